Context: an optimization exercise on an open-source flow, tuned for small area and a short achievable clock period. The choices shown serve that exercise and are no tape-out recipe.
At most, simulation tests tie the RTL to the original design; equivalence was not proved.
Order is by start time. A run may have started before the one above it ended, and the first run may already hold edits.
Some runs may be left out. An edit can pass the tests and still lose a function that they never use.
No functional check of the RTL was part of runs 4 to 6, 8 to 11, 17 and 18.

==> design.v <==
`timescale 1ns / 1ps
module cordic_advanced #(
    parameter DATA_WIDTH = 18,           
    parameter ANGLE_WIDTH = 32,          
    parameter ITERATIONS = 18,           
    parameter PIPELINE_STAGES = 18       
)(
    input  wire                         clk,
    input  wire                         rst_n,
    input  wire                         enable,
    input  wire signed [DATA_WIDTH-1:0] x_in,
    input  wire signed [DATA_WIDTH-1:0] y_in,
    input  wire signed [ANGLE_WIDTH-1:0] z_in,           
    input  wire                         data_valid_in,
    output wire                         data_ready_out,
    output wire signed [DATA_WIDTH:0]   x_out,
    output wire signed [DATA_WIDTH:0]   y_out,
    output wire signed [ANGLE_WIDTH-1:0] z_out,
    output wire                         data_valid_out,
    input  wire                         data_ready_in,
    output wire                         overflow,
    output wire [15:0]                  iterations_count,
    output wire [31:0]                  throughput_counter
);
    localparam real CORDIC_GAIN = 1.646760258121;
    localparam signed [DATA_WIDTH-1:0] K_INVERSE = 
        (DATA_WIDTH == 16) ? 16'd19898 :
        (DATA_WIDTH == 18) ? 18'd79593 :
        (DATA_WIDTH == 20) ? 20'd318371 : 16'd19898;
    function [ANGLE_WIDTH-1:0] atan_lut;
        input integer idx;
        begin
            case(idx)
                0:  atan_lut = 32'h20000000;   
                1:  atan_lut = 32'h12E4051E;   
                2:  atan_lut = 32'h09FB385B;   
                3:  atan_lut = 32'h051111D4;   
                4:  atan_lut = 32'h028B0D43;   
                5:  atan_lut = 32'h0145D7E1;   
                6:  atan_lut = 32'h00A2F61E;   
                7:  atan_lut = 32'h00517C55;   
                8:  atan_lut = 32'h0028BE53;   
                9:  atan_lut = 32'h00145F2E;   
                10: atan_lut = 32'h000A2F98;   
                11: atan_lut = 32'h000517CC;   
                12: atan_lut = 32'h00028BE6;   
                13: atan_lut = 32'h000145F3;   
                14: atan_lut = 32'h0000A2F9;
                15: atan_lut = 32'h0000517D;
                16: atan_lut = 32'h000028BE;
                17: atan_lut = 32'h0000145F;
                18: atan_lut = 32'h00000A2F;
                19: atan_lut = 32'h00000518;
                20: atan_lut = 32'h0000028C;
                21: atan_lut = 32'h00000146;
                22: atan_lut = 32'h000000A3;
                23: atan_lut = 32'h00000051;
                24: atan_lut = 32'h00000028;
                25: atan_lut = 32'h00000014;
                26: atan_lut = 32'h0000000A;
                27: atan_lut = 32'h00000005;
                28: atan_lut = 32'h00000002;
                29: atan_lut = 32'h00000001;
                default: atan_lut = 32'h00000000;
            endcase
        end
    endfunction
    reg signed [DATA_WIDTH:0]   x_pipe [0:PIPELINE_STAGES];
    reg signed [DATA_WIDTH:0]   y_pipe [0:PIPELINE_STAGES];
    reg signed [ANGLE_WIDTH-1:0] z_pipe [0:PIPELINE_STAGES];
    reg                         valid_pipe [0:PIPELINE_STAGES];
    reg [15:0] iteration_counter;
    reg [31:0] throughput_cnt;
    reg        overflow_flag;
    assign data_ready_out = enable;
    assign data_valid_out = valid_pipe[PIPELINE_STAGES];
    assign iterations_count = iteration_counter;
    assign throughput_counter = throughput_cnt;
    assign overflow = overflow_flag;
    wire [1:0] quadrant;
    assign quadrant = z_in[ANGLE_WIDTH-1:ANGLE_WIDTH-2];
    always @(posedge clk or negedge rst_n) begin
        if (!rst_n) begin
            x_pipe[0] <= 0;
            y_pipe[0] <= 0;
            z_pipe[0] <= 0;
            valid_pipe[0] <= 0;
        end else if (enable && data_valid_in) begin
            valid_pipe[0] <= 1'b1;
            case (quadrant)
                2'b00, 2'b11: begin   
                    x_pipe[0] <= {x_in[DATA_WIDTH-1], x_in};
                    y_pipe[0] <= {y_in[DATA_WIDTH-1], y_in};
                    z_pipe[0] <= z_in;
                end
                2'b01: begin   
                    x_pipe[0] <= -{y_in[DATA_WIDTH-1], y_in};
                    y_pipe[0] <= {x_in[DATA_WIDTH-1], x_in};
                    z_pipe[0] <= {2'b00, z_in[ANGLE_WIDTH-3:0]};
                end
                2'b10: begin   
                    x_pipe[0] <= {y_in[DATA_WIDTH-1], y_in};
                    y_pipe[0] <= -{x_in[DATA_WIDTH-1], x_in};
                    z_pipe[0] <= {2'b11, z_in[ANGLE_WIDTH-3:0]};
                end
            endcase
        end else if (enable) begin
            valid_pipe[0] <= 0;
        end
    end
    genvar i;
    generate
        for (i = 0; i < PIPELINE_STAGES; i = i + 1) begin : cordic_pipeline
            wire decision_sign;
            wire signed [DATA_WIDTH:0] x_shifted, y_shifted;
            assign x_shifted = x_pipe[i] >>> i;
            assign y_shifted = y_pipe[i] >>> i;
            assign decision_sign = z_pipe[i][ANGLE_WIDTH-1];
            always @(posedge clk or negedge rst_n) begin
                if (!rst_n) begin
                    x_pipe[i+1] <= 0;
                    y_pipe[i+1] <= 0;
                    z_pipe[i+1] <= 0;
                    valid_pipe[i+1] <= 0;
                end else if (enable) begin
                    valid_pipe[i+1] <= valid_pipe[i];
                    if (valid_pipe[i]) begin
                        if (decision_sign) begin   
                            x_pipe[i+1] <= x_pipe[i] + y_shifted;
                            y_pipe[i+1] <= y_pipe[i] - x_shifted;
                            z_pipe[i+1] <= z_pipe[i] + atan_lut(i);
                        end else begin   
                            x_pipe[i+1] <= x_pipe[i] - y_shifted;
                            y_pipe[i+1] <= y_pipe[i] + x_shifted;
                            z_pipe[i+1] <= z_pipe[i] - atan_lut(i);
                        end
                    end else begin
                        x_pipe[i+1] <= x_pipe[i];
                        y_pipe[i+1] <= y_pipe[i];
                        z_pipe[i+1] <= z_pipe[i];
                    end
                end
            end
        end
    endgenerate
    assign x_out = x_pipe[PIPELINE_STAGES];
    assign y_out = y_pipe[PIPELINE_STAGES];
    assign z_out = z_pipe[PIPELINE_STAGES];
    always @(posedge clk or negedge rst_n) begin
        if (!rst_n) begin
            overflow_flag <= 0;
        end else begin
            if (valid_pipe[PIPELINE_STAGES]) begin
                overflow_flag <= (x_pipe[PIPELINE_STAGES] == {1'b1, {DATA_WIDTH{1'b0}}}) ||
                                 (y_pipe[PIPELINE_STAGES] == {1'b1, {DATA_WIDTH{1'b0}}});
            end
        end
    end
    always @(posedge clk or negedge rst_n) begin
        if (!rst_n) begin
            iteration_counter <= 0;
            throughput_cnt <= 0;
        end else begin
            if (data_valid_in && enable)
                iteration_counter <= iteration_counter + 1;
            if (data_valid_out && data_ready_in)
                throughput_cnt <= throughput_cnt + 1;
        end
    end
endmodule
module cordic_sincos #(
    parameter DATA_WIDTH = 18,
    parameter ANGLE_WIDTH = 32,
    parameter PIPELINE_STAGES = 18
)(
    input  wire                         clk,
    input  wire                         rst_n,
    input  wire                         enable,
    input  wire signed [ANGLE_WIDTH-1:0] angle,
    input  wire                         angle_valid,
    output wire                         angle_ready,
    output wire signed [DATA_WIDTH:0]   cos_out,
    output wire signed [DATA_WIDTH:0]   sin_out,
    output wire                         result_valid,
    input  wire                         result_ready
);
    localparam signed [DATA_WIDTH-1:0] K_INV = 
        (DATA_WIDTH == 16) ? 16'd19898 :
        (DATA_WIDTH == 18) ? 18'd79593 :
        (DATA_WIDTH == 20) ? 20'd318371 : 16'd19898;
    wire overflow;
    wire [15:0] iter_count;
    wire [31:0] throughput;
    cordic_advanced #(
        .DATA_WIDTH(DATA_WIDTH),
        .ANGLE_WIDTH(ANGLE_WIDTH),
        .ITERATIONS(PIPELINE_STAGES),
        .PIPELINE_STAGES(PIPELINE_STAGES)
    ) cordic_core (
        .clk(clk),
        .rst_n(rst_n),
        .enable(enable),
        .x_in(K_INV),
        .y_in({DATA_WIDTH{1'b0}}),
        .z_in(angle),
        .data_valid_in(angle_valid),
        .data_ready_out(angle_ready),
        .x_out(cos_out),
        .y_out(sin_out),
        .z_out(),
        .data_valid_out(result_valid),
        .data_ready_in(result_ready),
        .overflow(overflow),
        .iterations_count(iter_count),
        .throughput_counter(throughput)
    );
endmodule
==> run.sh <==
#!/bin/bash
# synth_recipe.tcl (not shown) runs the flow's synth.tcl, then flattens the netlist and writes it again
# the make line also repeats each setting of config.mk as NAME=value (left out here)
make -C /OpenROAD-flow-scripts/flow DESIGN_CONFIG=/design/flow/config.mk WORK_HOME=/design/flow/orfs CLKGATE_MAP_FILE= SYNTH_SCRIPT=/design/flow/synth_recipe.tcl finish
==> config.mk <==
export PLATFORM = sky130hd
export DESIGN_NAME = cordic_advanced
export DESIGN_NICKNAME = cordic_advanced
export VERILOG_FILES = /design/flow/design.v
export SDC_FILE = /design/flow/constraint.sdc
export NUM_CORES = 4
export LEC_CHECK = 0
export CAP_MARGIN = 20
export CORE_MARGIN = 2
export CORE_UTILIZATION = 40
export SLEW_MARGIN = 20
==> constraint.sdc <==
create_clock -name core_clock -period 4.5 [get_ports {clk}]
set_input_delay 0.9000 -clock core_clock [delete_from_list [all_inputs] [get_ports {clk}]]
set_output_delay 0.9000 -clock core_clock [all_outputs]
set_load 0.01 [all_outputs]
==> parameters.txt, run 1 <==
Parameter                              Value

Floorplanning
  Standard-cell rows ... 204
  Area of the core region ... 0.309 mm2
  Die outline width ... 561 um
  Die outline area ... 0.314 mm2
  Die extent in y ... 561 um
  Initial Utilization ... 40.1%
  Ports placed on the boundary ... 194

Cells and area
  Register Area ... 0.0350 mm2
  Total area of multi-input combinational cells ... 0.0844 mm2
  Layout cells sized above 1 ... 4.86%
  Fillcell total ... 30,678
  Net count of the finished layout ... 16,270
  Synth-to-layout area growth ... 10.4%

Logic synthesis
  Share of synthesized registers carrying an async set or reset ... 100%
  Number of enable flip-flop cells after synthesis ... 0
  Avg Cell Area, Syn ... 8.30 um2
  Flop and latch count out of synthesis ... 1,398
  Top cells by area in the synthesized netlist ... sky130_fd_sc_hd__dfrtp_1 28%, sky130_fd_sc_hd__ha_1 13%, sky130_fd_sc_hd__a21oi_1 8.4%
  Synthesized instance count ... 14,926
  Number of different library cells in the post-synthesis netlist ... 98
  Share of the synthesized area in the top cell type ... 28.2%
  Sequential element share of the synthesized area ... 28.2%
  Largest area contributor in the netlist ... sky130_fd_sc_hd__dfrtp_1
  Warning count from the yosys run ... 5
  Flip-flop cell with the highest count after synthesis ... sky130_fd_sc_hd__dfrtp_1
  Post-Synthesis Cell Area ... 0.124 mm2

STA
  Sum of negative setup slack ... 0 ns
  Final hold vios ... 0
  Unrepaired setup endpoints after global routing ... no
  Final setup viols ... 0
  Minimum period implied by the final worst setup slack ... 4.18 ns
  Max-slew violations ... 0
  Period utilization ... 92.9%
  Top achievable clock speed ... 0.239 GHz
  Relative slew margins ... 26.8%
  Maximum clock skew at final layout ... 0.0708 ns
  Worst slew pin tran ... 1.10 ns

Global route
  Global-route wire length before repair ... 559 mm
  Total Routing Usage GR ... 21.5%
  Number of antenna violations at the first check in global routing ... 3
  Leftover overflow at the end of global routing ... 0
  Pin count of the biggest net entering global routing ... 172
  Via count of the first global-routing pass ... 101,158

Hold path
  Worst min path class ... flop to flop

Clock tree
  Later-pin clock latency in the skew report ... 0.89 ns
  Clock tree from TritonCTS ... done
  Number of H-tree branching levels ... 4
  TritonCTS Buffers ... 178
  Number of buffers inserted to repair setup after CTS ... 0
  Clock transition at the registers of the reported paths ... 0.06 ns
  Cell at the root of the clock tree ... sky130_fd_sc_hd__clkbuf_16
  CTS Sinks ... 1,398
  Clock Path Buffers ... 4

Worst setup path
  Critical Path Source Type ... flop
  Slowest Stage Delay on Critical Path ... 0.45 ns
  Ordered cell list for the critical path ... inv_1, ha_1, nor3b_1, nand3b_1, ha_1, mux2_2, ha_1, a21o_1, a21oi_1, o21ai_0, a211oi_1, nor3b_1, o21a_1, o41ai_1, o21ai_0, nand3_1
  Most repeated library cell on the critical path ... sky130_fd_sc_hd__ha_1
  Largest fanout on the critical path ... 5
  Classification of the worst setup path ... flop to flop
  Critical path data required time ... 5.29 ns
  Standard cell with the maximum stage delay on the critical path ... sky130_fd_sc_hd__dfrtp_1
  Kind of capture point of the worst setup path ... flop
  Arrival time of data at the critical path endpoint ... 4.97 ns

Detailed routing
  Detailed-route DRC error count ... 0
  Post-detailed-route wirelength per cell ... 18.2 um
  Violation count after the first detailed-routing iteration ... 6,510
  Count of TritonRoute iterations in the first routing pass ... 6
  Number of antenna-violating nets in the routed design ... 0
  Number of vias in the routed layout ... 106,670
  Avg Vias per Cell ... 5.57
  Aggregate routed wire length ... 348 mm

Placed design
  Half-perimeter wire length after placement ... 263 mm
  Count of buffers from port buffering ... 193
  Final weighted congestion of routability-driven global placement ... 0.905

Status
  Result of the run ... timing/DRC/antenna clean

Run
  Count of max-cap constraint violations ... 0
-- worst max-delay path: cells and delay by family (launching register included) --
| family | cells | cell delay (ns) |
|---|---|---|
| simple gates | 4 | 0.86 |
| mux | 1 | 0.26 |
| compound gates | 7 | 1.65 |
| flops | 1 | 0.45 |
| buf+inv | 1 | 0.11 |
| fa+ha+maj | 3 | 0.81 |
-- final cells by class --
type | instances | share of cell area [%]
Sequential cell | 1398 | 25.6
Tap cell | 4120 | 3.77
Inverter | 559 | 1.54
Multi-Input combinational cell | 12333 | 61.7
Clock inverter | 85 | 0.746
Clock buffer | 236 | 3.70
Timing Repair Buffer | 406 | 2.90
Antenna cell | 1 | 0.00183
-- state kept, by name, summed over array words and instances, names as in the netlist --
| register | flops |
|---|---|
| y_pipe | 361 |
| z_pipe | 608 |
| x_pipe | 361 |
| valid_pipe | 19 |
| overflow_flag | 1 |
| throughput_cnt | 32 |
| iteration_counter | 16 |
-- synth_stat cells, types with 107 or more instances --
master / n
sky130_fd_sc_hd__a21oi_1: 2076
sky130_fd_sc_hd__nor2_1: 1896
sky130_fd_sc_hd__dfrtp_1: 1398
sky130_fd_sc_hd__ha_1: 1266
sky130_fd_sc_hd__xnor2_1: 908
sky130_fd_sc_hd__nand2_1: 841
sky130_fd_sc_hd__mux2i_1: 776
sky130_fd_sc_hd__o21ai_0: 582
sky130_fd_sc_hd__a21o_1: 551
sky130_fd_sc_hd__inv_1: 544
sky130_fd_sc_hd__clkbuf_1: 525
sky130_fd_sc_hd__xor2_1: 376
sky130_fd_sc_hd__nand3_1: 313
sky130_fd_sc_hd__nor3_1: 294
sky130_fd_sc_hd__nor2b_1: 192
sky130_fd_sc_hd__a31oi_1: 185
sky130_fd_sc_hd__a211oi_1: 178
sky130_fd_sc_hd__o21bai_1: 133
sky130_fd_sc_hd__or3_1: 132
sky130_fd_sc_hd__o21a_1: 131
sky130_fd_sc_hd__o21ai_1: 130
sky130_fd_sc_hd__nand2b_1: 119
sky130_fd_sc_hd__and3_1: 107
-- stage by stage --
stage	instance area (um2)	setup slack, ns	utilization [%]	cells	hold slack, ns
global placement	131000	0.428	42.3	18815	0.457
floorplan	124000	0.397	-	14926	0.440
finish	137000	0.320	44.3	19138	0.472
global route	137000	0.0147	44.3	19138	0.479
CTS	137000	0.409	44.3	19137	0.444
detailed placement	131000	0.411	42.3	18815	0.457
-- placed cells by master (no fill, tap or decap), types with 37 or more instances in the layout --
master                            instances
sky130_fd_sc_hd__a211o_1                 39
sky130_fd_sc_hd__a211oi_1               178
sky130_fd_sc_hd__a21o_1                 551
sky130_fd_sc_hd__a21oi_1               2076
sky130_fd_sc_hd__a31oi_1                185
sky130_fd_sc_hd__and3_1                 107
sky130_fd_sc_hd__buf_4                  180
sky130_fd_sc_hd__clkbuf_16              181
sky130_fd_sc_hd__clkdlybuf4s50_1        191
sky130_fd_sc_hd__dfrtp_1               1378
sky130_fd_sc_hd__fa_1                    55
sky130_fd_sc_hd__ha_1                  1266
sky130_fd_sc_hd__inv_1                  543
sky130_fd_sc_hd__mux2_2                  95
sky130_fd_sc_hd__mux2i_1                776
sky130_fd_sc_hd__nand2_1                840
sky130_fd_sc_hd__nand2b_1               119
sky130_fd_sc_hd__nand3_1                313
sky130_fd_sc_hd__nand4_1                 92
sky130_fd_sc_hd__nor2_1                1896
sky130_fd_sc_hd__nor2b_1                192
sky130_fd_sc_hd__nor3_1                 294
sky130_fd_sc_hd__nor4_1                  57
sky130_fd_sc_hd__o211ai_1               100
sky130_fd_sc_hd__o21a_1                 131
sky130_fd_sc_hd__o21ai_0                582
sky130_fd_sc_hd__o21ai_1                130
sky130_fd_sc_hd__o21bai_1               133
sky130_fd_sc_hd__o221ai_1                40
sky130_fd_sc_hd__o31ai_1                 68
sky130_fd_sc_hd__o41ai_1                 37
sky130_fd_sc_hd__or2_2                   38
sky130_fd_sc_hd__or3_1                  132
sky130_fd_sc_hd__xnor2_1                908
sky130_fd_sc_hd__xor2_1                 376
-- kinds of logic (layout without fill, tap and decap cells) --
family                   after synthesis  count (layout)  share of synthesized area [%]
AO/OA/AOI/OAI                       4616            4616                           22.8
other                                  0               1                              0
flip-flops                          1398            1398                           28.2
XOR/XNOR                            1284            1284                           9.08
multiplexers                         874             874                           7.16
AND/OR/NAND/NOR                     4238            4238                           15.4
adder cells (fa/ha/maj)             1321            1321                           13.7
buffers and inverters               1195            1286                           3.63
-- routing by layer --
layer | routed length (um) | vias to the layer above | track usage, % | part of all wire (%)
li1 | - | 53784 | - | -
met1 | 160000 | 50448 | 28.9 | 46
met2 | 165000 | 1950 | 36.5 | 47
met3 | 12300 | 488 | 2.00 | 3.5
met4 | 10400 | 0 | 6.22 | 3.0
met5 | 0 | - | 0 | 0
-- final timing paths --
kind,startpoint,endpoint,slack [ns],depth (start not counted)
max,x_pipe[10][10]$_DFFE_PN0P_,y_pipe[11][18]$_DFFE_PN0P_,0.32,16
min,z_pipe[0][10]$_DFFE_PN0P_,z_pipe[0][10]$_DFFE_PN0P_,0.47,2
max reg2reg,x_pipe[10][10]$_DFFE_PN0P_,y_pipe[11][18]$_DFFE_PN0P_,0.32,16
min reg2reg,z_pipe[0][10]$_DFFE_PN0P_,z_pipe[0][10]$_DFFE_PN0P_,0.47,2
max in group asynchronous,rst_n,x_pipe[5][1]$_DFFE_PN0P_,2.57,4
min in group asynchronous,rst_n,x_pipe[10][3]$_DFFE_PN0P_,0.60,2
-- timing repair --
| item | in CTS | in global routing |
|---|---|---|
| endpoints found under the setup margin | 0 | 1 |
| hold buffers | 1 | 0 |
| endpoints found under the hold margin | 35 | 0 |
| resized for setup | 0 | 1 |
Power of run 1 is not shown: the default activity estimate is doubtful for this run.
==> run 2: changes to the inputs <==
==> design.v (replaced) <==
module cordic_advanced #(
    parameter DATA_WIDTH = 18,
    parameter ANGLE_WIDTH = 32,
    parameter ITERATIONS = 18,
    parameter PIPELINE_STAGES = 18
)(
    input  wire                         clk,
    input  wire                         rst_n,
    input  wire                         enable,
    input  wire signed [DATA_WIDTH-1:0] x_in,
    input  wire signed [DATA_WIDTH-1:0] y_in,
    input  wire signed [ANGLE_WIDTH-1:0] z_in,
    input  wire                         data_valid_in,
    output wire                         data_ready_out,
    output wire signed [DATA_WIDTH:0]   x_out,
    output wire signed [DATA_WIDTH:0]   y_out,
    output wire signed [ANGLE_WIDTH-1:0] z_out,
    output wire                         data_valid_out,
    input  wire                         data_ready_in,
    output wire                         overflow,
    output wire [15:0]                  iterations_count,
    output wire [31:0]                  throughput_counter
);
    assign data_ready_out = enable;
    wire accept = enable & data_valid_in;
    wire [18:0] xe = {x_in[17], x_in};
    wire [18:0] ye = {y_in[17], y_in};
    wire [1:0] q = z_in[31:30];
    wire [18:0] x0 = (q == 2'b01) ? -ye : (q == 2'b10) ? ye : xe;
    wire [18:0] y0 = (q == 2'b01) ? xe : (q == 2'b10) ? -xe : ye;
    wire [30:0] z0 = {q[0] ^ q[1] ? q[1] : z_in[30], z_in[29:0]};
    wire v0 = data_valid_in;
    wire d0 = z0[30];
    wire [18:0] xs0 = y0;
    wire [18:0] ys0 = x0;
    wire [18:0] x1 = x0 + (xs0 ^ {19{~d0}}) + {18'd0, ~d0};
    wire [18:0] y1 = y0 + (ys0 ^ {19{d0}}) + {18'd0, d0};
    wire [29:0] z1 = z0[29:0] + (d0 ? 30'h20000000 : 30'h20000000);
    wire v1 = v0;
    reg [18:0] xq1, yq1;
    reg [29:0] zq1;
    reg vq1;
    always @(posedge clk) if (enable) begin xq1 <= x1; yq1 <= y1; zq1 <= z1; end
    always @(posedge clk or negedge rst_n)
        if (!rst_n) vq1 <= 1'b0; else if (enable) vq1 <= v1;
    wire d1 = zq1[29];
    wire [18:0] xs1 = {{1{yq1[18]}}, yq1[18:1]};
    wire [18:0] ys1 = {{1{xq1[18]}}, xq1[18:1]};
    wire [18:0] x2 = xq1 + (xs1 ^ {19{~d1}}) + {18'd0, ~d1};
    wire [18:0] y2 = yq1 + (ys1 ^ {19{d1}}) + {18'd0, d1};
    wire [29:0] z2 = zq1[29:0] + (d1 ? 30'h12e4051e : 30'h2d1bfae2);
    wire v2 = vq1;
    reg [18:0] xq2, yq2;
    reg [29:0] zq2;
    reg vq2;
    always @(posedge clk) if (enable) begin xq2 <= x2; yq2 <= y2; zq2 <= z2; end
    always @(posedge clk or negedge rst_n)
        if (!rst_n) vq2 <= 1'b0; else if (enable) vq2 <= v2;
    wire d2 = zq2[29];
    wire [18:0] xs2 = {{2{yq2[18]}}, yq2[18:2]};
    wire [18:0] ys2 = {{2{xq2[18]}}, xq2[18:2]};
    wire [18:0] x3 = xq2 + (xs2 ^ {19{~d2}}) + {18'd0, ~d2};
    wire [18:0] y3 = yq2 + (ys2 ^ {19{d2}}) + {18'd0, d2};
    wire [28:0] z3 = zq2[28:0] + (d2 ? 29'h9fb385b : 29'h1604c7a5);
    wire v3 = vq2;
    reg [18:0] xq3, yq3;
    reg [28:0] zq3;
    reg vq3;
    always @(posedge clk) if (enable) begin xq3 <= x3; yq3 <= y3; zq3 <= z3; end
    always @(posedge clk or negedge rst_n)
        if (!rst_n) vq3 <= 1'b0; else if (enable) vq3 <= v3;
    wire d3 = zq3[28];
    wire [18:0] xs3 = {{3{yq3[18]}}, yq3[18:3]};
    wire [18:0] ys3 = {{3{xq3[18]}}, xq3[18:3]};
    wire [18:0] x4 = xq3 + (xs3 ^ {19{~d3}}) + {18'd0, ~d3};
    wire [18:0] y4 = yq3 + (ys3 ^ {19{d3}}) + {18'd0, d3};
    wire [27:0] z4 = zq3[27:0] + (d3 ? 28'h51111d4 : 28'haeeee2c);
    wire v4 = vq3;
    reg [18:0] xq4, yq4;
    reg [27:0] zq4;
    reg vq4;
    always @(posedge clk) if (enable) begin xq4 <= x4; yq4 <= y4; zq4 <= z4; end
    always @(posedge clk or negedge rst_n)
        if (!rst_n) vq4 <= 1'b0; else if (enable) vq4 <= v4;
    wire d4 = zq4[27];
    wire [18:0] xs4 = {{4{yq4[18]}}, yq4[18:4]};
    wire [18:0] ys4 = {{4{xq4[18]}}, xq4[18:4]};
    wire [18:0] x5 = xq4 + (xs4 ^ {19{~d4}}) + {18'd0, ~d4};
    wire [18:0] y5 = yq4 + (ys4 ^ {19{d4}}) + {18'd0, d4};
    wire [26:0] z5 = zq4[26:0] + (d4 ? 27'h28b0d43 : 27'h574f2bd);
    wire v5 = vq4;
    reg [18:0] xq5, yq5;
    reg [26:0] zq5;
    reg vq5;
    always @(posedge clk) if (enable) begin xq5 <= x5; yq5 <= y5; zq5 <= z5; end
    always @(posedge clk or negedge rst_n)
        if (!rst_n) vq5 <= 1'b0; else if (enable) vq5 <= v5;
    wire d5 = zq5[26];
    wire [18:0] xs5 = {{5{yq5[18]}}, yq5[18:5]};
    wire [18:0] ys5 = {{5{xq5[18]}}, xq5[18:5]};
    wire [18:0] x6 = xq5 + (xs5 ^ {19{~d5}}) + {18'd0, ~d5};
    wire [18:0] y6 = yq5 + (ys5 ^ {19{d5}}) + {18'd0, d5};
    wire [25:0] z6 = zq5[25:0] + (d5 ? 26'h145d7e1 : 26'h2ba281f);
    wire v6 = vq5;
    reg [18:0] xq6, yq6;
    reg [25:0] zq6;
    reg vq6;
    always @(posedge clk) if (enable) begin xq6 <= x6; yq6 <= y6; zq6 <= z6; end
    always @(posedge clk or negedge rst_n)
        if (!rst_n) vq6 <= 1'b0; else if (enable) vq6 <= v6;
    wire d6 = zq6[25];
    wire [18:0] xs6 = {{6{yq6[18]}}, yq6[18:6]};
    wire [18:0] ys6 = {{6{xq6[18]}}, xq6[18:6]};
    wire [18:0] x7 = xq6 + (xs6 ^ {19{~d6}}) + {18'd0, ~d6};
    wire [18:0] y7 = yq6 + (ys6 ^ {19{d6}}) + {18'd0, d6};
    wire [24:0] z7 = zq6[24:0] + (d6 ? 25'ha2f61e : 25'h15d09e2);
    wire v7 = vq6;
    reg [18:0] xq7, yq7;
    reg [24:0] zq7;
    reg vq7;
    always @(posedge clk) if (enable) begin xq7 <= x7; yq7 <= y7; zq7 <= z7; end
    always @(posedge clk or negedge rst_n)
        if (!rst_n) vq7 <= 1'b0; else if (enable) vq7 <= v7;
    wire d7 = zq7[24];
    wire [18:0] xs7 = {{7{yq7[18]}}, yq7[18:7]};
    wire [18:0] ys7 = {{7{xq7[18]}}, xq7[18:7]};
    wire [18:0] x8 = xq7 + (xs7 ^ {19{~d7}}) + {18'd0, ~d7};
    wire [18:0] y8 = yq7 + (ys7 ^ {19{d7}}) + {18'd0, d7};
    wire [23:0] z8 = zq7[23:0] + (d7 ? 24'h517c55 : 24'hae83ab);
    wire v8 = vq7;
    reg [18:0] xq8, yq8;
    reg [23:0] zq8;
    reg vq8;
    always @(posedge clk) if (enable) begin xq8 <= x8; yq8 <= y8; zq8 <= z8; end
    always @(posedge clk or negedge rst_n)
        if (!rst_n) vq8 <= 1'b0; else if (enable) vq8 <= v8;
    wire d8 = zq8[23];
    wire [18:0] xs8 = {{8{yq8[18]}}, yq8[18:8]};
    wire [18:0] ys8 = {{8{xq8[18]}}, xq8[18:8]};
    wire [18:0] x9 = xq8 + (xs8 ^ {19{~d8}}) + {18'd0, ~d8};
    wire [18:0] y9 = yq8 + (ys8 ^ {19{d8}}) + {18'd0, d8};
    wire [22:0] z9 = zq8[22:0] + (d8 ? 23'h28be53 : 23'h5741ad);
    wire v9 = vq8;
    reg [18:0] xq9, yq9;
    reg [22:0] zq9;
    reg vq9;
    always @(posedge clk) if (enable) begin xq9 <= x9; yq9 <= y9; zq9 <= z9; end
    always @(posedge clk or negedge rst_n)
        if (!rst_n) vq9 <= 1'b0; else if (enable) vq9 <= v9;
    wire d9 = zq9[22];
    wire [18:0] xs9 = {{9{yq9[18]}}, yq9[18:9]};
    wire [18:0] ys9 = {{9{xq9[18]}}, xq9[18:9]};
    wire [18:0] x10 = xq9 + (xs9 ^ {19{~d9}}) + {18'd0, ~d9};
    wire [18:0] y10 = yq9 + (ys9 ^ {19{d9}}) + {18'd0, d9};
    wire [21:0] z10 = zq9[21:0] + (d9 ? 22'h145f2e : 22'h2ba0d2);
    wire v10 = vq9;
    reg [18:0] xq10, yq10;
    reg [21:0] zq10;
    reg vq10;
    always @(posedge clk) if (enable) begin xq10 <= x10; yq10 <= y10; zq10 <= z10; end
    always @(posedge clk or negedge rst_n)
        if (!rst_n) vq10 <= 1'b0; else if (enable) vq10 <= v10;
    wire d10 = zq10[21];
    wire [18:0] xs10 = {{10{yq10[18]}}, yq10[18:10]};
    wire [18:0] ys10 = {{10{xq10[18]}}, xq10[18:10]};
    wire [18:0] x11 = xq10 + (xs10 ^ {19{~d10}}) + {18'd0, ~d10};
    wire [18:0] y11 = yq10 + (ys10 ^ {19{d10}}) + {18'd0, d10};
    wire [20:0] z11 = zq10[20:0] + (d10 ? 21'ha2f98 : 21'h15d068);
    wire v11 = vq10;
    reg [18:0] xq11, yq11;
    reg [20:0] zq11;
    reg vq11;
    always @(posedge clk) if (enable) begin xq11 <= x11; yq11 <= y11; zq11 <= z11; end
    always @(posedge clk or negedge rst_n)
        if (!rst_n) vq11 <= 1'b0; else if (enable) vq11 <= v11;
    wire d11 = zq11[20];
    wire [18:0] xs11 = {{11{yq11[18]}}, yq11[18:11]};
    wire [18:0] ys11 = {{11{xq11[18]}}, xq11[18:11]};
    wire [18:0] x12 = xq11 + (xs11 ^ {19{~d11}}) + {18'd0, ~d11};
    wire [18:0] y12 = yq11 + (ys11 ^ {19{d11}}) + {18'd0, d11};
    wire [19:0] z12 = zq11[19:0] + (d11 ? 20'h517cc : 20'hae834);
    wire v12 = vq11;
    reg [18:0] xq12, yq12;
    reg [19:0] zq12;
    reg vq12;
    always @(posedge clk) if (enable) begin xq12 <= x12; yq12 <= y12; zq12 <= z12; end
    always @(posedge clk or negedge rst_n)
        if (!rst_n) vq12 <= 1'b0; else if (enable) vq12 <= v12;
    wire d12 = zq12[19];
    wire [18:0] xs12 = {{12{yq12[18]}}, yq12[18:12]};
    wire [18:0] ys12 = {{12{xq12[18]}}, xq12[18:12]};
    wire [18:0] x13 = xq12 + (xs12 ^ {19{~d12}}) + {18'd0, ~d12};
    wire [18:0] y13 = yq12 + (ys12 ^ {19{d12}}) + {18'd0, d12};
    wire [18:0] z13 = zq12[18:0] + (d12 ? 19'h28be6 : 19'h5741a);
    wire v13 = vq12;
    reg [18:0] xq13, yq13;
    reg [18:0] zq13;
    reg vq13;
    always @(posedge clk) if (enable) begin xq13 <= x13; yq13 <= y13; zq13 <= z13; end
    always @(posedge clk or negedge rst_n)
        if (!rst_n) vq13 <= 1'b0; else if (enable) vq13 <= v13;
    wire d13 = zq13[18];
    wire [18:0] xs13 = {{13{yq13[18]}}, yq13[18:13]};
    wire [18:0] ys13 = {{13{xq13[18]}}, xq13[18:13]};
    wire [18:0] x14 = xq13 + (xs13 ^ {19{~d13}}) + {18'd0, ~d13};
    wire [18:0] y14 = yq13 + (ys13 ^ {19{d13}}) + {18'd0, d13};
    wire [17:0] z14 = zq13[17:0] + (d13 ? 18'h145f3 : 18'h2ba0d);
    wire v14 = vq13;
    reg [18:0] xq14, yq14;
    reg [17:0] zq14;
    reg vq14;
    always @(posedge clk) if (enable) begin xq14 <= x14; yq14 <= y14; zq14 <= z14; end
    always @(posedge clk or negedge rst_n)
        if (!rst_n) vq14 <= 1'b0; else if (enable) vq14 <= v14;
    wire d14 = zq14[17];
    wire [18:0] xs14 = {{14{yq14[18]}}, yq14[18:14]};
    wire [18:0] ys14 = {{14{xq14[18]}}, xq14[18:14]};
    wire [18:0] x15 = xq14 + (xs14 ^ {19{~d14}}) + {18'd0, ~d14};
    wire [18:0] y15 = yq14 + (ys14 ^ {19{d14}}) + {18'd0, d14};
    wire [16:0] z15 = zq14[16:0] + (d14 ? 17'ha2f9 : 17'h15d07);
    wire v15 = vq14;
    reg [18:0] xq15, yq15;
    reg [16:0] zq15;
    reg vq15;
    always @(posedge clk) if (enable) begin xq15 <= x15; yq15 <= y15; zq15 <= z15; end
    always @(posedge clk or negedge rst_n)
        if (!rst_n) vq15 <= 1'b0; else if (enable) vq15 <= v15;
    wire d15 = zq15[16];
    wire [18:0] xs15 = {{15{yq15[18]}}, yq15[18:15]};
    wire [18:0] ys15 = {{15{xq15[18]}}, xq15[18:15]};
    wire [18:0] x16 = xq15 + (xs15 ^ {19{~d15}}) + {18'd0, ~d15};
    wire [18:0] y16 = yq15 + (ys15 ^ {19{d15}}) + {18'd0, d15};
    wire [15:0] z16 = zq15[15:0] + (d15 ? 16'h517d : 16'hae83);
    wire v16 = vq15;
    reg [18:0] xq16, yq16;
    reg [15:0] zq16;
    reg vq16;
    always @(posedge clk) if (enable) begin xq16 <= x16; yq16 <= y16; zq16 <= z16; end
    always @(posedge clk or negedge rst_n)
        if (!rst_n) vq16 <= 1'b0; else if (enable) vq16 <= v16;
    wire d16 = zq16[15];
    wire [18:0] xs16 = {{16{yq16[18]}}, yq16[18:16]};
    wire [18:0] ys16 = {{16{xq16[18]}}, xq16[18:16]};
    wire [18:0] x17 = xq16 + (xs16 ^ {19{~d16}}) + {18'd0, ~d16};
    wire [18:0] y17 = yq16 + (ys16 ^ {19{d16}}) + {18'd0, d16};
    wire [14:0] z17 = zq16[14:0] + (d16 ? 15'h28be : 15'h5742);
    wire v17 = vq16;
    reg [18:0] xq17, yq17;
    reg [14:0] zq17;
    reg vq17;
    always @(posedge clk) if (enable) begin xq17 <= x17; yq17 <= y17; zq17 <= z17; end
    always @(posedge clk or negedge rst_n)
        if (!rst_n) vq17 <= 1'b0; else if (enable) vq17 <= v17;
    wire d17 = zq17[14];
    wire [18:0] xs17 = {{17{yq17[18]}}, yq17[18:17]};
    wire [18:0] ys17 = {{17{xq17[18]}}, xq17[18:17]};
    wire [18:0] x18 = xq17 + (xs17 ^ {19{~d17}}) + {18'd0, ~d17};
    wire [18:0] y18 = yq17 + (ys17 ^ {19{d17}}) + {18'd0, d17};
    wire [13:0] z18 = zq17[13:0] + (d17 ? 14'h145f : 14'h2ba1);
    wire v18 = vq17;
    reg [18:0] xq18, yq18;
    reg [13:0] zq18;
    reg vq18;
    always @(posedge clk) if (enable) begin xq18 <= x18; yq18 <= y18; zq18 <= z18; end
    always @(posedge clk or negedge rst_n)
        if (!rst_n) vq18 <= 1'b0; else if (enable) vq18 <= v18;
    assign x_out = xq18;
    assign y_out = yq18;
    assign z_out = {{18{zq18[13]}}, zq18};
    assign data_valid_out = vq18;
    reg        overflow_flag;
    reg [15:0] iteration_counter;
    reg [31:0] throughput_cnt;
    assign overflow = overflow_flag;
    assign iterations_count = iteration_counter;
    assign throughput_counter = throughput_cnt;
    always @(posedge clk or negedge rst_n) begin
        if (!rst_n) begin
            overflow_flag <= 1'b0;
            iteration_counter <= 16'd0;
            throughput_cnt <= 32'd0;
        end else begin
            if (data_valid_out)
                overflow_flag <= (x_out == 19'h40000) || (y_out == 19'h40000);
            if (accept)
                iteration_counter <= iteration_counter + 16'd1;
            if (data_valid_out && data_ready_in)
                throughput_cnt <= throughput_cnt + 32'd1;
        end
    end
endmodule
==> run 2 against run 1 <==
Effect of this change:
- still clean on timing, DRC and antenna
- hold slack worse by 0.18 ns
- design area is 30% lower
- area after synthesis is 32% lower
- die area decreased by 32%
- global-route usage is 5.4 points lower
- flip-flop and latch count decreased by 244
- wire length decreased by 49%
- sequential share of layout area grew 10 points
- largest cell class unchanged
- highest routed layer unchanged
==> parameters.txt, run 2 <==
Parameter                              Value

Cells and area
  Net count of the finished layout ... 9,610
  Fillcell total ... 19,375
  Max reg flops ... 32
  Biggest register ... throughput_cnt
  Top library cells by usage in the layout, fill and taps aside ... 1,087 x sky130_fd_sc_hd__edfxtp_1, 943 x sky130_fd_sc_hd__ha_1, 781 x sky130_fd_sc_hd__xnor2_1, 702 x sky130_fd_sc_hd__nor2_1, 604 x sky130_fd_sc_hd__a21oi_1
  Largest registers ... throughput_cnt x32, zq1 x30, zq2 x30
  Layout cells sized above 1 ... 7.04%
  Commonest non-fill, non-tap cell in the layout ... sky130_fd_sc_hd__edfxtp_1
  Synth-to-layout area growth ... 13.5%

Worst setup path
  Largest fanout on the critical path ... 4
  Kind of capture point of the worst setup path ... flop
  Slowest Stage Delay on Critical Path ... 0.42 ns
  Gate family responsible for the most delay along the worst path ... compound AO/OA/AOI/OAI gates
  Classification of the worst setup path ... input pin to flop
  Arrival time of data at the critical path endpoint ... 4.85 ns
  Ordered cell list for the critical path ... clkdlybuf4s50_1, or3b_4, or3_4, or3_4, a22o_1, a221o_1, xnor2_1, ha_1, a21oi_2, nor2_1, a21oi_2, o31ai_4, nor4_2, buf_4, o311ai_2, o41ai_2, xnor2_1
  Standard cell with the maximum stage delay on the critical path ... sky130_fd_sc_hd__clkdlybuf4s50_1
  Critical path buffer and inverter count ... 2
  Critical Path Source Type ... input pin
  Critical path data required time ... 4.99 ns

Floorplanning
  Die extent in y ... 463 um
  Initial Utilization ... 40.3%
  Standard-cell rows ... 168
  Die outline area ... 0.215 mm2
  Area of the core region ... 0.210 mm2
  Die outline width ... 463 um
  Ports placed on the boundary ... 194

Logic synthesis
  Flip-flop cell with the highest count after synthesis ... sky130_fd_sc_hd__edfxtp_1
  Post-Synthesis Cell Area ... 0.0844 mm2
  Fraction of the mapped netlist area in compound gates ... 16.9%
  Largest area contributor in the netlist ... sky130_fd_sc_hd__edfxtp_1
  Adder-cell area share of the yosys netlist ... 15.3%
  Dominant combinational cell family by area after synthesis ... compound AO/OA/AOI/OAI gates
  Count leader, synth ... sky130_fd_sc_hd__edfxtp_1
  Most common library cells after synthesis ... 1,087 x sky130_fd_sc_hd__edfxtp_1, 944 x sky130_fd_sc_hd__ha_1, 781 x sky130_fd_sc_hd__xnor2_1, 702 x sky130_fd_sc_hd__nor2_1, 606 x sky130_fd_sc_hd__a21oi_1
  Xor and xnor fraction of the mapped netlist area ... 13.1%
  Top cells by area in the synthesized netlist ... sky130_fd_sc_hd__edfxtp_1 39%, sky130_fd_sc_hd__ha_1 14%, sky130_fd_sc_hd__xnor2_1 8.1%
  Area fraction in and, or, nand and nor cells after synthesis ... 11.6%
  Share of synthesized registers carrying an async set or reset ... 5.81%
  Synthesized instance count ... 8,051
  Number of enable flip-flop cells after synthesis ... 1,087
  Avg Cell Area, Syn ... 10.5 um2
  Sequential element share of the synthesized area ... 40.7%
  Flop and latch count out of synthesis ... 1,154
  Warning count from the yosys run ... 1
  Number of different library cells in the post-synthesis netlist ... 88
  Share of the synthesized area in the top cell type ... 38.7%
  Portion of netlist area occupied by mux cells ... 0.550%

Global route
  GR peak layer ... met2
  Number of antenna violations at the first check in global routing ... 1
  Met1 Resource Use GR ... 19.0%
  Global-route wire length before repair ... 292 mm
  Met3 track demand over resource ... 2.17%
  Leftover overflow at the end of global routing ... 0
  Global Route met2 Usage ... 30.3%
  Via count of the first global-routing pass ... 60,031
  Pin count of the biggest net entering global routing ... 171
  Total Routing Usage GR ... 16.1%

Clock tree
  Later-pin clock latency in the skew report ... 0.77 ns
  Post-CTS Hold Fix Bufs ... 0
  Cell at the root of the clock tree ... sky130_fd_sc_hd__clkbuf_16
  Number of H-tree branching levels ... 4
  Clock tree from TritonCTS ... done
  Clock Path Buffers ... 3
  TritonCTS Buffers ... 138
  CTS Sinks ... 1,154
  Clock transition at the registers of the reported paths ... 0.06 ns

Run
  Count of max-cap constraint violations ... 0

Detailed routing
  Aggregate routed wire length ... 178 mm
  Count of TritonRoute iterations in the first routing pass ... 5
  Detailed-route DRC error count ... 0
  Number of vias in the routed layout ... 60,621
  Avg Vias per Cell ... 5.29
  Violation count after the first detailed-routing iteration ... 2,916
  Number of antenna-violating nets in the routed design ... 0
  Post-detailed-route wirelength per cell ... 15.5 um

STA
  Minimum period implied by the final worst setup slack ... 4.36 ns
  Period utilization ... 96.8%
  Final setup viols ... 0
  Final hold vios ... 0
  Relative slew margins ... 35.8%
  Tightest hold margin ... 0.295 ns
  Unrepaired setup endpoints after global routing ... no
  Maximum clock skew at final layout ... 0.0303 ns
  Worst Setup Slack, final ... 0.143 ns
  Top achievable clock speed ... 0.230 GHz
  Worst slew pin tran ... 0.962 ns
  Sum of negative setup slack ... 0 ns
  Max-slew violations ... 0

Placed design
  Count of buffers from port buffering ... 193
  Half-perimeter wire length after placement ... 138 mm
  Worst Setup Slack post-DPL ... -1.09 ns
  Final weighted congestion of routability-driven global placement ... 0.880

Status
  Result of the run ... timing/DRC/antenna clean

Hold path
  Worst min path class ... input pin to async pin
[run 2: changes by cell type in the layout (fill, tap and decap cells not counted), sizes merged, moves of 322 or more]
cell	delta
a21oi	-1472
dfrtp	-1331
edfxtp	+1087
ha	-322
mux2i	-769
nand2	-487
nor2	-1194
o21ai	-336
[run 2: what timing repair did]
item                                    4_1_cts  5_1_grt
buffers inserted                              0        2
endpoints found under the setup margin        2        8
pin swaps                                     2        4
gates resized for setup                       2        9
[run 2: worst paths after layout]
kind,to,depth (start not counted),from,slack [ns]
worst max-delay path,yq1[18]$_DFFE_PP_,17,y_in[2],0.14
worst min-delay path,vq18$_DFFE_PN0P_,1,rst_n,0.29
worst max register to register,zq9[21]$_DFFE_PP_,11,zq8[23]$_DFFE_PP_,0.45
worst min register to register,zq12[1]$_DFFE_PP_,0,zq11[1]$_DFFE_PP_,0.41
max in group asynchronous,iteration_counter[1]$_DFFE_PN0P_,2,rst_n,3.32
min in group core_clock,zq12[1]$_DFFE_PP_,0,zq11[1]$_DFFE_PP_,0.41
[run 2: through the flow]
stage | cell area (um2) | std cells | util (%)
final | 95700 | 11452 | 45.7
after global routing | 95700 | 11450 | 45.7
after CTS | 95700 | 11448 | 45.7
after detailed placement | 91400 | 11203 | 43.6
after global placement | 91400 | 11203 | 43.6
after floorplan | 84400 | 8051 | -
[run 2: kinds of logic (layout without fill, tap and decap cells)]
group	Yosys count	after routing
AO/OA/AOI/OAI	2137	2137
AND/OR/NAND/NOR	2048	2048
XOR/XNOR	1263	1263
flip-flops	1154	1154
adder cells (fa/ha/maj)	997	997
buffers and inverters	410	1004
multiplexers	42	42
other	0	2
[run 2: worst register-to-register path: cells and delay by family (launching register included)]
family	cells	cell delay [ns]
buffers and inverters	2	0.62
AO/OA/AOI/OAI	7	2.11
flip-flops	1	0.63
adder cells (fa/ha/maj)	1	0.36
XOR/XNOR	1	0.09
[run 2: layer usage]
metal | vias up | wire length, um
li1 | 31082 | -
met1 | 28402 | 76200
met2 | 862 | 91400
met3 | 275 | 5710
met4 | 0 | 4350
met5 | - | 0
[run 2: final cells by class]
class                      count  area (um2)  share of cell area (%)
multi-input combinational   6487       48500                    50.7
sequential                  1154       34300                    35.8
timing repair buffer         461        4030                    4.21
clock buffer                 174        3640                    3.80
tap                         2805        3510                    3.67
inverter                     298        1120                    1.17
clock inverter                71         611                   0.638
antenna                        2        5.00                 0.00523
Power of run 2 is not shown: default switching activity piles up to over one toggle a cycle in this logic, so the estimate is an artifact.
==> run 3: changes to the inputs <==
--- a/design.v
+++ b/design.v
@@ -25,9 +25,15 @@
     wire accept = enable & data_valid_in;
-    wire [18:0] xe = {x_in[17], x_in};
-    wire [18:0] ye = {y_in[17], y_in};
-    wire [1:0] q = z_in[31:30];
+    reg [17:0] xr, yr;
+    reg [31:0] zr;
+    reg vin;
+    always @(posedge clk) if (enable) begin xr <= x_in; yr <= y_in; zr <= z_in; end
+    always @(posedge clk or negedge rst_n)
+        if (!rst_n) vin <= 1'b0; else if (enable) vin <= data_valid_in;
+    wire [18:0] xe = {xr[17], xr};
+    wire [18:0] ye = {yr[17], yr};
+    wire [1:0] q = zr[31:30];
     wire [18:0] x0 = (q == 2'b01) ? -ye : (q == 2'b10) ? ye : xe;
     wire [18:0] y0 = (q == 2'b01) ? xe : (q == 2'b10) ? -xe : ye;
-    wire [30:0] z0 = {q[0] ^ q[1] ? q[1] : z_in[30], z_in[29:0]};
-    wire v0 = data_valid_in;
+    wire [30:0] z0 = {q[0] ^ q[1] ? q[1] : zr[30], zr[29:0]};
+    wire v0 = vin;
     wire d0 = z0[30];
==> run 3 against run 2 <==
Effect of this change:
- maximum frequency shrank 0.75%
- first-iteration DRC count grew 13%
- synthesized cell count decreased by 1.2%
- non-clock buffer count shrank 126
- critical path depth grew 1
- setup slack worse by 0.033 ns
- area after synthesis rose by 2.0%
- wire length increased by 2.0%
==> parameters.txt, run 3 <==
Parameter                              Value

Global route
  Via count of the first global-routing pass ... 59,631
  Pin count of the biggest net entering global routing ... 155
  Global-route wire length before repair ... 296 mm
  Number of antenna violations at the first check in global routing ... 0
  Total Routing Usage GR ... 16.2%
  Leftover overflow at the end of global routing ... 0

Cells and area
  Final standard cell utilization of the core ... 45.4%
  Top library cells by usage in the layout, fill and taps aside ... 1,155 x sky130_fd_sc_hd__edfxtp_1, 940 x sky130_fd_sc_hd__ha_1, 848 x sky130_fd_sc_hd__xnor2_1, 789 x sky130_fd_sc_hd__a21oi_1, 468 x sky130_fd_sc_hd__xor2_1
  Layout cells sized above 1 ... 6.19%
  Net count of the finished layout ... 9,367
  Diode insertion count for antenna repair ... 0
  Commonest non-fill, non-tap cell in the layout ... sky130_fd_sc_hd__edfxtp_1
  Synth-to-layout area growth ... 13.0%
  Non-filler cells, final ... 11,250
  Largest registers ... throughput_cnt x32, zr x32

Logic synthesis
  Share of synthesized registers carrying an async set or reset ... 5.56%
  Xor and xnor fraction of the mapped netlist area ... 13.4%
  Number of enable flip-flop cells after synthesis ... 1,155
  Adder-cell area share of the yosys netlist ... 15.0%
  Dominant combinational cell family by area after synthesis ... compound AO/OA/AOI/OAI gates
  Post-Synthesis Cell Area ... 0.0861 mm2
  Fraction of the mapped netlist area in compound gates ... 17.9%
  Flip-flop cell with the highest count after synthesis ... sky130_fd_sc_hd__edfxtp_1
  Avg Cell Area, Syn ... 10.8 um2
  Share of the synthesized area in the top cell type ... 40.3%
  Portion of netlist area occupied by mux cells ... 0.519%
  Warning count from the yosys run ... 1
  Number of different library cells in the post-synthesis netlist ... 94
  Flop and latch count out of synthesis ... 1,223
  Sequential element share of the synthesized area ... 42.3%
  Count leader, synth ... sky130_fd_sc_hd__edfxtp_1
  Most common library cells after synthesis ... 1,155 x sky130_fd_sc_hd__edfxtp_1, 944 x sky130_fd_sc_hd__ha_1, 849 x sky130_fd_sc_hd__xnor2_1, 794 x sky130_fd_sc_hd__a21oi_1, 468 x sky130_fd_sc_hd__xor2_1
  Largest area contributor in the netlist ... sky130_fd_sc_hd__edfxtp_1
  Area fraction in and, or, nand and nor cells after synthesis ... 9.05%
  Top cells by area in the synthesized netlist ... sky130_fd_sc_hd__edfxtp_1 40%, sky130_fd_sc_hd__ha_1 14%, sky130_fd_sc_hd__xnor2_1 8.6%
  Synthesized instance count ... 7,951

Floorplanning
  Die extent in y ... 468 um
  Area of the core region ... 0.214 mm2
  Ports placed on the boundary ... 194
  Standard-cell rows ... 170
  Die outline width ... 468 um
  Die outline area ... 0.219 mm2
  Initial Utilization ... 40.2%

Placed design
  Final weighted congestion of routability-driven global placement ... 0.900
  Half-perimeter wire length after placement ... 139 mm
  Count of buffers from port buffering ... 193
  Placed instance count ... 10,984
  Worst Setup Slack post-DPL ... -0.179 ns

Clock tree
  Clock transition at the registers of the reported paths ... 0.06 ns
  Cell at the root of the clock tree ... sky130_fd_sc_hd__clkbuf_16
  CTS Sinks ... 1,223
  Number of H-tree branching levels ... 4
  Clock Path Buffers ... 3
  TritonCTS Buffers ... 144
  Clock tree from TritonCTS ... done
  Later-pin clock latency in the skew report ... 0.79 ns

Status
  Result of the run ... timing/DRC/antenna clean

STA
  Maximum clock skew at final layout ... 0.0316 ns
  Worst Setup Slack, final ... 0.110 ns
  Minimum period implied by the final worst setup slack ... 4.39 ns
  Period utilization ... 97.6%
  Max-slew violations ... 0
  Tightest hold margin ... 0.267 ns
  Relative slew margins ... 28.5%
  Unrepaired setup endpoints after global routing ... yes
  Worst slew pin tran ... 1.07 ns
  Final hold vios ... 0
  Top achievable clock speed ... 0.228 GHz
  Final setup viols ... 0

Worst setup path
  Arrival time of data at the critical path endpoint ... 4.90 ns
  Worst reg2reg setup slack ... 0.11 ns
  Critical Path Source Type ... flop
  Critical path data required time ... 5.01 ns
  Kind of capture point of the worst setup path ... flop
  Classification of the worst setup path ... flop to flop
  Largest fanout on the critical path ... 4

Detailed routing
  Avg Vias per Cell ... 5.36
  Detailed-route DRC error count ... 0
  Aggregate routed wire length ... 181 mm
  Number of vias in the routed layout ... 60,267
  Post-detailed-route wirelength per cell ... 16.1 um
  Violation count after the first detailed-routing iteration ... 3,290
  Number of antenna-violating nets in the routed design ... 0
  Count of TritonRoute iterations in the first routing pass ... 6

Run
  Count of max-cap constraint violations ... 0

Hold path
  Worst min path class ... input pin to async pin
==> run 3: critical path, stage by stage (launching register included) <==
cell	delay, ns
sky130_fd_sc_hd__edfxtp_1	0.39
sky130_fd_sc_hd__inv_2	0.07
sky130_fd_sc_hd__ha_2	0.18
sky130_fd_sc_hd__or3b_4	0.38
sky130_fd_sc_hd__or3_4	0.35
sky130_fd_sc_hd__or2_4	0.25
sky130_fd_sc_hd__a22o_1	0.18
sky130_fd_sc_hd__a221o_1	0.36
sky130_fd_sc_hd__xnor2_1	0.14
sky130_fd_sc_hd__ha_1	0.30
sky130_fd_sc_hd__and2_4	0.18
sky130_fd_sc_hd__a221oi_4	0.25
sky130_fd_sc_hd__o21ai_2	0.11
sky130_fd_sc_hd__a21o_1	0.19
sky130_fd_sc_hd__a21oi_2	0.15
sky130_fd_sc_hd__buf_6	0.13
sky130_fd_sc_hd__nor2b_4	0.04
sky130_fd_sc_hd__o41ai_2	0.32
sky130_fd_sc_hd__xnor2_1	0.12
==> run 3: cells by family after synthesis <==
group	after synthesis
buffers and inverters	419
AND/OR/NAND/NOR	1574
multiplexers	40
XOR/XNOR	1317
flip-flops	1223
adder cells (fa/ha/maj)	997
AO/OA/AOI/OAI	2381
==> run 3: final timing paths <==
check                      cells past startpoint         startpoint                        endpoint
setup / recovery                              18    yr[1]$_DFFE_PP_               yq1[16]$_DFFE_PP_
hold / removal                                 1              rst_n  throughput_cnt[27]$_DFFE_PN0P_
setup reg to reg                              18    yr[1]$_DFFE_PP_               yq1[16]$_DFFE_PP_
hold reg to reg                                0  zq16[0]$_DFFE_PP_               zq17[0]$_DFFE_PP_
max in group asynchronous                      2              rst_n                vq10$_DFFE_PN0P_
min in group core_clock                        0  zq16[0]$_DFFE_PP_               zq17[0]$_DFFE_PP_
==> run 3: per-stage QoR <==
step | area (um2) | setup TNS (ns)
5_1_grt | 97300 | -0.149
4_1_cts | 97000 | 0
2_1_floorplan | 86100 | 0
6_report | 97300 | 0
3_5_place_dp | 92100 | -0.486
3_3_place_gp | 92100 | -0.490
==> run 3: layout make-up <==
| type | instances | area (um2) |
|---|---|---|
| inverter | 284 | 1070 |
| timing repair buffer | 335 | 3130 |
| sequential | 1223 | 36400 |
| tap | 2838 | 3550 |
| multi-input combinational | 6309 | 48300 |
| clock buffer | 173 | 3830 |
| fill | 19598 | 117000 |
| clock inverter | 88 | 1000 |
==> run 3: routing by layer <==
layer	GRT usage, %	share of wire, %	up-vias
met5	0	0	-
met4	5.00	2.7	0
met3	2.55	3.8	288
met2	28.3	48	954
met1	20.6	45	28362
li1	-	-	30663
==> run 3: repair_timing <==
item,4_1_cts,5_1_grt
resized for setup,8,41
setup endpoints to repair,6,10
pin swaps,3,28
setup buffers,3,3
hold buffers,0,0
Power of run 3 is left out for the same reason.
==> run 4: changes to the inputs <==
==> design.v (replaced) <==
module cordic_advanced #(
    parameter DATA_WIDTH = 18,
    parameter ANGLE_WIDTH = 32,
    parameter ITERATIONS = 18,
    parameter PIPELINE_STAGES = 18
)(
    input  wire                         clk,
    input  wire                         rst_n,
    input  wire                         enable,
    input  wire signed [DATA_WIDTH-1:0] x_in,
    input  wire signed [DATA_WIDTH-1:0] y_in,
    input  wire signed [ANGLE_WIDTH-1:0] z_in,
    input  wire                         data_valid_in,
    output wire                         data_ready_out,
    output wire signed [DATA_WIDTH:0]   x_out,
    output wire signed [DATA_WIDTH:0]   y_out,
    output wire signed [ANGLE_WIDTH-1:0] z_out,
    output wire                         data_valid_out,
    input  wire                         data_ready_in,
    output wire                         overflow,
    output wire [15:0]                  iterations_count,
    output wire [31:0]                  throughput_counter
);
    assign data_ready_out = enable;
    wire accept = enable & data_valid_in;
    wire [18:0] xe = {x_in[17], x_in};
    wire [18:0] ye = {y_in[17], y_in};
    wire [18:0] nxe = -xe;
    wire [18:0] nye = -ye;
    wire q1 = z_in[31], q0 = z_in[30];
    wire [18:0] xa = (q1 == q0) ? xe : nxe;
    wire [18:0] xb = q1 ? ye : nye;
    wire [18:0] ya = q1 ? nxe : xe;
    wire [18:0] yb = (q1 == q0) ? ye : nye;
    wire [18:0] x1;
    add_sk_19 u_x1 (.a(xa), .b(xb), .ci(1'b0), .s(x1));
    wire [18:0] y1;
    add_sk_19 u_y1 (.a(ya), .b(yb), .ci(1'b0), .s(y1));
    wire [29:0] z1 = {~z_in[29], z_in[28:0]};
    wire v1 = data_valid_in;
    reg [18:0] xq1, yq1;
    reg [29:0] zq1;
    reg vq1;
    always @(posedge clk) if (enable) begin xq1 <= x1; yq1 <= y1; zq1 <= z1; end
    always @(posedge clk or negedge rst_n)
        if (!rst_n) vq1 <= 1'b0; else if (enable) vq1 <= v1;
    wire d1 = zq1[29];
    wire d2;
    wire [28:0] z3;
    zpair_1 u_zp1 (.z(zq1), .dn(d2), .zo(z3));
    wire [18:0] xb1 = {{1{yq1[18]}}, yq1[18:1]} ^ {19{~d1}};
    wire [18:0] yb1 = {{1{xq1[18]}}, xq1[18:1]} ^ {19{d1}};
    wire [18:0] x1h;
    add_sk_19 u_x1h (.a(xq1), .b(xb1), .ci(~d1), .s(x1h));
    wire [18:0] y1h;
    add_sk_19 u_y1h (.a(yq1), .b(yb1), .ci(d1), .s(y1h));
    wire [18:0] xb2 = {{2{y1h[18]}}, y1h[18:2]} ^ {19{~d2}};
    wire [18:0] yb2 = {{2{x1h[18]}}, x1h[18:2]} ^ {19{d2}};
    wire [18:0] x3;
    add_sk_19 u_x3 (.a(x1h), .b(xb2), .ci(~d2), .s(x3));
    wire [18:0] y3;
    add_sk_19 u_y3 (.a(y1h), .b(yb2), .ci(d2), .s(y3));
    wire v3 = vq1;
    reg [18:0] xq3, yq3;
    reg [28:0] zq3;
    reg vq3;
    always @(posedge clk) if (enable) begin xq3 <= x3; yq3 <= y3; zq3 <= z3; end
    always @(posedge clk or negedge rst_n)
        if (!rst_n) vq3 <= 1'b0; else if (enable) vq3 <= v3;
    wire d3 = zq3[28];
    wire d4;
    wire [26:0] z5;
    zpair_3 u_zp3 (.z(zq3), .dn(d4), .zo(z5));
    wire [18:0] xb3 = {{3{yq3[18]}}, yq3[18:3]} ^ {19{~d3}};
    wire [18:0] yb3 = {{3{xq3[18]}}, xq3[18:3]} ^ {19{d3}};
    wire [18:0] x3h;
    add_sk_19 u_x3h (.a(xq3), .b(xb3), .ci(~d3), .s(x3h));
    wire [18:0] y3h;
    add_sk_19 u_y3h (.a(yq3), .b(yb3), .ci(d3), .s(y3h));
    wire [18:0] xb4 = {{4{y3h[18]}}, y3h[18:4]} ^ {19{~d4}};
    wire [18:0] yb4 = {{4{x3h[18]}}, x3h[18:4]} ^ {19{d4}};
    wire [18:0] x5;
    add_sk_19 u_x5 (.a(x3h), .b(xb4), .ci(~d4), .s(x5));
    wire [18:0] y5;
    add_sk_19 u_y5 (.a(y3h), .b(yb4), .ci(d4), .s(y5));
    wire v5 = vq3;
    reg [18:0] xq5, yq5;
    reg [26:0] zq5;
    reg vq5;
    always @(posedge clk) if (enable) begin xq5 <= x5; yq5 <= y5; zq5 <= z5; end
    always @(posedge clk or negedge rst_n)
        if (!rst_n) vq5 <= 1'b0; else if (enable) vq5 <= v5;
    wire d5 = zq5[26];
    wire d6;
    wire [24:0] z7;
    zpair_5 u_zp5 (.z(zq5), .dn(d6), .zo(z7));
    wire [18:0] xb5 = {{5{yq5[18]}}, yq5[18:5]} ^ {19{~d5}};
    wire [18:0] yb5 = {{5{xq5[18]}}, xq5[18:5]} ^ {19{d5}};
    wire [18:0] x5h;
    add_sk_19 u_x5h (.a(xq5), .b(xb5), .ci(~d5), .s(x5h));
    wire [18:0] y5h;
    add_sk_19 u_y5h (.a(yq5), .b(yb5), .ci(d5), .s(y5h));
    wire [18:0] xb6 = {{6{y5h[18]}}, y5h[18:6]} ^ {19{~d6}};
    wire [18:0] yb6 = {{6{x5h[18]}}, x5h[18:6]} ^ {19{d6}};
    wire [18:0] x7;
    add_sk_19 u_x7 (.a(x5h), .b(xb6), .ci(~d6), .s(x7));
    wire [18:0] y7;
    add_sk_19 u_y7 (.a(y5h), .b(yb6), .ci(d6), .s(y7));
    wire v7 = vq5;
    reg [18:0] xq7, yq7;
    reg [24:0] zq7;
    reg vq7;
    always @(posedge clk) if (enable) begin xq7 <= x7; yq7 <= y7; zq7 <= z7; end
    always @(posedge clk or negedge rst_n)
        if (!rst_n) vq7 <= 1'b0; else if (enable) vq7 <= v7;
    wire d7 = zq7[24];
    wire d8;
    wire [22:0] z9;
    zpair_7 u_zp7 (.z(zq7), .dn(d8), .zo(z9));
    wire [18:0] xb7 = {{7{yq7[18]}}, yq7[18:7]} ^ {19{~d7}};
    wire [18:0] yb7 = {{7{xq7[18]}}, xq7[18:7]} ^ {19{d7}};
    wire [18:0] x7h;
    add_sk_19 u_x7h (.a(xq7), .b(xb7), .ci(~d7), .s(x7h));
    wire [18:0] y7h;
    add_sk_19 u_y7h (.a(yq7), .b(yb7), .ci(d7), .s(y7h));
    wire [18:0] xb8 = {{8{y7h[18]}}, y7h[18:8]} ^ {19{~d8}};
    wire [18:0] yb8 = {{8{x7h[18]}}, x7h[18:8]} ^ {19{d8}};
    wire [18:0] x9;
    add_sk_19 u_x9 (.a(x7h), .b(xb8), .ci(~d8), .s(x9));
    wire [18:0] y9;
    add_sk_19 u_y9 (.a(y7h), .b(yb8), .ci(d8), .s(y9));
    wire v9 = vq7;
    reg [18:0] xq9, yq9;
    reg [22:0] zq9;
    reg vq9;
    always @(posedge clk) if (enable) begin xq9 <= x9; yq9 <= y9; zq9 <= z9; end
    always @(posedge clk or negedge rst_n)
        if (!rst_n) vq9 <= 1'b0; else if (enable) vq9 <= v9;
    wire d9 = zq9[22];
    wire d10;
    wire [20:0] z11;
    zpair_9 u_zp9 (.z(zq9), .dn(d10), .zo(z11));
    wire [18:0] xb9 = {{9{yq9[18]}}, yq9[18:9]} ^ {19{~d9}};
    wire [18:0] yb9 = {{9{xq9[18]}}, xq9[18:9]} ^ {19{d9}};
    wire [18:0] x9h;
    add_sk_19 u_x9h (.a(xq9), .b(xb9), .ci(~d9), .s(x9h));
    wire [18:0] y9h;
    add_sk_19 u_y9h (.a(yq9), .b(yb9), .ci(d9), .s(y9h));
    wire [18:0] xb10 = {{10{y9h[18]}}, y9h[18:10]} ^ {19{~d10}};
    wire [18:0] yb10 = {{10{x9h[18]}}, x9h[18:10]} ^ {19{d10}};
    wire [18:0] x11;
    add_sk_19 u_x11 (.a(x9h), .b(xb10), .ci(~d10), .s(x11));
    wire [18:0] y11;
    add_sk_19 u_y11 (.a(y9h), .b(yb10), .ci(d10), .s(y11));
    wire v11 = vq9;
    reg [18:0] xq11, yq11;
    reg [20:0] zq11;
    reg vq11;
    always @(posedge clk) if (enable) begin xq11 <= x11; yq11 <= y11; zq11 <= z11; end
    always @(posedge clk or negedge rst_n)
        if (!rst_n) vq11 <= 1'b0; else if (enable) vq11 <= v11;
    wire d11 = zq11[20];
    wire d12;
    wire [18:0] z13;
    zpair_11 u_zp11 (.z(zq11), .dn(d12), .zo(z13));
    wire [18:0] xb11 = {{11{yq11[18]}}, yq11[18:11]} ^ {19{~d11}};
    wire [18:0] yb11 = {{11{xq11[18]}}, xq11[18:11]} ^ {19{d11}};
    wire [18:0] x11h;
    add_sk_19 u_x11h (.a(xq11), .b(xb11), .ci(~d11), .s(x11h));
    wire [18:0] y11h;
    add_sk_19 u_y11h (.a(yq11), .b(yb11), .ci(d11), .s(y11h));
    wire [18:0] xb12 = {{12{y11h[18]}}, y11h[18:12]} ^ {19{~d12}};
    wire [18:0] yb12 = {{12{x11h[18]}}, x11h[18:12]} ^ {19{d12}};
    wire [18:0] x13;
    add_sk_19 u_x13 (.a(x11h), .b(xb12), .ci(~d12), .s(x13));
    wire [18:0] y13;
    add_sk_19 u_y13 (.a(y11h), .b(yb12), .ci(d12), .s(y13));
    wire v13 = vq11;
    reg [18:0] xq13, yq13;
    reg [18:0] zq13;
    reg vq13;
    always @(posedge clk) if (enable) begin xq13 <= x13; yq13 <= y13; zq13 <= z13; end
    always @(posedge clk or negedge rst_n)
        if (!rst_n) vq13 <= 1'b0; else if (enable) vq13 <= v13;
    wire d13 = zq13[18];
    wire d14;
    wire [16:0] z15;
    zpair_13 u_zp13 (.z(zq13), .dn(d14), .zo(z15));
    wire [18:0] xb13 = {{13{yq13[18]}}, yq13[18:13]} ^ {19{~d13}};
    wire [18:0] yb13 = {{13{xq13[18]}}, xq13[18:13]} ^ {19{d13}};
    wire [18:0] x13h;
    add_sk_19 u_x13h (.a(xq13), .b(xb13), .ci(~d13), .s(x13h));
    wire [18:0] y13h;
    add_sk_19 u_y13h (.a(yq13), .b(yb13), .ci(d13), .s(y13h));
    wire [18:0] xb14 = {{14{y13h[18]}}, y13h[18:14]} ^ {19{~d14}};
    wire [18:0] yb14 = {{14{x13h[18]}}, x13h[18:14]} ^ {19{d14}};
    wire [18:0] x15;
    add_sk_19 u_x15 (.a(x13h), .b(xb14), .ci(~d14), .s(x15));
    wire [18:0] y15;
    add_sk_19 u_y15 (.a(y13h), .b(yb14), .ci(d14), .s(y15));
    wire v15 = vq13;
    reg [18:0] xq15, yq15;
    reg [16:0] zq15;
    reg vq15;
    always @(posedge clk) if (enable) begin xq15 <= x15; yq15 <= y15; zq15 <= z15; end
    always @(posedge clk or negedge rst_n)
        if (!rst_n) vq15 <= 1'b0; else if (enable) vq15 <= v15;
    wire d15 = zq15[16];
    wire d16;
    wire [14:0] z17;
    zpair_15 u_zp15 (.z(zq15), .dn(d16), .zo(z17));
    wire [18:0] xb15 = {{15{yq15[18]}}, yq15[18:15]} ^ {19{~d15}};
    wire [18:0] yb15 = {{15{xq15[18]}}, xq15[18:15]} ^ {19{d15}};
    wire [18:0] x15h;
    add_sk_19 u_x15h (.a(xq15), .b(xb15), .ci(~d15), .s(x15h));
    wire [18:0] y15h;
    add_sk_19 u_y15h (.a(yq15), .b(yb15), .ci(d15), .s(y15h));
    wire [18:0] xb16 = {{16{y15h[18]}}, y15h[18:16]} ^ {19{~d16}};
    wire [18:0] yb16 = {{16{x15h[18]}}, x15h[18:16]} ^ {19{d16}};
    wire [18:0] x17;
    add_sk_19 u_x17 (.a(x15h), .b(xb16), .ci(~d16), .s(x17));
    wire [18:0] y17;
    add_sk_19 u_y17 (.a(y15h), .b(yb16), .ci(d16), .s(y17));
    wire v17 = vq15;
    reg [18:0] xq17, yq17;
    reg [14:0] zq17;
    reg vq17;
    always @(posedge clk) if (enable) begin xq17 <= x17; yq17 <= y17; zq17 <= z17; end
    always @(posedge clk or negedge rst_n)
        if (!rst_n) vq17 <= 1'b0; else if (enable) vq17 <= v17;
    wire d17 = zq17[14];
    wire [18:0] xb17 = {{17{yq17[18]}}, yq17[18:17]} ^ {19{~d17}};
    wire [18:0] yb17 = {{17{xq17[18]}}, xq17[18:17]} ^ {19{d17}};
    wire [18:0] x18;
    add_sk_19 u_x18 (.a(xq17), .b(xb17), .ci(~d17), .s(x18));
    wire [18:0] y18;
    add_sk_19 u_y18 (.a(yq17), .b(yb17), .ci(d17), .s(y18));
    wire [13:0] z18 = zq17[13:0] + (d17 ? 14'h145f : 14'h2ba1);
    assign x_out = x18;
    assign y_out = y18;
    assign z_out = {{18{z18[13]}}, z18};
    assign data_valid_out = vq17;
    reg        overflow_flag;
    reg [15:0] iteration_counter;
    reg [31:0] throughput_cnt;
    assign overflow = overflow_flag;
    assign iterations_count = iteration_counter;
    assign throughput_counter = throughput_cnt;
    always @(posedge clk or negedge rst_n) begin
        if (!rst_n) begin
            overflow_flag <= 1'b0;
            iteration_counter <= 16'd0;
            throughput_cnt <= 32'd0;
        end else begin
            if (data_valid_out)
                overflow_flag <= (x_out == 19'h40000) || (y_out == 19'h40000);
            if (accept)
                iteration_counter <= iteration_counter + 16'd1;
            if (data_valid_out && data_ready_in)
                throughput_cnt <= throughput_cnt + 32'd1;
        end
    end
endmodule
module add_sk_19 (input [18:0] a, input [18:0] b, input ci, output [18:0] s);
    wire [18:0] p = a ^ b;
    wire [18:0] g = a & b;
    wire [18:0] c;
    wire G0_17 = g[17] | (p[17] & g[16]);
    wire P0_17 = p[17] & p[16];
    wire G0_15 = g[15] | (p[15] & g[14]);
    wire P0_15 = p[15] & p[14];
    wire G0_13 = g[13] | (p[13] & g[12]);
    wire P0_13 = p[13] & p[12];
    wire G0_11 = g[11] | (p[11] & g[10]);
    wire P0_11 = p[11] & p[10];
    wire G0_9 = g[9] | (p[9] & g[8]);
    wire P0_9 = p[9] & p[8];
    wire G0_7 = g[7] | (p[7] & g[6]);
    wire P0_7 = p[7] & p[6];
    wire G0_5 = g[5] | (p[5] & g[4]);
    wire P0_5 = p[5] & p[4];
    wire G0_3 = g[3] | (p[3] & g[2]);
    wire P0_3 = p[3] & p[2];
    wire G0_1 = g[1] | (p[1] & (g[0] | (p[0] & ci)));
    wire G1_15 = G0_15 | (P0_15 & G0_13);
    wire P1_15 = P0_15 & P0_13;
    wire G1_14 = g[14] | (p[14] & G0_13);
    wire P1_14 = p[14] & P0_13;
    wire G1_11 = G0_11 | (P0_11 & G0_9);
    wire P1_11 = P0_11 & P0_9;
    wire G1_10 = g[10] | (p[10] & G0_9);
    wire P1_10 = p[10] & P0_9;
    wire G1_7 = G0_7 | (P0_7 & G0_5);
    wire P1_7 = P0_7 & P0_5;
    wire G1_6 = g[6] | (p[6] & G0_5);
    wire P1_6 = p[6] & P0_5;
    wire G1_3 = G0_3 | (P0_3 & G0_1);
    wire P1_3 = P0_3 & p[1];
    wire G1_2 = g[2] | (p[2] & G0_1);
    wire P1_2 = p[2] & p[1];
    wire G2_15 = G1_15 | (P1_15 & G1_11);
    wire P2_15 = P1_15 & P1_11;
    wire G2_14 = G1_14 | (P1_14 & G1_11);
    wire P2_14 = P1_14 & P1_11;
    wire G2_13 = G0_13 | (P0_13 & G1_11);
    wire P2_13 = P0_13 & P1_11;
    wire G2_12 = g[12] | (p[12] & G1_11);
    wire P2_12 = p[12] & P1_11;
    wire G2_7 = G1_7 | (P1_7 & G1_3);
    wire P2_7 = P1_7 & P1_3;
    wire G2_6 = G1_6 | (P1_6 & G1_3);
    wire P2_6 = P1_6 & P1_3;
    wire G2_5 = G0_5 | (P0_5 & G1_3);
    wire P2_5 = P0_5 & P1_3;
    wire G2_4 = g[4] | (p[4] & G1_3);
    wire P2_4 = p[4] & P1_3;
    wire G3_15 = G2_15 | (P2_15 & G2_7);
    wire P3_15 = P2_15 & P2_7;
    wire G3_14 = G2_14 | (P2_14 & G2_7);
    wire P3_14 = P2_14 & P2_7;
    wire G3_13 = G2_13 | (P2_13 & G2_7);
    wire P3_13 = P2_13 & P2_7;
    wire G3_12 = G2_12 | (P2_12 & G2_7);
    wire P3_12 = P2_12 & P2_7;
    wire G3_11 = G1_11 | (P1_11 & G2_7);
    wire P3_11 = P1_11 & P2_7;
    wire G3_10 = G1_10 | (P1_10 & G2_7);
    wire P3_10 = P1_10 & P2_7;
    wire G3_9 = G0_9 | (P0_9 & G2_7);
    wire P3_9 = P0_9 & P2_7;
    wire G3_8 = g[8] | (p[8] & G2_7);
    wire P3_8 = p[8] & P2_7;
    wire G4_17 = G0_17 | (P0_17 & G3_15);
    wire P4_17 = P0_17 & P3_15;
    wire G4_16 = g[16] | (p[16] & G3_15);
    wire P4_16 = p[16] & P3_15;
    assign c[0] = ci;
    assign c[1] = (g[0] | (p[0] & ci));
    assign c[2] = G0_1;
    assign c[3] = G1_2;
    assign c[4] = G1_3;
    assign c[5] = G2_4;
    assign c[6] = G2_5;
    assign c[7] = G2_6;
    assign c[8] = G2_7;
    assign c[9] = G3_8;
    assign c[10] = G3_9;
    assign c[11] = G3_10;
    assign c[12] = G3_11;
    assign c[13] = G3_12;
    assign c[14] = G3_13;
    assign c[15] = G3_14;
    assign c[16] = G3_15;
    assign c[17] = G4_16;
    assign c[18] = G4_17;
    assign s = p ^ c;
endmodule
module zpair_1 (input [29:0] z, output dn, output [28:0] zo);
    wire d = z[29];
    wire [29:0] zp = z[29:0] + 30'h12e4051e;
    wire [29:0] zm = z[29:0] + 30'h2d1bfae2;
    assign dn = d ? zp[29] : zm[29];
    wire [28:0] k = d ? (dn ? 29'h1cdf3d79 : 29'h8e8ccc3) : (dn ? 29'h1717333d : 29'h320c287);
    assign zo = z[28:0] + k;
endmodule
module zpair_11 (input [20:0] z, output dn, output [18:0] zo);
    wire d = z[20];
    wire [19:0] zp = z[19:0] + 20'h517cc;
    wire [19:0] zm = z[19:0] + 20'hae834;
    assign dn = d ? zp[19] : zm[19];
    wire [18:0] k = d ? (dn ? 19'h7a3b2 : 19'h28be6) : (dn ? 19'h5741a : 19'h5c4e);
    assign zo = z[18:0] + k;
endmodule
module zpair_13 (input [18:0] z, output dn, output [16:0] zo);
    wire d = z[18];
    wire [17:0] zp = z[17:0] + 18'h145f3;
    wire [17:0] zm = z[17:0] + 18'h2ba0d;
    assign dn = d ? zp[17] : zm[17];
    wire [16:0] k = d ? (dn ? 17'h1e8ec : 17'ha2fa) : (dn ? 17'h15d06 : 17'h1714);
    assign zo = z[16:0] + k;
endmodule
module zpair_15 (input [16:0] z, output dn, output [14:0] zo);
    wire d = z[16];
    wire [15:0] zp = z[15:0] + 16'h517d;
    wire [15:0] zm = z[15:0] + 16'hae83;
    assign dn = d ? zp[15] : zm[15];
    wire [14:0] k = d ? (dn ? 15'h7a3b : 15'h28bf) : (dn ? 15'h5741 : 15'h5c5);
    assign zo = z[14:0] + k;
endmodule
module zpair_3 (input [28:0] z, output dn, output [26:0] zo);
    wire d = z[28];
    wire [27:0] zp = z[27:0] + 28'h51111d4;
    wire [27:0] zm = z[27:0] + 28'haeeee2c;
    assign dn = d ? zp[27] : zm[27];
    wire [26:0] k = d ? (dn ? 27'h79c1f17 : 27'h2860491) : (dn ? 27'h579fb6f : 27'h63e0e9);
    assign zo = z[26:0] + k;
endmodule
module zpair_5 (input [26:0] z, output dn, output [24:0] zo);
    wire d = z[26];
    wire [25:0] zp = z[25:0] + 26'h145d7e1;
    wire [25:0] zm = z[25:0] + 26'h2ba281f;
    assign dn = d ? zp[25] : zm[25];
    wire [24:0] k = d ? (dn ? 25'h1e8cdff : 25'ha2e1c3) : (dn ? 25'h15d1e3d : 25'h173201);
    assign zo = z[24:0] + k;
endmodule
module zpair_7 (input [24:0] z, output dn, output [22:0] zo);
    wire d = z[24];
    wire [23:0] zp = z[23:0] + 24'h517c55;
    wire [23:0] zm = z[23:0] + 24'hae83ab;
    assign dn = d ? zp[23] : zm[23];
    wire [22:0] k = d ? (dn ? 23'h7a3aa8 : 23'h28be02) : (dn ? 23'h5741fe : 23'h5c558);
    assign zo = z[22:0] + k;
endmodule
module zpair_9 (input [22:0] z, output dn, output [20:0] zo);
    wire d = z[22];
    wire [21:0] zp = z[21:0] + 22'h145f2e;
    wire [21:0] zm = z[21:0] + 22'h2ba0d2;
    assign dn = d ? zp[21] : zm[21];
    wire [20:0] k = d ? (dn ? 21'h1e8ec6 : 21'ha2f96) : (dn ? 21'h15d06a : 21'h1713a);
    assign zo = z[20:0] + k;
endmodule
--- a/config.mk
+++ b/config.mk
@@ -11 +11,2 @@
 export SLEW_MARGIN = 20
+export SYNTH_HIERARCHICAL = 1
==> run 4 against run 3 <==
Effect of this change:
- now fails the layout checks on setup timing
- sequential share of layout area down 19 points
- die area down 23%
- area after synthesis down 23%
- via count down 0.14%
- synthesized cell count down 13%
- global-route usage up 5.0 points
- critical path depth up 5
- clock skew up 0.016 ns
- highest routed layer unchanged
==> parameters.txt, run 4 <==
Parameter                              Value

STA
  Top achievable clock speed ... 0.192 GHz
  Maximum clock skew at final layout ... 0.0480 ns
  Minimum period implied by the final worst setup slack ... 5.20 ns
  Max-slew violations ... 0
  Worst Setup Slack, final ... -0.699 ns
  Period utilization ... 116%
  Worst slew pin tran ... 1.01 ns
  Final setup viols ... 325
  Unrepaired setup endpoints after global routing ... yes
  Final hold vios ... 0
  Relative slew margins ... 32.9%

Cells and area
  Layout cells sized above 1 ... 35.2%
  Register Area ... 0.0179 mm2
  Fillcell total ... 13,791
  Commonest non-fill, non-tap cell in the layout ... sky130_fd_sc_hd__buf_4
  Total area of multi-input combinational cells ... 0.0498 mm2
  Biggest register ... throughput_cnt
  Synth-to-layout area growth ... 45.3%
  Largest registers ... throughput_cnt x32, zq1 x30, zq3 x29
  Top library cells by usage in the layout, fill and taps aside ... 2,274 x sky130_fd_sc_hd__buf_4, 749 x sky130_fd_sc_hd__ha_1, 588 x sky130_fd_sc_hd__inv_1, 548 x sky130_fd_sc_hd__edfxtp_1, 475 x sky130_fd_sc_hd__xnor2_1
  Net count of the finished layout ... 10,535
  Max reg flops ... 32

Placed design
  Worst Setup Slack post-DPL ... -0.931 ns
  Count of buffers from port buffering ... 193
  Half-perimeter wire length after placement ... 146 mm
  Final weighted congestion of routability-driven global placement ... 0.886

Detailed routing
  Count of TritonRoute iterations in the first routing pass ... 5
  Post-detailed-route wirelength per cell ... 15.7 um
  Violation count after the first detailed-routing iteration ... 2,661
  Avg Vias per Cell ... 5.17
  Number of vias in the routed layout ... 60,181
  Number of antenna-violating nets in the routed design ... 0
  Aggregate routed wire length ... 183 mm
  Detailed-route DRC error count ... 0

Logic synthesis
  Number of enable flip-flop cells after synthesis ... 548
  Flop and latch count out of synthesis ... 606
  Most common library cells after synthesis ... 845 x sky130_fd_sc_hd__ha_1, 633 x sky130_fd_sc_hd__inv_1, 548 x sky130_fd_sc_hd__edfxtp_1, 538 x sky130_fd_sc_hd__xnor2_1, 462 x sky130_fd_sc_hd__nor2_1
  Post-Synthesis Cell Area ... 0.0662 mm2
  Synthesized instance count ... 6,885
  Avg Cell Area, Syn ... 9.61 um2
  Share of the synthesized area in the top cell type ... 24.9%
  Top cells by area in the synthesized netlist ... sky130_fd_sc_hd__edfxtp_1 25%, sky130_fd_sc_hd__ha_1 16%, sky130_fd_sc_hd__xnor2_1 7.1%
  Largest area contributor in the netlist ... sky130_fd_sc_hd__edfxtp_1
  Flip-flop cell with the highest count after synthesis ... sky130_fd_sc_hd__edfxtp_1
  Warning count from the yosys run ... 7
  Sequential element share of the synthesized area ... 27.1%
  Number of different library cells in the post-synthesis netlist ... 128
  Count leader, synth ... sky130_fd_sc_hd__ha_1
  Share of synthesized registers carrying an async set or reset ... 9.57%

Global route
  Via count of the first global-routing pass ... 62,288
  Leftover overflow at the end of global routing ... 0
  Number of antenna violations at the first check in global routing ... 2
  Global-route wire length before repair ... 300 mm
  Total Routing Usage GR ... 21.3%
  Pin count of the biggest net entering global routing ... 156

Floorplanning
  Standard-cell rows ... 149
  Die outline width ... 411 um
  Die extent in y ... 411 um
  Ports placed on the boundary ... 194
  Area of the core region ... 0.165 mm2
  Initial Utilization ... 40.2%
  Die outline area ... 0.169 mm2

Clock tree
  TritonCTS Buffers ... 78
  Cell at the root of the clock tree ... sky130_fd_sc_hd__clkbuf_16
  Clock transition at the registers of the reported paths ... 0.06 ns
  Clock Path Buffers ... 3
  Clock tree from TritonCTS ... done
  Later-pin clock latency in the skew report ... 0.71 ns
  CTS Sinks ... 606
  Number of H-tree branching levels ... 3

Status
  Result of the run ... complete, but fails checks
  SO Viols ... setup timing

Hold path
  Worst min path class ... input pin to async pin

Worst setup path
  Ordered cell list for the critical path ... buf_6, xor2_1, inv_1, fa_2, inv_2, fa_2, a211oi_4, buf_4, buf_4, nor3_1, o21a_1, buf_4, a2111oi_2, a211oi_1, buf_4, xnor2_4, ha_1, a21oi_1, o21ai_0, o2bb2ai_2, a211o_1, fa_2, xor2_1
  Most repeated library cell on the critical path ... sky130_fd_sc_hd__buf_4
  Arrival time of data at the critical path endpoint ... 5.64 ns
  Slowest Stage Delay on Critical Path ... 0.45 ns
  Critical path data required time ... 4.94 ns
  Standard cell with the maximum stage delay on the critical path ... sky130_fd_sc_hd__edfxtp_1
  Kind of capture point of the worst setup path ... flop
  Critical Path Source Type ... flop
  Largest fanout on the critical path ... 5
  Classification of the worst setup path ... flop to flop

Run
  Count of max-cap constraint violations ... 0
run 4: changes by cell type in the layout (fill, tap and decap cells not counted), sizes merged, moves of 123 or more:
cell | before | now
a21oi | 795 | 461
o21ai | 376 | 253
xnor2 | 849 | 541
edfxtp | 1155 | 548
buf | 144 | 2388
a21o | 384 | 245
fa | 53 | 223
inv | 293 | 640
run 4: routing by layer:
metal	routed length (um)	global-route usage [%]
met1	76200	25.0
met2	95200	40.4
met3	6140	2.01
met4	5120	6.44
met5	0	0
run 4: worst paths after layout:
path | start | end | slack [ns] | depth (start not counted)
max in group asynchronous | rst_n | iteration_counter[11]$_DFFE_PN0P_ | 3.43 | 2
setup reg to reg | zq7[24]$_DFFE_PP_ | xq9[17]$_DFFE_PP_ | -0.70 | 23
hold / removal | rst_n | throughput_cnt[19]$_DFFE_PN0P_ | 0.23 | 1
hold reg to reg | zq11[0]$_DFFE_PP_ | zq13[0]$_DFFE_PP_ | 0.42 | 0
min in group core_clock | zq11[0]$_DFFE_PP_ | zq13[0]$_DFFE_PP_ | 0.42 | 0
setup / recovery | zq7[24]$_DFFE_PP_ | xq9[17]$_DFFE_PP_ | -0.70 | 23
run 4: logic make-up after synthesis:
logic type / Yosys count / synth area share, %
AND/OR/NAND/NOR: 1560 / 12.2
other: 1 / 0.00567
multiplexers: 66 / 1.03
buffers and inverters: 788 / 4.74
flip-flops: 606 / 27.1
XOR/XNOR: 959 / 12.8
adder cells (fa/ha/maj): 1085 / 23.0
AO/OA/AOI/OAI: 1820 / 19.2
run 4: per-stage QoR:
step                      instance area, um2  std cells  setup TNS (ns)  hold WS (ns)  utilization, %
final                                  96200      11648          -91.15         0.235            58.4
after global routing                   96200      11647         -170.59         0.267            58.4
after CTS                              94200      11564          -96.48         0.201            57.2
after detailed placement               87900      11259         -112.96         0.408            53.4
after global placement                 87900      11259          -95.64         0.403            53.4
after floorplan                        67800       6886         -188.67         0.475               -
run 4: layout make-up:
class                           instances  area share, %
Clock buffer                           92           2.13
Antenna cell                            3        0.00780
Timing Repair Buffer                 2576           21.4
Sequential cell                       606           18.6
Inverter                              640           2.57
Clock inverter                         50          0.581
Tap cell                             2189           2.85
Multi-Input combinational cell       5492           51.8
run 4: repair_timing:
item	in CTS	in global routing
pin swaps	215	166
gates resized for setup	520	258
gates cloned	4	1
setup buffers	165	88
endpoints found under the setup margin	343	401
hold buffers	0	0
run 4: critical path, delay by kind of cell, from the launching register on:
family	cells	cell delay (ns)
AO/OA/AOI/OAI	8	1.85
adder cells (fa/ha/maj)	4	1.22
buffers and inverters	7	0.87
XOR/XNOR	3	0.52
flip-flops	1	0.45
AND/OR/NAND/NOR	1	0.05
run 4: modules after synthesis (local to each module, per instance), excerpt:
module	cells	area (um2)	flip-flops and latches	copies in the design
zpair_1	291	2170	0	1
zpair_5	289	2080	0	1
zpair_9	226	1710	0	1
zpair_13	127	1040	0	1
zpair_15	137	992	0	1
add_sk_19	99	788	0	36
Power of run 4 is left out for the same reason.
==> run 5: changes to the inputs <==
--- a/design.v
+++ b/design.v
@@ -35,5 +35,5 @@
     wire [18:0] x1;
-    add_sk_19 u_x1 (.a(xa), .b(xb), .ci(1'b0), .s(x1));
+    add_bk_19 u_x1 (.a(xa), .b(xb), .ci(1'b0), .s(x1));
     wire [18:0] y1;
-    add_sk_19 u_y1 (.a(ya), .b(yb), .ci(1'b0), .s(y1));
+    add_bk_19 u_y1 (.a(ya), .b(yb), .ci(1'b0), .s(y1));
     wire [29:0] z1 = {~z_in[29], z_in[28:0]};
@@ -53,5 +53,5 @@
     wire [18:0] x1h;
-    add_sk_19 u_x1h (.a(xq1), .b(xb1), .ci(~d1), .s(x1h));
+    add_bk_19 u_x1h (.a(xq1), .b(xb1), .ci(~d1), .s(x1h));
     wire [18:0] y1h;
-    add_sk_19 u_y1h (.a(yq1), .b(yb1), .ci(d1), .s(y1h));
+    add_bk_19 u_y1h (.a(yq1), .b(yb1), .ci(d1), .s(y1h));
     wire [18:0] xb2 = {{2{y1h[18]}}, y1h[18:2]} ^ {19{~d2}};
@@ -59,5 +59,5 @@
     wire [18:0] x3;
-    add_sk_19 u_x3 (.a(x1h), .b(xb2), .ci(~d2), .s(x3));
+    add_bk_19 u_x3 (.a(x1h), .b(xb2), .ci(~d2), .s(x3));
     wire [18:0] y3;
-    add_sk_19 u_y3 (.a(y1h), .b(yb2), .ci(d2), .s(y3));
+    add_bk_19 u_y3 (.a(y1h), .b(yb2), .ci(d2), .s(y3));
     wire v3 = vq1;
@@ -76,5 +76,5 @@
     wire [18:0] x3h;
-    add_sk_19 u_x3h (.a(xq3), .b(xb3), .ci(~d3), .s(x3h));
+    add_bk_19 u_x3h (.a(xq3), .b(xb3), .ci(~d3), .s(x3h));
     wire [18:0] y3h;
-    add_sk_19 u_y3h (.a(yq3), .b(yb3), .ci(d3), .s(y3h));
+    add_bk_19 u_y3h (.a(yq3), .b(yb3), .ci(d3), .s(y3h));
     wire [18:0] xb4 = {{4{y3h[18]}}, y3h[18:4]} ^ {19{~d4}};
@@ -82,5 +82,5 @@
     wire [18:0] x5;
-    add_sk_19 u_x5 (.a(x3h), .b(xb4), .ci(~d4), .s(x5));
+    add_bk_19 u_x5 (.a(x3h), .b(xb4), .ci(~d4), .s(x5));
     wire [18:0] y5;
-    add_sk_19 u_y5 (.a(y3h), .b(yb4), .ci(d4), .s(y5));
+    add_bk_19 u_y5 (.a(y3h), .b(yb4), .ci(d4), .s(y5));
     wire v5 = vq3;
@@ -99,5 +99,5 @@
     wire [18:0] x5h;
-    add_sk_19 u_x5h (.a(xq5), .b(xb5), .ci(~d5), .s(x5h));
+    add_bk_19 u_x5h (.a(xq5), .b(xb5), .ci(~d5), .s(x5h));
     wire [18:0] y5h;
-    add_sk_19 u_y5h (.a(yq5), .b(yb5), .ci(d5), .s(y5h));
+    add_bk_19 u_y5h (.a(yq5), .b(yb5), .ci(d5), .s(y5h));
     wire [18:0] xb6 = {{6{y5h[18]}}, y5h[18:6]} ^ {19{~d6}};
@@ -105,5 +105,5 @@
     wire [18:0] x7;
-    add_sk_19 u_x7 (.a(x5h), .b(xb6), .ci(~d6), .s(x7));
+    add_bk_19 u_x7 (.a(x5h), .b(xb6), .ci(~d6), .s(x7));
     wire [18:0] y7;
-    add_sk_19 u_y7 (.a(y5h), .b(yb6), .ci(d6), .s(y7));
+    add_bk_19 u_y7 (.a(y5h), .b(yb6), .ci(d6), .s(y7));
     wire v7 = vq5;
@@ -122,5 +122,5 @@
     wire [18:0] x7h;
-    add_sk_19 u_x7h (.a(xq7), .b(xb7), .ci(~d7), .s(x7h));
+    add_bk_19 u_x7h (.a(xq7), .b(xb7), .ci(~d7), .s(x7h));
     wire [18:0] y7h;
-    add_sk_19 u_y7h (.a(yq7), .b(yb7), .ci(d7), .s(y7h));
+    add_bk_19 u_y7h (.a(yq7), .b(yb7), .ci(d7), .s(y7h));
     wire [18:0] xb8 = {{8{y7h[18]}}, y7h[18:8]} ^ {19{~d8}};
@@ -128,5 +128,5 @@
     wire [18:0] x9;
-    add_sk_19 u_x9 (.a(x7h), .b(xb8), .ci(~d8), .s(x9));
+    add_bk_19 u_x9 (.a(x7h), .b(xb8), .ci(~d8), .s(x9));
     wire [18:0] y9;
-    add_sk_19 u_y9 (.a(y7h), .b(yb8), .ci(d8), .s(y9));
+    add_bk_19 u_y9 (.a(y7h), .b(yb8), .ci(d8), .s(y9));
     wire v9 = vq7;
@@ -145,5 +145,5 @@
     wire [18:0] x9h;
-    add_sk_19 u_x9h (.a(xq9), .b(xb9), .ci(~d9), .s(x9h));
+    add_bk_19 u_x9h (.a(xq9), .b(xb9), .ci(~d9), .s(x9h));
     wire [18:0] y9h;
-    add_sk_19 u_y9h (.a(yq9), .b(yb9), .ci(d9), .s(y9h));
+    add_bk_19 u_y9h (.a(yq9), .b(yb9), .ci(d9), .s(y9h));
     wire [18:0] xb10 = {{10{y9h[18]}}, y9h[18:10]} ^ {19{~d10}};
@@ -151,5 +151,5 @@
     wire [18:0] x11;
-    add_sk_19 u_x11 (.a(x9h), .b(xb10), .ci(~d10), .s(x11));
+    add_bk_19 u_x11 (.a(x9h), .b(xb10), .ci(~d10), .s(x11));
     wire [18:0] y11;
-    add_sk_19 u_y11 (.a(y9h), .b(yb10), .ci(d10), .s(y11));
+    add_bk_19 u_y11 (.a(y9h), .b(yb10), .ci(d10), .s(y11));
     wire v11 = vq9;
@@ -168,5 +168,5 @@
     wire [18:0] x11h;
-    add_sk_19 u_x11h (.a(xq11), .b(xb11), .ci(~d11), .s(x11h));
+    add_bk_19 u_x11h (.a(xq11), .b(xb11), .ci(~d11), .s(x11h));
     wire [18:0] y11h;
-    add_sk_19 u_y11h (.a(yq11), .b(yb11), .ci(d11), .s(y11h));
+    add_bk_19 u_y11h (.a(yq11), .b(yb11), .ci(d11), .s(y11h));
     wire [18:0] xb12 = {{12{y11h[18]}}, y11h[18:12]} ^ {19{~d12}};
@@ -174,5 +174,5 @@
     wire [18:0] x13;
-    add_sk_19 u_x13 (.a(x11h), .b(xb12), .ci(~d12), .s(x13));
+    add_bk_19 u_x13 (.a(x11h), .b(xb12), .ci(~d12), .s(x13));
     wire [18:0] y13;
-    add_sk_19 u_y13 (.a(y11h), .b(yb12), .ci(d12), .s(y13));
+    add_bk_19 u_y13 (.a(y11h), .b(yb12), .ci(d12), .s(y13));
     wire v13 = vq11;
@@ -191,5 +191,5 @@
     wire [18:0] x13h;
-    add_sk_19 u_x13h (.a(xq13), .b(xb13), .ci(~d13), .s(x13h));
+    add_bk_19 u_x13h (.a(xq13), .b(xb13), .ci(~d13), .s(x13h));
     wire [18:0] y13h;
-    add_sk_19 u_y13h (.a(yq13), .b(yb13), .ci(d13), .s(y13h));
+    add_bk_19 u_y13h (.a(yq13), .b(yb13), .ci(d13), .s(y13h));
     wire [18:0] xb14 = {{14{y13h[18]}}, y13h[18:14]} ^ {19{~d14}};
@@ -197,5 +197,5 @@
     wire [18:0] x15;
-    add_sk_19 u_x15 (.a(x13h), .b(xb14), .ci(~d14), .s(x15));
+    add_bk_19 u_x15 (.a(x13h), .b(xb14), .ci(~d14), .s(x15));
     wire [18:0] y15;
-    add_sk_19 u_y15 (.a(y13h), .b(yb14), .ci(d14), .s(y15));
+    add_bk_19 u_y15 (.a(y13h), .b(yb14), .ci(d14), .s(y15));
     wire v15 = vq13;
@@ -214,5 +214,5 @@
     wire [18:0] x15h;
-    add_sk_19 u_x15h (.a(xq15), .b(xb15), .ci(~d15), .s(x15h));
+    add_bk_19 u_x15h (.a(xq15), .b(xb15), .ci(~d15), .s(x15h));
     wire [18:0] y15h;
-    add_sk_19 u_y15h (.a(yq15), .b(yb15), .ci(d15), .s(y15h));
+    add_bk_19 u_y15h (.a(yq15), .b(yb15), .ci(d15), .s(y15h));
     wire [18:0] xb16 = {{16{y15h[18]}}, y15h[18:16]} ^ {19{~d16}};
@@ -220,5 +220,5 @@
     wire [18:0] x17;
-    add_sk_19 u_x17 (.a(x15h), .b(xb16), .ci(~d16), .s(x17));
+    add_bk_19 u_x17 (.a(x15h), .b(xb16), .ci(~d16), .s(x17));
     wire [18:0] y17;
-    add_sk_19 u_y17 (.a(y15h), .b(yb16), .ci(d16), .s(y17));
+    add_bk_19 u_y17 (.a(y15h), .b(yb16), .ci(d16), .s(y17));
     wire v17 = vq15;
@@ -234,5 +234,5 @@
     wire [18:0] x18;
-    add_sk_19 u_x18 (.a(xq17), .b(xb17), .ci(~d17), .s(x18));
+    add_bk_19 u_x18 (.a(xq17), .b(xb17), .ci(~d17), .s(x18));
     wire [18:0] y18;
-    add_sk_19 u_y18 (.a(yq17), .b(yb17), .ci(d17), .s(y18));
+    add_bk_19 u_y18 (.a(yq17), .b(yb17), .ci(d17), .s(y18));
     wire [13:0] z18 = zq17[13:0] + (d17 ? 14'h145f : 14'h2ba1);
@@ -263,3 +263,3 @@
 endmodule
-module add_sk_19 (input [18:0] a, input [18:0] b, input ci, output [18:0] s);
+module add_bk_19 (input [18:0] a, input [18:0] b, input ci, output [18:0] s);
     wire [18:0] p = a ^ b;
@@ -267,90 +267,78 @@
     wire [18:0] c;
-    wire G0_17 = g[17] | (p[17] & g[16]);
-    wire P0_17 = p[17] & p[16];
-    wire G0_15 = g[15] | (p[15] & g[14]);
-    wire P0_15 = p[15] & p[14];
-    wire G0_13 = g[13] | (p[13] & g[12]);
-    wire P0_13 = p[13] & p[12];
-    wire G0_11 = g[11] | (p[11] & g[10]);
-    wire P0_11 = p[11] & p[10];
-    wire G0_9 = g[9] | (p[9] & g[8]);
-    wire P0_9 = p[9] & p[8];
-    wire G0_7 = g[7] | (p[7] & g[6]);
-    wire P0_7 = p[7] & p[6];
-    wire G0_5 = g[5] | (p[5] & g[4]);
-    wire P0_5 = p[5] & p[4];
-    wire G0_3 = g[3] | (p[3] & g[2]);
-    wire P0_3 = p[3] & p[2];
-    wire G0_1 = g[1] | (p[1] & (g[0] | (p[0] & ci)));
-    wire G1_15 = G0_15 | (P0_15 & G0_13);
-    wire P1_15 = P0_15 & P0_13;
-    wire G1_14 = g[14] | (p[14] & G0_13);
-    wire P1_14 = p[14] & P0_13;
-    wire G1_11 = G0_11 | (P0_11 & G0_9);
-    wire P1_11 = P0_11 & P0_9;
-    wire G1_10 = g[10] | (p[10] & G0_9);
-    wire P1_10 = p[10] & P0_9;
-    wire G1_7 = G0_7 | (P0_7 & G0_5);
-    wire P1_7 = P0_7 & P0_5;
-    wire G1_6 = g[6] | (p[6] & G0_5);
-    wire P1_6 = p[6] & P0_5;
-    wire G1_3 = G0_3 | (P0_3 & G0_1);
-    wire P1_3 = P0_3 & p[1];
-    wire G1_2 = g[2] | (p[2] & G0_1);
-    wire P1_2 = p[2] & p[1];
-    wire G2_15 = G1_15 | (P1_15 & G1_11);
-    wire P2_15 = P1_15 & P1_11;
-    wire G2_14 = G1_14 | (P1_14 & G1_11);
-    wire P2_14 = P1_14 & P1_11;
-    wire G2_13 = G0_13 | (P0_13 & G1_11);
-    wire P2_13 = P0_13 & P1_11;
-    wire G2_12 = g[12] | (p[12] & G1_11);
-    wire P2_12 = p[12] & P1_11;
-    wire G2_7 = G1_7 | (P1_7 & G1_3);
-    wire P2_7 = P1_7 & P1_3;
-    wire G2_6 = G1_6 | (P1_6 & G1_3);
-    wire P2_6 = P1_6 & P1_3;
-    wire G2_5 = G0_5 | (P0_5 & G1_3);
-    wire P2_5 = P0_5 & P1_3;
-    wire G2_4 = g[4] | (p[4] & G1_3);
-    wire P2_4 = p[4] & P1_3;
-    wire G3_15 = G2_15 | (P2_15 & G2_7);
-    wire P3_15 = P2_15 & P2_7;
-    wire G3_14 = G2_14 | (P2_14 & G2_7);
-    wire P3_14 = P2_14 & P2_7;
-    wire G3_13 = G2_13 | (P2_13 & G2_7);
-    wire P3_13 = P2_13 & P2_7;
-    wire G3_12 = G2_12 | (P2_12 & G2_7);
-    wire P3_12 = P2_12 & P2_7;
-    wire G3_11 = G1_11 | (P1_11 & G2_7);
-    wire P3_11 = P1_11 & P2_7;
-    wire G3_10 = G1_10 | (P1_10 & G2_7);
-    wire P3_10 = P1_10 & P2_7;
-    wire G3_9 = G0_9 | (P0_9 & G2_7);
-    wire P3_9 = P0_9 & P2_7;
-    wire G3_8 = g[8] | (p[8] & G2_7);
-    wire P3_8 = p[8] & P2_7;
-    wire G4_17 = G0_17 | (P0_17 & G3_15);
-    wire P4_17 = P0_17 & P3_15;
-    wire G4_16 = g[16] | (p[16] & G3_15);
-    wire P4_16 = p[16] & P3_15;
+    wire Gu0_1 = g[1] | (p[1] & (g[0] | (p[0] & ci)));
+    wire Gu0_3 = g[3] | (p[3] & g[2]);
+    wire Pu0_3 = p[3] & p[2];
+    wire Gu0_5 = g[5] | (p[5] & g[4]);
+    wire Pu0_5 = p[5] & p[4];
+    wire Gu0_7 = g[7] | (p[7] & g[6]);
+    wire Pu0_7 = p[7] & p[6];
+    wire Gu0_9 = g[9] | (p[9] & g[8]);
+    wire Pu0_9 = p[9] & p[8];
+    wire Gu0_11 = g[11] | (p[11] & g[10]);
+    wire Pu0_11 = p[11] & p[10];
+    wire Gu0_13 = g[13] | (p[13] & g[12]);
+    wire Pu0_13 = p[13] & p[12];
+    wire Gu0_15 = g[15] | (p[15] & g[14]);
+    wire Pu0_15 = p[15] & p[14];
+    wire Gu0_17 = g[17] | (p[17] & g[16]);
+    wire Pu0_17 = p[17] & p[16];
+    wire Gu1_3 = Gu0_3 | (Pu0_3 & Gu0_1);
+    wire Pu1_3 = Pu0_3 & p[1];
+    wire Gu1_7 = Gu0_7 | (Pu0_7 & Gu0_5);
+    wire Pu1_7 = Pu0_7 & Pu0_5;
+    wire Gu1_11 = Gu0_11 | (Pu0_11 & Gu0_9);
+    wire Pu1_11 = Pu0_11 & Pu0_9;
+    wire Gu1_15 = Gu0_15 | (Pu0_15 & Gu0_13);
+    wire Pu1_15 = Pu0_15 & Pu0_13;
+    wire Gu2_7 = Gu1_7 | (Pu1_7 & Gu1_3);
+    wire Pu2_7 = Pu1_7 & Pu1_3;
+    wire Gu2_15 = Gu1_15 | (Pu1_15 & Gu1_11);
+    wire Pu2_15 = Pu1_15 & Pu1_11;
+    wire Gu3_15 = Gu2_15 | (Pu2_15 & Gu2_7);
+    wire Pu3_15 = Pu2_15 & Pu2_7;
+    wire Gd2_11 = Gu1_11 | (Pu1_11 & Gu2_7);
+    wire Pd2_11 = Pu1_11 & Pu2_7;
+    wire Gd1_5 = Gu0_5 | (Pu0_5 & Gu1_3);
+    wire Pd1_5 = Pu0_5 & Pu1_3;
+    wire Gd1_9 = Gu0_9 | (Pu0_9 & Gu2_7);
+    wire Pd1_9 = Pu0_9 & Pu2_7;
+    wire Gd1_13 = Gu0_13 | (Pu0_13 & Gd2_11);
+    wire Pd1_13 = Pu0_13 & Pd2_11;
+    wire Gd1_17 = Gu0_17 | (Pu0_17 & Gu3_15);
+    wire Pd1_17 = Pu0_17 & Pu3_15;
+    wire Gd0_2 = g[2] | (p[2] & Gu0_1);
+    wire Pd0_2 = p[2] & p[1];
+    wire Gd0_4 = g[4] | (p[4] & Gu1_3);
+    wire Pd0_4 = p[4] & Pu1_3;
+    wire Gd0_6 = g[6] | (p[6] & Gd1_5);
+    wire Pd0_6 = p[6] & Pd1_5;
+    wire Gd0_8 = g[8] | (p[8] & Gu2_7);
+    wire Pd0_8 = p[8] & Pu2_7;
+    wire Gd0_10 = g[10] | (p[10] & Gd1_9);
+    wire Pd0_10 = p[10] & Pd1_9;
+    wire Gd0_12 = g[12] | (p[12] & Gd2_11);
+    wire Pd0_12 = p[12] & Pd2_11;
+    wire Gd0_14 = g[14] | (p[14] & Gd1_13);
+    wire Pd0_14 = p[14] & Pd1_13;
+    wire Gd0_16 = g[16] | (p[16] & Gu3_15);
+    wire Pd0_16 = p[16] & Pu3_15;
     assign c[0] = ci;
     assign c[1] = (g[0] | (p[0] & ci));
-    assign c[2] = G0_1;
-    assign c[3] = G1_2;
-    assign c[4] = G1_3;
-    assign c[5] = G2_4;
-    assign c[6] = G2_5;
-    assign c[7] = G2_6;
-    assign c[8] = G2_7;
-    assign c[9] = G3_8;
-    assign c[10] = G3_9;
-    assign c[11] = G3_10;
-    assign c[12] = G3_11;
-    assign c[13] = G3_12;
-    assign c[14] = G3_13;
-    assign c[15] = G3_14;
-    assign c[16] = G3_15;
-    assign c[17] = G4_16;
-    assign c[18] = G4_17;
+    assign c[2] = Gu0_1;
+    assign c[3] = Gd0_2;
+    assign c[4] = Gu1_3;
+    assign c[5] = Gd0_4;
+    assign c[6] = Gd1_5;
+    assign c[7] = Gd0_6;
+    assign c[8] = Gu2_7;
+    assign c[9] = Gd0_8;
+    assign c[10] = Gd1_9;
+    assign c[11] = Gd0_10;
+    assign c[12] = Gd2_11;
+    assign c[13] = Gd0_12;
+    assign c[14] = Gd1_13;
+    assign c[15] = Gd0_14;
+    assign c[16] = Gu3_15;
+    assign c[17] = Gd0_16;
+    assign c[18] = Gd1_17;
     assign s = p ^ c;
==> run 5 against run 4 <==
Effect of this change:
- the layout still fails its checks (setup timing)
- critical path depth shrank 2
- core utilization decreased by 2.3 points
- synthesized cell count is 12% lower
- via count shrank 16%
- clock skew down 0.014 ns
- setup slack worse by 0.39 ns
- wire length down 16%
- flip-flop and latch count unchanged
- maximum frequency decreased by 6.9%
- register-to-register slack lost 0.39 ns
- highest routed layer unchanged
==> parameters.txt, run 5 <==
Parameter                              Value

Floorplanning
  Initial Utilization ... 40.3%
  Area of the core region ... 0.159 mm2
  Die outline area ... 0.163 mm2
  Die outline width ... 404 um
  Die extent in y ... 404 um
  Ports placed on the boundary ... 194
  Standard-cell rows ... 146

Logic synthesis
  Fraction of the mapped netlist area in compound gates ... 17.3%
  Share of the synthesized area in the top cell type ... 25.8%
  Top cells by area in the synthesized netlist ... sky130_fd_sc_hd__edfxtp_1 26%, sky130_fd_sc_hd__ha_1 17%, sky130_fd_sc_hd__fa_1 12%
  Largest area contributor in the netlist ... sky130_fd_sc_hd__edfxtp_1
  Portion of netlist area occupied by mux cells ... 0.529%
  Dominant combinational cell family by area after synthesis ... adder cells
  Flop and latch count out of synthesis ... 606
  Most common library cells after synthesis ... 845 x sky130_fd_sc_hd__ha_1, 561 x sky130_fd_sc_hd__inv_1, 548 x sky130_fd_sc_hd__edfxtp_1, 508 x sky130_fd_sc_hd__xnor2_1, 485 x sky130_fd_sc_hd__xor2_1
  Adder-cell area share of the yosys netlist ... 28.3%
  Warning count from the yosys run ... 7
  Share of synthesized registers carrying an async set or reset ... 9.57%
  Count leader, synth ... sky130_fd_sc_hd__ha_1
  Sequential element share of the synthesized area ... 28.0%
  Number of different library cells in the post-synthesis netlist ... 124
  Synthesized instance count ... 6,062
  Post-Synthesis Cell Area ... 0.0639 mm2
  Number of enable flip-flop cells after synthesis ... 548
  Flip-flop cell with the highest count after synthesis ... sky130_fd_sc_hd__edfxtp_1
  Area fraction in and, or, nand and nor cells after synthesis ... 7.37%
  Avg Cell Area, Syn ... 10.5 um2
  Xor and xnor fraction of the mapped netlist area ... 13.9%

Worst setup path
  Critical Path Source Type ... flop
  Slowest Stage Delay on Critical Path ... 0.56 ns
  Arrival time of data at the critical path endpoint ... 6.02 ns
  Critical path buffer and inverter count ... 4
  Critical path data required time ... 4.93 ns
  Kind of capture point of the worst setup path ... flop
  Classification of the worst setup path ... flop to flop
  Ordered cell list for the critical path ... buf_6, buf_4, buf_8, xnor2_4, fa_2, a211o_1, a211oi_2, o31ai_4, buf_4, a21o_1, a21o_1, fa_2, xor2_2, ha_1, a211o_1, a211oi_4, o31ai_4, a21o_1, a21o_1, fa_2, xor2_1
  Gate family responsible for the most delay along the worst path ... compound AO/OA/AOI/OAI gates
  Standard cell with the maximum stage delay on the critical path ... sky130_fd_sc_hd__fa_2
  Largest fanout on the critical path ... 4
  Most repeated library cell on the critical path ... sky130_fd_sc_hd__a21o_1

Detailed routing
  Number of vias in the routed layout ... 50,778
  Post-detailed-route wirelength per cell ... 15.2 um
  Aggregate routed wire length ... 154 mm
  Count of TritonRoute iterations in the first routing pass ... 5
  Detailed-route DRC error count ... 0
  Violation count after the first detailed-routing iteration ... 2,027
  Number of antenna-violating nets in the routed design ... 0
  Avg Vias per Cell ... 5.03

STA
  Minimum period implied by the final worst setup slack ... 5.59 ns
  Final setup viols ... 280
  Maximum clock skew at final layout ... 0.0336 ns
  Sum of negative setup slack ... -136.46 ns
  Top achievable clock speed ... 0.179 GHz
  Relative slew margins ... 45.0%
  Worst slew pin tran ... 0.825 ns
  Unrepaired setup endpoints after global routing ... yes
  Max-slew violations ... 0
  Period utilization ... 124%
  Final hold vios ... 0
  Worst Setup Slack, final ... -1.09 ns

Global route
  Via count of the first global-routing pass ... 53,403
  Total Routing Usage GR ... 18.7%
  Number of antenna violations at the first check in global routing ... 0
  Pin count of the biggest net entering global routing ... 142
  Leftover overflow at the end of global routing ... 0
  Global-route wire length before repair ... 254 mm

Hold path
  Worst min path class ... input pin to async pin

Cells and area
  Commonest non-fill, non-tap cell in the layout ... sky130_fd_sc_hd__buf_4
  Final design instance area without fill ... 0.0891 mm2
  Fillcell total ... 13,420
  Biggest register ... throughput_cnt
  Diode insertion count for antenna repair ... 0
  Layout cells sized above 1 ... 34.4%
  Net count of the finished layout ... 9,254
  Top library cells by usage in the layout, fill and taps aside ... 1,635 x sky130_fd_sc_hd__buf_4, 765 x sky130_fd_sc_hd__ha_1, 548 x sky130_fd_sc_hd__edfxtp_1, 499 x sky130_fd_sc_hd__inv_1, 448 x sky130_fd_sc_hd__xnor2_1
  Synth-to-layout area growth ... 39.4%
  Final standard cell utilization of the core ... 56.2%
  Max reg flops ... 32
  Largest registers ... throughput_cnt x32, zq1 x30, zq3 x29

Clock tree
  Clock transition at the registers of the reported paths ... 0.06 ns
  Number of H-tree branching levels ... 3
  Clock tree from TritonCTS ... done
  TritonCTS Buffers ... 78
  Clock Path Buffers ... 3
  CTS Sinks ... 606
  Later-pin clock latency in the skew report ... 0.69 ns
  Post-CTS Hold Fix Bufs ... 0
  Cell at the root of the clock tree ... sky130_fd_sc_hd__clkbuf_16

Placed design
  Half-perimeter wire length after placement ... 122 mm
  Final weighted congestion of routability-driven global placement ... 0.860
  Count of buffers from port buffering ... 193
  Worst Setup Slack post-DPL ... -1.17 ns
  Post-place instance area ... 0.0806 mm2

Status
  SO Viols ... setup timing
  Result of the run ... complete, but fails checks

Run
  Count of max-cap constraint violations ... 0
==> run 5: cell types whose count changed after synthesis, moves of 42 or more <==
cell                      previous run  this run
sky130_fd_sc_hd__nor2_1            462       171
sky130_fd_sc_hd__fa_1              223       367
sky130_fd_sc_hd__a31oi_1           149        38
sky130_fd_sc_hd__nor3_1            128        52
sky130_fd_sc_hd__a21oi_1           453       378
sky130_fd_sc_hd__nand3_1           163        89
sky130_fd_sc_hd__xor2_1            412       485
sky130_fd_sc_hd__and2_1             88        16
sky130_fd_sc_hd__inv_1             633       561
sky130_fd_sc_hd__or3_1              96        24
sky130_fd_sc_hd__o21ai_0           233       191
==> run 5: repair_timing <==
item,4_1_cts,5_1_grt
buffers inserted,196,95
resized for setup,643,185
cloned,6,0
pin swaps,375,232
setup endpoints to repair,356,364
==> run 5: layout make-up <==
| type | count | area, um2 | share of cell area (%) |
|---|---|---|---|
| flip-flops and latches | 606 | 17900 | 20.1 |
| clock inverters | 45 | 584 | 0.656 |
| inverters | 568 | 2210 | 2.48 |
| clock buffers | 95 | 2150 | 2.42 |
| multi-input cells | 4740 | 47400 | 53.3 |
| repair buffers | 1973 | 16200 | 18.1 |
| well taps | 2072 | 2590 | 2.91 |
| repair inverters | 2 | 12.5 | 0.0140 |
==> run 5: worst paths after layout <==
check | from | to | slack (ns) | cells past startpoint
max | zq11[20]$_DFFE_PP_ | yq13[15]$_DFFE_PP_ | -1.09 | 21
min | rst_n | throughput_cnt[15]$_DFFE_PN0P_ | 0.19 | 1
max reg2reg | zq11[20]$_DFFE_PP_ | yq13[15]$_DFFE_PP_ | -1.09 | 21
min reg2reg | zq11[0]$_DFFE_PP_ | zq13[0]$_DFFE_PP_ | 0.43 | 0
max in group asynchronous | rst_n | vq17$_DFFE_PN0P_ | 3.47 | 2
min in group core_clock | zq11[0]$_DFFE_PP_ | zq13[0]$_DFFE_PP_ | 0.43 | 0
==> run 5: cells by family (layout without fill, tap and decap cells) <==
group,count (synthesis),count (layout)
AOI/OAI and AO/OA,1551,1551
adders and majority gates,1230,1230
xor gates and xnor gates,1003,1003
and+or+nand+nor,922,922
buffers and inverters,717,2683
DFF,606,606
muxes,32,32
other,1,2
==> run 5: layer usage <==
| layer | vias up | global-route usage (%) | wire length (um) |
|---|---|---|---|
| met4 | 0 | 5.78 | 4340 |
| met2 | 621 | 37.6 | 85000 |
| li1 | 25539 | - | - |
| met1 | 24383 | 20.1 | 60700 |
| met3 | 235 | 1.80 | 3560 |
| met5 | - | 0 | 0 |
==> run 5: modules after synthesis, one instance, submodules excluded <==
module           cell area [um2]  copies in the design  cells inside  flops+latches
add_bk_19                    728                    36            77              0
cordic_advanced            24300                     1          1483            606
zpair_1                     2170                     1           291              0
zpair_11                    1710                     1           241              0
zpair_13                    1040                     1           127              0
zpair_15                     992                     1           137              0
zpair_3                     1930                     1           263              0
zpair_5                     2080                     1           289              0
zpair_7                     1780                     1           233              0
zpair_9                     1710                     1           226              0
==> run 5: worst register-to-register path, delay by kind of cell (launching register included) <==
kind / cells / cell delay [ns]
compound gates: 10 / 2.31
xor+xnor: 3 / 0.51
fa+ha+maj: 4 / 1.55
buf+inv: 4 / 0.58
flops: 1 / 0.40
==> run 5: metrics by stage <==
stage / hold slack [ns] / cells
floorplan: 0.475 / 6063
global placement: 0.411 / 9702
detailed placement: 0.415 / 9702
CTS: 0.141 / 10027
global route: 0.214 / 10101
finish: 0.186 / 10101
Power of run 5 is left out for the same reason.
==> run 6: changes to the inputs <==
==> design.v (replaced) <==
module cordic_advanced #(
    parameter DATA_WIDTH = 18,
    parameter ANGLE_WIDTH = 32,
    parameter ITERATIONS = 18,
    parameter PIPELINE_STAGES = 18
)(
    input  wire                         clk,
    input  wire                         rst_n,
    input  wire                         enable,
    input  wire signed [DATA_WIDTH-1:0] x_in,
    input  wire signed [DATA_WIDTH-1:0] y_in,
    input  wire signed [ANGLE_WIDTH-1:0] z_in,
    input  wire                         data_valid_in,
    output wire                         data_ready_out,
    output wire signed [DATA_WIDTH:0]   x_out,
    output wire signed [DATA_WIDTH:0]   y_out,
    output wire signed [ANGLE_WIDTH-1:0] z_out,
    output wire                         data_valid_out,
    input  wire                         data_ready_in,
    output wire                         overflow,
    output wire [15:0]                  iterations_count,
    output wire [31:0]                  throughput_counter
);
    assign data_ready_out = enable;
    wire accept = enable & data_valid_in;
    wire [18:0] xe = {x_in[17], x_in};
    wire [18:0] ye = {y_in[17], y_in};
    wire [18:0] nxe = -xe;
    wire [18:0] nye = -ye;
    wire q1 = z_in[31], q0 = z_in[30];
    wire [18:0] xa = (q1 == q0) ? xe : nxe;
    wire [18:0] xb = q1 ? ye : nye;
    wire [18:0] ya = q1 ? nxe : xe;
    wire [18:0] yb = (q1 == q0) ? ye : nye;
    wire [18:0] x1;
    add_sk_19 u_x1 (.a(xa), .b(xb), .ci(1'b0), .s(x1));
    wire [18:0] y1;
    add_sk_19 u_y1 (.a(ya), .b(yb), .ci(1'b0), .s(y1));
    wire [29:0] z1 = {~z_in[29], z_in[28:0]};
    wire dd1, dd2;
    wire [28:0] zz3;
    zpair_1 u_zp1 (.z(z1), .d(dd1), .dn(dd2), .zo(zz3));
    reg [18:0] xq1, yq1;
    reg [28:0] zq1;
    reg [1:0] dq1;
    reg vq1;
    always @(posedge clk) if (enable) begin
        xq1 <= x1; yq1 <= y1; zq1 <= zz3; dq1 <= {dd2, dd1};
    end
    always @(posedge clk or negedge rst_n)
        if (!rst_n) vq1 <= 1'b0; else if (enable) vq1 <= data_valid_in;
    wire d1 = dq1[0], d2 = dq1[1];
    wire [18:0] x1h;
    add_sk_19 u_x1h (.a(xq1), .b({{1{yq1[18]}}, yq1[18:1]} ^ {19{~d1}}), .ci(~d1), .s(x1h));
    wire [18:0] y1h;
    add_sk_19 u_y1h (.a(yq1), .b({{1{xq1[18]}}, xq1[18:1]} ^ {19{d1}}), .ci(d1), .s(y1h));
    wire [18:0] x3;
    add_sk_19 u_x3 (.a(x1h), .b({{2{y1h[18]}}, y1h[18:2]} ^ {19{~d2}}), .ci(~d2), .s(x3));
    wire [18:0] y3;
    add_sk_19 u_y3 (.a(y1h), .b({{2{x1h[18]}}, x1h[18:2]} ^ {19{d2}}), .ci(d2), .s(y3));
    wire dd3, dd4;
    wire [26:0] zz5;
    zpair_3 u_zp3 (.z(zq1), .d(dd3), .dn(dd4), .zo(zz5));
    reg [18:0] xq3, yq3;
    reg [26:0] zq3;
    reg [1:0] dq3;
    reg vq3;
    always @(posedge clk) if (enable) begin
        xq3 <= x3; yq3 <= y3; zq3 <= zz5; dq3 <= {dd4, dd3};
    end
    always @(posedge clk or negedge rst_n)
        if (!rst_n) vq3 <= 1'b0; else if (enable) vq3 <= vq1;
    wire d3 = dq3[0], d4 = dq3[1];
    wire [18:0] x3h;
    add_sk_19 u_x3h (.a(xq3), .b({{3{yq3[18]}}, yq3[18:3]} ^ {19{~d3}}), .ci(~d3), .s(x3h));
    wire [18:0] y3h;
    add_sk_19 u_y3h (.a(yq3), .b({{3{xq3[18]}}, xq3[18:3]} ^ {19{d3}}), .ci(d3), .s(y3h));
    wire [18:0] x5;
    add_sk_19 u_x5 (.a(x3h), .b({{4{y3h[18]}}, y3h[18:4]} ^ {19{~d4}}), .ci(~d4), .s(x5));
    wire [18:0] y5;
    add_sk_19 u_y5 (.a(y3h), .b({{4{x3h[18]}}, x3h[18:4]} ^ {19{d4}}), .ci(d4), .s(y5));
    wire dd5, dd6;
    wire [24:0] zz7;
    zpair_5 u_zp5 (.z(zq3), .d(dd5), .dn(dd6), .zo(zz7));
    reg [18:0] xq5, yq5;
    reg [24:0] zq5;
    reg [1:0] dq5;
    reg vq5;
    always @(posedge clk) if (enable) begin
        xq5 <= x5; yq5 <= y5; zq5 <= zz7; dq5 <= {dd6, dd5};
    end
    always @(posedge clk or negedge rst_n)
        if (!rst_n) vq5 <= 1'b0; else if (enable) vq5 <= vq3;
    wire d5 = dq5[0], d6 = dq5[1];
    wire [18:0] x5h;
    add_sk_19 u_x5h (.a(xq5), .b({{5{yq5[18]}}, yq5[18:5]} ^ {19{~d5}}), .ci(~d5), .s(x5h));
    wire [18:0] y5h;
    add_sk_19 u_y5h (.a(yq5), .b({{5{xq5[18]}}, xq5[18:5]} ^ {19{d5}}), .ci(d5), .s(y5h));
    wire [18:0] x7;
    add_sk_19 u_x7 (.a(x5h), .b({{6{y5h[18]}}, y5h[18:6]} ^ {19{~d6}}), .ci(~d6), .s(x7));
    wire [18:0] y7;
    add_sk_19 u_y7 (.a(y5h), .b({{6{x5h[18]}}, x5h[18:6]} ^ {19{d6}}), .ci(d6), .s(y7));
    wire dd7, dd8;
    wire [22:0] zz9;
    zpair_7 u_zp7 (.z(zq5), .d(dd7), .dn(dd8), .zo(zz9));
    reg [18:0] xq7, yq7;
    reg [22:0] zq7;
    reg [1:0] dq7;
    reg vq7;
    always @(posedge clk) if (enable) begin
        xq7 <= x7; yq7 <= y7; zq7 <= zz9; dq7 <= {dd8, dd7};
    end
    always @(posedge clk or negedge rst_n)
        if (!rst_n) vq7 <= 1'b0; else if (enable) vq7 <= vq5;
    wire d7 = dq7[0], d8 = dq7[1];
    wire [18:0] x7h;
    add_sk_19 u_x7h (.a(xq7), .b({{7{yq7[18]}}, yq7[18:7]} ^ {19{~d7}}), .ci(~d7), .s(x7h));
    wire [18:0] y7h;
    add_sk_19 u_y7h (.a(yq7), .b({{7{xq7[18]}}, xq7[18:7]} ^ {19{d7}}), .ci(d7), .s(y7h));
    wire [18:0] x9;
    add_sk_19 u_x9 (.a(x7h), .b({{8{y7h[18]}}, y7h[18:8]} ^ {19{~d8}}), .ci(~d8), .s(x9));
    wire [18:0] y9;
    add_sk_19 u_y9 (.a(y7h), .b({{8{x7h[18]}}, x7h[18:8]} ^ {19{d8}}), .ci(d8), .s(y9));
    wire dd9, dd10;
    wire [20:0] zz11;
    zpair_9 u_zp9 (.z(zq7), .d(dd9), .dn(dd10), .zo(zz11));
    reg [18:0] xq9, yq9;
    reg [20:0] zq9;
    reg [1:0] dq9;
    reg vq9;
    always @(posedge clk) if (enable) begin
        xq9 <= x9; yq9 <= y9; zq9 <= zz11; dq9 <= {dd10, dd9};
    end
    always @(posedge clk or negedge rst_n)
        if (!rst_n) vq9 <= 1'b0; else if (enable) vq9 <= vq7;
    wire d9 = dq9[0], d10 = dq9[1];
    wire [18:0] x9h;
    add_sk_19 u_x9h (.a(xq9), .b({{9{yq9[18]}}, yq9[18:9]} ^ {19{~d9}}), .ci(~d9), .s(x9h));
    wire [18:0] y9h;
    add_sk_19 u_y9h (.a(yq9), .b({{9{xq9[18]}}, xq9[18:9]} ^ {19{d9}}), .ci(d9), .s(y9h));
    wire [18:0] x11;
    add_sk_19 u_x11 (.a(x9h), .b({{10{y9h[18]}}, y9h[18:10]} ^ {19{~d10}}), .ci(~d10), .s(x11));
    wire [18:0] y11;
    add_sk_19 u_y11 (.a(y9h), .b({{10{x9h[18]}}, x9h[18:10]} ^ {19{d10}}), .ci(d10), .s(y11));
    wire dd11, dd12;
    wire [18:0] zz13;
    zpair_11 u_zp11 (.z(zq9), .d(dd11), .dn(dd12), .zo(zz13));
    reg [18:0] xq11, yq11;
    reg [18:0] zq11;
    reg [1:0] dq11;
    reg vq11;
    always @(posedge clk) if (enable) begin
        xq11 <= x11; yq11 <= y11; zq11 <= zz13; dq11 <= {dd12, dd11};
    end
    always @(posedge clk or negedge rst_n)
        if (!rst_n) vq11 <= 1'b0; else if (enable) vq11 <= vq9;
    wire d11 = dq11[0], d12 = dq11[1];
    wire [18:0] x11h;
    add_sk_19 u_x11h (.a(xq11), .b({{11{yq11[18]}}, yq11[18:11]} ^ {19{~d11}}), .ci(~d11), .s(x11h));
    wire [18:0] y11h;
    add_sk_19 u_y11h (.a(yq11), .b({{11{xq11[18]}}, xq11[18:11]} ^ {19{d11}}), .ci(d11), .s(y11h));
    wire [18:0] x13;
    add_sk_19 u_x13 (.a(x11h), .b({{12{y11h[18]}}, y11h[18:12]} ^ {19{~d12}}), .ci(~d12), .s(x13));
    wire [18:0] y13;
    add_sk_19 u_y13 (.a(y11h), .b({{12{x11h[18]}}, x11h[18:12]} ^ {19{d12}}), .ci(d12), .s(y13));
    wire dd13, dd14;
    wire [16:0] zz15;
    zpair_13 u_zp13 (.z(zq11), .d(dd13), .dn(dd14), .zo(zz15));
    reg [18:0] xq13, yq13;
    reg [16:0] zq13;
    reg [1:0] dq13;
    reg vq13;
    always @(posedge clk) if (enable) begin
        xq13 <= x13; yq13 <= y13; zq13 <= zz15; dq13 <= {dd14, dd13};
    end
    always @(posedge clk or negedge rst_n)
        if (!rst_n) vq13 <= 1'b0; else if (enable) vq13 <= vq11;
    wire d13 = dq13[0], d14 = dq13[1];
    wire [18:0] x13h;
    add_sk_19 u_x13h (.a(xq13), .b({{13{yq13[18]}}, yq13[18:13]} ^ {19{~d13}}), .ci(~d13), .s(x13h));
    wire [18:0] y13h;
    add_sk_19 u_y13h (.a(yq13), .b({{13{xq13[18]}}, xq13[18:13]} ^ {19{d13}}), .ci(d13), .s(y13h));
    wire [18:0] x15;
    add_sk_19 u_x15 (.a(x13h), .b({{14{y13h[18]}}, y13h[18:14]} ^ {19{~d14}}), .ci(~d14), .s(x15));
    wire [18:0] y15;
    add_sk_19 u_y15 (.a(y13h), .b({{14{x13h[18]}}, x13h[18:14]} ^ {19{d14}}), .ci(d14), .s(y15));
    wire dd15, dd16;
    wire [14:0] zz17;
    zpair_15 u_zp15 (.z(zq13), .d(dd15), .dn(dd16), .zo(zz17));
    reg [18:0] xq15, yq15;
    reg [14:0] zq15;
    reg [1:0] dq15;
    reg vq15;
    always @(posedge clk) if (enable) begin
        xq15 <= x15; yq15 <= y15; zq15 <= zz17; dq15 <= {dd16, dd15};
    end
    always @(posedge clk or negedge rst_n)
        if (!rst_n) vq15 <= 1'b0; else if (enable) vq15 <= vq13;
    wire d15 = dq15[0], d16 = dq15[1];
    wire [18:0] x15h;
    add_sk_19 u_x15h (.a(xq15), .b({{15{yq15[18]}}, yq15[18:15]} ^ {19{~d15}}), .ci(~d15), .s(x15h));
    wire [18:0] y15h;
    add_sk_19 u_y15h (.a(yq15), .b({{15{xq15[18]}}, xq15[18:15]} ^ {19{d15}}), .ci(d15), .s(y15h));
    wire [18:0] x17;
    add_sk_19 u_x17 (.a(x15h), .b({{16{y15h[18]}}, y15h[18:16]} ^ {19{~d16}}), .ci(~d16), .s(x17));
    wire [18:0] y17;
    add_sk_19 u_y17 (.a(y15h), .b({{16{x15h[18]}}, x15h[18:16]} ^ {19{d16}}), .ci(d16), .s(y17));
    wire dd17 = zq15[14];
    wire [13:0] zz18 = zq15[13:0] + (dd17 ? 14'h145f : 14'h2ba1);
    reg [18:0] xq17, yq17;
    reg [13:0] zq17;
    reg [0:0] dq17;
    reg vq17;
    always @(posedge clk) if (enable) begin
        xq17 <= x17; yq17 <= y17; zq17 <= zz18; dq17 <= dd17;
    end
    always @(posedge clk or negedge rst_n)
        if (!rst_n) vq17 <= 1'b0; else if (enable) vq17 <= vq15;
    wire d17 = dq17[0];
    wire [18:0] x18;
    add_sk_19 u_x18 (.a(xq17), .b({{17{yq17[18]}}, yq17[18:17]} ^ {19{~d17}}), .ci(~d17), .s(x18));
    wire [18:0] y18;
    add_sk_19 u_y18 (.a(yq17), .b({{17{xq17[18]}}, xq17[18:17]} ^ {19{d17}}), .ci(d17), .s(y18));
    assign x_out = x18;
    assign y_out = y18;
    assign z_out = {{18{zq17[13]}}, zq17};
    assign data_valid_out = vq17;
    reg        overflow_flag;
    reg [15:0] iteration_counter;
    reg [31:0] throughput_cnt;
    assign overflow = overflow_flag;
    assign iterations_count = iteration_counter;
    assign throughput_counter = throughput_cnt;
    always @(posedge clk or negedge rst_n) begin
        if (!rst_n) begin
            overflow_flag <= 1'b0;
            iteration_counter <= 16'd0;
            throughput_cnt <= 32'd0;
        end else begin
            if (data_valid_out)
                overflow_flag <= (x_out == 19'h40000) || (y_out == 19'h40000);
            if (accept)
                iteration_counter <= iteration_counter + 16'd1;
            if (data_valid_out && data_ready_in)
                throughput_cnt <= throughput_cnt + 32'd1;
        end
    end
endmodule
module add_sk_15 (input [14:0] a, input [14:0] b, input ci, output [14:0] s);
    wire [14:0] p = a ^ b;
    wire [14:0] g = a & b;
    wire [14:0] c;
    wire G0_13 = g[13] | (p[13] & g[12]);
    wire P0_13 = p[13] & p[12];
    wire G0_11 = g[11] | (p[11] & g[10]);
    wire P0_11 = p[11] & p[10];
    wire G0_9 = g[9] | (p[9] & g[8]);
    wire P0_9 = p[9] & p[8];
    wire G0_7 = g[7] | (p[7] & g[6]);
    wire P0_7 = p[7] & p[6];
    wire G0_5 = g[5] | (p[5] & g[4]);
    wire P0_5 = p[5] & p[4];
    wire G0_3 = g[3] | (p[3] & g[2]);
    wire P0_3 = p[3] & p[2];
    wire G0_1 = g[1] | (p[1] & (g[0] | (p[0] & ci)));
    wire G1_11 = G0_11 | (P0_11 & G0_9);
    wire P1_11 = P0_11 & P0_9;
    wire G1_10 = g[10] | (p[10] & G0_9);
    wire P1_10 = p[10] & P0_9;
    wire G1_7 = G0_7 | (P0_7 & G0_5);
    wire P1_7 = P0_7 & P0_5;
    wire G1_6 = g[6] | (p[6] & G0_5);
    wire P1_6 = p[6] & P0_5;
    wire G1_3 = G0_3 | (P0_3 & G0_1);
    wire G1_2 = g[2] | (p[2] & G0_1);
    wire G2_13 = G0_13 | (P0_13 & G1_11);
    wire P2_13 = P0_13 & P1_11;
    wire G2_12 = g[12] | (p[12] & G1_11);
    wire P2_12 = p[12] & P1_11;
    wire G2_7 = G1_7 | (P1_7 & G1_3);
    wire G2_6 = G1_6 | (P1_6 & G1_3);
    wire G2_5 = G0_5 | (P0_5 & G1_3);
    wire G2_4 = g[4] | (p[4] & G1_3);
    wire G3_13 = G2_13 | (P2_13 & G2_7);
    wire G3_12 = G2_12 | (P2_12 & G2_7);
    wire G3_11 = G1_11 | (P1_11 & G2_7);
    wire G3_10 = G1_10 | (P1_10 & G2_7);
    wire G3_9 = G0_9 | (P0_9 & G2_7);
    wire G3_8 = g[8] | (p[8] & G2_7);
    assign c[0] = ci;
    assign c[1] = (g[0] | (p[0] & ci));
    assign c[2] = G0_1;
    assign c[3] = G1_2;
    assign c[4] = G1_3;
    assign c[5] = G2_4;
    assign c[6] = G2_5;
    assign c[7] = G2_6;
    assign c[8] = G2_7;
    assign c[9] = G3_8;
    assign c[10] = G3_9;
    assign c[11] = G3_10;
    assign c[12] = G3_11;
    assign c[13] = G3_12;
    assign c[14] = G3_13;
    assign s = p ^ c;
endmodule
module add_sk_17 (input [16:0] a, input [16:0] b, input ci, output [16:0] s);
    wire [16:0] p = a ^ b;
    wire [16:0] g = a & b;
    wire [16:0] c;
    wire G0_15 = g[15] | (p[15] & g[14]);
    wire P0_15 = p[15] & p[14];
    wire G0_13 = g[13] | (p[13] & g[12]);
    wire P0_13 = p[13] & p[12];
    wire G0_11 = g[11] | (p[11] & g[10]);
    wire P0_11 = p[11] & p[10];
    wire G0_9 = g[9] | (p[9] & g[8]);
    wire P0_9 = p[9] & p[8];
    wire G0_7 = g[7] | (p[7] & g[6]);
    wire P0_7 = p[7] & p[6];
    wire G0_5 = g[5] | (p[5] & g[4]);
    wire P0_5 = p[5] & p[4];
    wire G0_3 = g[3] | (p[3] & g[2]);
    wire P0_3 = p[3] & p[2];
    wire G0_1 = g[1] | (p[1] & (g[0] | (p[0] & ci)));
    wire G1_15 = G0_15 | (P0_15 & G0_13);
    wire P1_15 = P0_15 & P0_13;
    wire G1_14 = g[14] | (p[14] & G0_13);
    wire P1_14 = p[14] & P0_13;
    wire G1_11 = G0_11 | (P0_11 & G0_9);
    wire P1_11 = P0_11 & P0_9;
    wire G1_10 = g[10] | (p[10] & G0_9);
    wire P1_10 = p[10] & P0_9;
    wire G1_7 = G0_7 | (P0_7 & G0_5);
    wire P1_7 = P0_7 & P0_5;
    wire G1_6 = g[6] | (p[6] & G0_5);
    wire P1_6 = p[6] & P0_5;
    wire G1_3 = G0_3 | (P0_3 & G0_1);
    wire G1_2 = g[2] | (p[2] & G0_1);
    wire G2_15 = G1_15 | (P1_15 & G1_11);
    wire P2_15 = P1_15 & P1_11;
    wire G2_14 = G1_14 | (P1_14 & G1_11);
    wire P2_14 = P1_14 & P1_11;
    wire G2_13 = G0_13 | (P0_13 & G1_11);
    wire P2_13 = P0_13 & P1_11;
    wire G2_12 = g[12] | (p[12] & G1_11);
    wire P2_12 = p[12] & P1_11;
    wire G2_7 = G1_7 | (P1_7 & G1_3);
    wire G2_6 = G1_6 | (P1_6 & G1_3);
    wire G2_5 = G0_5 | (P0_5 & G1_3);
    wire G2_4 = g[4] | (p[4] & G1_3);
    wire G3_15 = G2_15 | (P2_15 & G2_7);
    wire G3_14 = G2_14 | (P2_14 & G2_7);
    wire G3_13 = G2_13 | (P2_13 & G2_7);
    wire G3_12 = G2_12 | (P2_12 & G2_7);
    wire G3_11 = G1_11 | (P1_11 & G2_7);
    wire G3_10 = G1_10 | (P1_10 & G2_7);
    wire G3_9 = G0_9 | (P0_9 & G2_7);
    wire G3_8 = g[8] | (p[8] & G2_7);
    assign c[0] = ci;
    assign c[1] = (g[0] | (p[0] & ci));
    assign c[2] = G0_1;
    assign c[3] = G1_2;
    assign c[4] = G1_3;
    assign c[5] = G2_4;
    assign c[6] = G2_5;
    assign c[7] = G2_6;
    assign c[8] = G2_7;
    assign c[9] = G3_8;
    assign c[10] = G3_9;
    assign c[11] = G3_10;
    assign c[12] = G3_11;
    assign c[13] = G3_12;
    assign c[14] = G3_13;
    assign c[15] = G3_14;
    assign c[16] = G3_15;
    assign s = p ^ c;
endmodule
module add_sk_19 (input [18:0] a, input [18:0] b, input ci, output [18:0] s);
    wire [18:0] p = a ^ b;
    wire [18:0] g = a & b;
    wire [18:0] c;
    wire G0_17 = g[17] | (p[17] & g[16]);
    wire P0_17 = p[17] & p[16];
    wire G0_15 = g[15] | (p[15] & g[14]);
    wire P0_15 = p[15] & p[14];
    wire G0_13 = g[13] | (p[13] & g[12]);
    wire P0_13 = p[13] & p[12];
    wire G0_11 = g[11] | (p[11] & g[10]);
    wire P0_11 = p[11] & p[10];
    wire G0_9 = g[9] | (p[9] & g[8]);
    wire P0_9 = p[9] & p[8];
    wire G0_7 = g[7] | (p[7] & g[6]);
    wire P0_7 = p[7] & p[6];
    wire G0_5 = g[5] | (p[5] & g[4]);
    wire P0_5 = p[5] & p[4];
    wire G0_3 = g[3] | (p[3] & g[2]);
    wire P0_3 = p[3] & p[2];
    wire G0_1 = g[1] | (p[1] & (g[0] | (p[0] & ci)));
    wire G1_15 = G0_15 | (P0_15 & G0_13);
    wire P1_15 = P0_15 & P0_13;
    wire G1_14 = g[14] | (p[14] & G0_13);
    wire P1_14 = p[14] & P0_13;
    wire G1_11 = G0_11 | (P0_11 & G0_9);
    wire P1_11 = P0_11 & P0_9;
    wire G1_10 = g[10] | (p[10] & G0_9);
    wire P1_10 = p[10] & P0_9;
    wire G1_7 = G0_7 | (P0_7 & G0_5);
    wire P1_7 = P0_7 & P0_5;
    wire G1_6 = g[6] | (p[6] & G0_5);
    wire P1_6 = p[6] & P0_5;
    wire G1_3 = G0_3 | (P0_3 & G0_1);
    wire G1_2 = g[2] | (p[2] & G0_1);
    wire G2_15 = G1_15 | (P1_15 & G1_11);
    wire P2_15 = P1_15 & P1_11;
    wire G2_14 = G1_14 | (P1_14 & G1_11);
    wire P2_14 = P1_14 & P1_11;
    wire G2_13 = G0_13 | (P0_13 & G1_11);
    wire P2_13 = P0_13 & P1_11;
    wire G2_12 = g[12] | (p[12] & G1_11);
    wire P2_12 = p[12] & P1_11;
    wire G2_7 = G1_7 | (P1_7 & G1_3);
    wire G2_6 = G1_6 | (P1_6 & G1_3);
    wire G2_5 = G0_5 | (P0_5 & G1_3);
    wire G2_4 = g[4] | (p[4] & G1_3);
    wire G3_15 = G2_15 | (P2_15 & G2_7);
    wire G3_14 = G2_14 | (P2_14 & G2_7);
    wire G3_13 = G2_13 | (P2_13 & G2_7);
    wire G3_12 = G2_12 | (P2_12 & G2_7);
    wire G3_11 = G1_11 | (P1_11 & G2_7);
    wire G3_10 = G1_10 | (P1_10 & G2_7);
    wire G3_9 = G0_9 | (P0_9 & G2_7);
    wire G3_8 = g[8] | (p[8] & G2_7);
    wire G4_17 = G0_17 | (P0_17 & G3_15);
    wire G4_16 = g[16] | (p[16] & G3_15);
    assign c[0] = ci;
    assign c[1] = (g[0] | (p[0] & ci));
    assign c[2] = G0_1;
    assign c[3] = G1_2;
    assign c[4] = G1_3;
    assign c[5] = G2_4;
    assign c[6] = G2_5;
    assign c[7] = G2_6;
    assign c[8] = G2_7;
    assign c[9] = G3_8;
    assign c[10] = G3_9;
    assign c[11] = G3_10;
    assign c[12] = G3_11;
    assign c[13] = G3_12;
    assign c[14] = G3_13;
    assign c[15] = G3_14;
    assign c[16] = G3_15;
    assign c[17] = G4_16;
    assign c[18] = G4_17;
    assign s = p ^ c;
endmodule
module add_sk_21 (input [20:0] a, input [20:0] b, input ci, output [20:0] s);
    wire [20:0] p = a ^ b;
    wire [20:0] g = a & b;
    wire [20:0] c;
    wire G0_19 = g[19] | (p[19] & g[18]);
    wire P0_19 = p[19] & p[18];
    wire G0_17 = g[17] | (p[17] & g[16]);
    wire P0_17 = p[17] & p[16];
    wire G0_15 = g[15] | (p[15] & g[14]);
    wire P0_15 = p[15] & p[14];
    wire G0_13 = g[13] | (p[13] & g[12]);
    wire P0_13 = p[13] & p[12];
    wire G0_11 = g[11] | (p[11] & g[10]);
    wire P0_11 = p[11] & p[10];
    wire G0_9 = g[9] | (p[9] & g[8]);
    wire P0_9 = p[9] & p[8];
    wire G0_7 = g[7] | (p[7] & g[6]);
    wire P0_7 = p[7] & p[6];
    wire G0_5 = g[5] | (p[5] & g[4]);
    wire P0_5 = p[5] & p[4];
    wire G0_3 = g[3] | (p[3] & g[2]);
    wire P0_3 = p[3] & p[2];
    wire G0_1 = g[1] | (p[1] & (g[0] | (p[0] & ci)));
    wire G1_19 = G0_19 | (P0_19 & G0_17);
    wire P1_19 = P0_19 & P0_17;
    wire G1_18 = g[18] | (p[18] & G0_17);
    wire P1_18 = p[18] & P0_17;
    wire G1_15 = G0_15 | (P0_15 & G0_13);
    wire P1_15 = P0_15 & P0_13;
    wire G1_14 = g[14] | (p[14] & G0_13);
    wire P1_14 = p[14] & P0_13;
    wire G1_11 = G0_11 | (P0_11 & G0_9);
    wire P1_11 = P0_11 & P0_9;
    wire G1_10 = g[10] | (p[10] & G0_9);
    wire P1_10 = p[10] & P0_9;
    wire G1_7 = G0_7 | (P0_7 & G0_5);
    wire P1_7 = P0_7 & P0_5;
    wire G1_6 = g[6] | (p[6] & G0_5);
    wire P1_6 = p[6] & P0_5;
    wire G1_3 = G0_3 | (P0_3 & G0_1);
    wire G1_2 = g[2] | (p[2] & G0_1);
    wire G2_15 = G1_15 | (P1_15 & G1_11);
    wire P2_15 = P1_15 & P1_11;
    wire G2_14 = G1_14 | (P1_14 & G1_11);
    wire P2_14 = P1_14 & P1_11;
    wire G2_13 = G0_13 | (P0_13 & G1_11);
    wire P2_13 = P0_13 & P1_11;
    wire G2_12 = g[12] | (p[12] & G1_11);
    wire P2_12 = p[12] & P1_11;
    wire G2_7 = G1_7 | (P1_7 & G1_3);
    wire G2_6 = G1_6 | (P1_6 & G1_3);
    wire G2_5 = G0_5 | (P0_5 & G1_3);
    wire G2_4 = g[4] | (p[4] & G1_3);
    wire G3_15 = G2_15 | (P2_15 & G2_7);
    wire G3_14 = G2_14 | (P2_14 & G2_7);
    wire G3_13 = G2_13 | (P2_13 & G2_7);
    wire G3_12 = G2_12 | (P2_12 & G2_7);
    wire G3_11 = G1_11 | (P1_11 & G2_7);
    wire G3_10 = G1_10 | (P1_10 & G2_7);
    wire G3_9 = G0_9 | (P0_9 & G2_7);
    wire G3_8 = g[8] | (p[8] & G2_7);
    wire G4_19 = G1_19 | (P1_19 & G3_15);
    wire G4_18 = G1_18 | (P1_18 & G3_15);
    wire G4_17 = G0_17 | (P0_17 & G3_15);
    wire G4_16 = g[16] | (p[16] & G3_15);
    assign c[0] = ci;
    assign c[1] = (g[0] | (p[0] & ci));
    assign c[2] = G0_1;
    assign c[3] = G1_2;
    assign c[4] = G1_3;
    assign c[5] = G2_4;
    assign c[6] = G2_5;
    assign c[7] = G2_6;
    assign c[8] = G2_7;
    assign c[9] = G3_8;
    assign c[10] = G3_9;
    assign c[11] = G3_10;
    assign c[12] = G3_11;
    assign c[13] = G3_12;
    assign c[14] = G3_13;
    assign c[15] = G3_14;
    assign c[16] = G3_15;
    assign c[17] = G4_16;
    assign c[18] = G4_17;
    assign c[19] = G4_18;
    assign c[20] = G4_19;
    assign s = p ^ c;
endmodule
module add_sk_23 (input [22:0] a, input [22:0] b, input ci, output [22:0] s);
    wire [22:0] p = a ^ b;
    wire [22:0] g = a & b;
    wire [22:0] c;
    wire G0_21 = g[21] | (p[21] & g[20]);
    wire P0_21 = p[21] & p[20];
    wire G0_19 = g[19] | (p[19] & g[18]);
    wire P0_19 = p[19] & p[18];
    wire G0_17 = g[17] | (p[17] & g[16]);
    wire P0_17 = p[17] & p[16];
    wire G0_15 = g[15] | (p[15] & g[14]);
    wire P0_15 = p[15] & p[14];
    wire G0_13 = g[13] | (p[13] & g[12]);
    wire P0_13 = p[13] & p[12];
    wire G0_11 = g[11] | (p[11] & g[10]);
    wire P0_11 = p[11] & p[10];
    wire G0_9 = g[9] | (p[9] & g[8]);
    wire P0_9 = p[9] & p[8];
    wire G0_7 = g[7] | (p[7] & g[6]);
    wire P0_7 = p[7] & p[6];
    wire G0_5 = g[5] | (p[5] & g[4]);
    wire P0_5 = p[5] & p[4];
    wire G0_3 = g[3] | (p[3] & g[2]);
    wire P0_3 = p[3] & p[2];
    wire G0_1 = g[1] | (p[1] & (g[0] | (p[0] & ci)));
    wire G1_19 = G0_19 | (P0_19 & G0_17);
    wire P1_19 = P0_19 & P0_17;
    wire G1_18 = g[18] | (p[18] & G0_17);
    wire P1_18 = p[18] & P0_17;
    wire G1_15 = G0_15 | (P0_15 & G0_13);
    wire P1_15 = P0_15 & P0_13;
    wire G1_14 = g[14] | (p[14] & G0_13);
    wire P1_14 = p[14] & P0_13;
    wire G1_11 = G0_11 | (P0_11 & G0_9);
    wire P1_11 = P0_11 & P0_9;
    wire G1_10 = g[10] | (p[10] & G0_9);
    wire P1_10 = p[10] & P0_9;
    wire G1_7 = G0_7 | (P0_7 & G0_5);
    wire P1_7 = P0_7 & P0_5;
    wire G1_6 = g[6] | (p[6] & G0_5);
    wire P1_6 = p[6] & P0_5;
    wire G1_3 = G0_3 | (P0_3 & G0_1);
    wire G1_2 = g[2] | (p[2] & G0_1);
    wire G2_21 = G0_21 | (P0_21 & G1_19);
    wire P2_21 = P0_21 & P1_19;
    wire G2_20 = g[20] | (p[20] & G1_19);
    wire P2_20 = p[20] & P1_19;
    wire G2_15 = G1_15 | (P1_15 & G1_11);
    wire P2_15 = P1_15 & P1_11;
    wire G2_14 = G1_14 | (P1_14 & G1_11);
    wire P2_14 = P1_14 & P1_11;
    wire G2_13 = G0_13 | (P0_13 & G1_11);
    wire P2_13 = P0_13 & P1_11;
    wire G2_12 = g[12] | (p[12] & G1_11);
    wire P2_12 = p[12] & P1_11;
    wire G2_7 = G1_7 | (P1_7 & G1_3);
    wire G2_6 = G1_6 | (P1_6 & G1_3);
    wire G2_5 = G0_5 | (P0_5 & G1_3);
    wire G2_4 = g[4] | (p[4] & G1_3);
    wire G3_15 = G2_15 | (P2_15 & G2_7);
    wire G3_14 = G2_14 | (P2_14 & G2_7);
    wire G3_13 = G2_13 | (P2_13 & G2_7);
    wire G3_12 = G2_12 | (P2_12 & G2_7);
    wire G3_11 = G1_11 | (P1_11 & G2_7);
    wire G3_10 = G1_10 | (P1_10 & G2_7);
    wire G3_9 = G0_9 | (P0_9 & G2_7);
    wire G3_8 = g[8] | (p[8] & G2_7);
    wire G4_21 = G2_21 | (P2_21 & G3_15);
    wire G4_20 = G2_20 | (P2_20 & G3_15);
    wire G4_19 = G1_19 | (P1_19 & G3_15);
    wire G4_18 = G1_18 | (P1_18 & G3_15);
    wire G4_17 = G0_17 | (P0_17 & G3_15);
    wire G4_16 = g[16] | (p[16] & G3_15);
    assign c[0] = ci;
    assign c[1] = (g[0] | (p[0] & ci));
    assign c[2] = G0_1;
    assign c[3] = G1_2;
    assign c[4] = G1_3;
    assign c[5] = G2_4;
    assign c[6] = G2_5;
    assign c[7] = G2_6;
    assign c[8] = G2_7;
    assign c[9] = G3_8;
    assign c[10] = G3_9;
    assign c[11] = G3_10;
    assign c[12] = G3_11;
    assign c[13] = G3_12;
    assign c[14] = G3_13;
    assign c[15] = G3_14;
    assign c[16] = G3_15;
    assign c[17] = G4_16;
    assign c[18] = G4_17;
    assign c[19] = G4_18;
    assign c[20] = G4_19;
    assign c[21] = G4_20;
    assign c[22] = G4_21;
    assign s = p ^ c;
endmodule
module add_sk_25 (input [24:0] a, input [24:0] b, input ci, output [24:0] s);
    wire [24:0] p = a ^ b;
    wire [24:0] g = a & b;
    wire [24:0] c;
    wire G0_23 = g[23] | (p[23] & g[22]);
    wire P0_23 = p[23] & p[22];
    wire G0_21 = g[21] | (p[21] & g[20]);
    wire P0_21 = p[21] & p[20];
    wire G0_19 = g[19] | (p[19] & g[18]);
    wire P0_19 = p[19] & p[18];
    wire G0_17 = g[17] | (p[17] & g[16]);
    wire P0_17 = p[17] & p[16];
    wire G0_15 = g[15] | (p[15] & g[14]);
    wire P0_15 = p[15] & p[14];
    wire G0_13 = g[13] | (p[13] & g[12]);
    wire P0_13 = p[13] & p[12];
    wire G0_11 = g[11] | (p[11] & g[10]);
    wire P0_11 = p[11] & p[10];
    wire G0_9 = g[9] | (p[9] & g[8]);
    wire P0_9 = p[9] & p[8];
    wire G0_7 = g[7] | (p[7] & g[6]);
    wire P0_7 = p[7] & p[6];
    wire G0_5 = g[5] | (p[5] & g[4]);
    wire P0_5 = p[5] & p[4];
    wire G0_3 = g[3] | (p[3] & g[2]);
    wire P0_3 = p[3] & p[2];
    wire G0_1 = g[1] | (p[1] & (g[0] | (p[0] & ci)));
    wire G1_23 = G0_23 | (P0_23 & G0_21);
    wire P1_23 = P0_23 & P0_21;
    wire G1_22 = g[22] | (p[22] & G0_21);
    wire P1_22 = p[22] & P0_21;
    wire G1_19 = G0_19 | (P0_19 & G0_17);
    wire P1_19 = P0_19 & P0_17;
    wire G1_18 = g[18] | (p[18] & G0_17);
    wire P1_18 = p[18] & P0_17;
    wire G1_15 = G0_15 | (P0_15 & G0_13);
    wire P1_15 = P0_15 & P0_13;
    wire G1_14 = g[14] | (p[14] & G0_13);
    wire P1_14 = p[14] & P0_13;
    wire G1_11 = G0_11 | (P0_11 & G0_9);
    wire P1_11 = P0_11 & P0_9;
    wire G1_10 = g[10] | (p[10] & G0_9);
    wire P1_10 = p[10] & P0_9;
    wire G1_7 = G0_7 | (P0_7 & G0_5);
    wire P1_7 = P0_7 & P0_5;
    wire G1_6 = g[6] | (p[6] & G0_5);
    wire P1_6 = p[6] & P0_5;
    wire G1_3 = G0_3 | (P0_3 & G0_1);
    wire G1_2 = g[2] | (p[2] & G0_1);
    wire G2_23 = G1_23 | (P1_23 & G1_19);
    wire P2_23 = P1_23 & P1_19;
    wire G2_22 = G1_22 | (P1_22 & G1_19);
    wire P2_22 = P1_22 & P1_19;
    wire G2_21 = G0_21 | (P0_21 & G1_19);
    wire P2_21 = P0_21 & P1_19;
    wire G2_20 = g[20] | (p[20] & G1_19);
    wire P2_20 = p[20] & P1_19;
    wire G2_15 = G1_15 | (P1_15 & G1_11);
    wire P2_15 = P1_15 & P1_11;
    wire G2_14 = G1_14 | (P1_14 & G1_11);
    wire P2_14 = P1_14 & P1_11;
    wire G2_13 = G0_13 | (P0_13 & G1_11);
    wire P2_13 = P0_13 & P1_11;
    wire G2_12 = g[12] | (p[12] & G1_11);
    wire P2_12 = p[12] & P1_11;
    wire G2_7 = G1_7 | (P1_7 & G1_3);
    wire G2_6 = G1_6 | (P1_6 & G1_3);
    wire G2_5 = G0_5 | (P0_5 & G1_3);
    wire G2_4 = g[4] | (p[4] & G1_3);
    wire G3_15 = G2_15 | (P2_15 & G2_7);
    wire G3_14 = G2_14 | (P2_14 & G2_7);
    wire G3_13 = G2_13 | (P2_13 & G2_7);
    wire G3_12 = G2_12 | (P2_12 & G2_7);
    wire G3_11 = G1_11 | (P1_11 & G2_7);
    wire G3_10 = G1_10 | (P1_10 & G2_7);
    wire G3_9 = G0_9 | (P0_9 & G2_7);
    wire G3_8 = g[8] | (p[8] & G2_7);
    wire G4_23 = G2_23 | (P2_23 & G3_15);
    wire G4_22 = G2_22 | (P2_22 & G3_15);
    wire G4_21 = G2_21 | (P2_21 & G3_15);
    wire G4_20 = G2_20 | (P2_20 & G3_15);
    wire G4_19 = G1_19 | (P1_19 & G3_15);
    wire G4_18 = G1_18 | (P1_18 & G3_15);
    wire G4_17 = G0_17 | (P0_17 & G3_15);
    wire G4_16 = g[16] | (p[16] & G3_15);
    assign c[0] = ci;
    assign c[1] = (g[0] | (p[0] & ci));
    assign c[2] = G0_1;
    assign c[3] = G1_2;
    assign c[4] = G1_3;
    assign c[5] = G2_4;
    assign c[6] = G2_5;
    assign c[7] = G2_6;
    assign c[8] = G2_7;
    assign c[9] = G3_8;
    assign c[10] = G3_9;
    assign c[11] = G3_10;
    assign c[12] = G3_11;
    assign c[13] = G3_12;
    assign c[14] = G3_13;
    assign c[15] = G3_14;
    assign c[16] = G3_15;
    assign c[17] = G4_16;
    assign c[18] = G4_17;
    assign c[19] = G4_18;
    assign c[20] = G4_19;
    assign c[21] = G4_20;
    assign c[22] = G4_21;
    assign c[23] = G4_22;
    assign c[24] = G4_23;
    assign s = p ^ c;
endmodule
module add_sk_27 (input [26:0] a, input [26:0] b, input ci, output [26:0] s);
    wire [26:0] p = a ^ b;
    wire [26:0] g = a & b;
    wire [26:0] c;
    wire G0_25 = g[25] | (p[25] & g[24]);
    wire P0_25 = p[25] & p[24];
    wire G0_23 = g[23] | (p[23] & g[22]);
    wire P0_23 = p[23] & p[22];
    wire G0_21 = g[21] | (p[21] & g[20]);
    wire P0_21 = p[21] & p[20];
    wire G0_19 = g[19] | (p[19] & g[18]);
    wire P0_19 = p[19] & p[18];
    wire G0_17 = g[17] | (p[17] & g[16]);
    wire P0_17 = p[17] & p[16];
    wire G0_15 = g[15] | (p[15] & g[14]);
    wire P0_15 = p[15] & p[14];
    wire G0_13 = g[13] | (p[13] & g[12]);
    wire P0_13 = p[13] & p[12];
    wire G0_11 = g[11] | (p[11] & g[10]);
    wire P0_11 = p[11] & p[10];
    wire G0_9 = g[9] | (p[9] & g[8]);
    wire P0_9 = p[9] & p[8];
    wire G0_7 = g[7] | (p[7] & g[6]);
    wire P0_7 = p[7] & p[6];
    wire G0_5 = g[5] | (p[5] & g[4]);
    wire P0_5 = p[5] & p[4];
    wire G0_3 = g[3] | (p[3] & g[2]);
    wire P0_3 = p[3] & p[2];
    wire G0_1 = g[1] | (p[1] & (g[0] | (p[0] & ci)));
    wire G1_23 = G0_23 | (P0_23 & G0_21);
    wire P1_23 = P0_23 & P0_21;
    wire G1_22 = g[22] | (p[22] & G0_21);
    wire P1_22 = p[22] & P0_21;
    wire G1_19 = G0_19 | (P0_19 & G0_17);
    wire P1_19 = P0_19 & P0_17;
    wire G1_18 = g[18] | (p[18] & G0_17);
    wire P1_18 = p[18] & P0_17;
    wire G1_15 = G0_15 | (P0_15 & G0_13);
    wire P1_15 = P0_15 & P0_13;
    wire G1_14 = g[14] | (p[14] & G0_13);
    wire P1_14 = p[14] & P0_13;
    wire G1_11 = G0_11 | (P0_11 & G0_9);
    wire P1_11 = P0_11 & P0_9;
    wire G1_10 = g[10] | (p[10] & G0_9);
    wire P1_10 = p[10] & P0_9;
    wire G1_7 = G0_7 | (P0_7 & G0_5);
    wire P1_7 = P0_7 & P0_5;
    wire G1_6 = g[6] | (p[6] & G0_5);
    wire P1_6 = p[6] & P0_5;
    wire G1_3 = G0_3 | (P0_3 & G0_1);
    wire G1_2 = g[2] | (p[2] & G0_1);
    wire G2_23 = G1_23 | (P1_23 & G1_19);
    wire P2_23 = P1_23 & P1_19;
    wire G2_22 = G1_22 | (P1_22 & G1_19);
    wire P2_22 = P1_22 & P1_19;
    wire G2_21 = G0_21 | (P0_21 & G1_19);
    wire P2_21 = P0_21 & P1_19;
    wire G2_20 = g[20] | (p[20] & G1_19);
    wire P2_20 = p[20] & P1_19;
    wire G2_15 = G1_15 | (P1_15 & G1_11);
    wire P2_15 = P1_15 & P1_11;
    wire G2_14 = G1_14 | (P1_14 & G1_11);
    wire P2_14 = P1_14 & P1_11;
    wire G2_13 = G0_13 | (P0_13 & G1_11);
    wire P2_13 = P0_13 & P1_11;
    wire G2_12 = g[12] | (p[12] & G1_11);
    wire P2_12 = p[12] & P1_11;
    wire G2_7 = G1_7 | (P1_7 & G1_3);
    wire G2_6 = G1_6 | (P1_6 & G1_3);
    wire G2_5 = G0_5 | (P0_5 & G1_3);
    wire G2_4 = g[4] | (p[4] & G1_3);
    wire G3_25 = G0_25 | (P0_25 & G2_23);
    wire P3_25 = P0_25 & P2_23;
    wire G3_24 = g[24] | (p[24] & G2_23);
    wire P3_24 = p[24] & P2_23;
    wire G3_15 = G2_15 | (P2_15 & G2_7);
    wire G3_14 = G2_14 | (P2_14 & G2_7);
    wire G3_13 = G2_13 | (P2_13 & G2_7);
    wire G3_12 = G2_12 | (P2_12 & G2_7);
    wire G3_11 = G1_11 | (P1_11 & G2_7);
    wire G3_10 = G1_10 | (P1_10 & G2_7);
    wire G3_9 = G0_9 | (P0_9 & G2_7);
    wire G3_8 = g[8] | (p[8] & G2_7);
    wire G4_25 = G3_25 | (P3_25 & G3_15);
    wire G4_24 = G3_24 | (P3_24 & G3_15);
    wire G4_23 = G2_23 | (P2_23 & G3_15);
    wire G4_22 = G2_22 | (P2_22 & G3_15);
    wire G4_21 = G2_21 | (P2_21 & G3_15);
    wire G4_20 = G2_20 | (P2_20 & G3_15);
    wire G4_19 = G1_19 | (P1_19 & G3_15);
    wire G4_18 = G1_18 | (P1_18 & G3_15);
    wire G4_17 = G0_17 | (P0_17 & G3_15);
    wire G4_16 = g[16] | (p[16] & G3_15);
    assign c[0] = ci;
    assign c[1] = (g[0] | (p[0] & ci));
    assign c[2] = G0_1;
    assign c[3] = G1_2;
    assign c[4] = G1_3;
    assign c[5] = G2_4;
    assign c[6] = G2_5;
    assign c[7] = G2_6;
    assign c[8] = G2_7;
    assign c[9] = G3_8;
    assign c[10] = G3_9;
    assign c[11] = G3_10;
    assign c[12] = G3_11;
    assign c[13] = G3_12;
    assign c[14] = G3_13;
    assign c[15] = G3_14;
    assign c[16] = G3_15;
    assign c[17] = G4_16;
    assign c[18] = G4_17;
    assign c[19] = G4_18;
    assign c[20] = G4_19;
    assign c[21] = G4_20;
    assign c[22] = G4_21;
    assign c[23] = G4_22;
    assign c[24] = G4_23;
    assign c[25] = G4_24;
    assign c[26] = G4_25;
    assign s = p ^ c;
endmodule
module add_sk_29 (input [28:0] a, input [28:0] b, input ci, output [28:0] s);
    wire [28:0] p = a ^ b;
    wire [28:0] g = a & b;
    wire [28:0] c;
    wire G0_27 = g[27] | (p[27] & g[26]);
    wire P0_27 = p[27] & p[26];
    wire G0_25 = g[25] | (p[25] & g[24]);
    wire P0_25 = p[25] & p[24];
    wire G0_23 = g[23] | (p[23] & g[22]);
    wire P0_23 = p[23] & p[22];
    wire G0_21 = g[21] | (p[21] & g[20]);
    wire P0_21 = p[21] & p[20];
    wire G0_19 = g[19] | (p[19] & g[18]);
    wire P0_19 = p[19] & p[18];
    wire G0_17 = g[17] | (p[17] & g[16]);
    wire P0_17 = p[17] & p[16];
    wire G0_15 = g[15] | (p[15] & g[14]);
    wire P0_15 = p[15] & p[14];
    wire G0_13 = g[13] | (p[13] & g[12]);
    wire P0_13 = p[13] & p[12];
    wire G0_11 = g[11] | (p[11] & g[10]);
    wire P0_11 = p[11] & p[10];
    wire G0_9 = g[9] | (p[9] & g[8]);
    wire P0_9 = p[9] & p[8];
    wire G0_7 = g[7] | (p[7] & g[6]);
    wire P0_7 = p[7] & p[6];
    wire G0_5 = g[5] | (p[5] & g[4]);
    wire P0_5 = p[5] & p[4];
    wire G0_3 = g[3] | (p[3] & g[2]);
    wire P0_3 = p[3] & p[2];
    wire G0_1 = g[1] | (p[1] & (g[0] | (p[0] & ci)));
    wire G1_27 = G0_27 | (P0_27 & G0_25);
    wire P1_27 = P0_27 & P0_25;
    wire G1_26 = g[26] | (p[26] & G0_25);
    wire P1_26 = p[26] & P0_25;
    wire G1_23 = G0_23 | (P0_23 & G0_21);
    wire P1_23 = P0_23 & P0_21;
    wire G1_22 = g[22] | (p[22] & G0_21);
    wire P1_22 = p[22] & P0_21;
    wire G1_19 = G0_19 | (P0_19 & G0_17);
    wire P1_19 = P0_19 & P0_17;
    wire G1_18 = g[18] | (p[18] & G0_17);
    wire P1_18 = p[18] & P0_17;
    wire G1_15 = G0_15 | (P0_15 & G0_13);
    wire P1_15 = P0_15 & P0_13;
    wire G1_14 = g[14] | (p[14] & G0_13);
    wire P1_14 = p[14] & P0_13;
    wire G1_11 = G0_11 | (P0_11 & G0_9);
    wire P1_11 = P0_11 & P0_9;
    wire G1_10 = g[10] | (p[10] & G0_9);
    wire P1_10 = p[10] & P0_9;
    wire G1_7 = G0_7 | (P0_7 & G0_5);
    wire P1_7 = P0_7 & P0_5;
    wire G1_6 = g[6] | (p[6] & G0_5);
    wire P1_6 = p[6] & P0_5;
    wire G1_3 = G0_3 | (P0_3 & G0_1);
    wire G1_2 = g[2] | (p[2] & G0_1);
    wire G2_23 = G1_23 | (P1_23 & G1_19);
    wire P2_23 = P1_23 & P1_19;
    wire G2_22 = G1_22 | (P1_22 & G1_19);
    wire P2_22 = P1_22 & P1_19;
    wire G2_21 = G0_21 | (P0_21 & G1_19);
    wire P2_21 = P0_21 & P1_19;
    wire G2_20 = g[20] | (p[20] & G1_19);
    wire P2_20 = p[20] & P1_19;
    wire G2_15 = G1_15 | (P1_15 & G1_11);
    wire P2_15 = P1_15 & P1_11;
    wire G2_14 = G1_14 | (P1_14 & G1_11);
    wire P2_14 = P1_14 & P1_11;
    wire G2_13 = G0_13 | (P0_13 & G1_11);
    wire P2_13 = P0_13 & P1_11;
    wire G2_12 = g[12] | (p[12] & G1_11);
    wire P2_12 = p[12] & P1_11;
    wire G2_7 = G1_7 | (P1_7 & G1_3);
    wire G2_6 = G1_6 | (P1_6 & G1_3);
    wire G2_5 = G0_5 | (P0_5 & G1_3);
    wire G2_4 = g[4] | (p[4] & G1_3);
    wire G3_27 = G1_27 | (P1_27 & G2_23);
    wire P3_27 = P1_27 & P2_23;
    wire G3_26 = G1_26 | (P1_26 & G2_23);
    wire P3_26 = P1_26 & P2_23;
    wire G3_25 = G0_25 | (P0_25 & G2_23);
    wire P3_25 = P0_25 & P2_23;
    wire G3_24 = g[24] | (p[24] & G2_23);
    wire P3_24 = p[24] & P2_23;
    wire G3_15 = G2_15 | (P2_15 & G2_7);
    wire G3_14 = G2_14 | (P2_14 & G2_7);
    wire G3_13 = G2_13 | (P2_13 & G2_7);
    wire G3_12 = G2_12 | (P2_12 & G2_7);
    wire G3_11 = G1_11 | (P1_11 & G2_7);
    wire G3_10 = G1_10 | (P1_10 & G2_7);
    wire G3_9 = G0_9 | (P0_9 & G2_7);
    wire G3_8 = g[8] | (p[8] & G2_7);
    wire G4_27 = G3_27 | (P3_27 & G3_15);
    wire G4_26 = G3_26 | (P3_26 & G3_15);
    wire G4_25 = G3_25 | (P3_25 & G3_15);
    wire G4_24 = G3_24 | (P3_24 & G3_15);
    wire G4_23 = G2_23 | (P2_23 & G3_15);
    wire G4_22 = G2_22 | (P2_22 & G3_15);
    wire G4_21 = G2_21 | (P2_21 & G3_15);
    wire G4_20 = G2_20 | (P2_20 & G3_15);
    wire G4_19 = G1_19 | (P1_19 & G3_15);
    wire G4_18 = G1_18 | (P1_18 & G3_15);
    wire G4_17 = G0_17 | (P0_17 & G3_15);
    wire G4_16 = g[16] | (p[16] & G3_15);
    assign c[0] = ci;
    assign c[1] = (g[0] | (p[0] & ci));
    assign c[2] = G0_1;
    assign c[3] = G1_2;
    assign c[4] = G1_3;
    assign c[5] = G2_4;
    assign c[6] = G2_5;
    assign c[7] = G2_6;
    assign c[8] = G2_7;
    assign c[9] = G3_8;
    assign c[10] = G3_9;
    assign c[11] = G3_10;
    assign c[12] = G3_11;
    assign c[13] = G3_12;
    assign c[14] = G3_13;
    assign c[15] = G3_14;
    assign c[16] = G3_15;
    assign c[17] = G4_16;
    assign c[18] = G4_17;
    assign c[19] = G4_18;
    assign c[20] = G4_19;
    assign c[21] = G4_20;
    assign c[22] = G4_21;
    assign c[23] = G4_22;
    assign c[24] = G4_23;
    assign c[25] = G4_24;
    assign c[26] = G4_25;
    assign c[27] = G4_26;
    assign c[28] = G4_27;
    assign s = p ^ c;
endmodule
module msb_11m (input [19:0] z, output o);
    wire t0g = 1'b0 | (z[1] & 1'b0);
    wire t0p = z[1] & z[0];
    wire t1g = 1'b0 | (z[3] & z[2]);
    wire t1p = z[3] & ~z[2];
    wire t2g = z[5] | (~z[5] & z[4]);
    wire t2p = ~z[5] & ~z[4];
    wire t3g = 1'b0 | (z[7] & 1'b0);
    wire t3p = z[7] & z[6];
    wire t4g = 1'b0 | (z[9] & 1'b0);
    wire t4p = z[9] & z[8];
    wire t5g = z[11] | (~z[11] & 1'b0);
    wire t5p = ~z[11] & z[10];
    wire t6g = z[13] | (~z[13] & 1'b0);
    wire t6p = ~z[13] & z[12];
    wire t7g = z[15] | (~z[15] & z[14]);
    wire t7p = ~z[15] & ~z[14];
    wire t8g = z[17] | (~z[17] & 1'b0);
    wire t8p = ~z[17] & z[16];
    wire t9g = t1g | (t1p & t0g);
    wire t9p = t1p & t0p;
    wire t10g = t3g | (t3p & t2g);
    wire t10p = t3p & t2p;
    wire t11g = t5g | (t5p & t4g);
    wire t11p = t5p & t4p;
    wire t12g = t7g | (t7p & t6g);
    wire t12p = t7p & t6p;
    wire t13g = 1'b0 | (z[18] & t8g);
    wire t13p = z[18] & t8p;
    wire t14g = t10g | (t10p & t9g);
    wire t14p = t10p & t9p;
    wire t15g = t12g | (t12p & t11g);
    wire t15p = t12p & t11p;
    wire t16g = t15g | (t15p & t14g);
    wire t16p = t15p & t14p;
    wire t17g = t13g | (t13p & t16g);
    wire t17p = t13p & t16p;
    assign o = z[19] ^ t17g ^ 1'b1;
endmodule
module msb_11p (input [19:0] z, output o);
    wire t0g = 1'b0 | (z[1] & 1'b0);
    wire t0p = z[1] & z[0];
    wire t1g = z[3] | (~z[3] & z[2]);
    wire t1p = ~z[3] & ~z[2];
    wire t2g = 1'b0 | (z[5] & 1'b0);
    wire t2p = z[5] & z[4];
    wire t3g = z[7] | (~z[7] & z[6]);
    wire t3p = ~z[7] & ~z[6];
    wire t4g = z[9] | (~z[9] & z[8]);
    wire t4p = ~z[9] & ~z[8];
    wire t5g = 1'b0 | (z[11] & z[10]);
    wire t5p = z[11] & ~z[10];
    wire t6g = 1'b0 | (z[13] & z[12]);
    wire t6p = z[13] & ~z[12];
    wire t7g = 1'b0 | (z[15] & 1'b0);
    wire t7p = z[15] & z[14];
    wire t8g = 1'b0 | (z[17] & z[16]);
    wire t8p = z[17] & ~z[16];
    wire t9g = t1g | (t1p & t0g);
    wire t9p = t1p & t0p;
    wire t10g = t3g | (t3p & t2g);
    wire t10p = t3p & t2p;
    wire t11g = t5g | (t5p & t4g);
    wire t11p = t5p & t4p;
    wire t12g = t7g | (t7p & t6g);
    wire t12p = t7p & t6p;
    wire t13g = z[18] | (~z[18] & t8g);
    wire t13p = ~z[18] & t8p;
    wire t14g = t10g | (t10p & t9g);
    wire t14p = t10p & t9p;
    wire t15g = t12g | (t12p & t11g);
    wire t15p = t12p & t11p;
    wire t16g = t15g | (t15p & t14g);
    wire t16p = t15p & t14p;
    wire t17g = t13g | (t13p & t16g);
    wire t17p = t13p & t16p;
    assign o = z[19] ^ t17g;
endmodule
module msb_13m (input [17:0] z, output o);
    wire t0g = 1'b0 | (z[1] & z[0]);
    wire t0p = z[1] & ~z[0];
    wire t1g = z[3] | (~z[3] & z[2]);
    wire t1p = ~z[3] & ~z[2];
    wire t2g = 1'b0 | (z[5] & 1'b0);
    wire t2p = z[5] & z[4];
    wire t3g = 1'b0 | (z[7] & 1'b0);
    wire t3p = z[7] & z[6];
    wire t4g = z[9] | (~z[9] & 1'b0);
    wire t4p = ~z[9] & z[8];
    wire t5g = z[11] | (~z[11] & 1'b0);
    wire t5p = ~z[11] & z[10];
    wire t6g = z[13] | (~z[13] & z[12]);
    wire t6p = ~z[13] & ~z[12];
    wire t7g = z[15] | (~z[15] & 1'b0);
    wire t7p = ~z[15] & z[14];
    wire t8g = t1g | (t1p & t0g);
    wire t8p = t1p & t0p;
    wire t9g = t3g | (t3p & t2g);
    wire t9p = t3p & t2p;
    wire t10g = t5g | (t5p & t4g);
    wire t10p = t5p & t4p;
    wire t11g = t7g | (t7p & t6g);
    wire t11p = t7p & t6p;
    wire t12g = t9g | (t9p & t8g);
    wire t12p = t9p & t8p;
    wire t13g = t11g | (t11p & t10g);
    wire t13p = t11p & t10p;
    wire t14g = t13g | (t13p & t12g);
    wire t14p = t13p & t12p;
    wire t15g = 1'b0 | (z[16] & t14g);
    wire t15p = z[16] & t14p;
    assign o = z[17] ^ t15g ^ 1'b1;
endmodule
module msb_13p (input [17:0] z, output o);
    wire t0g = z[1] | (~z[1] & z[0]);
    wire t0p = ~z[1] & ~z[0];
    wire t1g = 1'b0 | (z[3] & 1'b0);
    wire t1p = z[3] & z[2];
    wire t2g = z[5] | (~z[5] & z[4]);
    wire t2p = ~z[5] & ~z[4];
    wire t3g = z[7] | (~z[7] & z[6]);
    wire t3p = ~z[7] & ~z[6];
    wire t4g = 1'b0 | (z[9] & z[8]);
    wire t4p = z[9] & ~z[8];
    wire t5g = 1'b0 | (z[11] & z[10]);
    wire t5p = z[11] & ~z[10];
    wire t6g = 1'b0 | (z[13] & 1'b0);
    wire t6p = z[13] & z[12];
    wire t7g = 1'b0 | (z[15] & z[14]);
    wire t7p = z[15] & ~z[14];
    wire t8g = t1g | (t1p & t0g);
    wire t8p = t1p & t0p;
    wire t9g = t3g | (t3p & t2g);
    wire t9p = t3p & t2p;
    wire t10g = t5g | (t5p & t4g);
    wire t10p = t5p & t4p;
    wire t11g = t7g | (t7p & t6g);
    wire t11p = t7p & t6p;
    wire t12g = t9g | (t9p & t8g);
    wire t12p = t9p & t8p;
    wire t13g = t11g | (t11p & t10g);
    wire t13p = t11p & t10p;
    wire t14g = t13g | (t13p & t12g);
    wire t14p = t13p & t12p;
    wire t15g = z[16] | (~z[16] & t14g);
    wire t15p = ~z[16] & t14p;
    assign o = z[17] ^ t15g;
endmodule
module msb_15m (input [15:0] z, output o);
    wire t0g = z[1] | (~z[1] & z[0]);
    wire t0p = ~z[1] & ~z[0];
    wire t1g = 1'b0 | (z[3] & 1'b0);
    wire t1p = z[3] & z[2];
    wire t2g = 1'b0 | (z[5] & 1'b0);
    wire t2p = z[5] & z[4];
    wire t3g = z[7] | (~z[7] & 1'b0);
    wire t3p = ~z[7] & z[6];
    wire t4g = z[9] | (~z[9] & 1'b0);
    wire t4p = ~z[9] & z[8];
    wire t5g = z[11] | (~z[11] & z[10]);
    wire t5p = ~z[11] & ~z[10];
    wire t6g = z[13] | (~z[13] & 1'b0);
    wire t6p = ~z[13] & z[12];
    wire t7g = t1g | (t1p & t0g);
    wire t7p = t1p & t0p;
    wire t8g = t3g | (t3p & t2g);
    wire t8p = t3p & t2p;
    wire t9g = t5g | (t5p & t4g);
    wire t9p = t5p & t4p;
    wire t10g = 1'b0 | (z[14] & t6g);
    wire t10p = z[14] & t6p;
    wire t11g = t8g | (t8p & t7g);
    wire t11p = t8p & t7p;
    wire t12g = t10g | (t10p & t9g);
    wire t12p = t10p & t9p;
    wire t13g = t12g | (t12p & t11g);
    wire t13p = t12p & t11p;
    assign o = z[15] ^ t13g ^ 1'b1;
endmodule
module msb_15p (input [15:0] z, output o);
    wire t0g = 1'b0 | (z[1] & z[0]);
    wire t0p = z[1] & ~z[0];
    wire t1g = z[3] | (~z[3] & z[2]);
    wire t1p = ~z[3] & ~z[2];
    wire t2g = z[5] | (~z[5] & z[4]);
    wire t2p = ~z[5] & ~z[4];
    wire t3g = 1'b0 | (z[7] & z[6]);
    wire t3p = z[7] & ~z[6];
    wire t4g = 1'b0 | (z[9] & z[8]);
    wire t4p = z[9] & ~z[8];
    wire t5g = 1'b0 | (z[11] & 1'b0);
    wire t5p = z[11] & z[10];
    wire t6g = 1'b0 | (z[13] & z[12]);
    wire t6p = z[13] & ~z[12];
    wire t7g = t1g | (t1p & t0g);
    wire t7p = t1p & t0p;
    wire t8g = t3g | (t3p & t2g);
    wire t8p = t3p & t2p;
    wire t9g = t5g | (t5p & t4g);
    wire t9p = t5p & t4p;
    wire t10g = z[14] | (~z[14] & t6g);
    wire t10p = ~z[14] & t6p;
    wire t11g = t8g | (t8p & t7g);
    wire t11p = t8p & t7p;
    wire t12g = t10g | (t10p & t9g);
    wire t12p = t10p & t9p;
    wire t13g = t12g | (t12p & t11g);
    wire t13p = t12p & t11p;
    assign o = z[15] ^ t13g;
endmodule
module msb_1m (input [29:0] z, output o);
    wire t0g = z[1] | (~z[1] & 1'b0);
    wire t0p = ~z[1] & z[0];
    wire t1g = 1'b0 | (z[3] & 1'b0);
    wire t1p = z[3] & z[2];
    wire t2g = z[5] | (~z[5] & 1'b0);
    wire t2p = ~z[5] & z[4];
    wire t3g = z[7] | (~z[7] & z[6]);
    wire t3p = ~z[7] & ~z[6];
    wire t4g = z[9] | (~z[9] & 1'b0);
    wire t4p = ~z[9] & z[8];
    wire t5g = z[11] | (~z[11] & 1'b0);
    wire t5p = ~z[11] & z[10];
    wire t6g = z[13] | (~z[13] & z[12]);
    wire t6p = ~z[13] & ~z[12];
    wire t7g = z[15] | (~z[15] & z[14]);
    wire t7p = ~z[15] & ~z[14];
    wire t8g = z[17] | (~z[17] & z[16]);
    wire t8p = ~z[17] & ~z[16];
    wire t9g = z[19] | (~z[19] & 1'b0);
    wire t9p = ~z[19] & z[18];
    wire t10g = 1'b0 | (z[21] & z[20]);
    wire t10p = z[21] & ~z[20];
    wire t11g = 1'b0 | (z[23] & 1'b0);
    wire t11p = z[23] & z[22];
    wire t12g = 1'b0 | (z[25] & z[24]);
    wire t12p = z[25] & ~z[24];
    wire t13g = z[27] | (~z[27] & z[26]);
    wire t13p = ~z[27] & ~z[26];
    wire t14g = t1g | (t1p & t0g);
    wire t14p = t1p & t0p;
    wire t15g = t3g | (t3p & t2g);
    wire t15p = t3p & t2p;
    wire t16g = t5g | (t5p & t4g);
    wire t16p = t5p & t4p;
    wire t17g = t7g | (t7p & t6g);
    wire t17p = t7p & t6p;
    wire t18g = t9g | (t9p & t8g);
    wire t18p = t9p & t8p;
    wire t19g = t11g | (t11p & t10g);
    wire t19p = t11p & t10p;
    wire t20g = t13g | (t13p & t12g);
    wire t20p = t13p & t12p;
    wire t21g = t15g | (t15p & t14g);
    wire t21p = t15p & t14p;
    wire t22g = t17g | (t17p & t16g);
    wire t22p = t17p & t16p;
    wire t23g = t19g | (t19p & t18g);
    wire t23p = t19p & t18p;
    wire t24g = 1'b0 | (z[28] & t20g);
    wire t24p = z[28] & t20p;
    wire t25g = t22g | (t22p & t21g);
    wire t25p = t22p & t21p;
    wire t26g = t24g | (t24p & t23g);
    wire t26p = t24p & t23p;
    wire t27g = t26g | (t26p & t25g);
    wire t27p = t26p & t25p;
    assign o = z[29] ^ t27g ^ 1'b1;
endmodule
module msb_1p (input [29:0] z, output o);
    wire t0g = z[1] | (~z[1] & 1'b0);
    wire t0p = ~z[1] & z[0];
    wire t1g = z[3] | (~z[3] & z[2]);
    wire t1p = ~z[3] & ~z[2];
    wire t2g = 1'b0 | (z[5] & z[4]);
    wire t2p = z[5] & ~z[4];
    wire t3g = 1'b0 | (z[7] & 1'b0);
    wire t3p = z[7] & z[6];
    wire t4g = 1'b0 | (z[9] & z[8]);
    wire t4p = z[9] & ~z[8];
    wire t5g = 1'b0 | (z[11] & z[10]);
    wire t5p = z[11] & ~z[10];
    wire t6g = 1'b0 | (z[13] & 1'b0);
    wire t6p = z[13] & z[12];
    wire t7g = 1'b0 | (z[15] & 1'b0);
    wire t7p = z[15] & z[14];
    wire t8g = 1'b0 | (z[17] & 1'b0);
    wire t8p = z[17] & z[16];
    wire t9g = 1'b0 | (z[19] & z[18]);
    wire t9p = z[19] & ~z[18];
    wire t10g = z[21] | (~z[21] & 1'b0);
    wire t10p = ~z[21] & z[20];
    wire t11g = z[23] | (~z[23] & z[22]);
    wire t11p = ~z[23] & ~z[22];
    wire t12g = z[25] | (~z[25] & 1'b0);
    wire t12p = ~z[25] & z[24];
    wire t13g = 1'b0 | (z[27] & 1'b0);
    wire t13p = z[27] & z[26];
    wire t14g = t1g | (t1p & t0g);
    wire t14p = t1p & t0p;
    wire t15g = t3g | (t3p & t2g);
    wire t15p = t3p & t2p;
    wire t16g = t5g | (t5p & t4g);
    wire t16p = t5p & t4p;
    wire t17g = t7g | (t7p & t6g);
    wire t17p = t7p & t6p;
    wire t18g = t9g | (t9p & t8g);
    wire t18p = t9p & t8p;
    wire t19g = t11g | (t11p & t10g);
    wire t19p = t11p & t10p;
    wire t20g = t13g | (t13p & t12g);
    wire t20p = t13p & t12p;
    wire t21g = t15g | (t15p & t14g);
    wire t21p = t15p & t14p;
    wire t22g = t17g | (t17p & t16g);
    wire t22p = t17p & t16p;
    wire t23g = t19g | (t19p & t18g);
    wire t23p = t19p & t18p;
    wire t24g = z[28] | (~z[28] & t20g);
    wire t24p = ~z[28] & t20p;
    wire t25g = t22g | (t22p & t21g);
    wire t25p = t22p & t21p;
    wire t26g = t24g | (t24p & t23g);
    wire t26p = t24p & t23p;
    wire t27g = t26g | (t26p & t25g);
    wire t27p = t26p & t25p;
    assign o = z[29] ^ t27g;
endmodule
module msb_3m (input [27:0] z, output o);
    wire t0g = 1'b0 | (z[1] & 1'b0);
    wire t0p = z[1] & z[0];
    wire t1g = z[3] | (~z[3] & z[2]);
    wire t1p = ~z[3] & ~z[2];
    wire t2g = z[5] | (~z[5] & 1'b0);
    wire t2p = ~z[5] & z[4];
    wire t3g = 1'b0 | (z[7] & 1'b0);
    wire t3p = z[7] & z[6];
    wire t4g = z[9] | (~z[9] & 1'b0);
    wire t4p = ~z[9] & z[8];
    wire t5g = z[11] | (~z[11] & z[10]);
    wire t5p = ~z[11] & ~z[10];
    wire t6g = z[13] | (~z[13] & 1'b0);
    wire t6p = ~z[13] & z[12];
    wire t7g = z[15] | (~z[15] & z[14]);
    wire t7p = ~z[15] & ~z[14];
    wire t8g = z[17] | (~z[17] & 1'b0);
    wire t8p = ~z[17] & z[16];
    wire t9g = z[19] | (~z[19] & z[18]);
    wire t9p = ~z[19] & ~z[18];
    wire t10g = z[21] | (~z[21] & 1'b0);
    wire t10p = ~z[21] & z[20];
    wire t11g = z[23] | (~z[23] & z[22]);
    wire t11p = ~z[23] & ~z[22];
    wire t12g = z[25] | (~z[25] & 1'b0);
    wire t12p = ~z[25] & z[24];
    wire t13g = t1g | (t1p & t0g);
    wire t13p = t1p & t0p;
    wire t14g = t3g | (t3p & t2g);
    wire t14p = t3p & t2p;
    wire t15g = t5g | (t5p & t4g);
    wire t15p = t5p & t4p;
    wire t16g = t7g | (t7p & t6g);
    wire t16p = t7p & t6p;
    wire t17g = t9g | (t9p & t8g);
    wire t17p = t9p & t8p;
    wire t18g = t11g | (t11p & t10g);
    wire t18p = t11p & t10p;
    wire t19g = 1'b0 | (z[26] & t12g);
    wire t19p = z[26] & t12p;
    wire t20g = t14g | (t14p & t13g);
    wire t20p = t14p & t13p;
    wire t21g = t16g | (t16p & t15g);
    wire t21p = t16p & t15p;
    wire t22g = t18g | (t18p & t17g);
    wire t22p = t18p & t17p;
    wire t23g = t21g | (t21p & t20g);
    wire t23p = t21p & t20p;
    wire t24g = t19g | (t19p & t22g);
    wire t24p = t19p & t22p;
    wire t25g = t24g | (t24p & t23g);
    wire t25p = t24p & t23p;
    assign o = z[27] ^ t25g ^ 1'b1;
endmodule
module msb_3p (input [27:0] z, output o);
    wire t0g = 1'b0 | (z[1] & 1'b0);
    wire t0p = z[1] & z[0];
    wire t1g = 1'b0 | (z[3] & z[2]);
    wire t1p = z[3] & ~z[2];
    wire t2g = 1'b0 | (z[5] & z[4]);
    wire t2p = z[5] & ~z[4];
    wire t3g = z[7] | (~z[7] & z[6]);
    wire t3p = ~z[7] & ~z[6];
    wire t4g = 1'b0 | (z[9] & z[8]);
    wire t4p = z[9] & ~z[8];
    wire t5g = 1'b0 | (z[11] & 1'b0);
    wire t5p = z[11] & z[10];
    wire t6g = 1'b0 | (z[13] & z[12]);
    wire t6p = z[13] & ~z[12];
    wire t7g = 1'b0 | (z[15] & 1'b0);
    wire t7p = z[15] & z[14];
    wire t8g = 1'b0 | (z[17] & z[16]);
    wire t8p = z[17] & ~z[16];
    wire t9g = 1'b0 | (z[19] & 1'b0);
    wire t9p = z[19] & z[18];
    wire t10g = 1'b0 | (z[21] & z[20]);
    wire t10p = z[21] & ~z[20];
    wire t11g = 1'b0 | (z[23] & 1'b0);
    wire t11p = z[23] & z[22];
    wire t12g = 1'b0 | (z[25] & z[24]);
    wire t12p = z[25] & ~z[24];
    wire t13g = t1g | (t1p & t0g);
    wire t13p = t1p & t0p;
    wire t14g = t3g | (t3p & t2g);
    wire t14p = t3p & t2p;
    wire t15g = t5g | (t5p & t4g);
    wire t15p = t5p & t4p;
    wire t16g = t7g | (t7p & t6g);
    wire t16p = t7p & t6p;
    wire t17g = t9g | (t9p & t8g);
    wire t17p = t9p & t8p;
    wire t18g = t11g | (t11p & t10g);
    wire t18p = t11p & t10p;
    wire t19g = z[26] | (~z[26] & t12g);
    wire t19p = ~z[26] & t12p;
    wire t20g = t14g | (t14p & t13g);
    wire t20p = t14p & t13p;
    wire t21g = t16g | (t16p & t15g);
    wire t21p = t16p & t15p;
    wire t22g = t18g | (t18p & t17g);
    wire t22p = t18p & t17p;
    wire t23g = t21g | (t21p & t20g);
    wire t23p = t21p & t20p;
    wire t24g = t19g | (t19p & t22g);
    wire t24p = t19p & t22p;
    wire t25g = t24g | (t24p & t23g);
    wire t25p = t24p & t23p;
    assign o = z[27] ^ t25g;
endmodule
module msb_5m (input [25:0] z, output o);
    wire t0g = z[1] | (~z[1] & z[0]);
    wire t0p = ~z[1] & ~z[0];
    wire t1g = z[3] | (~z[3] & z[2]);
    wire t1p = ~z[3] & ~z[2];
    wire t2g = 1'b0 | (z[5] & z[4]);
    wire t2p = z[5] & ~z[4];
    wire t3g = 1'b0 | (z[7] & 1'b0);
    wire t3p = z[7] & z[6];
    wire t4g = 1'b0 | (z[9] & 1'b0);
    wire t4p = z[9] & z[8];
    wire t5g = z[11] | (~z[11] & 1'b0);
    wire t5p = ~z[11] & z[10];
    wire t6g = z[13] | (~z[13] & 1'b0);
    wire t6p = ~z[13] & z[12];
    wire t7g = 1'b0 | (z[15] & 1'b0);
    wire t7p = z[15] & z[14];
    wire t8g = z[17] | (~z[17] & 1'b0);
    wire t8p = ~z[17] & z[16];
    wire t9g = z[19] | (~z[19] & 1'b0);
    wire t9p = ~z[19] & z[18];
    wire t10g = z[21] | (~z[21] & z[20]);
    wire t10p = ~z[21] & ~z[20];
    wire t11g = z[23] | (~z[23] & 1'b0);
    wire t11p = ~z[23] & z[22];
    wire t12g = t1g | (t1p & t0g);
    wire t12p = t1p & t0p;
    wire t13g = t3g | (t3p & t2g);
    wire t13p = t3p & t2p;
    wire t14g = t5g | (t5p & t4g);
    wire t14p = t5p & t4p;
    wire t15g = t7g | (t7p & t6g);
    wire t15p = t7p & t6p;
    wire t16g = t9g | (t9p & t8g);
    wire t16p = t9p & t8p;
    wire t17g = t11g | (t11p & t10g);
    wire t17p = t11p & t10p;
    wire t18g = t13g | (t13p & t12g);
    wire t18p = t13p & t12p;
    wire t19g = t15g | (t15p & t14g);
    wire t19p = t15p & t14p;
    wire t20g = t17g | (t17p & t16g);
    wire t20p = t17p & t16p;
    wire t21g = t19g | (t19p & t18g);
    wire t21p = t19p & t18p;
    wire t22g = 1'b0 | (z[24] & t20g);
    wire t22p = z[24] & t20p;
    wire t23g = t22g | (t22p & t21g);
    wire t23p = t22p & t21p;
    assign o = z[25] ^ t23g ^ 1'b1;
endmodule
module msb_5p (input [25:0] z, output o);
    wire t0g = 1'b0 | (z[1] & z[0]);
    wire t0p = z[1] & ~z[0];
    wire t1g = 1'b0 | (z[3] & 1'b0);
    wire t1p = z[3] & z[2];
    wire t2g = z[5] | (~z[5] & 1'b0);
    wire t2p = ~z[5] & z[4];
    wire t3g = z[7] | (~z[7] & z[6]);
    wire t3p = ~z[7] & ~z[6];
    wire t4g = z[9] | (~z[9] & z[8]);
    wire t4p = ~z[9] & ~z[8];
    wire t5g = 1'b0 | (z[11] & z[10]);
    wire t5p = z[11] & ~z[10];
    wire t6g = 1'b0 | (z[13] & z[12]);
    wire t6p = z[13] & ~z[12];
    wire t7g = z[15] | (~z[15] & z[14]);
    wire t7p = ~z[15] & ~z[14];
    wire t8g = 1'b0 | (z[17] & z[16]);
    wire t8p = z[17] & ~z[16];
    wire t9g = 1'b0 | (z[19] & z[18]);
    wire t9p = z[19] & ~z[18];
    wire t10g = 1'b0 | (z[21] & 1'b0);
    wire t10p = z[21] & z[20];
    wire t11g = 1'b0 | (z[23] & z[22]);
    wire t11p = z[23] & ~z[22];
    wire t12g = t1g | (t1p & t0g);
    wire t12p = t1p & t0p;
    wire t13g = t3g | (t3p & t2g);
    wire t13p = t3p & t2p;
    wire t14g = t5g | (t5p & t4g);
    wire t14p = t5p & t4p;
    wire t15g = t7g | (t7p & t6g);
    wire t15p = t7p & t6p;
    wire t16g = t9g | (t9p & t8g);
    wire t16p = t9p & t8p;
    wire t17g = t11g | (t11p & t10g);
    wire t17p = t11p & t10p;
    wire t18g = t13g | (t13p & t12g);
    wire t18p = t13p & t12p;
    wire t19g = t15g | (t15p & t14g);
    wire t19p = t15p & t14p;
    wire t20g = t17g | (t17p & t16g);
    wire t20p = t17p & t16p;
    wire t21g = t19g | (t19p & t18g);
    wire t21p = t19p & t18p;
    wire t22g = z[24] | (~z[24] & t20g);
    wire t22p = ~z[24] & t20p;
    wire t23g = t22g | (t22p & t21g);
    wire t23p = t22p & t21p;
    assign o = z[25] ^ t23g;
endmodule
module msb_7m (input [23:0] z, output o);
    wire t0g = z[1] | (~z[1] & z[0]);
    wire t0p = ~z[1] & ~z[0];
    wire t1g = z[3] | (~z[3] & 1'b0);
    wire t1p = ~z[3] & z[2];
    wire t2g = z[5] | (~z[5] & 1'b0);
    wire t2p = ~z[5] & z[4];
    wire t3g = z[7] | (~z[7] & 1'b0);
    wire t3p = ~z[7] & z[6];
    wire t4g = z[9] | (~z[9] & z[8]);
    wire t4p = ~z[9] & ~z[8];
    wire t5g = 1'b0 | (z[11] & 1'b0);
    wire t5p = z[11] & z[10];
    wire t6g = 1'b0 | (z[13] & 1'b0);
    wire t6p = z[13] & z[12];
    wire t7g = z[15] | (~z[15] & 1'b0);
    wire t7p = ~z[15] & z[14];
    wire t8g = z[17] | (~z[17] & 1'b0);
    wire t8p = ~z[17] & z[16];
    wire t9g = z[19] | (~z[19] & z[18]);
    wire t9p = ~z[19] & ~z[18];
    wire t10g = z[21] | (~z[21] & 1'b0);
    wire t10p = ~z[21] & z[20];
    wire t11g = t1g | (t1p & t0g);
    wire t11p = t1p & t0p;
    wire t12g = t3g | (t3p & t2g);
    wire t12p = t3p & t2p;
    wire t13g = t5g | (t5p & t4g);
    wire t13p = t5p & t4p;
    wire t14g = t7g | (t7p & t6g);
    wire t14p = t7p & t6p;
    wire t15g = t9g | (t9p & t8g);
    wire t15p = t9p & t8p;
    wire t16g = 1'b0 | (z[22] & t10g);
    wire t16p = z[22] & t10p;
    wire t17g = t12g | (t12p & t11g);
    wire t17p = t12p & t11p;
    wire t18g = t14g | (t14p & t13g);
    wire t18p = t14p & t13p;
    wire t19g = t16g | (t16p & t15g);
    wire t19p = t16p & t15p;
    wire t20g = t18g | (t18p & t17g);
    wire t20p = t18p & t17p;
    wire t21g = t19g | (t19p & t20g);
    wire t21p = t19p & t20p;
    assign o = z[23] ^ t21g ^ 1'b1;
endmodule
module msb_7p (input [23:0] z, output o);
    wire t0g = 1'b0 | (z[1] & z[0]);
    wire t0p = z[1] & ~z[0];
    wire t1g = 1'b0 | (z[3] & z[2]);
    wire t1p = z[3] & ~z[2];
    wire t2g = 1'b0 | (z[5] & z[4]);
    wire t2p = z[5] & ~z[4];
    wire t3g = 1'b0 | (z[7] & z[6]);
    wire t3p = z[7] & ~z[6];
    wire t4g = 1'b0 | (z[9] & 1'b0);
    wire t4p = z[9] & z[8];
    wire t5g = z[11] | (~z[11] & z[10]);
    wire t5p = ~z[11] & ~z[10];
    wire t6g = z[13] | (~z[13] & z[12]);
    wire t6p = ~z[13] & ~z[12];
    wire t7g = 1'b0 | (z[15] & z[14]);
    wire t7p = z[15] & ~z[14];
    wire t8g = 1'b0 | (z[17] & z[16]);
    wire t8p = z[17] & ~z[16];
    wire t9g = 1'b0 | (z[19] & 1'b0);
    wire t9p = z[19] & z[18];
    wire t10g = 1'b0 | (z[21] & z[20]);
    wire t10p = z[21] & ~z[20];
    wire t11g = t1g | (t1p & t0g);
    wire t11p = t1p & t0p;
    wire t12g = t3g | (t3p & t2g);
    wire t12p = t3p & t2p;
    wire t13g = t5g | (t5p & t4g);
    wire t13p = t5p & t4p;
    wire t14g = t7g | (t7p & t6g);
    wire t14p = t7p & t6p;
    wire t15g = t9g | (t9p & t8g);
    wire t15p = t9p & t8p;
    wire t16g = z[22] | (~z[22] & t10g);
    wire t16p = ~z[22] & t10p;
    wire t17g = t12g | (t12p & t11g);
    wire t17p = t12p & t11p;
    wire t18g = t14g | (t14p & t13g);
    wire t18p = t14p & t13p;
    wire t19g = t16g | (t16p & t15g);
    wire t19p = t16p & t15p;
    wire t20g = t18g | (t18p & t17g);
    wire t20p = t18p & t17p;
    wire t21g = t19g | (t19p & t20g);
    wire t21p = t19p & t20p;
    assign o = z[23] ^ t21g;
endmodule
module msb_9m (input [21:0] z, output o);
    wire t0g = z[1] | (~z[1] & 1'b0);
    wire t0p = ~z[1] & z[0];
    wire t1g = 1'b0 | (z[3] & 1'b0);
    wire t1p = z[3] & z[2];
    wire t2g = 1'b0 | (z[5] & z[4]);
    wire t2p = z[5] & ~z[4];
    wire t3g = z[7] | (~z[7] & z[6]);
    wire t3p = ~z[7] & ~z[6];
    wire t4g = 1'b0 | (z[9] & 1'b0);
    wire t4p = z[9] & z[8];
    wire t5g = 1'b0 | (z[11] & 1'b0);
    wire t5p = z[11] & z[10];
    wire t6g = z[13] | (~z[13] & 1'b0);
    wire t6p = ~z[13] & z[12];
    wire t7g = z[15] | (~z[15] & 1'b0);
    wire t7p = ~z[15] & z[14];
    wire t8g = z[17] | (~z[17] & z[16]);
    wire t8p = ~z[17] & ~z[16];
    wire t9g = z[19] | (~z[19] & 1'b0);
    wire t9p = ~z[19] & z[18];
    wire t10g = t1g | (t1p & t0g);
    wire t10p = t1p & t0p;
    wire t11g = t3g | (t3p & t2g);
    wire t11p = t3p & t2p;
    wire t12g = t5g | (t5p & t4g);
    wire t12p = t5p & t4p;
    wire t13g = t7g | (t7p & t6g);
    wire t13p = t7p & t6p;
    wire t14g = t9g | (t9p & t8g);
    wire t14p = t9p & t8p;
    wire t15g = t11g | (t11p & t10g);
    wire t15p = t11p & t10p;
    wire t16g = t13g | (t13p & t12g);
    wire t16p = t13p & t12p;
    wire t17g = 1'b0 | (z[20] & t14g);
    wire t17p = z[20] & t14p;
    wire t18g = t16g | (t16p & t15g);
    wire t18p = t16p & t15p;
    wire t19g = t17g | (t17p & t18g);
    wire t19p = t17p & t18p;
    assign o = z[21] ^ t19g ^ 1'b1;
endmodule
module msb_9p (input [21:0] z, output o);
    wire t0g = z[1] | (~z[1] & 1'b0);
    wire t0p = ~z[1] & z[0];
    wire t1g = z[3] | (~z[3] & z[2]);
    wire t1p = ~z[3] & ~z[2];
    wire t2g = z[5] | (~z[5] & 1'b0);
    wire t2p = ~z[5] & z[4];
    wire t3g = 1'b0 | (z[7] & 1'b0);
    wire t3p = z[7] & z[6];
    wire t4g = z[9] | (~z[9] & z[8]);
    wire t4p = ~z[9] & ~z[8];
    wire t5g = z[11] | (~z[11] & z[10]);
    wire t5p = ~z[11] & ~z[10];
    wire t6g = 1'b0 | (z[13] & z[12]);
    wire t6p = z[13] & ~z[12];
    wire t7g = 1'b0 | (z[15] & z[14]);
    wire t7p = z[15] & ~z[14];
    wire t8g = 1'b0 | (z[17] & 1'b0);
    wire t8p = z[17] & z[16];
    wire t9g = 1'b0 | (z[19] & z[18]);
    wire t9p = z[19] & ~z[18];
    wire t10g = t1g | (t1p & t0g);
    wire t10p = t1p & t0p;
    wire t11g = t3g | (t3p & t2g);
    wire t11p = t3p & t2p;
    wire t12g = t5g | (t5p & t4g);
    wire t12p = t5p & t4p;
    wire t13g = t7g | (t7p & t6g);
    wire t13p = t7p & t6p;
    wire t14g = t9g | (t9p & t8g);
    wire t14p = t9p & t8p;
    wire t15g = t11g | (t11p & t10g);
    wire t15p = t11p & t10p;
    wire t16g = t13g | (t13p & t12g);
    wire t16p = t13p & t12p;
    wire t17g = z[20] | (~z[20] & t14g);
    wire t17p = ~z[20] & t14p;
    wire t18g = t16g | (t16p & t15g);
    wire t18p = t16p & t15p;
    wire t19g = t17g | (t17p & t18g);
    wire t19p = t17p & t18p;
    assign o = z[21] ^ t19g;
endmodule
module zpair_1 (input [29:0] z, output d, output dn, output [28:0] zo);
    assign d = z[29];
    wire sp, sm;
    msb_1p u_p (.z(z[29:0]), .o(sp));
    msb_1m u_m (.z(z[29:0]), .o(sm));
    assign dn = d ? sp : sm;
    wire [28:0] k = d ? (dn ? 29'h1cdf3d79 : 29'h8e8ccc3) : (dn ? 29'h1717333d : 29'h320c287);
    add_sk_29 u_add (.a(z[28:0]), .b(k), .ci(1'b0), .s(zo));
endmodule
module zpair_11 (input [20:0] z, output d, output dn, output [18:0] zo);
    assign d = z[20];
    wire sp, sm;
    msb_11p u_p (.z(z[19:0]), .o(sp));
    msb_11m u_m (.z(z[19:0]), .o(sm));
    assign dn = d ? sp : sm;
    wire [18:0] k = d ? (dn ? 19'h7a3b2 : 19'h28be6) : (dn ? 19'h5741a : 19'h5c4e);
    add_sk_19 u_add (.a(z[18:0]), .b(k), .ci(1'b0), .s(zo));
endmodule
module zpair_13 (input [18:0] z, output d, output dn, output [16:0] zo);
    assign d = z[18];
    wire sp, sm;
    msb_13p u_p (.z(z[17:0]), .o(sp));
    msb_13m u_m (.z(z[17:0]), .o(sm));
    assign dn = d ? sp : sm;
    wire [16:0] k = d ? (dn ? 17'h1e8ec : 17'ha2fa) : (dn ? 17'h15d06 : 17'h1714);
    add_sk_17 u_add (.a(z[16:0]), .b(k), .ci(1'b0), .s(zo));
endmodule
module zpair_15 (input [16:0] z, output d, output dn, output [14:0] zo);
    assign d = z[16];
    wire sp, sm;
    msb_15p u_p (.z(z[15:0]), .o(sp));
    msb_15m u_m (.z(z[15:0]), .o(sm));
    assign dn = d ? sp : sm;
    wire [14:0] k = d ? (dn ? 15'h7a3b : 15'h28bf) : (dn ? 15'h5741 : 15'h5c5);
    add_sk_15 u_add (.a(z[14:0]), .b(k), .ci(1'b0), .s(zo));
endmodule
module zpair_3 (input [28:0] z, output d, output dn, output [26:0] zo);
    assign d = z[28];
    wire sp, sm;
    msb_3p u_p (.z(z[27:0]), .o(sp));
    msb_3m u_m (.z(z[27:0]), .o(sm));
    assign dn = d ? sp : sm;
    wire [26:0] k = d ? (dn ? 27'h79c1f17 : 27'h2860491) : (dn ? 27'h579fb6f : 27'h63e0e9);
    add_sk_27 u_add (.a(z[26:0]), .b(k), .ci(1'b0), .s(zo));
endmodule
module zpair_5 (input [26:0] z, output d, output dn, output [24:0] zo);
    assign d = z[26];
    wire sp, sm;
    msb_5p u_p (.z(z[25:0]), .o(sp));
    msb_5m u_m (.z(z[25:0]), .o(sm));
    assign dn = d ? sp : sm;
    wire [24:0] k = d ? (dn ? 25'h1e8cdff : 25'ha2e1c3) : (dn ? 25'h15d1e3d : 25'h173201);
    add_sk_25 u_add (.a(z[24:0]), .b(k), .ci(1'b0), .s(zo));
endmodule
module zpair_7 (input [24:0] z, output d, output dn, output [22:0] zo);
    assign d = z[24];
    wire sp, sm;
    msb_7p u_p (.z(z[23:0]), .o(sp));
    msb_7m u_m (.z(z[23:0]), .o(sm));
    assign dn = d ? sp : sm;
    wire [22:0] k = d ? (dn ? 23'h7a3aa8 : 23'h28be02) : (dn ? 23'h5741fe : 23'h5c558);
    add_sk_23 u_add (.a(z[22:0]), .b(k), .ci(1'b0), .s(zo));
endmodule
module zpair_9 (input [22:0] z, output d, output dn, output [20:0] zo);
    assign d = z[22];
    wire sp, sm;
    msb_9p u_p (.z(z[21:0]), .o(sp));
    msb_9m u_m (.z(z[21:0]), .o(sm));
    assign dn = d ? sp : sm;
    wire [20:0] k = d ? (dn ? 21'h1e8ec6 : 21'ha2f96) : (dn ? 21'h15d06a : 21'h1713a);
    add_sk_21 u_add (.a(z[20:0]), .b(k), .ci(1'b0), .s(zo));
endmodule
==> run 6 against run 5 <==
Effect of this change:
- still fails the layout checks on setup timing
- global-route usage grew 1.7 points
- non-clock buffer count is 152 higher
- flip-flop and latch count is 1 higher
- critical path depth is 2 higher
- die area is 3.0% lower
- design area increased by 0.34%
- critical endpoint is now yq9[17]$_DFFE_PP_
==> parameters.txt, run 6 <==
Parameter                              Value

Status
  Result of the run ... complete, but fails checks
  SO Viols ... setup timing

Floorplanning
  Standard-cell rows ... 144
  Area of the core region ... 0.154 mm2
  Die outline width ... 397 um
  Initial Utilization ... 40.3%
  Ports placed on the boundary ... 194
  Die extent in y ... 397 um
  Die outline area ... 0.158 mm2

Logic synthesis
  Sequential element share of the synthesized area ... 29.0%
  Fraction of the mapped netlist area in compound gates ... 17.5%
  Most common library cells after synthesis ... 744 x sky130_fd_sc_hd__ha_1, 671 x sky130_fd_sc_hd__inv_1, 549 x sky130_fd_sc_hd__edfxtp_1, 500 x sky130_fd_sc_hd__xnor2_1, 409 x sky130_fd_sc_hd__xor2_1
  Top cells by area in the synthesized netlist ... sky130_fd_sc_hd__edfxtp_1 27%, sky130_fd_sc_hd__ha_1 15%, sky130_fd_sc_hd__fa_1 8.5%
  Largest area contributor in the netlist ... sky130_fd_sc_hd__edfxtp_1
  Synthesized instance count ... 6,220
  Dominant combinational cell family by area after synthesis ... adder cells
  Area fraction in and, or, nand and nor cells after synthesis ... 11.2%
  Xor and xnor fraction of the mapped netlist area ... 12.9%
  Flip-flop cell with the highest count after synthesis ... sky130_fd_sc_hd__edfxtp_1
  Share of the synthesized area in the top cell type ... 26.6%
  Avg Cell Area, Syn ... 9.96 um2
  Number of different library cells in the post-synthesis netlist ... 120
  Flop and latch count out of synthesis ... 607
  Number of enable flip-flop cells after synthesis ... 549
  Post-Synthesis Cell Area ... 0.0619 mm2
  Portion of netlist area occupied by mux cells ... 1.11%
  Adder-cell area share of the yosys netlist ... 23.5%
  Warning count from the yosys run ... 7
  Share of synthesized registers carrying an async set or reset ... 9.56%
  Count leader, synth ... sky130_fd_sc_hd__ha_1

Worst setup path
  Ordered cell list for the critical path ... xnor2_2, inv_1, fa_2, inv_2, fa_2, a211oi_4, buf_4, nor3_1, o21a_1, a211o_1, buf_4, a211oi_4, buf_6, xor2_4, buf_12, buf_6, ha_1, a21o_1, a21oi_2, o2bb2ai_1, a211o_1, fa_2, xor2_1
  Largest fanout on the critical path ... 5
  Critical Path Source Type ... flop
  Gate family responsible for the most delay along the worst path ... compound AO/OA/AOI/OAI gates
  Critical path data required time ... 4.91 ns
  Most repeated library cell on the critical path ... sky130_fd_sc_hd__fa_2
  Slowest Stage Delay on Critical Path ... 0.50 ns
  Arrival time of data at the critical path endpoint ... 5.65 ns
  Classification of the worst setup path ... flop to flop
  Kind of capture point of the worst setup path ... flop
  Critical path buffer and inverter count ... 7
  Standard cell with the maximum stage delay on the critical path ... sky130_fd_sc_hd__edfxtp_1

STA
  Final hold vios ... 0
  Top achievable clock speed ... 0.191 GHz
  Minimum period implied by the final worst setup slack ... 5.23 ns
  Period utilization ... 116%
  Maximum clock skew at final layout ... 0.0430 ns
  Worst Setup Slack, final ... -0.734 ns
  Unrepaired setup endpoints after global routing ... yes
  Final setup viols ... 207
  Max-slew violations ... 0
  Relative slew margins ... 12.1%
  Worst slew pin tran ... 1.32 ns

Cells and area
  Commonest non-fill, non-tap cell in the layout ... sky130_fd_sc_hd__buf_4
  Synth-to-layout area growth ... 44.3%
  Largest registers ... throughput_cnt x32, zq1 x29, zq3 x27
  Biggest register ... throughput_cnt
  Top library cells by usage in the layout, fill and taps aside ... 1,805 x sky130_fd_sc_hd__buf_4, 698 x sky130_fd_sc_hd__ha_1, 614 x sky130_fd_sc_hd__inv_1, 549 x sky130_fd_sc_hd__edfxtp_1, 412 x sky130_fd_sc_hd__xnor2_1
  Final design instance area without fill ... 0.0894 mm2
  Max reg flops ... 32
  Layout cells sized above 1 ... 35.8%
  Net count of the finished layout ... 9,421
  Diode insertion count for antenna repair ... 0

Clock tree
  Post-CTS Hold Fix Bufs ... 0
  Clock transition at the registers of the reported paths ... 0.06 ns
  Clock Path Buffers ... 3
  Number of H-tree branching levels ... 3
  CTS Sinks ... 607
  Clock tree from TritonCTS ... done
  TritonCTS Buffers ... 76
  Later-pin clock latency in the skew report ... 0.69 ns
  Cell at the root of the clock tree ... sky130_fd_sc_hd__clkbuf_16

Detailed routing
  Number of antenna-violating nets in the routed design ... 0
  Count of TritonRoute iterations in the first routing pass ... 5
  Aggregate routed wire length ... 165 mm
  Avg Vias per Cell ... 5.12
  Post-detailed-route wirelength per cell ... 15.8 um
  Violation count after the first detailed-routing iteration ... 2,320
  Detailed-route DRC error count ... 0
  Number of vias in the routed layout ... 53,450

Placed design
  Final weighted congestion of routability-driven global placement ... 0.856
  Post-place instance area ... 0.0798 mm2
  Count of buffers from port buffering ... 193
  Half-perimeter wire length after placement ... 130 mm

Global route
  Pin count of the biggest net entering global routing ... 158
  Number of antenna violations at the first check in global routing ... 0
  Global-route wire length before repair ... 269 mm
  Total Routing Usage GR ... 20.4%
  Via count of the first global-routing pass ... 55,150
  Leftover overflow at the end of global routing ... 0

Hold path
  Worst min path class ... input pin to async pin

Run
  Count of max-cap constraint violations ... 0
run 6: cell families (layout without fill, tap and decap cells):
logic type | count (synthesis) | count (layout)
multiplexers | 64 | 64
AO/OA/AOI/OAI | 1545 | 1545
buffers and inverters | 760 | 2934
flip-flops | 607 | 607
AND/OR/NAND/NOR | 1313 | 1313
XOR/XNOR | 909 | 910
adder cells (fa/ha/maj) | 1007 | 1007
other | 15 | 20
run 6: cell type report:
| type | count | area [um2] |
|---|---|---|
| Fill cell | 12876 | 64500 |
| Multi-Input combinational cell | 4859 | 46500 |
| Sequential cell | 607 | 17900 |
| Timing Repair Buffer | 2125 | 17000 |
| Tap cell | 2044 | 2560 |
| Inverter | 672 | 2520 |
| Clock buffer | 85 | 1990 |
| Clock inverter | 52 | 818 |
run 6: layer usage:
metal | track usage, % | part of all wire [%] | wire length, um
met4 | 5.81 | 2.6 | 4240
met3 | 1.87 | 2.7 | 4510
met5 | 0 | 0 | 0
met2 | 36.8 | 50 | 82800
met1 | 25.8 | 44 | 73300
run 6: path summary, 6_finish.rpt:
kind / from / to / slack [ns] / cells past startpoint
max in group asynchronous: rst_n / vq9$_DFFE_PN0P_ / 3.41 / 2
hold reg to reg: iteration_counter[15]$_DFFE_PN0P_ / iteration_counter[15]$_DFFE_PN0P_ / 0.47 / 1
setup / recovery: dq7[0]$_DFFE_PP_ / yq9[17]$_DFFE_PP_ / -0.73 / 23
min in group core_clock: iteration_counter[15]$_DFFE_PN0P_ / iteration_counter[15]$_DFFE_PN0P_ / 0.47 / 1
hold / removal: rst_n / iteration_counter[13]$_DFFE_PN0P_ / 0.23 / 1
setup reg to reg: dq7[0]$_DFFE_PP_ / yq9[17]$_DFFE_PP_ / -0.73 / 23
run 6: modules after synthesis (local to each module, per instance), a selection:
module	cells inside	copies in the design	flops+latches	cell area (um2)
zpair_5	6	1	0	43.8
msb_5p	14	1	0	98.8
add_sk_23	116	1	0	965
zpair_11	6	1	0	43.8
msb_15m	8	1	0	72.6
zpair_7	9	1	0	51.3
msb_9m	10	1	0	82.6
zpair_13	8	1	0	50.0
add_sk_27	140	1	0	1120
zpair_9	6	1	0	43.8
msb_3p	15	1	0	109
cordic_advanced	1479	1	607	24300
add_sk_21	126	1	0	972
msb_11p	8	1	0	56.3
msb_7p	13	1	0	83.8
run 6: timing repair:
item,CTS,global route
endpoints found under the setup margin,233,276
setup buffers,210,129
pin swaps,308,263
gates resized for setup,618,382
gates cloned,1,1
hold endpoints to repair,0,0
run 6: stage by stage:
| stage | worst slack, ns | TNS [ns] | hold WS (ns) | util, % | instances |
|---|---|---|---|---|---|
| 3_3_place_gp | -0.733 | -55.56 | 0.455 | 51.9 | 10034 |
| 3_5_place_dp | -0.763 | -69.85 | 0.465 | 51.9 | 10034 |
| 2_1_floorplan | -0.656 | -19.01 | 0.475 | - | 6225 |
| 4_1_cts | -0.646 | -49.41 | 0.187 | 56.4 | 10363 |
| 6_report | -0.734 | -56.55 | 0.229 | 58.1 | 10444 |
| 5_1_grt | -0.925 | -102.63 | 0.265 | 58.1 | 10444 |
Power of run 6 is left out for the same reason.
==> run 7: too many edits to list; what changed since run 6 <==
design.v: 1804 -> 13178 lines; modules unchanged: 32
  cordic_advanced: edited, 248 -> 11604 lines, shown in part
  g_a21oi: new, 3 lines
  g_inv: new, 3 lines
  g_nand2: new, 3 lines
  g_nor2: new, 3 lines
  g_o21ai: new, 3 lines
  g_xor2: new, 3 lines
==> module cordic_advanced, changes in run 7, first 51 of 11519 lines <==
@@ -52,10 +52,1436 @@
     wire d1 = dq1[0], d2 = dq1[1];
-    wire [18:0] x1h;
-    add_sk_19 u_x1h (.a(xq1), .b({{1{yq1[18]}}, yq1[18:1]} ^ {19{~d1}}), .ci(~d1), .s(x1h));
-    wire [18:0] y1h;
-    add_sk_19 u_y1h (.a(yq1), .b({{1{xq1[18]}}, xq1[18:1]} ^ {19{d1}}), .ci(d1), .s(y1h));
-    wire [18:0] x3;
-    add_sk_19 u_x3 (.a(x1h), .b({{2{y1h[18]}}, y1h[18:2]} ^ {19{~d2}}), .ci(~d2), .s(x3));
-    wire [18:0] y3;
-    add_sk_19 u_y3 (.a(y1h), .b({{2{x1h[18]}}, x1h[18:2]} ^ {19{d2}}), .ci(d2), .s(y3));
+    wire n1;
+    g_xor2 u_n1 (.a(yq1[1]), .b(d1), .y(n1));
+    wire n2;
+    g_xor2 u_n2 (.a(yq1[2]), .b(d1), .y(n2));
+    wire n3;
+    g_xor2 u_n3 (.a(yq1[3]), .b(d1), .y(n3));
+    wire n4;
+    g_xor2 u_n4 (.a(yq1[4]), .b(d1), .y(n4));
+    wire n5;
+    g_xor2 u_n5 (.a(yq1[5]), .b(d1), .y(n5));
+    wire n6;
+    g_xor2 u_n6 (.a(yq1[6]), .b(d1), .y(n6));
+    wire n7;
+    g_xor2 u_n7 (.a(yq1[7]), .b(d1), .y(n7));
+    wire n8;
+    g_xor2 u_n8 (.a(yq1[8]), .b(d1), .y(n8));
+    wire n9;
+    g_xor2 u_n9 (.a(yq1[9]), .b(d1), .y(n9));
+    wire n10;
+    g_xor2 u_n10 (.a(yq1[10]), .b(d1), .y(n10));
+    wire n11;
+    g_xor2 u_n11 (.a(yq1[11]), .b(d1), .y(n11));
+    wire n12;
+    g_xor2 u_n12 (.a(yq1[12]), .b(d1), .y(n12));
+    wire n13;
+    g_xor2 u_n13 (.a(yq1[13]), .b(d1), .y(n13));
+    wire n14;
+    g_xor2 u_n14 (.a(yq1[14]), .b(d1), .y(n14));
+    wire n15;
+    g_xor2 u_n15 (.a(yq1[15]), .b(d1), .y(n15));
+    wire n16;
+    g_xor2 u_n16 (.a(yq1[16]), .b(d1), .y(n16));
+    wire n17;
+    g_xor2 u_n17 (.a(yq1[17]), .b(d1), .y(n17));
+    wire n18;
+    g_xor2 u_n18 (.a(yq1[18]), .b(d1), .y(n18));
+    wire n19;
+    g_xor2 u_n19 (.a(xq1[0]), .b(n1), .y(n19));
+    wire n20;
+    g_xor2 u_n20 (.a(xq1[1]), .b(n2), .y(n20));
+    wire n21;
==> module g_a21oi as of run 7 <==
module g_a21oi (input a1, input a2, input b1, output y);
    assign y = ~((a1 & a2) | b1);
endmodule
==> module g_inv as of run 7 <==
module g_inv (input a, output y);
    assign y = ~a;
endmodule
==> module g_nand2 as of run 7 <==
module g_nand2 (input a, input b, output y);
    assign y = ~(a & b);
endmodule
==> module g_nor2 as of run 7 <==
module g_nor2 (input a, input b, output y);
    assign y = ~(a | b);
endmodule
==> module g_o21ai as of run 7 <==
module g_o21ai (input a1, input a2, input b1, output y);
    assign y = ~((a1 | a2) & b1);
endmodule
==> module g_xor2 as of run 7 <==
module g_xor2 (input a, input b, output y);
    assign y = a ^ b;
endmodule
==> run 7 against run 6 <==
Effect of this change:
- the run now finishes clean
- via count increased by 0.47%
- die area increased by 4.5%
- count of clock-buffer cells in the layout increased by 15
- maximum frequency increased by 19%
- core utilization decreased by 9.5 points
- area after synthesis increased by 4.6%
- clock skew decreased by 0.019 ns
- critical path depth decreased by 9
- global-route usage decreased by 3.5 points
- synthesized cell count increased by 30%
- non-clock buffer count decreased by 1456
- design area decreased by 13%
- critical path type unchanged
- critical endpoint is now zq7[22]$_DFFE_PP_
==> parameters.txt, run 7 <==
Parameter                              Value

Status
  Result of the run ... timing/DRC/antenna clean

Cells and area
  Layout cells sized above 1 ... 17.7%
  Net count of the finished layout ... 9,123
  Non-filler cells, final ... 11,011
  Synth-to-layout area growth ... 20.6%
  Diode insertion count for antenna repair ... 0
  Biggest register ... throughput_cnt
  Max reg flops ... 32
  Commonest non-fill, non-tap cell in the layout ... sky130_fd_sc_hd__xor2_1
  Top library cells by usage in the layout, fill and taps aside ... 1,651 x sky130_fd_sc_hd__xor2_1, 1,084 x sky130_fd_sc_hd__inv_1, 1,021 x sky130_fd_sc_hd__nor2_1, 942 x sky130_fd_sc_hd__nand2_1, 629 x sky130_fd_sc_hd__o21ai_1
  Largest registers ... throughput_cnt x32, zq1 x29, zq3 x27
  Final standard cell utilization of the core ... 48.6%

Logic synthesis
  Sequential element share of the synthesized area ... 27.7%
  Most common library cells after synthesis ... 1,732 x sky130_fd_sc_hd__xor2_1, 1,124 x sky130_fd_sc_hd__nor2_1, 1,111 x sky130_fd_sc_hd__inv_1, 953 x sky130_fd_sc_hd__nand2_1, 759 x sky130_fd_sc_hd__o21ai_1
  Number of different library cells in the post-synthesis netlist ... 120
  Share of synthesized registers carrying an async set or reset ... 9.56%
  Largest area contributor in the netlist ... sky130_fd_sc_hd__edfxtp_1
  Top cells by area in the synthesized netlist ... sky130_fd_sc_hd__edfxtp_1 25%, sky130_fd_sc_hd__xor2_1 23%, sky130_fd_sc_hd__a21oi_2 6.6%
  Synthesized instance count ... 8,105
  Count leader, synth ... sky130_fd_sc_hd__xor2_1
  Post-Synthesis Cell Area ... 0.0648 mm2
  Flop and latch count out of synthesis ... 607
  Warning count from the yosys run ... 7
  Flip-flop cell with the highest count after synthesis ... sky130_fd_sc_hd__edfxtp_1
  Share of the synthesized area in the top cell type ... 25.5%
  Number of enable flip-flop cells after synthesis ... 549
  Avg Cell Area, Syn ... 7.99 um2

Placed design
  Final weighted congestion of routability-driven global placement ... 0.875
  Placed instance count ... 10,723
  Half-perimeter wire length after placement ... 114 mm
  Count of buffers from port buffering ... 193

Worst setup path
  Slowest Stage Delay on Critical Path ... 0.46 ns
  Kind of capture point of the worst setup path ... flop
  Arrival time of data at the critical path endpoint ... 4.80 ns
  Ordered cell list for the critical path ... nand4b_1, or4_4, a2111o_1, o211ai_1, nor2b_4, a21o_4, ha_4, a21oi_4, a21oi_2, o31a_2, a2111o_1, a221o_1, or4_1, and3_1
  Critical path data required time ... 4.91 ns
  Classification of the worst setup path ... flop to flop
  Reg-to-reg startpoint ... zq5[21]$_DFFE_PP_
  Critical path buffer and inverter count ... 0
  Standard cell with the maximum stage delay on the critical path ... sky130_fd_sc_hd__or4_1
  Critical Path Source Type ... flop
  Largest fanout on the critical path ... 4
  Worst Setup SP ... zq5[21]$_DFFE_PP_
  Gate family responsible for the most delay along the worst path ... compound AO/OA/AOI/OAI gates
  Most repeated library cell on the critical path ... sky130_fd_sc_hd__a2111o_1

STA
  Top achievable clock speed ... 0.228 GHz
  Period utilization ... 97.5%
  Worst slew pin tran ... 0.966 ns
  Final hold vios ... 0
  Maximum clock skew at final layout ... 0.0237 ns
  Relative slew margins ... 35.6%
  Sum of negative setup slack ... 0 ns
  Tightest hold margin ... 0.260 ns
  Final setup viols ... 0
  Unrepaired setup endpoints after global routing ... yes
  Max-slew violations ... 0
  Minimum period implied by the final worst setup slack ... 4.39 ns

Clock tree
  Clock Path Buffers ... 3
  Number of H-tree branching levels ... 3
  Cell at the root of the clock tree ... sky130_fd_sc_hd__clkbuf_16
  CTS Sinks ... 607
  Clock tree from TritonCTS ... done
  Clock transition at the registers of the reported paths ... 0.06 ns
  Later-pin clock latency in the skew report ... 0.67 ns
  TritonCTS Buffers ... 81

Detailed routing
  Avg Vias per Cell ... 4.88
  Number of antenna-violating nets in the routed design ... 0
  Number of vias in the routed layout ... 53,701
  Violation count after the first detailed-routing iteration ... 2,213
  Count of TritonRoute iterations in the first routing pass ... 6
  Detailed-route DRC error count ... 0
  Aggregate routed wire length ... 145 mm
  Post-detailed-route wirelength per cell ... 13.2 um

Global route
  Pin count of the biggest net entering global routing ... 153
  Leftover overflow at the end of global routing ... 0
  Global-route wire length before repair ... 238 mm
  Total Routing Usage GR ... 16.9%
  Via count of the first global-routing pass ... 51,517
  Number of antenna violations at the first check in global routing ... 0

Floorplanning
  Area of the core region ... 0.161 mm2
  Die extent in y ... 406 um
  Initial Utilization ... 40.3%
  Die outline width ... 406 um
  Standard-cell rows ... 147
  Die outline area ... 0.165 mm2
  Ports placed on the boundary ... 194

Run
  Count of max-cap constraint violations ... 0

Hold path
  Worst min path class ... input pin to async pin
-- run 7: changes by cell type after synthesis, moves of 239 or more --
| cell | previous run | this run |
|---|---|---|
| sky130_fd_sc_hd__a21oi_1 | 359 | 120 |
| sky130_fd_sc_hd__a21oi_2 | 11 | 488 |
| sky130_fd_sc_hd__ha_1 | 744 | 200 |
| sky130_fd_sc_hd__inv_1 | 671 | 1111 |
| sky130_fd_sc_hd__nand2_1 | 171 | 953 |
| sky130_fd_sc_hd__nor2_1 | 399 | 1124 |
| sky130_fd_sc_hd__o21ai_1 | 16 | 759 |
| sky130_fd_sc_hd__xnor2_1 | 500 | 156 |
| sky130_fd_sc_hd__xor2_1 | 409 | 1732 |
-- run 7: timing repair --
| item | CTS | global route |
|---|---|---|
| hold buffers | 0 | 0 |
| cloned | 1 | 18 |
| setup endpoints to repair | 36 | 172 |
| gates resized for setup | 23 | 188 |
| pin swaps | 7 | 63 |
| buffers inserted | 12 | 114 |
-- run 7: path summary, 6_finish.rpt --
path	endpoint	slack (ns)	depth (start not counted)
worst max-delay path	zq7[22]$_DFFE_PP_	0.11	14
worst min-delay path	throughput_cnt[13]$_DFFE_PN0P_	0.26	1
worst max register to register	zq7[22]$_DFFE_PP_	0.11	14
worst min register to register	throughput_cnt[31]$_DFFE_PN0P_	0.47	1
max in group asynchronous	iteration_counter[11]$_DFFE_PN0P_	3.40	2
min in group core_clock	throughput_cnt[31]$_DFFE_PN0P_	0.47	1
-- run 7: stage by stage --
stage	setup slack, ns	area [um2]
after floorplan	-0.816	66200
after detailed placement	-0.224	73100
after CTS	0.00329	76000
final	0.112	78100
after global placement	-0.239	73100
after global routing	-0.0625	78100
-- run 7: layout make-up --
type | instances | area (um2)
clock buffers | 100 | 2210
repair buffers | 669 | 6030
fillers | 15282 | 82600
well taps | 2160 | 2700
inverters | 1112 | 4210
multi-input cells | 6311 | 44500
repair inverters | 9 | 65.1
flip-flops and latches | 607 | 17900
clock inverters | 43 | 423
-- run 7: cell families after synthesis --
| group | after synthesis | share of synthesized area [%] |
|---|---|---|
| other cells | 15 | 0.0869 |
| compound gates | 1703 | 17.6 |
| xor+xnor | 1888 | 25.5 |
| simple gates | 2410 | 15.6 |
| fa+ha+maj | 259 | 5.69 |
| buf+inv | 1194 | 7.31 |
| mux | 29 | 0.524 |
| flops | 607 | 27.7 |
-- run 7: layer usage --
metal	track usage [%]	up-vias	wire length (um)
met1	19.3	24918	60400
met5	0	-	0
met2	33.0	681	77000
met3	1.93	230	3890
li1	-	27872	-
met4	4.09	0	3840
-- run 7: modules after synthesis, one instance, submodules excluded, a selection --
| module | times used | area [um2] | cells |
|---|---|---|---|
| add_sk_29 | 1 | 1210 | 152 |
| add_sk_27 | 1 | 1180 | 154 |
| add_sk_21 | 1 | 917 | 108 |
| add_sk_19 | 3 | 788 | 99 |
| add_sk_17 | 1 | 658 | 81 |
| msb_5m | 1 | 161 | 22 |
| msb_3m | 1 | 134 | 18 |
| msb_1p | 1 | 116 | 16 |
| msb_9p | 1 | 115 | 17 |
| msb_3p | 1 | 109 | 15 |
| msb_11m | 1 | 108 | 13 |
| msb_9m | 1 | 82.6 | 10 |
| msb_13p | 1 | 70.1 | 11 |
| msb_15p | 1 | 56.3 | 8 |
| zpair_1 | 1 | 43.8 | 6 |
| g_inv | 935 | 3.75 | 1 |
Power of run 7 is left out for the same reason.
==> run 8: too many edits to list; what changed since run 7 <==
design.v: 13178 -> 13624 lines; modules unchanged: 22
  cordic_advanced: edited, 11604 -> 12194 lines, shown in part
  add_bk_15: new, 50 lines
  add_bk_17: new, 60 lines
  add_bk_19: new, 66 lines, not shown
  add_bk_21: new, 74 lines, not shown
  add_bk_23: new, 80 lines, not shown
  add_bk_25: new, 90 lines, not shown
  add_bk_27: new, 96 lines, not shown
  add_bk_29: new, 104 lines, not shown
  zpair_1: edited, 9 -> 9 lines
  zpair_11: edited, 9 -> 9 lines
  zpair_13: edited, 9 -> 9 lines
  zpair_15: edited, 9 -> 9 lines
  zpair_3: edited, 9 -> 9 lines
  zpair_5: edited, 9 -> 9 lines
  zpair_7: edited, 9 -> 9 lines
  zpair_9: edited, 9 -> 9 lines
  removed: add_sk_15, add_sk_17, add_sk_19, add_sk_21, add_sk_23, add_sk_25, add_sk_27, add_sk_29
==> module cordic_advanced, changes in run 8, first 49 of 17984 lines <==
@@ -34,4545 +34,4528 @@
     wire [18:0] yb = (q1 == q0) ? ye : nye;
-    wire [18:0] x1;
-    add_sk_19 u_x1 (.a(xa), .b(xb), .ci(1'b0), .s(x1));
-    wire [18:0] y1;
-    add_sk_19 u_y1 (.a(ya), .b(yb), .ci(1'b0), .s(y1));
-    wire [29:0] z1 = {~z_in[29], z_in[28:0]};
-    wire dd1, dd2;
-    wire [28:0] zz3;
-    zpair_1 u_zp1 (.z(z1), .d(dd1), .dn(dd2), .zo(zz3));
-    reg [18:0] xq1, yq1;
-    reg [28:0] zq1;
-    reg [1:0] dq1;
-    reg vq1;
-    always @(posedge clk) if (enable) begin
-        xq1 <= x1; yq1 <= y1; zq1 <= zz3; dq1 <= {dd2, dd1};
-    end
-    always @(posedge clk or negedge rst_n)
-        if (!rst_n) vq1 <= 1'b0; else if (enable) vq1 <= data_valid_in;
-    wire d1 = dq1[0], d2 = dq1[1];
     wire n1;
-    g_xor2 u_n1 (.a(yq1[1]), .b(d1), .y(n1));
+    g_nand2 u_n1 (.a(xa[0]), .b(xb[0]), .y(n1));
     wire n2;
-    g_xor2 u_n2 (.a(yq1[2]), .b(d1), .y(n2));
+    g_nor2 u_n2 (.a(xa[0]), .b(xb[0]), .y(n2));
     wire n3;
-    g_xor2 u_n3 (.a(yq1[3]), .b(d1), .y(n3));
+    g_xor2 u_n3 (.a(xa[0]), .b(xb[0]), .y(n3));
     wire n4;
-    g_xor2 u_n4 (.a(yq1[4]), .b(d1), .y(n4));
+    g_nand2 u_n4 (.a(xa[1]), .b(xb[1]), .y(n4));
     wire n5;
-    g_xor2 u_n5 (.a(yq1[5]), .b(d1), .y(n5));
+    g_nor2 u_n5 (.a(xa[1]), .b(xb[1]), .y(n5));
     wire n6;
-    g_xor2 u_n6 (.a(yq1[6]), .b(d1), .y(n6));
+    g_xor2 u_n6 (.a(xa[1]), .b(xb[1]), .y(n6));
     wire n7;
-    g_xor2 u_n7 (.a(yq1[7]), .b(d1), .y(n7));
+    g_nand2 u_n7 (.a(xa[2]), .b(xb[2]), .y(n7));
     wire n8;
-    g_xor2 u_n8 (.a(yq1[8]), .b(d1), .y(n8));
+    g_nor2 u_n8 (.a(xa[2]), .b(xb[2]), .y(n8));
     wire n9;
-    g_xor2 u_n9 (.a(yq1[9]), .b(d1), .y(n9));
+    g_xor2 u_n9 (.a(xa[2]), .b(xb[2]), .y(n9));
     wire n10;
-    g_xor2 u_n10 (.a(yq1[10]), .b(d1), .y(n10));
==> module add_bk_15 as of run 8 <==
module add_bk_15 (input [14:0] a, input [14:0] b, input ci, output [14:0] s);
    wire [14:0] p = a ^ b;
    wire [14:0] g = a & b;
    wire [14:0] c;
    wire Gu0_1 = g[1] | (p[1] & (g[0] | (p[0] & ci)));
    wire Gu0_3 = g[3] | (p[3] & g[2]);
    wire Pu0_3 = p[3] & p[2];
    wire Gu0_5 = g[5] | (p[5] & g[4]);
    wire Pu0_5 = p[5] & p[4];
    wire Gu0_7 = g[7] | (p[7] & g[6]);
    wire Pu0_7 = p[7] & p[6];
    wire Gu0_9 = g[9] | (p[9] & g[8]);
    wire Pu0_9 = p[9] & p[8];
    wire Gu0_11 = g[11] | (p[11] & g[10]);
    wire Pu0_11 = p[11] & p[10];
    wire Gu0_13 = g[13] | (p[13] & g[12]);
    wire Pu0_13 = p[13] & p[12];
    wire Gu1_3 = Gu0_3 | (Pu0_3 & Gu0_1);
    wire Gu1_7 = Gu0_7 | (Pu0_7 & Gu0_5);
    wire Pu1_7 = Pu0_7 & Pu0_5;
    wire Gu1_11 = Gu0_11 | (Pu0_11 & Gu0_9);
    wire Pu1_11 = Pu0_11 & Pu0_9;
    wire Gu2_7 = Gu1_7 | (Pu1_7 & Gu1_3);
    wire Gd2_11 = Gu1_11 | (Pu1_11 & Gu2_7);
    wire Gd1_5 = Gu0_5 | (Pu0_5 & Gu1_3);
    wire Gd1_9 = Gu0_9 | (Pu0_9 & Gu2_7);
    wire Gd1_13 = Gu0_13 | (Pu0_13 & Gd2_11);
    wire Gd0_2 = g[2] | (p[2] & Gu0_1);
    wire Gd0_4 = g[4] | (p[4] & Gu1_3);
    wire Gd0_6 = g[6] | (p[6] & Gd1_5);
    wire Gd0_8 = g[8] | (p[8] & Gu2_7);
    wire Gd0_10 = g[10] | (p[10] & Gd1_9);
    wire Gd0_12 = g[12] | (p[12] & Gd2_11);
    assign c[0] = ci;
    assign c[1] = (g[0] | (p[0] & ci));
    assign c[2] = Gu0_1;
    assign c[3] = Gd0_2;
    assign c[4] = Gu1_3;
    assign c[5] = Gd0_4;
    assign c[6] = Gd1_5;
    assign c[7] = Gd0_6;
    assign c[8] = Gu2_7;
    assign c[9] = Gd0_8;
    assign c[10] = Gd1_9;
    assign c[11] = Gd0_10;
    assign c[12] = Gd2_11;
    assign c[13] = Gd0_12;
    assign c[14] = Gd1_13;
    assign s = p ^ c;
endmodule
==> module add_bk_17 as of run 8 <==
module add_bk_17 (input [16:0] a, input [16:0] b, input ci, output [16:0] s);
    wire [16:0] p = a ^ b;
    wire [16:0] g = a & b;
    wire [16:0] c;
    wire Gu0_1 = g[1] | (p[1] & (g[0] | (p[0] & ci)));
    wire Gu0_3 = g[3] | (p[3] & g[2]);
    wire Pu0_3 = p[3] & p[2];
    wire Gu0_5 = g[5] | (p[5] & g[4]);
    wire Pu0_5 = p[5] & p[4];
    wire Gu0_7 = g[7] | (p[7] & g[6]);
    wire Pu0_7 = p[7] & p[6];
    wire Gu0_9 = g[9] | (p[9] & g[8]);
    wire Pu0_9 = p[9] & p[8];
    wire Gu0_11 = g[11] | (p[11] & g[10]);
    wire Pu0_11 = p[11] & p[10];
    wire Gu0_13 = g[13] | (p[13] & g[12]);
    wire Pu0_13 = p[13] & p[12];
    wire Gu0_15 = g[15] | (p[15] & g[14]);
    wire Pu0_15 = p[15] & p[14];
    wire Gu1_3 = Gu0_3 | (Pu0_3 & Gu0_1);
    wire Gu1_7 = Gu0_7 | (Pu0_7 & Gu0_5);
    wire Pu1_7 = Pu0_7 & Pu0_5;
    wire Gu1_11 = Gu0_11 | (Pu0_11 & Gu0_9);
    wire Pu1_11 = Pu0_11 & Pu0_9;
    wire Gu1_15 = Gu0_15 | (Pu0_15 & Gu0_13);
    wire Pu1_15 = Pu0_15 & Pu0_13;
    wire Gu2_7 = Gu1_7 | (Pu1_7 & Gu1_3);
    wire Gu2_15 = Gu1_15 | (Pu1_15 & Gu1_11);
    wire Pu2_15 = Pu1_15 & Pu1_11;
    wire Gu3_15 = Gu2_15 | (Pu2_15 & Gu2_7);
    wire Gd2_11 = Gu1_11 | (Pu1_11 & Gu2_7);
    wire Gd1_5 = Gu0_5 | (Pu0_5 & Gu1_3);
    wire Gd1_9 = Gu0_9 | (Pu0_9 & Gu2_7);
    wire Gd1_13 = Gu0_13 | (Pu0_13 & Gd2_11);
    wire Gd0_2 = g[2] | (p[2] & Gu0_1);
    wire Gd0_4 = g[4] | (p[4] & Gu1_3);
    wire Gd0_6 = g[6] | (p[6] & Gd1_5);
    wire Gd0_8 = g[8] | (p[8] & Gu2_7);
    wire Gd0_10 = g[10] | (p[10] & Gd1_9);
    wire Gd0_12 = g[12] | (p[12] & Gd2_11);
    wire Gd0_14 = g[14] | (p[14] & Gd1_13);
    assign c[0] = ci;
    assign c[1] = (g[0] | (p[0] & ci));
    assign c[2] = Gu0_1;
    assign c[3] = Gd0_2;
    assign c[4] = Gu1_3;
    assign c[5] = Gd0_4;
    assign c[6] = Gd1_5;
    assign c[7] = Gd0_6;
    assign c[8] = Gu2_7;
    assign c[9] = Gd0_8;
    assign c[10] = Gd1_9;
    assign c[11] = Gd0_10;
    assign c[12] = Gd2_11;
    assign c[13] = Gd0_12;
    assign c[14] = Gd1_13;
    assign c[15] = Gd0_14;
    assign c[16] = Gu3_15;
    assign s = p ^ c;
endmodule
==> module zpair_1, changes in run 8 <==
@@ -7,3 +7,3 @@
     wire [28:0] k = d ? (dn ? 29'h1cdf3d79 : 29'h8e8ccc3) : (dn ? 29'h1717333d : 29'h320c287);
-    add_sk_29 u_add (.a(z[28:0]), .b(k), .ci(1'b0), .s(zo));
+    add_bk_29 u_add (.a(z[28:0]), .b(k), .ci(1'b0), .s(zo));
 endmodule
==> module zpair_11, changes in run 8 <==
@@ -7,3 +7,3 @@
     wire [18:0] k = d ? (dn ? 19'h7a3b2 : 19'h28be6) : (dn ? 19'h5741a : 19'h5c4e);
-    add_sk_19 u_add (.a(z[18:0]), .b(k), .ci(1'b0), .s(zo));
+    add_bk_19 u_add (.a(z[18:0]), .b(k), .ci(1'b0), .s(zo));
 endmodule
==> module zpair_13, changes in run 8 <==
@@ -7,3 +7,3 @@
     wire [16:0] k = d ? (dn ? 17'h1e8ec : 17'ha2fa) : (dn ? 17'h15d06 : 17'h1714);
-    add_sk_17 u_add (.a(z[16:0]), .b(k), .ci(1'b0), .s(zo));
+    add_bk_17 u_add (.a(z[16:0]), .b(k), .ci(1'b0), .s(zo));
 endmodule
==> module zpair_15, changes in run 8 <==
@@ -7,3 +7,3 @@
     wire [14:0] k = d ? (dn ? 15'h7a3b : 15'h28bf) : (dn ? 15'h5741 : 15'h5c5);
-    add_sk_15 u_add (.a(z[14:0]), .b(k), .ci(1'b0), .s(zo));
+    add_bk_15 u_add (.a(z[14:0]), .b(k), .ci(1'b0), .s(zo));
 endmodule
==> module zpair_3, changes in run 8 <==
@@ -7,3 +7,3 @@
     wire [26:0] k = d ? (dn ? 27'h79c1f17 : 27'h2860491) : (dn ? 27'h579fb6f : 27'h63e0e9);
-    add_sk_27 u_add (.a(z[26:0]), .b(k), .ci(1'b0), .s(zo));
+    add_bk_27 u_add (.a(z[26:0]), .b(k), .ci(1'b0), .s(zo));
 endmodule
==> module zpair_5, changes in run 8 <==
@@ -7,3 +7,3 @@
     wire [24:0] k = d ? (dn ? 25'h1e8cdff : 25'ha2e1c3) : (dn ? 25'h15d1e3d : 25'h173201);
-    add_sk_25 u_add (.a(z[24:0]), .b(k), .ci(1'b0), .s(zo));
+    add_bk_25 u_add (.a(z[24:0]), .b(k), .ci(1'b0), .s(zo));
 endmodule
==> module zpair_7, changes in run 8 <==
@@ -7,3 +7,3 @@
     wire [22:0] k = d ? (dn ? 23'h7a3aa8 : 23'h28be02) : (dn ? 23'h5741fe : 23'h5c558);
-    add_sk_23 u_add (.a(z[22:0]), .b(k), .ci(1'b0), .s(zo));
+    add_bk_23 u_add (.a(z[22:0]), .b(k), .ci(1'b0), .s(zo));
 endmodule
==> module zpair_9, changes in run 8 <==
@@ -7,3 +7,3 @@
     wire [20:0] k = d ? (dn ? 21'h1e8ec6 : 21'ha2f96) : (dn ? 21'h15d06a : 21'h1713a);
-    add_sk_21 u_add (.a(z[20:0]), .b(k), .ci(1'b0), .s(zo));
+    add_bk_21 u_add (.a(z[20:0]), .b(k), .ci(1'b0), .s(zo));
 endmodule
==> run 8 against run 7 <==
Effect of this change:
- wire length down 1.5%
- hold slack better by 0.089 ns
- clock skew up 0.035 ns
- area after synthesis grew 0.20%
- flip-flop and latch count unchanged
- critical path depth grew 1
==> parameters.txt, run 8 <==
Parameter                              Value

STA
  Period utilization ... 95.7%
  Final hold vios ... 0
  Unrepaired setup endpoints after global routing ... yes
  Worst slew pin tran ... 1.02 ns
  Top achievable clock speed ... 0.232 GHz
  Final setup viols ... 0
  Minimum period implied by the final worst setup slack ... 4.30 ns
  Max-slew violations ... 0
  Maximum clock skew at final layout ... 0.0586 ns
  Relative slew margins ... 32.1%
  Tightest hold margin ... 0.350 ns
  Sum of negative setup slack ... 0 ns

Cells and area
  Top library cells by usage in the layout, fill and taps aside ... 1,720 x sky130_fd_sc_hd__xor2_1, 1,136 x sky130_fd_sc_hd__inv_1, 1,040 x sky130_fd_sc_hd__nor2_1, 1,008 x sky130_fd_sc_hd__nand2_1, 685 x sky130_fd_sc_hd__o21ai_1
  Commonest non-fill, non-tap cell in the layout ... sky130_fd_sc_hd__xor2_1
  Synth-to-layout area growth ... 20.1%
  Net count of the finished layout ... 9,161
  Final design instance area without fill ... 0.0780 mm2
  Biggest register ... throughput_cnt
  Layout cells sized above 1 ... 17.4%
  Max reg flops ... 32
  Largest registers ... throughput_cnt x32, zq1 x29, zq3 x27

Detailed routing
  Violation count after the first detailed-routing iteration ... 2,301
  Detailed-route DRC error count ... 0
  Post-detailed-route wirelength per cell ... 12.9 um
  Count of TritonRoute iterations in the first routing pass ... 6
  Number of vias in the routed layout ... 53,234
  Aggregate routed wire length ... 143 mm
  Number of antenna-violating nets in the routed design ... 0
  Avg Vias per Cell ... 4.82

Clock tree
  Cell at the root of the clock tree ... sky130_fd_sc_hd__clkbuf_16
  Clock tree from TritonCTS ... done
  Clock transition at the registers of the reported paths ... 0.05 ns
  TritonCTS Buffers ... 79
  Number of H-tree branching levels ... 3
  Clock Path Buffers ... 3
  Later-pin clock latency in the skew report ... 0.69 ns
  CTS Sinks ... 607

Placed design
  Post-place instance area ... 0.0735 mm2
  Count of buffers from port buffering ... 193
  Half-perimeter wire length after placement ... 114 mm
  Final weighted congestion of routability-driven global placement ... 0.858

Worst setup path
  Worst reg2reg setup slack ... 0.20 ns
  Standard cell with the maximum stage delay on the critical path ... sky130_fd_sc_hd__or4_1
  Path depth of the worst reg2reg path ... 15
  Classification of the worst setup path ... flop to flop
  Reg-to-reg startpoint ... zq5[13]$_DFFE_PP_
  Kind of capture point of the worst setup path ... flop
  Critical Path Source Type ... flop
  RR Endpoint ... zq7[21]$_DFFE_PP_
  Slowest Stage Delay on Critical Path ... 0.53 ns
  Arrival time of data at the critical path endpoint ... 4.71 ns
  Critical path data required time ... 4.91 ns
  Largest fanout on the critical path ... 4
  Ordered cell list for the critical path ... or4_1, o21ai_1, o21ai_1, a31oi_2, xnor2_2, a21oi_1, fa_1, a211o_1, a211oi_2, o31ai_2, a21oi_2, inv_2, o21a_1, fa_1, xor2_1

Logic synthesis
  Warning count from the yosys run ... 7
  Avg Cell Area, Syn ... 7.98 um2
  Largest area contributor in the netlist ... sky130_fd_sc_hd__edfxtp_1
  Post-Synthesis Cell Area ... 0.0649 mm2
  Most common library cells after synthesis ... 1,800 x sky130_fd_sc_hd__xor2_1, 1,162 x sky130_fd_sc_hd__inv_1, 1,122 x sky130_fd_sc_hd__nor2_1, 1,017 x sky130_fd_sc_hd__nand2_1, 810 x sky130_fd_sc_hd__o21ai_1
  Number of different library cells in the post-synthesis netlist ... 116
  Share of the synthesized area in the top cell type ... 25.4%
  Sequential element share of the synthesized area ... 27.6%
  Count leader, synth ... sky130_fd_sc_hd__xor2_1
  Share of synthesized registers carrying an async set or reset ... 9.56%
  Top cells by area in the synthesized netlist ... sky130_fd_sc_hd__edfxtp_1 25%, sky130_fd_sc_hd__xor2_1 24%, sky130_fd_sc_hd__a21oi_2 6.9%
  Flip-flop cell with the highest count after synthesis ... sky130_fd_sc_hd__edfxtp_1
  Flop and latch count out of synthesis ... 607
  Synthesized instance count ... 8,132
  Number of enable flip-flop cells after synthesis ... 549

Floorplanning
  Die outline width ... 407 um
  Die outline area ... 0.165 mm2
  Standard-cell rows ... 147
  Area of the core region ... 0.161 mm2
  Ports placed on the boundary ... 194
  Initial Utilization ... 40.4%
  Die extent in y ... 407 um

Global route
  Number of antenna violations at the first check in global routing ... 1
  Global-route wire length before repair ... 238 mm
  Leftover overflow at the end of global routing ... 0
  Via count of the first global-routing pass ... 52,137
  Pin count of the biggest net entering global routing ... 136
  Total Routing Usage GR ... 16.9%

Hold path
  Worst min path class ... input pin to async pin

Run
  Count of max-cap constraint violations ... 0

Status
  Result of the run ... timing/DRC/antenna clean
## run 8: cell types whose count changed in the layout (fill, tap and decap cells not counted), moves of 29 or more
cell,previous run,this run
sky130_fd_sc_hd__fa_1,58,93
sky130_fd_sc_hd__ha_1,197,168
sky130_fd_sc_hd__inv_1,1084,1136
sky130_fd_sc_hd__nand2_1,942,1008
sky130_fd_sc_hd__o21ai_1,629,685
sky130_fd_sc_hd__xnor2_1,155,123
sky130_fd_sc_hd__xor2_1,1651,1720
## run 8: critical path: cells and delay by family, from the launching register on
kind,cells,cell delay [ns]
DFF,1,0.42
and+or+nand+nor,1,0.53
buffers and inverters,1,0.05
AOI/OAI and AO/OA,9,1.84
xor gates and xnor gates,2,0.36
adders and majority gates,2,0.84
## run 8: per-module statistics from Yosys (local to each module, per instance), a selection
module	cell area (um2)	cells
add_bk_29	1240	145
add_bk_27	1130	130
add_bk_21	896	103
add_bk_17	714	81
msb_11m	108	13
msb_5p	98.8	14
msb_7p	83.8	13
msb_15p	56.3	8
zpair_9	43.8	6
zpair_11	43.8	6
g_o21ai	5.00	1
g_inv	3.75	1
## run 8: per-stage QoR
step                      setup WS, ns  std cells  util, %
after CTS                      0.00152      10953     47.5
final                            0.196      11049     48.5
after global routing            -0.140      11048     48.5
after global placement          -0.492      10784     45.7
after floorplan                 -0.816       8136        -
after detailed placement        -0.465      10784     45.7
## run 8: how the worst max path moves through the flow
stage                      startpoint                 end  slack [ns]  cells past startpoint
floorplan           dq15[0]$_DFFE_PP_  yq17[18]$_DFFE_PP_       -0.82                     20
global placement             z_in[17]   zq1[27]$_DFFE_PP_       -0.49                     18
detailed placement           z_in[17]   zq1[27]$_DFFE_PP_       -0.47                     18
CTS                 dq13[0]$_DFFE_PP_  xq15[17]$_DFFE_PP_       0.002                     23
global route         dq9[0]$_DFFE_PP_  xq11[18]$_DFFE_PP_       -0.14                     24
finish              zq5[13]$_DFFE_PP_   zq7[21]$_DFFE_PP_        0.20                     15
## run 8: cell type report
type	count	area [um2]
timing repair inverter	7	50.0
fill	15277	82800
clock buffer	99	2090
multi-input combinational	6288	44200
inverter	1164	4410
tap	2160	2700
timing repair buffer	680	6080
clock inverter	43	493
antenna	1	2.50
sequential	607	17900
## run 8: cell families (layout without fill, tap and decap cells)
| family | count (synthesis) | after routing | synth area share [%] |
|---|---|---|---|
| mux | 26 | 26 | 0.476 |
| xor+xnor | 1924 | 1925 | 26.0 |
| compound gates | 1682 | 1682 | 17.2 |
| flops | 607 | 607 | 27.6 |
| fa+ha+maj | 261 | 261 | 6.11 |
| simple gates | 2376 | 2376 | 14.9 |
| other cells | 14 | 19 | 0.0810 |
| buf+inv | 1242 | 1993 | 7.57 |
## run 8: metal layers
layer	wire length [um]	vias up	track usage [%]
met1	59800	24583	19.3
met2	75500	661	32.7
met5	0	-	0
met4	3810	0	5.06
li1	-	27754	-
met3	3840	236	1.98
## run 8: repair_timing
action	4_1_cts	5_1_grt
cloned	2	10
endpoints found under the hold margin	0	0
hold buffers	0	0
pin swaps	6	36
gates resized for setup	11	145
buffers inserted	25	85
endpoints found under the setup margin	26	159
Power of run 8 is left out for the same reason.
## Run 9: large edit since run 8, in outline
design.v: 13624 -> 12643 lines; modules unchanged: 38
  cordic_advanced: edited, 12194 -> 11210 lines, shown in part
  g_xnor2: new, 3 lines
==> module cordic_advanced, changes in run 9, first 51 of 17405 lines <==
@@ -279,3 +279,3 @@
     wire n123;
-    g_xor2 u_n123 (.a(n6), .b(n1), .y(n123));
+    g_xnor2 u_n123 (.a(n6), .b(n1), .y(n123));
     wire n124;
@@ -285,3 +285,3 @@
     wire n126;
-    g_xor2 u_n126 (.a(n15), .b(n77), .y(n126));
+    g_xnor2 u_n126 (.a(n15), .b(n77), .y(n126));
     wire n127;
@@ -289,3 +289,3 @@
     wire n128;
-    g_xor2 u_n128 (.a(n21), .b(n98), .y(n128));
+    g_xnor2 u_n128 (.a(n21), .b(n98), .y(n128));
     wire n129;
@@ -297,3 +297,3 @@
     wire n132;
-    g_xor2 u_n132 (.a(n33), .b(n113), .y(n132));
+    g_xnor2 u_n132 (.a(n33), .b(n113), .y(n132));
     wire n133;
@@ -303,3 +303,3 @@
     wire n135;
-    g_xor2 u_n135 (.a(n42), .b(n116), .y(n135));
+    g_xnor2 u_n135 (.a(n42), .b(n116), .y(n135));
     wire n136;
@@ -307,5 +307,5 @@
     wire n137;
-    g_xor2 u_n137 (.a(n48), .b(n118), .y(n137));
+    g_xnor2 u_n137 (.a(n48), .b(n118), .y(n137));
     wire n138;
-    g_xor2 u_n138 (.a(n51), .b(n119), .y(n138));
+    g_xnor2 u_n138 (.a(n51), .b(n119), .y(n138));
     wire n139;
@@ -313,11858 +313,10874 @@
     wire n140;
-    g_xor2 u_n140 (.a(n57), .b(n122), .y(n140));
+    g_xnor2 u_n140 (.a(n57), .b(n122), .y(n140));
+    wire [18:0] x1 = {n140, n139, n138, n137, n136, n135, n134, n133, n132, n131, n130, n129, n128, n127, n126, n125, n124, n123, n3};
     wire n141;
-    g_inv u_n141 (.a(n123), .y(n141));
+    g_nand2 u_n141 (.a(ya[0]), .b(yb[0]), .y(n141));
     wire n142;
-    g_inv u_n142 (.a(n126), .y(n142));
+    g_nor2 u_n142 (.a(ya[0]), .b(yb[0]), .y(n142));
     wire n143;
-    g_inv u_n143 (.a(n128), .y(n143));
+    g_xor2 u_n143 (.a(ya[0]), .b(yb[0]), .y(n143));
     wire n144;
-    g_inv u_n144 (.a(n132), .y(n144));
+    g_nand2 u_n144 (.a(ya[1]), .b(yb[1]), .y(n144));
     wire n145;
==> module g_xnor2 as of run 9 <==
module g_xnor2 (input a, input b, output y);
    assign y = ~(a ^ b);
endmodule
==> run 9 against run 8 <==
Effect of this change:
- still clean
- register-to-register slack improved by 0.06 ns
- critical path depth is 3 lower
- synthesized cell count is 6.1% lower
- area after synthesis decreased by 2.8%
- global-route usage rose by 0.26 points
- via count is 3.5% lower
- critical path type is now flop to output pin
- critical endpoint is now x_out[14]
- largest cell class unchanged
==> parameters.txt, run 9 <==
Parameter                              Value

Placed design
  Post-place instance area ... 0.0718 mm2
  Final weighted congestion of routability-driven global placement ... 0.888
  Count of buffers from port buffering ... 193
  Half-perimeter wire length after placement ... 115 mm
  Placed instance count ... 10,243

Worst setup path
  Worst reg2reg setup slack ... 0.26 ns
  Classification of the worst setup path ... flop to output pin
  Reg-to-reg startpoint ... dq9[0]$_DFFE_PP_
  Critical Path Source Type ... flop
  Arrival time of data at the critical path endpoint ... 3.51 ns
  RR Endpoint ... yq11[18]$_DFFE_PP_
  Capture point of the critical path ... x_out[14]
  Path depth of the worst reg2reg path ... 23
  Largest fanout on the critical path ... 7
  Critical path data required time ... 3.60 ns
  Worst Setup SP ... dq17$_DFFE_PP_
  Kind of capture point of the worst setup path ... output pin

Clock tree
  CTS Sinks ... 607
  Clock tree from TritonCTS ... done
  Later-pin clock latency in the skew report ... 0.69 ns
  Clock transition at the registers of the reported paths ... 0.05 ns
  Clock Path Buffers ... 3
  Cell at the root of the clock tree ... sky130_fd_sc_hd__clkbuf_16
  TritonCTS Buffers ... 78
  Number of H-tree branching levels ... 3

Logic synthesis
  Number of different library cells in the post-synthesis netlist ... 116
  Count leader, synth ... sky130_fd_sc_hd__xor2_1
  Number of enable flip-flop cells after synthesis ... 549
  Flop and latch count out of synthesis ... 607
  Avg Cell Area, Syn ... 8.25 um2
  Sequential element share of the synthesized area ... 28.5%
  Warning count from the yosys run ... 7
  Flip-flop cell with the highest count after synthesis ... sky130_fd_sc_hd__edfxtp_1
  Share of synthesized registers carrying an async set or reset ... 9.56%
  Largest area contributor in the netlist ... sky130_fd_sc_hd__edfxtp_1
  Synthesized instance count ... 7,640
  Share of the synthesized area in the top cell type ... 26.2%
  Most common library cells after synthesis ... 1,359 x sky130_fd_sc_hd__xor2_1, 1,122 x sky130_fd_sc_hd__nor2_1, 1,017 x sky130_fd_sc_hd__nand2_1, 810 x sky130_fd_sc_hd__o21ai_1, 670 x sky130_fd_sc_hd__inv_1
  Post-Synthesis Cell Area ... 0.0630 mm2
  Top cells by area in the synthesized netlist ... sky130_fd_sc_hd__edfxtp_1 26%, sky130_fd_sc_hd__xor2_1 19%, sky130_fd_sc_hd__xnor2_1 7.8%

Global route
  Total Routing Usage GR ... 17.2%
  Global-route wire length before repair ... 235 mm
  Via count of the first global-routing pass ... 49,746
  Number of antenna violations at the first check in global routing ... 1
  Pin count of the biggest net entering global routing ... 173
  Leftover overflow at the end of global routing ... 0

STA
  Relative slew margins ... 27.2%
  Final setup viols ... 0
  Maximum clock skew at final layout ... 0.0395 ns
  Minimum period implied by the final worst setup slack ... 4.41 ns
  Worst slew pin tran ... 1.09 ns
  Final hold vios ... 0
  Max-slew violations ... 0
  Period utilization ... 97.9%
  Top achievable clock speed ... 0.227 GHz
  Sum of negative setup slack ... 0 ns

Cells and area
  Non-filler cells, final ... 10,450
  Final standard cell utilization of the core ... 48.3%
  Synth-to-layout area growth ... 19.8%
  Top library cells by usage in the layout, fill and taps aside ... 1,329 x sky130_fd_sc_hd__xor2_1, 1,072 x sky130_fd_sc_hd__nor2_1, 1,013 x sky130_fd_sc_hd__nand2_1, 691 x sky130_fd_sc_hd__o21ai_1, 661 x sky130_fd_sc_hd__inv_1
  Layout cells sized above 1 ... 17.7%
  Final design instance area without fill ... 0.0756 mm2
  Biggest register ... throughput_cnt
  Commonest non-fill, non-tap cell in the layout ... sky130_fd_sc_hd__xor2_1
  Net count of the finished layout ... 8,665
  Largest registers ... throughput_cnt x32, zq1 x29, zq3 x27
  Max reg flops ... 32

Floorplanning
  Die outline area ... 0.161 mm2
  Die outline width ... 401 um
  Ports placed on the boundary ... 194
  Standard-cell rows ... 145
  Initial Utilization ... 40.3%
  Die extent in y ... 401 um
  Area of the core region ... 0.156 mm2

Run
  Count of max-cap constraint violations ... 0

Detailed routing
  Post-detailed-route wirelength per cell ... 13.6 um
  Number of antenna-violating nets in the routed design ... 0
  Detailed-route DRC error count ... 0
  Violation count after the first detailed-routing iteration ... 2,345
  Aggregate routed wire length ... 142 mm
  Number of vias in the routed layout ... 51,384
  Avg Vias per Cell ... 4.92
  Count of TritonRoute iterations in the first routing pass ... 7

Status
  Result of the run ... timing/DRC/antenna clean

Hold path
  Worst min path class ... input pin to async pin
==> run 9: worst min path at each step <==
stage / endpoint / slack, ns / cells past startpoint
floorplan: vq11$_DFFE_PN0P_ / 0.47 / 1
global placement: throughput_cnt[31]$_DFFE_PN0P_ / 0.46 / 1
detailed placement: throughput_cnt[31]$_DFFE_PN0P_ / 0.47 / 1
CTS: throughput_cnt[30]$_DFFE_PN0P_ / 0.33 / 1
global route: iteration_counter[2]$_DFFE_PN0P_ / 0.40 / 1
finish: iteration_counter[2]$_DFFE_PN0P_ / 0.36 / 1
==> run 9: modules after synthesis, one instance, submodules excluded, excerpt <==
module / cells inside / area, um2
msb_11p: 8 / 56.3
add_bk_15: 71 / 619
zpair_1: 6 / 43.8
zpair_9: 6 / 43.8
g_xnor2: 1 / 8.76
msb_15m: 8 / 72.6
add_bk_21: 103 / 896
cordic_advanced: 1100 / 21300
zpair_13: 8 / 50.0
==> run 9: metrics by stage <==
stage / setup slack, ns / hold WS [ns]
after floorplan: -0.376 / 0.475
after global placement: -0.435 / 0.461
after detailed placement: -0.448 / 0.469
after CTS: 0.00933 / 0.330
after global routing: -0.0851 / 0.401
final: 0.0942 / 0.363
==> run 9: layout make-up <==
class | instances | area (um2)
inverters | 672 | 2520
clock buffers | 93 | 2030
diodes | 1 | 2.50
repair buffers | 680 | 5930
clock inverters | 47 | 533
flip-flops and latches | 607 | 17900
fillers | 14799 | 80800
well taps | 2058 | 2570
multi-input cells | 6292 | 44000
==> run 9: critical path, cell delays in order, from the launching register on <==
cell and delay (ns):
sky130_fd_sc_hd__edfxtp_1 0.41, sky130_fd_sc_hd__buf_12 0.17, sky130_fd_sc_hd__xnor2_2 0.21, sky130_fd_sc_hd__nor2_1 0.07, sky130_fd_sc_hd__o21ai_1 0.19, sky130_fd_sc_hd__inv_1 0.10, sky130_fd_sc_hd__o21ai_4 0.18, sky130_fd_sc_hd__a21oi_2 0.10
sky130_fd_sc_hd__o21ai_1 0.19, sky130_fd_sc_hd__inv_1 0.13, sky130_fd_sc_hd__o21ai_1 0.20, sky130_fd_sc_hd__xor2_1 0.27, sky130_fd_sc_hd__clkdlybuf4s50_1 0.60
==> run 9: logic make-up after synthesis <==
kind of cell    after synthesis  synth area share (%)
xor+xnor                   1924                  26.7
fa+ha+maj                   261                  6.29
mux                          26                 0.490
other cells                  14                0.0834
compound gates             1682                  17.7
buf+inv                     750                  4.87
flops                       607                  28.5
simple gates               2376                  15.3
==> run 9: what timing repair did <==
action                                  in CTS  in global routing
pin swaps                                    6                 21
setup buffers                               13                 47
cloned                                       0                  6
endpoints found under the setup margin      28                144
gates resized for setup                     12                 82
hold buffers                                 0                  0
==> run 9: layer usage <==
layer  GRT usage (%)  vias to the layer above  share of wire, %
li1                -                    26781                 -
met1            20.4                    23755                43
met2            32.1                      661                51
met3            2.01                      187               3.3
met4            5.22                        0               2.6
met5               0                        -                 0
Power of run 9 is left out for the same reason.
## Run 10: large edit since run 9, in outline
design.v: 12643 -> 12237 lines; modules unchanged: 39
  cordic_advanced: edited, 11210 -> 10798 lines, shown in part
  g_a22oi: new, 3 lines
  g_a2bb2oi: new, 3 lines
==> module cordic_advanced, changes in run 10, first 42 of 15405 lines <==
@@ -755,735 +755,735 @@
     wire n353;
-    g_nand2 u_n353 (.a(xq1[18]), .b(n298), .y(n353));
+    g_o21ai u_n353 (.a1(n300), .a2(d1), .b1(n299), .y(n353));
     wire n354;
-    g_nor2 u_n354 (.a(xq1[18]), .b(n298), .y(n354));
+    g_inv u_n354 (.a(n353), .y(n354));
     wire n355;
-    g_xor2 u_n355 (.a(xq1[18]), .b(n298), .y(n355));
+    g_o21ai u_n355 (.a1(n303), .a2(n354), .b1(n302), .y(n355));
     wire n356;
-    g_o21ai u_n356 (.a1(n300), .a2(d1), .b1(n299), .y(n356));
+    g_o21ai u_n356 (.a1(n309), .a2(n305), .b1(n308), .y(n356));
     wire n357;
-    g_inv u_n357 (.a(n356), .y(n357));
+    g_nor2 u_n357 (.a(n309), .b(n306), .y(n357));
     wire n358;
-    g_o21ai u_n358 (.a1(n303), .a2(n357), .b1(n302), .y(n358));
+    g_o21ai u_n358 (.a1(n315), .a2(n311), .b1(n314), .y(n358));
     wire n359;
-    g_o21ai u_n359 (.a1(n309), .a2(n305), .b1(n308), .y(n359));
+    g_nor2 u_n359 (.a(n315), .b(n312), .y(n359));
     wire n360;
-    g_nor2 u_n360 (.a(n309), .b(n306), .y(n360));
+    g_o21ai u_n360 (.a1(n321), .a2(n317), .b1(n320), .y(n360));
     wire n361;
-    g_o21ai u_n361 (.a1(n315), .a2(n311), .b1(n314), .y(n361));
+    g_nor2 u_n361 (.a(n321), .b(n318), .y(n361));
     wire n362;
-    g_nor2 u_n362 (.a(n315), .b(n312), .y(n362));
+    g_o21ai u_n362 (.a1(n327), .a2(n323), .b1(n326), .y(n362));
     wire n363;
-    g_o21ai u_n363 (.a1(n321), .a2(n317), .b1(n320), .y(n363));
+    g_nor2 u_n363 (.a(n327), .b(n324), .y(n363));
     wire n364;
-    g_nor2 u_n364 (.a(n321), .b(n318), .y(n364));
+    g_o21ai u_n364 (.a1(n333), .a2(n329), .b1(n332), .y(n364));
     wire n365;
-    g_o21ai u_n365 (.a1(n327), .a2(n323), .b1(n326), .y(n365));
+    g_nor2 u_n365 (.a(n333), .b(n330), .y(n365));
     wire n366;
-    g_nor2 u_n366 (.a(n327), .b(n324), .y(n366));
==> module g_a22oi as of run 10 <==
module g_a22oi (input a1, input a2, input b1, input b2, output y);
    assign y = ~((a1 & a2) | (b1 & b2));
endmodule
==> module g_a2bb2oi as of run 10 <==
module g_a2bb2oi (input a1n, input a2n, input b1, input b2, output y);
    assign y = ~((~a1n & ~a2n) | (b1 & b2));
endmodule
==> run 10 against run 9 <==
Effect of this change:
- flip-flop and latch count did not move
- wire length fell by 0.98%
- maximum frequency is 0.60% higher
- first-iteration DRC count down 19%
- highest routed layer is now met5
==> parameters.txt, run 10 <==
Parameter                              Value

Status
  Result of the run ... timing/DRC/antenna clean

Global route
  Pin count of the biggest net entering global routing ... 151
  Leftover overflow at the end of global routing ... 0
  Via count of the first global-routing pass ... 48,162
  Global-route wire length before repair ... 231 mm
  Total Routing Usage GR ... 17.5%
  Number of antenna violations at the first check in global routing ... 6

Cells and area
  Biggest register ... throughput_cnt
  Non-filler cells, final ... 10,202
  Top library cells by usage in the layout, fill and taps aside ... 1,186 x sky130_fd_sc_hd__nand2_1, 926 x sky130_fd_sc_hd__nor2_1, 907 x sky130_fd_sc_hd__xor2_1, 888 x sky130_fd_sc_hd__inv_1, 618 x sky130_fd_sc_hd__xnor2_1
  Final design instance area without fill ... 0.0747 mm2
  Synth-to-layout area growth ... 21.1%
  Total area of multi-input combinational cells ... 0.0417 mm2
  Largest registers ... throughput_cnt x32, zq1 x29, zq3 x27
  Register Area ... 0.0179 mm2
  Net count of the finished layout ... 8,431
  Max reg flops ... 32
  Final standard cell utilization of the core ... 48.6%
  Layout cells sized above 1 ... 19.7%
  Fillcell total ... 14,451
  Commonest non-fill, non-tap cell in the layout ... sky130_fd_sc_hd__nand2_1

Detailed routing
  Violation count after the first detailed-routing iteration ... 1,904
  Count of TritonRoute iterations in the first routing pass ... 6
  Aggregate routed wire length ... 141 mm
  Post-detailed-route wirelength per cell ... 13.8 um
  Avg Vias per Cell ... 4.84
  Detailed-route DRC error count ... 0
  Number of vias in the routed layout ... 49,370
  Number of antenna-violating nets in the routed design ... 0

Worst setup path
  Critical path data required time ... 4.92 ns
  Kind of capture point of the worst setup path ... flop
  Classification of the worst setup path ... flop to flop
  Reg-to-reg startpoint ... dq9[0]$_DFFE_PP_
  Worst reg2reg setup slack ... 0.12 ns
  Standard cell with the maximum stage delay on the critical path ... sky130_fd_sc_hd__edfxtp_1
  Critical path buffer and inverter count ... 5
  Largest fanout on the critical path ... 14
  Arrival time of data at the critical path endpoint ... 4.79 ns
  Worst Setup SP ... dq9[0]$_DFFE_PP_
  Most repeated library cell on the critical path ... sky130_fd_sc_hd__nor2_1
  Critical Path Source Type ... flop
  Slowest Stage Delay on Critical Path ... 0.41 ns
  Ordered cell list for the critical path ... buf_12, xnor2_4, nor2_1, o21ai_1, inv_1, o21ai_2, a21oi_2, o21ai_4, a21oi_4, inv_1, nand2_1, a2bb2oi_2, xnor2_2, xor2_1, nor2_1, nor2_1, a21oi_2, o21ai_2, inv_2, o21ai_4, buf_4, nand2_2, a2bb2oi_2, xnor2_1
  Cell count along the critical path ... 24
  RR Endpoint ... yq11[11]$_DFFE_PP_
  Capture point of the critical path ... yq11[11]$_DFFE_PP_
  Gate family responsible for the most delay along the worst path ... compound AO/OA/AOI/OAI gates
  Path depth of the worst reg2reg path ... 24

Hold path
  Worst min path class ... input pin to async pin

Logic synthesis
  Count leader, synth ... sky130_fd_sc_hd__nand2_1
  Share of synthesized registers carrying an async set or reset ... 9.56%
  Avg Cell Area, Syn ... 8.42 um2
  Number of different library cells in the post-synthesis netlist ... 114
  Warning count from the yosys run ... 7
  Largest area contributor in the netlist ... sky130_fd_sc_hd__edfxtp_1
  Synthesized instance count ... 7,331
  Top cells by area in the synthesized netlist ... sky130_fd_sc_hd__edfxtp_1 27%, sky130_fd_sc_hd__xor2_1 14%, sky130_fd_sc_hd__xnor2_1 10%
  Flop and latch count out of synthesis ... 607
  Most common library cells after synthesis ... 1,199 x sky130_fd_sc_hd__nand2_1, 990 x sky130_fd_sc_hd__nor2_1, 953 x sky130_fd_sc_hd__xor2_1, 908 x sky130_fd_sc_hd__inv_1, 701 x sky130_fd_sc_hd__xnor2_1
  Post-Synthesis Cell Area ... 0.0617 mm2
  Sequential element share of the synthesized area ... 29.1%
  Share of the synthesized area in the top cell type ... 26.7%
  Number of enable flip-flop cells after synthesis ... 549
  Flip-flop cell with the highest count after synthesis ... sky130_fd_sc_hd__edfxtp_1

STA
  Max-slew violations ... 0
  Sum of negative setup slack ... 0 ns
  Minimum period implied by the final worst setup slack ... 4.38 ns
  Final setup viols ... 0
  Maximum clock skew at final layout ... 0.0287 ns
  Final hold vios ... 0
  Unrepaired setup endpoints after global routing ... yes
  Relative slew margins ... 34.7%
  Period utilization ... 97.3%
  Top achievable clock speed ... 0.228 GHz
  Worst slew pin tran ... 0.979 ns

Floorplanning
  Die outline width ... 397 um
  Ports placed on the boundary ... 194
  Initial Utilization ... 40.1%
  Die outline area ... 0.157 mm2
  Die extent in y ... 397 um
  Area of the core region ... 0.154 mm2
  Standard-cell rows ... 144

Clock tree
  Clock transition at the registers of the reported paths ... 0.07 ns
  TritonCTS Buffers ... 79
  Number of H-tree branching levels ... 3
  Cell at the root of the clock tree ... sky130_fd_sc_hd__clkbuf_16
  Later-pin clock latency in the skew report ... 0.68 ns
  Clock tree from TritonCTS ... done
  CTS Sinks ... 607
  Clock Path Buffers ... 3

Placed design
  Final weighted congestion of routability-driven global placement ... 0.863
  Count of buffers from port buffering ... 193
  Half-perimeter wire length after placement ... 114 mm
  Placed instance count ... 10,005
  Post-place instance area ... 0.0704 mm2

Run
  Count of max-cap constraint violations ... 0
run 10: cell count changes after synthesis, moves of 182 or more:
cell	before	now
sky130_fd_sc_hd__a21oi_2	509	235
sky130_fd_sc_hd__nand2_1	1017	1199
sky130_fd_sc_hd__xor2_1	1359	953
sky130_fd_sc_hd__inv_1	670	908
sky130_fd_sc_hd__a2bb2oi_2	0	196
sky130_fd_sc_hd__o21ai_1	810	455
run 10: worst register-to-register path: stages, from the launching register on:
cell	delay [ns]
sky130_fd_sc_hd__edfxtp_1	0.41
sky130_fd_sc_hd__buf_12	0.18
sky130_fd_sc_hd__xnor2_4	0.19
sky130_fd_sc_hd__nor2_1	0.05
sky130_fd_sc_hd__o21ai_1	0.16
sky130_fd_sc_hd__inv_1	0.07
sky130_fd_sc_hd__o21ai_2	0.20
sky130_fd_sc_hd__a21oi_2	0.11
sky130_fd_sc_hd__o21ai_4	0.26
sky130_fd_sc_hd__a21oi_4	0.14
sky130_fd_sc_hd__inv_1	0.14
sky130_fd_sc_hd__nand2_1	0.16
sky130_fd_sc_hd__a2bb2oi_2	0.18
sky130_fd_sc_hd__xnor2_2	0.21
sky130_fd_sc_hd__xor2_1	0.24
sky130_fd_sc_hd__nor2_1	0.09
sky130_fd_sc_hd__nor2_1	0.15
sky130_fd_sc_hd__a21oi_2	0.11
sky130_fd_sc_hd__o21ai_2	0.24
sky130_fd_sc_hd__inv_2	0.07
sky130_fd_sc_hd__o21ai_4	0.22
sky130_fd_sc_hd__buf_4	0.15
sky130_fd_sc_hd__nand2_2	0.10
sky130_fd_sc_hd__a2bb2oi_2	0.16
sky130_fd_sc_hd__xnor2_1	0.15
run 10: per-layer routing:
metal / wire length, um / vias to the layer above / global-route usage, %
li1: - / 25621 / -
met4: 4940 / 2 / 6.45
met1: 59100 / 22855 / 20.2
met2: 72500 / 652 / 33.0
met5: 7 / - / 0
met3: 4000 / 240 / 1.91
run 10: worst min-delay path by stage:
stage | startpoint | end | slack [ns]
2_1_floorplan | vq11$_DFFE_PN0P_ | vq11$_DFFE_PN0P_ | 0.47
3_3_place_gp | iteration_counter[15]$_DFFE_PN0P_ | iteration_counter[15]$_DFFE_PN0P_ | 0.47
3_5_place_dp | throughput_cnt[31]$_DFFE_PN0P_ | throughput_cnt[31]$_DFFE_PN0P_ | 0.47
4_1_cts | rst_n | throughput_cnt[26]$_DFFE_PN0P_ | 0.31
5_1_grt | rst_n | throughput_cnt[24]$_DFFE_PN0P_ | 0.39
6_report | rst_n | throughput_cnt[26]$_DFFE_PN0P_ | 0.36
run 10: kinds of logic (layout without fill, tap and decap cells):
family / Yosys count / in the layout / synth area share (%)
adder cells (fa/ha/maj): 261 / 261 / 6.43
other: 14 / 19 / 0.0852
AO/OA/AOI/OAI: 1333 / 1333 / 17.8
multiplexers: 25 / 25 / 0.485
XOR/XNOR: 1654 / 1654 / 23.5
buffers and inverters: 996 / 1818 / 6.49
AND/OR/NAND/NOR: 2441 / 2441 / 16.1
flip-flops: 607 / 607 / 29.1
run 10: stage by stage:
step,worst slack (ns),hold WS [ns]
final,0.121,0.357
after global routing,-0.140,0.394
after CTS,0.000465,0.311
after detailed placement,-0.488,0.472
after global placement,-0.562,0.466
after floorplan,-0.221,0.475
run 10: final cells by class:
class,count,area share (%)
inverter,910,4.57
antenna,1,0.00335
timing repair buffer,767,8.64
sequential,607,24.0
clock inverter,42,0.642
multi-input combinational,5732,55.9
clock buffer,99,2.86
tap,2044,3.42
run 10: modules after synthesis (local to each module, per instance), excerpt:
module	cell area, um2	cells	copies in the design
add_bk_15	619	71	1
add_bk_23	990	115	1
g_a21oi	8.76	1	230
g_nand2	3.75	1	1094
msb_11m	108	13	1
msb_11p	56.3	8	1
msb_1p	116	16	1
msb_7m	118	17	1
msb_7p	83.8	13	1
msb_9p	115	17	1
zpair_1	43.8	6	1
zpair_15	43.8	6	1
run 10: what timing repair did:
item                       CTS  global route
setup endpoints to repair   61           185
buffers inserted             5            49
hold buffers                 0             0
gates resized for setup     15           185
cloned                       0             1
pin swaps                    1            71
Power of run 10 is left out for the same reason.
==> run 11: changes to the inputs <==
==> design.v: back to that of run 9 <==
--- a/config.mk
+++ b/config.mk
@@ -10,2 +10,4 @@
 export CORE_UTILIZATION = 40
+export CTS_CLUSTER_DIAMETER = 100
+export CTS_CLUSTER_SIZE = 30
 export SLEW_MARGIN = 20
==> run 11 against run 10 <==
Effect of this change:
- maximum frequency rose by 1.3%
- area after synthesis up 2.2%
- global-route usage decreased by 0.50 points
==> parameters.txt, run 11 <==
Parameter                              Value

Worst setup path
  Classification of the worst setup path ... flop to output pin
  Capture point of the critical path ... y_out[9]
  Largest fanout on the critical path ... 7
  Worst reg2reg setup slack ... 0.26 ns
  Slowest Stage Delay on Critical Path ... 0.59 ns
  Critical path data required time ... 3.60 ns
  Kind of capture point of the worst setup path ... output pin
  Critical Path Source Type ... flop
  Arrival time of data at the critical path endpoint ... 3.42 ns
  Reg-to-reg startpoint ... zq5[13]$_DFFE_PP_
  Ordered cell list for the critical path ... buf_12, xor2_4, buf_4, nor2_1, o21ai_2, a21oi_2, o21ai_1, inv_1, o21ai_1, xor2_1, clkdlybuf4s50_1
  RR Endpoint ... zq7[21]$_DFFE_PP_
  Worst Setup SP ... dq17$_DFFE_PP_
  Path depth of the worst reg2reg path ... 15
  Most repeated library cell on the critical path ... sky130_fd_sc_hd__o21ai_1
  Standard cell with the maximum stage delay on the critical path ... sky130_fd_sc_hd__clkdlybuf4s50_1

STA
  Final setup viols ... 0
  Minimum period implied by the final worst setup slack ... 4.32 ns
  Final hold vios ... 0
  Worst Setup Slack, final ... 0.176 ns
  Maximum clock skew at final layout ... 0.0251 ns
  Period utilization ... 96.1%
  Relative slew margins ... 28.2%
  Top achievable clock speed ... 0.231 GHz
  Worst slew pin tran ... 1.08 ns
  Sum of negative setup slack ... 0 ns
  Max-slew violations ... 0

Detailed routing
  Count of TritonRoute iterations in the first routing pass ... 5
  Avg Vias per Cell ... 4.93
  Post-detailed-route wirelength per cell ... 13.6 um
  Aggregate routed wire length ... 141 mm
  Number of vias in the routed layout ... 51,109
  Violation count after the first detailed-routing iteration ... 2,382
  Number of antenna-violating nets in the routed design ... 0
  Detailed-route DRC error count ... 0

Global route
  Global-route wire length before repair ... 234 mm
  Pin count of the biggest net entering global routing ... 173
  Total Routing Usage GR ... 17.0%
  Via count of the first global-routing pass ... 49,339
  Leftover overflow at the end of global routing ... 0
  Number of antenna violations at the first check in global routing ... 1

Placed design
  Worst Setup Slack post-DPL ... -0.448 ns
  Placed instance count ... 10,243
  Final weighted congestion of routability-driven global placement ... 0.888
  Count of buffers from port buffering ... 193
  Half-perimeter wire length after placement ... 115 mm

Run
  Count of max-cap constraint violations ... 0

Hold path
  Worst min path class ... input pin to async pin

Floorplanning
  Die outline area ... 0.161 mm2
  Die outline width ... 401 um
  Standard-cell rows ... 145
  Die extent in y ... 401 um
  Ports placed on the boundary ... 194
  Area of the core region ... 0.156 mm2
  Initial Utilization ... 40.3%

Clock tree
  Clock Path Buffers ... 3
  Post-CTS Hold Fix Bufs ... 0
  Clock transition at the registers of the reported paths ... 0.11 ns
  Cell at the root of the clock tree ... sky130_fd_sc_hd__clkbuf_16
  Number of H-tree branching levels ... 2
  Clock tree from TritonCTS ... done
  TritonCTS Buffers ... 36
  Later-pin clock latency in the skew report ... 0.63 ns
  CTS Sinks ... 607

Logic synthesis
  Count leader, synth ... sky130_fd_sc_hd__xor2_1
  Share of the synthesized area in the top cell type ... 26.2%
  Top cells by area in the synthesized netlist ... sky130_fd_sc_hd__edfxtp_1 26%, sky130_fd_sc_hd__xor2_1 19%, sky130_fd_sc_hd__xnor2_1 7.8%
  Flip-flop cell with the highest count after synthesis ... sky130_fd_sc_hd__edfxtp_1
  Synthesized instance count ... 7,640
  Number of enable flip-flop cells after synthesis ... 549
  Most common library cells after synthesis ... 1,359 x sky130_fd_sc_hd__xor2_1, 1,122 x sky130_fd_sc_hd__nor2_1, 1,017 x sky130_fd_sc_hd__nand2_1, 810 x sky130_fd_sc_hd__o21ai_1, 670 x sky130_fd_sc_hd__inv_1
  Flop and latch count out of synthesis ... 607
  Warning count from the yosys run ... 7
  Avg Cell Area, Syn ... 8.25 um2
  Post-Synthesis Cell Area ... 0.0630 mm2
  Share of synthesized registers carrying an async set or reset ... 9.56%
  Sequential element share of the synthesized area ... 28.5%
  Largest area contributor in the netlist ... sky130_fd_sc_hd__edfxtp_1
  Number of different library cells in the post-synthesis netlist ... 116

Cells and area
  Top library cells by usage in the layout, fill and taps aside ... 1,329 x sky130_fd_sc_hd__xor2_1, 1,074 x sky130_fd_sc_hd__nor2_1, 1,013 x sky130_fd_sc_hd__nand2_1, 694 x sky130_fd_sc_hd__o21ai_1, 660 x sky130_fd_sc_hd__inv_1
  Largest registers ... throughput_cnt x32, zq1 x29, zq3 x27
  Layout cells sized above 1 ... 17.1%
  Non-filler cells, final ... 10,376
  Final standard cell utilization of the core ... 47.5%
  Biggest register ... throughput_cnt
  Max reg flops ... 32
  Commonest non-fill, non-tap cell in the layout ... sky130_fd_sc_hd__xor2_1
  Net count of the finished layout ... 8,622
  Synth-to-layout area growth ... 17.8%

Status
  Result of the run ... timing/DRC/antenna clean
[run 11: cell type report]
| class | count | area, um2 |
|---|---|---|
| repair buffers | 679 | 5910 |
| inverters | 672 | 2520 |
| clock buffers | 38 | 930 |
| fillers | 14924 | 82100 |
| diodes | 2 | 5.00 |
| multi-input cells | 6292 | 44000 |
| well taps | 2058 | 2570 |
| clock inverters | 28 | 380 |
| flip-flops and latches | 607 | 17900 |
[run 11: Yosys stat by module, one instance, submodules excluded, excerpt]
module / cells / times used
cordic_advanced: 1100 / 1
g_nand2: 1 / 900
msb_5p: 14 / 1
g_inv: 1 / 483
msb_13p: 11 / 1
g_nor2: 1 / 1042
add_bk_23: 115 / 1
[run 11: metrics by stage]
step	area [um2]	hold WS, ns
floorplan	64400	0.475
global route	74200	0.401
finish	74300	0.368
global placement	71800	0.461
CTS	73300	0.348
detailed placement	71800	0.469
[run 11: worst min-delay path by stage]
stage	end	cells past startpoint	start	slack, ns
2_1_floorplan	vq11$_DFFE_PN0P_	1	vq11$_DFFE_PN0P_	0.47
3_3_place_gp	throughput_cnt[31]$_DFFE_PN0P_	1	throughput_cnt[31]$_DFFE_PN0P_	0.46
3_5_place_dp	throughput_cnt[31]$_DFFE_PN0P_	1	throughput_cnt[31]$_DFFE_PN0P_	0.47
4_1_cts	throughput_cnt[30]$_DFFE_PN0P_	1	rst_n	0.35
5_1_grt	throughput_cnt[22]$_DFFE_PN0P_	1	rst_n	0.40
6_report	throughput_cnt[25]$_DFFE_PN0P_	1	rst_n	0.37
[run 11: per-layer routing]
metal | vias up | routed length, um | GRT usage, %
met4 | 0 | 3760 | 4.55
met2 | 620 | 71800 | 32.1
li1 | 26657 | - | -
met3 | 168 | 3590 | 1.52
met1 | 23664 | 61500 | 20.4
met5 | - | 0 | 0
[run 11: cells by family (layout without fill, tap and decap cells)]
kind of cell | count (synthesis) | in the layout | share of synthesized area (%)
AND/OR/NAND/NOR | 2376 | 2376 | 15.3
multiplexers | 26 | 26 | 0.490
adder cells (fa/ha/maj) | 261 | 261 | 6.29
flip-flops | 607 | 607 | 28.5
AO/OA/AOI/OAI | 1682 | 1682 | 17.7
XOR/XNOR | 1924 | 1929 | 26.7
other | 14 | 20 | 0.0834
buffers and inverters | 750 | 1417 | 4.87
[run 11: worst max-delay path, delay by kind of cell, from the launching register on]
family / cells / cell delay, ns
AOI/OAI and AO/OA: 4 / 0.68
xor gates and xnor gates: 2 / 0.58
buffers and inverters: 4 / 1.06
DFF: 1 / 0.42
and+or+nand+nor: 1 / 0.05
[run 11: timing repair]
action / CTS / global route
gates cloned: 0 / 5
pin swaps: 6 / 19
setup endpoints to repair: 24 / 137
buffers inserted: 12 / 48
resized for setup: 6 / 80
endpoints found under the hold margin: 0 / 0
Power of run 11 is left out for the same reason.
==> run 12: too many edits to list; what changed since run 11 <==
design.v: 12643 -> 12419 lines; modules unchanged: 39
  cordic_advanced: edited, 11210 -> 10986 lines, shown in part
==> module cordic_advanced, changes in run 12, first 42 of 15402 lines <==
@@ -755,735 +755,735 @@
     wire n353;
-    g_nand2 u_n353 (.a(xq1[18]), .b(n298), .y(n353));
+    g_o21ai u_n353 (.a1(n300), .a2(d1), .b1(n299), .y(n353));
     wire n354;
-    g_nor2 u_n354 (.a(xq1[18]), .b(n298), .y(n354));
+    g_inv u_n354 (.a(n353), .y(n354));
     wire n355;
-    g_xor2 u_n355 (.a(xq1[18]), .b(n298), .y(n355));
+    g_o21ai u_n355 (.a1(n303), .a2(n354), .b1(n302), .y(n355));
     wire n356;
-    g_o21ai u_n356 (.a1(n300), .a2(d1), .b1(n299), .y(n356));
+    g_o21ai u_n356 (.a1(n309), .a2(n305), .b1(n308), .y(n356));
     wire n357;
-    g_inv u_n357 (.a(n356), .y(n357));
+    g_nor2 u_n357 (.a(n309), .b(n306), .y(n357));
     wire n358;
-    g_o21ai u_n358 (.a1(n303), .a2(n357), .b1(n302), .y(n358));
+    g_o21ai u_n358 (.a1(n315), .a2(n311), .b1(n314), .y(n358));
     wire n359;
-    g_o21ai u_n359 (.a1(n309), .a2(n305), .b1(n308), .y(n359));
+    g_nor2 u_n359 (.a(n315), .b(n312), .y(n359));
     wire n360;
-    g_nor2 u_n360 (.a(n309), .b(n306), .y(n360));
+    g_o21ai u_n360 (.a1(n321), .a2(n317), .b1(n320), .y(n360));
     wire n361;
-    g_o21ai u_n361 (.a1(n315), .a2(n311), .b1(n314), .y(n361));
+    g_nor2 u_n361 (.a(n321), .b(n318), .y(n361));
     wire n362;
-    g_nor2 u_n362 (.a(n315), .b(n312), .y(n362));
+    g_o21ai u_n362 (.a1(n327), .a2(n323), .b1(n326), .y(n362));
     wire n363;
-    g_o21ai u_n363 (.a1(n321), .a2(n317), .b1(n320), .y(n363));
+    g_nor2 u_n363 (.a(n327), .b(n324), .y(n363));
     wire n364;
-    g_nor2 u_n364 (.a(n321), .b(n318), .y(n364));
+    g_o21ai u_n364 (.a1(n333), .a2(n329), .b1(n332), .y(n364));
     wire n365;
-    g_o21ai u_n365 (.a1(n327), .a2(n323), .b1(n326), .y(n365));
+    g_nor2 u_n365 (.a(n333), .b(n330), .y(n365));
     wire n366;
-    g_nor2 u_n366 (.a(n327), .b(n324), .y(n366));
--- a/config.mk
+++ b/config.mk
@@ -7,3 +7,3 @@
 export LEC_CHECK = 0
-export CAP_MARGIN = 20
+export CAP_MARGIN = 5
 export CORE_MARGIN = 2
@@ -12,3 +12,3 @@
 export CTS_CLUSTER_SIZE = 30
-export SLEW_MARGIN = 20
+export SLEW_MARGIN = 5
 export SYNTH_HIERARCHICAL = 1
==> run 12 against run 11 <==
Effect of this change:
- still clean
- area after synthesis decreased by 5.6%
- cell count down 2.9%
- register-to-register slack worse by 0.08 ns
- count of clock-buffer cells in the layout increased by 4
- via count decreased by 4.0%
- core utilization increased by 0.60 points
- critical path type is now flop to flop
==> parameters.txt, run 12 <==
Parameter                              Value

Status
  Result of the run ... timing/DRC/antenna clean

Logic synthesis
  Portion of netlist area occupied by mux cells ... 0.502%
  Sequential element share of the synthesized area ... 30.1%
  Avg Cell Area, Syn ... 8.01 um2
  Largest area contributor in the netlist ... sky130_fd_sc_hd__edfxtp_1
  Dominant combinational cell family by area after synthesis ... XOR/XNOR gates
  Warning count from the yosys run ... 7
  Xor and xnor fraction of the mapped netlist area ... 24.3%
  Most common library cells after synthesis ... 1,353 x sky130_fd_sc_hd__nand2_1, 1,225 x sky130_fd_sc_hd__xor2_1, 1,110 x sky130_fd_sc_hd__nor2_1, 734 x sky130_fd_sc_hd__inv_1, 727 x sky130_fd_sc_hd__o21ai_1
  Area fraction in and, or, nand and nor cells after synthesis ... 18.4%
  Post-Synthesis Cell Area ... 0.0595 mm2
  Top cells by area in the synthesized netlist ... sky130_fd_sc_hd__edfxtp_1 28%, sky130_fd_sc_hd__xor2_1 18%, sky130_fd_sc_hd__nand2_1 8.5%
  Flip-flop cell with the highest count after synthesis ... sky130_fd_sc_hd__edfxtp_1
  Fraction of the mapped netlist area in compound gates ... 14.2%
  Adder-cell area share of the yosys netlist ... 6.66%
  Count leader, synth ... sky130_fd_sc_hd__nand2_1
  Flop and latch count out of synthesis ... 607
  Share of synthesized registers carrying an async set or reset ... 9.56%
  Number of enable flip-flop cells after synthesis ... 549
  Synthesized instance count ... 7,429
  Share of the synthesized area in the top cell type ... 27.7%
  Number of different library cells in the post-synthesis netlist ... 113

Detailed routing
  Avg Vias per Cell ... 4.87
  Count of TritonRoute iterations in the first routing pass ... 5
  Post-detailed-route wirelength per cell ... 13.5 um
  Detailed-route DRC error count ... 0
  Aggregate routed wire length ... 136 mm
  Violation count after the first detailed-routing iteration ... 1,868
  Number of antenna-violating nets in the routed design ... 0
  Number of vias in the routed layout ... 49,066

STA
  Max-slew violations ... 0
  Sum of negative setup slack ... 0 ns
  Period utilization ... 96.0%
  Unrepaired setup endpoints after global routing ... yes
  Relative slew margins ... 30.7%
  Maximum clock skew at final layout ... 0.0382 ns
  Final hold vios ... 0
  Worst slew pin tran ... 1.03 ns
  Final setup viols ... 0
  Top achievable clock speed ... 0.231 GHz
  Minimum period implied by the final worst setup slack ... 4.32 ns

Global route
  Pin count of the biggest net entering global routing ... 181
  Global-route wire length before repair ... 222 mm
  Leftover overflow at the end of global routing ... 0
  Number of antenna violations at the first check in global routing ... 2
  Total Routing Usage GR ... 17.2%
  Via count of the first global-routing pass ... 47,129

Cells and area
  Net count of the finished layout ... 8,443
  Final standard cell utilization of the core ... 48.1%
  Layout cells sized above 1 ... 15.7%
  Largest registers ... throughput_cnt x32, zq1 x29, zq3 x27
  Max reg flops ... 32
  Commonest non-fill, non-tap cell in the layout ... sky130_fd_sc_hd__nand2_1
  Non-filler cells, final ... 10,070
  Synth-to-layout area growth ... 19.3%
  Final design instance area without fill ... 0.0710 mm2
  Fillcell total ... 14,025
  Biggest register ... throughput_cnt
  Top library cells by usage in the layout, fill and taps aside ... 1,330 x sky130_fd_sc_hd__nand2_1, 1,156 x sky130_fd_sc_hd__xor2_1, 1,043 x sky130_fd_sc_hd__nor2_1, 717 x sky130_fd_sc_hd__inv_1, 607 x sky130_fd_sc_hd__o21ai_1

Worst setup path
  Critical path buffer and inverter count ... 7
  Arrival time of data at the critical path endpoint ... 4.73 ns
  Classification of the worst setup path ... flop to flop
  Kind of capture point of the worst setup path ... flop
  Critical Path Source Type ... flop
  Cell count along the critical path ... 27
  Most repeated library cell on the critical path ... sky130_fd_sc_hd__o21ai_4
  Largest fanout on the critical path ... 7
  Slowest Stage Delay on Critical Path ... 0.44 ns
  Worst Setup SP ... dq7[0]$_DFFE_PP_
  Gate family responsible for the most delay along the worst path ... compound AO/OA/AOI/OAI gates
  Reg-to-reg startpoint ... dq7[0]$_DFFE_PP_
  Capture point of the critical path ... yq9[17]$_DFFE_PP_
  Standard cell with the maximum stage delay on the critical path ... sky130_fd_sc_hd__edfxtp_1
  Worst reg2reg setup slack ... 0.18 ns
  RR Endpoint ... yq9[17]$_DFFE_PP_
  Path depth of the worst reg2reg path ... 27
  Critical path data required time ... 4.91 ns

Clock tree
  Cell at the root of the clock tree ... sky130_fd_sc_hd__clkbuf_16
  CTS Sinks ... 607
  Number of H-tree branching levels ... 2
  Post-CTS Hold Fix Bufs ... 0
  Later-pin clock latency in the skew report ... 0.65 ns
  Clock Path Buffers ... 3
  TritonCTS Buffers ... 38
  Clock tree from TritonCTS ... done
  Clock transition at the registers of the reported paths ... 0.12 ns

Floorplanning
  Die outline area ... 0.152 mm2
  Standard-cell rows ... 141
  Ports placed on the boundary ... 194
  Initial Utilization ... 40.3%
  Area of the core region ... 0.148 mm2
  Die outline width ... 390 um
  Die extent in y ... 390 um

Placed design
  Half-perimeter wire length after placement ... 109 mm
  Post-place instance area ... 0.0674 mm2
  Count of buffers from port buffering ... 193
  Placed instance count ... 9,909
  Final weighted congestion of routability-driven global placement ... 0.868

Hold path
  Worst min path class ... input pin to async pin

Run
  Count of max-cap constraint violations ... 0
==> run 12: changes by cell type after synthesis, moves of 6 or more <==
cell / change
sky130_fd_sc_hd__nand2_1: +336
sky130_fd_sc_hd__a21oi_2: -274
sky130_fd_sc_hd__xnor2_1: -136
sky130_fd_sc_hd__xor2_1: -134
sky130_fd_sc_hd__o21ai_1: -83
sky130_fd_sc_hd__inv_1: +64
sky130_fd_sc_hd__nor2_1: -12
sky130_fd_sc_hd__clkbuf_1: +7
sky130_fd_sc_hd__a21oi_1: -6
sky130_fd_sc_hd__and3_1: +6
==> run 12: kinds of logic (layout without fill, tap and decap cells) <==
logic type      Yosys count  count (layout)
flops                   607             607
simple gates           2713            2713
mux                      25              25
other cells              14              20
buf+inv                 822            1527
fa+ha+maj               261             261
xor+xnor               1654            1654
compound gates         1333            1333
==> run 12: layout make-up <==
type	count	area [um2]	share of cell area (%)
antenna	2	5.00	0.00705
clock buffer	42	1030	1.45
timing repair buffer	722	6110	8.60
sequential	607	17900	25.3
inverter	736	2760	3.89
multi-input combinational	6004	40300	56.8
tap	1930	2410	3.40
clock inverter	27	423	0.596
==> run 12: worst reg2reg max path, stage by stage (launching register included) <==
cell	delay, ns
sky130_fd_sc_hd__edfxtp_1	0.44
sky130_fd_sc_hd__buf_12	0.18
sky130_fd_sc_hd__xnor2_4	0.17
sky130_fd_sc_hd__nor2_1	0.06
sky130_fd_sc_hd__o21ai_1	0.17
sky130_fd_sc_hd__inv_1	0.07
sky130_fd_sc_hd__o21ai_2	0.22
sky130_fd_sc_hd__a21oi_2	0.11
sky130_fd_sc_hd__o21ai_4	0.23
sky130_fd_sc_hd__inv_2	0.09
sky130_fd_sc_hd__o21ai_4	0.24
sky130_fd_sc_hd__inv_2	0.07
sky130_fd_sc_hd__nor2_2	0.09
sky130_fd_sc_hd__nand2_1	0.07
sky130_fd_sc_hd__o21ai_2	0.09
sky130_fd_sc_hd__xor2_2	0.24
sky130_fd_sc_hd__xor2_2	0.26
sky130_fd_sc_hd__buf_4	0.18
sky130_fd_sc_hd__nand2_4	0.05
sky130_fd_sc_hd__o21ai_4	0.09
sky130_fd_sc_hd__a21oi_2	0.09
sky130_fd_sc_hd__o21ai_4	0.09
sky130_fd_sc_hd__inv_2	0.08
sky130_fd_sc_hd__o21ai_4	0.24
sky130_fd_sc_hd__buf_6	0.14
sky130_fd_sc_hd__nand2_4	0.07
sky130_fd_sc_hd__o21ai_1	0.19
sky130_fd_sc_hd__xor2_1	0.09
==> run 12: how the worst min path moves through the flow <==
stage / end / slack, ns / cells after the start
2_1_floorplan: vq11$_DFFE_PN0P_ / 0.47 / 1
3_3_place_gp: throughput_cnt[31]$_DFFE_PN0P_ / 0.46 / 1
3_5_place_dp: iteration_counter[15]$_DFFE_PN0P_ / 0.47 / 1
4_1_cts: throughput_cnt[16]$_DFFE_PN0P_ / 0.24 / 1
5_1_grt: throughput_cnt[7]$_DFFE_PN0P_ / 0.28 / 1
6_report: throughput_cnt[15]$_DFFE_PN0P_ / 0.26 / 1
==> run 12: per-module statistics from Yosys, one instance, submodules excluded, excerpt <==
module | copies in the design | flops+latches | cells | area (um2)
zpair_7 | 1 | 0 | 9 | 51.3
msb_1p | 1 | 0 | 16 | 116
add_bk_19 | 1 | 0 | 77 | 728
g_inv | 549 | 0 | 1 | 3.75
msb_15p | 1 | 0 | 8 | 56.3
zpair_15 | 1 | 0 | 6 | 43.8
msb_5p | 1 | 0 | 14 | 98.8
msb_7m | 1 | 0 | 17 | 118
msb_13p | 1 | 0 | 11 | 70.1
g_a21oi | 230 | 0 | 1 | 8.76
==> run 12: metal layers <==
metal	up-vias	track usage, %	part of all wire [%]
met5	-	0	0
met4	0	4.98	3.2
met3	191	1.69	2.7
met2	627	33.7	53
met1	22623	19.5	41
li1	25625	-	-
==> run 12: what timing repair did <==
action                                 CTS  global route
setup endpoints to repair               49           187
setup buffers                            5            83
cloned                                   0             2
endpoints found under the hold margin    0             0
pin swaps                                1            78
gates resized for setup                 18           266
==> run 12: stage by stage <==
stage | hold slack (ns) | setup slack [ns]
2_1_floorplan | 0.475 | -0.235
6_report | 0.261 | 0.179
3_3_place_gp | 0.461 | -0.470
5_1_grt | 0.279 | -0.0710
4_1_cts | 0.236 | 0.00000844
3_5_place_dp | 0.470 | -0.465
Power of run 12 is left out for the same reason.
==> run 13: changes to the inputs <==
--- a/config.mk
+++ b/config.mk
@@ -7,3 +7,3 @@
 export LEC_CHECK = 0
-export CAP_MARGIN = 5
+export CAP_MARGIN = 20
 export CORE_MARGIN = 2
@@ -12,3 +12,3 @@
 export CTS_CLUSTER_SIZE = 30
-export SLEW_MARGIN = 5
+export SLEW_MARGIN = 20
 export SYNTH_HIERARCHICAL = 1
==> run 13 against run 12 <==
Effect of this change:
- clock skew unchanged
- synthesized cell count unchanged
- cell count unchanged
- still clean
- hold slack unchanged
==> parameters.txt, run 13 <==
Parameter                              Value

Cells and area
  Largest registers ... throughput_cnt x32, zq1 x29, zq3 x27
  Layout cells sized above 1 ... 15.7%
  Top library cells by usage in the layout, fill and taps aside ... 1,330 x sky130_fd_sc_hd__nand2_1, 1,156 x sky130_fd_sc_hd__xor2_1, 1,043 x sky130_fd_sc_hd__nor2_1, 717 x sky130_fd_sc_hd__inv_1, 607 x sky130_fd_sc_hd__o21ai_1
  Commonest non-fill, non-tap cell in the layout ... sky130_fd_sc_hd__nand2_1
  Max reg flops ... 32
  Final design instance area without fill ... 0.0710 mm2
  Biggest register ... throughput_cnt
  Synth-to-layout area growth ... 19.3%
  Net count of the finished layout ... 8,443

Worst setup path
  Largest fanout on the critical path ... 7
  Critical Path Source Type ... flop
  Slowest Stage Delay on Critical Path ... 0.44 ns
  Most repeated library cell on the critical path ... sky130_fd_sc_hd__o21ai_4
  Gate family responsible for the most delay along the worst path ... compound AO/OA/AOI/OAI gates
  Classification of the worst setup path ... flop to flop
  Standard cell with the maximum stage delay on the critical path ... sky130_fd_sc_hd__edfxtp_1
  Kind of capture point of the worst setup path ... flop
  Arrival time of data at the critical path endpoint ... 4.73 ns
  Critical path data required time ... 4.91 ns
  Critical path buffer and inverter count ... 7

Logic synthesis
  Largest area contributor in the netlist ... sky130_fd_sc_hd__edfxtp_1
  Avg Cell Area, Syn ... 8.01 um2
  Number of enable flip-flop cells after synthesis ... 549
  Top cells by area in the synthesized netlist ... sky130_fd_sc_hd__edfxtp_1 28%, sky130_fd_sc_hd__xor2_1 18%, sky130_fd_sc_hd__nand2_1 8.5%
  Post-Synthesis Cell Area ... 0.0595 mm2
  Share of the synthesized area in the top cell type ... 27.7%
  Count leader, synth ... sky130_fd_sc_hd__nand2_1
  Sequential element share of the synthesized area ... 30.1%
  Synthesized instance count ... 7,429
  Number of different library cells in the post-synthesis netlist ... 113
  Share of synthesized registers carrying an async set or reset ... 9.56%
  Warning count from the yosys run ... 7
  Flip-flop cell with the highest count after synthesis ... sky130_fd_sc_hd__edfxtp_1
  Most common library cells after synthesis ... 1,353 x sky130_fd_sc_hd__nand2_1, 1,225 x sky130_fd_sc_hd__xor2_1, 1,110 x sky130_fd_sc_hd__nor2_1, 734 x sky130_fd_sc_hd__inv_1, 727 x sky130_fd_sc_hd__o21ai_1
  Flop and latch count out of synthesis ... 607

Detailed routing
  Violation count after the first detailed-routing iteration ... 1,868
  Post-detailed-route wirelength per cell ... 13.5 um
  Detailed-route DRC error count ... 0
  Count of TritonRoute iterations in the first routing pass ... 5
  Number of antenna-violating nets in the routed design ... 0
  Avg Vias per Cell ... 4.87
  Aggregate routed wire length ... 136 mm
  Number of vias in the routed layout ... 49,066

STA
  Relative slew margins ... 30.7%
  Max-slew violations ... 0
  Unrepaired setup endpoints after global routing ... yes
  Maximum clock skew at final layout ... 0.0382 ns
  Minimum period implied by the final worst setup slack ... 4.32 ns
  Final hold vios ... 0
  Top achievable clock speed ... 0.231 GHz
  Period utilization ... 96.0%
  Final setup viols ... 0
  Worst slew pin tran ... 1.03 ns

Floorplanning
  Ports placed on the boundary ... 194
  Die extent in y ... 390 um
  Die outline area ... 0.152 mm2
  Area of the core region ... 0.148 mm2
  Standard-cell rows ... 141
  Initial Utilization ... 40.3%
  Die outline width ... 390 um

Clock tree
  Clock tree from TritonCTS ... done
  TritonCTS Buffers ... 38
  Clock transition at the registers of the reported paths ... 0.12 ns
  Clock Path Buffers ... 3
  Number of H-tree branching levels ... 2
  Cell at the root of the clock tree ... sky130_fd_sc_hd__clkbuf_16
  Later-pin clock latency in the skew report ... 0.65 ns
  CTS Sinks ... 607

Run
  Count of max-cap constraint violations ... 0

Status
  Result of the run ... timing/DRC/antenna clean

Hold path
  Worst min path class ... input pin to async pin

Global route
  Leftover overflow at the end of global routing ... 0
  Via count of the first global-routing pass ... 47,129
  Global-route wire length before repair ... 222 mm
  Pin count of the biggest net entering global routing ... 181
  Number of antenna violations at the first check in global routing ... 2
  Total Routing Usage GR ... 17.2%

Placed design
  Post-place instance area ... 0.0674 mm2
  Half-perimeter wire length after placement ... 109 mm
  Final weighted congestion of routability-driven global placement ... 0.868
  Count of buffers from port buffering ... 193
==> run 13: cell counts after synthesis <==
Identical to the previous run, type by type.
==> run 13: routing by layer <==
metal  vias up  part of all wire, %  GRT usage [%]  wire (um)
met5         -                    0              0          0
met1     22623                   41           19.5      56200
met4         0                  3.2           4.98       4340
li1      25625                    -              -          -
met3       191                  2.7           1.69       3720
met2       627                   53           33.7      71400
==> run 13: metrics by stage <==
| step | setup TNS, ns | setup WS [ns] | hold WS (ns) | utilization [%] | instances |
|---|---|---|---|---|---|
| final | 0 | 0.179 | 0.261 | 48.1 | 10070 |
| after global routing | -1.33 | -0.0710 | 0.279 | 48.1 | 10069 |
| after CTS | 0 | 0.00000844 | 0.236 | 46.7 | 9983 |
| after detailed placement | -5.03 | -0.465 | 0.470 | 45.6 | 9909 |
| after global placement | -4.46 | -0.470 | 0.461 | 45.6 | 9909 |
| after floorplan | -3.38 | -0.235 | 0.475 | - | 7433 |
==> run 13: cell type report <==
cell class              count  area (um2)
repair buffers            722        6110
diodes                      2        5.00
fillers                 14025       76700
well taps                1930        2410
inverters                 736        2760
multi-input cells        6004       40300
flip-flops and latches    607       17900
clock inverters            27         423
clock buffers              42        1030
==> run 13: what timing repair did <==
action,in CTS,in global routing
cloned,0,2
endpoints found under the setup margin,49,187
buffers inserted,5,83
hold buffers,0,0
pin swaps,1,78
gates resized for setup,18,266
endpoints found under the hold margin,0,0
==> run 13: final timing paths <==
kind	endpoint	cells past startpoint	from	slack, ns
min	throughput_cnt[15]$_DFFE_PN0P_	1	rst_n	0.26
max reg2reg	yq9[17]$_DFFE_PP_	27	dq7[0]$_DFFE_PP_	0.18
max	yq9[17]$_DFFE_PP_	27	dq7[0]$_DFFE_PP_	0.18
min reg2reg	throughput_cnt[31]$_DFFE_PN0P_	1	throughput_cnt[31]$_DFFE_PN0P_	0.48
max in group asynchronous	iteration_counter[1]$_DFFE_PN0P_	2	rst_n	3.37
min in group core_clock	throughput_cnt[31]$_DFFE_PN0P_	1	throughput_cnt[31]$_DFFE_PN0P_	0.48
==> run 13: modules after synthesis (local to each module, per instance), excerpt <==
module	flops+latches	area (um2)	copies in the design	cells
add_bk_27	0	1130	1	130
add_bk_15	0	619	1	71
g_inv	0	3.75	549	1
msb_13m	0	80.1	1	11
zpair_1	0	43.8	1	6
msb_5m	0	161	1	22
add_bk_17	0	714	1	81
msb_11m	0	108	1	13
msb_13p	0	70.1	1	11
zpair_5	0	43.8	1	6
msb_1p	0	116	1	16
==> run 13: kinds of logic after synthesis <==
logic type | share of synthesized area [%]
multiplexers | 0.502
adder cells (fa/ha/maj) | 6.66
flip-flops | 30.1
other | 0.0883
XOR/XNOR | 24.3
buffers and inverters | 5.63
AND/OR/NAND/NOR | 18.4
AO/OA/AOI/OAI | 14.2
==> run 13: worst reg2reg max path, cell delays in order (launching register included) <==
cell and delay [ns]:
sky130_fd_sc_hd__edfxtp_1 0.44, sky130_fd_sc_hd__buf_12 0.18, sky130_fd_sc_hd__xnor2_4 0.17, sky130_fd_sc_hd__nor2_1 0.06
sky130_fd_sc_hd__o21ai_1 0.17, sky130_fd_sc_hd__inv_1 0.07, sky130_fd_sc_hd__o21ai_2 0.22, sky130_fd_sc_hd__a21oi_2 0.11
sky130_fd_sc_hd__o21ai_4 0.23, sky130_fd_sc_hd__inv_2 0.09, sky130_fd_sc_hd__o21ai_4 0.24, sky130_fd_sc_hd__inv_2 0.07
sky130_fd_sc_hd__nor2_2 0.09, sky130_fd_sc_hd__nand2_1 0.07, sky130_fd_sc_hd__o21ai_2 0.09, sky130_fd_sc_hd__xor2_2 0.24
sky130_fd_sc_hd__xor2_2 0.26, sky130_fd_sc_hd__buf_4 0.18, sky130_fd_sc_hd__nand2_4 0.05, sky130_fd_sc_hd__o21ai_4 0.09
sky130_fd_sc_hd__a21oi_2 0.09, sky130_fd_sc_hd__o21ai_4 0.09, sky130_fd_sc_hd__inv_2 0.08, sky130_fd_sc_hd__o21ai_4 0.24
sky130_fd_sc_hd__buf_6 0.14, sky130_fd_sc_hd__nand2_4 0.07, sky130_fd_sc_hd__o21ai_1 0.19, sky130_fd_sc_hd__xor2_1 0.09
Power of run 13 is left out for the same reason.
==> run 14: changes to the inputs <==
--- a/config.mk
+++ b/config.mk
@@ -12,2 +12,3 @@
 export CTS_CLUSTER_SIZE = 30
+export GPL_TIMING_DRIVEN = 0
 export SLEW_MARGIN = 20
==> run 14 against run 13 <==
Effect of this change:
- clock skew fell by 0.0058 ns
- sequential share of layout area fell by 0.51 points
- hold slack got worse by 0.17 ns
- flip-flop and latch count did not move
- via count fell by 0.98%
- core utilization rose by 0.99 points
- maximum frequency fell by 2.0%
- non-clock buffer count fell by 151
- highest routed layer unchanged
==> parameters.txt, run 14 <==
Parameter                              Value

Worst setup path
  Kind of capture point of the worst setup path ... flop
  Path depth of the worst reg2reg path ... 25
  Gate family responsible for the most delay along the worst path ... compound AO/OA/AOI/OAI gates
  Slowest Stage Delay on Critical Path ... 0.45 ns
  Critical Path Source Type ... flop
  Critical path buffer and inverter count ... 5
  Standard cell with the maximum stage delay on the critical path ... sky130_fd_sc_hd__edfxtp_1
  Cell count along the critical path ... 25
  Most repeated library cell on the critical path ... sky130_fd_sc_hd__o21ai_2
  Largest fanout on the critical path ... 7
  Arrival time of data at the critical path endpoint ... 4.78 ns
  Critical path data required time ... 4.87 ns
  Classification of the worst setup path ... flop to flop

Floorplanning
  Die outline area ... 0.152 mm2
  Initial Utilization ... 40.3%
  Area of the core region ... 0.148 mm2
  Die extent in y ... 390 um
  Die outline width ... 390 um
  Standard-cell rows ... 141
  Ports placed on the boundary ... 194

Hold path
  Worst min path class ... input pin to async pin

Detailed routing
  Count of TritonRoute iterations in the first routing pass ... 6
  Number of antenna-violating nets in the routed design ... 0
  Aggregate routed wire length ... 136 mm
  Number of vias in the routed layout ... 48,585
  Violation count after the first detailed-routing iteration ... 2,051
  Detailed-route DRC error count ... 0
  Avg Vias per Cell ... 4.90
  Post-detailed-route wirelength per cell ... 13.7 um

Logic synthesis
  Share of synthesized registers carrying an async set or reset ... 9.56%
  Share of the synthesized area in the top cell type ... 27.7%
  Avg Cell Area, Syn ... 8.01 um2
  Flop and latch count out of synthesis ... 607
  Largest area contributor in the netlist ... sky130_fd_sc_hd__edfxtp_1
  Most common library cells after synthesis ... 1,353 x sky130_fd_sc_hd__nand2_1, 1,225 x sky130_fd_sc_hd__xor2_1, 1,110 x sky130_fd_sc_hd__nor2_1, 734 x sky130_fd_sc_hd__inv_1, 727 x sky130_fd_sc_hd__o21ai_1
  Sequential element share of the synthesized area ... 30.1%
  Top cells by area in the synthesized netlist ... sky130_fd_sc_hd__edfxtp_1 28%, sky130_fd_sc_hd__xor2_1 18%, sky130_fd_sc_hd__nand2_1 8.5%
  Number of enable flip-flop cells after synthesis ... 549
  Synthesized instance count ... 7,429
  Warning count from the yosys run ... 7
  Flip-flop cell with the highest count after synthesis ... sky130_fd_sc_hd__edfxtp_1
  Post-Synthesis Cell Area ... 0.0595 mm2
  Number of different library cells in the post-synthesis netlist ... 113
  Count leader, synth ... sky130_fd_sc_hd__nand2_1

Clock tree
  Clock transition at the registers of the reported paths ... 0.12 ns
  Later-pin clock latency in the skew report ... 0.64 ns
  CTS Sinks ... 607
  Cell at the root of the clock tree ... sky130_fd_sc_hd__clkbuf_16
  Clock Path Buffers ... 3
  TritonCTS Buffers ... 35
  Number of H-tree branching levels ... 2
  Clock tree from TritonCTS ... done

Cells and area
  Layout cells sized above 1 ... 17.5%
  Top library cells by usage in the layout, fill and taps aside ... 1,309 x sky130_fd_sc_hd__nand2_1, 1,040 x sky130_fd_sc_hd__xor2_1, 1,010 x sky130_fd_sc_hd__nor2_1, 707 x sky130_fd_sc_hd__inv_1, 551 x sky130_fd_sc_hd__o21ai_1
  Non-filler cells, final ... 9,911
  Max reg flops ... 32
  Commonest non-fill, non-tap cell in the layout ... sky130_fd_sc_hd__nand2_1
  Final design instance area without fill ... 0.0725 mm2
  Final standard cell utilization of the core ... 49.1%
  Largest registers ... throughput_cnt x32, zq1 x29, zq3 x27
  Diode insertion count for antenna repair ... 0
  Synth-to-layout area growth ... 21.7%
  Biggest register ... throughput_cnt
  Net count of the finished layout ... 8,290

Placed design
  Half-perimeter wire length after placement ... 105 mm
  Final weighted congestion of routability-driven global placement ... 0.863
  Count of buffers from port buffering ... 186
  Post-place instance area ... 0.0650 mm2
  Placed instance count ... 9,578

STA
  Max-slew violations ... 0
  Unrepaired setup endpoints after global routing ... yes
  Final setup viols ... 0
  Top achievable clock speed ... 0.227 GHz
  Period utilization ... 98.0%
  Maximum clock skew at final layout ... 0.0324 ns
  Final hold vios ... 0
  Worst slew pin tran ... 1.37 ns
  Minimum period implied by the final worst setup slack ... 4.41 ns
  Relative slew margins ... 8.52%

Global route
  Leftover overflow at the end of global routing ... 0
  Total Routing Usage GR ... 17.1%
  Pin count of the biggest net entering global routing ... 103
  Via count of the first global-routing pass ... 45,816
  Number of antenna violations at the first check in global routing ... 3
  Global-route wire length before repair ... 220 mm

Run
  Count of max-cap constraint violations ... 0

Status
  Result of the run ... timing/DRC/antenna clean
## run 14: cell counts after synthesis
No cell type changed its count.
## run 14: layout make-up
cell class / instances / area [um2]
Fill cell: 13641 / 75200
Inverter: 736 / 2770
Multi-Input combinational cell: 6005 / 42700
Tap cell: 1930 / 2410
Sequential cell: 607 / 17900
Timing Repair Buffer: 485 / 4690
Clock buffer: 38 / 930
Clock inverter: 24 / 397
Buffer: 86 / 589
## run 14: final timing paths
path,from,endpoint,slack (ns)
setup / recovery,dq9[0]$_DFFE_PP_,yq11[18]$_DFFE_PP_,0.09
hold / removal,rst_n,throughput_cnt[4]$_DFFE_PN0P_,0.1
setup reg to reg,dq9[0]$_DFFE_PP_,yq11[18]$_DFFE_PP_,0.09
hold reg to reg,throughput_cnt[31]$_DFFE_PN0P_,throughput_cnt[31]$_DFFE_PN0P_,0.49
max in group asynchronous,rst_n,throughput_cnt[15]$_DFFE_PN0P_,3.89
min in group core_clock,throughput_cnt[31]$_DFFE_PN0P_,throughput_cnt[31]$_DFFE_PN0P_,0.49
## run 14: kinds of logic after synthesis
| family | after synthesis | synth area share (%) |
|---|---|---|
| AO/OA/AOI/OAI | 1333 | 14.2 |
| AND/OR/NAND/NOR | 2713 | 18.4 |
| flip-flops | 607 | 30.1 |
| XOR/XNOR | 1654 | 24.3 |
| other | 14 | 0.0883 |
| adder cells (fa/ha/maj) | 261 | 6.66 |
| multiplexers | 25 | 0.502 |
| buffers and inverters | 822 | 5.63 |
## run 14: what timing repair did
action,4_1_cts,5_1_grt
hold buffers,0,0
gates resized for setup,210,481
cloned,2,2
pin swaps,54,201
hold endpoints to repair,0,0
setup buffers,76,191
endpoints found under the setup margin,213,225
## run 14: per-layer routing
layer	track usage (%)	share of wire, %	vias to the layer above
met5	0	0	-
met4	5.17	3.0	0
met3	1.67	2.6	201
met2	32.6	52	655
met1	20.0	42	22552
li1	-	-	25177
## run 14: metrics by stage
stage | worst slack [ns] | TNS, ns | hold WS (ns)
finish | 0.0888 | 0 | 0.0961
global route | -0.178 | -4.64 | 0.0556
CTS | -0.00932 | -0.0201 | 0.0431
detailed placement | -1.10 | -109.19 | 0.477
global placement | -19.85 | -9650.93 | 0.469
floorplan | -0.235 | -3.38 | 0.475
## run 14: worst reg2reg max path: stages, from the launching register on
cell and delay, ns:
sky130_fd_sc_hd__edfxtp_1 0.45, sky130_fd_sc_hd__buf_12 0.18, sky130_fd_sc_hd__buf_16 0.17, sky130_fd_sc_hd__xnor2_4 0.16, sky130_fd_sc_hd__nor2_1 0.06, sky130_fd_sc_hd__o21ai_1 0.19
sky130_fd_sc_hd__inv_1 0.10, sky130_fd_sc_hd__o21ai_4 0.20, sky130_fd_sc_hd__a21oi_4 0.10, sky130_fd_sc_hd__o21ai_4 0.23, sky130_fd_sc_hd__a21oi_4 0.13, sky130_fd_sc_hd__xnor2_2 0.18
sky130_fd_sc_hd__xor2_2 0.30, sky130_fd_sc_hd__xor2_2 0.23, sky130_fd_sc_hd__nor2_2 0.06, sky130_fd_sc_hd__o21ai_2 0.16, sky130_fd_sc_hd__inv_1 0.06, sky130_fd_sc_hd__o21ai_2 0.16
sky130_fd_sc_hd__a21oi_2 0.11, sky130_fd_sc_hd__o21ai_2 0.19, sky130_fd_sc_hd__inv_2 0.07, sky130_fd_sc_hd__o21ai_4 0.26, sky130_fd_sc_hd__nor2_4 0.11, sky130_fd_sc_hd__nand2_2 0.08
sky130_fd_sc_hd__o21ai_2 0.06, sky130_fd_sc_hd__xor2_1 0.16
## run 14: per-module statistics from Yosys, one instance, submodules excluded, a selection
module	cells	area (um2)	flops+latches
add_bk_17	81	714	0
add_bk_19	77	728	0
add_bk_27	130	1130	0
g_xor2	1	8.76	0
msb_11m	13	108	0
msb_13m	11	80.1	0
msb_15m	8	72.6	0
msb_3p	15	109	0
msb_5m	22	161	0
msb_7p	13	83.8	0
zpair_1	6	43.8	0
zpair_11	6	43.8	0
zpair_15	6	43.8	0
zpair_5	6	43.8	0
zpair_7	9	51.3	0
zpair_9	6	43.8	0
Power of run 14 is left out for the same reason.
==> run 15: changes to the inputs <==
--- a/config.mk
+++ b/config.mk
@@ -12,3 +12,3 @@
 export CTS_CLUSTER_SIZE = 30
-export GPL_TIMING_DRIVEN = 0
+export SETUP_SLACK_MARGIN = 0.7
 export SLEW_MARGIN = 20
==> run 15 against run 14 <==
Effect of this change:
- highest routed layer unchanged
- non-clock buffer count up 320
- synthesized cell count did not move
- count of clock-buffer cells in the layout grew 2
- wire length increased by 3.6%
- maximum frequency up 3.1%
- die area is the same
- via count up 2.8%
==> parameters.txt, run 15 <==
Parameter                              Value

Status
  Result of the run ... timing/DRC/antenna clean

Logic synthesis
  Warning count from the yosys run ... 7
  Sequential element share of the synthesized area ... 30.1%
  Flip-flop cell with the highest count after synthesis ... sky130_fd_sc_hd__edfxtp_1
  Number of different library cells in the post-synthesis netlist ... 113
  Top cells by area in the synthesized netlist ... sky130_fd_sc_hd__edfxtp_1 28%, sky130_fd_sc_hd__xor2_1 18%, sky130_fd_sc_hd__nand2_1 8.5%
  Number of enable flip-flop cells after synthesis ... 549
  Count leader, synth ... sky130_fd_sc_hd__nand2_1
  Flop and latch count out of synthesis ... 607
  Largest area contributor in the netlist ... sky130_fd_sc_hd__edfxtp_1
  Share of the synthesized area in the top cell type ... 27.7%
  Post-Synthesis Cell Area ... 0.0595 mm2
  Avg Cell Area, Syn ... 8.01 um2
  Share of synthesized registers carrying an async set or reset ... 9.56%
  Synthesized instance count ... 7,429
  Most common library cells after synthesis ... 1,353 x sky130_fd_sc_hd__nand2_1, 1,225 x sky130_fd_sc_hd__xor2_1, 1,110 x sky130_fd_sc_hd__nor2_1, 734 x sky130_fd_sc_hd__inv_1, 727 x sky130_fd_sc_hd__o21ai_1

STA
  Max-slew violations ... 0
  Final setup viols ... 0
  Period utilization ... 95.1%
  Top achievable clock speed ... 0.234 GHz
  Relative slew margins ... 11.3%
  Tightest hold margin ... 0.198 ns
  Final hold vios ... 0
  Minimum period implied by the final worst setup slack ... 4.28 ns
  Maximum clock skew at final layout ... 0.0649 ns
  Unrepaired setup endpoints after global routing ... yes
  Worst slew pin tran ... 1.33 ns

Placed design
  Post-place instance area ... 0.0678 mm2
  Half-perimeter wire length after placement ... 109 mm
  Placed instance count ... 9,854
  Final weighted congestion of routability-driven global placement ... 0.867
  Count of buffers from port buffering ... 193

Floorplanning
  Die outline width ... 390 um
  Standard-cell rows ... 141
  Die extent in y ... 390 um
  Initial Utilization ... 40.3%
  Die outline area ... 0.152 mm2
  Ports placed on the boundary ... 194
  Area of the core region ... 0.148 mm2

Detailed routing
  Detailed-route DRC error count ... 0
  Post-detailed-route wirelength per cell ... 13.7 um
  Violation count after the first detailed-routing iteration ... 2,016
  Aggregate routed wire length ... 141 mm
  Number of vias in the routed layout ... 49,955
  Number of antenna-violating nets in the routed design ... 0
  Avg Vias per Cell ... 4.88
  Count of TritonRoute iterations in the first routing pass ... 6

Global route
  Leftover overflow at the end of global routing ... 0
  Global-route wire length before repair ... 226 mm
  Via count of the first global-routing pass ... 48,184
  Pin count of the biggest net entering global routing ... 107
  Total Routing Usage GR ... 17.7%
  Number of antenna violations at the first check in global routing ... 0

Clock tree
  Number of H-tree branching levels ... 2
  Later-pin clock latency in the skew report ... 0.66 ns
  Post-CTS Hold Fix Bufs ... 0
  TritonCTS Buffers ... 37
  Clock Path Buffers ... 3
  CTS Sinks ... 607
  Clock transition at the registers of the reported paths ... 0.11 ns
  Cell at the root of the clock tree ... sky130_fd_sc_hd__clkbuf_16
  Clock tree from TritonCTS ... done

Cells and area
  Final standard cell utilization of the core ... 50.9%
  Biggest register ... throughput_cnt
  Max reg flops ... 32
  Synth-to-layout area growth ... 26.2%
  Fillcell total ... 13,554
  Top library cells by usage in the layout, fill and taps aside ... 1,311 x sky130_fd_sc_hd__nand2_1, 1,097 x sky130_fd_sc_hd__xor2_1, 962 x sky130_fd_sc_hd__nor2_1, 696 x sky130_fd_sc_hd__inv_1, 644 x sky130_fd_sc_hd__buf_4
  Layout cells sized above 1 ... 22.0%
  Final design instance area without fill ... 0.0751 mm2
  Largest registers ... throughput_cnt x32, zq1 x29, zq3 x27
  Net count of the finished layout ... 8,613
  Commonest non-fill, non-tap cell in the layout ... sky130_fd_sc_hd__nand2_1
  Non-filler cells, final ... 10,237

Worst setup path
  Kind of capture point of the worst setup path ... flop
  Arrival time of data at the critical path endpoint ... 4.68 ns
  Standard cell with the maximum stage delay on the critical path ... sky130_fd_sc_hd__edfxtp_1
  Largest fanout on the critical path ... 5
  Critical Path Source Type ... flop
  Critical path data required time ... 4.90 ns
  Classification of the worst setup path ... flop to flop
  Most repeated library cell on the critical path ... sky130_fd_sc_hd__buf_4
  Slowest Stage Delay on Critical Path ... 0.39 ns

Run
  Count of max-cap constraint violations ... 0

Hold path
  Worst min path class ... input pin to async pin
-- run 15: metal layers --
| metal | share of wire (%) | GRT usage (%) |
|---|---|---|
| met2 | 54 | 35.3 |
| met3 | 2.5 | 1.64 |
| met1 | 40 | 19.0 |
| met4 | 3.5 | 6.26 |
| met5 | 0 | 0 |
-- run 15: logic make-up (layout without fill, tap and decap cells) --
kind of cell | count (synthesis) | after routing | synth area share [%]
other | 14 | 19 | 0.0883
AO/OA/AOI/OAI | 1333 | 1333 | 14.2
flip-flops | 607 | 607 | 30.1
XOR/XNOR | 1654 | 1654 | 24.3
multiplexers | 25 | 27 | 0.502
buffers and inverters | 822 | 1693 | 5.63
AND/OR/NAND/NOR | 2713 | 2713 | 18.4
adder cells (fa/ha/maj) | 261 | 261 | 6.66
-- run 15: worst paths after layout --
path / cells after the start / from / end / slack (ns)
setup / recovery: 28 / dq9[0]$_DFFE_PP_ / yq11[11]$_DFFE_PP_ / 0.22
hold / removal: 1 / rst_n / throughput_cnt[23]$_DFFE_PN0P_ / 0.20
setup reg to reg: 28 / dq9[0]$_DFFE_PP_ / yq11[11]$_DFFE_PP_ / 0.22
hold reg to reg: 1 / throughput_cnt[31]$_DFFE_PN0P_ / throughput_cnt[31]$_DFFE_PN0P_ / 0.47
max in group asynchronous: 2 / rst_n / throughput_cnt[0]$_DFFE_PN0P_ / 3.46
min in group core_clock: 1 / throughput_cnt[31]$_DFFE_PN0P_ / throughput_cnt[31]$_DFFE_PN0P_ / 0.47
-- run 15: per-module statistics from Yosys (local to each module, per instance), excerpt --
module           cells  area (um2)
msb_7m              17         118
cordic_advanced   1111       21400
msb_11m             13         108
zpair_7              9        51.3
msb_1m              17         136
msb_13p             11        70.1
-- run 15: repair_timing --
item | in CTS | in global routing
gates resized for setup | 304 | 397
pin swaps | 143 | 165
setup buffers | 190 | 116
cloned | 3 | 7
endpoints found under the setup margin | 304 | 354
-- run 15: per-stage QoR --
| step | worst slack [ns] | setup TNS [ns] |
|---|---|---|
| 4_1_cts | 0.246 | 0 |
| 2_1_floorplan | -0.235 | -3.82 |
| 6_report | 0.221 | 0 |
| 3_3_place_gp | -0.451 | -4.91 |
| 3_5_place_dp | -0.357 | -3.92 |
| 5_1_grt | -0.0228 | -0.0682 |
-- run 15: cell type report --
class / instances / area, um2 / share of cell area (%)
inverters: 736 / 2770 / 3.69
multi-input cells: 6006 / 43000 / 57.2
well taps: 1930 / 2410 / 3.22
flip-flops and latches: 607 / 17900 / 23.9
clock buffers: 40 / 958 / 1.28
diodes: 1 / 2.50 / 0.00333
clock inverters: 26 / 358 / 0.477
repair buffers: 891 / 7660 / 10.2
-- run 15: worst max-delay path, delay by kind of cell (launching register included) --
| kind | cells | cell delay, ns |
|---|---|---|
| simple gates | 5 | 0.48 |
| flops | 1 | 0.39 |
| compound gates | 11 | 1.49 |
| buf+inv | 8 | 0.99 |
| xor+xnor | 4 | 0.70 |
Power of run 15 is left out for the same reason.
==> run 16: changes to the inputs <==
--- a/config.mk
+++ b/config.mk
@@ -12,3 +12,3 @@
 export CTS_CLUSTER_SIZE = 30
-export SETUP_SLACK_MARGIN = 0.7
+export SETUP_SLACK_MARGIN = 0.3
 export SLEW_MARGIN = 20
==> run 16 against run 15 <==
Effect of this change:
- still clean
- hold slack got worse by 0.0051 ns
- register-to-register slack improved by 0.04 ns
- global-route usage increased by 0.73 points
- via count decreased by 0.67%
- design area decreased by 3.3%
- non-clock buffer count decreased by 111
- critical path depth decreased by 7
- setup slack improved by 0.042 ns
- cell count decreased by 1.0%
- first-iteration DRC count increased by 29%
==> parameters.txt, run 16 <==
Parameter                              Value

Detailed routing
  Number of vias in the routed layout ... 49,622
  Number of antenna-violating nets in the routed design ... 0
  Aggregate routed wire length ... 145 mm
  Count of TritonRoute iterations in the first routing pass ... 6
  Post-detailed-route wirelength per cell ... 14.3 um
  Avg Vias per Cell ... 4.90
  Violation count after the first detailed-routing iteration ... 2,596
  Detailed-route DRC error count ... 0

Global route
  Total Routing Usage GR ... 18.4%
  Pin count of the biggest net entering global routing ... 165
  Number of antenna violations at the first check in global routing ... 4
  Global-route wire length before repair ... 233 mm
  Leftover overflow at the end of global routing ... 0
  Via count of the first global-routing pass ... 47,140

Floorplanning
  Initial Utilization ... 40.3%
  Area of the core region ... 0.148 mm2
  Die outline width ... 390 um
  Die outline area ... 0.152 mm2
  Standard-cell rows ... 141
  Ports placed on the boundary ... 194
  Die extent in y ... 390 um

Logic synthesis
  Flip-flop cell with the highest count after synthesis ... sky130_fd_sc_hd__edfxtp_1
  Flop and latch count out of synthesis ... 607
  Synthesized instance count ... 7,429
  Top cells by area in the synthesized netlist ... sky130_fd_sc_hd__edfxtp_1 28%, sky130_fd_sc_hd__xor2_1 18%, sky130_fd_sc_hd__nand2_1 8.5%
  Share of synthesized registers carrying an async set or reset ... 9.56%
  Post-Synthesis Cell Area ... 0.0595 mm2
  Avg Cell Area, Syn ... 8.01 um2
  Share of the synthesized area in the top cell type ... 27.7%
  Warning count from the yosys run ... 7
  Most common library cells after synthesis ... 1,353 x sky130_fd_sc_hd__nand2_1, 1,225 x sky130_fd_sc_hd__xor2_1, 1,110 x sky130_fd_sc_hd__nor2_1, 734 x sky130_fd_sc_hd__inv_1, 727 x sky130_fd_sc_hd__o21ai_1
  Sequential element share of the synthesized area ... 30.1%
  Number of enable flip-flop cells after synthesis ... 549
  Largest area contributor in the netlist ... sky130_fd_sc_hd__edfxtp_1
  Number of different library cells in the post-synthesis netlist ... 113
  Count leader, synth ... sky130_fd_sc_hd__nand2_1

Clock tree
  Number of H-tree branching levels ... 2
  TritonCTS Buffers ... 39
  Later-pin clock latency in the skew report ... 0.65 ns
  Cell at the root of the clock tree ... sky130_fd_sc_hd__clkbuf_16
  Clock transition at the registers of the reported paths ... 0.11 ns
  Clock tree from TritonCTS ... done
  Clock Path Buffers ... 3
  CTS Sinks ... 607

Worst setup path
  Worst reg2reg setup slack ... 0.26 ns
  Kind of capture point of the worst setup path ... flop
  Arrival time of data at the critical path endpoint ... 4.61 ns
  Largest fanout on the critical path ... 13
  Classification of the worst setup path ... flop to flop
  Critical path data required time ... 4.88 ns
  Critical Path Source Type ... flop

Cells and area
  Top library cells by usage in the layout, fill and taps aside ... 1,313 x sky130_fd_sc_hd__nand2_1, 1,137 x sky130_fd_sc_hd__xor2_1, 1,004 x sky130_fd_sc_hd__nor2_1, 704 x sky130_fd_sc_hd__inv_1, 561 x sky130_fd_sc_hd__buf_4
  Register Area ... 0.0179 mm2
  Commonest non-fill, non-tap cell in the layout ... sky130_fd_sc_hd__nand2_1
  Net count of the finished layout ... 8,502
  Max reg flops ... 32
  Synth-to-layout area growth ... 22.0%
  Fillcell total ... 13,799
  Biggest register ... throughput_cnt
  Total area of multi-input combinational cells ... 0.0414 mm2
  Largest registers ... throughput_cnt x32, zq1 x29, zq3 x27
  Layout cells sized above 1 ... 18.5%

STA
  Max-slew violations ... 0
  Final hold vios ... 0
  Period utilization ... 94.2%
  Final setup viols ... 0
  Sum of negative setup slack ... 0 ns
  Maximum clock skew at final layout ... 0.0477 ns
  Top achievable clock speed ... 0.236 GHz
  Relative slew margins ... 25.9%
  Minimum period implied by the final worst setup slack ... 4.24 ns
  Worst slew pin tran ... 1.11 ns
  Unrepaired setup endpoints after global routing ... yes

Placed design
  Half-perimeter wire length after placement ... 114 mm
  Count of buffers from port buffering ... 193
  Final weighted congestion of routability-driven global placement ... 0.872

Hold path
  Worst min path class ... input pin to async pin

Status
  Result of the run ... timing/DRC/antenna clean

Run
  Count of max-cap constraint violations ... 0
-- run 16: cell count changes in the layout (fill, tap and decap cells not counted), moves of 18 or more --
cell	delta
sky130_fd_sc_hd__o21ai_2	-37
sky130_fd_sc_hd__nor2_1	+42
sky130_fd_sc_hd__buf_4	-83
sky130_fd_sc_hd__xnor2_1	+37
sky130_fd_sc_hd__o21ai_1	+46
sky130_fd_sc_hd__xnor2_4	-22
sky130_fd_sc_hd__xor2_1	+40
sky130_fd_sc_hd__xor2_2	-29
sky130_fd_sc_hd__clkdlybuf4s50_1	+18
sky130_fd_sc_hd__nor2_2	-28
-- run 16: cell families after synthesis --
family / synth area share (%)
and+or+nand+nor: 18.4
xor gates and xnor gates: 24.3
AOI/OAI and AO/OA: 14.2
buffers and inverters: 5.63
DFF: 30.1
adders and majority gates: 6.66
muxes: 0.502
other: 0.0883
-- run 16: worst paths after layout --
path                            depth (start not counted)                        endpoint                           start
worst max-delay path                                   21               yq7[14]$_DFFE_PP_                dq5[0]$_DFFE_PP_
worst min-delay path                                    1  throughput_cnt[25]$_DFFE_PN0P_                           rst_n
worst max register to register                         21               yq7[14]$_DFFE_PP_                dq5[0]$_DFFE_PP_
worst min register to register                          1  throughput_cnt[31]$_DFFE_PN0P_  throughput_cnt[31]$_DFFE_PN0P_
max in group asynchronous                               2                vq13$_DFFE_PN0P_                           rst_n
min in group core_clock                                 1  throughput_cnt[31]$_DFFE_PN0P_  throughput_cnt[31]$_DFFE_PN0P_
-- run 16: repair_timing --
item                       4_1_cts  5_1_grt
pin swaps                       79      129
cloned                           0        4
hold buffers                     0        0
hold endpoints to repair         0        0
buffers inserted               158      107
setup endpoints to repair      180      237
gates resized for setup        136      286
-- run 16: metal layers --
metal	global-route usage (%)	routed length [um]
met4	4.11	2780
met3	1.69	4350
met2	34.3	74900
met1	22.7	63200
met5	0	27
-- run 16: modules after synthesis, one instance, submodules excluded, a selection --
module / cells inside / flops+latches
add_bk_19: 77 / 0
msb_13m: 11 / 0
add_bk_21: 103 / 0
msb_11m: 13 / 0
zpair_9: 6 / 0
msb_5m: 22 / 0
msb_15m: 8 / 0
add_bk_15: 71 / 0
add_bk_23: 115 / 0
add_bk_27: 130 / 0
msb_1p: 16 / 0
zpair_1: 6 / 0
g_xor2: 1 / 0
g_inv: 1 / 0
zpair_13: 8 / 0
add_bk_25: 122 / 0
-- run 16: cell type report --
| type | count | area share (%) |
|---|---|---|
| multi-input cells | 6004 | 57.0 |
| inverters | 736 | 3.80 |
| repair buffers | 780 | 9.08 |
| well taps | 1930 | 3.33 |
| diodes | 2 | 0.00689 |
| clock inverters | 30 | 0.731 |
| flip-flops and latches | 607 | 24.7 |
| clock buffers | 41 | 1.38 |
-- run 16: critical path: stages (launching register included) --
cell and delay, ns:
sky130_fd_sc_hd__edfxtp_1 0.45, sky130_fd_sc_hd__buf_4 0.19, sky130_fd_sc_hd__clkbuf_16 0.19, sky130_fd_sc_hd__xnor2_2 0.17
sky130_fd_sc_hd__nor2_1 0.23, sky130_fd_sc_hd__o21ai_4 0.11, sky130_fd_sc_hd__a21oi_2 0.31, sky130_fd_sc_hd__inv_1 0.10
sky130_fd_sc_hd__a21oi_2 0.17, sky130_fd_sc_hd__xnor2_2 0.15, sky130_fd_sc_hd__xor2_1 0.30, sky130_fd_sc_hd__nor2_1 0.09
sky130_fd_sc_hd__o21ai_1 0.19, sky130_fd_sc_hd__inv_1 0.08, sky130_fd_sc_hd__o21ai_2 0.24, sky130_fd_sc_hd__a21oi_2 0.15
sky130_fd_sc_hd__o21ai_2 0.29, sky130_fd_sc_hd__a21oi_2 0.11, sky130_fd_sc_hd__buf_4 0.15, sky130_fd_sc_hd__nand2_1 0.08
sky130_fd_sc_hd__o21ai_1 0.07, sky130_fd_sc_hd__xor2_1 0.16
-- run 16: metrics by stage --
| stage | cells | area [um2] | hold WS (ns) | setup slack [ns] | util (%) |
|---|---|---|---|---|---|
| detailed placement | 9788 | 66900 | 0.464 | -0.444 | 45.3 |
| global placement | 9788 | 66900 | 0.461 | -0.434 | 45.3 |
| floorplan | 7433 | 60600 | 0.475 | -0.235 | - |
| finish | 10130 | 72600 | 0.193 | 0.263 | 49.2 |
| global route | 10128 | 72600 | 0.209 | 0.00282 | 49.2 |
| CTS | 10017 | 70200 | 0.159 | 0.240 | 47.6 |
Power of run 16 is left out for the same reason.
--- run 17: outline of the changes from run 16 ---
design.v: 12419 -> 12739 lines; modules unchanged: 39
  cordic_advanced: edited, 10986 -> 11306 lines, shown in part
==> module cordic_advanced, changes in run 17, first 44 of 15440 lines <==
@@ -925,4204 +925,4203 @@
     wire n438;
-    g_inv u_n438 (.a(n419), .y(n438));
+    g_xor2 u_n438 (.a(n307), .b(d2), .y(n438));
     wire n439;
-    g_inv u_n439 (.a(n298), .y(n439));
+    g_xor2 u_n439 (.a(n438), .b(n355), .y(n439));
     wire n440;
-    g_nand2 u_n440 (.a(n438), .b(n439), .y(n440));
+    g_xor2 u_n440 (.a(n310), .b(d2), .y(n440));
     wire n441;
-    g_nand2 u_n441 (.a(n419), .b(n298), .y(n441));
+    g_xor2 u_n441 (.a(n440), .b(n373), .y(n441));
     wire n442;
-    g_nor2 u_n442 (.a(n419), .b(n298), .y(n442));
+    g_xor2 u_n442 (.a(n313), .b(d2), .y(n442));
     wire n443;
-    g_nor2 u_n443 (.a(n438), .b(n439), .y(n443));
+    g_xnor2 u_n443 (.a(n442), .b(n374), .y(n443));
     wire n444;
-    g_xnor2 u_n444 (.a(n419), .b(n298), .y(n444));
+    g_xor2 u_n444 (.a(n316), .b(d2), .y(n444));
     wire n445;
-    g_xor2 u_n445 (.a(xq1[18]), .b(n444), .y(n445));
-    wire [18:0] x1h = {n445, n437, n436, n435, n434, n433, n432, n431, n430, n429, n428, n427, n426, n425, n424, n423, n422, n421, n420};
+    g_xor2 u_n445 (.a(n444), .b(n393), .y(n445));
     wire n446;
-    g_xor2 u_n446 (.a(xq1[1]), .b(d1), .y(n446));
+    g_xor2 u_n446 (.a(n319), .b(d2), .y(n446));
     wire n447;
-    g_xor2 u_n447 (.a(xq1[2]), .b(d1), .y(n447));
+    g_xnor2 u_n447 (.a(n446), .b(n395), .y(n447));
     wire n448;
-    g_xor2 u_n448 (.a(xq1[3]), .b(d1), .y(n448));
+    g_xor2 u_n448 (.a(n322), .b(d2), .y(n448));
     wire n449;
-    g_xor2 u_n449 (.a(xq1[4]), .b(d1), .y(n449));
+    g_xor2 u_n449 (.a(n448), .b(n396), .y(n449));
     wire n450;
-    g_xor2 u_n450 (.a(xq1[5]), .b(d1), .y(n450));
+    g_xor2 u_n450 (.a(n325), .b(d2), .y(n450));
     wire n451;
-    g_xor2 u_n451 (.a(xq1[6]), .b(d1), .y(n451));
+    g_xor2 u_n451 (.a(n450), .b(n397), .y(n451));
--- a/config.mk
+++ b/config.mk
@@ -12,3 +12,2 @@
 export CTS_CLUSTER_SIZE = 30
-export SETUP_SLACK_MARGIN = 0.3
 export SLEW_MARGIN = 20
==> run 17 against run 16 <==
Effect of this change:
- still clean on timing, DRC and antenna
- first-iteration DRC count down 29%
- register-to-register slack worse by 0.05 ns
- setup slack worse by 0.099 ns
- area after synthesis up 2.4%
- non-clock buffer count down 239
- critical path depth down 5
- synthesized cell count up 2.2%
- critical path type is now input pin to flop
==> parameters.txt, run 17 <==
Parameter                              Value

Status
  Result of the run ... timing/DRC/antenna clean

Floorplanning
  Initial Utilization ... 40.2%
  Standard-cell rows ... 143
  Area of the core region ... 0.152 mm2
  Die outline width ... 394 um
  Ports placed on the boundary ... 194
  Die outline area ... 0.155 mm2
  Die extent in y ... 394 um

Worst setup path
  Arrival time of data at the critical path endpoint ... 4.71 ns
  Path depth of the worst reg2reg path ... 15
  Largest fanout on the critical path ... 4
  Classification of the worst setup path ... input pin to flop
  RR Endpoint ... zq7[21]$_DFFE_PP_
  Critical path data required time ... 4.87 ns
  Reg-to-reg startpoint ... zq5[21]$_DFFE_PP_
  Critical Path Source Type ... input pin
  Standard cell with the maximum stage delay on the critical path ... sky130_fd_sc_hd__clkdlybuf4s50_1
  Ordered cell list for the critical path ... clkdlybuf4s50_1, o21ai_1, a2111oi_2, a2111o_1, a22oi_2, xor2_1, mux2i_2, ha_1, a21oi_1, o211ai_2, a211oi_2, nor2_1, o211ai_1, nand2_1, fa_1, xor2_1
  Slowest Stage Delay on Critical Path ... 0.51 ns
  Worst reg2reg setup slack ... 0.21 ns
  Gate family responsible for the most delay along the worst path ... compound AO/OA/AOI/OAI gates
  Critical path buffer and inverter count ... 1
  Kind of capture point of the worst setup path ... flop
  Most repeated library cell on the critical path ... sky130_fd_sc_hd__xor2_1

Global route
  Global-route wire length before repair ... 223 mm
  Pin count of the biggest net entering global routing ... 156
  Number of antenna violations at the first check in global routing ... 0
  Leftover overflow at the end of global routing ... 0
  Via count of the first global-routing pass ... 47,344
  Total Routing Usage GR ... 16.8%

Clock tree
  CTS Sinks ... 607
  Clock transition at the registers of the reported paths ... 0.11 ns
  Number of H-tree branching levels ... 2
  Cell at the root of the clock tree ... sky130_fd_sc_hd__clkbuf_16
  Clock Path Buffers ... 3
  Clock tree from TritonCTS ... done
  TritonCTS Buffers ... 37
  Later-pin clock latency in the skew report ... 0.65 ns

STA
  Minimum period implied by the final worst setup slack ... 4.34 ns
  Final hold vios ... 0
  Relative slew margins ... 37.9%
  Unrepaired setup endpoints after global routing ... yes
  Max-slew violations ... 0
  Final setup viols ... 0
  Period utilization ... 96.4%
  Top achievable clock speed ... 0.231 GHz
  Worst slew pin tran ... 0.931 ns
  Maximum clock skew at final layout ... 0.0327 ns
  Worst Setup Slack, final ... 0.163 ns

Logic synthesis
  Share of the synthesized area in the top cell type ... 27.1%
  Portion of netlist area occupied by mux cells ... 0.491%
  Sequential element share of the synthesized area ... 29.4%
  Count leader, synth ... sky130_fd_sc_hd__xor2_1
  Flop and latch count out of synthesis ... 607
  Number of different library cells in the post-synthesis netlist ... 113
  Synthesized instance count ... 7,589
  Most common library cells after synthesis ... 1,355 x sky130_fd_sc_hd__xor2_1, 1,353 x sky130_fd_sc_hd__nand2_1, 1,110 x sky130_fd_sc_hd__nor2_1, 734 x sky130_fd_sc_hd__inv_1, 727 x sky130_fd_sc_hd__o21ai_1
  Share of synthesized registers carrying an async set or reset ... 9.56%
  Post-Synthesis Cell Area ... 0.0609 mm2
  Warning count from the yosys run ... 7
  Fraction of the mapped netlist area in compound gates ... 13.9%
  Flip-flop cell with the highest count after synthesis ... sky130_fd_sc_hd__edfxtp_1
  Area fraction in and, or, nand and nor cells after synthesis ... 18.0%
  Number of enable flip-flop cells after synthesis ... 549
  Top cells by area in the synthesized netlist ... sky130_fd_sc_hd__edfxtp_1 27%, sky130_fd_sc_hd__xor2_1 19%, sky130_fd_sc_hd__nand2_1 8.3%
  Largest area contributor in the netlist ... sky130_fd_sc_hd__edfxtp_1
  Avg Cell Area, Syn ... 8.03 um2
  Adder-cell area share of the yosys netlist ... 6.51%
  Dominant combinational cell family by area after synthesis ... XOR/XNOR gates
  Xor and xnor fraction of the mapped netlist area ... 26.1%

Cells and area
  Register Area ... 0.0179 mm2
  Largest registers ... throughput_cnt x32, zq1 x29, zq3 x27
  Commonest non-fill, non-tap cell in the layout ... sky130_fd_sc_hd__nand2_1
  Total area of multi-input combinational cells ... 0.0409 mm2
  Diode insertion count for antenna repair ... 0
  Top library cells by usage in the layout, fill and taps aside ... 1,344 x sky130_fd_sc_hd__nand2_1, 1,309 x sky130_fd_sc_hd__xor2_1, 1,081 x sky130_fd_sc_hd__nor2_1, 728 x sky130_fd_sc_hd__inv_1, 641 x sky130_fd_sc_hd__o21ai_1
  Synth-to-layout area growth ... 15.2%
  Layout cells sized above 1 ... 11.8%
  Biggest register ... throughput_cnt
  Max reg flops ... 32
  Fillcell total ... 14,585
  Net count of the finished layout ... 8,421

Placed design
  Half-perimeter wire length after placement ... 110 mm
  Count of buffers from port buffering ... 193
  Worst Setup Slack post-DPL ... -0.501 ns
  Final weighted congestion of routability-driven global placement ... 0.885

Detailed routing
  Topmost layer with routed signal wires ... met4
  WL met3 ... 3.38 mm
  Number of vias in the routed layout ... 48,991
  Avg Vias per Cell ... 4.83
  Count of TritonRoute iterations in the first routing pass ... 5
  Aggregate routed wire length ... 134 mm
  Detailed-route DRC error count ... 0
  Post-detailed-route wirelength per cell ... 13.2 um
  WL met2 ... 71.5 mm
  DRT met1 WL ... 54.8 mm
  Violation count after the first detailed-routing iteration ... 1,842
  Number of antenna-violating nets in the routed design ... 0

Hold path
  Worst min path class ... input pin to async pin

Run
  Count of max-cap constraint violations ... 0
==> run 17: cell type report <==
type                       count  area share (%)
multi-input combinational   6164            58.2
clock buffer                  41            1.40
timing repair buffer         541            6.70
inverter                     736            3.94
clock inverter                27           0.540
tap                         2030            3.62
sequential                   607            25.6
==> run 17: Yosys stat by module, one instance, submodules excluded, excerpt <==
module,copies in the design,area (um2),flip-flops and latches
add_bk_15,1,619,0
add_bk_17,1,714,0
g_a21oi,230,8.76,0
g_inv,549,3.75,0
g_nand2,1248,3.75,0
g_xor2,1259,8.76,0
msb_13m,1,80.1,0
msb_15m,1,72.6,0
msb_3m,1,134,0
msb_3p,1,109,0
msb_5m,1,161,0
zpair_1,1,43.8,0
zpair_11,1,43.8,0
zpair_13,1,50.0,0
zpair_5,1,43.8,0
==> run 17: through the flow <==
stage	hold slack, ns	util [%]	setup TNS, ns	cells	instance area, um2
3_3_place_gp	0.468	44.7	-4.18	10048	67700
5_1_grt	0.420	46.3	-0.227	10146	70200
2_1_floorplan	0.475	-	-0.0703	7593	61300
3_5_place_dp	0.470	44.7	-6.16	10048	67700
4_1_cts	0.369	45.6	0	10118	69100
6_report	0.384	46.3	0	10146	70200
==> run 17: cells by family after synthesis <==
logic type,count (synthesis)
flops,607
simple gates,2713
buf+inv,822
xor+xnor,1814
compound gates,1333
mux,25
other cells,14
fa+ha+maj,261
==> run 17: layer usage <==
| layer | up-vias | global-route usage (%) |
|---|---|---|
| met4 | 0 | 5.77 |
| met2 | 664 | 33.0 |
| met5 | - | 0 |
| met3 | 202 | 1.45 |
| met1 | 22385 | 18.7 |
| li1 | 25740 | - |
==> run 17: what timing repair did <==
item                                    4_1_cts  5_1_grt
hold buffers                                  0        0
buffers inserted                              2       27
endpoints found under the setup margin       43      182
pin swaps                                     0       45
hold endpoints to repair                      0        0
resized for setup                             6      158
gates cloned                                  0        1
==> run 17: how the worst max path moves through the flow <==
| stage | to | start | slack [ns] | depth (start not counted) |
|---|---|---|---|---|
| floorplan | xq3[18]$_DFFE_PP_ | dq1[0]$_DFFE_PP_ | -0.04 | 21 |
| global placement | zq1[27]$_DFFE_PP_ | z_in[17] | -0.44 | 18 |
| detailed placement | zq1[23]$_DFFE_PP_ | z_in[16] | -0.50 | 16 |
| finish | zq1[23]$_DFFE_PP_ | z_in[16] | 0.16 | 16 |
| CTS | xq13[11]$_DFFE_PP_ | dq11[0]$_DFFE_PP_ | 0.0008 | 25 |
| global route | zq1[27]$_DFFE_PP_ | z_in[16] | -0.05 | 17 |
Power of run 17 is left out for the same reason.
## Run 18: large edit since run 17, in outline
design.v: 12739 -> 13583 lines; modules unchanged: 7
  cordic_advanced: edited, 11306 -> 11306 lines, shown in part
  add_sk_15: new, 58 lines
  add_sk_17: new, 72 lines, not shown
  add_sk_19: new, 78 lines, not shown
  add_sk_21: new, 88 lines, not shown
  add_sk_23: new, 98 lines, not shown
  add_sk_25: new, 112 lines, not shown
  add_sk_27: new, 122 lines, not shown
  add_sk_29: new, 136 lines, not shown
  msb_11m: edited, 39 -> 67 lines, not shown
  msb_11p: edited, 39 -> 77 lines, not shown
  msb_13m: edited, 35 -> 61 lines, not shown
  msb_13p: edited, 35 -> 61 lines, not shown
  msb_15m: edited, 31 -> 55 lines
  msb_15p: edited, 31 -> 65 lines, not shown
  msb_1m: edited, 59 -> 111 lines, not shown
  msb_1p: edited, 59 -> 119 lines, not shown
  msb_3m: edited, 55 -> 97 lines, not shown
  msb_3p: edited, 55 -> 125 lines, not shown
  msb_5m: edited, 51 -> 101 lines, not shown
  msb_5p: edited, 51 -> 101 lines, not shown
  msb_7m: edited, 47 -> 93 lines, not shown
  msb_7p: edited, 47 -> 111 lines, not shown
  msb_9m: edited, 43 -> 81 lines, not shown
  msb_9p: edited, 43 -> 83 lines, not shown
  zpair_1: edited, 9 -> 9 lines
  zpair_11: edited, 9 -> 9 lines
  zpair_13: edited, 9 -> 9 lines
  zpair_15: edited, 9 -> 9 lines
  zpair_3: edited, 9 -> 9 lines
  and 7 more new or edited modules, 7 of them shown
  removed: add_bk_15, add_bk_17, add_bk_19, add_bk_21, add_bk_23, add_bk_25, add_bk_27, add_bk_29
==> module cordic_advanced, changes in run 18, first 60 of 2552 lines <==
@@ -183,3 +183,3 @@
     wire n75;
-    g_inv u_n75 (.a(n58), .y(n75));
+    g_o21a u_n75 (.a1(n5), .a2(n1), .b1(n4), .y(n75));
     wire n76;
@@ -189,5 +189,5 @@
     wire n78;
-    g_inv u_n78 (.a(n19), .y(n78));
+    g_and2 u_n78 (.a(xa[6]), .b(xb[6]), .y(n78));
     wire n79;
-    g_inv u_n79 (.a(n20), .y(n79));
+    g_or2 u_n79 (.a(xa[6]), .b(xb[6]), .y(n79));
     wire n80;
@@ -201,5 +201,5 @@
     wire n84;
-    g_inv u_n84 (.a(n31), .y(n84));
+    g_and2 u_n84 (.a(xa[10]), .b(xb[10]), .y(n84));
     wire n85;
-    g_inv u_n85 (.a(n32), .y(n85));
+    g_or2 u_n85 (.a(xa[10]), .b(xb[10]), .y(n85));
     wire n86;
@@ -213,5 +213,5 @@
     wire n90;
-    g_inv u_n90 (.a(n43), .y(n90));
+    g_and2 u_n90 (.a(xa[14]), .b(xb[14]), .y(n90));
     wire n91;
-    g_inv u_n91 (.a(n44), .y(n91));
+    g_or2 u_n91 (.a(xa[14]), .b(xb[14]), .y(n91));
     wire n92;
@@ -227,3 +227,3 @@
     wire n97;
-    g_inv u_n97 (.a(n77), .y(n97));
+    g_a21o u_n97 (.a1(n60), .a2(n58), .b1(n59), .y(n97));
     wire n98;
@@ -239,3 +239,3 @@
     wire n103;
-    g_inv u_n103 (.a(n88), .y(n103));
+    g_a21o u_n103 (.a1(n68), .a2(n65), .b1(n67), .y(n103));
     wire n104;
@@ -243,3 +243,3 @@
     wire n105;
-    g_inv u_n105 (.a(n89), .y(n105));
+    g_and2 u_n105 (.a(n68), .b(n66), .y(n105));
     wire n106;
@@ -255,3 +255,3 @@
     wire n111;
-    g_inv u_n111 (.a(n100), .y(n111));
+    g_o21a u_n111 (.a1(n83), .a2(n77), .b1(n82), .y(n111));
     wire n112;
@@ -275,3 +275,3 @@
     wire n121;
-    g_inv u_n121 (.a(n119), .y(n121));
+    g_a21o u_n121 (.a1(n110), .a2(n100), .b1(n109), .y(n121));
     wire n122;
@@ -464,3 +464,3 @@
     wire n215;
-    g_inv u_n215 (.a(n198), .y(n215));
+    g_o21a u_n215 (.a1(n145), .a2(n141), .b1(n144), .y(n215));
     wire n216;
@@ -470,5 +470,5 @@
==> module add_sk_15 as of run 18 <==
module add_sk_15 (input [14:0] a, input [14:0] b, input ci, output [14:0] s);
    wire [14:0] p = a ^ b;
    wire [14:0] g = a & b;
    wire [14:0] c;
    wire G0_13 = g[13] | (p[13] & g[12]);
    wire P0_13 = p[13] & p[12];
    wire G0_11 = g[11] | (p[11] & g[10]);
    wire P0_11 = p[11] & p[10];
    wire G0_9 = g[9] | (p[9] & g[8]);
    wire P0_9 = p[9] & p[8];
    wire G0_7 = g[7] | (p[7] & g[6]);
    wire P0_7 = p[7] & p[6];
    wire G0_5 = g[5] | (p[5] & g[4]);
    wire P0_5 = p[5] & p[4];
    wire G0_3 = g[3] | (p[3] & g[2]);
    wire P0_3 = p[3] & p[2];
    wire G0_1 = g[1] | (p[1] & (g[0] | (p[0] & ci)));
    wire G1_11 = G0_11 | (P0_11 & G0_9);
    wire P1_11 = P0_11 & P0_9;
    wire G1_10 = g[10] | (p[10] & G0_9);
    wire P1_10 = p[10] & P0_9;
    wire G1_7 = G0_7 | (P0_7 & G0_5);
    wire P1_7 = P0_7 & P0_5;
    wire G1_6 = g[6] | (p[6] & G0_5);
    wire P1_6 = p[6] & P0_5;
    wire G1_3 = G0_3 | (P0_3 & G0_1);
    wire G1_2 = g[2] | (p[2] & G0_1);
    wire G2_13 = G0_13 | (P0_13 & G1_11);
    wire P2_13 = P0_13 & P1_11;
    wire G2_12 = g[12] | (p[12] & G1_11);
    wire P2_12 = p[12] & P1_11;
    wire G2_7 = G1_7 | (P1_7 & G1_3);
    wire G2_6 = G1_6 | (P1_6 & G1_3);
    wire G2_5 = G0_5 | (P0_5 & G1_3);
    wire G2_4 = g[4] | (p[4] & G1_3);
    wire G3_13 = G2_13 | (P2_13 & G2_7);
    wire G3_12 = G2_12 | (P2_12 & G2_7);
    wire G3_11 = G1_11 | (P1_11 & G2_7);
    wire G3_10 = G1_10 | (P1_10 & G2_7);
    wire G3_9 = G0_9 | (P0_9 & G2_7);
    wire G3_8 = g[8] | (p[8] & G2_7);
    assign c[0] = ci;
    assign c[1] = (g[0] | (p[0] & ci));
    assign c[2] = G0_1;
    assign c[3] = G1_2;
    assign c[4] = G1_3;
    assign c[5] = G2_4;
    assign c[6] = G2_5;
    assign c[7] = G2_6;
    assign c[8] = G2_7;
    assign c[9] = G3_8;
    assign c[10] = G3_9;
    assign c[11] = G3_10;
    assign c[12] = G3_11;
    assign c[13] = G3_12;
    assign c[14] = G3_13;
    assign s = p ^ c;
endmodule
==> module msb_15m as of run 18 <==
module msb_15m (input [15:0] z, output o);
    wire msb_15m_1;
    g_nor2 u_msb_15m_1 (.a(z[1]), .b(z[0]), .y(msb_15m_1));
    wire msb_15m_2;
    g_nand2 u_msb_15m_2 (.a(z[3]), .b(z[2]), .y(msb_15m_2));
    wire msb_15m_3;
    g_nand2 u_msb_15m_3 (.a(z[5]), .b(z[4]), .y(msb_15m_3));
    wire msb_15m_4;
    g_nor2 u_msb_15m_4 (.a(z[11]), .b(z[10]), .y(msb_15m_4));
    wire msb_15m_5;
    g_nor2 u_msb_15m_5 (.a(msb_15m_2), .b(msb_15m_1), .y(msb_15m_5));
    wire msb_15m_6;
    g_and2 u_msb_15m_6 (.a(z[5]), .b(z[4]), .y(msb_15m_6));
    wire msb_15m_7;
    g_nand2 u_msb_15m_7 (.a(z[6]), .b(msb_15m_6), .y(msb_15m_7));
    wire msb_15m_8;
    g_inv u_msb_15m_8 (.a(z[9]), .y(msb_15m_8));
    wire msb_15m_9;
    g_nand2 u_msb_15m_9 (.a(msb_15m_4), .b(msb_15m_8), .y(msb_15m_9));
    wire msb_15m_10;
    g_nand2 u_msb_15m_10 (.a(z[14]), .b(z[13]), .y(msb_15m_10));
    wire msb_15m_11;
    g_nand2 u_msb_15m_11 (.a(z[14]), .b(z[12]), .y(msb_15m_11));
    wire msb_15m_12;
    g_and2 u_msb_15m_12 (.a(z[6]), .b(msb_15m_6), .y(msb_15m_12));
    wire msb_15m_13;
    g_nand2 u_msb_15m_13 (.a(msb_15m_12), .b(msb_15m_5), .y(msb_15m_13));
    wire msb_15m_14;
    g_inv u_msb_15m_14 (.a(z[7]), .y(msb_15m_14));
    wire msb_15m_15;
    g_nand2 u_msb_15m_15 (.a(msb_15m_14), .b(msb_15m_13), .y(msb_15m_15));
    wire msb_15m_16;
    g_nor2 u_msb_15m_16 (.a(msb_15m_7), .b(msb_15m_2), .y(msb_15m_16));
    wire msb_15m_17;
    g_and2 u_msb_15m_17 (.a(z[14]), .b(z[12]), .y(msb_15m_17));
    wire msb_15m_18;
    g_nand2 u_msb_15m_18 (.a(msb_15m_17), .b(msb_15m_9), .y(msb_15m_18));
    wire msb_15m_19;
    g_nand2 u_msb_15m_19 (.a(msb_15m_10), .b(msb_15m_18), .y(msb_15m_19));
    wire msb_15m_20;
    g_nand2 u_msb_15m_20 (.a(msb_15m_17), .b(z[8]), .y(msb_15m_20));
    wire msb_15m_21;
    g_and2 u_msb_15m_21 (.a(msb_15m_17), .b(z[8]), .y(msb_15m_21));
    wire msb_15m_22;
    g_nand2 u_msb_15m_22 (.a(msb_15m_21), .b(msb_15m_15), .y(msb_15m_22));
    wire msb_15m_23;
    g_and2 u_msb_15m_23 (.a(msb_15m_10), .b(msb_15m_18), .y(msb_15m_23));
    wire msb_15m_24;
    g_nand2 u_msb_15m_24 (.a(msb_15m_23), .b(msb_15m_22), .y(msb_15m_24));
    wire msb_15m_25;
    g_nand2 u_msb_15m_25 (.a(msb_15m_21), .b(msb_15m_16), .y(msb_15m_25));
    wire msb_15m_26;
    g_xnor2 u_msb_15m_26 (.a(z[15]), .b(msb_15m_24), .y(msb_15m_26));
    assign o = msb_15m_26;
endmodule
==> module zpair_1, changes in run 18 <==
@@ -7,3 +7,3 @@
     wire [28:0] k = d ? (dn ? 29'h1cdf3d79 : 29'h8e8ccc3) : (dn ? 29'h1717333d : 29'h320c287);
-    add_bk_29 u_add (.a(z[28:0]), .b(k), .ci(1'b0), .s(zo));
+    add_sk_29 u_add (.a(z[28:0]), .b(k), .ci(1'b0), .s(zo));
 endmodule
==> module zpair_11, changes in run 18 <==
@@ -7,3 +7,3 @@
     wire [18:0] k = d ? (dn ? 19'h7a3b2 : 19'h28be6) : (dn ? 19'h5741a : 19'h5c4e);
-    add_bk_19 u_add (.a(z[18:0]), .b(k), .ci(1'b0), .s(zo));
+    add_sk_19 u_add (.a(z[18:0]), .b(k), .ci(1'b0), .s(zo));
 endmodule
==> module zpair_13, changes in run 18 <==
@@ -7,3 +7,3 @@
     wire [16:0] k = d ? (dn ? 17'h1e8ec : 17'ha2fa) : (dn ? 17'h15d06 : 17'h1714);
-    add_bk_17 u_add (.a(z[16:0]), .b(k), .ci(1'b0), .s(zo));
+    add_sk_17 u_add (.a(z[16:0]), .b(k), .ci(1'b0), .s(zo));
 endmodule
==> module zpair_15, changes in run 18 <==
@@ -7,3 +7,3 @@
     wire [14:0] k = d ? (dn ? 15'h7a3b : 15'h28bf) : (dn ? 15'h5741 : 15'h5c5);
-    add_bk_15 u_add (.a(z[14:0]), .b(k), .ci(1'b0), .s(zo));
+    add_sk_15 u_add (.a(z[14:0]), .b(k), .ci(1'b0), .s(zo));
 endmodule
==> module zpair_3, changes in run 18 <==
@@ -7,3 +7,3 @@
     wire [26:0] k = d ? (dn ? 27'h79c1f17 : 27'h2860491) : (dn ? 27'h579fb6f : 27'h63e0e9);
-    add_bk_27 u_add (.a(z[26:0]), .b(k), .ci(1'b0), .s(zo));
+    add_sk_27 u_add (.a(z[26:0]), .b(k), .ci(1'b0), .s(zo));
 endmodule
==> module zpair_5, changes in run 18 <==
@@ -7,3 +7,3 @@
     wire [24:0] k = d ? (dn ? 25'h1e8cdff : 25'ha2e1c3) : (dn ? 25'h15d1e3d : 25'h173201);
-    add_bk_25 u_add (.a(z[24:0]), .b(k), .ci(1'b0), .s(zo));
+    add_sk_25 u_add (.a(z[24:0]), .b(k), .ci(1'b0), .s(zo));
 endmodule
==> module zpair_7, changes in run 18 <==
@@ -7,3 +7,3 @@
     wire [22:0] k = d ? (dn ? 23'h7a3aa8 : 23'h28be02) : (dn ? 23'h5741fe : 23'h5c558);
-    add_bk_23 u_add (.a(z[22:0]), .b(k), .ci(1'b0), .s(zo));
+    add_sk_23 u_add (.a(z[22:0]), .b(k), .ci(1'b0), .s(zo));
 endmodule
==> module zpair_9, changes in run 18 <==
@@ -7,3 +7,3 @@
     wire [20:0] k = d ? (dn ? 21'h1e8ec6 : 21'ha2f96) : (dn ? 21'h15d06a : 21'h1713a);
-    add_bk_21 u_add (.a(z[20:0]), .b(k), .ci(1'b0), .s(zo));
+    add_sk_21 u_add (.a(z[20:0]), .b(k), .ci(1'b0), .s(zo));
 endmodule
==> module g_a21o as of run 18 <==
module g_a21o (input a1, input a2, input b1, output y);
    assign y = (a1 & a2) | b1;
endmodule
==> module g_and2 as of run 18 <==
module g_and2 (input a, input b, output y);
    assign y = a & b;
endmodule
==> module g_o21a as of run 18 <==
module g_o21a (input a1, input a2, input b1, output y);
    assign y = (a1 | a2) & b1;
endmodule
==> module g_or2 as of run 18 <==
module g_or2 (input a, input b, output y);
    assign y = a | b;
endmodule
==> run 18 against run 17 <==
Effect of this change:
- count of clock-buffer cells in the layout up 1
- non-clock buffer count grew 13
- synthesized cell count grew 3.7%
- clock skew is 0.025 ns higher
- critical path depth grew 3
- register-to-register slack lost 0.03 ns
- area after synthesis is 3.2% higher
- maximum frequency grew 0.29%
- first-iteration DRC count is 52% higher
- highest routed layer is now met5
- core utilization fell by 0.28 points
- still clean
==> parameters.txt, run 18 <==
Parameter                              Value

Logic synthesis
  Flop and latch count out of synthesis ... 607
  Number of different library cells in the post-synthesis netlist ... 102
  Portion of netlist area occupied by mux cells ... 0.508%
  Fraction of the mapped netlist area in compound gates ... 15.0%
  Sequential element share of the synthesized area ... 28.5%
  Share of the synthesized area in the top cell type ... 26.2%
  Area fraction in and, or, nand and nor cells after synthesis ... 23.1%
  Avg Cell Area, Syn ... 7.99 um2
  Number of enable flip-flop cells after synthesis ... 549
  Largest area contributor in the netlist ... sky130_fd_sc_hd__edfxtp_1
  Dominant combinational cell family by area after synthesis ... XOR/XNOR gates
  Adder-cell area share of the yosys netlist ... 4.84%
  Count leader, synth ... sky130_fd_sc_hd__nand2_1
  Most common library cells after synthesis ... 1,526 x sky130_fd_sc_hd__nand2_1, 1,358 x sky130_fd_sc_hd__xor2_1, 1,158 x sky130_fd_sc_hd__nor2_1, 708 x sky130_fd_sc_hd__o21ai_1, 549 x sky130_fd_sc_hd__edfxtp_1
  Synthesized instance count ... 7,866
  Xor and xnor fraction of the mapped netlist area ... 25.7%
  Post-Synthesis Cell Area ... 0.0629 mm2
  Share of synthesized registers carrying an async set or reset ... 9.56%
  Top cells by area in the synthesized netlist ... sky130_fd_sc_hd__edfxtp_1 26%, sky130_fd_sc_hd__xor2_1 19%, sky130_fd_sc_hd__nand2_1 9.1%
  Warning count from the yosys run ... 7
  Flip-flop cell with the highest count after synthesis ... sky130_fd_sc_hd__edfxtp_1

Detailed routing
  Count of TritonRoute iterations in the first routing pass ... 6
  WL met3 ... 3.61 mm
  Number of vias in the routed layout ... 51,776
  Post-detailed-route wirelength per cell ... 14.2 um
  Detailed-route DRC error count ... 0
  WL met2 ... 73.3 mm
  Avg Vias per Cell ... 4.95
  Aggregate routed wire length ... 148 mm
  Violation count after the first detailed-routing iteration ... 2,799
  Topmost layer with routed signal wires ... met5
  Number of antenna-violating nets in the routed design ... 0
  DRT met1 WL ... 67.8 mm

Clock tree
  Clock Path Buffers ... 3
  Clock tree from TritonCTS ... done
  Later-pin clock latency in the skew report ... 0.66 ns
  Number of H-tree branching levels ... 2
  Clock transition at the registers of the reported paths ... 0.11 ns
  CTS Sinks ... 607
  Cell at the root of the clock tree ... sky130_fd_sc_hd__clkbuf_16
  TritonCTS Buffers ... 37
  Post-CTS Hold Fix Bufs ... 0

Floorplanning
  Die extent in y ... 400 um
  Ports placed on the boundary ... 194
  Die outline width ... 400 um
  Initial Utilization ... 40.2%
  Area of the core region ... 0.156 mm2
  Standard-cell rows ... 145
  Die outline area ... 0.160 mm2

STA
  Worst slew pin tran ... 0.838 ns
  Final setup viols ... 0
  Relative slew margins ... 44.1%
  Max-slew violations ... 0
  Minimum period implied by the final worst setup slack ... 4.32 ns
  Sum of negative setup slack ... 0 ns
  Final hold vios ... 0
  Maximum clock skew at final layout ... 0.0578 ns
  Period utilization ... 96.1%
  Top achievable clock speed ... 0.231 GHz

Placed design
  Post-place instance area ... 0.0695 mm2
  Placed instance count ... 10,360
  Final weighted congestion of routability-driven global placement ... 0.857
  Half-perimeter wire length after placement ... 120 mm
  Count of buffers from port buffering ... 193

Worst setup path
  Reg-to-reg startpoint ... zq5[13]$_DFFE_PP_
  Critical path data required time ... 4.92 ns
  Path depth of the worst reg2reg path ... 19
  Arrival time of data at the critical path endpoint ... 4.75 ns
  Kind of capture point of the worst setup path ... flop
  RR Endpoint ... zq7[22]$_DFFE_PP_
  Worst reg2reg setup slack ... 0.18 ns
  Classification of the worst setup path ... flop to flop
  Largest fanout on the critical path ... 4
  Critical Path Source Type ... flop

Run
  Count of max-cap constraint violations ... 0

Cells and area
  Biggest register ... throughput_cnt
  Layout cells sized above 1 ... 11.0%
  Diode insertion count for antenna repair ... 0
  Top library cells by usage in the layout, fill and taps aside ... 1,519 x sky130_fd_sc_hd__nand2_1, 1,313 x sky130_fd_sc_hd__xor2_1, 1,135 x sky130_fd_sc_hd__nor2_1, 657 x sky130_fd_sc_hd__o21ai_1, 549 x sky130_fd_sc_hd__edfxtp_1
  Commonest non-fill, non-tap cell in the layout ... sky130_fd_sc_hd__nand2_1
  Synth-to-layout area growth ... 14.4%
  Max reg flops ... 32
  Final design instance area without fill ... 0.0719 mm2
  Largest registers ... throughput_cnt x32, zq1 x29, zq3 x27
  Non-filler cells, final ... 10,457
  Net count of the finished layout ... 8,659

Global route
  Global-route wire length before repair ... 245 mm
  Total Routing Usage GR ... 18.0%
  Leftover overflow at the end of global routing ... 0
  Pin count of the biggest net entering global routing ... 147
  Via count of the first global-routing pass ... 49,497
  Number of antenna violations at the first check in global routing ... 1

Status
  Result of the run ... timing/DRC/antenna clean

Hold path
  Worst min path class ... input pin to async pin
## run 18: cell count changes in the layout (fill, tap and decap cells not counted), moves of 16 or more
cell / change
sky130_fd_sc_hd__o21ai_1: +16
sky130_fd_sc_hd__nor2_1: +54
sky130_fd_sc_hd__nand2_1: +175
sky130_fd_sc_hd__inv_1: -509
sky130_fd_sc_hd__o21a_1: +108
sky130_fd_sc_hd__and2_1: +300
sky130_fd_sc_hd__xnor2_1: +22
sky130_fd_sc_hd__a21o_1: +64
sky130_fd_sc_hd__fa_1: -45
sky130_fd_sc_hd__or2_1: +181
## run 18: cell families (layout without fill, tap and decap cells)
kind of cell	after synthesis	after routing
xor+xnor	1843	1843
simple gates	3388	3388
compound gates	1460	1460
flops	607	607
other cells	14	18
buf+inv	312	841
mux	27	27
fa+ha+maj	215	215
## run 18: how the worst max path moves through the flow
stage                      start  depth (start not counted)                  to
6_report       zq5[13]$_DFFE_PP_                         19   zq7[22]$_DFFE_PP_
2_1_floorplan   dq1[0]$_DFFE_PP_                         18   xq3[18]$_DFFE_PP_
5_1_grt         zq5[1]$_DFFE_PP_                         20   zq7[22]$_DFFE_PP_
3_5_place_dp            z_in[16]                         19   zq1[28]$_DFFE_PP_
4_1_cts         dq9[0]$_DFFE_PP_                         21  yq11[18]$_DFFE_PP_
3_3_place_gp             z_in[6]                         19   zq1[28]$_DFFE_PP_
## run 18: per-stage QoR
| step | utilization (%) | hold WS [ns] | setup slack, ns |
|---|---|---|---|
| floorplan | - | 0.475 | -0.0401 |
| global placement | 44.5 | 0.464 | -0.0715 |
| detailed placement | 44.5 | 0.471 | -0.0642 |
| CTS | 45.3 | 0.252 | 0.00835 |
| global route | 46.0 | 0.301 | -0.0321 |
| finish | 46.0 | 0.277 | 0.176 |
## run 18: per-module statistics from Yosys (local to each module, per instance), excerpt
| module | cells inside | flip-flops and latches | cell area [um2] | copies in the design |
|---|---|---|---|---|
| g_a21o | 1 | 0 | 7.51 | 56 |
| add_sk_19 | 99 | 0 | 788 | 1 |
| add_sk_27 | 140 | 0 | 1120 | 1 |
| zpair_3 | 6 | 0 | 43.8 | 1 |
| add_sk_15 | 76 | 0 | 639 | 1 |
| g_xnor2 | 1 | 0 | 8.76 | 343 |
| add_sk_23 | 105 | 0 | 857 | 1 |
| cordic_advanced | 1153 | 607 | 21700 | 1 |
| g_o21ai | 1 | 0 | 5.00 | 706 |
| zpair_11 | 6 | 0 | 43.8 | 1 |
| add_sk_21 | 108 | 0 | 917 | 1 |
| zpair_13 | 8 | 0 | 50.0 | 1 |
| zpair_9 | 6 | 0 | 43.8 | 1 |
| add_sk_29 | 152 | 0 | 1210 | 1 |
| g_inv | 1 | 0 | 3.75 | 77 |
## run 18: critical path, cell delays in order (launching register included)
cell and delay (ns):
sky130_fd_sc_hd__edfxtp_1 0.42, sky130_fd_sc_hd__and2_1 0.19, sky130_fd_sc_hd__and2_1 0.13, sky130_fd_sc_hd__nand2_1 0.05, sky130_fd_sc_hd__and2_1 0.11, sky130_fd_sc_hd__nand2_1 0.05
sky130_fd_sc_hd__nand2_1 0.05, sky130_fd_sc_hd__nand2_1 0.08, sky130_fd_sc_hd__xnor2_2 0.16, sky130_fd_sc_hd__nor2_1 0.13, sky130_fd_sc_hd__a21oi_2 0.07, sky130_fd_sc_hd__fa_2 0.36
sky130_fd_sc_hd__a21o_1 0.18, sky130_fd_sc_hd__nand4_1 0.11, sky130_fd_sc_hd__a21oi_2 0.08, sky130_fd_sc_hd__o31a_2 0.38, sky130_fd_sc_hd__a2111o_1 0.44, sky130_fd_sc_hd__a221o_1 0.42
sky130_fd_sc_hd__or4_4 0.51, sky130_fd_sc_hd__and3_4 0.16
## run 18: cell type report
cell class	instances	area [um2]
tap	2058	2570
fill	15082	84300
multi-input combinational	6951	44400
clock inverter	25	349
timing repair buffer	554	4770
clock buffer	42	987
sequential	607	17900
inverter	220	826
## run 18: what timing repair did
item | in CTS | in global routing
pin swaps | 0 | 40
setup buffers | 0 | 30
setup endpoints to repair | 17 | 154
gates resized for setup | 6 | 152
## run 18: routing by layer
layer	track usage, %	up-vias
met5	0	-
met3	1.35	138
li1	-	27130
met1	23.0	23847
met2	32.8	659
met4	4.47	2
Power of run 18 is left out for the same reason.
--- run 19: outline of the changes from run 18 ---
design.v: 13583 -> 12751 lines; modules unchanged: 12
  add_bk_15: new, 50 lines, not shown
  add_bk_17: new, 60 lines, not shown
  add_bk_19: new, 66 lines, not shown
  add_bk_21: new, 74 lines, not shown
  add_bk_23: new, 80 lines, not shown
  add_bk_25: new, 90 lines, not shown
  add_bk_27: new, 96 lines, not shown
  add_bk_29: new, 104 lines, shown in part
  msb_11m: edited, 67 -> 39 lines, not shown
  msb_11p: edited, 77 -> 39 lines, not shown
  msb_13m: edited, 61 -> 35 lines
  msb_13p: edited, 61 -> 35 lines
  msb_15m: edited, 55 -> 31 lines
  msb_15p: edited, 65 -> 31 lines
  msb_1m: edited, 111 -> 59 lines, not shown
  msb_1p: edited, 119 -> 59 lines, not shown
  msb_3m: edited, 97 -> 55 lines, not shown
  msb_3p: edited, 125 -> 55 lines, not shown
  msb_5m: edited, 101 -> 51 lines, not shown
  msb_5p: edited, 101 -> 51 lines, not shown
  msb_7m: edited, 93 -> 47 lines, not shown
  msb_7p: edited, 111 -> 47 lines, not shown
  msb_9m: edited, 81 -> 43 lines, not shown
  msb_9p: edited, 83 -> 43 lines, not shown
  zpair_1: edited, 9 -> 9 lines
  zpair_11: edited, 9 -> 9 lines
  zpair_13: edited, 9 -> 9 lines
  zpair_15: edited, 9 -> 9 lines
  zpair_3: edited, 9 -> 9 lines
  zpair_5: edited, 9 -> 9 lines
  and 2 more new or edited modules, 2 of them shown
  removed: add_sk_15, add_sk_17, add_sk_19, add_sk_21, add_sk_23, add_sk_25, add_sk_27, add_sk_29
==> module add_bk_29 as of run 19, first 46 of 104 lines <==
module add_bk_29 (input [28:0] a, input [28:0] b, input ci, output [28:0] s);
    wire [28:0] p = a ^ b;
    wire [28:0] g = a & b;
    wire [28:0] c;
    wire Gu0_1 = g[1] | (p[1] & (g[0] | (p[0] & ci)));
    wire Gu0_3 = g[3] | (p[3] & g[2]);
    wire Pu0_3 = p[3] & p[2];
    wire Gu0_5 = g[5] | (p[5] & g[4]);
    wire Pu0_5 = p[5] & p[4];
    wire Gu0_7 = g[7] | (p[7] & g[6]);
    wire Pu0_7 = p[7] & p[6];
    wire Gu0_9 = g[9] | (p[9] & g[8]);
    wire Pu0_9 = p[9] & p[8];
    wire Gu0_11 = g[11] | (p[11] & g[10]);
    wire Pu0_11 = p[11] & p[10];
    wire Gu0_13 = g[13] | (p[13] & g[12]);
    wire Pu0_13 = p[13] & p[12];
    wire Gu0_15 = g[15] | (p[15] & g[14]);
    wire Pu0_15 = p[15] & p[14];
    wire Gu0_17 = g[17] | (p[17] & g[16]);
    wire Pu0_17 = p[17] & p[16];
    wire Gu0_19 = g[19] | (p[19] & g[18]);
    wire Pu0_19 = p[19] & p[18];
    wire Gu0_21 = g[21] | (p[21] & g[20]);
    wire Pu0_21 = p[21] & p[20];
    wire Gu0_23 = g[23] | (p[23] & g[22]);
    wire Pu0_23 = p[23] & p[22];
    wire Gu0_25 = g[25] | (p[25] & g[24]);
    wire Pu0_25 = p[25] & p[24];
    wire Gu0_27 = g[27] | (p[27] & g[26]);
    wire Pu0_27 = p[27] & p[26];
    wire Gu1_3 = Gu0_3 | (Pu0_3 & Gu0_1);
    wire Gu1_7 = Gu0_7 | (Pu0_7 & Gu0_5);
    wire Pu1_7 = Pu0_7 & Pu0_5;
    wire Gu1_11 = Gu0_11 | (Pu0_11 & Gu0_9);
    wire Pu1_11 = Pu0_11 & Pu0_9;
    wire Gu1_15 = Gu0_15 | (Pu0_15 & Gu0_13);
    wire Pu1_15 = Pu0_15 & Pu0_13;
    wire Gu1_19 = Gu0_19 | (Pu0_19 & Gu0_17);
    wire Pu1_19 = Pu0_19 & Pu0_17;
    wire Gu1_23 = Gu0_23 | (Pu0_23 & Gu0_21);
    wire Pu1_23 = Pu0_23 & Pu0_21;
    wire Gu1_27 = Gu0_27 | (Pu0_27 & Gu0_25);
    wire Pu1_27 = Pu0_27 & Pu0_25;
    wire Gu2_7 = Gu1_7 | (Pu1_7 & Gu1_3);
    wire Gu2_15 = Gu1_15 | (Pu1_15 & Gu1_11);
==> module msb_13m as of run 19 <==
module msb_13m (input [17:0] z, output o);
    wire t0g = 1'b0 | (z[1] & z[0]);
    wire t0p = z[1] & ~z[0];
    wire t1g = z[3] | (~z[3] & z[2]);
    wire t1p = ~z[3] & ~z[2];
    wire t2g = 1'b0 | (z[5] & 1'b0);
    wire t2p = z[5] & z[4];
    wire t3g = 1'b0 | (z[7] & 1'b0);
    wire t3p = z[7] & z[6];
    wire t4g = z[9] | (~z[9] & 1'b0);
    wire t4p = ~z[9] & z[8];
    wire t5g = z[11] | (~z[11] & 1'b0);
    wire t5p = ~z[11] & z[10];
    wire t6g = z[13] | (~z[13] & z[12]);
    wire t6p = ~z[13] & ~z[12];
    wire t7g = z[15] | (~z[15] & 1'b0);
    wire t7p = ~z[15] & z[14];
    wire t8g = t1g | (t1p & t0g);
    wire t8p = t1p & t0p;
    wire t9g = t3g | (t3p & t2g);
    wire t9p = t3p & t2p;
    wire t10g = t5g | (t5p & t4g);
    wire t10p = t5p & t4p;
    wire t11g = t7g | (t7p & t6g);
    wire t11p = t7p & t6p;
    wire t12g = t9g | (t9p & t8g);
    wire t12p = t9p & t8p;
    wire t13g = t11g | (t11p & t10g);
    wire t13p = t11p & t10p;
    wire t14g = t13g | (t13p & t12g);
    wire t14p = t13p & t12p;
    wire t15g = 1'b0 | (z[16] & t14g);
    wire t15p = z[16] & t14p;
    assign o = z[17] ^ t15g ^ 1'b1;
endmodule
==> module msb_13p as of run 19 <==
module msb_13p (input [17:0] z, output o);
    wire t0g = z[1] | (~z[1] & z[0]);
    wire t0p = ~z[1] & ~z[0];
    wire t1g = 1'b0 | (z[3] & 1'b0);
    wire t1p = z[3] & z[2];
    wire t2g = z[5] | (~z[5] & z[4]);
    wire t2p = ~z[5] & ~z[4];
    wire t3g = z[7] | (~z[7] & z[6]);
    wire t3p = ~z[7] & ~z[6];
    wire t4g = 1'b0 | (z[9] & z[8]);
    wire t4p = z[9] & ~z[8];
    wire t5g = 1'b0 | (z[11] & z[10]);
    wire t5p = z[11] & ~z[10];
    wire t6g = 1'b0 | (z[13] & 1'b0);
    wire t6p = z[13] & z[12];
    wire t7g = 1'b0 | (z[15] & z[14]);
    wire t7p = z[15] & ~z[14];
    wire t8g = t1g | (t1p & t0g);
    wire t8p = t1p & t0p;
    wire t9g = t3g | (t3p & t2g);
    wire t9p = t3p & t2p;
    wire t10g = t5g | (t5p & t4g);
    wire t10p = t5p & t4p;
    wire t11g = t7g | (t7p & t6g);
    wire t11p = t7p & t6p;
    wire t12g = t9g | (t9p & t8g);
    wire t12p = t9p & t8p;
    wire t13g = t11g | (t11p & t10g);
    wire t13p = t11p & t10p;
    wire t14g = t13g | (t13p & t12g);
    wire t14p = t13p & t12p;
    wire t15g = z[16] | (~z[16] & t14g);
    wire t15p = ~z[16] & t14p;
    assign o = z[17] ^ t15g;
endmodule
==> module msb_15m as of run 19 <==
module msb_15m (input [15:0] z, output o);
    wire t0g = z[1] | (~z[1] & z[0]);
    wire t0p = ~z[1] & ~z[0];
    wire t1g = 1'b0 | (z[3] & 1'b0);
    wire t1p = z[3] & z[2];
    wire t2g = 1'b0 | (z[5] & 1'b0);
    wire t2p = z[5] & z[4];
    wire t3g = z[7] | (~z[7] & 1'b0);
    wire t3p = ~z[7] & z[6];
    wire t4g = z[9] | (~z[9] & 1'b0);
    wire t4p = ~z[9] & z[8];
    wire t5g = z[11] | (~z[11] & z[10]);
    wire t5p = ~z[11] & ~z[10];
    wire t6g = z[13] | (~z[13] & 1'b0);
    wire t6p = ~z[13] & z[12];
    wire t7g = t1g | (t1p & t0g);
    wire t7p = t1p & t0p;
    wire t8g = t3g | (t3p & t2g);
    wire t8p = t3p & t2p;
    wire t9g = t5g | (t5p & t4g);
    wire t9p = t5p & t4p;
    wire t10g = 1'b0 | (z[14] & t6g);
    wire t10p = z[14] & t6p;
    wire t11g = t8g | (t8p & t7g);
    wire t11p = t8p & t7p;
    wire t12g = t10g | (t10p & t9g);
    wire t12p = t10p & t9p;
    wire t13g = t12g | (t12p & t11g);
    wire t13p = t12p & t11p;
    assign o = z[15] ^ t13g ^ 1'b1;
endmodule
==> module msb_15p as of run 19 <==
module msb_15p (input [15:0] z, output o);
    wire t0g = 1'b0 | (z[1] & z[0]);
    wire t0p = z[1] & ~z[0];
    wire t1g = z[3] | (~z[3] & z[2]);
    wire t1p = ~z[3] & ~z[2];
    wire t2g = z[5] | (~z[5] & z[4]);
    wire t2p = ~z[5] & ~z[4];
    wire t3g = 1'b0 | (z[7] & z[6]);
    wire t3p = z[7] & ~z[6];
    wire t4g = 1'b0 | (z[9] & z[8]);
    wire t4p = z[9] & ~z[8];
    wire t5g = 1'b0 | (z[11] & 1'b0);
    wire t5p = z[11] & z[10];
    wire t6g = 1'b0 | (z[13] & z[12]);
    wire t6p = z[13] & ~z[12];
    wire t7g = t1g | (t1p & t0g);
    wire t7p = t1p & t0p;
    wire t8g = t3g | (t3p & t2g);
    wire t8p = t3p & t2p;
    wire t9g = t5g | (t5p & t4g);
    wire t9p = t5p & t4p;
    wire t10g = z[14] | (~z[14] & t6g);
    wire t10p = ~z[14] & t6p;
    wire t11g = t8g | (t8p & t7g);
    wire t11p = t8p & t7p;
    wire t12g = t10g | (t10p & t9g);
    wire t12p = t10p & t9p;
    wire t13g = t12g | (t12p & t11g);
    wire t13p = t12p & t11p;
    assign o = z[15] ^ t13g;
endmodule
==> module zpair_1, changes in run 19 <==
@@ -7,3 +7,3 @@
     wire [28:0] k = d ? (dn ? 29'h1cdf3d79 : 29'h8e8ccc3) : (dn ? 29'h1717333d : 29'h320c287);
-    add_sk_29 u_add (.a(z[28:0]), .b(k), .ci(1'b0), .s(zo));
+    add_bk_29 u_add (.a(z[28:0]), .b(k), .ci(1'b0), .s(zo));
 endmodule
==> module zpair_11, changes in run 19 <==
@@ -7,3 +7,3 @@
     wire [18:0] k = d ? (dn ? 19'h7a3b2 : 19'h28be6) : (dn ? 19'h5741a : 19'h5c4e);
-    add_sk_19 u_add (.a(z[18:0]), .b(k), .ci(1'b0), .s(zo));
+    add_bk_19 u_add (.a(z[18:0]), .b(k), .ci(1'b0), .s(zo));
 endmodule
==> module zpair_13, changes in run 19 <==
@@ -7,3 +7,3 @@
     wire [16:0] k = d ? (dn ? 17'h1e8ec : 17'ha2fa) : (dn ? 17'h15d06 : 17'h1714);
-    add_sk_17 u_add (.a(z[16:0]), .b(k), .ci(1'b0), .s(zo));
+    add_bk_17 u_add (.a(z[16:0]), .b(k), .ci(1'b0), .s(zo));
 endmodule
==> module zpair_15, changes in run 19 <==
@@ -7,3 +7,3 @@
     wire [14:0] k = d ? (dn ? 15'h7a3b : 15'h28bf) : (dn ? 15'h5741 : 15'h5c5);
-    add_sk_15 u_add (.a(z[14:0]), .b(k), .ci(1'b0), .s(zo));
+    add_bk_15 u_add (.a(z[14:0]), .b(k), .ci(1'b0), .s(zo));
 endmodule
==> module zpair_3, changes in run 19 <==
@@ -7,3 +7,3 @@
     wire [26:0] k = d ? (dn ? 27'h79c1f17 : 27'h2860491) : (dn ? 27'h579fb6f : 27'h63e0e9);
-    add_sk_27 u_add (.a(z[26:0]), .b(k), .ci(1'b0), .s(zo));
+    add_bk_27 u_add (.a(z[26:0]), .b(k), .ci(1'b0), .s(zo));
 endmodule
==> module zpair_5, changes in run 19 <==
@@ -7,3 +7,3 @@
     wire [24:0] k = d ? (dn ? 25'h1e8cdff : 25'ha2e1c3) : (dn ? 25'h15d1e3d : 25'h173201);
-    add_sk_25 u_add (.a(z[24:0]), .b(k), .ci(1'b0), .s(zo));
+    add_bk_25 u_add (.a(z[24:0]), .b(k), .ci(1'b0), .s(zo));
 endmodule
==> module zpair_7, changes in run 19 <==
@@ -7,3 +7,3 @@
     wire [22:0] k = d ? (dn ? 23'h7a3aa8 : 23'h28be02) : (dn ? 23'h5741fe : 23'h5c558);
-    add_sk_23 u_add (.a(z[22:0]), .b(k), .ci(1'b0), .s(zo));
+    add_bk_23 u_add (.a(z[22:0]), .b(k), .ci(1'b0), .s(zo));
 endmodule
==> module zpair_9, changes in run 19 <==
@@ -7,3 +7,3 @@
     wire [20:0] k = d ? (dn ? 21'h1e8ec6 : 21'ha2f96) : (dn ? 21'h15d06a : 21'h1713a);
-    add_sk_21 u_add (.a(z[20:0]), .b(k), .ci(1'b0), .s(zo));
+    add_bk_21 u_add (.a(z[20:0]), .b(k), .ci(1'b0), .s(zo));
 endmodule
--- a/config.mk
+++ b/config.mk
@@ -9,5 +9,6 @@
 export CORE_MARGIN = 2
-export CORE_UTILIZATION = 40
+export CORE_UTILIZATION = 65
 export CTS_CLUSTER_DIAMETER = 100
 export CTS_CLUSTER_SIZE = 30
+export PLACE_DENSITY = 0.75
 export SLEW_MARGIN = 20
==> run 19 against run 18 <==
Effect of this change:
- non-clock buffer count down 40
- register-to-register slack lost 0.02 ns
- cell count is 11% lower
- count of clock-buffer cells in the layout shrank 9
- first-iteration DRC count rose by 19%
- sequential share of layout area is 0.86 points higher
- setup slack got worse by 0.022 ns
- die area shrank 39%
- via count fell by 0.70%
- maximum frequency is 0.51% lower
==> parameters.txt, run 19 <==
Parameter                              Value

Floorplanning
  Die outline width ... 313 um
  Area of the core region ... 0.0949 mm2
  Die outline area ... 0.0979 mm2
  Ports placed on the boundary ... 194
  Die extent in y ... 313 um
  Initial Utilization ... 65.4%
  Standard-cell rows ... 113

Worst setup path
  Largest fanout on the critical path ... 7
  Critical path data required time ... 4.99 ns
  Arrival time of data at the critical path endpoint ... 4.84 ns
  Critical Path Source Type ... flop
  Kind of capture point of the worst setup path ... flop
  Classification of the worst setup path ... flop to flop

Global route
  Pin count of the biggest net entering global routing ... 88
  Leftover overflow at the end of global routing ... 0
  Total Routing Usage GR ... 28.6%
  Number of antenna violations at the first check in global routing ... 2
  Global-route wire length before repair ... 235 mm
  Via count of the first global-routing pass ... 48,642

Cells and area
  Net count of the finished layout ... 8,302
  Max reg flops ... 32
  Largest registers ... throughput_cnt x32, zq1 x29, zq3 x27
  Fillcell total ... 7,463
  Top library cells by usage in the layout, fill and taps aside ... 1,322 x sky130_fd_sc_hd__xor2_1, 1,307 x sky130_fd_sc_hd__nand2_1, 1,050 x sky130_fd_sc_hd__nor2_1, 687 x sky130_fd_sc_hd__o21ai_1, 549 x sky130_fd_sc_hd__edfxtp_1
  Layout cells sized above 1 ... 10.6%
  Non-filler cells, final ... 9,256
  Biggest register ... throughput_cnt
  Synth-to-layout area growth ... 12.0%
  Commonest non-fill, non-tap cell in the layout ... sky130_fd_sc_hd__xor2_1

Logic synthesis
  Flop and latch count out of synthesis ... 607
  Adder-cell area share of the yosys netlist ... 6.39%
  Share of the synthesized area in the top cell type ... 26.6%
  Largest area contributor in the netlist ... sky130_fd_sc_hd__edfxtp_1
  Dominant combinational cell family by area after synthesis ... XOR/XNOR gates
  Avg Cell Area, Syn ... 8.27 um2
  Area fraction in and, or, nand and nor cells after synthesis ... 20.5%
  Number of different library cells in the post-synthesis netlist ... 112
  Warning count from the yosys run ... 7
  Number of enable flip-flop cells after synthesis ... 549
  Post-Synthesis Cell Area ... 0.0620 mm2
  Synthesized instance count ... 7,503
  Most common library cells after synthesis ... 1,355 x sky130_fd_sc_hd__xor2_1, 1,313 x sky130_fd_sc_hd__nand2_1, 1,067 x sky130_fd_sc_hd__nor2_1, 724 x sky130_fd_sc_hd__o21ai_1, 549 x sky130_fd_sc_hd__edfxtp_1
  Xor and xnor fraction of the mapped netlist area ... 25.6%
  Flip-flop cell with the highest count after synthesis ... sky130_fd_sc_hd__edfxtp_1
  Share of synthesized registers carrying an async set or reset ... 9.56%
  Top cells by area in the synthesized netlist ... sky130_fd_sc_hd__edfxtp_1 27%, sky130_fd_sc_hd__xor2_1 19%, sky130_fd_sc_hd__nand2_1 7.9%
  Fraction of the mapped netlist area in compound gates ... 15.6%
  Count leader, synth ... sky130_fd_sc_hd__xor2_1
  Sequential element share of the synthesized area ... 28.9%
  Portion of netlist area occupied by mux cells ... 0.482%

Detailed routing
  DRT met1 WL ... 64.3 mm
  WL met3 ... 6.31 mm
  WL met2 ... 69.4 mm
  Detailed-route DRC error count ... 0
  Avg Vias per Cell ... 5.55
  Count of TritonRoute iterations in the first routing pass ... 8
  Aggregate routed wire length ... 143 mm
  Number of antenna-violating nets in the routed design ... 0
  Topmost layer with routed signal wires ... met4
  Post-detailed-route wirelength per cell ... 15.5 um
  Violation count after the first detailed-routing iteration ... 3,337
  Number of vias in the routed layout ... 51,415

Placed design
  Final weighted congestion of routability-driven global placement ... 0.913
  Placed instance count ... 9,178
  Count of buffers from port buffering ... 193
  Worst Setup Slack post-DPL ... -0.620 ns
  Half-perimeter wire length after placement ... 115 mm

STA
  Maximum clock skew at final layout ... 0.0322 ns
  Max-slew violations ... 0
  Worst slew pin tran ... 1.07 ns
  Final setup viols ... 0
  Worst Setup Slack, final ... 0.154 ns
  Relative slew margins ... 28.1%
  Final hold vios ... 0
  Sum of negative setup slack ... 0 ns
  Period utilization ... 96.6%
  Top achievable clock speed ... 0.230 GHz
  Minimum period implied by the final worst setup slack ... 4.35 ns

Clock tree
  Clock Path Buffers ... 3
  Clock tree from TritonCTS ... done
  Cell at the root of the clock tree ... sky130_fd_sc_hd__clkbuf_16
  TritonCTS Buffers ... 31
  Later-pin clock latency in the skew report ... 0.69 ns
  CTS Sinks ... 607
  Clock transition at the registers of the reported paths ... 0.12 ns
  Number of H-tree branching levels ... 1

Run
  Count of max-cap constraint violations ... 0

Status
  Result of the run ... timing/DRC/antenna clean

Hold path
  Worst min path class ... input pin to async pin
## run 19: cell types whose count changed after synthesis, sizes merged, moves of 24 or more
cell   previous run  this run
xnor2           485       461
and2            307       181
nand2          1528      1314
fa               47        93
nor2           1158      1068
## run 19: area by class of cell
type                       count  area (um2)  area share (%)
tap                         1265        1580            2.28
multi-input combinational   6576       43500            62.6
timing repair buffer         514        4500            6.48
antenna                        2        5.00         0.00720
clock buffer                  33         783            1.13
clock inverter                21         309           0.445
sequential                   607       17900            25.8
inverter                     238         893            1.29
## run 19: per-module statistics from Yosys (local to each module, per instance), excerpt
module,area (um2),copies in the design,cells inside,flip-flops and latches
g_or2,6.26,162,1,0
zpair_9,43.8,1,6,0
cordic_advanced,21400,1,1111,607
msb_7p,83.8,1,13,0
add_bk_25,1080,1,122,0
zpair_7,51.3,1,9,0
## run 19: per-layer routing
metal / vias up / global-route usage, %
met3: 177 / 2.15
met1: 24001 / 38.3
met5: - / 0
met4: 0 / 7.17
li1: 26097 / -
met2: 1140 / 50.2
## run 19: worst paths after layout
check | start | endpoint | slack [ns] | cells past startpoint
hold reg to reg | iteration_counter[15]$_DFFE_PN0P_ | iteration_counter[15]$_DFFE_PN0P_ | 0.48 | 1
max in group asynchronous | rst_n | throughput_cnt[15]$_DFFE_PN0P_ | 3.49 | 2
setup / recovery | dq11[0]$_DFFE_PP_ | xq13[12]$_DFFE_PP_ | 0.15 | 19
min in group core_clock | iteration_counter[15]$_DFFE_PN0P_ | iteration_counter[15]$_DFFE_PN0P_ | 0.48 | 1
hold / removal | rst_n | iteration_counter[12]$_DFFE_PN0P_ | 0.19 | 1
setup reg to reg | dq11[0]$_DFFE_PP_ | xq13[12]$_DFFE_PP_ | 0.15 | 19
## run 19: critical path, stage by stage (launching register included)
cell and delay [ns]:
sky130_fd_sc_hd__edfxtp_1 0.39, sky130_fd_sc_hd__buf_4 0.19, sky130_fd_sc_hd__buf_4 0.17, sky130_fd_sc_hd__xor2_1 0.29, sky130_fd_sc_hd__nor2_1 0.13, sky130_fd_sc_hd__nor2_1 0.19
sky130_fd_sc_hd__a21oi_2 0.14, sky130_fd_sc_hd__o21a_1 0.22, sky130_fd_sc_hd__nor2_1 0.13, sky130_fd_sc_hd__nand2_1 0.08, sky130_fd_sc_hd__o21ai_1 0.17, sky130_fd_sc_hd__xor2_1 0.30
sky130_fd_sc_hd__nor2_1 0.12, sky130_fd_sc_hd__o21a_1 0.19, sky130_fd_sc_hd__o21ai_1 0.27, sky130_fd_sc_hd__a21oi_2 0.16, sky130_fd_sc_hd__o21ai_2 0.30, sky130_fd_sc_hd__nand2_1 0.26
sky130_fd_sc_hd__o21ai_1 0.22, sky130_fd_sc_hd__xor2_1 0.23
## run 19: metrics by stage
stage / utilization (%) / hold slack [ns] / area (um2)
floorplan: - / 0.475 / 62200
global placement: 71.1 / 0.461 / 67500
detailed placement: 71.1 / 0.464 / 67500
CTS: 72.3 / 0.164 / 68600
global route: 73.2 / 0.204 / 69500
finish: 73.2 / 0.193 / 69500
## run 19: logic make-up (layout without fill, tap and decap cells)
kind of cell | after synthesis | count (layout)
buf+inv | 324 | 806
flops | 607 | 607
xor+xnor | 1816 | 1816
other cells | 14 | 20
fa+ha+maj | 261 | 261
simple gates | 2965 | 2965
mux | 25 | 25
compound gates | 1491 | 1491
## run 19: what timing repair did
item / 4_1_cts / 5_1_grt
pin swaps: 0 / 20
buffers inserted: 0 / 21
gates resized for setup: 4 / 125
hold buffers: 0 / 0
gates cloned: 0 / 1
endpoints found under the setup margin: 16 / 168
Power of run 19 is left out for the same reason.
==> run 20: changes to the inputs <==
--- a/config.mk
+++ b/config.mk
@@ -9,6 +9,5 @@
 export CORE_MARGIN = 2
-export CORE_UTILIZATION = 65
+export CORE_UTILIZATION = 40
 export CTS_CLUSTER_DIAMETER = 100
 export CTS_CLUSTER_SIZE = 30
-export PLACE_DENSITY = 0.75
 export SLEW_MARGIN = 20
==> run 20 against run 19 <==
Effect of this change:
- still clean on timing, DRC and antenna
- wire length rose by 2.1%
- clock skew grew 0.013 ns
- design area up 2.6%
- cell count rose by 9.3%
- setup slack better by 0.061 ns
- die area grew 62%
- register-to-register slack better by 0.09 ns
- critical path depth fell by 3
- count of clock-buffer cells in the layout is 7 higher
- maximum frequency increased by 1.4%
- non-clock buffer count grew 67
- via count is 2.0% lower
- critical path type is now input pin to flop
- critical endpoint is now zq1[27]$_DFFE_PP_
==> parameters.txt, run 20 <==
Parameter                              Value

Status
  Result of the run ... timing/DRC/antenna clean

Clock tree
  Clock transition at the registers of the reported paths ... 0.11 ns
  Later-pin clock latency in the skew report ... 0.67 ns
  Number of H-tree branching levels ... 2
  Clock tree from TritonCTS ... done
  Post-CTS Hold Fix Bufs ... 0
  CTS Sinks ... 607
  Clock Path Buffers ... 3
  TritonCTS Buffers ... 39
  Cell at the root of the clock tree ... sky130_fd_sc_hd__clkbuf_16

STA
  Minimum period implied by the final worst setup slack ... 4.29 ns
  Worst Setup Slack, final ... 0.214 ns
  Max-slew violations ... 0
  Worst slew pin tran ... 1.01 ns
  Top achievable clock speed ... 0.233 GHz
  Relative slew margins ... 32.6%
  Period utilization ... 95.2%
  Maximum clock skew at final layout ... 0.0454 ns
  Final setup viols ... 0
  Final hold vios ... 0

Detailed routing
  Post-detailed-route wirelength per cell ... 14.5 um
  Detailed-route DRC error count ... 0
  Count of TritonRoute iterations in the first routing pass ... 6
  Aggregate routed wire length ... 146 mm
  Avg Vias per Cell ... 4.98
  Number of antenna-violating nets in the routed design ... 0
  Violation count after the first detailed-routing iteration ... 2,680
  Number of vias in the routed layout ... 50,409

Cells and area
  Layout cells sized above 1 ... 11.6%
  Commonest non-fill, non-tap cell in the layout ... sky130_fd_sc_hd__xor2_1
  Synth-to-layout area growth ... 14.9%
  Final design instance area without fill ... 0.0713 mm2
  Top library cells by usage in the layout, fill and taps aside ... 1,315 x sky130_fd_sc_hd__xor2_1, 1,304 x sky130_fd_sc_hd__nand2_1, 1,041 x sky130_fd_sc_hd__nor2_1, 679 x sky130_fd_sc_hd__o21ai_1, 549 x sky130_fd_sc_hd__edfxtp_1
  Net count of the finished layout ... 8,377
  Max reg flops ... 32
  Largest registers ... throughput_cnt x32, zq1 x29, zq3 x27
  Biggest register ... throughput_cnt
  Non-filler cells, final ... 10,119

Placed design
  Worst Setup Slack post-DPL ... -0.598 ns
  Placed instance count ... 10,022
  Final weighted congestion of routability-driven global placement ... 0.867
  Half-perimeter wire length after placement ... 119 mm
  Post-place instance area ... 0.0689 mm2
  Count of buffers from port buffering ... 193

Logic synthesis
  Share of the synthesized area in the top cell type ... 26.6%
  Avg Cell Area, Syn ... 8.27 um2
  Flip-flop cell with the highest count after synthesis ... sky130_fd_sc_hd__edfxtp_1
  Share of synthesized registers carrying an async set or reset ... 9.56%
  Number of different library cells in the post-synthesis netlist ... 112
  Warning count from the yosys run ... 7
  Post-Synthesis Cell Area ... 0.0620 mm2
  Top cells by area in the synthesized netlist ... sky130_fd_sc_hd__edfxtp_1 27%, sky130_fd_sc_hd__xor2_1 19%, sky130_fd_sc_hd__nand2_1 7.9%
  Sequential element share of the synthesized area ... 28.9%
  Most common library cells after synthesis ... 1,355 x sky130_fd_sc_hd__xor2_1, 1,313 x sky130_fd_sc_hd__nand2_1, 1,067 x sky130_fd_sc_hd__nor2_1, 724 x sky130_fd_sc_hd__o21ai_1, 549 x sky130_fd_sc_hd__edfxtp_1
  Flop and latch count out of synthesis ... 607
  Synthesized instance count ... 7,503
  Number of enable flip-flop cells after synthesis ... 549
  Count leader, synth ... sky130_fd_sc_hd__xor2_1
  Largest area contributor in the netlist ... sky130_fd_sc_hd__edfxtp_1

Floorplanning
  Area of the core region ... 0.154 mm2
  Ports placed on the boundary ... 194
  Standard-cell rows ... 144
  Initial Utilization ... 40.3%
  Die outline area ... 0.158 mm2
  Die outline width ... 398 um
  Die extent in y ... 398 um

Hold path
  Worst min path class ... input pin to async pin

Global route
  Via count of the first global-routing pass ... 48,269
  Number of antenna violations at the first check in global routing ... 1
  Total Routing Usage GR ... 18.1%
  Leftover overflow at the end of global routing ... 0
  Global-route wire length before repair ... 241 mm
  Pin count of the biggest net entering global routing ... 173

Run
  Count of max-cap constraint violations ... 0

Worst setup path
  Kind of capture point of the worst setup path ... flop
  Largest fanout on the critical path ... 6
  Classification of the worst setup path ... input pin to flop
  Critical path data required time ... 4.91 ns
  Arrival time of data at the critical path endpoint ... 4.70 ns
  Critical Path Source Type ... input pin
[run 20: layout make-up]
type / instances / area (um2)
tap: 2044 / 2560
fill: 14855 / 82800
sequential: 607 / 17900
multi-input combinational: 6576 / 43400
clock buffer: 40 / 1000
antenna: 1 / 2.50
clock inverter: 32 / 503
inverter: 238 / 893
timing repair buffer: 581 / 4960
[run 20: layer usage]
metal / part of all wire, % / track usage, %
met1: 46 / 23.1
met2: 50 / 33.0
met3: 2.9 / 1.59
met4: 2.1 / 4.13
met5: 0 / 0
[run 20: stage by stage]
step                TNS (ns)  utilization (%)  hold WS (ns)
floorplan            -0.0401                -         0.475
global placement       -6.66             44.7         0.465
detailed placement     -7.35             44.7         0.471
CTS                        0             45.7         0.348
global route        -0.00949             46.3         0.379
finish                     0             46.3         0.364
[run 20: logic make-up after synthesis]
logic type | Yosys count | synth area share (%)
AO/OA/AOI/OAI | 1491 | 15.6
XOR/XNOR | 1816 | 25.6
adder cells (fa/ha/maj) | 261 | 6.39
buffers and inverters | 324 | 2.39
flip-flops | 607 | 28.9
multiplexers | 25 | 0.482
other | 14 | 0.0847
AND/OR/NAND/NOR | 2965 | 20.5
[run 20: worst paths after layout]
path,start,endpoint,slack [ns],cells past startpoint
max,z_in[3],zq1[27]$_DFFE_PP_,0.21,16
min,rst_n,throughput_cnt[31]$_DFFE_PN0P_,0.36,2
max reg2reg,zq1[20]$_DFFE_PP_,zq3[19]$_DFFE_PP_,0.24,14
min reg2reg,throughput_cnt[31]$_DFFE_PN0P_,throughput_cnt[31]$_DFFE_PN0P_,0.49,1
max in group asynchronous,rst_n,throughput_cnt[17]$_DFFE_PN0P_,3.66,2
min in group core_clock,throughput_cnt[31]$_DFFE_PN0P_,throughput_cnt[31]$_DFFE_PN0P_,0.49,1
[run 20: what timing repair did]
action / in CTS / in global routing
endpoints found under the setup margin: 14 / 163
setup buffers: 1 / 23
resized for setup: 2 / 134
pin swaps: 0 / 21
[run 20: modules after synthesis (local to each module, per instance), a selection]
module,area (um2),cells
add_bk_27,1130,130
msb_7m,118,17
msb_15m,72.6,8
msb_11p,56.3,8
add_bk_21,896,103
msb_5p,98.8,14
[run 20: critical path, cell delays in order]
cell and delay, ns:
sky130_fd_sc_hd__clkdlybuf4s50_1 0.45, sky130_fd_sc_hd__and4_4 0.20, sky130_fd_sc_hd__o41ai_2 0.24, sky130_fd_sc_hd__nand3_1 0.12, sky130_fd_sc_hd__a22oi_1 0.22, sky130_fd_sc_hd__xor2_1 0.29
sky130_fd_sc_hd__mux2i_4 0.16, sky130_fd_sc_hd__fa_1 0.46, sky130_fd_sc_hd__a211oi_2 0.27, sky130_fd_sc_hd__o211ai_2 0.16, sky130_fd_sc_hd__a32oi_2 0.23, sky130_fd_sc_hd__o21a_1 0.21
sky130_fd_sc_hd__o21a_1 0.16, sky130_fd_sc_hd__o21ai_1 0.08, sky130_fd_sc_hd__fa_1 0.38, sky130_fd_sc_hd__xor2_1 0.15
Power of run 20 is left out for the same reason.

afterwards: timing with drivers on the ports:
No port has a modelled driver above. Below, the same layouts with a new extraction and two added sets of constraints. Step 1 assumes that a clkbuf_16 drives the clock port and a buf_2 every other input. Step 2 times the ports against the registers' clock, not the clock port: input delays grow and output delays shrink by t, the midpoint of the rising clock arrivals with the driver on. Slacks: no drivers / after step 1 / after step 2; pairs: no drivers / after step 1.
run	t (ns)	setup slack, ns	worst setup path at the end	slew at the worst register clock pin (ns)	worst data-port slew with drivers (ns)
run 1	0.946	0.320 / 0.320 / 0.320	register to register	0.07 / 0.07	0.12
run 2	0.847	0.143 / 0.208 / -0.639	input to register	0.06 / 0.06	0.06
run 3	0.853	0.110 / 0.110 / 0.110	register to register	0.07 / 0.07	0.13
run 4	0.768	-0.699 / -0.699 / -0.699	register to register	0.06 / 0.06	0.09
run 5	0.754	-1.086 / -1.086 / -1.086	register to register	0.07 / 0.07	0.05
run 6	0.746	-0.734 / -0.734 / -0.734	register to register	0.07 / 0.07	0.06
run 7	0.736	0.112 / 0.110 / -0.247	input to register	0.06 / 0.06	0.06
run 8	0.738	0.196 / 0.159 / -0.460	input to register	0.06 / 0.06	0.05
run 9	0.746	0.094 / 0.014 / -0.379	input to register	0.06 / 0.06	0.10
run 10	0.749	0.121 / 0.104 / -0.489	input to register	0.07 / 0.07	0.12
run 11	0.703	0.176 / 0.097 / -0.384	input to register	0.11 / 0.11	0.10
run 12	0.712	0.179 / 0.139 / -0.346	input to register	0.12 / 0.12	0.11
run 13	0.712	0.179 / 0.139 / -0.346	input to register	0.12 / 0.12	0.11
run 14	0.708	0.089 / 0.089 / -0.511	input to register	0.12 / 0.12	0.13
run 15	0.699	0.221 / 0.221 / -0.331	input to register	0.12 / 0.12	0.07
run 16	0.715	0.263 / 0.221 / -0.391	input to register	0.12 / 0.12	0.10
run 17	0.708	0.163 / 0.110 / -0.487	input to register	0.11 / 0.11	0.06
run 18	0.712	0.176 / 0.141 / -0.032	input to register	0.11 / 0.11	0.11
run 19	0.744	0.154 / 0.135 / -0.458	input to register	0.12 / 0.12	0.10
run 20	0.734	0.214 / 0.130 / -0.456	input to register	0.12 / 0.12	0.14
With both steps, setup timing fails in 15 of these runs, where it was met with ideal ports. For run 2, which loses most, drivers alone change the setup slack by +0.065 ns; drivers and shift together by -0.782 ns.
